Context: an optimization exercise on an open-source flow, tuned for small area, a short achievable clock period and few clock cycles per item. The choices shown serve that exercise and are no tape-out recipe.
RTL that was checked went through simulation tests only; none was proved equivalent to the original.
The runs stand in the order in which they began. Some may have run side by side, so a run need not build on the results above it, and the first need not be the original design.
Not every run is shown, and edits may drop behaviour that the tests do not exercise.
The RTL of runs 2 to 5, 8, 11, 23 and 32 was laid out without a check of its function.

==> design.v <==
module SHA1_hash (
	clk,
	nreset,
	start_hash,
	message_addr,
	message_size,
	hash,
	done,
   port_A_data_out,
   port_A_addr
	);
input  clk;
input  nreset;
input  start_hash;
input  [31:0] message_addr;
input  [31:0] message_size;
output [159:0] hash;
input  [31:0] port_A_data_out;
output [15:0] port_A_addr;
output done;  
function [31:0] changeEndian;
		input [31:0] value;
		changeEndian = { value[7:0], value[15:8], value[23:16], value[31:24]};
endfunction
function [31:0] leftCircleShift;
	input [31:0] value;
	input [31:0] shiftAmount;
	leftCircleShift = (value << shiftAmount) | (value >> (32 - shiftAmount));
endfunction
reg [1:0] STATE;
parameter s_set = 0,
			s_compute = 1,
			s_post = 2,
			s_done = 3;
reg [1:0] READ_STATE;
parameter s_msg = 0,
			s_one = 1,
			s_zero = 2,
			s_length = 3;
reg [1:0] T_STATE;
parameter s_0 = 0,
			s_1 = 1,
			s_2 = 2,
			s_3 = 3;
integer i;
reg [6:0]  t;
reg [15:0] read_addr;
reg [31:0] amount_read;
reg [31:0] W[0:15];
reg [31:0] A, B, C, D, E, F, K, P;
wire [31:0]	word_in, total_length;
wire [15:0]	read_addr_n;
reg [159:0] hash;
reg done;
assign port_A_addr = read_addr;
assign total_length = (message_size * 8) + 1 + 512 - (((8 * message_size) + 65) % 512) + 64;
assign read_addr_n = read_addr + 4;
assign word_in = changeEndian(port_A_data_out);
always@(posedge clk or negedge nreset)
begin
	if(!nreset) begin
		STATE <= s_set;
		T_STATE <= s_0;
		READ_STATE <= s_msg;
		read_addr <= 0;
		done <= 0;
		hash <= 0;
	end
	else begin
		case(STATE)
			s_set:
			begin
				if(start_hash) begin
					STATE <= s_compute;
					read_addr <= message_addr[15:0];
					hash[159:128] <= 32'h67452301;
					hash[127:96]  <= 32'hefcdab89;
					hash[95:64]   <= 32'h98badcfe;
					hash[63:32]   <= 32'h10325476;
					hash[31:0]    <= 32'hc3d2e1f0;
				end
			end
			s_compute:
			begin
				if(t < 16)
				begin
					read_addr <= read_addr + 4;
				end
				if(t < 17)
				begin
					case(READ_STATE)
						s_msg:
						begin
							if((message_size  < (amount_read + 32)/8)) READ_STATE <= s_one;
						end
						s_one:
						begin
							if(t != 0) READ_STATE <= s_zero;
						end
						s_zero:
						begin
							if(amount_read == total_length-32) READ_STATE <= s_length;
						end
						s_length:
						begin
						end
					endcase
				end
				if(t > 1)
				begin
					case(T_STATE)
						s_0: if(t == 20) begin T_STATE <= s_1; end
						s_1: if(t == 40) begin T_STATE <= s_2; end
						s_2: if(t == 60) begin T_STATE <= s_3; end
						s_3: if(t == 81) begin T_STATE <= s_0; end
					endcase
					if(t == 81)
					begin
						STATE <= s_post;
					end
				end
			end
			s_post:
			begin
				hash[159:128] <= hash[159:128] + A;
				hash[127:96]  <= hash[127:96]  + B;
				hash[95:64]   <= hash[95:64]   + C;
				hash[63:32]   <= hash[63:32]   + D;
				hash[31:0]    <= hash[31:0]    + E;
				if(amount_read >= total_length)
				begin
					STATE <= s_done;
				end
				else
				begin
					STATE <= s_compute;
				end
			end
			s_done:
			begin
				done <= 1;
			end
		endcase
	end
end
always@(posedge clk)
begin
	if(nreset) begin
		case(STATE)
			s_set:
			begin
				if(start_hash) begin
					amount_read <= 0;
					t <= 0;
					A <= 32'h67452301;
					B <= 32'hefcdab89;
					C <= 32'h98badcfe;
					D <= 32'h10325476;
					E <= 32'hc3d2e1f0;
					F <= (32'hefcdab89 & 32'h98badcfe) ^ (~32'hefcdab89 & 32'h10325476);
					P <= leftCircleShift( 32'hefcdab89, 30);
					K <= 32'h5a827999;
				end
			end
			s_compute:
			begin
				t <= t + 1;
				if(t < 16)
				begin
					amount_read <= amount_read+32;
				end
				if(t < 17)
				begin
					case(READ_STATE)
						s_msg:
						begin
							W[15] <= word_in;								 
						end
						s_one:
						begin
							case(message_size % 4)           
							0: W[15] <= 32'h80000000;
							1: W[15] <= word_in & 32'hFF000000 | 32'h00800000;
							2: W[15] <= word_in & 32'hFFFF0000 | 32'h00008000;
							3: W[15] <= word_in & 32'hFFFFFF00 | 32'h00000080;
							endcase
						end
						s_zero:
						begin
							W[15] <= 32'h00000000;           
						end
						s_length:
						begin
							W[15] <= (message_size * 8);		 
						end
					endcase
				end
				else
				begin
					W[15] <= leftCircleShift((W[13] ^ W[8] ^ W[2] ^ W[0]), 1);
				end
				for(i = 0; i < 15; i=i+1)
				begin
					W[i] <= W[i+1];
				end
				if(t > 1)
				begin
					case(T_STATE)
						s_0:
						begin
							K <= 32'h5a827999;
							F <= (A & P) ^ (~A & C);
						end
						s_1:
						begin
							K <= 32'h6ed9eba1;
							F <= A ^ P ^ C;
						end
						s_2:
						begin
							K <= 32'h8f1bbcdc;
							F <= (A & P) ^ (A & C) ^ (P & C);
						end
						s_3:
						begin
							K <= 32'hca62c1d6;
							F <=  A ^ P ^ C;
						end
					endcase
					A <= ((A << 5) | (A >> 27)) + F + W[15] + K + E;
					B <= A;
					C <= P;
					D <= C;
					E <= D;
					P <= leftCircleShift(A, 30);
				end
			end
			s_post:
			begin
				t <= 0;
				A <= hash[159:128] + A;
				B <= hash[127:96]  + B;
				C <= hash[95:64]   + C;
				D <= hash[63:32]   + D;
				E <= hash[31:0]    + E;
				F <= ((hash[127:96] + B) & (hash[95:64] + C)) ^ (~(hash[127:96] + B) & (hash[63:32] + D));
				P <= leftCircleShift((hash[127:96] + B), 30);
				K <= 32'h5a827999;
			end
			default:
			begin
			end
		endcase
	end
end
endmodule
==> run.sh <==
#!/bin/bash
# synth_recipe.tcl (not shown) runs the flow's synth.tcl, then flattens the netlist and writes it again
# the make line also repeats each setting of config.mk as NAME=value (left out here)
make -C /OpenROAD-flow-scripts/flow DESIGN_CONFIG=/design/flow/config.mk WORK_HOME=/design/flow/orfs CLKGATE_MAP_FILE= SYNTH_SCRIPT=/design/flow/synth_recipe.tcl finish
==> config.mk <==
export PLATFORM = sky130hd
export DESIGN_NAME = SHA1_hash
export DESIGN_NICKNAME = SHA1_hash
export VERILOG_FILES = /design/flow/design.v
export SDC_FILE = /design/flow/constraint.sdc
export NUM_CORES = 4
export LEC_CHECK = 0
export CAP_MARGIN = 20
export CORE_MARGIN = 2
export CORE_UTILIZATION = 40
export SLEW_MARGIN = 20
==> constraint.sdc <==
create_clock -name core_clock -period 6.0 [get_ports {clk}]
set_input_delay 1.2000 -clock core_clock [delete_from_list [all_inputs] [get_ports {clk}]]
set_output_delay 1.2000 -clock core_clock [all_outputs]
set_load 0.01 [all_outputs]
==> results of run 1 <==
[kinds of logic after synthesis]
kind of cell	Yosys count	synth area share
multiplexers	66	0.0139
flip-flops	934	0.537
AND/OR/NAND/NOR	792	0.0762
XOR/XNOR	342	0.0611
adder cells (fa/ha/maj)	423	0.123
AO/OA/AOI/OAI	1178	0.166
buffers and inverters	300	0.0227
[path summary, 6_finish.rpt]
kind                              to  cells after the start    start
setup / recovery               A[29]                     19     E[1]
hold / removal              hash[37]                      1   nreset
setup reg to reg               A[29]                     19     E[1]
hold reg to reg              W[8][8]                      0  W[9][8]
max in group asynchronous  hash[138]                      3   nreset
min in group core_clock      W[8][8]                      0  W[9][8]
[sequential cells by signal, summed over array words and instances (netlist names)]
signal,count
hash,160
W,512
t,7
K,13
E,32
done,1
B,1
C,32
READ_STATE,2
F,32
amount_read,27
T_STATE,2
P,31
D,32
read_addr,16
A,32
STATE,2
[synthesized netlist by cell type (all sizes together) (30+ instances only)]
library cell,n
clkbuf,131
a21o,105
nor3,36
dfrtp,183
inv,147
a211oi,30
nand3,89
mux2,33
mux2i,33
a22oi,41
o21bai,41
xnor2,257
nand2,212
a22o,58
xor2,81
edfxtp,751
nand4,35
o21a,43
o211ai,37
o22a,72
fa,125
nor2,222
o21ai,160
ha,298
and3,38
a221o,73
a21oi,286
[final cells by class]
cell class                      instances  area [um2]
Antenna cell                            1        2.50
Clock buffer                          147        2890
Clock inverter                         44         369
Fill cell                           11300       66900
Inverter                              147         567
Multi-Input combinational cell       2801       22400
Sequential cell                       934       27100
Tap cell                             1650        2060
Timing Repair Buffer                  333        3260
[metrics by stage]
step                      setup TNS (ns)  area [um2]  hold WS [ns]
final                                  0       58600         0.323
after global placement                 0       55300         0.401
after detailed placement               0       55300         0.405
after CTS                              0       58600         0.275
after global routing            -0.00400       58600         0.294
after floorplan                 -1711.37       50600         0.400
[per-layer routing]
metal	track usage	share of wire	up-vias
li1	-	-	16000
met1	0.319	0.42	17700
met2	0.373	0.46	1350
met3	0.0405	0.072	289
met4	0.101	0.047	0
met5	0	0	-
==> summary.log, run 1 <==
[die] floorplan die width 359 um
[sta] post-route worst setup slack 0.214 ns
[cts] post-CTS setup repair buffer count 0
[setup_path] Worst Path Max Fanout 3
[layout] fraction of final layout cells with drive strength greater than 1 0.0747
[cts] clock tree sinks 934
[sta] f_max 173 MHz
[cts] number of H-tree branching levels 3
[place] final weighted congestion of routability-driven global placement 0.920
[place] quantity of I/O buffers inserted on ports 259
[grt] GRT overflow 0
[route] DR pass1 iterations 7
[sta] skew final 0.0390 ns
[grt] Total GRT Usage 0.236
[route] post-route DRC violation count 0
[layout] post-route core utilization 0.467
[place] placement-stage worst setup slack 0.0664 ns
[layout] commonest cells after routing, fill and taps aside sky130_fd_sc_hd__edfxtp_1 (751), sky130_fd_sc_hd__ha_1 (296), sky130_fd_sc_hd__a21oi_1 (282)
[synthesis] yosys synthesis warning count 2
[die] Initial Util 0.402
[sta] Final Hold Fails 0
[cts] hold buffers post-CTS 0
[die] row count 130
[synthesis] share of the yosys chip area belonging to registers 0.537
[synthesis] number of flip-flops and latches in the synthesized netlist 934
[sta] transition time at the pin with the least slew margin 1.19 ns
[setup_path] required time of the critical path 6.44 ns
[cts] Clock Tree Root sky130_fd_sc_hd__clkbuf_16
[setup_path] kind of launch point of the worst setup path flip-flop
[grt] largest net degree at the start of global routing 166
[synthesis] top cell type by total area after synthesis sky130_fd_sc_hd__edfxtp_1
[die] area of the die 129000 um2
[cts] Worst-path clk slew 0.06 ns
[cts] number of CTS-inserted buffers 102
[setup_path] cell with the most instances on the worst path sky130_fd_sc_hd__fa_1
[setup_path] critical path's largest stage delay 0.67 ns
[synthesis] most instantiated flip-flop cell in the synthesis netlist sky130_fd_sc_hd__edfxtp_1
[setup_path] cell with the biggest individual delay on the critical path sky130_fd_sc_hd__o31ai_1
[setup_path] type of destination of the critical path flip-flop
[synthesis] number of flops mapped to enable cells by yosys 751
[setup_path] Buf+Inv Stages, Crit Path 2
[die] Core Footprint 126000 um2
[cts] worst skew pair latency 0.72 ns
[sta] number of max-slew violations in the final report 0
[setup_path] ordered cell list for the critical path fa_1 -> fa_1 -> inv_1 -> fa_1 -> inv_1 -> ha_1 -> fa_1 -> a21oi_1 -> o21bai_1 -> a211oi_2 -> o31ai_1 -> a211oi_2 -> o31a_1 -> a31oi_1 -> and3_1 -> o21ai_0 -> nor2b_1 -> xnor2_1 -> a221o_1
[route] starting DRC count in detailed routing 3790
[synthesis] proportion of netlist area held by the largest area contributor 0.446
[layout] NumNets Final 4841
[synthesis] Post-Syn Area 50500 um2
[place] cell count after placement 5864
[cts] TritonCTS clock tree done
[sta] Final Cycle Share 0.964
[synthesis] dominant cells by area after synthesis sky130_fd_sc_hd__edfxtp_1 (45%), sky130_fd_sc_hd__dfrtp_1 (9.1%), sky130_fd_sc_hd__ha_1 (7.4%)
[synthesis] gate count after technology mapping 4035
[route] Vias per Instance 5.83
[sta] post-route minimum period 5.79 ns
[grt] global-route wire length before repair 228000 um
[route] antenna-violating nets left 0
[synthesis] number of distinct library cells after synthesis 100
[hold_path] path category of the worst min-delay check in2async
[place] hpwl dp 113000 um
[cts] cts repair resizes 0
[cts] maximum clock path buffer count 3
[setup_path] arrival time of the worst setup path 6.23 ns
[route] routed length per placed instance 25.6 um
[die] Die Y-Extent 359 um
[setup_path] slack of the worst reg-to-reg path 0.21 ns
[grt] number of antenna violations at the first check in global routing 3
[layout] post-route non-filler standard cell count 6057
[layout] most common library cell in the layout ignoring fill and taps sky130_fd_sc_hd__edfxtp_1
[sta] remaining max-slew budget at the tightest pin 0.205
[route] DR vias 35300
[sta] final count of negative-setup-slack endpoints 0
[die] number of I/O pins 276
[grt] via count of the first global-routing pass 34300
[synthesis] fraction of registers with async set/reset 0.196
[route] wire length reported by the detailed router 155000 um
[job] number of violations of the max-capacitance limit 0
[synthesis] average footprint of a synthesized cell 12.5 um2
[setup_path] crit path kind reg2reg
[setup_path] top cell family by delay on the critical path compound AO/OA/AOI/OAI gates
[run_status] result of the run no timing/DRC/antenna violations
[layout] synthesis-to-layout area growth 16.0%
Testbench counts, summed over its fixed seeds: cycles 215,859, bytes 152,657.
Power of run 1 is left out: the tool's default activity adds up to more than one toggle a clock period on the data nets, which glitch-free logic cannot reach.
==> run 2: changes to the inputs <==
==> design.v (replaced) <==
module SHA1_hash (
    input              clk,
    input              nreset,
    input              start_hash,
    input      [31:0]  message_addr,
    input      [31:0]  message_size,
    output     [159:0] hash,
    output reg         done,
    input      [31:0]  port_A_data_out,
    output     [15:0]  port_A_addr
);
localparam [31:0] H0I = 32'h67452301, H1I = 32'hefcdab89, H2I = 32'h98badcfe,
                  H3I = 32'h10325476, H4I = 32'hc3d2e1f0;
localparam [31:0] K0 = 32'h5a827999, K1 = 32'h6ed9eba1, K2 = 32'h8f1bbcdc,
                  K3 = 32'hca62c1d6;
reg        run;         
reg        first;       
reg        lastblk;     
reg        past;        
reg [6:0]  t;           
reg [10:0] lb;          
reg [13:0] raddr;       
reg        c_inc;       
reg        c_ld;        
reg [3:0]  c_j;         
reg        c_part;      
reg        c_len;       
reg        c_hupd;      
reg        c_hxa;       
reg        c_ldc;       
reg        c_ldb;       
reg        c_lda;       
reg [1:0]  c_k;         
reg        c_ch, c_maj; 
reg        c_fin;       
assign port_A_addr = {raddr, 2'b00};
wire start  = !run && !done && start_hash;
wire finish = run && c_fin;
wire run_n  = start || (run && !c_fin);
wire [6:0] tn = !run ? 7'd76 : (t == 7'd81) ? 7'd0 : t + 7'd1;
wire       ldn = (tn >= 7'd79) || (tn <= 7'd12);
wire [6:0] jtn = (tn >= 7'd79) ? tn - 7'd79 : tn + 7'd3;
wire [14:0] gn = {lb, jtn[3:0]};
always @(posedge clk or negedge nreset) begin
    if (!nreset) begin
        run    <= 1'b0;
        done   <= 1'b0;
        raddr  <= 14'd0;
        c_hupd <= 1'b0;
    end else begin
        run    <= run_n;
        c_hupd <= run_n && (tn >= 7'd76) && (tn <= 7'd80);
        if (finish)
            done <= 1'b1;
        if (start)
            raddr <= message_addr[15:2];
        else if (run && c_inc)
            raddr <= raddr + 14'd1;
    end
end
always @(posedge clk) begin
    t      <= tn;
    c_inc  <= (tn >= 7'd78) || (tn <= 7'd11);
    c_ld   <= ldn;
    c_j    <= jtn[3:0];
    c_part <= ldn && (gn == message_size[16:2]);
    c_len  <= ldn && (jtn[3:0] == 4'd15) && past;
    c_hxa  <= (tn >= 7'd79);
    c_ldc  <= (tn == 7'd79) || (tn == 7'd80);
    c_ldb  <= (tn == 7'd80);
    c_lda  <= (tn >= 7'd80);
    c_k    <= (tn <= 7'd17 || tn >= 7'd80) ? 2'd0 :
              (tn <= 7'd37) ? 2'd1 : (tn <= 7'd57) ? 2'd2 : 2'd3;
    c_ch   <= (tn <= 7'd18) || (tn == 7'd81);
    c_maj  <= (tn >= 7'd39) && (tn <= 7'd58);
    c_fin  <= (tn == 7'd80) && lastblk;
    if (!run) begin
        first   <= 1'b1;
        lb      <= 11'd0;
        lastblk <= 1'b0;
        past    <= 1'b0;
    end else begin
        if (t == 7'd81)
            first <= 1'b0;
        if (t == 7'd77 && !first)
            lb <= lb + 11'd1;
        if (c_ld && c_part)
            past <= 1'b1;
        if (c_ld && c_len)
            lastblk <= 1'b1;
    end
end
wire [31:0] word_in = {port_A_data_out[7:0], port_A_data_out[15:8],
                       port_A_data_out[23:16], port_A_data_out[31:24]};
wire        w_full = !past && !c_part;
reg  [31:0] mword;
always @* begin
    if (w_full)
        mword = word_in;
    else if (c_part)
        case (message_size[1:0])
            2'd0: mword = 32'h80000000;
            2'd1: mword = {word_in[31:24], 24'h800000};
            2'd2: mword = {word_in[31:16], 16'h8000};
            default: mword = {word_in[31:8], 8'h80};
        endcase
    else if (c_len)
        mword = {message_size[28:0], 3'b000};
    else
        mword = 32'd0;
end
reg  [31:0] W [0:15];
wire [31:0] wx = W[13] ^ W[8] ^ W[2] ^ W[0];
integer i;
always @(posedge clk) begin
    for (i = 0; i < 15; i = i + 1)
        W[i] <= W[i+1];
    W[15] <= c_ld ? mword : {wx[30:0], wx[31]};
end
reg [31:0] A, B, C, Y, Z;
reg [31:0] Q0, Q1, Q2, Q3, Q4;
assign hash = {Q0, Q1, Q2, Q3, Q4};
wire [31:0] Br = {B[1:0], B[31:2]};    
reg [31:0] kz;
always @* begin
    case (c_k)
        2'd0: kz = K0;
        2'd1: kz = K1;
        2'd2: kz = K2;
        default: kz = K3;
    endcase
end
wire [31:0] fy = c_ch  ? ((A & Br) | (~A & C)) :
                 c_maj ? ((A & Br) | (A & C) | (Br & C)) :
                         (A ^ Br ^ C);
wire [31:0] hx = c_hxa ? A : {A[1:0], A[31:2]};
wire [31:0] hsum = Q4 + hx;
reg  [31:0] hinit;
always @* begin
    case (t[2:0])
        3'd4: hinit = H4I;    
        3'd5: hinit = H3I;
        3'd6: hinit = H2I;
        3'd7: hinit = H1I;
        default: hinit = H0I;  
    endcase
end
always @(posedge clk) begin
    Z <= C + kz + W[15];
    Y <= fy + Z;
    A <= c_lda ? Q0 : ({A[26:0], A[31:27]} + Y);
    B <= c_ldb ? {Q1[29:0], Q1[31:30]} : A;
    C <= c_ldc ? Q2 : Br;
    if (c_hupd) begin
        Q0 <= first ? hinit : hsum;
        Q1 <= Q0;
        Q2 <= Q1;
        Q3 <= Q2;
        Q4 <= Q3;
    end
end
endmodule
--- a/config.mk
+++ b/config.mk
@@ -9,3 +9,4 @@
 export CORE_MARGIN = 2
 export CORE_UTILIZATION = 40
+export SETUP_SLACK_MARGIN = 4
 export SLEW_MARGIN = 20
==> run 2 against run 1 <==
Area after synthesis decreased by 35%. Count of clock-buffer cells in the layout decreased by 32. Critical endpoint is now Z[19]. Critical path type unchanged. Cell count decreased by 24%. Synthesized cell count decreased by 31%. Critical path depth decreased by 2. Global-route usage decreased by 0.39 points. Die area decreased by 34%. Sequential share of layout area decreased by 3.5 points. Non-clock buffer count increased by 344. Largest cell class unchanged. Cell area decreased by 22%.
==> summary.log, run 2 <==
[synthesis] gate count after technology mapping 2776 [was 4035]
[die] row count 105 [was 130]
[layout] number of flip-flops in the largest register 512 [unchanged]
[setup_path] Worst setup startpoint c_k[1] [was E[1]]
[synthesis] share of the yosys chip area belonging to registers 0.586 [was 0.537]
[grt] largest net degree at the start of global routing 161 [was 166]
[die] number of I/O pins 276 [unchanged]
[synthesis] yosys synthesis warning count 2 [unchanged]
[grt] via count of the first global-routing pass 23800 [was 34300]
[setup_path] crit path kind reg2reg [unchanged]
[sta] transition time at the pin with the least slew margin 1.08 ns [was 1.19 ns]
[route] DR vias 23700 [was 35300]
[route] antenna-violating nets left 0 [unchanged]
[layout] synthesis-to-layout area growth 38.2% [was 16.0%]
[layout] Largest Register W [unchanged]
[sta] post-route minimum period 3.49 ns [was 5.79 ns]
[setup_path] Worst Path Max Fanout 3 [unchanged]
[grt] GRT overflow 0 [unchanged]
[cts] clock tree sinks 883 [was 934]
[grt] Total GRT Usage 0.232 [was 0.236]
[sta] skew final 0.0358 ns [was 0.0390 ns]
[synthesis] fraction of registers with async set/reset 0.0193 [was 0.196]
[grt] global-route wire length before repair 149000 um [was 228000 um]
[route] routed length per placed instance 22.0 um [was 25.6 um]
[synthesis] most common library cells after synthesis sky130_fd_sc_hd__dfxtp_1 (706), sky130_fd_sc_hd__a21oi_1 (184), sky130_fd_sc_hd__edfxtp_1 (160) [was sky130_fd_sc_hd__edfxtp_1 (751), sky130_fd_sc_hd__ha_1 (298), sky130_fd_sc_hd__a21oi_1 (283)]
[synthesis] proportion of netlist area held by the largest area contributor 0.428 [was 0.446]
[setup_path] required time of the critical path 6.55 ns [was 6.44 ns]
[route] starting DRC count in detailed routing 1482 [was 3790]
[sta] setup TNS 0 ns [unchanged]
[layout] commonest cells after routing, fill and taps aside sky130_fd_sc_hd__dfxtp_1 (649), sky130_fd_sc_hd__buf_4 (328), sky130_fd_sc_hd__edfxtp_1 (160) [was sky130_fd_sc_hd__edfxtp_1 (751), sky130_fd_sc_hd__ha_1 (296), sky130_fd_sc_hd__a21oi_1 (282)]
[synthesis] average footprint of a synthesized cell 11.9 um2 [was 12.5 um2]
[synthesis] number of distinct library cells after synthesis 83 [was 100]
[route] DR pass1 iterations 6 [was 7]
[place] final weighted congestion of routability-driven global placement 0.934 [was 0.920]
[synthesis] number of flops mapped to enable cells by yosys 160 [was 751]
[layout] most common library cell in the layout ignoring fill and taps sky130_fd_sc_hd__dfxtp_1 [was sky130_fd_sc_hd__edfxtp_1]
[layout] NumNets Final 3785 [was 4841]
[die] floorplan die width 291 um [was 359 um]
[die] Die Y-Extent 291 um [was 359 um]
[hold_path] path category of the worst min-delay check reg2reg [was in2async]
[layout] number of filler cells placed in the layout 6822 [was 11300]
[cts] number of CTS-inserted buffers 89 [was 102]
[cts] Worst-path clk slew 0.07 ns [was 0.06 ns]
[sta] RSZ-0062 raised after global routing true
[cts] number of H-tree branching levels 3 [unchanged]
[layout] ant diodes 0 [was 1]
[cts] maximum clock path buffer count 3 [unchanged]
[cts] TritonCTS clock tree done [unchanged]
[sta] remaining max-slew budget at the tightest pin 0.277 [was 0.205]
[run_status] result of the run no timing/DRC/antenna violations [unchanged]
[sta] number of max-slew violations in the final report 0 [unchanged]
[sta] Final Cycle Share 0.582 [was 0.964]
[sta] Final Hold Fails 0 [unchanged]
[synthesis] top cell type by total area after synthesis sky130_fd_sc_hd__dfxtp_1 [was sky130_fd_sc_hd__edfxtp_1]
[cts] worst skew pair latency 0.67 ns [was 0.72 ns]
[route] post-route DRC violation count 0 [unchanged]
[route] wire length reported by the detailed router 102000 um [was 155000 um]
[route] Vias per Instance 5.14 [was 5.83]
[place] quantity of I/O buffers inserted on ports 252 [was 259]
[synthesis] most instantiated flip-flop cell in the synthesis netlist sky130_fd_sc_hd__dfxtp_1 [was sky130_fd_sc_hd__edfxtp_1]
[synthesis] Post-Syn Area 33000 um2 [was 50500 um2]
[sta] f_max 286 MHz [was 173 MHz]
[die] Core Footprint 82000 um2 [was 126000 um2]
[sta] final count of negative-setup-slack endpoints 0 [unchanged]
[setup_path] type of destination of the critical path flip-flop [unchanged]
[synthesis] dominant cells by area after synthesis sky130_fd_sc_hd__dfxtp_1 (43%), sky130_fd_sc_hd__edfxtp_1 (15%), sky130_fd_sc_hd__ha_1 (5.6%) [was sky130_fd_sc_hd__edfxtp_1 (45%), sky130_fd_sc_hd__dfrtp_1 (9.1%), sky130_fd_sc_hd__ha_1 (7.4%)]
[cts] Clock Tree Root sky130_fd_sc_hd__clkbuf_16 [unchanged]
[grt] number of antenna violations at the first check in global routing 7 [was 3]
[place] hpwl dp 67200 um [was 113000 um]
[layout] fraction of final layout cells with drive strength greater than 1 0.364 [was 0.0747]
[hold_path] hold_sp W[4][26]
[die] area of the die 84900 um2 [was 129000 um2]
[synthesis] number of flip-flops and latches in the synthesized netlist 883 [was 934]
[setup_path] kind of launch point of the worst setup path flip-flop [unchanged]
[setup_path] origin of the critical flop-to-flop path c_k[1] [was E[1]]
[synthesis] most instantiated library cell after synthesis sky130_fd_sc_hd__dfxtp_1 [was sky130_fd_sc_hd__edfxtp_1]
[job] number of violations of the max-capacitance limit 0 [unchanged]
[die] Initial Util 0.403 [was 0.402]
[setup_path] arrival time of the worst setup path 4.05 ns [was 6.23 ns]
==> run 2: cell types whose count changed in the layout (fill, tap and decap cells not counted), moves of 76 or more <==
cell                              previous run  this run
sky130_fd_sc_hd__xnor2_1                   255       118
sky130_fd_sc_hd__buf_6                       0       107
sky130_fd_sc_hd__ha_1                      296        96
sky130_fd_sc_hd__dfrtp_1                   183        15
sky130_fd_sc_hd__dfxtp_1                     0       649
sky130_fd_sc_hd__o21ai_0                   152        76
sky130_fd_sc_hd__buf_4                      66       328
sky130_fd_sc_hd__buf_2                       0       146
sky130_fd_sc_hd__nor2_1                    216        94
sky130_fd_sc_hd__clkdlybuf4s50_1           258        75
sky130_fd_sc_hd__nand2_1                   210       123
sky130_fd_sc_hd__edfxtp_1                  751       160
sky130_fd_sc_hd__a21oi_1                   282       116
==> run 2: kinds of logic (layout without fill, tap and decap cells) <==
kind of cell,after synthesis,after routing,share of synthesized area
muxes,114,114,0.0377
adders and majority gates,213,213,0.0952
xor gates and xnor gates,228,228,0.0605
buffers and inverters,210,978,0.0244
other,1,2,0.000114
and+or+nand+nor,509,510,0.0760
AOI/OAI and AO/OA,618,618,0.120
DFF,883,883,0.586
==> run 2: timing repair <==
action | 4_1_cts | 5_1_grt
setup endpoints to repair | 358 | 317
hold buffers | 0 | 0
setup buffers | 298 | 112
gates resized for setup | 1040 | 241
cloned | 3 | 0
pin swaps | 180 | 160
==> run 2: worst max-delay path, cell delays in order, from the launching register on <==
cell and delay [ns]:
sky130_fd_sc_hd__dfxtp_4 0.37, sky130_fd_sc_hd__inv_4 0.08, sky130_fd_sc_hd__ha_4 0.15, sky130_fd_sc_hd__nor2_2 0.04, sky130_fd_sc_hd__or2_4 0.26, sky130_fd_sc_hd__fa_2 0.36
sky130_fd_sc_hd__inv_2 0.07, sky130_fd_sc_hd__ha_4 0.13, sky130_fd_sc_hd__inv_2 0.04, sky130_fd_sc_hd__fa_2 0.39, sky130_fd_sc_hd__nor2b_4 0.16, sky130_fd_sc_hd__o2111ai_4 0.13
sky130_fd_sc_hd__nand4b_1 0.23, sky130_fd_sc_hd__nand2_2 0.12, sky130_fd_sc_hd__o31ai_4 0.28, sky130_fd_sc_hd__a21o_1 0.20, sky130_fd_sc_hd__a2111oi_1 0.08, sky130_fd_sc_hd__a311o_1 0.28
==> run 2: final timing paths <==
check                      cells after the start   endpoint  slack [ns]
hold reg to reg                                0   W[3][26]        0.32
setup / recovery                              17      Z[19]        2.51
max in group asynchronous                      1     c_hupd        4.41
setup reg to reg                              17      Z[19]        2.51
hold / removal                                 0   W[3][26]        0.32
min in group asynchronous                      1  raddr[10]        0.99
==> run 2: final cells by class <==
type | instances | area, um2 | share of cell area
Timing Repair Buffer | 677 | 5560 | 0.122
Clock inverter | 49 | 706 | 0.0155
Inverter | 137 | 543 | 0.0119
Sequential cell | 883 | 19500 | 0.427
Tap cell | 1070 | 1340 | 0.0293
Clock buffer | 115 | 2450 | 0.0538
Multi-Input combinational cell | 1685 | 15500 | 0.340
==> run 2: routing by layer <==
metal  vias to the layer above  track usage  wire (um)
met2                       689        0.378      47600
met1                     11700        0.317      45700
met3                       171       0.0344       4800
li1                      11200            -          -
met5                         -            0          0
met4                         0       0.0761       3540
==> run 2: stage by stage <==
step                      area, um2   util  setup WS (ns)  hold slack, ns  instances
after global routing          45600  0.557           2.39           0.323       4616
after CTS                     43800  0.534           2.46           0.316       4504
after global placement        37500  0.458           2.17           0.310       4039
after floorplan               33900      -           2.79           0.310       2777
final                         45600  0.557           2.51           0.316       4616
after detailed placement      37500  0.458           2.12           0.312       4039
Power of run 2 is not shown: the default activity estimate is doubtful for this run.
==> run 3: changes to the inputs <==
--- a/config.mk
+++ b/config.mk
@@ -9,4 +9,4 @@
 export CORE_MARGIN = 2
 export CORE_UTILIZATION = 40
-export SETUP_SLACK_MARGIN = 4
+export SETUP_SLACK_MARGIN = 3
 export SLEW_MARGIN = 20
==> run 3 against run 2 <==
Register-to-register slack worse by 0.08 ns. Critical path type unchanged. Setup slack got worse by 0.079 ns. Wire length is 13% lower. Core utilization fell by 3.7 points. Clock skew shrank 0.010 ns. Global-route usage shrank 2.8 points. Non-clock buffer count is 277 lower. Count of clock-buffer cells in the layout stayed put. Area after synthesis unchanged. Via count fell by 6.7%.
==> summary.log, run 3 <==
[place] quantity of I/O buffers inserted on ports 252 [unchanged]
[setup_path] Worst setup startpoint A[13] [was c_k[1]]
[synthesis] number of flip-flops and latches in the synthesized netlist 883 [unchanged]
[layout] Largest Register W [unchanged]
[synthesis] dominant cells by area after synthesis sky130_fd_sc_hd__dfxtp_1 (43%), sky130_fd_sc_hd__edfxtp_1 (15%), sky130_fd_sc_hd__ha_1 (5.6%) [unchanged]
[layout] number of flip-flops in the largest register 512 [unchanged]
[route] routed length per placed instance 20.4 um [was 22.0 um]
[setup_path] origin of the critical flop-to-flop path A[13] [was c_k[1]]
[setup_path] R2R depth 14 [was 17]
[die] row count 105 [unchanged]
[route] wire length reported by the detailed router 88600 um [was 102000 um]
[synthesis] number of distinct library cells after synthesis 83 [unchanged]
[setup_path] worst setup path endpoint Y[29] [was Z[19]]
[sta] post-route minimum period 3.57 ns [was 3.49 ns]
[die] Core Footprint 82000 um2 [unchanged]
[setup_path] slack of the worst reg-to-reg path 2.43 ns [was 2.51 ns]
[die] floorplan die width 291 um [unchanged]
[layout] post-route core utilization 0.520 [was 0.557]
[layout] post-route non-filler standard cell count 4343 [was 4616]
[synthesis] most instantiated flip-flop cell in the synthesis netlist sky130_fd_sc_hd__dfxtp_1 [unchanged]
[synthesis] proportion of netlist area held by the largest area contributor 0.428 [unchanged]
[sta] RSZ-0062 raised after global routing true [unchanged]
[synthesis] most instantiated library cell after synthesis sky130_fd_sc_hd__dfxtp_1 [unchanged]
[cts] Worst-path clk slew 0.06 ns [was 0.07 ns]
[setup_path] kind of launch point of the worst setup path flip-flop [unchanged]
[synthesis] gate count after technology mapping 2776 [unchanged]
[grt] via count of the first global-routing pass 22800 [was 23800]
[grt] Total GRT Usage 0.204 [was 0.232]
[route] DR pass1 iterations 6 [unchanged]
[cts] maximum clock path buffer count 3 [unchanged]
[sta] skew final 0.0253 ns [was 0.0358 ns]
[route] starting DRC count in detailed routing 1344 [was 1482]
[setup_path] arrival time of the worst setup path 4.15 ns [was 4.05 ns]
[die] Initial Util 0.403 [unchanged]
[place] cell count after placement 4038 [was 4039]
[route] Vias per Instance 5.10 [was 5.14]
[layout] number of filler cells placed in the layout 7045 [was 6822]
[layout] NumNets Final 3508 [was 3785]
[grt] largest net degree at the start of global routing 77 [was 161]
[synthesis] Post-Syn Area 33000 um2 [unchanged]
[place] final weighted congestion of routability-driven global placement 0.954 [was 0.934]
[cts] number of CTS-inserted buffers 90 [was 89]
[route] DR vias 22200 [was 23700]
[sta] Final Cycle Share 0.595 [was 0.582]
[setup_path] endpoint of the lowest-slack register-to-register path Y[29] [was Z[19]]
[layout] most common library cell in the layout ignoring fill and taps sky130_fd_sc_hd__dfxtp_1 [unchanged]
[layout] fraction of final layout cells with drive strength greater than 1 0.204 [was 0.364]
[layout] commonest cells after routing, fill and taps aside sky130_fd_sc_hd__dfxtp_1 (658), sky130_fd_sc_hd__clkdlybuf4s50_1 (252), sky130_fd_sc_hd__edfxtp_1 (160) [was sky130_fd_sc_hd__dfxtp_1 (649), sky130_fd_sc_hd__buf_4 (328), sky130_fd_sc_hd__edfxtp_1 (160)]
[cts] number of H-tree branching levels 3 [unchanged]
[die] Die Y-Extent 291 um [unchanged]
[setup_path] type of destination of the critical path flip-flop [unchanged]
[grt] global-route wire length before repair 134000 um [was 149000 um]
[synthesis] average footprint of a synthesized cell 11.9 um2 [unchanged]
[synthesis] yosys synthesis warning count 2 [unchanged]
[die] area of the die 84900 um2 [unchanged]
[setup_path] crit path kind reg2reg [unchanged]
[synthesis] share of the yosys chip area belonging to registers 0.586 [unchanged]
[layout] synthesis-to-layout area growth 29.1% [was 38.2%]
[sta] number of max-slew violations in the final report 0 [unchanged]
[synthesis] fraction of registers with async set/reset 0.0193 [unchanged]
[cts] TritonCTS clock tree done [unchanged]
[die] number of I/O pins 276 [unchanged]
[cts] clock tree sinks 883 [unchanged]
[hold_path] path category of the worst min-delay check reg2reg [unchanged]
[setup_path] Worst Path Max Fanout 5 [was 3]
[cts] hold buffers post-CTS 0 [unchanged]
[place] hpwl dp 61900 um [was 67200 um]
[sta] transition time at the pin with the least slew margin 1.05 ns [was 1.08 ns]
[setup_path] required time of the critical path 6.57 ns [was 6.55 ns]
[synthesis] number of flops mapped to enable cells by yosys 160 [unchanged]
[cts] Clock Tree Root sky130_fd_sc_hd__clkbuf_16 [unchanged]
[sta] remaining max-slew budget at the tightest pin 0.302 [was 0.277]
[synthesis] top cell type by total area after synthesis sky130_fd_sc_hd__dfxtp_1 [unchanged]
[cts] worst skew pair latency 0.65 ns [was 0.67 ns]
[sta] Final Hold Fails 0 [unchanged]
[sta] final count of negative-setup-slack endpoints 0 [unchanged]
[job] number of violations of the max-capacitance limit 0 [unchanged]
[route] post-route DRC violation count 0 [unchanged]
[run_status] result of the run no timing/DRC/antenna violations [unchanged]
[sta] f_max 280 MHz [was 286 MHz]
[route] antenna-violating nets left 0 [unchanged]
[grt] GRT overflow 0 [unchanged]
[sta] setup TNS 0 ns [unchanged]
[grt] number of antenna violations at the first check in global routing 2 [was 7]
[synthesis] most common library cells after synthesis sky130_fd_sc_hd__dfxtp_1 (706), sky130_fd_sc_hd__a21oi_1 (184), sky130_fd_sc_hd__edfxtp_1 (160) [unchanged]
==> run 3: cell counts after synthesis <==
Identical to the previous run, type by type.
==> run 3: layer usage <==
metal / vias up / wire length [um] / global-route usage
li1: 10600 / - / -
met1: 10700 / 40400 / 0.273
met2: 643 / 40700 / 0.332
met3: 147 / 4370 / 0.0315
met4: 0 / 3130 / 0.0768
met5: - / 0 / 0
==> run 3: per-stage QoR <==
stage / area, um2 / hold slack (ns) / setup slack, ns
global route: 42600 / 0.316 / 2.33
detailed placement: 36900 / 0.312 / 2.01
global placement: 36900 / 0.310 / 2.02
finish: 42600 / 0.312 / 2.43
CTS: 41900 / 0.307 / 2.53
floorplan: 33200 / 0.310 / 2.77
==> run 3: logic make-up (layout without fill, tap and decap cells) <==
| logic type | Yosys count | count (layout) | synth area share |
|---|---|---|---|
| flip-flops | 883 | 883 | 0.586 |
| AO/OA/AOI/OAI | 618 | 618 | 0.120 |
| AND/OR/NAND/NOR | 509 | 509 | 0.0760 |
| XOR/XNOR | 228 | 228 | 0.0605 |
| adder cells (fa/ha/maj) | 213 | 213 | 0.0952 |
| buffers and inverters | 210 | 705 | 0.0244 |
| multiplexers | 114 | 114 | 0.0377 |
| other | 1 | 3 | 0.000114 |
==> run 3: worst max-delay path, stage by stage (launching register included) <==
cell	delay (ns)
sky130_fd_sc_hd__dfxtp_4	0.37
sky130_fd_sc_hd__fa_1	0.45
sky130_fd_sc_hd__nor2b_4	0.14
sky130_fd_sc_hd__a211oi_2	0.23
sky130_fd_sc_hd__a21oi_2	0.06
sky130_fd_sc_hd__ha_1	0.31
sky130_fd_sc_hd__and2_4	0.15
sky130_fd_sc_hd__a221o_1	0.37
sky130_fd_sc_hd__a211o_1	0.32
sky130_fd_sc_hd__a21oi_4	0.25
sky130_fd_sc_hd__buf_6	0.15
sky130_fd_sc_hd__nor3_2	0.03
sky130_fd_sc_hd__or3b_4	0.40
sky130_fd_sc_hd__a21oi_2	0.14
sky130_fd_sc_hd__xnor2_1	0.13
==> run 3: final cells by class <==
class,count,area [um2],area share
clock inverters,53,687,0.0161
diodes,1,2.50,0.0000587
flip-flops and latches,883,19500,0.457
inverters,137,532,0.0125
clock buffers,115,2470,0.0578
well taps,1070,1340,0.0314
repair buffers,400,3820,0.0897
multi-input cells,1684,14300,0.336
==> run 3: repair_timing <==
item,4_1_cts,5_1_grt
pin swaps,126,110
gates cloned,1,0
resized for setup,239,124
endpoints found under the hold margin,0,0
setup buffers,101,34
setup endpoints to repair,89,75
==> run 3: worst min-delay path by stage <==
stage               to  slack (ns)  cells after the start  startpoint
2_1_floorplan  W[0][0]        0.31                      0     W[1][0]
3_3_place_gp   W[5][0]        0.31                      0     W[6][0]
3_5_place_dp   W[0][1]        0.31                      0     W[1][1]
4_1_cts        W[6][7]        0.31                      0     W[7][7]
5_1_grt        W[6][7]        0.32                      0     W[7][7]
6_report       W[6][7]        0.31                      0     W[7][7]
Power of run 3 is not shown: the default activity estimate is doubtful for this run.
==> run 4: changes to the inputs <==
--- a/design.v
+++ b/design.v
@@ -70,6 +70,6 @@
     c_ldb  <= (tn == 7'd80);
     c_lda  <= (tn >= 7'd80);
-    c_k    <= (tn <= 7'd17 || tn >= 7'd80) ? 2'd0 :
-              (tn <= 7'd37) ? 2'd1 : (tn <= 7'd57) ? 2'd2 : 2'd3;
+    c_k    <= (tn <= 7'd16 || tn >= 7'd79) ? 2'd0 :
+              (tn <= 7'd36) ? 2'd1 : (tn <= 7'd56) ? 2'd2 : 2'd3;
     c_ch   <= (tn <= 7'd18) || (tn == 7'd81);
     c_maj  <= (tn >= 7'd39) && (tn <= 7'd58);
@@ -106,5 +106,5 @@
         endcase
     else if (c_len)
-        mword = {message_size[28:0], 3'b000};
+        mword = {12'd0, message_size[16:0], 3'b000};
     else
         mword = 32'd0;
@@ -118,5 +118,5 @@
     W[15] <= c_ld ? mword : {wx[30:0], wx[31]};
 end
-reg [31:0] A, B, C, Y, Z;
+reg [31:0] A, B, C, CK, Y, Z;
 reg [31:0] Q0, Q1, Q2, Q3, Q4;
 assign hash = {Q0, Q1, Q2, Q3, Q4};
@@ -147,5 +147,6 @@
 end
 always @(posedge clk) begin
-    Z <= C + kz + W[15];
+    Z <= CK + W[15];
+    CK <= (c_ldc ? Q2 : Br) + kz;
     Y <= fy + Z;
     A <= c_lda ? Q0 : ({A[26:0], A[31:27]} + Y);
==> flow/run.sh (new file) <==
#!/bin/bash
# Own flow: the standard layout, but synthesis maps adders without Yosys's
# full-adder extraction and with a delay-driven ABC script (flow/abc_speed.script).
set -euo pipefail
W=$PWD
rm -rf "$W/scripts_own"
cp -r "$FLOW_HOME/scripts" "$W/scripts_own"
cp "$W/flow/abc_speed.script" "$W/scripts_own/abc_speed.script"
bash standard.sh SCRIPTS_DIR="$W/scripts_own" ADDER_MAP_FILE= synth > "$W/synth.log" 2>&1
bash standard.sh > "$W/layout.log" 2>&1
==> flow/abc_speed.script (new file) <==
strash
dch
map -D 1800
buffer -c
upsize -c -D 1800
dnsize -c -D 1800
==> standard.sh (new file) <==
#!/bin/bash
# synth_recipe.tcl (not shown) runs the flow's synth.tcl, then flattens the netlist and writes it again
# the make line also repeats each setting of config.mk as NAME=value (left out here)
make -C /OpenROAD-flow-scripts/flow DESIGN_CONFIG=/design/flow/config.mk WORK_HOME=/design/flow/orfs CLKGATE_MAP_FILE= SYNTH_SCRIPT=/design/flow/synth_recipe.tcl "${@:-finish}"
--- a/config.mk
+++ b/config.mk
@@ -9,4 +9,4 @@
 export CORE_MARGIN = 2
 export CORE_UTILIZATION = 40
-export SETUP_SLACK_MARGIN = 3
+export SETUP_SLACK_MARGIN = 3.5
 export SLEW_MARGIN = 20
removed: run.sh
==> run 4 against run 3 <==
Area after synthesis rose by 4.2%. Cell area rose by 15%. Global-route usage rose by 2.8 points. Via count rose by 32%. Largest cell class unchanged. Die area rose by 4.1%. Worst hold slack got worse by 0.031 ns. Setup slack improved by 0.61 ns. Still clean on timing, DRC and antenna. Highest routed layer unchanged. Sequential share of layout area fell by 4.5 points. Core utilization rose by 5.4 points.
==> summary.log, run 4 <==
[run_status] result of the run no timing/DRC/antenna violations [unchanged]
[setup_path] type of destination of the critical path flip-flop [unchanged]
[die] Die Y-Extent 297 um [was 291 um]
[sta] number of max-slew violations in the final report 0 [unchanged]
[grt] number of antenna violations at the first check in global routing 4 [was 2]
[synthesis] number of distinct library cells after synthesis 74 [was 83]
[sta] f_max 337 MHz [was 280 MHz]
[route] routed length per placed instance 18.9 um [was 20.4 um]
[layout] NumNets Final 4735 [was 3508]
[synthesis] number of flops mapped to enable cells by yosys 160 [unchanged]
[setup_path] WP depth 17 [was 14]
[sta] RSZ-0062 raised after global routing true [unchanged]
[job] number of violations of the max-capacitance limit 0 [unchanged]
[sta] final hold slack 0.281 ns [was 0.312 ns]
[grt] via count of the first global-routing pass 27600 [was 22800]
[setup_path] Buf+Inv Stages, Crit Path 2 [was 1]
[setup_path] top cell family by delay on the critical path compound AO/OA/AOI/OAI gates [unchanged]
[setup_path] Worst Path Max Fanout 12 [was 5]
[sta] setup TNS 0 ns [unchanged]
[setup_path] arrival time of the worst setup path 3.36 ns [was 4.15 ns]
[synthesis] compound-cell area share of the yosys netlist 0.137 [was 0.120]
[setup_path] required time of the critical path 6.39 ns [was 6.57 ns]
[hold_path] path category of the worst min-delay check reg2reg [unchanged]
[setup_path] critical path's largest stage delay 0.37 ns [was 0.45 ns]
[route] Vias per Instance 5.00 [was 5.10]
[setup_path] R2R depth 17 [was 14]
[die] area of the die 88400 um2 [was 84900 um2]
[place] final weighted congestion of routability-driven global placement 0.942 [was 0.954]
[setup_path] slack of the worst reg-to-reg path 3.04 ns [was 2.43 ns]
[layout] commonest cells after routing, fill and taps aside sky130_fd_sc_hd__dfxtp_1 (689), sky130_fd_sc_hd__nor2_1 (476), sky130_fd_sc_hd__inv_1 (437) [was sky130_fd_sc_hd__dfxtp_1 (658), sky130_fd_sc_hd__clkdlybuf4s50_1 (252), sky130_fd_sc_hd__edfxtp_1 (160)]
[cts] worst skew pair latency 0.70 ns [was 0.65 ns]
[route] DR pass1 iterations 7 [was 6]
[sta] post-route minimum period 2.96 ns [was 3.57 ns]
[grt] Total GRT Usage 0.231 [was 0.204]
[cts] number of CTS-inserted buffers 92 [was 90]
[cts] clock tree sinks 915 [was 883]
[synthesis] dominant cells by area after synthesis sky130_fd_sc_hd__dfxtp_1 (43%), sky130_fd_sc_hd__edfxtp_1 (14%), sky130_fd_sc_hd__nor2_1 (7.4%) [was sky130_fd_sc_hd__dfxtp_1 (43%), sky130_fd_sc_hd__edfxtp_1 (15%), sky130_fd_sc_hd__ha_1 (5.6%)]
[synthesis] main combinational cell family by area after synthesis simple AND/OR/NAND/NOR gates [was compound AO/OA/AOI/OAI gates]
[die] Initial Util 0.404 [was 0.403]
[setup_path] cell with the biggest individual delay on the critical path sky130_fd_sc_hd__dfxtp_4 [was sky130_fd_sc_hd__fa_1]
[synthesis] average footprint of a synthesized cell 8.93 um2 [was 11.9 um2]
[synthesis] yosys synthesis warning count 2 [unchanged]
[route] post-route DRC violation count 0 [unchanged]
[synthesis] proportion of netlist area held by the largest area contributor 0.429 [was 0.428]
[synthesis] post-synthesis simple-gate area fraction 0.156 [was 0.0760]
[route] starting DRC count in detailed routing 1985 [was 1344]
[synthesis] Post-Syn Area 34400 um2 [was 33000 um2]
[die] row count 107 [was 105]
[synthesis] multiplexer share of the synthesized area 0 [was 0.0377]
[layout] number of flip-flops in the largest register 512 [unchanged]
[grt] largest net degree at the start of global routing 67 [was 77]
[die] number of I/O pins 276 [unchanged]
[synthesis] most common library cells after synthesis sky130_fd_sc_hd__dfxtp_1 (738), sky130_fd_sc_hd__nor2_1 (677), sky130_fd_sc_hd__inv_1 (476) [was sky130_fd_sc_hd__dfxtp_1 (706), sky130_fd_sc_hd__a21oi_1 (184), sky130_fd_sc_hd__edfxtp_1 (160)]
[synthesis] share of the yosys chip area belonging to registers 0.581 [was 0.586]
[sta] remaining max-slew budget at the tightest pin 0.282 [was 0.302]
[die] Core Footprint 85100 um2 [was 82000 um2]
[layout] most common library cell in the layout ignoring fill and taps sky130_fd_sc_hd__dfxtp_1 [unchanged]
[grt] GRT overflow 0 [unchanged]
[hold_path] hold_sp W[3][11] [was W[7][7]]
[sta] skew final 0.0677 ns [was 0.0253 ns]
[setup_path] worst setup path endpoint Q0[29] [was Y[29]]
[cts] Clock Tree Root sky130_fd_sc_hd__clkbuf_16 [unchanged]
[setup_path] endpoint of the lowest-slack register-to-register path Q0[29] [was Y[29]]
[sta] Final Hold Fails 0 [unchanged]
[setup_path] Worst setup startpoint c_hxa [was A[13]]
[cts] maximum clock path buffer count 3 [unchanged]
[grt] global-route wire length before repair 158000 um [was 134000 um]
[setup_path] kind of launch point of the worst setup path flip-flop [unchanged]
[cts] Worst-path clk slew 0.06 ns [about the same]
[synthesis] gate count after technology mapping 3851 [was 2776]
[setup_path] crit path kind reg2reg [unchanged]
[die] floorplan die width 297 um [was 291 um]
[synthesis] number of flip-flops and latches in the synthesized netlist 915 [was 883]
[route] antenna-violating nets left 0 [unchanged]
[place] quantity of I/O buffers inserted on ports 240 [was 252]
[route] wire length reported by the detailed router 110000 um [was 88600 um]
[synthesis] fraction of registers with async set/reset 0.0186 [was 0.0193]
[setup_path] origin of the critical flop-to-flop path c_hxa [was A[13]]
[synthesis] adder-cell area share of the yosys netlist 0 [was 0.0952]
[synthesis] most instantiated flip-flop cell in the synthesis netlist sky130_fd_sc_hd__dfxtp_1 [unchanged]
[cts] number of H-tree branching levels 3 [unchanged]
[layout] Largest Register W [unchanged]
[cts] hold buffers post-CTS 0 [unchanged]
[sta] final count of negative-setup-slack endpoints 0 [unchanged]
[setup_path] ordered cell list for the critical path buf_12 -> buf_12 -> nand2_1 -> o21ai_2 -> nor2_2 -> nor2_4 -> a21oi_2 -> o21ai_1 -> a21oi_2 -> o21ai_4 -> a21oi_4 -> o21ai_2 -> nand3_2 -> nand2_2 -> a31oi_2 -> xor2_1 -> o21ai_1 [was fa_1 -> nor2b_4 -> a211oi_2 -> a21oi_2 -> ha_1 -> and2_4 -> a221o_1 -> a211o_1 -> a21oi_4 -> buf_6 -> nor3_2 -> or3b_4 -> a21oi_2 -> xnor2_1]
[sta] transition time at the pin with the least slew margin 1.07 ns [was 1.05 ns]
[layout] synthesis-to-layout area growth 42.1% [was 29.1%]
[cts] TritonCTS clock tree done [unchanged]
[route] DR vias 29300 [was 22200]
[layout] fraction of final layout cells with drive strength greater than 1 0.337 [was 0.204]
[synthesis] most instantiated library cell after synthesis sky130_fd_sc_hd__dfxtp_1 [unchanged]
[place] hpwl dp 70700 um [was 61900 um]
[synthesis] top cell type by total area after synthesis sky130_fd_sc_hd__dfxtp_1 [unchanged]
[sta] Final Cycle Share 0.494 [was 0.595]
[synthesis] Post-Synth XOR/XNOR Area 0.0642 [was 0.0605]
-- run 4: how the worst min path moves through the flow --
stage / to / slack [ns] / depth (start not counted)
floorplan: W[0][0] / 0.31 / 0
global placement: W[5][2] / 0.31 / 0
detailed placement: W[10][23] / 0.31 / 0
CTS: W[6][10] / 0.28 / 0
global route: W[6][10] / 0.29 / 0
finish: W[2][11] / 0.28 / 0
-- run 4: final cells by class --
type                       count  area (um2)
fill                        7296       36300
timing repair buffer         746        6220
sequential                   915       20100
timing repair inverter         1        8.76
multi-input combinational   2390       16100
tap                         1144        1430
clock buffer                 120        2540
inverter                     490        1940
clock inverter                45         522
antenna                        1        2.50
-- run 4: stage by stage --
step           std cells  setup WS (ns)   util  area, um2
2_1_floorplan       3852           3.47      -      34500
3_3_place_gp        5196           2.05  0.448      38200
3_5_place_dp        5196           2.06  0.448      38200
4_1_cts             5731           3.00  0.546      46500
5_1_grt             5851           2.90  0.574      48900
6_report            5852           3.04  0.574      48900
-- run 4: cell families after synthesis --
kind of cell           after synthesis
AND/OR/NAND/NOR                   1330
flip-flops                         915
buffers and inverters              547
AO/OA/AOI/OAI                      809
other                                1
XOR/XNOR                           249
-- run 4: timing repair --
action	in CTS	in global routing
gates cloned	7	2
setup buffers	363	118
resized for setup	1476	450
endpoints found under the setup margin	331	159
pin swaps	194	268
-- run 4: layer usage --
metal,track usage,vias to the layer above,part of all wire
met5,0,-,0
met4,0.116,0,0.054
met3,0.0329,278,0.062
met2,0.372,1006,0.46
met1,0.305,13900,0.43
li1,-,14100,-
Power of run 4 is not shown: the default activity estimate is doubtful for this run.
==> run 5: changes to the inputs <==
==> run.sh (new file) <==
#!/bin/bash
# synth_recipe.tcl (not shown) runs the flow's synth.tcl, then flattens the netlist and writes it again
# the make line also repeats each setting of config.mk as NAME=value (left out here)
make -C /OpenROAD-flow-scripts/flow DESIGN_CONFIG=/design/flow/config.mk WORK_HOME=/design/flow/orfs CLKGATE_MAP_FILE= SYNTH_SCRIPT=/design/flow/synth_recipe.tcl finish
--- a/config.mk
+++ b/config.mk
@@ -9,4 +9,4 @@
 export CORE_MARGIN = 2
 export CORE_UTILIZATION = 40
-export SETUP_SLACK_MARGIN = 3.5
+export SETUP_SLACK_MARGIN = 2
 export SLEW_MARGIN = 20
removed: flow/run.sh
removed: flow/abc_speed.script
removed: standard.sh
==> run 5 against run 4 <==
Clock skew fell by 0.031 ns. Fmax is 24% lower. Critical path depth down 3. Global-route usage is 4.1 points lower. Cell area down 15%. Synthesized cell count shrank 23%. Critical endpoint is now CK[28].
==> summary.log, run 5 <==
[setup_path] kind of launch point of the worst setup path flip-flop [unchanged]
[synthesis] top cell type by total area after synthesis sky130_fd_sc_hd__dfxtp_1 [unchanged]
[place] hpwl dp 62800 um [was 70700 um]
[synthesis] dominant cells by area after synthesis sky130_fd_sc_hd__dfxtp_1 (43%), sky130_fd_sc_hd__edfxtp_1 (14%), sky130_fd_sc_hd__ha_1 (7.2%) [was sky130_fd_sc_hd__dfxtp_1 (43%), sky130_fd_sc_hd__edfxtp_1 (14%), sky130_fd_sc_hd__nor2_1 (7.4%)]
[grt] number of antenna violations at the first check in global routing 0 [was 4]
[sta] RSZ-0062 raised after global routing true [unchanged]
[hold_path] hold_sp W[9][17] [was W[3][11]]
[setup_path] type of destination of the critical path flip-flop [unchanged]
[sta] f_max 258 MHz [was 337 MHz]
[sta] transition time at the pin with the least slew margin 1.09 ns [was 1.07 ns]
[die] Die Y-Extent 296 um [was 297 um]
[grt] largest net degree at the start of global routing 68 [was 67]
[synthesis] average footprint of a synthesized cell 11.5 um2 [was 8.93 um2]
[layout] commonest cells after routing, fill and taps aside sky130_fd_sc_hd__dfxtp_1 (725), sky130_fd_sc_hd__clkdlybuf4s50_1 (240), sky130_fd_sc_hd__nand2_1 (217) [was sky130_fd_sc_hd__dfxtp_1 (689), sky130_fd_sc_hd__nor2_1 (476), sky130_fd_sc_hd__inv_1 (437)]
[run_status] result of the run no timing/DRC/antenna violations [unchanged]
[die] area of the die 87800 um2 [was 88400 um2]
[layout] most common library cell in the layout ignoring fill and taps sky130_fd_sc_hd__dfxtp_1 [unchanged]
[synthesis] share of the yosys chip area belonging to registers 0.585 [was 0.581]
[setup_path] origin of the critical flop-to-flop path c_k[0] [was c_hxa]
[cts] Clock Tree Root sky130_fd_sc_hd__clkbuf_16 [unchanged]
[cts] number of H-tree branching levels 3 [unchanged]
[synthesis] number of flops mapped to enable cells by yosys 160 [unchanged]
[die] Core Footprint 84900 um2 [was 85100 um2]
[sta] Final Cycle Share 0.646 [was 0.494]
[synthesis] gate count after technology mapping 2966 [was 3851]
[die] floorplan die width 296 um [was 297 um]
[synthesis] number of distinct library cells after synthesis 88 [was 74]
[cts] Worst-path clk slew 0.07 ns [was 0.06 ns]
[layout] synthesis-to-layout area growth 20.9% [was 42.1%]
[route] DR pass1 iterations 7 [unchanged]
[grt] Total GRT Usage 0.190 [was 0.231]
[layout] fraction of final layout cells with drive strength greater than 1 0.0841 [was 0.337]
[synthesis] most instantiated library cell after synthesis sky130_fd_sc_hd__dfxtp_1 [unchanged]
[setup_path] worst setup path endpoint CK[28] [was Q0[29]]
[route] starting DRC count in detailed routing 1664 [was 1985]
[setup_path] R2R depth 14 [was 17]
[synthesis] Post-Syn Area 34200 um2 [was 34400 um2]
[job] number of violations of the max-capacitance limit 0 [unchanged]
[synthesis] most common library cells after synthesis sky130_fd_sc_hd__dfxtp_1 (738), sky130_fd_sc_hd__nand2_1 (217), sky130_fd_sc_hd__a21oi_1 (210), sky130_fd_sc_hd__o21ai_0 (210), sky130_fd_sc_hd__ha_1 (198) [was sky130_fd_sc_hd__dfxtp_1 (738), sky130_fd_sc_hd__nor2_1 (677), sky130_fd_sc_hd__inv_1 (476)]
[cts] clock tree sinks 915 [unchanged]
[setup_path] Worst Path Max Fanout 4 [was 12]
[route] post-route DRC violation count 0 [unchanged]
[die] Initial Util 0.403 [was 0.404]
[synthesis] proportion of netlist area held by the largest area contributor 0.432 [was 0.429]
[sta] skew final 0.0364 ns [was 0.0677 ns]
[setup_path] crit path kind reg2reg [unchanged]
[cts] TritonCTS clock tree done [unchanged]
[layout] number of flip-flops in the largest register 512 [unchanged]
[grt] via count of the first global-routing pass 21400 [was 27600]
[sta] Final Hold Fails 0 [unchanged]
[place] quantity of I/O buffers inserted on ports 240 [unchanged]
[sta] setup TNS 0 ns [unchanged]
[cts] worst skew pair latency 0.66 ns [was 0.70 ns]
[synthesis] most instantiated flip-flop cell in the synthesis netlist sky130_fd_sc_hd__dfxtp_1 [unchanged]
[cts] hold buffers post-CTS 0 [unchanged]
[sta] post-route minimum period 3.88 ns [was 2.96 ns]
[grt] global-route wire length before repair 126000 um [was 158000 um]
[route] wire length reported by the detailed router 84100 um [was 110000 um]
[sta] number of max-slew violations in the final report 0 [unchanged]
[synthesis] fraction of registers with async set/reset 0.0186 [unchanged]
[place] placement-stage cell area 37800 um2 [was 38200 um2]
[route] Vias per Instance 5.02 [was 5.00]
[setup_path] slack of the worst reg-to-reg path 2.12 ns [was 3.04 ns]
[layout] Largest Register W [unchanged]
[cts] maximum clock path buffer count 3 [unchanged]
[place] final weighted congestion of routability-driven global placement 0.948 [was 0.942]
[die] row count 107 [unchanged]
[layout] total non-filler cell area in the finished layout 41300 um2 [was 48900 um2]
[layout] NumNets Final 3581 [was 4735]
[route] DR vias 22400 [was 29300]
[sta] final count of negative-setup-slack endpoints 0 [unchanged]
[setup_path] required time of the critical path 6.54 ns [was 6.39 ns]
[route] routed length per placed instance 18.8 um [was 18.9 um]
[synthesis] yosys synthesis warning count 2 [unchanged]
[synthesis] number of flip-flops and latches in the synthesized netlist 915 [unchanged]
[setup_path] endpoint of the lowest-slack register-to-register path CK[28] [was Q0[29]]
[die] number of I/O pins 276 [unchanged]
[setup_path] Worst setup startpoint c_k[0] [was c_hxa]
[hold_path] path category of the worst min-delay check reg2reg [unchanged]
[setup_path] arrival time of the worst setup path 4.41 ns [was 3.36 ns]
[grt] GRT overflow 0 [unchanged]
[sta] remaining max-slew budget at the tightest pin 0.272 [was 0.282]
[route] antenna-violating nets left 0 [unchanged]
[cts] number of CTS-inserted buffers 91 [was 92]
run 5: layer usage:
metal | GRT usage | part of all wire
met4 | 0.0632 | 0.026
met5 | 0 | 0
met1 | 0.260 | 0.46
met3 | 0.0273 | 0.045
met2 | 0.310 | 0.47
run 5: worst min-delay path by stage:
stage	end	slack (ns)	cells past startpoint
after floorplan	W[0][0]	0.31	0
after global placement	W[0][26]	0.31	0
after detailed placement	W[0][5]	0.31	0
after CTS	W[8][17]	0.30	0
after global routing	W[8][17]	0.30	0
final	W[8][17]	0.30	0
run 5: critical path, cell delays in order, from the launching register on:
cell	delay, ns
sky130_fd_sc_hd__dfxtp_1	0.40
sky130_fd_sc_hd__inv_1	0.10
sky130_fd_sc_hd__ha_1	0.34
sky130_fd_sc_hd__inv_4	0.17
sky130_fd_sc_hd__nand2_1	0.18
sky130_fd_sc_hd__ha_1	0.40
sky130_fd_sc_hd__nor2b_1	0.16
sky130_fd_sc_hd__o31a_1	0.27
sky130_fd_sc_hd__o211ai_1	0.38
sky130_fd_sc_hd__a31oi_2	0.25
sky130_fd_sc_hd__a2111oi_4	0.39
sky130_fd_sc_hd__nor2_1	0.11
sky130_fd_sc_hd__o2111ai_1	0.26
sky130_fd_sc_hd__nand4_1	0.17
sky130_fd_sc_hd__xor2_1	0.17
run 5: cell families after synthesis:
kind of cell | after synthesis | synth area share
AOI/OAI and AO/OA | 755 | 0.139
muxes | 45 | 0.0145
buffers and inverters | 184 | 0.0206
other | 1 | 0.000110
DFF | 915 | 0.585
and+or+nand+nor | 567 | 0.0790
xor gates and xnor gates | 263 | 0.0674
adders and majority gates | 236 | 0.0947
run 5: metrics by stage:
step	worst slack (ns)	hold slack, ns	std cells	util
after floorplan	2.28	0.310	2967	-
after global placement	1.72	0.310	4288	0.446
after detailed placement	1.70	0.312	4288	0.446
after CTS	2.01	0.300	4454	0.485
after global routing	1.94	0.301	4461	0.487
final	2.12	0.299	4462	0.487
run 5: timing repair:
| item | in CTS | in global routing |
|---|---|---|
| pin swaps | 3 | 16 |
| endpoints found under the hold margin | 0 | 0 |
| resized for setup | 9 | 38 |
| buffers inserted | 2 | 7 |
| setup endpoints to repair | 9 | 26 |
| gates cloned | 0 | 0 |
run 5: layout make-up:
| cell class | instances | area, um2 |
|---|---|---|
| fillers | 7766 | 43500 |
| flip-flops and latches | 915 | 20000 |
| multi-input cells | 1868 | 13600 |
| repair buffers | 262 | 2570 |
| clock buffers | 116 | 2470 |
| well taps | 1144 | 1430 |
| clock inverters | 48 | 787 |
| inverters | 108 | 412 |
| diodes | 1 | 2.50 |
Power of run 5 is not shown: the default activity estimate is doubtful for this run.
==> run 6: changes to the inputs <==
--- a/design.v
+++ b/design.v
@@ -19,9 +19,8 @@
 reg        past;        
 reg [6:0]  t;           
-reg [10:0] lb;          
+reg [14:0] rq;          
 reg [13:0] raddr;       
 reg        c_inc;       
 reg        c_ld;        
-reg [3:0]  c_j;         
 reg        c_part;      
 reg        c_len;       
@@ -38,8 +37,7 @@
 wire finish = run && c_fin;
 wire run_n  = start || (run && !c_fin);
+wire       first_n = !run || (first && t != 7'd81);
 wire [6:0] tn = !run ? 7'd76 : (t == 7'd81) ? 7'd0 : t + 7'd1;
 wire       ldn = (tn >= 7'd79) || (tn <= 7'd12);
-wire [6:0] jtn = (tn >= 7'd79) ? tn - 7'd79 : tn + 7'd3;
-wire [14:0] gn = {lb, jtn[3:0]};
 always @(posedge clk or negedge nreset) begin
     if (!nreset) begin
@@ -63,7 +61,6 @@
     c_inc  <= (tn >= 7'd78) || (tn <= 7'd11);
     c_ld   <= ldn;
-    c_j    <= jtn[3:0];
-    c_part <= ldn && (gn == message_size[16:2]);
-    c_len  <= ldn && (jtn[3:0] == 4'd15) && past;
+    c_part <= ldn && (c_ld ? (rq == 15'd1) : (rq == 15'd0));
+    c_len  <= (tn == 7'd12) && past;
     c_hxa  <= (tn >= 7'd79);
     c_ldc  <= (tn == 7'd79) || (tn == 7'd80);
@@ -75,14 +72,12 @@
     c_maj  <= (tn >= 7'd39) && (tn <= 7'd58);
     c_fin  <= (tn == 7'd80) && lastblk;
+    first <= first_n;
     if (!run) begin
-        first   <= 1'b1;
-        lb      <= 11'd0;
+        rq      <= message_size[16:2];
         lastblk <= 1'b0;
         past    <= 1'b0;
     end else begin
-        if (t == 7'd81)
-            first <= 1'b0;
-        if (t == 7'd77 && !first)
-            lb <= lb + 11'd1;
+        if (c_ld)
+            rq <= rq - 15'd1;
         if (c_ld && c_part)
             past <= 1'b1;
==> flow/run.sh (new file) <==
#!/bin/bash
# Own flow: the standard layout, but synthesis maps adders without Yosys's
# full-adder extraction and with a delay-driven ABC script (flow/abc_speed.script).
set -euo pipefail
W=$PWD
rm -rf "$W/scripts_own"
cp -r "$FLOW_HOME/scripts" "$W/scripts_own"
cp "$W/flow/abc_speed.script" "$W/scripts_own/abc_speed.script"
bash standard.sh SCRIPTS_DIR="$W/scripts_own" ADDER_MAP_FILE= synth > "$W/synth.log" 2>&1
bash standard.sh > "$W/layout.log" 2>&1
==> flow/abc_speed.script (new file) <==
strash
dch
map -D 1800
buffer -c
upsize -c -D 1800
dnsize -c -D 1800
==> standard.sh (new file) <==
#!/bin/bash
# synth_recipe.tcl (not shown) runs the flow's synth.tcl, then flattens the netlist and writes it again
# the make line also repeats each setting of config.mk as NAME=value (left out here)
make -C /OpenROAD-flow-scripts/flow DESIGN_CONFIG=/design/flow/config.mk WORK_HOME=/design/flow/orfs CLKGATE_MAP_FILE= SYNTH_SCRIPT=/design/flow/synth_recipe.tcl "${@:-finish}"
--- a/config.mk
+++ b/config.mk
@@ -9,4 +9,4 @@
 export CORE_MARGIN = 2
 export CORE_UTILIZATION = 40
-export SETUP_SLACK_MARGIN = 2
+export SETUP_SLACK_MARGIN = 3.0
 export SLEW_MARGIN = 20
removed: run.sh
==> run 6 against run 5 <==
Still clean on timing, DRC and antenna. Via count increased by 18%. Die area rose by 1.5%. Global-route usage rose by 1.7 points. Critical path type is now reg2out. Critical endpoint is now hash[88].
==> summary.log, run 6 <==
[run_status] result of the run no timing/DRC/antenna violations [unchanged]
[place] final weighted congestion of routability-driven global placement 0.920 [was 0.948]
[sta] post-route minimum period 2.96 ns [was 3.88 ns]
[place] quantity of I/O buffers inserted on ports 240 [unchanged]
[setup_path] WP depth 1 [was 14]
[sta] RSZ-0062 raised after global routing true [unchanged]
[setup_path] arrival time of the worst setup path 1.76 ns [was 4.41 ns]
[sta] setup TNS 0 ns [unchanged]
[synthesis] most instantiated library cell after synthesis sky130_fd_sc_hd__dfxtp_1 [unchanged]
[setup_path] endpoint of the lowest-slack register-to-register path Q0[31] [was CK[28]]
[synthesis] dominant cells by area after synthesis sky130_fd_sc_hd__dfxtp_1 (42%), sky130_fd_sc_hd__edfxtp_1 (15%), sky130_fd_sc_hd__nor2_1 (7.4%) [was sky130_fd_sc_hd__dfxtp_1 (43%), sky130_fd_sc_hd__edfxtp_1 (14%), sky130_fd_sc_hd__ha_1 (7.2%)]
[route] routed length per placed instance 17.5 um [was 18.8 um]
[setup_path] type of destination of the critical path output pin [was flip-flop]
[die] Core Footprint 86300 um2 [was 84900 um2]
[cts] maximum clock path buffer count 3 [unchanged]
[setup_path] cell with the biggest individual delay on the critical path sky130_fd_sc_hd__clkdlybuf4s50_1 [was sky130_fd_sc_hd__dfxtp_1]
[grt] largest net degree at the start of global routing 68 [unchanged]
[synthesis] gate count after technology mapping 3872 [was 2966]
[route] antenna-violating nets left 0 [unchanged]
[layout] synthesis-to-layout area growth 24.9% [was 20.9%]
[setup_path] top cell family by delay on the critical path buffers and inverters [was compound AO/OA/AOI/OAI gates]
[synthesis] number of distinct library cells after synthesis 76 [was 88]
[layout] NumNets Final 4338 [was 3581]
[grt] global-route wire length before repair 143000 um [was 126000 um]
[die] row count 108 [was 107]
[job] number of violations of the max-capacitance limit 0 [unchanged]
[layout] post-route core utilization 0.502 [was 0.487]
[setup_path] worst setup path endpoint hash[88] [was CK[28]]
[route] DR pass1 iterations 5 [was 7]
[sta] skew final 0.0579 ns [was 0.0364 ns]
[route] DRT met1 WL 43800 um [was 38600 um]
[grt] number of antenna violations at the first check in global routing 2 [was 0]
[synthesis] number of flops mapped to enable cells by yosys 175 [was 160]
[layout] number of flip-flops in the largest register 512 [unchanged]
[sta] transition time at the pin with the least slew margin 1.11 ns [was 1.09 ns]
[die] Die Y-Extent 299 um [was 296 um]
[synthesis] average footprint of a synthesized cell 8.96 um2 [was 11.5 um2]
[cts] number of CTS-inserted buffers 92 [was 91]
[layout] most common library cell in the layout ignoring fill and taps sky130_fd_sc_hd__dfxtp_1 [unchanged]
[cts] hold buffers post-CTS 0 [unchanged]
[die] number of I/O pins 276 [unchanged]
[route] post-route DRC violation count 0 [unchanged]
[synthesis] top cell type by total area after synthesis sky130_fd_sc_hd__dfxtp_1 [unchanged]
[layout] commonest cells after routing, fill and taps aside sky130_fd_sc_hd__dfxtp_1 (701), sky130_fd_sc_hd__nor2_1 (609), sky130_fd_sc_hd__nand2_1 (484) [was sky130_fd_sc_hd__dfxtp_1 (725), sky130_fd_sc_hd__clkdlybuf4s50_1 (240), sky130_fd_sc_hd__nand2_1 (217)]
[grt] via count of the first global-routing pass 25500 [was 21400]
[setup_path] kind of launch point of the worst setup path flip-flop [unchanged]
[route] met3 layer wire length in the routed design 4700 um [was 3780 um]
[die] floorplan die width 299 um [was 296 um]
[cts] clock tree sinks 919 [was 915]
[layout] fraction of final layout cells with drive strength greater than 1 0.125 [was 0.0841]
[layout] number of filler cells placed in the layout 7961 [was 7766]
[synthesis] yosys synthesis warning count 2 [unchanged]
[cts] worst skew pair latency 0.69 ns [was 0.66 ns]
[route] met2 wire length 43700 um [was 39500 um]
[layout] Largest Register W [unchanged]
[sta] f_max 337 MHz [was 258 MHz]
[cts] TritonCTS clock tree done [unchanged]
[cts] Worst-path clk slew 0.06 ns [was 0.07 ns]
[sta] Final Hold Fails 0 [unchanged]
[setup_path] critical path's largest stage delay 0.60 ns [was 0.40 ns]
[route] starting DRC count in detailed routing 1912 [was 1664]
[setup_path] slack of the worst reg-to-reg path 3.07 ns [was 2.12 ns]
[synthesis] share of the yosys chip area belonging to registers 0.583 [was 0.585]
[synthesis] number of flip-flops and latches in the synthesized netlist 919 [was 915]
[setup_path] crit path kind reg2out [was reg2reg]
[grt] Total GRT Usage 0.207 [was 0.190]
[setup_path] Buf+Inv Stages, Crit Path 1 [was 2]
[setup_path] required time of the critical path 4.80 ns [was 6.54 ns]
[sta] remaining max-slew budget at the tightest pin 0.258 [was 0.272]
[route] DR vias 26500 [was 22400]
[synthesis] most common library cells after synthesis sky130_fd_sc_hd__dfxtp_1 (727), sky130_fd_sc_hd__nor2_1 (682), sky130_fd_sc_hd__nand2_1 (500) [was sky130_fd_sc_hd__dfxtp_1 (738), sky130_fd_sc_hd__nand2_1 (217), sky130_fd_sc_hd__a21oi_1 (210), sky130_fd_sc_hd__o21ai_0 (210), sky130_fd_sc_hd__ha_1 (198)]
[grt] GRT overflow 0 [unchanged]
[setup_path] Worst setup startpoint Q2[24] [was c_k[0]]
[synthesis] most instantiated flip-flop cell in the synthesis netlist sky130_fd_sc_hd__dfxtp_1 [unchanged]
[synthesis] fraction of registers with async set/reset 0.0185 [was 0.0186]
[die] area of the die 89200 um2 [was 87800 um2]
[synthesis] Post-Syn Area 34700 um2 [was 34200 um2]
[cts] number of H-tree branching levels 3 [unchanged]
[sta] final count of negative-setup-slack endpoints 0 [unchanged]
[cts] Clock Tree Root sky130_fd_sc_hd__clkbuf_16 [unchanged]
[route] wire length reported by the detailed router 95900 um [was 84100 um]
[place] hpwl dp 70100 um [was 62800 um]
[synthesis] proportion of netlist area held by the largest area contributor 0.419 [was 0.432]
[sta] number of max-slew violations in the final report 0 [unchanged]
[setup_path] origin of the critical flop-to-flop path c_hxa [was c_k[0]]
[hold_path] path category of the worst min-delay check reg2reg [unchanged]
[sta] Final Cycle Share 0.494 [was 0.646]
[setup_path] R2R depth 14 [unchanged]
[die] Initial Util 0.402 [was 0.403]
[route] uppermost signal routing layer after detailed routing met4 [unchanged]
[setup_path] ordered cell list for the critical path clkdlybuf4s50_1 [was inv_1 -> ha_1 -> inv_4 -> nand2_1 -> ha_1 -> nor2b_1 -> o31a_1 -> o211ai_1 -> a31oi_2 -> a2111oi_4 -> nor2_1 -> o2111ai_1 -> nand4_1 -> xor2_1]
[route] Vias per Instance 4.84 [was 5.02]
[setup_path] Worst Path Max Fanout 3 [was 4]
[run 6: metal layers]
layer	vias to the layer above	global-route usage
met5	-	0
met4	0	0.0810
met3	183	0.0351
met2	677	0.336
met1	12300	0.276
li1	13300	-
[run 6: worst reg2reg max path, cell delays in order, from the launching register on]
cell and delay [ns]:
sky130_fd_sc_hd__dfxtp_4 0.41, sky130_fd_sc_hd__buf_12 0.19, sky130_fd_sc_hd__nand2_1 0.07, sky130_fd_sc_hd__o21ai_1 0.17, sky130_fd_sc_hd__nor2_1 0.07, sky130_fd_sc_hd__inv_1 0.12
sky130_fd_sc_hd__nand2_1 0.14, sky130_fd_sc_hd__o21ai_0 0.37, sky130_fd_sc_hd__a21oi_1 0.07, sky130_fd_sc_hd__o21a_1 0.18, sky130_fd_sc_hd__o21ai_2 0.25, sky130_fd_sc_hd__a21o_1 0.23
sky130_fd_sc_hd__a41oi_2 0.14, sky130_fd_sc_hd__nor2_1 0.11, sky130_fd_sc_hd__o21ai_1 0.07
[run 6: final cells by class]
class | instances | area [um2] | area share
flip-flops and latches | 919 | 20300 | 0.468
inverters | 475 | 1840 | 0.0423
multi-input cells | 2417 | 13300 | 0.306
repair buffers | 334 | 3300 | 0.0762
well taps | 1155 | 1450 | 0.0333
clock inverters | 49 | 592 | 0.0136
clock buffers | 121 | 2600 | 0.0600
diodes | 1 | 2.50 | 0.0000577
[run 6: stage by stage]
stage | setup slack, ns | instance area, um2 | std cells | hold WS [ns]
2_1_floorplan | 3.49 | 34700 | 3873 | 0.310
3_3_place_gp | 2.43 | 38400 | 5224 | 0.310
3_5_place_dp | 2.41 | 38400 | 5224 | 0.312
4_1_cts | 2.91 | 42100 | 5417 | 0.300
5_1_grt | 2.96 | 43400 | 5471 | 0.317
6_report | 3.04 | 43400 | 5471 | 0.304
[run 6: cell families (layout without fill, tap and decap cells)]
group | count (synthesis) | in the layout | share of synthesized area
AND/OR/NAND/NOR | 1368 | 1368 | 0.159
flip-flops | 919 | 919 | 0.583
AO/OA/AOI/OAI | 793 | 793 | 0.134
buffers and inverters | 537 | 979 | 0.0598
XOR/XNOR | 254 | 254 | 0.0645
other | 1 | 3 | 0.000108
[run 6: repair_timing]
action | 4_1_cts | 5_1_grt
buffers inserted | 22 | 51
gates cloned | 1 | 2
setup endpoints to repair | 74 | 63
pin swaps | 15 | 52
gates resized for setup | 91 | 242
[run 6: worst min-delay path by stage]
stage	startpoint	to	slack (ns)	depth (start not counted)
4_1_cts	W[5][30]	W[4][30]	0.30	0
3_3_place_gp	W[5][17]	W[4][17]	0.31	0
5_1_grt	W[6][0]	W[5][0]	0.32	0
2_1_floorplan	W[1][0]	W[0][0]	0.31	0
3_5_place_dp	W[7][0]	W[6][0]	0.31	0
6_report	W[6][0]	W[5][0]	0.30	0
Testbench counts for the RTL of run 6, summed over its fixed seeds: cycles 214,546, bytes 152,657.
Power of run 6 is not shown: the default activity estimate is doubtful for this run.
==> run 7: changes to the inputs <==
--- a/config.mk
+++ b/config.mk
@@ -9,4 +9,4 @@
 export CORE_MARGIN = 2
 export CORE_UTILIZATION = 40
-export SETUP_SLACK_MARGIN = 3.0
+export SETUP_SLACK_MARGIN = 3.3
 export SLEW_MARGIN = 20
==> run 7 against run 6 <==
Still clean. Clock skew fell by 0.0042 ns. Worst hold slack improved by 0.00055 ns. Cell area increased by 8.0%. Fmax up 3.1%. Global-route usage rose by 1.2 points. Sequential share of layout area shrank 3.4 points. Synthesized cell count unchanged. Register-to-register slack improved by 0.05 ns. Non-clock buffer count up 203.
==> summary.log, run 7 <==
[layout] synthesis-to-layout area growth 34.9% [was 24.9%]
[synthesis] number of flip-flops and latches in the synthesized netlist 919 [unchanged]
[die] number of I/O pins 276 [unchanged]
[synthesis] most common library cells after synthesis sky130_fd_sc_hd__dfxtp_1 (727), sky130_fd_sc_hd__nor2_1 (682), sky130_fd_sc_hd__nand2_1 (500) [unchanged]
[die] area of the die 89200 um2 [unchanged]
[synthesis] most instantiated library cell after synthesis sky130_fd_sc_hd__dfxtp_1 [unchanged]
[setup_path] required time of the critical path 6.37 ns [was 4.80 ns]
[route] wire length reported by the detailed router 103000 um [was 95900 um]
[grt] largest net degree at the start of global routing 68 [unchanged]
[setup_path] endpoint of the lowest-slack register-to-register path Q0[27] [was Q0[31]]
[route] post-route DRC violation count 0 [unchanged]
[sta] final count of negative-setup-slack endpoints 0 [unchanged]
[setup_path] critical path's largest stage delay 0.42 ns [was 0.60 ns]
[run_status] result of the run no timing/DRC/antenna violations [unchanged]
[sta] number of max-slew violations in the final report 0 [unchanged]
[grt] via count of the first global-routing pass 26600 [was 25500]
[cts] worst skew pair latency 0.69 ns [about the same]
[setup_path] arrival time of the worst setup path 3.25 ns [was 1.76 ns]
[synthesis] top cell type by total area after synthesis sky130_fd_sc_hd__dfxtp_1 [unchanged]
[setup_path] Worst Path Max Fanout 28 [was 3]
[synthesis] fraction of registers with async set/reset 0.0185 [unchanged]
[layout] Largest Register W [unchanged]
[sta] setup TNS 0 ns [unchanged]
[grt] GRT overflow 0 [unchanged]
[synthesis] gate count after technology mapping 3872 [unchanged]
[grt] number of antenna violations at the first check in global routing 3 [was 2]
[route] antenna-violating nets left 0 [unchanged]
[place] hpwl dp 70100 um [unchanged]
[layout] number of flip-flops in the largest register 512 [unchanged]
[place] quantity of I/O buffers inserted on ports 240 [unchanged]
[job] number of violations of the max-capacitance limit 0 [unchanged]
[synthesis] proportion of netlist area held by the largest area contributor 0.419 [unchanged]
[die] row count 108 [unchanged]
[die] Die Y-Extent 299 um [unchanged]
[sta] remaining max-slew budget at the tightest pin 0.322 [was 0.258]
[synthesis] yosys synthesis warning count 2 [unchanged]
[hold_path] sink of the worst hold path W[4][30] [was W[5][0]]
[cts] TritonCTS clock tree done [unchanged]
[hold_path] path category of the worst min-delay check reg2reg [unchanged]
[cts] clock tree sinks 919 [unchanged]
[layout] commonest cells after routing, fill and taps aside sky130_fd_sc_hd__dfxtp_1 (685), sky130_fd_sc_hd__nor2_1 (534), sky130_fd_sc_hd__inv_1 (433) [was sky130_fd_sc_hd__dfxtp_1 (701), sky130_fd_sc_hd__nor2_1 (609), sky130_fd_sc_hd__nand2_1 (484)]
[sta] post-route minimum period 2.88 ns [was 2.96 ns]
[setup_path] kind of launch point of the worst setup path flip-flop [unchanged]
[setup_path] cell with the biggest individual delay on the critical path sky130_fd_sc_hd__dfxtp_4 [was sky130_fd_sc_hd__clkdlybuf4s50_1]
[cts] hold buffers post-CTS 0 [unchanged]
[setup_path] crit path kind reg2reg [was reg2out]
[layout] most common library cell in the layout ignoring fill and taps sky130_fd_sc_hd__dfxtp_1 [unchanged]
[die] floorplan die width 299 um [unchanged]
[sta] RSZ-0062 raised after global routing true [unchanged]
[sta] f_max 348 MHz [was 337 MHz]
[die] Initial Util 0.402 [unchanged]
[setup_path] origin of the critical flop-to-flop path c_hxa [unchanged]
[setup_path] R2R depth 15 [was 14]
[sta] Final Hold Fails 0 [unchanged]
[cts] Clock Tree Root sky130_fd_sc_hd__clkbuf_16 [unchanged]
[synthesis] share of the yosys chip area belonging to registers 0.583 [unchanged]
[hold_path] hold path cells 0 [unchanged]
[cts] Worst-path clk slew 0.06 ns [about the same]
[route] routed length per placed instance 18.2 um [was 17.5 um]
[layout] number of filler cells placed in the layout 7594 [was 7961]
[layout] NumNets Final 4542 [was 4338]
[route] DR vias 27900 [was 26500]
[synthesis] most instantiated flip-flop cell in the synthesis netlist sky130_fd_sc_hd__dfxtp_1 [unchanged]
[setup_path] ordered cell list for the critical path buf_12 -> nand2_1 -> o21ai_1 -> nor2_1 -> inv_1 -> nand2_2 -> nor3_4 -> nand3_1 -> o21a_4 -> o21ai_2 -> a21o_1 -> buf_4 -> a21oi_2 -> nor2_1 -> o21ai_1 [was clkdlybuf4s50_1]
[grt] global-route wire length before repair 151000 um [was 143000 um]
[route] Vias per Instance 4.92 [was 4.84]
[layout] fraction of final layout cells with drive strength greater than 1 0.233 [was 0.125]
[cts] maximum clock path buffer count 3 [unchanged]
[die] Core Footprint 86300 um2 [unchanged]
[setup_path] type of destination of the critical path flip-flop [was output pin]
[synthesis] dominant cells by area after synthesis sky130_fd_sc_hd__dfxtp_1 (42%), sky130_fd_sc_hd__edfxtp_1 (15%), sky130_fd_sc_hd__nor2_1 (7.4%) [unchanged]
[grt] Total GRT Usage 0.220 [was 0.207]
[route] starting DRC count in detailed routing 1965 [was 1912]
[hold_path] hold_sp W[5][30] [was W[6][0]]
[sta] Final Cycle Share 0.479 [was 0.494]
[place] final weighted congestion of routability-driven global placement 0.920 [unchanged]
[synthesis] number of distinct library cells after synthesis 76 [unchanged]
[cts] number of H-tree branching levels 3 [unchanged]
[sta] transition time at the pin with the least slew margin 1.02 ns [was 1.11 ns]
[synthesis] Post-Syn Area 34700 um2 [unchanged]
[cts] number of CTS-inserted buffers 92 [unchanged]
[sta] skew final 0.0536 ns [was 0.0579 ns]
[route] DR pass1 iterations 5 [unchanged]
[setup_path] slack of the worst reg-to-reg path 3.12 ns [was 3.07 ns]
[synthesis] average footprint of a synthesized cell 8.96 um2 [unchanged]
[synthesis] number of flops mapped to enable cells by yosys 175 [unchanged]
-- run 7: cell count changes in the layout (fill, tap and decap cells not counted), sizes merged, moves of 3 or more --
cell	change
clkdlybuf4s50	-173
dlygate4sd2	+169
clkbuf	-3
buf	+205
clkinvlp	+3
clkdlybuf4s15	+6
inv	-3
-- run 7: final cells by class --
cell class | count | area, um2 | area share
timing repair inverter | 1 | 5.00 | 0.000107
clock buffer | 121 | 2600 | 0.0556
clock inverter | 49 | 592 | 0.0126
multi-input combinational | 2417 | 15100 | 0.323
tap | 1155 | 1450 | 0.0309
antenna | 1 | 2.50 | 0.0000534
timing repair buffer | 537 | 4820 | 0.103
sequential | 919 | 20300 | 0.435
inverter | 475 | 1860 | 0.0398
-- run 7: worst max path at each step --
stage                     from         to  slack (ns)  cells after the start
5_1_grt                  c_hxa     Q0[31]        3.02                     14
3_5_place_dp   message_size[1]  W[15][23]        2.41                      5
4_1_cts                  c_hxa     Q0[31]        3.13                     15
3_3_place_gp   message_size[1]  W[15][23]        2.43                      5
2_1_floorplan            c_hxa     Q0[31]        3.49                     13
6_report                 c_hxa     Q0[27]        3.12                     15
-- run 7: timing repair --
item | in CTS | in global routing
resized for setup | 590 | 465
gates cloned | 5 | 1
endpoints found under the setup margin | 280 | 92
pin swaps | 94 | 211
setup buffers | 170 | 104
-- run 7: cell families after synthesis --
group                  Yosys count  share of synthesized area
AND/OR/NAND/NOR               1368                      0.159
flip-flops                     919                      0.583
AO/OA/AOI/OAI                  793                      0.134
other                            1                   0.000108
buffers and inverters          537                     0.0598
XOR/XNOR                       254                     0.0645
-- run 7: per-layer routing --
layer | GRT usage | part of all wire | up-vias
li1 | - | - | 13800
met1 | 0.290 | 0.44 | 13100
met3 | 0.0350 | 0.055 | 222
met5 | 0 | 0 | -
met2 | 0.358 | 0.46 | 830
met4 | 0.0916 | 0.046 | 0
-- run 7: stage by stage --
| step | worst slack (ns) | hold WS [ns] | cell area [um2] | utilization | std cells |
|---|---|---|---|---|---|
| after global routing | 3.02 | 0.317 | 46800 | 0.542 | 5675 |
| after detailed placement | 2.41 | 0.312 | 38400 | 0.445 | 5224 |
| final | 3.12 | 0.305 | 46800 | 0.542 | 5675 |
| after CTS | 3.13 | 0.300 | 44300 | 0.514 | 5569 |
| after floorplan | 3.49 | 0.310 | 34700 | - | 3873 |
| after global placement | 2.43 | 0.310 | 38400 | 0.445 | 5224 |
-- run 7: worst max-delay path: cells and delay by family (launching register included) --
kind,cells,cell delay (ns)
compound gates,6,0.97
buf+inv,3,0.46
flops,1,0.42
simple gates,6,0.69
Power of run 7 is not shown: the default activity estimate is doubtful for this run.
==> run 8: changes to the inputs <==
--- a/design.v
+++ b/design.v
@@ -26,10 +26,11 @@
 reg        c_len;       
 reg        c_hupd;      
-reg        c_hxa;       
-reg        c_ldc;       
+reg        c_hxa, c_hxa2;   
+reg        c_ldc, c_ldc2;   
 reg        c_ldb;       
-reg        c_lda;       
-reg [1:0]  c_k;         
-reg        c_ch, c_maj; 
+reg        c_lda, c_lda2;   
+reg [1:0]  c_k, c_k2;   
+reg        c_ch, c_maj, c_ch2, c_maj2;  
+reg        first2;
 reg        c_fin;       
 assign port_A_addr = {raddr, 2'b00};
@@ -46,5 +47,20 @@
         raddr  <= 14'd0;
         c_hupd <= 1'b0;
+        c_hxa2 <= 1'b0;
+        c_ldc2 <= 1'b0;
+        c_lda2 <= 1'b0;
+        c_k2   <= 2'd0;
+        c_ch2  <= 1'b0;
+        c_maj2 <= 1'b0;
+        first2 <= 1'b1;
     end else begin
+        c_hxa2 <= (tn >= 7'd79);
+        c_ldc2 <= (tn == 7'd79) || (tn == 7'd80);
+        c_lda2 <= (tn >= 7'd80);
+        c_k2   <= (tn <= 7'd16 || tn >= 7'd79) ? 2'd0 :
+                  (tn <= 7'd36) ? 2'd1 : (tn <= 7'd56) ? 2'd2 : 2'd3;
+        c_ch2  <= (tn <= 7'd18) || (tn == 7'd81);
+        c_maj2 <= (tn >= 7'd39) && (tn <= 7'd58);
+        first2 <= first_n;
         run    <= run_n;
         c_hupd <= run_n && (tn >= 7'd76) && (tn <= 7'd80);
@@ -117,18 +133,28 @@
 assign hash = {Q0, Q1, Q2, Q3, Q4};
 wire [31:0] Br = {B[1:0], B[31:2]};    
-reg [31:0] kz;
-always @* begin
-    case (c_k)
-        2'd0: kz = K0;
-        2'd1: kz = K1;
-        2'd2: kz = K2;
-        default: kz = K3;
+function [31:0] kof;
+    input [1:0] k;
+    case (k)
+        2'd0: kof = K0;
+        2'd1: kof = K1;
+        2'd2: kof = K2;
+        default: kof = K3;
     endcase
-end
-wire [31:0] fy = c_ch  ? ((A & Br) | (~A & C)) :
-                 c_maj ? ((A & Br) | (A & C) | (Br & C)) :
-                         (A ^ Br ^ C);
-wire [31:0] hx = c_hxa ? A : {A[1:0], A[31:2]};
-wire [31:0] hsum = Q4 + hx;
+endfunction
+wire [31:0] k_lo = kof(c_k);
+wire [31:0] k_hi = kof(c_k2);
+wire [31:0] kz = {k_hi[31:16], k_lo[15:0]};
+function [15:0] f16;
+    input ch, maj;
+    input [15:0] a, b, c;
+    f16 = ch  ? ((a & b) | (~a & c)) :
+          maj ? ((a & b) | (a & c) | (b & c)) :
+                (a ^ b ^ c);
+endfunction
+wire [31:0] fy = {f16(c_ch2, c_maj2, A[31:16], Br[31:16], C[31:16]),
+                  f16(c_ch,  c_maj,  A[15:0],  Br[15:0],  C[15:0])};
+wire [31:0] Ar = {A[1:0], A[31:2]};    
+wire [31:0] hx = {first2 ? 16'd0 : c_hxa2 ? A[31:16] : Ar[31:16],
+                  first  ? 16'd0 : c_hxa  ? A[15:0]  : Ar[15:0]};
 reg  [31:0] hinit;
 always @* begin
@@ -141,13 +167,20 @@
     endcase
 end
+wire [31:0] hq = {first2 ? hinit[31:16] : Q4[31:16],
+                  first  ? hinit[15:0]  : Q4[15:0]};
+wire [31:0] hsum = hq + hx;
+wire [31:0] cin  = c_ldc  ? Q2 : Br;
+wire [31:0] cin2 = c_ldc2 ? Q2 : Br;
 always @(posedge clk) begin
     Z <= CK + W[15];
-    CK <= (c_ldc ? Q2 : Br) + kz;
+    CK <= cin2 + kz;
     Y <= fy + Z;
-    A <= c_lda ? Q0 : ({A[26:0], A[31:27]} + Y);
+    A <= {c_lda2 ? Q0[31:16] : 16'd0, c_lda ? Q0[15:0] : 16'd0} |
+         ({c_lda2 ? 16'd0 : 16'hffff, c_lda ? 16'd0 : 16'hffff} &
+          ({A[26:0], A[31:27]} + Y));
     B <= c_ldb ? {Q1[29:0], Q1[31:30]} : A;
-    C <= c_ldc ? Q2 : Br;
+    C <= cin;
     if (c_hupd) begin
-        Q0 <= first ? hinit : hsum;
+        Q0 <= hsum;
         Q1 <= Q0;
         Q2 <= Q1;
--- a/config.mk
+++ b/config.mk
@@ -9,4 +9,4 @@
 export CORE_MARGIN = 2
 export CORE_UTILIZATION = 40
-export SETUP_SLACK_MARGIN = 3.3
+export SETUP_SLACK_MARGIN = 3.0
 export SLEW_MARGIN = 20
==> run 8 against run 7 <==
Critical path type unchanged. Cell count is 1.8% lower. Sequential share of layout area rose by 2.8 points. Critical endpoint is now Q0[31]. Still clean. Global-route usage down 0.61 points. Setup slack worse by 0.23 ns. Worst hold slack worse by 0.022 ns. Sequential cell count is 8 higher. Fmax shrank 7.3%.
==> summary.log, run 8 <==
[layout] number of filler cells placed in the layout 8146 [was 7594]
[synthesis] share of the yosys chip area belonging to registers 0.578 [was 0.583]
[synthesis] average footprint of a synthesized cell 8.97 um2 [was 8.96 um2]
[cts] TritonCTS clock tree done [unchanged]
[setup_path] origin of the critical flop-to-flop path first2 [was c_hxa]
[hold_path] hold path cells 0 [unchanged]
[sta] post-route minimum period 3.10 ns [was 2.88 ns]
[layout] commonest cells after routing, fill and taps aside sky130_fd_sc_hd__dfxtp_1 (697), sky130_fd_sc_hd__nor2_1 (581), sky130_fd_sc_hd__nand2_1 (514) [was sky130_fd_sc_hd__dfxtp_1 (685), sky130_fd_sc_hd__nor2_1 (534), sky130_fd_sc_hd__inv_1 (433)]
[cts] Worst-path clk slew 0.06 ns [about the same]
[synthesis] main combinational cell family by area after synthesis simple AND/OR/NAND/NOR gates [unchanged]
[grt] Total GRT Usage 0.213 [was 0.220]
[cts] number of CTS-inserted buffers 94 [was 92]
[route] antenna-violating nets left 0 [unchanged]
[setup_path] critical path's largest stage delay 0.56 ns [was 0.42 ns]
[layout] flip-flop and latch area 20500 um2 [was 20300 um2]
[layout] fraction of final layout cells with drive strength greater than 1 0.139 [was 0.233]
[synthesis] proportion of netlist area held by the largest area contributor 0.412 [was 0.419]
[synthesis] post-synthesis simple-gate area fraction 0.161 [was 0.159]
[sta] f_max 322 MHz [was 348 MHz]
[synthesis] top cell type by total area after synthesis sky130_fd_sc_hd__dfxtp_1 [unchanged]
[synthesis] fraction of registers with async set/reset 0.0270 [was 0.0185]
[hold_path] hold_sp W[4][25] [was W[5][30]]
[sta] Final Cycle Share 0.517 [was 0.479]
[route] wire length reported by the detailed router 99800 um [was 103000 um]
[sta] transition time at the pin with the least slew margin 1.03 ns [was 1.02 ns]
[die] number of I/O pins 276 [unchanged]
[grt] via count of the first global-routing pass 26400 [was 26600]
[sta] remaining max-slew budget at the tightest pin 0.315 [was 0.322]
[synthesis] dominant cells by area after synthesis sky130_fd_sc_hd__dfxtp_1 (41%), sky130_fd_sc_hd__edfxtp_1 (15%), sky130_fd_sc_hd__nor2_1 (6.9%) [was sky130_fd_sc_hd__dfxtp_1 (42%), sky130_fd_sc_hd__edfxtp_1 (15%), sky130_fd_sc_hd__nor2_1 (7.4%)]
[die] Initial Util 0.402 [about the same]
[route] Vias per Instance 4.92 [about the same]
[place] final weighted congestion of routability-driven global placement 0.917 [was 0.920]
[grt] largest net degree at the start of global routing 79 [was 68]
[sta] number of max-slew violations in the final report 0 [unchanged]
[synthesis] number of flip-flops and latches in the synthesized netlist 927 [was 919]
[job] number of violations of the max-capacitance limit 0 [unchanged]
[synthesis] multiplexer share of the synthesized area 0.000319 [was 0]
[synthesis] Post-Syn Area 35300 um2 [was 34700 um2]
[route] DR vias 27400 [was 27900]
[synthesis] number of distinct library cells after synthesis 76 [unchanged]
[setup_path] cell with the biggest individual delay on the critical path sky130_fd_sc_hd__dfstp_2 [was sky130_fd_sc_hd__dfxtp_4]
[cts] number of H-tree branching levels 3 [unchanged]
[die] floorplan die width 301 um [was 299 um]
[synthesis] adder-cell area share of the yosys netlist 0 [unchanged]
[synthesis] number of flops mapped to enable cells by yosys 175 [unchanged]
[sta] Final Hold Fails 0 [unchanged]
[layout] multi-input logic area 14100 um2 [was 15100 um2]
[die] Die Y-Extent 301 um [was 299 um]
[sta] setup TNS 0 ns [unchanged]
[layout] synthesis-to-layout area growth 25.6% [was 34.9%]
[route] DR pass1 iterations 6 [was 5]
[setup_path] type of destination of the critical path flip-flop [unchanged]
[sta] final count of negative-setup-slack endpoints 0 [unchanged]
[hold_path] path category of the worst min-delay check reg2reg [unchanged]
[run_status] result of the run no timing/DRC/antenna violations [unchanged]
[sta] skew final 0.0566 ns [was 0.0536 ns]
[synthesis] most instantiated library cell after synthesis sky130_fd_sc_hd__dfxtp_1 [unchanged]
[grt] global-route wire length before repair 149000 um [was 151000 um]
[synthesis] Post-Synth XOR/XNOR Area 0.0679 [was 0.0645]
[setup_path] kind of launch point of the worst setup path flip-flop [unchanged]
[route] routed length per placed instance 17.9 um [was 18.2 um]
[synthesis] yosys synthesis warning count 2 [unchanged]
[cts] Clock Tree Root sky130_fd_sc_hd__clkbuf_16 [unchanged]
[hold_path] sink of the worst hold path W[3][25] [was W[4][30]]
[layout] Largest Register W [unchanged]
[setup_path] arrival time of the worst setup path 3.48 ns [was 3.25 ns]
[synthesis] most common library cells after synthesis sky130_fd_sc_hd__dfxtp_1 (727), sky130_fd_sc_hd__nor2_1 (650), sky130_fd_sc_hd__nand2_1 (543) [was sky130_fd_sc_hd__dfxtp_1 (727), sky130_fd_sc_hd__nor2_1 (682), sky130_fd_sc_hd__nand2_1 (500)]
[grt] GRT overflow 0 [unchanged]
[route] starting DRC count in detailed routing 1628 [was 1965]
[cts] maximum clock path buffer count 3 [unchanged]
[setup_path] required time of the critical path 6.38 ns [was 6.37 ns]
[die] row count 109 [was 108]
[synthesis] most instantiated flip-flop cell in the synthesis netlist sky130_fd_sc_hd__dfxtp_1 [unchanged]
[cts] clock tree sinks 927 [was 919]
[route] post-route DRC violation count 0 [unchanged]
[layout] NumNets Final 4430 [was 4542]
[sta] RSZ-0062 raised after global routing true [unchanged]
[layout] number of flip-flops in the largest register 512 [unchanged]
[die] area of the die 90700 um2 [was 89200 um2]
[place] hpwl dp 72100 um [was 70100 um]
[setup_path] ordered cell list for the critical path buf_12 -> clkinvlp_4 -> buf_4 -> a21oi_4 -> nor2_1 -> inv_1 -> nand2_1 -> inv_1 -> nor2_1 -> inv_1 -> nor2_1 -> and3_1 -> nand2_1 -> o21ai_0 -> a2111oi_2 -> o21ai_2 -> xor2_1 [was buf_12 -> nand2_1 -> o21ai_1 -> nor2_1 -> inv_1 -> nand2_2 -> nor3_4 -> nand3_1 -> o21a_4 -> o21ai_2 -> a21o_1 -> buf_4 -> a21oi_2 -> nor2_1 -> o21ai_1]
[grt] number of antenna violations at the first check in global routing 1 [was 3]
[synthesis] compound-cell area share of the yosys netlist 0.137 [was 0.134]
[place] quantity of I/O buffers inserted on ports 240 [unchanged]
[setup_path] endpoint of the lowest-slack register-to-register path Q0[31] [was Q0[27]]
[layout] most common library cell in the layout ignoring fill and taps sky130_fd_sc_hd__dfxtp_1 [unchanged]
[setup_path] R2R depth 17 [was 15]
[setup_path] crit path kind reg2reg [unchanged]
[layout] post-route non-filler standard cell count 5574 [was 5675]
[cts] worst skew pair latency 0.68 ns [was 0.69 ns]
[place] cell count after placement 5297 [was 5224]
[synthesis] gate count after technology mapping 3941 [was 3872]
[setup_path] Worst Path Max Fanout 12 [was 28]
[die] Core Footprint 88000 um2 [was 86300 um2]
[setup_path] slack of the worst reg-to-reg path 2.90 ns [was 3.12 ns]
==> run 8: cell types whose count changed in the layout (fill, tap and decap cells not counted), moves of 57 or more <==
cell | previous run | this run
sky130_fd_sc_hd__clkdlybuf4s50_1 | 65 | 240
sky130_fd_sc_hd__dlygate4sd2_1 | 169 | 0
sky130_fd_sc_hd__buf_4 | 250 | 102
sky130_fd_sc_hd__nand2_1 | 417 | 514
sky130_fd_sc_hd__nor2_4 | 79 | 13
sky130_fd_sc_hd__o21ai_0 | 209 | 266
==> run 8: area by class of cell <==
class / count / area share
diodes: 2 / 0.000113
inverters: 448 / 0.0391
repair buffers: 357 / 0.0776
repair inverters: 3 / 0.000536
well taps: 1165 / 0.0329
clock inverters: 35 / 0.00953
clock buffers: 137 / 0.0610
multi-input cells: 2500 / 0.317
flip-flops and latches: 927 / 0.462
==> run 8: what timing repair did <==
action / 4_1_cts / 5_1_grt
cloned: 5 / 0
hold buffers: 0 / 0
pin swaps: 32 / 64
setup endpoints to repair: 75 / 74
setup buffers: 44 / 53
gates resized for setup: 140 / 249
==> run 8: metrics by stage <==
| step | area [um2] | hold slack, ns | setup slack [ns] | utilization |
|---|---|---|---|---|
| 2_1_floorplan | 35300 | 0.310 | 3.49 | - |
| 3_3_place_gp | 39000 | 0.310 | 2.31 | 0.444 |
| 3_5_place_dp | 39000 | 0.312 | 2.31 | 0.444 |
| 4_1_cts | 43100 | 0.285 | 2.90 | 0.490 |
| 5_1_grt | 44400 | 0.300 | 2.79 | 0.504 |
| 6_report | 44400 | 0.283 | 2.90 | 0.504 |
==> run 8: worst max path at each step <==
stage                start     end  cells after the start
CTS                 first2  Q0[31]                     13
global placement    first2  Q0[31]                     13
finish              first2  Q0[31]                     17
floorplan           c_hupd   Q0[0]                      0
global route        first2  Q0[31]                     17
detailed placement  first2  Q0[31]                     13
==> run 8: cell families after synthesis <==
logic type	count (synthesis)
compound gates	830
flops	927
simple gates	1397
mux	1
xor+xnor	270
other cells	1
buf+inv	515
==> run 8: routing by layer <==
layer / global-route usage / share of wire / up-vias
li1: - / - / 13700
met1: 0.287 / 0.45 / 12800
met2: 0.342 / 0.45 / 751
met3: 0.0339 / 0.049 / 199
met4: 0.0893 / 0.043 / 2
met5: 0 / 0.000070 / -
==> run 8: worst max-delay path, delay by kind of cell (launching register included) <==
family	cells	cell delay, ns
compound gates	4	0.75
xor+xnor	1	0.16
simple gates	6	0.56
buf+inv	6	0.74
flops	1	0.56
Power of run 8 is not shown: the default activity estimate is doubtful for this run.
==> run 9: changes to the inputs <==
==> design.v: back to that of run 6 <==
--- a/config.mk
+++ b/config.mk
@@ -9,4 +9,6 @@
 export CORE_MARGIN = 2
 export CORE_UTILIZATION = 40
+export CTS_CLUSTER_DIAMETER = 60
+export CTS_CLUSTER_SIZE = 24
 export SETUP_SLACK_MARGIN = 3.0
 export SLEW_MARGIN = 20
==> run 9 against run 8 <==
Still clean on timing, DRC and antenna. Global-route usage shrank 0.99 points. Area after synthesis shrank 1.8%. Setup slack gained 0.17 ns. Worst hold slack gained 0.041 ns.
==> summary.log, run 9 <==
[grt] number of antenna violations at the first check in global routing 1 [unchanged]
[grt] Total GRT Usage 0.204 [was 0.213]
[die] area of the die 89200 um2 [was 90700 um2]
[cts] TritonCTS clock tree done [unchanged]
[route] routed length per placed instance 17.4 um [was 17.9 um]
[layout] number of flip-flops in the largest register 512 [unchanged]
[synthesis] Post-Syn Area 34700 um2 [was 35300 um2]
[sta] remaining max-slew budget at the tightest pin 0.276 [was 0.315]
[setup_path] top cell family by delay on the critical path buffers and inverters [was compound AO/OA/AOI/OAI gates]
[cts] clock tree sinks 919 [was 927]
[route] DR pass1 iterations 5 [was 6]
[synthesis] yosys synthesis warning count 2 [unchanged]
[synthesis] most instantiated library cell after synthesis sky130_fd_sc_hd__dfxtp_1 [unchanged]
[layout] Largest Register W [unchanged]
[sta] final count of negative-setup-slack endpoints 0 [unchanged]
[synthesis] fraction of registers with async set/reset 0.0185 [was 0.0270]
[sta] skew final 0.0256 ns [was 0.0566 ns]
[setup_path] Buf+Inv Stages, Crit Path 1 [was 6]
[hold_path] hold path cells 0 [unchanged]
[synthesis] number of flip-flops and latches in the synthesized netlist 919 [was 927]
[grt] global-route wire length before repair 141000 um [was 149000 um]
[sta] transition time at the pin with the least slew margin 1.09 ns [was 1.03 ns]
[route] post-route DRC violation count 0 [unchanged]
[die] Die Y-Extent 299 um [was 301 um]
[route] starting DRC count in detailed routing 1848 [was 1628]
[setup_path] R2R depth 16 [was 17]
[grt] largest net degree at the start of global routing 68 [was 79]
[setup_path] required time of the critical path 4.80 ns [was 6.38 ns]
[synthesis] dominant cells by area after synthesis sky130_fd_sc_hd__dfxtp_1 (42%), sky130_fd_sc_hd__edfxtp_1 (15%), sky130_fd_sc_hd__nor2_1 (7.4%) [was sky130_fd_sc_hd__dfxtp_1 (41%), sky130_fd_sc_hd__edfxtp_1 (15%), sky130_fd_sc_hd__nor2_1 (6.9%)]
[synthesis] most instantiated flip-flop cell in the synthesis netlist sky130_fd_sc_hd__dfxtp_1 [unchanged]
[cts] number of H-tree branching levels 3 [unchanged]
[setup_path] Worst Path Max Fanout 3 [was 12]
[setup_path] arrival time of the worst setup path 1.73 ns [was 3.48 ns]
[die] row count 108 [was 109]
[die] Core Footprint 86300 um2 [was 88000 um2]
[layout] fraction of final layout cells with drive strength greater than 1 0.103 [was 0.139]
[route] Vias per Instance 4.82 [was 4.92]
[synthesis] proportion of netlist area held by the largest area contributor 0.419 [was 0.412]
[setup_path] kind of launch point of the worst setup path flip-flop [unchanged]
[synthesis] most common library cells after synthesis sky130_fd_sc_hd__dfxtp_1 (727), sky130_fd_sc_hd__nor2_1 (682), sky130_fd_sc_hd__nand2_1 (500) [was sky130_fd_sc_hd__dfxtp_1 (727), sky130_fd_sc_hd__nor2_1 (650), sky130_fd_sc_hd__nand2_1 (543)]
[sta] number of max-slew violations in the final report 0 [unchanged]
[layout] NumNets Final 4297 [was 4430]
[route] DR vias 26000 [was 27400]
[job] number of violations of the max-capacitance limit 0 [unchanged]
[die] floorplan die width 299 um [was 301 um]
[layout] commonest cells after routing, fill and taps aside sky130_fd_sc_hd__dfxtp_1 (703), sky130_fd_sc_hd__nor2_1 (621), sky130_fd_sc_hd__nand2_1 (492) [was sky130_fd_sc_hd__dfxtp_1 (697), sky130_fd_sc_hd__nor2_1 (581), sky130_fd_sc_hd__nand2_1 (514)]
[synthesis] average footprint of a synthesized cell 8.96 um2 [was 8.97 um2]
[cts] number of CTS-inserted buffers 69 [was 94]
[sta] f_max 341 MHz [was 322 MHz]
[setup_path] WP depth 1 [was 17]
[setup_path] crit path kind reg2out [was reg2reg]
[synthesis] gate count after technology mapping 3872 [was 3941]
[synthesis] top cell type by total area after synthesis sky130_fd_sc_hd__dfxtp_1 [unchanged]
[synthesis] number of distinct library cells after synthesis 76 [unchanged]
[cts] Clock Tree Root sky130_fd_sc_hd__clkbuf_16 [unchanged]
[setup_path] ordered cell list for the critical path clkdlybuf4s50_1 [was buf_12 -> clkinvlp_4 -> buf_4 -> a21oi_4 -> nor2_1 -> inv_1 -> nand2_1 -> inv_1 -> nor2_1 -> inv_1 -> nor2_1 -> and3_1 -> nand2_1 -> o21ai_0 -> a2111oi_2 -> o21ai_2 -> xor2_1]
[synthesis] number of flops mapped to enable cells by yosys 175 [unchanged]
[sta] Final Cycle Share 0.488 [was 0.517]
[grt] GRT overflow 0 [unchanged]
[sta] Final Hold Fails 0 [unchanged]
[route] antenna-violating nets left 0 [unchanged]
[setup_path] cell with the biggest individual delay on the critical path sky130_fd_sc_hd__clkdlybuf4s50_1 [was sky130_fd_sc_hd__dfstp_2]
[place] final weighted congestion of routability-driven global placement 0.920 [was 0.917]
[cts] Worst-path clk slew 0.08 ns [was 0.06 ns]
[layout] most common library cell in the layout ignoring fill and taps sky130_fd_sc_hd__dfxtp_1 [unchanged]
[place] hpwl dp 70100 um [was 72100 um]
[run_status] result of the run no timing/DRC/antenna violations [unchanged]
[sta] post-route minimum period 2.93 ns [was 3.10 ns]
[hold_path] path category of the worst min-delay check reg2reg [unchanged]
[route] wire length reported by the detailed router 93800 um [was 99800 um]
[place] quantity of I/O buffers inserted on ports 240 [unchanged]
[cts] worst skew pair latency 0.62 ns [was 0.68 ns]
[synthesis] share of the yosys chip area belonging to registers 0.583 [was 0.578]
[setup_path] type of destination of the critical path output pin [was flip-flop]
[cts] maximum clock path buffer count 3 [unchanged]
[grt] via count of the first global-routing pass 25100 [was 26400]
[die] Initial Util 0.402 [about the same]
[sta] setup TNS 0 ns [unchanged]
[cts] hold buffers post-CTS 0 [unchanged]
[sta] RSZ-0062 raised after global routing true [unchanged]
[layout] synthesis-to-layout area growth 21.1% [was 25.6%]
[die] number of I/O pins 276 [unchanged]
[setup_path] critical path's largest stage delay 0.61 ns [was 0.56 ns]
run 9: final cells by class:
class                           instances  area (um2)
Clock inverter                         38         438
Fill cell                            8102       44300
Timing Repair Buffer                  316        3100
Multi-Input combinational cell       2417       13100
Clock buffer                           80        1820
Antenna cell                            1        2.50
Sequential cell                       919       20300
Tap cell                             1155        1450
Inverter                              475        1830
run 9: cells by family after synthesis:
logic type / Yosys count / synth area share
and+or+nand+nor: 1368 / 0.159
DFF: 919 / 0.583
AOI/OAI and AO/OA: 793 / 0.134
buffers and inverters: 537 / 0.0598
xor gates and xnor gates: 254 / 0.0645
other: 1 / 0.000108
run 9: per-layer routing:
layer,track usage,part of all wire,routed length (um),vias to the layer above
met3,0.0333,0.049,4630,156
met4,0.0790,0.038,3540,0
met1,0.273,0.46,42900,12000
met2,0.330,0.46,42700,588
met5,0,0,0,-
li1,-,-,-,13200
run 9: worst paths after layout:
check,from,endpoint,slack [ns]
max reg2reg,A[27],Y[30],3.08
min in group asynchronous,nreset,raddr[7],1.04
min reg2reg,W[1][24],W[0][24],0.32
max,Q2[25],hash[89],3.07
min,W[1][24],W[0][24],0.32
max in group asynchronous,nreset,c_hupd,4.36
run 9: timing repair:
item / 4_1_cts / 5_1_grt
resized for setup: 71 / 190
pin swaps: 8 / 38
setup buffers: 17 / 39
setup endpoints to repair: 68 / 57
cloned: 1 / 1
run 9: stage by stage:
step,area (um2),hold slack [ns],std cells,util,setup slack [ns]
floorplan,34700,0.310,3873,-,3.49
global placement,38400,0.310,5224,0.445,2.43
detailed placement,38400,0.312,5224,0.445,2.41
CTS,41100,0.329,5360,0.476,2.94
global route,42000,0.318,5401,0.487,2.91
finish,42000,0.323,5401,0.487,3.07
Testbench counts for the RTL of run 9, summed over its fixed seeds: cycles 214,546, bytes 152,657.
Power of run 9 is not shown: the default activity estimate is doubtful for this run.
==> run 10: changes to the inputs <==
==> flow/run.sh (replaced) <==
#!/bin/bash
# Own flow: the standard layout (standard.sh) with three changes:
# - synthesis maps adders without Yosys's full-adder extraction
#   (ADDER_MAP_FILE empty) and with a delay-driven ABC script
#   (flow/abc_speed.script, copied over ORFS's);
# - ports are buffered with a plain buffer instead of a delay buffer.
# Each step's output goes to a log file of its own here.
set -euo pipefail
W=$PWD
rm -rf "$W/scripts_own"
cp -r "$FLOW_HOME/scripts" "$W/scripts_own"
cp "$W/flow/abc_speed.script" "$W/scripts_own/abc_speed.script"
bash standard.sh SCRIPTS_DIR="$W/scripts_own" ADDER_MAP_FILE= synth > "$W/synth.log" 2>&1
bash standard.sh "BUFFER_PORTS_ARGS=-buffer_cell sky130_fd_sc_hd__buf_2" > "$W/layout.log" 2>&1
--- a/config.mk
+++ b/config.mk
@@ -9,6 +9,4 @@
 export CORE_MARGIN = 2
 export CORE_UTILIZATION = 40
-export CTS_CLUSTER_DIAMETER = 60
-export CTS_CLUSTER_SIZE = 24
 export SETUP_SLACK_MARGIN = 3.0
 export SLEW_MARGIN = 20
==> run 10 against run 9 <==
Critical path depth is 13 higher. Cell count is 1.1% higher. Cell area is 0.11% higher. Count of clock-buffer cells in the layout is 41 higher. Clock skew is 0.027 ns higher. Synthesized cell count stayed put. Area after synthesis stayed put. Die area stayed put.
==> summary.log, run 10 <==
[route] Vias per Instance 4.87 [was 4.82]
[synthesis] post-synthesis simple-gate area fraction 0.159 [unchanged]
[layout] number of flip-flops in the largest register 512 [unchanged]
[setup_path] kind of launch point of the worst setup path flip-flop [unchanged]
[synthesis] most instantiated flip-flop cell in the synthesis netlist sky130_fd_sc_hd__dfxtp_1 [unchanged]
[hold_path] hold_sp W[14][0] [was W[1][24]]
[sta] remaining max-slew budget at the tightest pin 0.264 [was 0.276]
[cts] maximum clock path buffer count 3 [unchanged]
[synthesis] average footprint of a synthesized cell 8.96 um2 [unchanged]
[route] DR vias 26600 [was 26000]
[layout] synthesis-to-layout area growth 21.3% [was 21.1%]
[place] quantity of I/O buffers inserted on ports 240 [unchanged]
[sta] RSZ-0062 raised after global routing true [unchanged]
[sta] Final Cycle Share 0.493 [was 0.488]
[cts] worst skew pair latency 0.69 ns [was 0.62 ns]
[sta] post-route minimum period 2.96 ns [was 2.93 ns]
[cts] hold buffers post-CTS 0 [unchanged]
[layout] number of filler cells placed in the layout 8177 [was 8102]
[setup_path] origin of the critical flop-to-flop path c_hxa [was A[27]]
[grt] number of antenna violations at the first check in global routing 2 [was 1]
[route] post-route DRC violation count 0 [unchanged]
[grt] Total GRT Usage 0.205 [was 0.204]
[grt] via count of the first global-routing pass 25300 [was 25100]
[grt] global-route wire length before repair 141000 um [about the same]
[setup_path] top cell family by delay on the critical path compound AO/OA/AOI/OAI gates [was buffers and inverters]
[synthesis] compound-cell area share of the yosys netlist 0.134 [unchanged]
[synthesis] most instantiated library cell after synthesis sky130_fd_sc_hd__dfxtp_1 [unchanged]
[setup_path] required time of the critical path 6.35 ns [was 4.80 ns]
[setup_path] Buf+Inv Stages, Crit Path 3 [was 1]
[setup_path] arrival time of the worst setup path 3.31 ns [was 1.73 ns]
[layout] fraction of final layout cells with drive strength greater than 1 0.174 [was 0.103]
[hold_path] hold path cells 0 [unchanged]
[die] Core Footprint 86300 um2 [unchanged]
[synthesis] share of the yosys chip area belonging to registers 0.583 [unchanged]
[route] uppermost signal routing layer after detailed routing met4 [unchanged]
[die] area of the die 89200 um2 [unchanged]
[sta] transition time at the pin with the least slew margin 1.09 ns [about the same]
[synthesis] yosys synthesis warning count 2 [unchanged]
[synthesis] most common library cells after synthesis sky130_fd_sc_hd__dfxtp_1 (727), sky130_fd_sc_hd__nor2_1 (682), sky130_fd_sc_hd__nand2_1 (500) [unchanged]
[route] DRT met1 WL 43300 um [was 42900 um]
[route] routed length per placed instance 17.4 um [about the same]
[synthesis] multiplexer share of the synthesized area 0 [unchanged]
[sta] setup TNS 0 ns [unchanged]
[route] DR pass1 iterations 5 [unchanged]
[cts] clock tree sinks 919 [unchanged]
[cts] Clock Tree Root sky130_fd_sc_hd__clkbuf_16 [unchanged]
[setup_path] critical path's largest stage delay 0.40 ns [was 0.61 ns]
[place] placement-stage cell area 37200 um2 [was 38400 um2]
[layout] Largest Register W [unchanged]
[sta] f_max 338 MHz [was 341 MHz]
[synthesis] fraction of registers with async set/reset 0.0185 [unchanged]
[cts] Worst-path clk slew 0.06 ns [was 0.08 ns]
[place] final weighted congestion of routability-driven global placement 0.930 [was 0.920]
[setup_path] slack of the worst reg-to-reg path 3.04 ns [was 3.08 ns]
[route] met3 layer wire length in the routed design 4350 um [was 4630 um]
[sta] skew final 0.0529 ns [was 0.0256 ns]
[run_status] result of the run no timing/DRC/antenna violations [unchanged]
[route] starting DRC count in detailed routing 1781 [was 1848]
[layout] total non-filler cell area in the finished layout 42100 um2 [was 42000 um2]
[setup_path] ordered cell list for the critical path buf_12 -> buf_16 -> o211a_1 -> or3_1 -> o21ai_2 -> inv_1 -> a21oi_2 -> o21a_2 -> o21ai_2 -> a21o_1 -> a41oi_2 -> nand2_1 -> nand2_1 -> o21ai_1 [was clkdlybuf4s50_1]
[synthesis] main combinational cell family by area after synthesis simple AND/OR/NAND/NOR gates [unchanged]
[cts] number of CTS-inserted buffers 93 [was 69]
[place] hpwl dp 69600 um [was 70100 um]
[route] met2 wire length 44200 um [was 42700 um]
[setup_path] endpoint of the lowest-slack register-to-register path Q0[31] [was Y[30]]
[route] wire length reported by the detailed router 95100 um [was 93800 um]
[synthesis] number of distinct library cells after synthesis 76 [unchanged]
[die] floorplan die width 299 um [unchanged]
[die] row count 108 [unchanged]
[setup_path] Worst Path Max Fanout 33 [was 3]
[synthesis] adder-cell area share of the yosys netlist 0 [unchanged]
[route] antenna-violating nets left 0 [unchanged]
[hold_path] sink of the worst hold path W[13][0] [was W[0][24]]
[cts] TritonCTS clock tree done [unchanged]
[grt] GRT overflow 0 [unchanged]
[setup_path] R2R depth 14 [was 16]
[layout] commonest cells after routing, fill and taps aside sky130_fd_sc_hd__dfxtp_1 (700), sky130_fd_sc_hd__nor2_1 (608), sky130_fd_sc_hd__nand2_1 (488) [was sky130_fd_sc_hd__dfxtp_1 (703), sky130_fd_sc_hd__nor2_1 (621), sky130_fd_sc_hd__nand2_1 (492)]
[die] Die Y-Extent 299 um [unchanged]
[layout] most common library cell in the layout ignoring fill and taps sky130_fd_sc_hd__dfxtp_1 [unchanged]
[synthesis] number of flip-flops and latches in the synthesized netlist 919 [unchanged]
[cts] number of H-tree branching levels 3 [unchanged]
[synthesis] Post-Syn Area 34700 um2 [unchanged]
[job] number of violations of the max-capacitance limit 0 [unchanged]
[sta] Final Hold Fails 0 [unchanged]
[sta] number of max-slew violations in the final report 0 [unchanged]
[die] number of I/O pins 276 [unchanged]
[setup_path] crit path kind reg2reg [was reg2out]
[synthesis] Post-Synth XOR/XNOR Area 0.0645 [unchanged]
[die] Initial Util 0.402 [unchanged]
[synthesis] dominant cells by area after synthesis sky130_fd_sc_hd__dfxtp_1 (42%), sky130_fd_sc_hd__edfxtp_1 (15%), sky130_fd_sc_hd__nor2_1 (7.4%) [unchanged]
[sta] final hold slack 0.297 ns [was 0.323 ns]
[setup_path] WP depth 14 [was 1]
[synthesis] number of flops mapped to enable cells by yosys 175 [unchanged]
[grt] largest net degree at the start of global routing 145 [was 68]
[hold_path] path category of the worst min-delay check reg2reg [unchanged]
[layout] NumNets Final 4320 [was 4297]
[synthesis] top cell type by total area after synthesis sky130_fd_sc_hd__dfxtp_1 [unchanged]
[synthesis] gate count after technology mapping 3872 [unchanged]
[synthesis] proportion of netlist area held by the largest area contributor 0.419 [unchanged]
[sta] final count of negative-setup-slack endpoints 0 [unchanged]
[setup_path] type of destination of the critical path flip-flop [was output pin]
[setup_path] cell with the biggest individual delay on the critical path sky130_fd_sc_hd__dfxtp_4 [was sky130_fd_sc_hd__clkdlybuf4s50_1]
[run 10: cells by family (layout without fill, tap and decap cells)]
family | Yosys count | after routing
AOI/OAI and AO/OA | 793 | 793
xor gates and xnor gates | 254 | 254
buffers and inverters | 537 | 966
DFF | 919 | 919
other | 1 | 3
and+or+nand+nor | 1368 | 1368
[run 10: final cells by class]
| cell class | count | area, um2 | share of cell area |
|---|---|---|---|
| diodes | 1 | 2.50 | 0.0000595 |
| clock buffers | 121 | 2580 | 0.0612 |
| clock inverters | 55 | 838 | 0.0199 |
| inverters | 475 | 1820 | 0.0433 |
| multi-input cells | 2417 | 13200 | 0.313 |
| flip-flops and latches | 919 | 20300 | 0.482 |
| well taps | 1155 | 1450 | 0.0343 |
| repair buffers | 315 | 1950 | 0.0462 |
[run 10: worst max-delay path by stage]
stage	start	to
finish	c_hxa	Q0[31]
global route	c_hxa	Q0[30]
CTS	A[7]	Y[30]
detailed placement	c_maj	Y[30]
global placement	c_maj	Y[30]
floorplan	c_hxa	Q0[31]
[run 10: layer usage]
layer | vias to the layer above | track usage
met5 | - | 0
li1 | 13300 | -
met2 | 667 | 0.339
met3 | 162 | 0.0305
met4 | 0 | 0.0750
met1 | 12400 | 0.273
[run 10: through the flow]
| stage | util | worst slack, ns | cells |
|---|---|---|---|
| after floorplan | - | 3.49 | 3873 |
| after CTS | 0.477 | 2.97 | 5428 |
| after global routing | 0.487 | 2.91 | 5458 |
| after detailed placement | 0.431 | 2.49 | 5222 |
| final | 0.487 | 3.04 | 5458 |
| after global placement | 0.431 | 2.50 | 5222 |
[run 10: worst register-to-register path: stages, from the launching register on]
cell and delay [ns]:
sky130_fd_sc_hd__dfxtp_4 0.40, sky130_fd_sc_hd__buf_12 0.15, sky130_fd_sc_hd__buf_16 0.17, sky130_fd_sc_hd__o211a_1 0.28, sky130_fd_sc_hd__or3_1 0.36, sky130_fd_sc_hd__o21ai_2 0.10, sky130_fd_sc_hd__inv_1 0.11, sky130_fd_sc_hd__a21oi_2 0.18
sky130_fd_sc_hd__o21a_2 0.21, sky130_fd_sc_hd__o21ai_2 0.10, sky130_fd_sc_hd__a21o_1 0.22, sky130_fd_sc_hd__a41oi_2 0.18, sky130_fd_sc_hd__nand2_1 0.07, sky130_fd_sc_hd__nand2_1 0.06, sky130_fd_sc_hd__o21ai_1 0.05
[run 10: repair_timing]
| item | CTS | global route |
|---|---|---|
| setup endpoints to repair | 68 | 57 |
| setup buffers | 28 | 27 |
| gates cloned | 2 | 2 |
| endpoints found under the hold margin | 0 | 0 |
| resized for setup | 88 | 195 |
| pin swaps | 14 | 38 |
Power of run 10 is not shown: the default activity estimate is doubtful for this run.
==> run 11: changes to the inputs <==
--- a/design.v
+++ b/design.v
@@ -113,4 +113,25 @@
     W[15] <= c_ld ? mword : {wx[30:0], wx[31]};
 end
+function [31:0] add32;
+    input [31:0] x, y;
+    reg [31:0] g, p, g2, p2;
+    integer k, d;
+    begin
+        g = x & y;
+        p = x ^ y;
+        for (d = 1; d < 32; d = d * 2) begin
+            g2 = g;
+            p2 = p;
+            for (k = 0; k < 32; k = k + 1)
+                if (k & d) begin
+                    g2[k] = g[k] | (p[k] & g[(k & ~(d - 1)) - 1]);
+                    p2[k] = p[k] & p[(k & ~(d - 1)) - 1];
+                end
+            g = g2;
+            p = p2;
+        end
+        add32 = x ^ y ^ {g[30:0], 1'b0};
+    end
+endfunction
 reg [31:0] A, B, C, CK, Y, Z;
 reg [31:0] Q0, Q1, Q2, Q3, Q4;
@@ -130,5 +151,5 @@
                          (A ^ Br ^ C);
 wire [31:0] hx = c_hxa ? A : {A[1:0], A[31:2]};
-wire [31:0] hsum = Q4 + hx;
+wire [31:0] hsum = add32(Q4, hx);
 reg  [31:0] hinit;
 always @* begin
@@ -142,8 +163,8 @@
 end
 always @(posedge clk) begin
-    Z <= CK + W[15];
-    CK <= (c_ldc ? Q2 : Br) + kz;
-    Y <= fy + Z;
-    A <= c_lda ? Q0 : ({A[26:0], A[31:27]} + Y);
+    Z <= add32(CK, W[15]);
+    CK <= add32(c_ldc ? Q2 : Br, kz);
+    Y <= add32(fy, Z);
+    A <= c_lda ? Q0 : add32({A[26:0], A[31:27]}, Y);
     B <= c_ldb ? {Q1[29:0], Q1[31:30]} : A;
     C <= c_ldc ? Q2 : Br;
--- a/config.mk
+++ b/config.mk
@@ -9,4 +9,6 @@
 export CORE_MARGIN = 2
 export CORE_UTILIZATION = 40
+export CTS_CLUSTER_DIAMETER = 60
+export CTS_CLUSTER_SIZE = 30
 export SETUP_SLACK_MARGIN = 3.0
 export SLEW_MARGIN = 20
==> run 11 against run 10 <==
Critical path type unchanged. Sequential cell count did not move. Global-route usage shrank 1.8 points. Count of clock-buffer cells in the layout decreased by 42. Via count decreased by 9.3%. Cell area shrank 5.9%. Core utilization shrank 1.2 points. Non-clock buffer count is 16 lower. Setup slack better by 0.065 ns. Worst hold slack better by 0.019 ns. Die area is 3.6% lower. Area after synthesis shrank 3.6%.
==> summary.log, run 11 <==
[run_status] result of the run no timing/DRC/antenna violations [unchanged]
[sta] post-route minimum period 2.90 ns [was 2.96 ns]
[layout] flip-flop and latch area 20300 um2 [about the same]
[setup_path] type of destination of the critical path flip-flop [unchanged]
[route] starting DRC count in detailed routing 1529 [was 1781]
[sta] remaining max-slew budget at the tightest pin 0.309 [was 0.264]
[job] number of violations of the max-capacitance limit 0 [unchanged]
[layout] most common library cell in the layout ignoring fill and taps sky130_fd_sc_hd__dfxtp_1 [unchanged]
[grt] global-route wire length before repair 125000 um [was 141000 um]
[layout] synthesis-to-layout area growth 18.4% [was 21.3%]
[route] antenna-violating nets left 0 [unchanged]
[die] number of I/O pins 276 [unchanged]
[sta] transition time at the pin with the least slew margin 1.04 ns [was 1.09 ns]
[place] quantity of I/O buffers inserted on ports 240 [unchanged]
[sta] Final Cycle Share 0.483 [was 0.493]
[cts] worst skew pair latency 0.63 ns [was 0.69 ns]
[die] row count 106 [was 108]
[synthesis] yosys synthesis warning count 2 [unchanged]
[cts] clock tree sinks 919 [unchanged]
[layout] commonest cells after routing, fill and taps aside sky130_fd_sc_hd__dfxtp_1 (695), sky130_fd_sc_hd__nor2_1 (517), sky130_fd_sc_hd__nand2_1 (489) [was sky130_fd_sc_hd__dfxtp_1 (700), sky130_fd_sc_hd__nor2_1 (608), sky130_fd_sc_hd__nand2_1 (488)]
[hold_path] path category of the worst min-delay check reg2reg [unchanged]
[synthesis] most instantiated flip-flop cell in the synthesis netlist sky130_fd_sc_hd__dfxtp_1 [unchanged]
[synthesis] top cell type by total area after synthesis sky130_fd_sc_hd__dfxtp_1 [unchanged]
[layout] multi-input logic area 11900 um2 [was 13200 um2]
[place] final weighted congestion of routability-driven global placement 0.879 [was 0.930]
[grt] number of antenna violations at the first check in global routing 1 [was 2]
[grt] GRT overflow 0 [unchanged]
[route] DR vias 24100 [was 26600]
[setup_path] arrival time of the worst setup path 3.26 ns [was 3.31 ns]
[sta] Final Hold Fails 0 [unchanged]
[synthesis] most common library cells after synthesis sky130_fd_sc_hd__dfxtp_1 (727), sky130_fd_sc_hd__nor2_1 (548), sky130_fd_sc_hd__nand2_1 (504) [was sky130_fd_sc_hd__dfxtp_1 (727), sky130_fd_sc_hd__nor2_1 (682), sky130_fd_sc_hd__nand2_1 (500)]
[synthesis] dominant cells by area after synthesis sky130_fd_sc_hd__dfxtp_1 (43%), sky130_fd_sc_hd__edfxtp_1 (16%), sky130_fd_sc_hd__nor2_1 (6.1%) [was sky130_fd_sc_hd__dfxtp_1 (42%), sky130_fd_sc_hd__edfxtp_1 (15%), sky130_fd_sc_hd__nor2_1 (7.4%)]
[cts] number of CTS-inserted buffers 68 [was 93]
[route] DRT met1 WL 39000 um [was 43300 um]
[route] uppermost signal routing layer after detailed routing met5 [was met4]
[synthesis] number of distinct library cells after synthesis 75 [was 76]
[setup_path] kind of launch point of the worst setup path flip-flop [unchanged]
[sta] number of max-slew violations in the final report 0 [unchanged]
[route] Vias per Instance 4.79 [was 4.87]
[place] hpwl dp 60000 um [was 69600 um]
[setup_path] slack of the worst reg-to-reg path 3.10 ns [was 3.04 ns]
[layout] Largest Register W [unchanged]
[synthesis] fraction of registers with async set/reset 0.0185 [unchanged]
[setup_path] endpoint of the lowest-slack register-to-register path Q0[29] [was Q0[31]]
[cts] maximum clock path buffer count 3 [unchanged]
[grt] Total GRT Usage 0.188 [was 0.205]
[sta] skew final 0.0378 ns [was 0.0529 ns]
[setup_path] crit path kind reg2reg [unchanged]
[route] met2 wire length 36200 um [was 44200 um]
[die] Die Y-Extent 293 um [was 299 um]
[layout] NumNets Final 3988 [was 4320]
[sta] f_max 345 MHz [was 338 MHz]
[grt] via count of the first global-routing pass 22100 [was 25300]
[cts] number of H-tree branching levels 3 [unchanged]
[hold_path] hold_sp W[5][17] [was W[14][0]]
[die] Initial Util 0.402 [about the same]
[setup_path] required time of the critical path 6.37 ns [was 6.35 ns]
[synthesis] most instantiated library cell after synthesis sky130_fd_sc_hd__dfxtp_1 [unchanged]
[route] DR pass1 iterations 6 [was 5]
[cts] TritonCTS clock tree done [unchanged]
[sta] RSZ-0062 raised after global routing true [unchanged]
[cts] hold buffers post-CTS 0 [unchanged]
[hold_path] hold path cells 0 [unchanged]
[route] met3 layer wire length in the routed design 4710 um [was 4350 um]
[route] wire length reported by the detailed router 83000 um [was 95100 um]
[synthesis] number of flops mapped to enable cells by yosys 175 [unchanged]
[layout] fraction of final layout cells with drive strength greater than 1 0.171 [was 0.174]
[synthesis] share of the yosys chip area belonging to registers 0.605 [was 0.583]
[layout] number of filler cells placed in the layout 7797 [was 8177]
[synthesis] gate count after technology mapping 3581 [was 3872]
[sta] setup TNS 0 ns [unchanged]
[die] Core Footprint 83300 um2 [was 86300 um2]
[die] area of the die 86000 um2 [was 89200 um2]
[setup_path] R2R depth 16 [was 14]
[cts] Clock Tree Root sky130_fd_sc_hd__clkbuf_16 [unchanged]
[sta] final count of negative-setup-slack endpoints 0 [unchanged]
[cts] Worst-path clk slew 0.09 ns [was 0.06 ns]
[setup_path] Worst Path Max Fanout 7 [was 33]
[synthesis] number of flip-flops and latches in the synthesized netlist 919 [unchanged]
[die] floorplan die width 293 um [was 299 um]
[grt] largest net degree at the start of global routing 161 [was 145]
[synthesis] average footprint of a synthesized cell 9.34 um2 [was 8.96 um2]
[setup_path] origin of the critical flop-to-flop path c_hxa [unchanged]
[layout] number of flip-flops in the largest register 512 [unchanged]
[route] routed length per placed instance 16.5 um [was 17.4 um]
[route] post-route DRC violation count 0 [unchanged]
[synthesis] proportion of netlist area held by the largest area contributor 0.435 [was 0.419]
[synthesis] Post-Syn Area 33500 um2 [was 34700 um2]
[hold_path] sink of the worst hold path W[4][17] [was W[13][0]]
==> run 11: cell types whose count changed after synthesis, sizes merged, moves of 17 or more <==
cell   previous run  this run
nor3             38        20
xor2            143       105
nor2            688       571
o21ai           344       319
a21oi           254       161
a31oi            34        51
inv             474       433
nand3            73        55
==> run 11: cell type report <==
| class | count | share of cell area |
|---|---|---|
| inverters | 434 | 0.0423 |
| well taps | 1080 | 0.0341 |
| flip-flops and latches | 919 | 0.512 |
| clock inverters | 47 | 0.0169 |
| multi-input cells | 2167 | 0.300 |
| diodes | 3 | 0.000190 |
| repair buffers | 299 | 0.0469 |
| clock buffers | 79 | 0.0472 |
==> run 11: timing repair <==
item,in CTS,in global routing
setup buffers,9,29
pin swaps,5,44
setup endpoints to repair,83,78
resized for setup,53,189
gates cloned,3,4
==> run 11: metal layers <==
metal  vias to the layer above  GRT usage
met3                       134     0.0267
met5                         -          0
met2                       691      0.288
li1                      12300          -
met4                         2     0.0727
met1                     11000      0.267
==> run 11: cell families after synthesis <==
logic type | share of synthesized area
other | 0.000112
AO/OA/AOI/OAI | 0.123
adder cells (fa/ha/maj) | 0.000598
XOR/XNOR | 0.0591
flip-flops | 0.605
AND/OR/NAND/NOR | 0.154
buffers and inverters | 0.0586
==> run 11: how the worst max path moves through the flow <==
| stage | startpoint | end | slack (ns) |
|---|---|---|---|
| finish | c_hxa | Q0[29] | 3.10 |
| global route | c_hxa | Q0[29] | 2.89 |
| CTS | c_ldc | CK[26] | 3.01 |
| detailed placement | c_maj | Y[19] | 2.15 |
| global placement | c_maj | Y[23] | 2.15 |
| floorplan | c_hupd | Q0[0] | 3.49 |
==> run 11: worst max-delay path, stage by stage (launching register included) <==
cell	delay [ns]
sky130_fd_sc_hd__dfxtp_4	0.47
sky130_fd_sc_hd__buf_12	0.16
sky130_fd_sc_hd__nand2_2	0.07
sky130_fd_sc_hd__o21ai_4	0.08
sky130_fd_sc_hd__or2_4	0.16
sky130_fd_sc_hd__nand2_2	0.06
sky130_fd_sc_hd__o21ai_2	0.17
sky130_fd_sc_hd__a21oi_2	0.09
sky130_fd_sc_hd__o21bai_2	0.23
sky130_fd_sc_hd__nand2_2	0.10
sky130_fd_sc_hd__o211ai_4	0.14
sky130_fd_sc_hd__nand2_2	0.09
sky130_fd_sc_hd__o31a_1	0.33
sky130_fd_sc_hd__nor2_2	0.18
sky130_fd_sc_hd__a311oi_4	0.06
sky130_fd_sc_hd__a21oi_2	0.17
sky130_fd_sc_hd__a21oi_2	0.07
==> run 11: stage by stage <==
step	hold WS, ns	cell area [um2]	utilization	cells	setup slack, ns
final	0.316	39600	0.476	5028	3.10
after global routing	0.312	39600	0.475	5025	2.89
after CTS	0.316	38700	0.465	4992	3.01
after detailed placement	0.312	35800	0.430	4854	2.15
after global placement	0.310	35800	0.430	4854	2.15
after floorplan	0.310	33500	-	3582	3.49
Power of run 11 is not shown: the default activity estimate is doubtful for this run.
==> run 12: changes to the inputs <==
--- a/design.v
+++ b/design.v
@@ -113,25 +113,4 @@
     W[15] <= c_ld ? mword : {wx[30:0], wx[31]};
 end
-function [31:0] add32;
-    input [31:0] x, y;
-    reg [31:0] g, p, g2, p2;
-    integer k, d;
-    begin
-        g = x & y;
-        p = x ^ y;
-        for (d = 1; d < 32; d = d * 2) begin
-            g2 = g;
-            p2 = p;
-            for (k = 0; k < 32; k = k + 1)
-                if (k & d) begin
-                    g2[k] = g[k] | (p[k] & g[(k & ~(d - 1)) - 1]);
-                    p2[k] = p[k] & p[(k & ~(d - 1)) - 1];
-                end
-            g = g2;
-            p = p2;
-        end
-        add32 = x ^ y ^ {g[30:0], 1'b0};
-    end
-endfunction
 reg [31:0] A, B, C, CK, Y, Z;
 reg [31:0] Q0, Q1, Q2, Q3, Q4;
@@ -151,5 +130,5 @@
                          (A ^ Br ^ C);
 wire [31:0] hx = c_hxa ? A : {A[1:0], A[31:2]};
-wire [31:0] hsum = add32(Q4, hx);
+wire [31:0] hsum = Q4 + hx;
 reg  [31:0] hinit;
 always @* begin
@@ -163,8 +142,8 @@
 end
 always @(posedge clk) begin
-    Z <= add32(CK, W[15]);
-    CK <= add32(c_ldc ? Q2 : Br, kz);
-    Y <= add32(fy, Z);
-    A <= c_lda ? Q0 : add32({A[26:0], A[31:27]}, Y);
+    Z <= CK + W[15];
+    CK <= (c_ldc ? Q2 : Br) + kz;
+    Y <= fy + Z;
+    A <= c_lda ? Q0 : ({A[26:0], A[31:27]} + Y);
     B <= c_ldb ? {Q1[29:0], Q1[31:30]} : A;
     C <= c_ldc ? Q2 : Br;
--- a/config.mk
+++ b/config.mk
@@ -10,5 +10,5 @@
 export CORE_UTILIZATION = 40
 export CTS_CLUSTER_DIAMETER = 60
-export CTS_CLUSTER_SIZE = 30
+export CTS_CLUSTER_SIZE = 24
 export SETUP_SLACK_MARGIN = 3.0
 export SLEW_MARGIN = 20
==> run 12 against run 11 <==
Sequential cell count unchanged. Worst hold slack got worse by 0.0050 ns. Non-clock buffer count increased by 13. Setup slack got worse by 0.071 ns. Global-route usage increased by 1.4 points. Sequential share of layout area decreased by 2.0 points. Critical endpoint is now Q0[31].
==> summary.log, run 12 <==
[setup_path] type of destination of the critical path flip-flop [unchanged]
[setup_path] origin of the critical flop-to-flop path c_hxa [unchanged]
[cts] clock tree sinks 919 [unchanged]
[hold_path] hold path cells 0 [unchanged]
[synthesis] number of flops mapped to enable cells by yosys 175 [unchanged]
[sta] final hold slack 0.311 ns [was 0.316 ns]
[route] wire length reported by the detailed router 93600 um [was 83000 um]
[cts] Clock Tree Root sky130_fd_sc_hd__clkbuf_16 [unchanged]
[layout] multi-input logic area 13200 um2 [was 11900 um2]
[die] floorplan die width 299 um [was 293 um]
[synthesis] number of distinct library cells after synthesis 76 [was 75]
[setup_path] kind of launch point of the worst setup path flip-flop [unchanged]
[die] Initial Util 0.402 [about the same]
[synthesis] yosys synthesis warning count 2 [unchanged]
[place] final weighted congestion of routability-driven global placement 0.930 [was 0.879]
[grt] met2 Usage GRT 0.334 [was 0.288]
[grt] Total GRT Usage 0.202 [was 0.188]
[route] DR vias 26200 [was 24100]
[grt] GRT overflow 0 [unchanged]
[synthesis] top cell type by total area after synthesis sky130_fd_sc_hd__dfxtp_1 [unchanged]
[place] quantity of I/O buffers inserted on ports 240 [unchanged]
[synthesis] share of the yosys chip area belonging to registers 0.583 [was 0.605]
[layout] number of filler cells placed in the layout 8254 [was 7797]
[die] area of the die 89200 um2 [was 86000 um2]
[grt] busiest grt layer met2 [unchanged]
[sta] post-route worst setup slack 3.03 ns [was 3.10 ns]
[synthesis] average footprint of a synthesized cell 8.96 um2 [was 9.34 um2]
[grt] GRT met3 Usage 0.0275 [was 0.0267]
[grt] global-route wire length before repair 139000 um [was 125000 um]
[place] placement-stage worst setup slack 2.49 ns [was 2.15 ns]
[route] Vias per Instance 4.84 [was 4.79]
[grt] via count of the first global-routing pass 24900 [was 22100]
[hold_path] path category of the worst min-delay check reg2reg [unchanged]
[place] hpwl dp 69600 um [was 60000 um]
[sta] Final Cycle Share 0.494 [was 0.483]
[route] routed length per placed instance 17.3 um [was 16.5 um]
[layout] synthesis-to-layout area growth 18.9% [was 18.4%]
[cts] worst skew pair latency 0.65 ns [was 0.63 ns]
[layout] number of flip-flops in the largest register 512 [unchanged]
[synthesis] dominant cells by area after synthesis sky130_fd_sc_hd__dfxtp_1 (42%), sky130_fd_sc_hd__edfxtp_1 (15%), sky130_fd_sc_hd__nor2_1 (7.4%) [was sky130_fd_sc_hd__dfxtp_1 (43%), sky130_fd_sc_hd__edfxtp_1 (16%), sky130_fd_sc_hd__nor2_1 (6.1%)]
[sta] remaining max-slew budget at the tightest pin 0.285 [was 0.309]
[grt] number of antenna violations at the first check in global routing 2 [was 1]
[route] DR pass1 iterations 6 [unchanged]
[cts] number of CTS-inserted buffers 73 [was 68]
[sta] transition time at the pin with the least slew margin 1.07 ns [was 1.04 ns]
[cts] maximum clock path buffer count 3 [unchanged]
[cts] number of H-tree branching levels 3 [unchanged]
[grt] met1 usage 0.271 [was 0.267]
[setup_path] crit path kind reg2reg [unchanged]
[sta] setup TNS 0 ns [unchanged]
[hold_path] sink of the worst hold path W[13][18] [was W[4][17]]
[sta] Final Hold Fails 0 [unchanged]
[synthesis] proportion of netlist area held by the largest area contributor 0.419 [was 0.435]
[synthesis] fraction of registers with async set/reset 0.0185 [unchanged]
[layout] total non-filler cell area in the finished layout 41300 um2 [was 39600 um2]
[synthesis] most common library cells after synthesis sky130_fd_sc_hd__dfxtp_1 (727), sky130_fd_sc_hd__nor2_1 (682), sky130_fd_sc_hd__nand2_1 (500) [was sky130_fd_sc_hd__dfxtp_1 (727), sky130_fd_sc_hd__nor2_1 (548), sky130_fd_sc_hd__nand2_1 (504)]
[hold_path] hold_sp W[14][18] [was W[5][17]]
[layout] commonest cells after routing, fill and taps aside sky130_fd_sc_hd__dfxtp_1 (700), sky130_fd_sc_hd__nor2_1 (617), sky130_fd_sc_hd__nand2_1 (487) [was sky130_fd_sc_hd__dfxtp_1 (695), sky130_fd_sc_hd__nor2_1 (517), sky130_fd_sc_hd__nand2_1 (489)]
[die] Die Y-Extent 299 um [was 293 um]
[die] row count 108 [was 106]
[layout] NumNets Final 4297 [was 3988]
[job] number of violations of the max-capacitance limit 0 [unchanged]
[synthesis] Post-Syn Area 34700 um2 [was 33500 um2]
[setup_path] required time of the critical path 6.36 ns [was 6.37 ns]
[synthesis] gate count after technology mapping 3872 [was 3581]
[cts] TritonCTS clock tree done [unchanged]
[setup_path] slack of the worst reg-to-reg path 3.03 ns [was 3.10 ns]
[layout] most common library cell in the layout ignoring fill and taps sky130_fd_sc_hd__dfxtp_1 [unchanged]
[cts] hold buffers post-CTS 0 [unchanged]
[sta] f_max 337 MHz [was 345 MHz]
[route] post-route DRC violation count 0 [unchanged]
[sta] RSZ-0062 raised after global routing true [unchanged]
[setup_path] arrival time of the worst setup path 3.32 ns [was 3.26 ns]
[run_status] result of the run no timing/DRC/antenna violations [unchanged]
[place] placement-stage cell area 37200 um2 [was 35800 um2]
[setup_path] R2R depth 16 [unchanged]
[layout] flip-flop and latch area 20300 um2 [about the same]
[sta] skew final 0.0393 ns [was 0.0378 ns]
[route] starting DRC count in detailed routing 1727 [was 1529]
[route] antenna-violating nets left 0 [unchanged]
[setup_path] Worst Path Max Fanout 7 [unchanged]
[synthesis] most instantiated library cell after synthesis sky130_fd_sc_hd__dfxtp_1 [unchanged]
[layout] fraction of final layout cells with drive strength greater than 1 0.167 [was 0.171]
[setup_path] endpoint of the lowest-slack register-to-register path Q0[31] [was Q0[29]]
[layout] Largest Register W [unchanged]
[die] number of I/O pins 276 [unchanged]
[sta] final count of negative-setup-slack endpoints 0 [unchanged]
[grt] largest net degree at the start of global routing 145 [was 161]
[synthesis] number of flip-flops and latches in the synthesized netlist 919 [unchanged]
[sta] number of max-slew violations in the final report 0 [unchanged]
[synthesis] most instantiated flip-flop cell in the synthesis netlist sky130_fd_sc_hd__dfxtp_1 [unchanged]
[cts] Worst-path clk slew 0.09 ns [about the same]
[sta] post-route minimum period 2.97 ns [was 2.90 ns]
[die] Core Footprint 86300 um2 [was 83300 um2]
[run 12: worst max-delay path, stage by stage, from the launching register on]
cell and delay [ns]:
sky130_fd_sc_hd__dfxtp_4 0.40, sky130_fd_sc_hd__buf_12 0.16, sky130_fd_sc_hd__nand2_4 0.07, sky130_fd_sc_hd__o21ai_4 0.06, sky130_fd_sc_hd__and2_4 0.17, sky130_fd_sc_hd__buf_4 0.13, sky130_fd_sc_hd__or3_1 0.37, sky130_fd_sc_hd__o21ai_2 0.10
sky130_fd_sc_hd__inv_1 0.11, sky130_fd_sc_hd__a21oi_2 0.17, sky130_fd_sc_hd__o21a_1 0.25, sky130_fd_sc_hd__o21ai_2 0.11, sky130_fd_sc_hd__a21o_1 0.23, sky130_fd_sc_hd__a41oi_2 0.18, sky130_fd_sc_hd__nand2_1 0.07, sky130_fd_sc_hd__nand2_1 0.06
sky130_fd_sc_hd__o21ai_1 0.05
[run 12: final cells by class]
type,count,area share
Sequential cell,919,0.492
Multi-Input combinational cell,2417,0.319
Clock buffer,82,0.0471
Timing Repair Buffer,312,0.0469
Inverter,475,0.0443
Tap cell,1155,0.0350
Clock inverter,48,0.0158
Antenna cell,2,0.000121
[run 12: logic make-up after synthesis]
logic type | synth area share
buffers and inverters | 0.0598
other | 0.000108
DFF | 0.583
AOI/OAI and AO/OA | 0.134
xor gates and xnor gates | 0.0645
and+or+nand+nor | 0.159
[run 12: worst max-delay path by stage]
stage,from,end,slack (ns),cells past startpoint
2_1_floorplan,c_hxa,Q0[31],3.49,13
3_3_place_gp,c_maj,Y[30],2.50,16
3_5_place_dp,c_maj,Y[30],2.49,16
4_1_cts,c_ch,Y[30],2.95,14
5_1_grt,c_hxa,Q0[30],2.94,16
6_report,c_hxa,Q0[31],3.03,16
[run 12: repair_timing]
action	4_1_cts	5_1_grt
endpoints found under the hold margin	0	0
setup endpoints to repair	70	57
resized for setup	81	209
gates cloned	2	2
pin swaps	8	46
setup buffers	14	38
[run 12: layer usage]
metal	share of wire	vias up	wire length (um)
met5	0	-	0
met4	0.034	0	3150
met3	0.046	135	4330
met2	0.46	605	43300
met1	0.46	12200	42900
li1	-	13300	-
[run 12: stage by stage]
stage,utilization,cells
6_report,0.478,5410
5_1_grt,0.478,5409
4_1_cts,0.466,5368
3_5_place_dp,0.431,5222
3_3_place_gp,0.431,5222
2_1_floorplan,-,3873
Testbench counts for the RTL of run 12, summed over its fixed seeds: cycles 214,546, bytes 152,657.
Power of run 12 is not shown: the default activity estimate is doubtful for this run.
==> run 13: changes to the inputs <==
--- a/design.v
+++ b/design.v
@@ -23,4 +23,5 @@
 reg        c_inc;       
 reg        c_ld;        
+reg        c_ldw;       
 reg        c_part;      
 reg        c_len;       
@@ -61,5 +62,6 @@
     c_inc  <= (tn >= 7'd78) || (tn <= 7'd11);
     c_ld   <= ldn;
-    c_part <= ldn && (c_ld ? (rq == 15'd1) : (rq == 15'd0));
+    c_ldw  <= run && (t >= 7'd78 || t <= 7'd11);
+    c_part <= c_ld ? (rq == 15'd1) : (rq == 15'd0);
     c_len  <= (tn == 7'd12) && past;
     c_hxa  <= (tn >= 7'd79);
@@ -111,6 +113,27 @@
     for (i = 0; i < 15; i = i + 1)
         W[i] <= W[i+1];
-    W[15] <= c_ld ? mword : {wx[30:0], wx[31]};
+    W[15] <= c_ldw ? mword : {wx[30:0], wx[31]};
 end
+function [31:0] add32;
+    input [31:0] x, y;
+    reg [31:0] g, p, g2, p2;
+    integer k, d;
+    begin
+        g = x & y;
+        p = x ^ y;
+        for (d = 1; d < 32; d = d * 2) begin
+            g2 = g;
+            p2 = p;
+            for (k = 0; k < 32; k = k + 1)
+                if (k & d) begin
+                    g2[k] = g[k] | (p[k] & g[(k & ~(d - 1)) - 1]);
+                    p2[k] = p[k] & p[(k & ~(d - 1)) - 1];
+                end
+            g = g2;
+            p = p2;
+        end
+        add32 = x ^ y ^ {g[30:0], 1'b0};
+    end
+endfunction
 reg [31:0] A, B, C, CK, Y, Z;
 reg [31:0] Q0, Q1, Q2, Q3, Q4;
@@ -130,5 +153,5 @@
                          (A ^ Br ^ C);
 wire [31:0] hx = c_hxa ? A : {A[1:0], A[31:2]};
-wire [31:0] hsum = Q4 + hx;
+wire [31:0] hsum = add32(Q4, hx);
 reg  [31:0] hinit;
 always @* begin
@@ -142,8 +165,8 @@
 end
 always @(posedge clk) begin
-    Z <= CK + W[15];
-    CK <= (c_ldc ? Q2 : Br) + kz;
-    Y <= fy + Z;
-    A <= c_lda ? Q0 : ({A[26:0], A[31:27]} + Y);
+    Z <= add32(CK, W[15]);
+    CK <= add32(c_ldc ? Q2 : Br, kz);
+    Y <= add32(fy, Z);
+    A <= c_lda ? Q0 : add32({A[26:0], A[31:27]}, Y);
     B <= c_ldb ? {Q1[29:0], Q1[31:30]} : A;
     C <= c_ldc ? Q2 : Br;
--- a/config.mk
+++ b/config.mk
@@ -10,5 +10,5 @@
 export CORE_UTILIZATION = 40
 export CTS_CLUSTER_DIAMETER = 60
-export CTS_CLUSTER_SIZE = 24
+export CTS_CLUSTER_SIZE = 30
 export SETUP_SLACK_MARGIN = 3.0
 export SLEW_MARGIN = 20
==> run 13 against run 12 <==
Still clean. Cell area fell by 4.5%. Non-clock buffer count fell by 18. Core utilization down 0.48 points. Critical path depth fell by 1. Register-to-register slack better by 0.11 ns. First-iteration DRC count fell by 8.0%. Global-route usage down 1.5 points. Wire length down 12%. Die area fell by 3.4%. Cell count fell by 7.9%. Worst hold slack improved by 0.0017 ns. Critical endpoint is now Y[30]. Largest cell class unchanged. Highest routed layer unchanged.
==> summary.log, run 13 <==
[run_status] result of the run no timing/DRC/antenna violations [unchanged]
[sta] final count of negative-setup-slack endpoints 0 [unchanged]
[cts] TritonCTS clock tree done [unchanged]
[layout] commonest cells after routing, fill and taps aside sky130_fd_sc_hd__dfxtp_1 (697), sky130_fd_sc_hd__nor2_1 (522), sky130_fd_sc_hd__nand2_1 (461) [was sky130_fd_sc_hd__dfxtp_1 (700), sky130_fd_sc_hd__nor2_1 (617), sky130_fd_sc_hd__nand2_1 (487)]
[grt] largest net degree at the start of global routing 69 [was 145]
[grt] via count of the first global-routing pass 21900 [was 24900]
[sta] Final Cycle Share 0.476 [was 0.494]
[route] routed length per placed instance 16.6 um [was 17.3 um]
[synthesis] compound-cell area share of the yosys netlist 0.123 [was 0.134]
[setup_path] crit path kind reg2reg [unchanged]
[synthesis] yosys synthesis warning count 2 [unchanged]
[synthesis] dominant cells by area after synthesis sky130_fd_sc_hd__dfxtp_1 (43%), sky130_fd_sc_hd__edfxtp_1 (16%), sky130_fd_sc_hd__nor2_1 (6.2%) [was sky130_fd_sc_hd__dfxtp_1 (42%), sky130_fd_sc_hd__edfxtp_1 (15%), sky130_fd_sc_hd__nor2_1 (7.4%)]
[synthesis] top cell type by total area after synthesis sky130_fd_sc_hd__dfxtp_1 [unchanged]
[grt] number of antenna violations at the first check in global routing 3 [was 2]
[setup_path] arrival time of the worst setup path 3.35 ns [was 3.32 ns]
[synthesis] multiplexer share of the synthesized area 0 [unchanged]
[setup_path] cell with the most instances on the worst path sky130_fd_sc_hd__nand2_1
[sta] transition time at the pin with the least slew margin 0.897 ns [was 1.07 ns]
[synthesis] share of the yosys chip area belonging to registers 0.604 [was 0.583]
[die] Die Y-Extent 293 um [was 299 um]
[synthesis] most instantiated library cell after synthesis sky130_fd_sc_hd__dfxtp_1 [unchanged]
[setup_path] endpoint of the lowest-slack register-to-register path Y[30] [was Q0[31]]
[layout] number of flip-flops in the largest register 512 [unchanged]
[grt] Total GRT Usage 0.187 [was 0.202]
[setup_path] ordered cell list for the critical path inv_2 -> nor2_4 -> nor2_1 -> a211oi_1 -> a31oi_1 -> o21ai_2 -> xor2_1 -> and2_1 -> a221oi_2 -> nand2_2 -> a21boi_4 -> clkbuf_16 -> o21ai_0 -> nand2_1 -> nand2_1 [was buf_12 -> nand2_4 -> o21ai_4 -> and2_4 -> buf_4 -> or3_1 -> o21ai_2 -> inv_1 -> a21oi_2 -> o21a_1 -> o21ai_2 -> a21o_1 -> a41oi_2 -> nand2_1 -> nand2_1 -> o21ai_1]
[setup_path] kind of launch point of the worst setup path flip-flop [unchanged]
[place] hpwl dp 59700 um [was 69600 um]
[setup_path] origin of the critical flop-to-flop path A[6] [was c_hxa]
[place] placement-stage worst setup slack 2.47 ns [was 2.49 ns]
[layout] fraction of final layout cells with drive strength greater than 1 0.171 [was 0.167]
[route] starting DRC count in detailed routing 1589 [was 1727]
[synthesis] post-synthesis simple-gate area fraction 0.152 [was 0.159]
[synthesis] main combinational cell family by area after synthesis simple AND/OR/NAND/NOR gates [unchanged]
[die] area of the die 86100 um2 [was 89200 um2]
[setup_path] Buf+Inv Stages, Crit Path 2 [was 3]
[layout] most common library cell in the layout ignoring fill and taps sky130_fd_sc_hd__dfxtp_1 [unchanged]
[die] number of I/O pins 276 [unchanged]
[route] DR vias 23900 [was 26200]
[layout] number of filler cells placed in the layout 7821 [was 8254]
[synthesis] most instantiated flip-flop cell in the synthesis netlist sky130_fd_sc_hd__dfxtp_1 [unchanged]
[die] Core Footprint 83300 um2 [was 86300 um2]
[cts] number of H-tree branching levels 3 [unchanged]
[route] Vias per Instance 4.80 [was 4.84]
[cts] maximum clock path buffer count 3 [unchanged]
[sta] remaining max-slew budget at the tightest pin 0.398 [was 0.285]
[setup_path] Worst Path Max Fanout 7 [unchanged]
[layout] synthesis-to-layout area growth 17.6% [was 18.9%]
[sta] f_max 350 MHz [was 337 MHz]
[cts] Clock Tree Root sky130_fd_sc_hd__clkbuf_16 [unchanged]
[setup_path] cell with the biggest individual delay on the critical path sky130_fd_sc_hd__dfxtp_2 [was sky130_fd_sc_hd__dfxtp_4]
[die] row count 106 [was 108]
[hold_path] sink of the worst hold path W[11][3] [was W[13][18]]
[hold_path] hold_sp W[12][3] [was W[14][18]]
[grt] GRT overflow 0 [unchanged]
[place] quantity of I/O buffers inserted on ports 240 [unchanged]
[sta] setup TNS 0 ns [unchanged]
[cts] clock tree sinks 920 [was 919]
[grt] global-route wire length before repair 124000 um [was 139000 um]
[setup_path] R2R depth 15 [was 16]
[setup_path] type of destination of the critical path flip-flop [unchanged]
[synthesis] Post-Synth XOR/XNOR Area 0.0609 [was 0.0645]
[cts] worst skew pair latency 0.63 ns [was 0.65 ns]
[synthesis] number of flip-flops and latches in the synthesized netlist 920 [was 919]
[synthesis] average footprint of a synthesized cell 9.44 um2 [was 8.96 um2]
[setup_path] top cell family by delay on the critical path compound AO/OA/AOI/OAI gates [unchanged]
[synthesis] gate count after technology mapping 3552 [was 3872]
[layout] NumNets Final 3950 [was 4297]
[sta] Final Hold Fails 0 [unchanged]
[route] wire length reported by the detailed router 82500 um [was 93600 um]
[synthesis] Post-Syn Area 33500 um2 [was 34700 um2]
[job] number of violations of the max-capacitance limit 0 [unchanged]
[sta] skew final 0.0383 ns [was 0.0393 ns]
[sta] post-route minimum period 2.85 ns [was 2.97 ns]
[synthesis] number of distinct library cells after synthesis 79 [was 76]
[place] final weighted congestion of routability-driven global placement 0.887 [was 0.930]
[die] floorplan die width 293 um [was 299 um]
[setup_path] critical path's largest stage delay 0.41 ns [was 0.40 ns]
[sta] RSZ-0062 raised after global routing true [unchanged]
[synthesis] fraction of registers with async set/reset 0.0185 [about the same]
[cts] Worst-path clk slew 0.10 ns [was 0.09 ns]
[die] Initial Util 0.402 [about the same]
[synthesis] most common library cells after synthesis sky130_fd_sc_hd__dfxtp_1 (728), sky130_fd_sc_hd__nor2_1 (552), sky130_fd_sc_hd__nand2_1 (464) [was sky130_fd_sc_hd__dfxtp_1 (727), sky130_fd_sc_hd__nor2_1 (682), sky130_fd_sc_hd__nand2_1 (500)]
[layout] Largest Register W [unchanged]
[route] DR pass1 iterations 5 [was 6]
[cts] number of CTS-inserted buffers 67 [was 73]
[setup_path] required time of the critical path 6.50 ns [was 6.36 ns]
[hold_path] path category of the worst min-delay check reg2reg [unchanged]
[sta] number of max-slew violations in the final report 0 [unchanged]
[route] antenna-violating nets left 0 [unchanged]
[sta] post-route worst setup slack 3.15 ns [was 3.03 ns]
[hold_path] hold path cells 0 [unchanged]
[synthesis] number of flops mapped to enable cells by yosys 175 [unchanged]
[synthesis] adder-cell area share of the yosys netlist 0.000635 [was 0]
[synthesis] proportion of netlist area held by the largest area contributor 0.435 [was 0.419]
[route] post-route DRC violation count 0 [unchanged]
[setup_path] slack of the worst reg-to-reg path 3.15 ns [was 3.03 ns]
-- run 13: worst register-to-register path: cells and delay by family (launching register included) --
kind                   cells  cell delay (ns)
buffers and inverters      2             0.33
XOR/XNOR                   1             0.12
flip-flops                 1             0.41
AO/OA/AOI/OAI              6             1.17
AND/OR/NAND/NOR            6             0.74
-- run 13: cells by family (layout without fill, tap and decap cells) --
logic type | count (synthesis) | in the layout
buf+inv | 493 | 843
xor+xnor | 232 | 232
other cells | 1 | 3
simple gates | 1226 | 1226
flops | 920 | 920
fa+ha+maj | 2 | 2
compound gates | 678 | 678
-- run 13: cell type report --
class | count | area, um2 | share of cell area
clock buffer | 74 | 1790 | 0.0454
tap | 1080 | 1350 | 0.0343
multi-input combinational | 2140 | 11800 | 0.298
sequential | 920 | 20300 | 0.516
clock inverter | 47 | 704 | 0.0179
inverter | 428 | 1650 | 0.0419
antenna | 1 | 2.50 | 0.0000635
timing repair buffer | 294 | 1830 | 0.0465
-- run 13: worst max-delay path by stage --
stage,cells past startpoint,end,slack (ns),from
final,15,Y[30],3.15,A[6]
after global routing,18,CK[28],2.97,c_ldc
after CTS,13,Y[21],3.01,c_ch
after detailed placement,13,Y[25],2.47,c_ch
after global placement,13,Y[21],2.55,c_ch
after floorplan,0,Q0[0],3.49,c_hupd
-- run 13: repair_timing --
item	4_1_cts	5_1_grt
endpoints found under the setup margin	68	67
pin swaps	5	35
gates cloned	3	4
setup buffers	4	26
gates resized for setup	38	156
hold buffers	0	0
-- run 13: layer usage --
metal  track usage  vias to the layer above  wire length, um
li1              -                    12100                -
met1         0.262                    11000            38400
met2         0.287                      631            36500
met3        0.0280                      141             4390
met4        0.0768                        0             3280
met5             0                        -                0
-- run 13: through the flow --
| stage | utilization | instance area [um2] | hold slack [ns] | std cells |
|---|---|---|---|---|
| after floorplan | - | 33500 | 0.310 | 3553 |
| after global placement | 0.430 | 35800 | 0.310 | 4825 |
| after detailed placement | 0.430 | 35800 | 0.312 | 4825 |
| after CTS | 0.463 | 38600 | 0.311 | 4953 |
| after global routing | 0.473 | 39400 | 0.313 | 4984 |
| final | 0.473 | 39400 | 0.313 | 4984 |
Testbench counts for the RTL of run 13, summed over its fixed seeds: cycles 214,546, bytes 152,657.
Power of run 13 is not shown: the default activity estimate is doubtful for this run.
==> run 14: changes to the inputs <==
--- a/config.mk
+++ b/config.mk
@@ -11,4 +11,4 @@
 export CTS_CLUSTER_DIAMETER = 60
 export CTS_CLUSTER_SIZE = 30
-export SETUP_SLACK_MARGIN = 3.0
+export SETUP_SLACK_MARGIN = 3.2
 export SLEW_MARGIN = 20
==> run 14 against run 13 <==
Worst hold slack got worse by 0.00059 ns. Non-clock buffer count rose by 61. Global-route usage rose by 0.35 points. Clock skew fell by 0.0010 ns. Via count rose by 2.2%. Area after synthesis did not move. Critical path type unchanged.
==> summary.log, run 14 <==
[synthesis] fraction of registers with async set/reset 0.0185 [unchanged]
[sta] number of max-slew violations in the final report 0 [unchanged]
[cts] number of H-tree branching levels 3 [unchanged]
[cts] hold buffers post-CTS 0 [unchanged]
[place] placement-stage cell area 35800 um2 [unchanged]
[place] hpwl dp 59700 um [unchanged]
[cts] maximum clock path buffer count 3 [unchanged]
[sta] f_max 352 MHz [was 350 MHz]
[sta] setup TNS 0 ns [unchanged]
[route] Vias per Instance 4.84 [was 4.80]
[synthesis] proportion of netlist area held by the largest area contributor 0.435 [unchanged]
[setup_path] kind of launch point of the worst setup path flip-flop [unchanged]
[sta] final count of negative-setup-slack endpoints 0 [unchanged]
[synthesis] dominant cells by area after synthesis sky130_fd_sc_hd__dfxtp_1 (43%), sky130_fd_sc_hd__edfxtp_1 (16%), sky130_fd_sc_hd__nor2_1 (6.2%) [unchanged]
[route] starting DRC count in detailed routing 1724 [was 1589]
[synthesis] most common library cells after synthesis sky130_fd_sc_hd__dfxtp_1 (728), sky130_fd_sc_hd__nor2_1 (552), sky130_fd_sc_hd__nand2_1 (464) [unchanged]
[setup_path] crit path kind reg2reg [unchanged]
[grt] largest net degree at the start of global routing 69 [unchanged]
[layout] synthesis-to-layout area growth 21.7% [was 17.6%]
[die] Initial Util 0.402 [unchanged]
[route] antenna-violating nets left 0 [unchanged]
[cts] Worst-path clk slew 0.10 ns [about the same]
[cts] worst skew pair latency 0.63 ns [about the same]
[synthesis] top cell type by total area after synthesis sky130_fd_sc_hd__dfxtp_1 [unchanged]
[synthesis] yosys synthesis warning count 2 [unchanged]
[synthesis] share of the yosys chip area belonging to registers 0.604 [unchanged]
[sta] RSZ-0062 raised after global routing true [unchanged]
[synthesis] most instantiated library cell after synthesis sky130_fd_sc_hd__dfxtp_1 [unchanged]
[job] number of violations of the max-capacitance limit 0 [unchanged]
[setup_path] required time of the critical path 6.36 ns [was 6.50 ns]
[route] routed length per placed instance 16.8 um [was 16.6 um]
[run_status] result of the run no timing/DRC/antenna violations [unchanged]
[grt] global-route wire length before repair 126000 um [was 124000 um]
[layout] multi-input logic area 12500 um2 [was 11800 um2]
[layout] fraction of final layout cells with drive strength greater than 1 0.221 [was 0.171]
[synthesis] number of flops mapped to enable cells by yosys 175 [unchanged]
[synthesis] gate count after technology mapping 3552 [unchanged]
[synthesis] number of distinct library cells after synthesis 79 [unchanged]
[route] post-route DRC violation count 0 [unchanged]
[layout] commonest cells after routing, fill and taps aside sky130_fd_sc_hd__dfxtp_1 (687), sky130_fd_sc_hd__nor2_1 (482), sky130_fd_sc_hd__nand2_1 (439) [was sky130_fd_sc_hd__dfxtp_1 (697), sky130_fd_sc_hd__nor2_1 (522), sky130_fd_sc_hd__nand2_1 (461)]
[synthesis] most instantiated flip-flop cell in the synthesis netlist sky130_fd_sc_hd__dfxtp_1 [unchanged]
[sta] Final Hold Fails 0 [unchanged]
[cts] clock tree sinks 920 [unchanged]
[sta] Final Cycle Share 0.473 [was 0.476]
[die] Core Footprint 83300 um2 [unchanged]
[place] quantity of I/O buffers inserted on ports 240 [unchanged]
[die] area of the die 86100 um2 [unchanged]
[layout] total non-filler cell area in the finished layout 40800 um2 [was 39400 um2]
[route] DR pass1 iterations 8 [was 5]
[die] Die Y-Extent 293 um [unchanged]
[grt] GRT overflow 0 [unchanged]
[sta] transition time at the pin with the least slew margin 1.03 ns [was 0.897 ns]
[setup_path] type of destination of the critical path flip-flop [unchanged]
[synthesis] number of flip-flops and latches in the synthesized netlist 920 [unchanged]
[cts] Clock Tree Root sky130_fd_sc_hd__clkbuf_16 [unchanged]
[grt] via count of the first global-routing pass 22300 [was 21900]
[layout] Largest Register W [unchanged]
[layout] number of flip-flops in the largest register 512 [unchanged]
[sta] remaining max-slew budget at the tightest pin 0.307 [was 0.398]
[cts] number of CTS-inserted buffers 67 [unchanged]
[route] wire length reported by the detailed router 84900 um [was 82500 um]
[grt] number of antenna violations at the first check in global routing 2 [was 3]
[hold_path] path category of the worst min-delay check reg2reg [unchanged]
[layout] most common library cell in the layout ignoring fill and taps sky130_fd_sc_hd__dfxtp_1 [unchanged]
[route] DR vias 24400 [was 23900]
[setup_path] arrival time of the worst setup path 3.20 ns [was 3.35 ns]
[die] floorplan die width 293 um [unchanged]
[layout] flip-flop and latch area 20400 um2 [was 20300 um2]
[cts] TritonCTS clock tree done [unchanged]
[setup_path] Worst Path Max Fanout 6 [was 7]
[synthesis] average footprint of a synthesized cell 9.44 um2 [unchanged]
[sta] post-route minimum period 2.84 ns [was 2.85 ns]
[layout] NumNets Final 4011 [was 3950]
[place] final weighted congestion of routability-driven global placement 0.887 [unchanged]
[die] number of I/O pins 276 [unchanged]
[sta] skew final 0.0373 ns [was 0.0383 ns]
[synthesis] Post-Syn Area 33500 um2 [unchanged]
[layout] number of filler cells placed in the layout 7642 [was 7821]
[die] row count 106 [unchanged]
[grt] Total GRT Usage 0.190 [was 0.187]
[run 14: cell types whose count changed in the layout (fill, tap and decap cells not counted), sizes merged]
cell / change
buf: +63
inv: -3
clkinvlp: +3
clkbuf: -2
[run 14: per-stage QoR]
step / instances / hold WS, ns / setup slack [ns] / util
finish: 5045 / 0.312 / 3.16 / 0.490
global route: 5045 / 0.312 / 3.06 / 0.490
CTS: 4986 / 0.311 / 3.13 / 0.472
detailed placement: 4825 / 0.312 / 2.47 / 0.430
global placement: 4825 / 0.310 / 2.55 / 0.430
floorplan: 3553 / 0.310 / 3.49 / -
[run 14: kinds of logic (layout without fill, tap and decap cells)]
family	after synthesis	count (layout)	synth area share
buffers and inverters	493	904	0.0591
adders and majority gates	2	2	0.000635
xor gates and xnor gates	232	232	0.0609
other	1	3	0.000112
DFF	920	920	0.604
and+or+nand+nor	1226	1226	0.152
AOI/OAI and AO/OA	678	678	0.123
[run 14: timing repair]
item,in CTS,in global routing
endpoints found under the hold margin,0,0
resized for setup,153,304
gates cloned,6,2
pin swaps,31,94
setup endpoints to repair,89,87
buffers inserted,34,56
[run 14: layer usage]
layer	vias to the layer above	global-route usage	share of wire
met1	11400	0.264	0.46
met4	0	0.0808	0.042
met2	642	0.296	0.45
met5	-	0	0
li1	12300	-	-
met3	158	0.0277	0.048
[run 14: worst paths after layout]
path | from | to | slack [ns] | depth (start not counted)
max | c_hxa | Q0[28] | 3.16 | 16
min | W[12][3] | W[11][3] | 0.31 | 0
max reg2reg | c_hxa | Q0[28] | 3.16 | 16
min reg2reg | W[12][3] | W[11][3] | 0.31 | 0
max in group asynchronous | nreset | c_hupd | 5.16 | 1
min in group asynchronous | nreset | raddr[9] | 0.49 | 1
[run 14: critical path, cell delays in order (launching register included)]
cell	delay, ns
sky130_fd_sc_hd__dfxtp_4	0.40
sky130_fd_sc_hd__buf_8	0.16
sky130_fd_sc_hd__clkbuf_16	0.17
sky130_fd_sc_hd__o21ai_2	0.12
sky130_fd_sc_hd__inv_1	0.07
sky130_fd_sc_hd__or2_0	0.21
sky130_fd_sc_hd__nand2_2	0.12
sky130_fd_sc_hd__nor2_2	0.06
sky130_fd_sc_hd__nand2_1	0.14
sky130_fd_sc_hd__nor2_4	0.06
sky130_fd_sc_hd__nand2_1	0.07
sky130_fd_sc_hd__o211ai_1	0.11
sky130_fd_sc_hd__buf_4	0.16
sky130_fd_sc_hd__a31oi_4	0.31
sky130_fd_sc_hd__o21a_1	0.21
sky130_fd_sc_hd__or2_0	0.12
sky130_fd_sc_hd__a31oi_1	0.08
[run 14: final cells by class]
class	count	area share
repair buffers	355	0.0590
multi-input cells	2140	0.307
inverters	428	0.0411
diodes	1	0.0000613
flip-flops and latches	920	0.499
clock inverters	47	0.0173
well taps	1080	0.0331
clock buffers	74	0.0438
Power of run 14 is not shown: the default activity estimate is doubtful for this run.
==> run 15: changes to the inputs <==
--- a/config.mk
+++ b/config.mk
@@ -8,7 +8,8 @@
 export CAP_MARGIN = 20
 export CORE_MARGIN = 2
-export CORE_UTILIZATION = 40
+export CORE_UTILIZATION = 55
 export CTS_CLUSTER_DIAMETER = 60
 export CTS_CLUSTER_SIZE = 30
-export SETUP_SLACK_MARGIN = 3.2
+export PLACE_DENSITY = 0.75
+export SETUP_SLACK_MARGIN = 3.0
 export SLEW_MARGIN = 20
==> run 15 against run 14 <==
Still clean. Count of clock-buffer cells in the layout fell by 18. Non-clock buffer count fell by 67. Clock skew rose by 0.0048 ns.
==> summary.log, run 15 <==
[setup_path] Worst Path Max Fanout 7 [was 6]
[setup_path] type of destination of the critical path flip-flop [unchanged]
[setup_path] arrival time of the worst setup path 3.45 ns [was 3.20 ns]
[layout] post-route non-filler standard cell count 4645 [was 5045]
[setup_path] kind of launch point of the worst setup path flip-flop [unchanged]
[synthesis] top cell type by total area after synthesis sky130_fd_sc_hd__dfxtp_1 [unchanged]
[sta] Final Hold Fails 0 [unchanged]
[synthesis] number of flops mapped to enable cells by yosys 175 [unchanged]
[die] floorplan die width 251 um [was 293 um]
[die] Initial Util 0.556 [was 0.402]
[synthesis] dominant cells by area after synthesis sky130_fd_sc_hd__dfxtp_1 (43%), sky130_fd_sc_hd__edfxtp_1 (16%), sky130_fd_sc_hd__nor2_1 (6.2%) [unchanged]
[synthesis] number of distinct library cells after synthesis 79 [unchanged]
[die] area of the die 62900 um2 [was 86100 um2]
[route] DR vias 24100 [was 24400]
[synthesis] fraction of registers with async set/reset 0.0185 [unchanged]
[grt] largest net degree at the start of global routing 66 [was 69]
[route] antenna-violating nets left 0 [unchanged]
[cts] maximum clock path buffer count 3 [unchanged]
[grt] via count of the first global-routing pass 21400 [was 22300]
[route] DR pass1 iterations 5 [was 8]
[synthesis] most instantiated library cell after synthesis sky130_fd_sc_hd__dfxtp_1 [unchanged]
[cts] clock tree sinks 920 [unchanged]
[die] Die Y-Extent 251 um [was 293 um]
[cts] worst skew pair latency 0.66 ns [was 0.63 ns]
[sta] RSZ-0062 raised after global routing true [unchanged]
[route] post-route DRC violation count 0 [unchanged]
[die] row count 90 [was 106]
[setup_path] slack of the worst reg-to-reg path 3.07 ns [was 3.16 ns]
[hold_path] hold path cells 0 [unchanged]
[sta] setup TNS 0 ns [unchanged]
[cts] number of CTS-inserted buffers 52 [was 67]
[layout] flip-flop and latch area 20300 um2 [was 20400 um2]
[synthesis] Post-Syn Area 33500 um2 [unchanged]
[route] Vias per Instance 5.18 [was 4.84]
[sta] skew final 0.0421 ns [was 0.0373 ns]
[route] wire length reported by the detailed router 78300 um [was 84900 um]
[setup_path] required time of the critical path 6.52 ns [was 6.36 ns]
[synthesis] proportion of netlist area held by the largest area contributor 0.435 [unchanged]
[die] Core Footprint 60200 um2 [was 83300 um2]
[grt] GRT overflow 0 [unchanged]
[sta] f_max 342 MHz [was 352 MHz]
[cts] Clock Tree Root sky130_fd_sc_hd__clkbuf_16 [unchanged]
[sta] remaining max-slew budget at the tightest pin 0.332 [was 0.307]
[synthesis] average footprint of a synthesized cell 9.44 um2 [unchanged]
[setup_path] R2R depth 15 [was 16]
[hold_path] hold_sp W[11][7] [was W[12][3]]
[synthesis] most common library cells after synthesis sky130_fd_sc_hd__dfxtp_1 (728), sky130_fd_sc_hd__nor2_1 (552), sky130_fd_sc_hd__nand2_1 (464) [unchanged]
[cts] number of H-tree branching levels 2 [was 3]
[layout] number of filler cells placed in the layout 4813 [was 7642]
[place] quantity of I/O buffers inserted on ports 240 [unchanged]
[grt] Total GRT Usage 0.239 [was 0.190]
[setup_path] crit path kind reg2reg [unchanged]
[grt] number of antenna violations at the first check in global routing 0 [was 2]
[synthesis] most instantiated flip-flop cell in the synthesis netlist sky130_fd_sc_hd__dfxtp_1 [unchanged]
[sta] Final Cycle Share 0.488 [was 0.473]
[route] starting DRC count in detailed routing 1818 [was 1724]
[synthesis] gate count after technology mapping 3552 [unchanged]
[setup_path] origin of the critical flop-to-flop path c_k[0] [was c_hxa]
[layout] number of flip-flops in the largest register 512 [unchanged]
[run_status] result of the run no timing/DRC/antenna violations [unchanged]
[route] routed length per placed instance 16.8 um [about the same]
[synthesis] number of flip-flops and latches in the synthesized netlist 920 [unchanged]
[synthesis] share of the yosys chip area belonging to registers 0.604 [unchanged]
[layout] NumNets Final 3929 [was 4011]
[place] cell count after placement 4524 [was 4825]
[hold_path] path category of the worst min-delay check reg2reg [unchanged]
[hold_path] sink of the worst hold path W[10][7] [was W[11][3]]
[sta] post-route minimum period 2.93 ns [was 2.84 ns]
[cts] Worst-path clk slew 0.10 ns [about the same]
[layout] post-route core utilization 0.634 [was 0.490]
[job] number of violations of the max-capacitance limit 0 [unchanged]
[setup_path] Worst setup startpoint c_k[0] [was c_hxa]
[layout] synthesis-to-layout area growth 13.9% [was 21.7%]
[sta] final hold slack 0.305 ns [was 0.312 ns]
[layout] most common library cell in the layout ignoring fill and taps sky130_fd_sc_hd__dfxtp_1 [unchanged]
[grt] global-route wire length before repair 117000 um [was 126000 um]
[layout] ant diodes 0 [was 1]
[sta] final count of negative-setup-slack endpoints 0 [unchanged]
[layout] commonest cells after routing, fill and taps aside sky130_fd_sc_hd__dfxtp_1 (705), sky130_fd_sc_hd__nor2_1 (527), sky130_fd_sc_hd__nand2_1 (460) [was sky130_fd_sc_hd__dfxtp_1 (687), sky130_fd_sc_hd__nor2_1 (482), sky130_fd_sc_hd__nand2_1 (439)]
[die] number of I/O pins 276 [unchanged]
[layout] multi-input logic area 11600 um2 [was 12500 um2]
[layout] Largest Register W [unchanged]
[synthesis] yosys synthesis warning count 2 [unchanged]
[cts] TritonCTS clock tree done [unchanged]
[setup_path] endpoint of the lowest-slack register-to-register path CK[28] [was Q0[28]]
[sta] number of max-slew violations in the final report 0 [unchanged]
[sta] transition time at the pin with the least slew margin 0.997 ns [was 1.03 ns]
[layout] fraction of final layout cells with drive strength greater than 1 0.157 [was 0.221]
[place] final weighted congestion of routability-driven global placement 0.943 [was 0.887]
[place] hpwl dp 56300 um [was 59700 um]
==> run 15: cell types whose count changed in the layout (fill, tap and decap cells not counted), moves of 16 or more <==
cell / before / now
sky130_fd_sc_hd__clkbuf_16: 73 / 57
sky130_fd_sc_hd__nand2_2: 31 / 12
sky130_fd_sc_hd__o21ai_0: 214 / 243
sky130_fd_sc_hd__a21oi_1: 122 / 142
sky130_fd_sc_hd__nor2_4: 41 / 12
sky130_fd_sc_hd__a21oi_2: 27 / 9
sky130_fd_sc_hd__nor2_2: 53 / 37
sky130_fd_sc_hd__nor2_1: 482 / 527
sky130_fd_sc_hd__dfxtp_1: 687 / 705
sky130_fd_sc_hd__nand2_1: 439 / 460
sky130_fd_sc_hd__buf_4: 89 / 34
==> run 15: critical path, cell delays in order (launching register included) <==
cell and delay [ns]:
sky130_fd_sc_hd__dfxtp_4 0.42, sky130_fd_sc_hd__inv_2 0.11, sky130_fd_sc_hd__nor2_4 0.20, sky130_fd_sc_hd__clkinvlp_4 0.25, sky130_fd_sc_hd__nand2_4 0.15, sky130_fd_sc_hd__nand2_1 0.10
sky130_fd_sc_hd__inv_1 0.10, sky130_fd_sc_hd__or2_2 0.13, sky130_fd_sc_hd__nor2_2 0.06, sky130_fd_sc_hd__a221oi_2 0.34, sky130_fd_sc_hd__o21bai_2 0.15, sky130_fd_sc_hd__a21oi_4 0.23
sky130_fd_sc_hd__nor2_2 0.06, sky130_fd_sc_hd__a211oi_2 0.26, sky130_fd_sc_hd__nand2_1 0.09, sky130_fd_sc_hd__xor2_1 0.15
==> run 15: stage by stage <==
stage / area [um2] / setup WS, ns
floorplan: 33500 / 3.49
global placement: 35400 / 2.41
detailed placement: 35400 / 2.36
CTS: 37500 / 3.00
global route: 38200 / 2.93
finish: 38200 / 3.07
==> run 15: worst max-delay path by stage <==
| stage | end |
|---|---|
| after CTS | c_k[0] |
| after floorplan | Q0[0] |
| after global placement | c_k[0] |
| after detailed placement | c_k[0] |
| final | CK[28] |
| after global routing | CK[28] |
==> run 15: cell families after synthesis <==
| kind of cell | after synthesis | synth area share |
|---|---|---|
| simple gates | 1226 | 0.152 |
| flops | 920 | 0.604 |
| compound gates | 678 | 0.123 |
| buf+inv | 493 | 0.0591 |
| xor+xnor | 232 | 0.0609 |
| fa+ha+maj | 2 | 0.000635 |
| other cells | 1 | 0.000112 |
==> run 15: final cells by class <==
cell class | instances | share of cell area
clock buffers | 56 | 0.0356
clock inverters | 31 | 0.0123
inverters | 428 | 0.0434
multi-input cells | 2140 | 0.305
flip-flops and latches | 920 | 0.532
well taps | 782 | 0.0256
repair buffers | 288 | 0.0462
==> run 15: routing by layer <==
layer	track usage	routed length, um	part of all wire	up-vias
met5	0	0	0	-
met2	0.368	34200	0.44	791
met3	0.0337	5160	0.066	131
li1	-	-	-	12100
met4	0.0862	2920	0.037	0
met1	0.347	36000	0.46	11100
==> run 15: what timing repair did <==
| action | CTS | global route |
|---|---|---|
| resized for setup | 33 | 127 |
| hold endpoints to repair | 0 | 0 |
| gates cloned | 2 | 4 |
| setup buffers | 4 | 24 |
| hold buffers | 0 | 0 |
| pin swaps | 3 | 20 |
| endpoints found under the setup margin | 103 | 78 |
Power of run 15 is not shown: the default activity estimate is doubtful for this run.
==> run 16: changes to the inputs <==
==> flow/run.sh (replaced) <==
#!/bin/bash
# Own flow: the standard layout (standard.sh) with three changes:
# - synthesis maps adders without Yosys's full-adder extraction
#   (ADDER_MAP_FILE empty) and with a delay-driven ABC script
#   (flow/abc_speed.script, copied over ORFS's);
# - ports are buffered with a plain buffer instead of a delay buffer;
# - clock tree sinks are clustered in groups of up to 30, without dummy loads.
# Each step's output goes to a log file of its own here.
set -euo pipefail
W=$PWD
rm -rf "$W/scripts_own"
cp -r "$FLOW_HOME/scripts" "$W/scripts_own"
cp "$W/flow/abc_speed.script" "$W/scripts_own/abc_speed.script"
bash standard.sh SCRIPTS_DIR="$W/scripts_own" ADDER_MAP_FILE= synth > "$W/synth.log" 2>&1
bash standard.sh "BUFFER_PORTS_ARGS=-buffer_cell sky130_fd_sc_hd__buf_2" \
  "CTS_ARGS=-sink_clustering_enable -repair_clock_nets -sink_clustering_size 30 -sink_clustering_max_diameter 60 -buf_list sky130_fd_sc_hd__clkbuf_16 -dont_use_dummy_load" > "$W/layout.log" 2>&1
--- a/config.mk
+++ b/config.mk
@@ -8,8 +8,5 @@
 export CAP_MARGIN = 20
 export CORE_MARGIN = 2
-export CORE_UTILIZATION = 55
-export CTS_CLUSTER_DIAMETER = 60
-export CTS_CLUSTER_SIZE = 30
-export PLACE_DENSITY = 0.75
+export CORE_UTILIZATION = 40
 export SETUP_SLACK_MARGIN = 3.0
 export SLEW_MARGIN = 20
==> run 16 against run 15 <==
Area after synthesis unchanged. Critical endpoint unchanged. Critical path depth down 2. Sequential share of layout area down 0.82 points. Fmax up 1.0%. Cell area up 1.7%. Core utilization down 17 points. Clock skew up 0.026 ns. Sequential cell count unchanged. Via count down 0.66%. Global-route usage down 5.3 points. Register-to-register slack better by 0.03 ns.
==> summary.log, run 16 <==
[cts] TritonCTS clock tree done [unchanged]
[synthesis] gate count after technology mapping 3552 [unchanged]
[place] cell count after placement 4825 [was 4524]
[cts] maximum clock path buffer count 3 [unchanged]
[sta] f_max 345 MHz [was 342 MHz]
[synthesis] most common library cells after synthesis sky130_fd_sc_hd__dfxtp_1 (728), sky130_fd_sc_hd__nor2_1 (552), sky130_fd_sc_hd__nand2_1 (464) [unchanged]
[grt] via count of the first global-routing pass 21900 [was 21400]
[sta] number of max-slew violations in the final report 0 [unchanged]
[layout] synthesis-to-layout area growth 15.8% [was 13.9%]
[layout] number of flip-flops in the largest register 512 [unchanged]
[die] number of I/O pins 276 [unchanged]
[grt] global-route wire length before repair 124000 um [was 117000 um]
[synthesis] number of distinct library cells after synthesis 79 [unchanged]
[setup_path] type of destination of the critical path flip-flop [unchanged]
[grt] GRT overflow 0 [unchanged]
[sta] setup TNS 0 ns [unchanged]
[sta] post-route minimum period 2.90 ns [was 2.93 ns]
[hold_path] path category of the worst min-delay check reg2reg [unchanged]
[setup_path] origin of the critical flop-to-flop path c_ldc [was c_k[0]]
[hold_path] hold_sp W[14][17] [was W[11][7]]
[cts] hold buffers post-CTS 0 [unchanged]
[setup_path] slack of the worst reg-to-reg path 3.10 ns [was 3.07 ns]
[setup_path] WP depth 13 [was 15]
[die] Initial Util 0.402 [was 0.556]
[synthesis] most instantiated flip-flop cell in the synthesis netlist sky130_fd_sc_hd__dfxtp_1 [unchanged]
[route] post-route DRC violation count 0 [unchanged]
[sta] transition time at the pin with the least slew margin 0.896 ns [was 0.997 ns]
[setup_path] R2R depth 13 [was 15]
[run_status] result of the run no timing/DRC/antenna violations [unchanged]
[die] row count 106 [was 90]
[route] routed length per placed instance 16.7 um [was 16.8 um]
[synthesis] share of the yosys chip area belonging to registers 0.604 [unchanged]
[sta] remaining max-slew budget at the tightest pin 0.400 [was 0.332]
[synthesis] yosys synthesis warning count 2 [unchanged]
[route] DR vias 23900 [was 24100]
[sta] RSZ-0062 raised after global routing true [unchanged]
[synthesis] top cell type by total area after synthesis sky130_fd_sc_hd__dfxtp_1 [unchanged]
[layout] commonest cells after routing, fill and taps aside sky130_fd_sc_hd__dfxtp_1 (696), sky130_fd_sc_hd__nor2_1 (519), sky130_fd_sc_hd__nand2_1 (459) [was sky130_fd_sc_hd__dfxtp_1 (705), sky130_fd_sc_hd__nor2_1 (527), sky130_fd_sc_hd__nand2_1 (460)]
[setup_path] required time of the critical path 6.46 ns [was 6.52 ns]
[cts] Clock Tree Root sky130_fd_sc_hd__clkbuf_16 [unchanged]
[cts] Worst-path clk slew 0.10 ns [about the same]
[cts] number of H-tree branching levels 3 [was 2]
[cts] clock tree sinks 920 [unchanged]
[route] antenna-violating nets left 0 [unchanged]
[sta] Final Cycle Share 0.483 [was 0.488]
[place] final weighted congestion of routability-driven global placement 0.887 [was 0.943]
[setup_path] Buf+Inv Stages, Crit Path 2 [was 3]
[setup_path] top cell family by delay on the critical path compound AO/OA/AOI/OAI gates [unchanged]
[layout] most common library cell in the layout ignoring fill and taps sky130_fd_sc_hd__dfxtp_1 [unchanged]
[setup_path] critical path's largest stage delay 0.39 ns [was 0.42 ns]
[place] hpwl dp 59700 um [was 56300 um]
[die] Die Y-Extent 293 um [was 251 um]
[grt] number of antenna violations at the first check in global routing 2 [was 0]
[sta] skew final 0.0679 ns [was 0.0421 ns]
[setup_path] crit path kind reg2reg [unchanged]
[setup_path] Worst setup startpoint c_ldc [was c_k[0]]
[synthesis] fraction of registers with async set/reset 0.0185 [unchanged]
[synthesis] average footprint of a synthesized cell 9.44 um2 [unchanged]
[hold_path] hold path cells 0 [unchanged]
[setup_path] arrival time of the worst setup path 3.36 ns [was 3.45 ns]
[setup_path] cell with the biggest individual delay on the critical path sky130_fd_sc_hd__dfxtp_4 [unchanged]
[layout] NumNets Final 3965 [was 3929]
[synthesis] most instantiated library cell after synthesis sky130_fd_sc_hd__dfxtp_1 [unchanged]
[synthesis] Post-Syn Area 33500 um2 [unchanged]
[layout] fraction of final layout cells with drive strength greater than 1 0.165 [was 0.157]
[sta] Final Hold Fails 0 [unchanged]
[route] DR pass1 iterations 5 [unchanged]
[sta] final count of negative-setup-slack endpoints 0 [unchanged]
[die] area of the die 86100 um2 [was 62900 um2]
[setup_path] Worst Path Max Fanout 5 [was 7]
[synthesis] dominant cells by area after synthesis sky130_fd_sc_hd__dfxtp_1 (43%), sky130_fd_sc_hd__edfxtp_1 (16%), sky130_fd_sc_hd__nor2_1 (6.2%) [unchanged]
[layout] number of filler cells placed in the layout 7866 [was 4813]
[grt] Total GRT Usage 0.186 [was 0.239]
[route] wire length reported by the detailed router 82800 um [was 78300 um]
[route] starting DRC count in detailed routing 1725 [was 1818]
[die] floorplan die width 293 um [was 251 um]
[setup_path] kind of launch point of the worst setup path flip-flop [unchanged]
[die] Core Footprint 83300 um2 [was 60200 um2]
[synthesis] number of flip-flops and latches in the synthesized netlist 920 [unchanged]
[layout] Largest Register W [unchanged]
[grt] largest net degree at the start of global routing 69 [was 66]
[place] quantity of I/O buffers inserted on ports 240 [unchanged]
[synthesis] number of flops mapped to enable cells by yosys 175 [unchanged]
[cts] worst skew pair latency 0.63 ns [was 0.66 ns]
[cts] number of CTS-inserted buffers 67 [was 52]
[layout] post-route non-filler standard cell count 4945 [was 4645]
[setup_path] ordered cell list for the critical path buf_12 -> buf_8 -> o21ai_1 -> xor2_1 -> nand2_1 -> o21ai_2 -> a221oi_2 -> o21bai_2 -> a21oi_4 -> nor2_2 -> a211oi_2 -> nand2_1 -> xor2_1 [was inv_2 -> nor2_4 -> clkinvlp_4 -> nand2_4 -> nand2_1 -> inv_1 -> or2_2 -> nor2_2 -> a221oi_2 -> o21bai_2 -> a21oi_4 -> nor2_2 -> a211oi_2 -> nand2_1 -> xor2_1]
[synthesis] proportion of netlist area held by the largest area contributor 0.435 [unchanged]
[job] number of violations of the max-capacitance limit 0 [unchanged]
[route] Vias per Instance 4.84 [was 5.18]
[run 16: changes by cell type in the layout (fill, tap and decap cells not counted), sizes merged]
cell	before	now
inv	438	425
clkbuf	61	73
clkinv	18	3
diode	0	1
clkinvlp	3	1
bufbuf	2	3
buf	281	299
[run 16: what timing repair did]
| item | 4_1_cts | 5_1_grt |
|---|---|---|
| resized for setup | 37 | 181 |
| buffers inserted | 4 | 40 |
| cloned | 3 | 5 |
| pin swaps | 6 | 50 |
| endpoints found under the setup margin | 71 | 68 |
[run 16: cell families (layout without fill, tap and decap cells)]
kind of cell / Yosys count / in the layout / share of synthesized area
simple gates: 1226 / 1226 / 0.152
other cells: 1 / 3 / 0.000112
fa+ha+maj: 2 / 2 / 0.000635
xor+xnor: 232 / 232 / 0.0609
buf+inv: 493 / 804 / 0.0591
flops: 920 / 920 / 0.604
compound gates: 678 / 678 / 0.123
[run 16: final timing paths]
check	to
worst max-delay path	CK[28]
worst min-delay path	W[13][17]
worst max register to register	CK[28]
worst min register to register	W[13][17]
max in group asynchronous	c_hupd
min in group asynchronous	raddr[9]
[run 16: cell type report]
type / count / area (um2) / area share
inverters: 428 / 1670 / 0.0431
multi-input cells: 2140 / 11800 / 0.305
well taps: 1080 / 1350 / 0.0348
clock buffers: 67 / 1680 / 0.0432
repair buffers: 308 / 1950 / 0.0502
repair inverters: 1 / 11.3 / 0.000290
diodes: 1 / 2.50 / 0.0000645
flip-flops and latches: 920 / 20300 / 0.524
[run 16: per-layer routing]
layer / vias up / global-route usage / part of all wire
met5: - / 0 / 0
met4: 0 / 0.0765 / 0.040
met3: 146 / 0.0244 / 0.049
met2: 645 / 0.289 / 0.44
met1: 11000 / 0.262 / 0.47
li1: 12100 / - / -
[run 16: stage by stage]
step	cell area [um2]	hold WS [ns]	utilization	setup slack [ns]
floorplan	33500	0.310	-	3.49
global placement	35800	0.310	0.430	2.55
detailed placement	35800	0.312	0.430	2.47
CTS	37800	0.290	0.454	3.00
global route	38800	0.295	0.466	2.91
finish	38800	0.290	0.466	3.10
[run 16: worst register-to-register path, delay by kind of cell, from the launching register on]
kind	cells	cell delay (ns)
flip-flops	1	0.39
buffers and inverters	2	0.29
XOR/XNOR	2	0.33
AO/OA/AOI/OAI	6	1.38
AND/OR/NAND/NOR	3	0.36
Power of run 16 is not shown: the default activity estimate is doubtful for this run.
==> run 17: changes to the inputs <==
==> flow/run.sh (replaced) <==
#!/bin/bash
# Own flow: the standard layout (standard.sh) with three changes:
# - synthesis maps adders without Yosys's full-adder extraction
#   (ADDER_MAP_FILE empty) and with a delay-driven ABC script
#   (flow/abc_speed.script, copied over ORFS's);
# - ports are buffered with a plain buffer instead of a delay buffer.
# Each step's output goes to a log file of its own here.
set -euo pipefail
W=$PWD
rm -rf "$W/scripts_own"
cp -r "$FLOW_HOME/scripts" "$W/scripts_own"
cp "$W/flow/abc_speed.script" "$W/scripts_own/abc_speed.script"
bash standard.sh SCRIPTS_DIR="$W/scripts_own" ADDER_MAP_FILE= synth > "$W/synth.log" 2>&1
bash standard.sh "BUFFER_PORTS_ARGS=-buffer_cell sky130_fd_sc_hd__buf_2" > "$W/layout.log" 2>&1
==> flow/abc_speed.script (replaced) <==
strash
dch
map -D 2200
buffer -c
upsize -c -D 2200
dnsize -c -D 2200
--- a/config.mk
+++ b/config.mk
@@ -9,4 +9,6 @@
 export CORE_MARGIN = 2
 export CORE_UTILIZATION = 40
+export CTS_CLUSTER_DIAMETER = 60
+export CTS_CLUSTER_SIZE = 30
 export SETUP_SLACK_MARGIN = 3.0
 export SLEW_MARGIN = 20
==> run 17 against run 16 <==
Highest routed layer unchanged. Worst hold slack gained 0.030 ns. Die area shrank 1.2%. First-iteration DRC count shrank 17%. Critical endpoint is now Q0[25]. Global-route usage shrank 0.40 points.
==> summary.log, run 17 <==
[run_status] result of the run no timing/DRC/antenna violations [unchanged]
[sta] setup TNS 0 ns [unchanged]
[sta] final hold slack 0.320 ns [was 0.290 ns]
[grt] Total GRT Usage 0.182 [was 0.186]
[route] wire length reported by the detailed router 80900 um [was 82800 um]
[setup_path] arrival time of the worst setup path 3.31 ns [was 3.36 ns]
[sta] f_max 340 MHz [was 345 MHz]
[layout] commonest cells after routing, fill and taps aside sky130_fd_sc_hd__dfxtp_1 (701), sky130_fd_sc_hd__nor2_1 (531), sky130_fd_sc_hd__inv_1 (424) [was sky130_fd_sc_hd__dfxtp_1 (696), sky130_fd_sc_hd__nor2_1 (519), sky130_fd_sc_hd__nand2_1 (459)]
[die] Initial Util 0.404 [was 0.402]
[layout] total non-filler cell area in the finished layout 39000 um2 [was 38800 um2]
[route] antenna-violating nets left 0 [unchanged]
[cts] maximum clock path buffer count 3 [unchanged]
[die] row count 105 [was 106]
[route] DR vias 23600 [was 23900]
[sta] Final Hold Fails 0 [unchanged]
[grt] via count of the first global-routing pass 21500 [was 21900]
[sta] remaining max-slew budget at the tightest pin 0.272 [was 0.400]
[setup_path] kind of launch point of the worst setup path flip-flop [unchanged]
[route] routed length per placed instance 16.3 um [was 16.7 um]
[die] Die Y-Extent 292 um [was 293 um]
[grt] GRT overflow 0 [unchanged]
[synthesis] gate count after technology mapping 3514 [was 3552]
[route] starting DRC count in detailed routing 1432 [was 1725]
[synthesis] most instantiated library cell after synthesis sky130_fd_sc_hd__dfxtp_1 [unchanged]
[sta] RSZ-0062 raised after global routing true [unchanged]
[die] Core Footprint 82000 um2 [was 83300 um2]
[setup_path] crit path kind reg2reg [unchanged]
[synthesis] dominant cells by area after synthesis sky130_fd_sc_hd__dfxtp_1 (44%), sky130_fd_sc_hd__edfxtp_1 (16%), sky130_fd_sc_hd__nor2_1 (6.5%) [was sky130_fd_sc_hd__dfxtp_1 (43%), sky130_fd_sc_hd__edfxtp_1 (16%), sky130_fd_sc_hd__nor2_1 (6.2%)]
[layout] number of filler cells placed in the layout 7787 [was 7866]
[sta] post-route worst setup slack 3.06 ns [was 3.10 ns]
[route] Vias per Instance 4.76 [was 4.84]
[layout] Largest Register W [unchanged]
[synthesis] top cell type by total area after synthesis sky130_fd_sc_hd__dfxtp_1 [unchanged]
[sta] number of max-slew violations in the final report 0 [unchanged]
[layout] fraction of final layout cells with drive strength greater than 1 0.179 [was 0.165]
[setup_path] Worst Path Max Fanout 16 [was 5]
[layout] synthesis-to-layout area growth 17.7% [was 15.8%]
[cts] number of CTS-inserted buffers 56 [was 67]
[hold_path] path category of the worst min-delay check reg2reg [unchanged]
[place] hpwl dp 58400 um [was 59700 um]
[layout] NumNets Final 3940 [was 3965]
[die] number of I/O pins 276 [unchanged]
[synthesis] number of flip-flops and latches in the synthesized netlist 920 [unchanged]
[grt] number of antenna violations at the first check in global routing 1 [was 2]
[synthesis] number of flops mapped to enable cells by yosys 175 [unchanged]
[cts] Worst-path clk slew 0.10 ns [about the same]
[cts] number of H-tree branching levels 2 [was 3]
[grt] largest net degree at the start of global routing 65 [was 69]
[synthesis] fraction of registers with async set/reset 0.0185 [unchanged]
[place] final weighted congestion of routability-driven global placement 0.884 [was 0.887]
[synthesis] share of the yosys chip area belonging to registers 0.612 [was 0.604]
[setup_path] type of destination of the critical path flip-flop [unchanged]
[synthesis] most instantiated flip-flop cell in the synthesis netlist sky130_fd_sc_hd__dfxtp_1 [unchanged]
[route] DR pass1 iterations 8 [was 5]
[die] floorplan die width 292 um [was 293 um]
[cts] Clock Tree Root sky130_fd_sc_hd__clkbuf_16 [unchanged]
[place] placement-stage cell area 35500 um2 [was 35800 um2]
[synthesis] proportion of netlist area held by the largest area contributor 0.440 [was 0.435]
[die] area of the die 85100 um2 [was 86100 um2]
[cts] TritonCTS clock tree done [unchanged]
[sta] post-route minimum period 2.94 ns [was 2.90 ns]
[sta] Final Cycle Share 0.490 [was 0.483]
[setup_path] slack of the worst reg-to-reg path 3.06 ns [was 3.10 ns]
[place] quantity of I/O buffers inserted on ports 240 [unchanged]
[synthesis] average footprint of a synthesized cell 9.42 um2 [was 9.44 um2]
[job] number of violations of the max-capacitance limit 0 [unchanged]
[setup_path] required time of the critical path 6.37 ns [was 6.46 ns]
[synthesis] number of distinct library cells after synthesis 70 [was 79]
[cts] worst skew pair latency 0.65 ns [was 0.63 ns]
[synthesis] Post-Syn Area 33100 um2 [was 33500 um2]
[layout] most common library cell in the layout ignoring fill and taps sky130_fd_sc_hd__dfxtp_1 [unchanged]
[sta] skew final 0.0339 ns [was 0.0679 ns]
[synthesis] most common library cells after synthesis sky130_fd_sc_hd__dfxtp_1 (728), sky130_fd_sc_hd__nor2_1 (577), sky130_fd_sc_hd__inv_1 (437) [was sky130_fd_sc_hd__dfxtp_1 (728), sky130_fd_sc_hd__nor2_1 (552), sky130_fd_sc_hd__nand2_1 (464)]
[layout] number of flip-flops in the largest register 512 [unchanged]
[sta] transition time at the pin with the least slew margin 1.08 ns [was 0.896 ns]
[place] placement-stage worst setup slack 2.26 ns [was 2.47 ns]
[cts] clock tree sinks 920 [unchanged]
[route] post-route DRC violation count 0 [unchanged]
[grt] global-route wire length before repair 121000 um [was 124000 um]
[sta] final count of negative-setup-slack endpoints 0 [unchanged]
[synthesis] yosys synthesis warning count 2 [unchanged]
-- run 17: metal layers --
metal	track usage	share of wire	routed length, um	vias to the layer above
li1	-	-	-	12000
met1	0.260	0.48	38800	10900
met2	0.280	0.43	35000	576
met3	0.0229	0.043	3510	136
met4	0.0742	0.044	3540	0
met5	0	0	0	-
-- run 17: timing repair --
| item | CTS | global route |
|---|---|---|
| setup endpoints to repair | 103 | 99 |
| gates cloned | 3 | 3 |
| hold buffers | 0 | 0 |
| buffers inserted | 13 | 56 |
| resized for setup | 64 | 216 |
| pin swaps | 10 | 50 |
-- run 17: worst max-delay path, stage by stage, from the launching register on --
cell,delay (ns)
sky130_fd_sc_hd__dfxtp_4,0.40
sky130_fd_sc_hd__bufbuf_16,0.31
sky130_fd_sc_hd__o21ai_1,0.25
sky130_fd_sc_hd__nor2_1,0.09
sky130_fd_sc_hd__inv_1,0.09
sky130_fd_sc_hd__o21ai_0,0.17
sky130_fd_sc_hd__a21oi_2,0.25
sky130_fd_sc_hd__inv_1,0.08
sky130_fd_sc_hd__nand2_2,0.09
sky130_fd_sc_hd__nand3_4,0.10
sky130_fd_sc_hd__nor2_4,0.26
sky130_fd_sc_hd__clkinv_4,0.15
sky130_fd_sc_hd__nand2_2,0.09
sky130_fd_sc_hd__o211ai_1,0.09
sky130_fd_sc_hd__xor2_1,0.16
sky130_fd_sc_hd__o21ai_1,0.08
-- run 17: path summary, 6_finish.rpt --
kind,start,end,cells after the start
setup / recovery,c_hxa,Q0[25],15
hold / removal,W[5][2],W[4][2],0
setup reg to reg,c_hxa,Q0[25],15
max in group asynchronous,nreset,c_hupd,1
min in group asynchronous,nreset,raddr[10],1
hold reg to reg,W[5][2],W[4][2],0
-- run 17: layout make-up --
class | instances | area, um2 | area share
inverter | 462 | 1810 | 0.0463
antenna | 1 | 2.50 | 0.0000642
multi-input combinational | 2074 | 11500 | 0.295
timing repair buffer | 327 | 2010 | 0.0517
tap | 1070 | 1340 | 0.0343
clock buffer | 63 | 1500 | 0.0385
clock inverter | 35 | 499 | 0.0128
sequential | 920 | 20300 | 0.521
-- run 17: metrics by stage --
stage | util | cells
global route | 0.476 | 4952
detailed placement | 0.433 | 4778
CTS | 0.461 | 4892
global placement | 0.433 | 4778
floorplan | - | 3515
finish | 0.476 | 4952
-- run 17: logic make-up (layout without fill, tap and decap cells) --
family / after synthesis / count (layout) / synth area share
simple gates: 1169 / 1170 / 0.146
flops: 920 / 920 / 0.612
compound gates: 655 / 655 / 0.115
buf+inv: 522 / 887 / 0.0615
xor+xnor: 247 / 247 / 0.0658
other cells: 1 / 3 / 0.000113
Power of run 17 is not shown: the default activity estimate is doubtful for this run.
==> run 18: changes to the inputs <==
==> flow/run.sh (replaced) <==
#!/bin/bash
# Own flow: the standard layout (standard.sh) with three changes:
# - synthesis maps adders without Yosys's full-adder extraction
#   (ADDER_MAP_FILE empty) and with a delay-driven ABC script
#   (flow/abc_speed.script, copied over ORFS's);
# - ports are buffered with a plain buffer instead of a delay buffer;
# - clock tree sinks are clustered in groups of up to 30, without dummy loads.
# Each step's output goes to a log file of its own here.
set -euo pipefail
W=$PWD
rm -rf "$W/scripts_own"
cp -r "$FLOW_HOME/scripts" "$W/scripts_own"
cp "$W/flow/abc_speed.script" "$W/scripts_own/abc_speed.script"
bash standard.sh SCRIPTS_DIR="$W/scripts_own" ADDER_MAP_FILE= synth > "$W/synth.log" 2>&1
bash standard.sh "BUFFER_PORTS_ARGS=-buffer_cell sky130_fd_sc_hd__buf_2" \
  "CTS_ARGS=-sink_clustering_enable -repair_clock_nets -sink_clustering_size 30 -sink_clustering_max_diameter 60 -buf_list sky130_fd_sc_hd__clkbuf_16 -dont_use_dummy_load" > "$W/layout.log" 2>&1
==> flow/abc_speed.script (replaced) <==
strash
dch
map -D 1800
buffer -c
upsize -c -D 1800
dnsize -c -D 1800
--- a/config.mk
+++ b/config.mk
@@ -9,6 +9,4 @@
 export CORE_MARGIN = 2
 export CORE_UTILIZATION = 40
-export CTS_CLUSTER_DIAMETER = 60
-export CTS_CLUSTER_SIZE = 30
-export SETUP_SLACK_MARGIN = 3.0
+export SETUP_SLACK_MARGIN = 2.8
 export SLEW_MARGIN = 20
==> run 18 against run 17 <==
Still clean on timing, DRC and antenna. Die area grew 1.2%. Global-route usage grew 0.15 points. Synthesized cell count grew 1.1%. Non-clock buffer count shrank 55. Wire length shrank 0.12%. Count of clock-buffer cells in the layout grew 4. Sequential cell count is the same. Highest routed layer unchanged.
==> summary.log, run 18 <==
[run_status] result of the run no timing/DRC/antenna violations [unchanged]
[setup_path] R2R depth 15 [unchanged]
[grt] number of antenna violations at the first check in global routing 2 [was 1]
[die] number of I/O pins 276 [unchanged]
[setup_path] endpoint of the lowest-slack register-to-register path Y[17] [was Q0[25]]
[synthesis] Post-Syn Area 33500 um2 [was 33100 um2]
[synthesis] gate count after technology mapping 3552 [was 3514]
[synthesis] yosys synthesis warning count 2 [unchanged]
[sta] final hold slack 0.289 ns [was 0.320 ns]
[synthesis] most instantiated flip-flop cell in the synthesis netlist sky130_fd_sc_hd__dfxtp_1 [unchanged]
[synthesis] share of the yosys chip area belonging to registers 0.604 [was 0.612]
[synthesis] dominant cells by area after synthesis sky130_fd_sc_hd__dfxtp_1 (43%), sky130_fd_sc_hd__edfxtp_1 (16%), sky130_fd_sc_hd__nor2_1 (6.2%) [was sky130_fd_sc_hd__dfxtp_1 (44%), sky130_fd_sc_hd__edfxtp_1 (16%), sky130_fd_sc_hd__nor2_1 (6.5%)]
[setup_path] arrival time of the worst setup path 3.45 ns [was 3.31 ns]
[setup_path] Worst Path Max Fanout 29 [was 16]
[die] row count 106 [was 105]
[layout] multi-input logic area 11400 um2 [was 11500 um2]
[route] antenna-violating nets left 0 [unchanged]
[sta] transition time at the pin with the least slew margin 1.01 ns [was 1.08 ns]
[cts] Worst-path clk slew 0.10 ns [about the same]
[grt] Total GRT Usage 0.184 [was 0.182]
[synthesis] number of distinct library cells after synthesis 79 [was 70]
[cts] clock tree sinks 920 [unchanged]
[cts] number of H-tree branching levels 3 [was 2]
[sta] Final Hold Fails 0 [unchanged]
[route] Vias per Instance 4.82 [was 4.76]
[grt] global-route wire length before repair 122000 um [was 121000 um]
[synthesis] average footprint of a synthesized cell 9.44 um2 [was 9.42 um2]
[route] DR vias 23700 [was 23600]
[hold_path] hold path cells 0 [unchanged]
[cts] TritonCTS clock tree done [unchanged]
[job] number of violations of the max-capacitance limit 0 [unchanged]
[synthesis] most instantiated library cell after synthesis sky130_fd_sc_hd__dfxtp_1 [unchanged]
[cts] maximum clock path buffer count 3 [unchanged]
[layout] NumNets Final 3928 [was 3940]
[synthesis] top cell type by total area after synthesis sky130_fd_sc_hd__dfxtp_1 [unchanged]
[synthesis] most common library cells after synthesis sky130_fd_sc_hd__dfxtp_1 (728), sky130_fd_sc_hd__nor2_1 (552), sky130_fd_sc_hd__nand2_1 (464) [was sky130_fd_sc_hd__dfxtp_1 (728), sky130_fd_sc_hd__nor2_1 (577), sky130_fd_sc_hd__inv_1 (437)]
[layout] number of flip-flops in the largest register 512 [unchanged]
[hold_path] sink of the worst hold path W[13][17] [was W[4][2]]
[cts] hold buffers post-CTS 0 [unchanged]
[sta] skew final 0.0683 ns [was 0.0339 ns]
[die] area of the die 86100 um2 [was 85100 um2]
[setup_path] kind of launch point of the worst setup path flip-flop [unchanged]
[cts] worst skew pair latency 0.63 ns [was 0.65 ns]
[grt] via count of the first global-routing pass 21700 [was 21500]
[place] hpwl dp 59700 um [was 58400 um]
[sta] Final Cycle Share 0.500 [was 0.490]
[place] quantity of I/O buffers inserted on ports 240 [unchanged]
[die] Die Y-Extent 293 um [was 292 um]
[sta] f_max 334 MHz [was 340 MHz]
[synthesis] number of flip-flops and latches in the synthesized netlist 920 [unchanged]
[layout] synthesis-to-layout area growth 13.2% [was 17.7%]
[route] starting DRC count in detailed routing 1665 [was 1432]
[setup_path] crit path kind reg2reg [unchanged]
[cts] Clock Tree Root sky130_fd_sc_hd__clkbuf_16 [unchanged]
[sta] RSZ-0062 raised after global routing false [was true]
[synthesis] number of flops mapped to enable cells by yosys 175 [unchanged]
[layout] flip-flop and latch area 20300 um2 [about the same]
[hold_path] path category of the worst min-delay check reg2reg [unchanged]
[grt] largest net degree at the start of global routing 69 [was 65]
[sta] number of max-slew violations in the final report 0 [unchanged]
[layout] fraction of final layout cells with drive strength greater than 1 0.136 [was 0.179]
[layout] commonest cells after routing, fill and taps aside sky130_fd_sc_hd__dfxtp_1 (714), sky130_fd_sc_hd__nor2_1 (543), sky130_fd_sc_hd__nand2_1 (464) [was sky130_fd_sc_hd__dfxtp_1 (701), sky130_fd_sc_hd__nor2_1 (531), sky130_fd_sc_hd__inv_1 (424)]
[sta] final count of negative-setup-slack endpoints 0 [unchanged]
[synthesis] proportion of netlist area held by the largest area contributor 0.435 [was 0.440]
[cts] number of CTS-inserted buffers 67 [was 56]
[layout] Largest Register W [unchanged]
[route] DR pass1 iterations 6 [was 8]
[route] post-route DRC violation count 0 [unchanged]
[die] floorplan die width 293 um [was 292 um]
[hold_path] hold_sp W[14][17] [was W[5][2]]
[setup_path] slack of the worst reg-to-reg path 3.00 ns [was 3.06 ns]
[setup_path] origin of the critical flop-to-flop path A[9] [was c_hxa]
[die] Initial Util 0.402 [was 0.404]
[route] wire length reported by the detailed router 80800 um [was 80900 um]
[layout] most common library cell in the layout ignoring fill and taps sky130_fd_sc_hd__dfxtp_1 [unchanged]
[layout] number of filler cells placed in the layout 7953 [was 7787]
[sta] remaining max-slew budget at the tightest pin 0.327 [was 0.272]
[die] Core Footprint 83300 um2 [was 82000 um2]
[sta] post-route minimum period 3.00 ns [was 2.94 ns]
[place] final weighted congestion of routability-driven global placement 0.887 [was 0.884]
[grt] GRT overflow 0 [unchanged]
[synthesis] fraction of registers with async set/reset 0.0185 [unchanged]
[route] routed length per placed instance 16.5 um [was 16.3 um]
[setup_path] required time of the critical path 6.46 ns [was 6.37 ns]
[layout] post-route core utilization 0.455 [was 0.476]
[setup_path] type of destination of the critical path flip-flop [unchanged]
[sta] setup TNS 0 ns [unchanged]
## run 18: final cells by class
cell class / count / share of cell area
antenna: 1 / 0.0000660
clock buffer: 67 / 0.0442
inverter: 428 / 0.0427
multi-input combinational: 2140 / 0.302
sequential: 920 / 0.535
tap: 1080 / 0.0356
timing repair buffer: 272 / 0.0410
## run 18: worst max-delay path, cell delays in order, from the launching register on
cell,delay (ns)
sky130_fd_sc_hd__dfxtp_1,0.54
sky130_fd_sc_hd__inv_2,0.14
sky130_fd_sc_hd__nor2_2,0.19
sky130_fd_sc_hd__nor2_1,0.08
sky130_fd_sc_hd__a211oi_1,0.20
sky130_fd_sc_hd__a31oi_1,0.06
sky130_fd_sc_hd__o21ai_1,0.17
sky130_fd_sc_hd__or2_2,0.15
sky130_fd_sc_hd__nand2_1,0.08
sky130_fd_sc_hd__nor2_1,0.23
sky130_fd_sc_hd__nand2_1,0.12
sky130_fd_sc_hd__nor3_1,0.30
sky130_fd_sc_hd__a21boi_2,0.12
sky130_fd_sc_hd__buf_8,0.19
sky130_fd_sc_hd__o2111ai_1,0.21
sky130_fd_sc_hd__nand2_1,0.08
## run 18: cell families (layout without fill, tap and decap cells)
logic type,after synthesis,count (layout),share of synthesized area
buffers and inverters,493,767,0.0591
flip-flops,920,920,0.604
adder cells (fa/ha/maj),2,2,0.000635
XOR/XNOR,232,232,0.0609
AO/OA/AOI/OAI,678,678,0.123
AND/OR/NAND/NOR,1226,1226,0.152
other,1,3,0.000112
## run 18: worst max-delay path by stage
stage                 from     to  slack, ns  depth (start not counted)
floorplan           c_hupd  Q0[0]       3.49                          0
global placement      c_ch  Y[21]       2.55                         13
detailed placement    c_ch  Y[25]       2.47                         13
CTS                   c_ch  Y[21]       2.82                         15
global route         A[11]  Y[21]       2.78                         17
finish                A[9]  Y[17]       3.00                         15
## run 18: layer usage
layer  up-vias  share of wire  routed length [um]  GRT usage
met5         -              0                   0          0
met4         0          0.040                3240     0.0781
met3       138          0.054                4370     0.0253
met2       656           0.44               35300      0.280
met1     10800           0.47               37900      0.261
li1      12000              -                   -          -
## run 18: timing repair
item,4_1_cts,5_1_grt
buffers inserted,0,12
gates resized for setup,14,49
endpoints found under the setup margin,42,51
pin swaps,0,11
cloned,0,3
## run 18: through the flow
stage | setup slack [ns] | cell area, um2 | std cells
4_1_cts | 2.82 | 37600 | 4892
3_5_place_dp | 2.47 | 35800 | 4825
2_1_floorplan | 3.49 | 33500 | 3553
5_1_grt | 2.78 | 37900 | 4908
6_report | 3.00 | 37900 | 4908
3_3_place_gp | 2.55 | 35800 | 4825
Power of run 18 is not shown: the default activity estimate is doubtful for this run.
==> run 19: changes to the inputs <==
==> flow/run.sh (replaced) <==
#!/bin/bash
# Own flow: the standard layout (standard.sh) with three changes:
# - synthesis maps adders without Yosys's full-adder extraction
#   (ADDER_MAP_FILE empty) and with a delay-driven ABC script
#   (flow/abc_speed.script, copied over ORFS's);
# - ports are buffered with a plain buffer instead of a delay buffer;
# - clock tree sinks are clustered in groups of up to 36, without dummy loads.
# Each step's output goes to a log file of its own here.
set -euo pipefail
W=$PWD
rm -rf "$W/scripts_own"
cp -r "$FLOW_HOME/scripts" "$W/scripts_own"
cp "$W/flow/abc_speed.script" "$W/scripts_own/abc_speed.script"
bash standard.sh SCRIPTS_DIR="$W/scripts_own" ADDER_MAP_FILE= synth > "$W/synth.log" 2>&1
bash standard.sh "BUFFER_PORTS_ARGS=-buffer_cell sky130_fd_sc_hd__buf_2" \
  "CTS_ARGS=-sink_clustering_enable -repair_clock_nets -sink_clustering_size 36 -sink_clustering_max_diameter 60 -buf_list sky130_fd_sc_hd__clkbuf_16 -dont_use_dummy_load" > "$W/layout.log" 2>&1
--- a/config.mk
+++ b/config.mk
@@ -9,4 +9,4 @@
 export CORE_MARGIN = 2
 export CORE_UTILIZATION = 40
-export SETUP_SLACK_MARGIN = 2.8
+export SETUP_SLACK_MARGIN = 3.0
 export SLEW_MARGIN = 20
==> run 19 against run 18 <==
Still clean. Global-route usage up 0.21 points. Sequential share of layout area down 1.0 points. Area after synthesis unchanged. Setup slack better by 0.11 ns. Critical path depth unchanged. Worst hold slack worse by 0.012 ns. Cell area up 2.1%.
==> summary.log, run 19 <==
[setup_path] kind of launch point of the worst setup path flip-flop [unchanged]
[layout] NumNets Final 3960 [was 3928]
[route] antenna-violating nets left 0 [unchanged]
[cts] TritonCTS clock tree done [unchanged]
[die] floorplan die width 293 um [unchanged]
[layout] synthesis-to-layout area growth 15.6% [was 13.2%]
[grt] number of antenna violations at the first check in global routing 3 [was 2]
[die] Initial Util 0.402 [unchanged]
[synthesis] top cell type by total area after synthesis sky130_fd_sc_hd__dfxtp_1 [unchanged]
[sta] Final Hold Fails 0 [unchanged]
[synthesis] number of flip-flops and latches in the synthesized netlist 920 [unchanged]
[place] final weighted congestion of routability-driven global placement 0.887 [unchanged]
[place] quantity of I/O buffers inserted on ports 240 [unchanged]
[die] Core Footprint 83300 um2 [unchanged]
[synthesis] gate count after technology mapping 3552 [unchanged]
[setup_path] Worst Path Max Fanout 7 [was 29]
[route] wire length reported by the detailed router 82400 um [was 80800 um]
[setup_path] endpoint of the lowest-slack register-to-register path CK[28] [was Y[17]]
[route] DR vias 23800 [was 23700]
[die] number of I/O pins 276 [unchanged]
[synthesis] dominant cells by area after synthesis sky130_fd_sc_hd__dfxtp_1 (43%), sky130_fd_sc_hd__edfxtp_1 (16%), sky130_fd_sc_hd__nor2_1 (6.2%) [unchanged]
[cts] clock tree sinks 920 [unchanged]
[route] post-route DRC violation count 0 [unchanged]
[synthesis] share of the yosys chip area belonging to registers 0.604 [unchanged]
[layout] fraction of final layout cells with drive strength greater than 1 0.165 [was 0.136]
[run_status] result of the run no timing/DRC/antenna violations [unchanged]
[hold_path] sink of the worst hold path W[4][23] [was W[13][17]]
[setup_path] slack of the worst reg-to-reg path 3.12 ns [was 3.00 ns]
[sta] transition time at the pin with the least slew margin 0.996 ns [was 1.01 ns]
[grt] global-route wire length before repair 124000 um [was 122000 um]
[setup_path] origin of the critical flop-to-flop path c_ldc [was A[9]]
[sta] remaining max-slew budget at the tightest pin 0.336 [was 0.327]
[setup_path] required time of the critical path 6.47 ns [was 6.46 ns]
[sta] RSZ-0062 raised after global routing true [was false]
[hold_path] hold path cells 0 [unchanged]
[synthesis] yosys synthesis warning count 2 [unchanged]
[die] row count 106 [unchanged]
[grt] GRT overflow 0 [unchanged]
[grt] Total GRT Usage 0.186 [was 0.184]
[cts] number of H-tree branching levels 3 [unchanged]
[layout] number of flip-flops in the largest register 512 [unchanged]
[route] DR pass1 iterations 5 [was 6]
[layout] post-route core utilization 0.465 [was 0.455]
[setup_path] R2R depth 15 [unchanged]
[synthesis] Post-Syn Area 33500 um2 [unchanged]
[setup_path] type of destination of the critical path flip-flop [unchanged]
[grt] largest net degree at the start of global routing 69 [unchanged]
[hold_path] path category of the worst min-delay check reg2reg [unchanged]
[synthesis] most instantiated library cell after synthesis sky130_fd_sc_hd__dfxtp_1 [unchanged]
[sta] setup TNS 0 ns [unchanged]
[setup_path] arrival time of the worst setup path 3.35 ns [was 3.45 ns]
[grt] via count of the first global-routing pass 21900 [was 21700]
[cts] Clock Tree Root sky130_fd_sc_hd__clkbuf_16 [unchanged]
[place] hpwl dp 59700 um [unchanged]
[hold_path] hold_sp W[5][23] [was W[14][17]]
[sta] Final Cycle Share 0.481 [was 0.500]
[layout] most common library cell in the layout ignoring fill and taps sky130_fd_sc_hd__dfxtp_1 [unchanged]
[cts] number of CTS-inserted buffers 66 [was 67]
[sta] final hold slack 0.278 ns [was 0.289 ns]
[synthesis] number of flops mapped to enable cells by yosys 175 [unchanged]
[die] Die Y-Extent 293 um [unchanged]
[route] Vias per Instance 4.83 [was 4.82]
[synthesis] most instantiated flip-flop cell in the synthesis netlist sky130_fd_sc_hd__dfxtp_1 [unchanged]
[layout] Largest Register W [unchanged]
[synthesis] most common library cells after synthesis sky130_fd_sc_hd__dfxtp_1 (728), sky130_fd_sc_hd__nor2_1 (552), sky130_fd_sc_hd__nand2_1 (464) [unchanged]
[cts] Worst-path clk slew 0.12 ns [was 0.10 ns]
[layout] commonest cells after routing, fill and taps aside sky130_fd_sc_hd__dfxtp_1 (697), sky130_fd_sc_hd__nor2_1 (519), sky130_fd_sc_hd__nand2_1 (459) [was sky130_fd_sc_hd__dfxtp_1 (714), sky130_fd_sc_hd__nor2_1 (543), sky130_fd_sc_hd__nand2_1 (464)]
[sta] final count of negative-setup-slack endpoints 0 [unchanged]
[sta] skew final 0.0873 ns [was 0.0683 ns]
[route] starting DRC count in detailed routing 1710 [was 1665]
[die] area of the die 86100 um2 [unchanged]
[job] number of violations of the max-capacitance limit 0 [unchanged]
[route] routed length per placed instance 16.7 um [was 16.5 um]
[cts] hold buffers post-CTS 0 [unchanged]
[synthesis] number of distinct library cells after synthesis 79 [unchanged]
[cts] maximum clock path buffer count 3 [unchanged]
[synthesis] average footprint of a synthesized cell 9.44 um2 [unchanged]
[synthesis] proportion of netlist area held by the largest area contributor 0.435 [unchanged]
[setup_path] crit path kind reg2reg [unchanged]
[synthesis] fraction of registers with async set/reset 0.0185 [unchanged]
[sta] number of max-slew violations in the final report 0 [unchanged]
[cts] worst skew pair latency 0.65 ns [was 0.63 ns]
[sta] post-route minimum period 2.88 ns [was 3.00 ns]
[sta] f_max 347 MHz [was 334 MHz]
run 19: cell counts after synthesis:
No cell type changed its count.
run 19: cell families after synthesis:
| logic type | share of synthesized area |
|---|---|
| other | 0.000112 |
| xor gates and xnor gates | 0.0609 |
| buffers and inverters | 0.0591 |
| DFF | 0.604 |
| and+or+nand+nor | 0.152 |
| adders and majority gates | 0.000635 |
| AOI/OAI and AO/OA | 0.123 |
run 19: worst max path at each step:
stage | start | end | cells after the start
after CTS | c_ch | Y[31] | 13
after global placement | c_ch | Y[21] | 13
after global routing | c_ldc | CK[22] | 16
after floorplan | c_hupd | Q0[0] | 0
after detailed placement | c_ch | Y[25] | 13
final | c_ldc | CK[28] | 15
run 19: final cells by class:
class / instances / area [um2]
fill: 7869 / 44600
sequential: 920 / 20300
multi-input combinational: 2140 / 11800
timing repair buffer: 304 / 1900
inverter: 428 / 1670
clock buffer: 66 / 1650
tap: 1080 / 1350
timing repair inverter: 1 / 11.3
antenna: 1 / 2.50
run 19: per-layer routing:
metal  vias up  track usage  share of wire
met1     11000        0.261           0.47
met4         0       0.0714          0.036
met3       131       0.0283          0.051
met5         -            0              0
li1      12100            -              -
met2       627        0.288           0.45
run 19: timing repair:
action                                  in CTS  in global routing
gates cloned                                 3                  4
resized for setup                           37                180
pin swaps                                    6                 49
buffers inserted                             4                 37
endpoints found under the setup margin      72                 68
run 19: critical path, stage by stage, from the launching register on:
cell and delay [ns]:
sky130_fd_sc_hd__dfxtp_4 0.42, sky130_fd_sc_hd__buf_12 0.16, sky130_fd_sc_hd__clkinv_16 0.06, sky130_fd_sc_hd__buf_2 0.18, sky130_fd_sc_hd__or2_2 0.28, sky130_fd_sc_hd__o21ai_0 0.13
sky130_fd_sc_hd__inv_1 0.15, sky130_fd_sc_hd__nor2_4 0.13, sky130_fd_sc_hd__a21oi_4 0.05, sky130_fd_sc_hd__nand4_1 0.14, sky130_fd_sc_hd__nand2_4 0.10, sky130_fd_sc_hd__a31oi_4 0.34
sky130_fd_sc_hd__nor2_4 0.09, sky130_fd_sc_hd__a211oi_2 0.24, sky130_fd_sc_hd__nand2_1 0.10, sky130_fd_sc_hd__xor2_1 0.16
run 19: per-stage QoR:
stage	setup slack (ns)	std cells	instance area, um2
2_1_floorplan	3.49	3553	33500
3_3_place_gp	2.55	4825	35800
3_5_place_dp	2.47	4825	35800
4_1_cts	3.00	4898	37800
5_1_grt	2.94	4940	38700
6_report	3.12	4940	38700
Power of run 19 is not shown: the default activity estimate is doubtful for this run.
==> run 20: changes to the inputs <==
==> flow/run.sh (replaced) <==
#!/bin/bash
# Own flow: the standard layout (standard.sh) with three changes:
# - synthesis maps adders without Yosys's full-adder extraction
#   (ADDER_MAP_FILE empty) and with a delay-driven ABC script
#   (flow/abc_speed.script, copied over ORFS's);
# - ports are buffered with a plain buffer instead of a delay buffer;
# - clock tree sinks are clustered in groups of up to 30, without dummy loads.
# Each step's output goes to a log file of its own here.
set -euo pipefail
W=$PWD
rm -rf "$W/scripts_own"
cp -r "$FLOW_HOME/scripts" "$W/scripts_own"
cp "$W/flow/abc_speed.script" "$W/scripts_own/abc_speed.script"
bash standard.sh SCRIPTS_DIR="$W/scripts_own" ADDER_MAP_FILE= synth > "$W/synth.log" 2>&1
bash standard.sh "BUFFER_PORTS_ARGS=-buffer_cell sky130_fd_sc_hd__buf_2" \
  "CTS_ARGS=-sink_clustering_enable -repair_clock_nets -sink_clustering_size 30 -sink_clustering_max_diameter 60 -buf_list sky130_fd_sc_hd__clkbuf_16 -dont_use_dummy_load" > "$W/layout.log" 2>&1
--- a/config.mk
+++ b/config.mk
@@ -9,4 +9,5 @@
 export CORE_MARGIN = 2
 export CORE_UTILIZATION = 40
-export SETUP_SLACK_MARGIN = 3.0
+export SETUP_SLACK_MARGIN = 3.25
 export SLEW_MARGIN = 20
+export TNS_END_PERCENT = 5
==> run 20 against run 19 <==
Cell count grew 0.87%. Fmax grew 2.2%. Core utilization grew 1.2 points. Area after synthesis is the same. Critical endpoint is now Q0[28].
==> summary.log, run 20 <==
[place] final weighted congestion of routability-driven global placement 0.887 [unchanged]
[layout] NumNets Final 4003 [was 3960]
[synthesis] fraction of registers with async set/reset 0.0185 [unchanged]
[route] antenna-violating nets left 0 [unchanged]
[die] Die Y-Extent 293 um [unchanged]
[synthesis] most instantiated flip-flop cell in the synthesis netlist sky130_fd_sc_hd__dfxtp_1 [unchanged]
[grt] number of antenna violations at the first check in global routing 2 [was 3]
[setup_path] slack of the worst reg-to-reg path 3.18 ns [was 3.12 ns]
[setup_path] type of destination of the critical path flip-flop [unchanged]
[synthesis] adder-cell area share of the yosys netlist 0.000635 [unchanged]
[grt] Total GRT Usage 0.187 [was 0.186]
[setup_path] origin of the critical flop-to-flop path c_hxa [was c_ldc]
[hold_path] path category of the worst min-delay check reg2reg [unchanged]
[sta] Final Hold Fails 0 [unchanged]
[synthesis] number of flip-flops and latches in the synthesized netlist 920 [unchanged]
[layout] fraction of final layout cells with drive strength greater than 1 0.202 [was 0.165]
[route] met3 layer wire length in the routed design 4310 um [was 4160 um]
[setup_path] R2R depth 17 [was 15]
[route] met2 wire length 38000 um [was 36800 um]
[route] uppermost signal routing layer after detailed routing met4 [unchanged]
[cts] number of H-tree branching levels 3 [unchanged]
[hold_path] sink of the worst hold path W[13][16] [was W[4][23]]
[synthesis] main combinational cell family by area after synthesis simple AND/OR/NAND/NOR gates [unchanged]
[setup_path] arrival time of the worst setup path 3.26 ns [was 3.35 ns]
[layout] most common library cell in the layout ignoring fill and taps sky130_fd_sc_hd__dfxtp_1 [unchanged]
[synthesis] multiplexer share of the synthesized area 0 [unchanged]
[synthesis] average footprint of a synthesized cell 9.44 um2 [unchanged]
[die] number of I/O pins 276 [unchanged]
[synthesis] gate count after technology mapping 3552 [unchanged]
[grt] GRT overflow 0 [unchanged]
[sta] Final Cycle Share 0.470 [was 0.481]
[synthesis] dominant cells by area after synthesis sky130_fd_sc_hd__dfxtp_1 (43%), sky130_fd_sc_hd__edfxtp_1 (16%), sky130_fd_sc_hd__nor2_1 (6.2%) [unchanged]
[layout] number of flip-flops in the largest register 512 [unchanged]
[grt] via count of the first global-routing pass 22000 [was 21900]
[setup_path] Worst setup startpoint c_hxa [was c_ldc]
[run_status] result of the run no timing/DRC/antenna violations [unchanged]
[die] row count 106 [unchanged]
[synthesis] compound-cell area share of the yosys netlist 0.123 [unchanged]
[cts] TritonCTS clock tree done [unchanged]
[route] starting DRC count in detailed routing 1710 [unchanged]
[layout] post-route core utilization 0.477 [was 0.465]
[route] post-route DRC violation count 0 [unchanged]
[grt] largest net degree at the start of global routing 69 [unchanged]
[grt] global-route wire length before repair 125000 um [was 124000 um]
[cts] Worst-path clk slew 0.10 ns [was 0.12 ns]
[route] DR pass1 iterations 6 [was 5]
[synthesis] yosys synthesis warning count 2 [unchanged]
[synthesis] share of the yosys chip area belonging to registers 0.604 [unchanged]
[hold_path] hold path cells 0 [unchanged]
[setup_path] crit path kind reg2reg [unchanged]
[route] DR vias 24300 [was 23800]
[sta] post-route minimum period 2.82 ns [was 2.88 ns]
[setup_path] kind of launch point of the worst setup path flip-flop [unchanged]
[sta] remaining max-slew budget at the tightest pin 0.397 [was 0.336]
[layout] synthesis-to-layout area growth 18.5% [was 15.6%]
[sta] setup TNS 0 ns [unchanged]
[die] Initial Util 0.402 [unchanged]
[cts] clock tree sinks 920 [unchanged]
[sta] skew final 0.0699 ns [was 0.0873 ns]
[place] quantity of I/O buffers inserted on ports 240 [unchanged]
[synthesis] number of distinct library cells after synthesis 79 [unchanged]
[layout] commonest cells after routing, fill and taps aside sky130_fd_sc_hd__dfxtp_1 (690), sky130_fd_sc_hd__nor2_1 (488), sky130_fd_sc_hd__nand2_1 (442) [was sky130_fd_sc_hd__dfxtp_1 (697), sky130_fd_sc_hd__nor2_1 (519), sky130_fd_sc_hd__nand2_1 (459)]
[synthesis] Post-Syn Area 33500 um2 [unchanged]
[cts] worst skew pair latency 0.63 ns [was 0.65 ns]
[synthesis] most common library cells after synthesis sky130_fd_sc_hd__dfxtp_1 (728), sky130_fd_sc_hd__nor2_1 (552), sky130_fd_sc_hd__nand2_1 (464) [unchanged]
[setup_path] Worst Path Max Fanout 6 [was 7]
[cts] hold buffers post-CTS 0 [unchanged]
[synthesis] most instantiated library cell after synthesis sky130_fd_sc_hd__dfxtp_1 [unchanged]
[die] floorplan die width 293 um [unchanged]
[synthesis] proportion of netlist area held by the largest area contributor 0.435 [unchanged]
[sta] transition time at the pin with the least slew margin 0.898 ns [was 0.996 ns]
[synthesis] post-synthesis simple-gate area fraction 0.152 [unchanged]
[route] DRT met1 WL 38700 um [was 38400 um]
[cts] maximum clock path buffer count 3 [unchanged]
[setup_path] endpoint of the lowest-slack register-to-register path Q0[28] [was CK[28]]
[place] placement-stage cell area 35800 um2 [unchanged]
[synthesis] number of flops mapped to enable cells by yosys 175 [unchanged]
[die] Core Footprint 83300 um2 [unchanged]
[layout] total non-filler cell area in the finished layout 39700 um2 [was 38700 um2]
[route] Vias per Instance 4.87 [was 4.83]
[synthesis] top cell type by total area after synthesis sky130_fd_sc_hd__dfxtp_1 [unchanged]
[sta] RSZ-0062 raised after global routing true [unchanged]
[cts] Clock Tree Root sky130_fd_sc_hd__clkbuf_16 [unchanged]
[sta] final count of negative-setup-slack endpoints 0 [unchanged]
[setup_path] required time of the critical path 6.44 ns [was 6.47 ns]
[layout] Largest Register W [unchanged]
[synthesis] Post-Synth XOR/XNOR Area 0.0609 [unchanged]
[job] number of violations of the max-capacitance limit 0 [unchanged]
[place] hpwl dp 59700 um [unchanged]
[sta] number of max-slew violations in the final report 0 [unchanged]
[route] wire length reported by the detailed router 84500 um [was 82400 um]
[cts] number of CTS-inserted buffers 67 [was 66]
[sta] f_max 354 MHz [was 347 MHz]
[hold_path] hold_sp W[14][16] [was W[5][23]]
[route] routed length per placed instance 17.0 um [was 16.7 um]
[die] area of the die 86100 um2 [unchanged]
[run 20: routing by layer]
metal / track usage / up-vias
met1: 0.263 / 11300
met2: 0.291 / 634
met3: 0.0251 / 154
met4: 0.0783 / 0
li1: - / 12200
met5: 0 / -
[run 20: what timing repair did]
action | 4_1_cts | 5_1_grt
setup buffers | 16 | 65
pin swaps | 18 | 99
resized for setup | 97 | 307
endpoints found under the setup margin | 97 | 109
cloned | 4 | 5
[run 20: area by class of cell]
cell class | instances | area (um2)
diodes | 1 | 2.50
repair buffers | 346 | 2300
well taps | 1080 | 1350
flip-flops and latches | 920 | 20400
repair inverters | 1 | 11.3
clock buffers | 67 | 1680
fillers | 7752 | 43600
multi-input cells | 2140 | 12300
inverters | 428 | 1700
[run 20: kinds of logic (layout without fill, tap and decap cells)]
family	after synthesis	count (layout)
DFF	920	920
xor gates and xnor gates	232	232
and+or+nand+nor	1226	1226
other	1	3
buffers and inverters	493	842
adders and majority gates	2	2
AOI/OAI and AO/OA	678	678
[run 20: how the worst max path moves through the flow]
stage | to | slack, ns | cells after the start
4_1_cts | CK[30] | 3.05 | 15
6_report | Q0[28] | 3.18 | 17
5_1_grt | Q0[28] | 3.02 | 17
2_1_floorplan | Q0[0] | 3.49 | 0
3_5_place_dp | Y[25] | 2.47 | 13
3_3_place_gp | Y[21] | 2.55 | 13
[run 20: critical path: stages, from the launching register on]
cell                        delay, ns
sky130_fd_sc_hd__dfxtp_4         0.40
sky130_fd_sc_hd__buf_8           0.16
sky130_fd_sc_hd__clkbuf_16       0.16
sky130_fd_sc_hd__nand2_1         0.05
sky130_fd_sc_hd__o21ai_0         0.13
sky130_fd_sc_hd__nand2_1         0.11
sky130_fd_sc_hd__inv_1           0.08
sky130_fd_sc_hd__nor2_4          0.15
sky130_fd_sc_hd__nand3_2         0.12
sky130_fd_sc_hd__nor3_4          0.23
sky130_fd_sc_hd__nand2_2         0.12
sky130_fd_sc_hd__nor2_4          0.12
sky130_fd_sc_hd__nand2_1         0.09
sky130_fd_sc_hd__nor2_2          0.11
sky130_fd_sc_hd__nand2_1         0.09
sky130_fd_sc_hd__o21a_1          0.21
sky130_fd_sc_hd__or2_0           0.20
sky130_fd_sc_hd__a31oi_1         0.15
[run 20: per-stage QoR]
stage | std cells | worst slack [ns] | hold WS, ns
3_3_place_gp | 4825 | 2.55 | 0.310
2_1_floorplan | 3553 | 3.49 | 0.310
6_report | 4983 | 3.18 | 0.290
3_5_place_dp | 4825 | 2.47 | 0.312
5_1_grt | 4983 | 3.02 | 0.295
4_1_cts | 4912 | 3.05 | 0.290
Power of run 20 is not shown: the default activity estimate is doubtful for this run.
==> run 21: changes to the inputs <==
==> flow/abc_speed.script (replaced) <==
strash
dch
map -D 1800
topo
dnsize -c -D 1800
--- a/config.mk
+++ b/config.mk
@@ -9,5 +9,5 @@
 export CORE_MARGIN = 2
 export CORE_UTILIZATION = 40
-export SETUP_SLACK_MARGIN = 3.25
+export SETUP_SLACK_MARGIN = 3.1
 export SLEW_MARGIN = 20
-export TNS_END_PERCENT = 5
+export TNS_END_PERCENT = 10
==> run 21 against run 20 <==
Still clean. Sequential cell count unchanged. Fmax decreased by 4.1%. Clock skew increased by 0.017 ns. Cell count decreased by 1.0%. Register-to-register slack got worse by 0.12 ns. Non-clock buffer count decreased by 21.
==> summary.log, run 21 <==
[setup_path] origin of the critical flop-to-flop path c_ldc [was c_hxa]
[hold_path] sink of the worst hold path W[3][24] [was W[13][16]]
[layout] synthesis-to-layout area growth 18.1% [was 18.5%]
[die] Core Footprint 80800 um2 [was 83300 um2]
[sta] final count of negative-setup-slack endpoints 0 [unchanged]
[hold_path] hold_sp W[4][24] [was W[14][16]]
[sta] Final Hold Fails 0 [unchanged]
[sta] skew final 0.0864 ns [was 0.0699 ns]
[die] number of I/O pins 276 [unchanged]
[sta] Final Cycle Share 0.490 [was 0.470]
[layout] number of flip-flops in the largest register 512 [unchanged]
[route] post-route DRC violation count 0 [unchanged]
[layout] number of filler cells placed in the layout 7456 [was 7752]
[hold_path] hold path cells 0 [unchanged]
[place] quantity of I/O buffers inserted on ports 240 [unchanged]
[synthesis] most common library cells after synthesis sky130_fd_sc_hd__dfxtp_1 (728), sky130_fd_sc_hd__nor2_1 (576), sky130_fd_sc_hd__nand2_1 (474) [was sky130_fd_sc_hd__dfxtp_1 (728), sky130_fd_sc_hd__nor2_1 (552), sky130_fd_sc_hd__nand2_1 (464)]
[synthesis] number of flip-flops and latches in the synthesized netlist 920 [unchanged]
[layout] most common library cell in the layout ignoring fill and taps sky130_fd_sc_hd__dfxtp_1 [unchanged]
[die] area of the die 84300 um2 [was 86100 um2]
[layout] commonest cells after routing, fill and taps aside sky130_fd_sc_hd__dfxtp_1 (691), sky130_fd_sc_hd__nor2_1 (517), sky130_fd_sc_hd__nand2_1 (455) [was sky130_fd_sc_hd__dfxtp_1 (690), sky130_fd_sc_hd__nor2_1 (488), sky130_fd_sc_hd__nand2_1 (442)]
[cts] Worst-path clk slew 0.10 ns [about the same]
[die] Initial Util 0.406 [was 0.402]
[hold_path] path category of the worst min-delay check reg2reg [unchanged]
[sta] f_max 340 MHz [was 354 MHz]
[cts] Clock Tree Root sky130_fd_sc_hd__clkbuf_16 [unchanged]
[setup_path] kind of launch point of the worst setup path flip-flop [unchanged]
[layout] flip-flop and latch area 20300 um2 [was 20400 um2]
[synthesis] top cell type by total area after synthesis sky130_fd_sc_hd__dfxtp_1 [unchanged]
[synthesis] dominant cells by area after synthesis sky130_fd_sc_hd__dfxtp_1 (44%), sky130_fd_sc_hd__edfxtp_1 (16%), sky130_fd_sc_hd__nor2_1 (6.6%) [was sky130_fd_sc_hd__dfxtp_1 (43%), sky130_fd_sc_hd__edfxtp_1 (16%), sky130_fd_sc_hd__nor2_1 (6.2%)]
[place] final weighted congestion of routability-driven global placement 0.919 [was 0.887]
[setup_path] R2R depth 12 [was 17]
[sta] transition time at the pin with the least slew margin 0.973 ns [was 0.898 ns]
[synthesis] number of distinct library cells after synthesis 48 [was 79]
[cts] maximum clock path buffer count 3 [unchanged]
[setup_path] arrival time of the worst setup path 3.42 ns [was 3.26 ns]
[die] floorplan die width 290 um [was 293 um]
[layout] NumNets Final 3972 [was 4003]
[synthesis] proportion of netlist area held by the largest area contributor 0.445 [was 0.435]
[synthesis] share of the yosys chip area belonging to registers 0.618 [was 0.604]
[cts] hold buffers post-CTS 0 [unchanged]
[sta] RSZ-0062 raised after global routing true [unchanged]
[setup_path] required time of the critical path 6.48 ns [was 6.44 ns]
[route] Vias per Instance 4.89 [was 4.87]
[cts] worst skew pair latency 0.66 ns [was 0.63 ns]
[setup_path] Worst setup startpoint c_ldc [was c_hxa]
[cts] number of CTS-inserted buffers 55 [was 67]
[job] number of violations of the max-capacitance limit 0 [unchanged]
[sta] remaining max-slew budget at the tightest pin 0.348 [was 0.397]
[route] starting DRC count in detailed routing 1456 [was 1710]
[setup_path] slack of the worst reg-to-reg path 3.06 ns [was 3.18 ns]
[route] DR vias 24100 [was 24300]
[grt] largest net degree at the start of global routing 65 [was 69]
[route] wire length reported by the detailed router 84000 um [was 84500 um]
[sta] setup TNS 0 ns [unchanged]
[route] antenna-violating nets left 0 [unchanged]
[sta] post-route minimum period 2.94 ns [was 2.82 ns]
[die] row count 104 [was 106]
[synthesis] yosys synthesis warning count 2 [unchanged]
[setup_path] crit path kind reg2reg [unchanged]
[grt] global-route wire length before repair 123000 um [was 125000 um]
[layout] Largest Register W [unchanged]
[synthesis] average footprint of a synthesized cell 9.40 um2 [was 9.44 um2]
[grt] number of antenna violations at the first check in global routing 0 [was 2]
[run_status] result of the run no timing/DRC/antenna violations [unchanged]
[grt] GRT overflow 0 [unchanged]
[synthesis] most instantiated library cell after synthesis sky130_fd_sc_hd__dfxtp_1 [unchanged]
[synthesis] number of flops mapped to enable cells by yosys 175 [unchanged]
[cts] number of H-tree branching levels 2 [was 3]
[setup_path] type of destination of the critical path flip-flop [unchanged]
[layout] fraction of final layout cells with drive strength greater than 1 0.176 [was 0.202]
[grt] Total GRT Usage 0.187 [about the same]
[layout] multi-input logic area 11900 um2 [was 12300 um2]
[cts] TritonCTS clock tree done [unchanged]
[layout] post-route core utilization 0.479 [was 0.477]
[cts] clock tree sinks 920 [unchanged]
[synthesis] fraction of registers with async set/reset 0.0185 [unchanged]
[setup_path] endpoint of the lowest-slack register-to-register path CK[29] [was Q0[28]]
[synthesis] gate count after technology mapping 3489 [was 3552]
[setup_path] Worst Path Max Fanout 22 [was 6]
[sta] final hold slack 0.275 ns [was 0.290 ns]
[place] hpwl dp 59500 um [was 59700 um]
[synthesis] Post-Syn Area 32800 um2 [was 33500 um2]
[sta] number of max-slew violations in the final report 0 [unchanged]
[route] routed length per placed instance 17.0 um [about the same]
[grt] via count of the first global-routing pass 21500 [was 22000]
[synthesis] most instantiated flip-flop cell in the synthesis netlist sky130_fd_sc_hd__dfxtp_1 [unchanged]
[route] DR pass1 iterations 5 [was 6]
[die] Die Y-Extent 290 um [was 293 um]
run 21: cell count changes after synthesis, moves of 20 or more:
cell | previous run | this run
sky130_fd_sc_hd__inv_2 | 28 | 0
sky130_fd_sc_hd__o21ai_0 | 262 | 317
sky130_fd_sc_hd__clkinv_1 | 2 | 428
sky130_fd_sc_hd__nor2_2 | 20 | 0
sky130_fd_sc_hd__o21ai_1 | 44 | 0
sky130_fd_sc_hd__clkbuf_1 | 32 | 0
sky130_fd_sc_hd__nor2_1 | 552 | 576
sky130_fd_sc_hd__inv_1 | 398 | 0
run 21: how the worst max path moves through the flow:
stage	depth (start not counted)	slack (ns)	end
after floorplan	15	2.26	CK[28]
after global placement	16	1.55	CK[28]
after detailed placement	16	1.49	CK[26]
after CTS	16	2.86	Y[29]
after global routing	16	2.90	Q0[22]
final	12	3.06	CK[29]
run 21: kinds of logic after synthesis:
kind of cell               synth area share
AOI/OAI and AO/OA                     0.119
and+or+nand+nor                       0.151
adders and majority gates          0.000611
other                              0.000114
DFF                                   0.618
xor gates and xnor gates             0.0620
buffers and inverters                0.0495
run 21: routing by layer:
metal,share of wire,track usage,vias up
li1,-,-,12200
met1,0.46,0.265,11100
met2,0.44,0.287,687
met3,0.055,0.0260,146
met4,0.043,0.0742,0
met5,0,0,-
run 21: repair_timing:
action,CTS,global route
setup endpoints to repair,131,116
pin swaps,13,51
cloned,3,3
setup buffers,19,44
gates resized for setup,129,274
run 21: area by class of cell:
| cell class | count | area share |
|---|---|---|
| antenna | 1 | 0.0000646 |
| sequential | 920 | 0.525 |
| timing repair buffer | 325 | 0.0530 |
| inverter | 428 | 0.0442 |
| multi-input combinational | 2141 | 0.307 |
| clock buffer | 55 | 0.0356 |
| timing repair inverter | 2 | 0.000582 |
| tap | 1060 | 0.0343 |
run 21: through the flow:
step | area, um2 | setup WS [ns] | instances
global route | 38700 | 2.90 | 4931
global placement | 35500 | 1.55 | 4806
floorplan | 32800 | 2.26 | 3490
finish | 38700 | 3.06 | 4932
detailed placement | 35500 | 1.49 | 4806
CTS | 37500 | 2.86 | 4883
run 21: critical path, cell delays in order (launching register included):
cell and delay [ns]:
sky130_fd_sc_hd__dfxtp_4 0.40, sky130_fd_sc_hd__bufbuf_16 0.32, sky130_fd_sc_hd__o21ai_2 0.31, sky130_fd_sc_hd__xor2_1 0.37, sky130_fd_sc_hd__nor2_2 0.12, sky130_fd_sc_hd__a221oi_2 0.29, sky130_fd_sc_hd__o21bai_1 0.14, sky130_fd_sc_hd__a21oi_2 0.27
sky130_fd_sc_hd__buf_4 0.16, sky130_fd_sc_hd__nor2_1 0.04, sky130_fd_sc_hd__nor2_1 0.14, sky130_fd_sc_hd__o221ai_2 0.12, sky130_fd_sc_hd__xor2_1 0.15
Power of run 21 is not shown: the default activity estimate is doubtful for this run.
==> run 22: changes to the inputs <==
==> flow/abc_speed.script (replaced) <==
strash
dch
map -D 1800
buffer -c
upsize -c -D 1800
dnsize -c -D 1800
==> run 22 against run 21 <==
Critical path depth increased by 2. Cell count grew 0.28%. Via count decreased by 0.90%. Global-route usage fell by 0.061 points. Largest cell class unchanged. Count of clock-buffer cells in the layout increased by 12. Setup slack better by 0.11 ns. Area after synthesis is 2.2% higher. Sequential share of layout area shrank 0.25 points. Synthesized cell count grew 1.8%. Worst hold slack improved by 0.015 ns.
==> summary.log, run 22 <==
[die] floorplan die width 293 um [was 290 um]
[synthesis] Post-Syn Area 33500 um2 [was 32800 um2]
[sta] Final Hold Fails 0 [unchanged]
[cts] maximum clock path buffer count 3 [unchanged]
[synthesis] share of the yosys chip area belonging to registers 0.604 [was 0.618]
[sta] remaining max-slew budget at the tightest pin 0.409 [was 0.348]
[setup_path] cell with the biggest individual delay on the critical path sky130_fd_sc_hd__dfxtp_4 [unchanged]
[grt] Total GRT Usage 0.186 [was 0.187]
[setup_path] Buf+Inv Stages, Crit Path 1 [was 2]
[cts] TritonCTS clock tree done [unchanged]
[setup_path] kind of launch point of the worst setup path flip-flop [unchanged]
[layout] most common library cell in the layout ignoring fill and taps sky130_fd_sc_hd__dfxtp_1 [unchanged]
[hold_path] path category of the worst min-delay check reg2reg [unchanged]
[cts] clock tree sinks 920 [unchanged]
[synthesis] top cell type by total area after synthesis sky130_fd_sc_hd__dfxtp_1 [unchanged]
[layout] commonest cells after routing, fill and taps aside sky130_fd_sc_hd__dfxtp_1 (692), sky130_fd_sc_hd__nor2_1 (519), sky130_fd_sc_hd__nand2_1 (456) [was sky130_fd_sc_hd__dfxtp_1 (691), sky130_fd_sc_hd__nor2_1 (517), sky130_fd_sc_hd__nand2_1 (455)]
[sta] final count of negative-setup-slack endpoints 0 [unchanged]
[route] antenna-violating nets left 0 [unchanged]
[setup_path] critical path's largest stage delay 0.40 ns [about the same]
[route] routed length per placed instance 16.7 um [was 17.0 um]
[place] hpwl dp 59700 um [was 59500 um]
[synthesis] most common library cells after synthesis sky130_fd_sc_hd__dfxtp_1 (728), sky130_fd_sc_hd__nor2_1 (552), sky130_fd_sc_hd__nand2_1 (464) [was sky130_fd_sc_hd__dfxtp_1 (728), sky130_fd_sc_hd__nor2_1 (576), sky130_fd_sc_hd__nand2_1 (474)]
[grt] largest net degree at the start of global routing 69 [was 65]
[synthesis] fraction of registers with async set/reset 0.0185 [unchanged]
[cts] Worst-path clk slew 0.10 ns [about the same]
[setup_path] required time of the critical path 6.44 ns [was 6.48 ns]
[setup_path] Worst Path Max Fanout 13 [was 22]
[synthesis] average footprint of a synthesized cell 9.44 um2 [was 9.40 um2]
[route] DR vias 23900 [was 24100]
[layout] fraction of final layout cells with drive strength greater than 1 0.172 [was 0.176]
[cts] number of CTS-inserted buffers 67 [was 55]
[cts] number of H-tree branching levels 3 [was 2]
[layout] NumNets Final 3966 [was 3972]
[sta] RSZ-0062 raised after global routing true [unchanged]
[sta] transition time at the pin with the least slew margin 0.880 ns [was 0.973 ns]
[job] number of violations of the max-capacitance limit 0 [unchanged]
[sta] post-route minimum period 2.84 ns [was 2.94 ns]
[route] starting DRC count in detailed routing 1819 [was 1456]
[route] post-route DRC violation count 0 [unchanged]
[route] DR pass1 iterations 6 [was 5]
[synthesis] most instantiated flip-flop cell in the synthesis netlist sky130_fd_sc_hd__dfxtp_1 [unchanged]
[sta] setup TNS 0 ns [unchanged]
[route] wire length reported by the detailed router 82500 um [was 84000 um]
[die] row count 106 [was 104]
[synthesis] number of flops mapped to enable cells by yosys 175 [unchanged]
[synthesis] dominant cells by area after synthesis sky130_fd_sc_hd__dfxtp_1 (43%), sky130_fd_sc_hd__edfxtp_1 (16%), sky130_fd_sc_hd__nor2_1 (6.2%) [was sky130_fd_sc_hd__dfxtp_1 (44%), sky130_fd_sc_hd__edfxtp_1 (16%), sky130_fd_sc_hd__nor2_1 (6.6%)]
[layout] synthesis-to-layout area growth 16.1% [was 18.1%]
[setup_path] type of destination of the critical path flip-flop [unchanged]
[setup_path] ordered cell list for the critical path buf_12 -> o21ai_0 -> nor2_1 -> nor2_2 -> nand3_1 -> nor3_4 -> nand2_1 -> nor2_2 -> nand2_1 -> nor2_1 -> nand2_1 -> o21a_1 -> or2_0 -> a31oi_1 [was bufbuf_16 -> o21ai_2 -> xor2_1 -> nor2_2 -> a221oi_2 -> o21bai_1 -> a21oi_2 -> buf_4 -> nor2_1 -> nor2_1 -> o221ai_2 -> xor2_1]
[synthesis] number of distinct library cells after synthesis 79 [was 48]
[place] final weighted congestion of routability-driven global placement 0.887 [was 0.919]
[sta] skew final 0.0671 ns [was 0.0864 ns]
[synthesis] yosys synthesis warning count 2 [unchanged]
[grt] global-route wire length before repair 124000 um [was 123000 um]
[sta] number of max-slew violations in the final report 0 [unchanged]
[setup_path] crit path kind reg2reg [unchanged]
[synthesis] proportion of netlist area held by the largest area contributor 0.435 [was 0.445]
[die] Core Footprint 83300 um2 [was 80800 um2]
[setup_path] cell with the most instances on the worst path sky130_fd_sc_hd__nand2_1
[grt] via count of the first global-routing pass 21900 [was 21500]
[cts] Clock Tree Root sky130_fd_sc_hd__clkbuf_16 [unchanged]
[layout] Largest Register W [unchanged]
[synthesis] most instantiated library cell after synthesis sky130_fd_sc_hd__dfxtp_1 [unchanged]
[grt] GRT overflow 0 [unchanged]
[die] number of I/O pins 276 [unchanged]
[place] quantity of I/O buffers inserted on ports 240 [unchanged]
[route] Vias per Instance 4.83 [was 4.89]
[sta] Final Cycle Share 0.473 [was 0.490]
[synthesis] number of flip-flops and latches in the synthesized netlist 920 [unchanged]
[synthesis] gate count after technology mapping 3552 [was 3489]
[cts] worst skew pair latency 0.63 ns [was 0.66 ns]
[setup_path] arrival time of the worst setup path 3.27 ns [was 3.42 ns]
[grt] number of antenna violations at the first check in global routing 2 [was 0]
[die] area of the die 86100 um2 [was 84300 um2]
[sta] f_max 353 MHz [was 340 MHz]
[run_status] result of the run no timing/DRC/antenna violations [unchanged]
[setup_path] top cell family by delay on the critical path simple AND/OR/NAND/NOR gates [was compound AO/OA/AOI/OAI gates]
[die] Die Y-Extent 293 um [was 290 um]
[die] Initial Util 0.402 [was 0.406]
[layout] number of flip-flops in the largest register 512 [unchanged]
-- run 22: cell types whose count changed after synthesis, sizes merged --
cell | previous run | this run
clkinv | 428 | 2
clkbuf | 0 | 33
buf | 2 | 32
inv | 0 | 426
-- run 22: worst paths after layout --
| path | slack, ns | cells past startpoint | end | startpoint |
|---|---|---|---|---|
| max in group asynchronous | 5.16 | 1 | c_hupd | nreset |
| setup / recovery | 3.16 | 14 | Q0[28] | c_hxa |
| min in group asynchronous | 0.50 | 1 | raddr[9] | nreset |
| hold reg to reg | 0.29 | 0 | W[13][17] | W[14][17] |
| setup reg to reg | 3.16 | 14 | Q0[28] | c_hxa |
| hold / removal | 0.29 | 0 | W[13][17] | W[14][17] |
-- run 22: layer usage --
metal	part of all wire	vias up	GRT usage
li1	-	12100	-
met1	0.47	11100	0.262
met2	0.44	598	0.289
met3	0.051	141	0.0244
met4	0.040	0	0.0770
met5	0	-	0
-- run 22: through the flow --
step / setup slack (ns) / area, um2 / util / instances / hold slack (ns)
6_report: 3.16 / 38900 / 0.467 / 4946 / 0.290
5_1_grt: 2.97 / 38900 / 0.467 / 4946 / 0.295
4_1_cts: 3.04 / 37800 / 0.454 / 4902 / 0.290
3_5_place_dp: 2.47 / 35800 / 0.430 / 4825 / 0.312
3_3_place_gp: 2.55 / 35800 / 0.430 / 4825 / 0.310
2_1_floorplan: 3.49 / 33500 / - / 3553 / 0.310
-- run 22: logic make-up (layout without fill, tap and decap cells) --
family | Yosys count | in the layout | share of synthesized area
buf+inv | 493 | 805 | 0.0591
flops | 920 | 920 | 0.604
fa+ha+maj | 2 | 2 | 0.000635
other cells | 1 | 3 | 0.000112
xor+xnor | 232 | 232 | 0.0609
simple gates | 1226 | 1226 | 0.152
compound gates | 678 | 678 | 0.123
-- run 22: worst register-to-register path: stages, from the launching register on --
cell and delay (ns):
sky130_fd_sc_hd__dfxtp_4 0.40, sky130_fd_sc_hd__buf_12 0.18, sky130_fd_sc_hd__o21ai_0 0.30, sky130_fd_sc_hd__nor2_1 0.09
sky130_fd_sc_hd__nor2_2 0.18, sky130_fd_sc_hd__nand3_1 0.18, sky130_fd_sc_hd__nor3_4 0.19, sky130_fd_sc_hd__nand2_1 0.14
sky130_fd_sc_hd__nor2_2 0.15, sky130_fd_sc_hd__nand2_1 0.08, sky130_fd_sc_hd__nor2_1 0.14, sky130_fd_sc_hd__nand2_1 0.10
sky130_fd_sc_hd__o21a_1 0.21, sky130_fd_sc_hd__or2_0 0.20, sky130_fd_sc_hd__a31oi_1 0.15
-- run 22: cell type report --
class	count	area (um2)
tap	1080	1350
sequential	920	20300
antenna	1	2.50
multi-input combinational	2140	11900
timing repair buffer	310	1980
clock buffer	67	1680
fill	7870	44400
inverter	428	1670
-- run 22: what timing repair did --
item	CTS	global route
hold buffers	0	0
resized for setup	48	202
setup endpoints to repair	82	88
gates cloned	3	4
buffers inserted	7	39
pin swaps	6	52
Power of run 22 is not shown: the default activity estimate is doubtful for this run.
==> run 23: changes to the inputs <==
--- a/design.v
+++ b/design.v
@@ -167,6 +167,6 @@
     Z <= add32(CK, W[15]);
     CK <= add32(c_ldc ? Q2 : Br, kz);
-    Y <= add32(fy, Z);
-    A <= c_lda ? Q0 : add32({A[26:0], A[31:27]}, Y);
+    Y <= fy + Z;
+    A <= c_lda ? Q0 : ({A[26:0], A[31:27]} + Y);
     B <= c_ldb ? {Q1[29:0], Q1[31:30]} : A;
     C <= c_ldc ? Q2 : Br;
==> run 23 against run 22 <==
Sequential share of layout area shrank 1.1 points. Critical path depth is 1 higher. Non-clock buffer count increased by 1. Register-to-register slack worse by 0.04 ns. Highest routed layer unchanged. Worst hold slack worse by 0.0051 ns. Sequential cell count did not move. Die area rose by 2.2%. Fmax shrank 1.3%.
==> summary.log, run 23 <==
[run_status] result of the run no timing/DRC/antenna violations [unchanged]
[job] number of violations of the max-capacitance limit 0 [unchanged]
[hold_path] path category of the worst min-delay check reg2reg [unchanged]
[setup_path] ordered cell list for the critical path inv_4 -> nand2_2 -> nand4_4 -> nand2_4 -> a31oi_4 -> a221oi_4 -> a31oi_4 -> o21bai_4 -> nand2_1 -> nand2_1 -> and3_4 -> nor2_1 -> o211ai_1 -> xor2_1 -> o21ai_1 [was buf_12 -> o21ai_0 -> nor2_1 -> nor2_2 -> nand3_1 -> nor3_4 -> nand2_1 -> nor2_2 -> nand2_1 -> nor2_1 -> nand2_1 -> o21a_1 -> or2_0 -> a31oi_1]
[sta] Final Hold Fails 0 [unchanged]
[route] Vias per Instance 4.82 [was 4.83]
[grt] GRT met3 Usage 0.0268 [was 0.0244]
[layout] most common library cell in the layout ignoring fill and taps sky130_fd_sc_hd__dfxtp_1 [unchanged]
[place] quantity of I/O buffers inserted on ports 240 [unchanged]
[synthesis] Post-Syn Area 34300 um2 [was 33500 um2]
[grt] met2 Usage GRT 0.317 [was 0.289]
[grt] busiest grt layer met2 [unchanged]
[synthesis] gate count after technology mapping 3724 [was 3552]
[grt] Total GRT Usage 0.195 [was 0.186]
[route] post-route DRC violation count 0 [unchanged]
[cts] TritonCTS clock tree done [unchanged]
[grt] GRT overflow 0 [unchanged]
[route] antenna-violating nets left 0 [unchanged]
[setup_path] type of destination of the critical path flip-flop [unchanged]
[die] row count 107 [was 106]
[synthesis] share of the yosys chip area belonging to registers 0.591 [was 0.604]
[setup_path] cell with the biggest individual delay on the critical path sky130_fd_sc_hd__dfxtp_4 [unchanged]
[grt] global-route wire length before repair 131000 um [was 124000 um]
[synthesis] most common library cells after synthesis sky130_fd_sc_hd__dfxtp_1 (728), sky130_fd_sc_hd__nor2_1 (654), sky130_fd_sc_hd__nand2_1 (498) [was sky130_fd_sc_hd__dfxtp_1 (728), sky130_fd_sc_hd__nor2_1 (552), sky130_fd_sc_hd__nand2_1 (464)]
[grt] largest net degree at the start of global routing 135 [was 69]
[synthesis] fraction of registers with async set/reset 0.0185 [unchanged]
[cts] worst skew pair latency 0.67 ns [was 0.63 ns]
[layout] post-route core utilization 0.467 [about the same]
[synthesis] most instantiated flip-flop cell in the synthesis netlist sky130_fd_sc_hd__dfxtp_1 [unchanged]
[cts] Worst-path clk slew 0.10 ns [about the same]
[route] routed length per placed instance 17.1 um [was 16.7 um]
[setup_path] arrival time of the worst setup path 3.37 ns [was 3.27 ns]
[sta] post-route minimum period 2.87 ns [was 2.84 ns]
[cts] number of H-tree branching levels 2 [was 3]
[cts] number of CTS-inserted buffers 61 [was 67]
[grt] via count of the first global-routing pass 23200 [was 21900]
[die] Initial Util 0.403 [was 0.402]
[synthesis] dominant cells by area after synthesis sky130_fd_sc_hd__dfxtp_1 (43%), sky130_fd_sc_hd__edfxtp_1 (15%), sky130_fd_sc_hd__nor2_1 (7.2%) [was sky130_fd_sc_hd__dfxtp_1 (43%), sky130_fd_sc_hd__edfxtp_1 (16%), sky130_fd_sc_hd__nor2_1 (6.2%)]
[layout] synthesis-to-layout area growth 15.9% [was 16.1%]
[die] Die Y-Extent 297 um [was 293 um]
[route] starting DRC count in detailed routing 1557 [was 1819]
[cts] clock tree sinks 920 [unchanged]
[die] number of I/O pins 276 [unchanged]
[place] hpwl dp 64600 um [was 59700 um]
[setup_path] crit path kind reg2reg [unchanged]
[hold_path] hold path cells 0 [unchanged]
[layout] ant diodes 0 [was 1]
[synthesis] number of flip-flops and latches in the synthesized netlist 920 [unchanged]
[layout] commonest cells after routing, fill and taps aside sky130_fd_sc_hd__dfxtp_1 (697), sky130_fd_sc_hd__nor2_1 (590), sky130_fd_sc_hd__nand2_1 (486) [was sky130_fd_sc_hd__dfxtp_1 (692), sky130_fd_sc_hd__nor2_1 (519), sky130_fd_sc_hd__nand2_1 (456)]
[synthesis] number of flops mapped to enable cells by yosys 175 [unchanged]
[synthesis] number of distinct library cells after synthesis 88 [was 79]
[sta] Final Cycle Share 0.479 [was 0.473]
[sta] setup TNS 0 ns [unchanged]
[cts] Clock Tree Root sky130_fd_sc_hd__clkbuf_16 [unchanged]
[synthesis] yosys synthesis warning count 2 [unchanged]
[setup_path] required time of the critical path 6.50 ns [was 6.44 ns]
[synthesis] proportion of netlist area held by the largest area contributor 0.425 [was 0.435]
[layout] fraction of final layout cells with drive strength greater than 1 0.162 [was 0.172]
[setup_path] kind of launch point of the worst setup path flip-flop [unchanged]
[layout] Largest Register W [unchanged]
[route] DR pass1 iterations 5 [was 6]
[cts] hold buffers post-CTS 0 [unchanged]
[synthesis] most instantiated library cell after synthesis sky130_fd_sc_hd__dfxtp_1 [unchanged]
[sta] final count of negative-setup-slack endpoints 0 [unchanged]
[setup_path] R2R depth 15 [was 14]
[sta] f_max 348 MHz [was 353 MHz]
[route] DR vias 25000 [was 23900]
[cts] maximum clock path buffer count 3 [unchanged]
[sta] remaining max-slew budget at the tightest pin 0.409 [about the same]
[route] wire length reported by the detailed router 88500 um [was 82500 um]
[setup_path] Worst Path Max Fanout 5 [was 13]
[sta] RSZ-0062 raised after global routing true [unchanged]
[layout] number of flip-flops in the largest register 512 [unchanged]
[sta] skew final 0.0731 ns [was 0.0671 ns]
[place] final weighted congestion of routability-driven global placement 0.916 [was 0.887]
[grt] number of antenna violations at the first check in global routing 0 [was 2]
[sta] number of max-slew violations in the final report 0 [unchanged]
[die] area of the die 88000 um2 [was 86100 um2]
[die] Core Footprint 85000 um2 [was 83300 um2]
[synthesis] average footprint of a synthesized cell 9.20 um2 [was 9.44 um2]
[layout] NumNets Final 4134 [was 3966]
[synthesis] top cell type by total area after synthesis sky130_fd_sc_hd__dfxtp_1 [unchanged]
[die] floorplan die width 297 um [was 293 um]
[grt] met1 usage 0.268 [was 0.262]
[sta] transition time at the pin with the least slew margin 0.886 ns [was 0.880 ns]
[setup_path] critical path's largest stage delay 0.44 ns [was 0.40 ns]
[run 23: repair_timing]
item,in CTS,in global routing
endpoints found under the setup margin,85,81
buffers inserted,16,31
resized for setup,66,195
cloned,5,3
pin swaps,12,43
[run 23: cells by family (layout without fill, tap and decap cells)]
family / Yosys count / after routing / share of synthesized area
AOI/OAI and AO/OA: 692 / 692 / 0.122
DFF: 920 / 920 / 0.591
adders and majority gates: 1 / 1 / 0.000292
buffers and inverters: 510 / 817 / 0.0596
other: 1 / 2 / 0.000109
muxes: 1 / 1 / 0.000329
and+or+nand+nor: 1348 / 1349 / 0.162
xor gates and xnor gates: 251 / 251 / 0.0644
[run 23: per-stage QoR]
stage                     hold WS, ns  cells  setup WS [ns]  cell area [um2]
final                           0.285   5177           3.13            39700
after global routing            0.285   5177           2.99            39700
after global placement          0.310   5061           2.24            36700
after detailed placement        0.312   5061           2.24            36700
after CTS                       0.285   5143           3.05            38700
after floorplan                 0.310   3725           3.49            34300
[run 23: path summary, 6_finish.rpt]
kind                       slack (ns)       end  startpoint
max                              3.13     A[24]       A[28]
min reg2reg                      0.29  W[11][2]    W[12][2]
max reg2reg                      3.13     A[24]       A[28]
min                              0.29  W[11][2]    W[12][2]
min in group asynchronous        0.45  raddr[4]      nreset
max in group asynchronous        5.20    c_hupd      nreset
[run 23: critical path: cells and delay by family (launching register included)]
family / cells / cell delay, ns
simple gates: 7 / 0.79
buf+inv: 1 / 0.10
xor+xnor: 1 / 0.27
compound gates: 6 / 1.13
flops: 1 / 0.44
[run 23: per-layer routing]
layer | up-vias | part of all wire
met5 | - | 0
met4 | 0 | 0.035
met3 | 149 | 0.048
met2 | 601 | 0.45
met1 | 11600 | 0.46
li1 | 12600 | -
[run 23: layout make-up]
type | instances | area (um2)
fill | 8050 | 45300
sequential | 920 | 20300
multi-input combinational | 2296 | 12700
timing repair buffer | 311 | 2010
inverter | 445 | 1700
clock buffer | 61 | 1530
tap | 1144 | 1430
Power of run 23 is not shown: the default activity estimate is doubtful for this run.
==> run 24: changes to the inputs <==
--- a/design.v
+++ b/design.v
@@ -167,6 +167,6 @@
     Z <= add32(CK, W[15]);
     CK <= add32(c_ldc ? Q2 : Br, kz);
-    Y <= fy + Z;
-    A <= c_lda ? Q0 : ({A[26:0], A[31:27]} + Y);
+    Y <= add32(fy, Z);
+    A <= c_lda ? Q0 : add32({A[26:0], A[31:27]}, Y);
     B <= c_ldb ? {Q1[29:0], Q1[31:30]} : A;
     C <= c_ldc ? Q2 : Br;
--- a/flow/run.sh
+++ b/flow/run.sh
@@ -13,4 +13,4 @@
 cp "$W/flow/abc_speed.script" "$W/scripts_own/abc_speed.script"
 bash standard.sh SCRIPTS_DIR="$W/scripts_own" ADDER_MAP_FILE= synth > "$W/synth.log" 2>&1
-bash standard.sh "BUFFER_PORTS_ARGS=-buffer_cell sky130_fd_sc_hd__buf_2" \
+bash standard.sh "BUFFER_PORTS_ARGS=-buffer_cell sky130_fd_sc_hd__buf_1" \
   "CTS_ARGS=-sink_clustering_enable -repair_clock_nets -sink_clustering_size 30 -sink_clustering_max_diameter 60 -buf_list sky130_fd_sc_hd__clkbuf_16 -dont_use_dummy_load" > "$W/layout.log" 2>&1
==> run 24 against run 23 <==
Sequential cell count is the same. Cell count is 4.7% lower. Synthesized cell count shrank 4.6%. Wire length decreased by 7.0%. Register-to-register slack got worse by 0.04 ns. Clock skew grew 0.0043 ns.
==> summary.log, run 24 <==
[layout] most common library cell in the layout ignoring fill and taps sky130_fd_sc_hd__dfxtp_1 [unchanged]
[cts] Clock Tree Root sky130_fd_sc_hd__clkbuf_16 [unchanged]
[setup_path] cell with the most instances on the worst path sky130_fd_sc_hd__nand2_1
[synthesis] most instantiated library cell after synthesis sky130_fd_sc_hd__dfxtp_1 [unchanged]
[sta] skew final 0.0775 ns [was 0.0731 ns]
[die] row count 106 [was 107]
[die] number of I/O pins 276 [unchanged]
[die] area of the die 86100 um2 [was 88000 um2]
[route] Vias per Instance 4.83 [was 4.82]
[setup_path] arrival time of the worst setup path 3.25 ns [was 3.37 ns]
[die] Core Footprint 83300 um2 [was 85000 um2]
[layout] number of flip-flops in the largest register 512 [unchanged]
[place] final weighted congestion of routability-driven global placement 0.879 [was 0.916]
[setup_path] critical path's largest stage delay 0.40 ns [was 0.44 ns]
[setup_path] type of destination of the critical path flip-flop [unchanged]
[layout] Largest Register W [unchanged]
[cts] hold buffers post-CTS 0 [unchanged]
[die] Die Y-Extent 293 um [was 297 um]
[route] post-route DRC violation count 0 [unchanged]
[setup_path] required time of the critical path 6.34 ns [was 6.50 ns]
[layout] fraction of final layout cells with drive strength greater than 1 0.108 [was 0.162]
[route] DR vias 23800 [was 25000]
[synthesis] most instantiated flip-flop cell in the synthesis netlist sky130_fd_sc_hd__dfxtp_1 [unchanged]
[layout] synthesis-to-layout area growth 14.6% [was 15.9%]
[die] Initial Util 0.402 [was 0.403]
[synthesis] number of flip-flops and latches in the synthesized netlist 920 [unchanged]
[route] antenna-violating nets left 0 [unchanged]
[cts] number of CTS-inserted buffers 61 [unchanged]
[synthesis] gate count after technology mapping 3552 [was 3724]
[synthesis] average footprint of a synthesized cell 9.44 um2 [was 9.20 um2]
[sta] f_max 344 MHz [was 348 MHz]
[cts] maximum clock path buffer count 3 [unchanged]
[synthesis] top cell type by total area after synthesis sky130_fd_sc_hd__dfxtp_1 [unchanged]
[setup_path] ordered cell list for the critical path buf_8 -> clkbuf_16 -> o21ai_2 -> inv_1 -> or2_0 -> nand2_1 -> nor2_1 -> nand2_1 -> nor2_4 -> nand2_1 -> o211ai_1 -> buf_4 -> o21bai_4 -> a21oi_1 -> xor2_1 -> o21ai_0 [was inv_4 -> nand2_2 -> nand4_4 -> nand2_4 -> a31oi_4 -> a221oi_4 -> a31oi_4 -> o21bai_4 -> nand2_1 -> nand2_1 -> and3_4 -> nor2_1 -> o211ai_1 -> xor2_1 -> o21ai_1]
[sta] post-route minimum period 2.91 ns [was 2.87 ns]
[layout] number of filler cells placed in the layout 7890 [was 8050]
[grt] number of antenna violations at the first check in global routing 1 [was 0]
[sta] RSZ-0062 raised after global routing true [unchanged]
[layout] multi-input logic area 12000 um2 [was 12700 um2]
[run_status] result of the run no timing/DRC/antenna violations [unchanged]
[synthesis] Post-Syn Area 33500 um2 [was 34300 um2]
[setup_path] crit path kind reg2reg [unchanged]
[grt] GRT overflow 0 [unchanged]
[sta] setup TNS 0 ns [unchanged]
[cts] worst skew pair latency 0.66 ns [was 0.67 ns]
[synthesis] most common library cells after synthesis sky130_fd_sc_hd__dfxtp_1 (728), sky130_fd_sc_hd__nor2_1 (552), sky130_fd_sc_hd__nand2_1 (464) [was sky130_fd_sc_hd__dfxtp_1 (728), sky130_fd_sc_hd__nor2_1 (654), sky130_fd_sc_hd__nand2_1 (498)]
[job] number of violations of the max-capacitance limit 0 [unchanged]
[synthesis] fraction of registers with async set/reset 0.0185 [unchanged]
[synthesis] share of the yosys chip area belonging to registers 0.604 [was 0.591]
[route] wire length reported by the detailed router 82400 um [was 88500 um]
[place] hpwl dp 59300 um [was 64600 um]
[cts] clock tree sinks 920 [unchanged]
[synthesis] proportion of netlist area held by the largest area contributor 0.435 [was 0.425]
[sta] remaining max-slew budget at the tightest pin 0.369 [was 0.409]
[synthesis] number of flops mapped to enable cells by yosys 175 [unchanged]
[grt] global-route wire length before repair 123000 um [was 131000 um]
[layout] ant diodes 0 [unchanged]
[synthesis] dominant cells by area after synthesis sky130_fd_sc_hd__dfxtp_1 (43%), sky130_fd_sc_hd__edfxtp_1 (16%), sky130_fd_sc_hd__nor2_1 (6.2%) [was sky130_fd_sc_hd__dfxtp_1 (43%), sky130_fd_sc_hd__edfxtp_1 (15%), sky130_fd_sc_hd__nor2_1 (7.2%)]
[layout] NumNets Final 3957 [was 4134]
[layout] flip-flop and latch area 20300 um2 [about the same]
[grt] largest net degree at the start of global routing 66 [was 135]
[die] floorplan die width 293 um [was 297 um]
[cts] Worst-path clk slew 0.10 ns [about the same]
[route] DR pass1 iterations 6 [was 5]
[route] starting DRC count in detailed routing 1603 [was 1557]
[sta] Final Cycle Share 0.485 [was 0.479]
[cts] TritonCTS clock tree done [unchanged]
[cts] number of H-tree branching levels 2 [unchanged]
[setup_path] Worst Path Max Fanout 12 [was 5]
[grt] via count of the first global-routing pass 21700 [was 23200]
[place] quantity of I/O buffers inserted on ports 240 [unchanged]
[sta] number of max-slew violations in the final report 0 [unchanged]
[sta] Final Hold Fails 0 [unchanged]
[sta] final count of negative-setup-slack endpoints 0 [unchanged]
[sta] transition time at the pin with the least slew margin 0.947 ns [was 0.886 ns]
[hold_path] path category of the worst min-delay check reg2reg [unchanged]
[route] routed length per placed instance 16.7 um [was 17.1 um]
[synthesis] number of distinct library cells after synthesis 79 [was 88]
[setup_path] cell with the biggest individual delay on the critical path sky130_fd_sc_hd__dfxtp_4 [unchanged]
[grt] Total GRT Usage 0.184 [was 0.195]
[synthesis] yosys synthesis warning count 2 [unchanged]
[layout] commonest cells after routing, fill and taps aside sky130_fd_sc_hd__dfxtp_1 (695), sky130_fd_sc_hd__nor2_1 (515), sky130_fd_sc_hd__nand2_1 (453) [was sky130_fd_sc_hd__dfxtp_1 (697), sky130_fd_sc_hd__nor2_1 (590), sky130_fd_sc_hd__nand2_1 (486)]
[setup_path] kind of launch point of the worst setup path flip-flop [unchanged]
-- run 24: changes by cell type after synthesis, moves of 15 or more --
cell / previous run / this run
sky130_fd_sc_hd__nor2_1: 654 / 552
sky130_fd_sc_hd__nand2_1: 498 / 464
sky130_fd_sc_hd__a21oi_1: 175 / 146
sky130_fd_sc_hd__inv_1: 423 / 398
sky130_fd_sc_hd__a211o_1: 22 / 6
sky130_fd_sc_hd__a211oi_1: 12 / 27
-- run 24: worst max-delay path: cells and delay by family (launching register included) --
kind                      cells  cell delay (ns)
AOI/OAI and AO/OA             5             0.79
xor gates and xnor gates      1             0.15
DFF                           1             0.40
buffers and inverters         4             0.63
and+or+nand+nor               6             0.65
-- run 24: cell type report --
class / count / area share
well taps: 1080 / 0.0352
multi-input cells: 2141 / 0.311
inverters: 428 / 0.0429
clock buffers: 61 / 0.0397
repair buffers: 306 / 0.0414
flip-flops and latches: 920 / 0.529
-- run 24: logic make-up (layout without fill, tap and decap cells) --
family                   count (synthesis)  in the layout  share of synthesized area
AO/OA/AOI/OAI                          678            679                      0.123
XOR/XNOR                               232            232                     0.0609
adder cells (fa/ha/maj)                  2              2                   0.000635
buffers and inverters                  493            795                     0.0591
flip-flops                             920            920                      0.604
other                                    1              2                   0.000112
AND/OR/NAND/NOR                       1226           1226                      0.152
-- run 24: stage by stage --
step	utilization	hold WS [ns]	worst slack, ns	area (um2)	cells
5_1_grt	0.461	0.262	2.96	38400	4936
3_5_place_dp	0.427	0.312	2.14	35500	4825
4_1_cts	0.448	0.272	3.07	37300	4898
3_3_place_gp	0.427	0.310	2.24	35500	4825
2_1_floorplan	-	0.310	3.49	33500	3553
6_report	0.461	0.273	3.09	38400	4936
-- run 24: worst paths after layout --
kind / end / startpoint / depth (start not counted) / slack, ns
setup / recovery: Q0[27] / c_hxa / 16 / 3.09
hold / removal: W[8][18] / W[9][18] / 0 / 0.27
setup reg to reg: Q0[27] / c_hxa / 16 / 3.09
hold reg to reg: W[8][18] / W[9][18] / 0 / 0.27
max in group asynchronous: c_hupd / nreset / 1 / 4.64
min in group asynchronous: raddr[9] / nreset / 1 / 0.65
-- run 24: repair_timing --
item / CTS / global route
pin swaps: 4 / 45
setup buffers: 10 / 33
gates resized for setup: 43 / 215
gates cloned: 2 / 4
setup endpoints to repair: 87 / 79
-- run 24: layer usage --
layer | vias to the layer above | share of wire | track usage
li1 | 12100 | - | -
met1 | 11000 | 0.47 | 0.261
met2 | 625 | 0.44 | 0.282
met3 | 155 | 0.049 | 0.0259
met4 | 0 | 0.043 | 0.0755
met5 | - | 0 | 0
Testbench counts for the RTL of run 24, summed over its fixed seeds: cycles 214,546, bytes 152,657.
Power of run 24 is not shown: the default activity estimate is doubtful for this run.
==> run 25: changes to the inputs <==
--- a/config.mk
+++ b/config.mk
@@ -9,4 +9,5 @@
 export CORE_MARGIN = 2
 export CORE_UTILIZATION = 40
+export GPL_TIMING_DRIVEN = 0
 export SETUP_SLACK_MARGIN = 3.1
 export SLEW_MARGIN = 20
==> run 25 against run 24 <==
Still clean. Global-route usage up 0.74 points. Fmax up 0.63%. Critical path depth down 3. First-iteration DRC count up 7.8%. Non-clock buffer count up 41. Die area unchanged. Cell area up 0.63%. Count of clock-buffer cells in the layout up 6. Clock skew down 0.025 ns. Core utilization up 0.29 points. Critical path type unchanged.
==> summary.log, run 25 <==
[synthesis] proportion of netlist area held by the largest area contributor 0.435 [unchanged]
[setup_path] type of destination of the critical path flip-flop [unchanged]
[synthesis] Post-Syn Area 33500 um2 [unchanged]
[grt] GRT overflow 0 [unchanged]
[grt] via count of the first global-routing pass 21700 [about the same]
[layout] multi-input logic area 11900 um2 [was 12000 um2]
[sta] setup TNS 0 ns [unchanged]
[setup_path] required time of the critical path 6.44 ns [was 6.34 ns]
[cts] Worst-path clk slew 0.11 ns [was 0.10 ns]
[layout] commonest cells after routing, fill and taps aside sky130_fd_sc_hd__dfxtp_1 (699), sky130_fd_sc_hd__nor2_1 (501), sky130_fd_sc_hd__nand2_1 (454) [was sky130_fd_sc_hd__dfxtp_1 (695), sky130_fd_sc_hd__nor2_1 (515), sky130_fd_sc_hd__nand2_1 (453)]
[route] wire length reported by the detailed router 84900 um [was 82400 um]
[synthesis] top cell type by total area after synthesis sky130_fd_sc_hd__dfxtp_1 [unchanged]
[route] antenna-violating nets left 0 [unchanged]
[sta] post-route minimum period 2.89 ns [was 2.91 ns]
[place] final weighted congestion of routability-driven global placement 0.897 [was 0.879]
[layout] ant diodes 0 [unchanged]
[synthesis] fraction of registers with async set/reset 0.0185 [unchanged]
[die] row count 106 [unchanged]
[setup_path] slack of the worst reg-to-reg path 3.11 ns [was 3.09 ns]
[cts] TritonCTS clock tree done [unchanged]
[setup_path] Buf+Inv Stages, Crit Path 3 [was 4]
[run_status] result of the run no timing/DRC/antenna violations [unchanged]
[grt] number of antenna violations at the first check in global routing 1 [unchanged]
[route] DRT met1 WL 38900 um [was 38700 um]
[setup_path] cell with the biggest individual delay on the critical path sky130_fd_sc_hd__dfxtp_1 [was sky130_fd_sc_hd__dfxtp_4]
[grt] Total GRT Usage 0.191 [was 0.184]
[hold_path] path category of the worst min-delay check reg2reg [unchanged]
[cts] number of H-tree branching levels 3 [was 2]
[sta] number of max-slew violations in the final report 0 [unchanged]
[route] met2 wire length 38300 um [was 36000 um]
[route] starting DRC count in detailed routing 1728 [was 1603]
[route] uppermost signal routing layer after detailed routing met5 [was met4]
[grt] global-route wire length before repair 126000 um [was 123000 um]
[place] quantity of I/O buffers inserted on ports 240 [unchanged]
[synthesis] most instantiated flip-flop cell in the synthesis netlist sky130_fd_sc_hd__dfxtp_1 [unchanged]
[sta] skew final 0.0526 ns [was 0.0775 ns]
[layout] NumNets Final 4003 [was 3957]
[die] Die Y-Extent 293 um [unchanged]
[route] routed length per placed instance 17.0 um [was 16.7 um]
[synthesis] average footprint of a synthesized cell 9.44 um2 [unchanged]
[sta] transition time at the pin with the least slew margin 1.10 ns [was 0.947 ns]
[cts] maximum clock path buffer count 3 [unchanged]
[setup_path] arrival time of the worst setup path 3.33 ns [was 3.25 ns]
[cts] Clock Tree Root sky130_fd_sc_hd__clkbuf_16 [unchanged]
[synthesis] number of flip-flops and latches in the synthesized netlist 920 [unchanged]
[sta] remaining max-slew budget at the tightest pin 0.262 [was 0.369]
[route] met3 layer wire length in the routed design 4380 um [was 4000 um]
[synthesis] number of distinct library cells after synthesis 79 [unchanged]
[layout] most common library cell in the layout ignoring fill and taps sky130_fd_sc_hd__dfxtp_1 [unchanged]
[setup_path] ordered cell list for the critical path inv_1 -> nor2_1 -> nor2_1 -> inv_1 -> nor2_1 -> a21oi_2 -> o21ai_2 -> nand3_1 -> nand2_2 -> buf_4 -> a21oi_1 -> xor2_1 -> o21ai_0 [was buf_8 -> clkbuf_16 -> o21ai_2 -> inv_1 -> or2_0 -> nand2_1 -> nor2_1 -> nand2_1 -> nor2_4 -> nand2_1 -> o211ai_1 -> buf_4 -> o21bai_4 -> a21oi_1 -> xor2_1 -> o21ai_0]
[die] Initial Util 0.402 [unchanged]
[sta] f_max 346 MHz [was 344 MHz]
[setup_path] cell with the most instances on the worst path sky130_fd_sc_hd__nor2_1 [was sky130_fd_sc_hd__nand2_1]
[setup_path] Worst Path Max Fanout 10 [was 12]
[synthesis] share of the yosys chip area belonging to registers 0.604 [unchanged]
[sta] RSZ-0062 raised after global routing true [unchanged]
[setup_path] kind of launch point of the worst setup path flip-flop [unchanged]
[die] area of the die 86100 um2 [unchanged]
[die] floorplan die width 293 um [unchanged]
[layout] flip-flop and latch area 20300 um2 [about the same]
[sta] Final Hold Fails 0 [unchanged]
[synthesis] most instantiated library cell after synthesis sky130_fd_sc_hd__dfxtp_1 [unchanged]
[layout] fraction of final layout cells with drive strength greater than 1 0.114 [was 0.108]
[synthesis] yosys synthesis warning count 2 [unchanged]
[route] DR vias 24100 [was 23800]
[setup_path] crit path kind reg2reg [unchanged]
[sta] final count of negative-setup-slack endpoints 0 [unchanged]
[setup_path] top cell family by delay on the critical path simple AND/OR/NAND/NOR gates [was compound AO/OA/AOI/OAI gates]
[setup_path] critical path's largest stage delay 0.61 ns [was 0.40 ns]
[place] hpwl dp 64400 um [was 59300 um]
[job] number of violations of the max-capacitance limit 0 [unchanged]
[synthesis] number of flops mapped to enable cells by yosys 175 [unchanged]
[layout] Largest Register W [unchanged]
[layout] synthesis-to-layout area growth 15.4% [was 14.6%]
[cts] number of CTS-inserted buffers 67 [was 61]
[route] Vias per Instance 4.84 [was 4.83]
[synthesis] gate count after technology mapping 3552 [unchanged]
[layout] number of filler cells placed in the layout 7878 [was 7890]
[route] post-route DRC violation count 0 [unchanged]
[synthesis] dominant cells by area after synthesis sky130_fd_sc_hd__dfxtp_1 (43%), sky130_fd_sc_hd__edfxtp_1 (16%), sky130_fd_sc_hd__nor2_1 (6.2%) [unchanged]
[cts] worst skew pair latency 0.63 ns [was 0.66 ns]
[synthesis] most common library cells after synthesis sky130_fd_sc_hd__dfxtp_1 (728), sky130_fd_sc_hd__nor2_1 (552), sky130_fd_sc_hd__nand2_1 (464) [unchanged]
[route] DR pass1 iterations 6 [unchanged]
[grt] largest net degree at the start of global routing 60 [was 66]
[layout] number of flip-flops in the largest register 512 [unchanged]
[die] Core Footprint 83300 um2 [unchanged]
[cts] hold buffers post-CTS 0 [unchanged]
[die] number of I/O pins 276 [unchanged]
[cts] clock tree sinks 920 [unchanged]
[sta] Final Cycle Share 0.482 [was 0.485]
[layout] post-route core utilization 0.464 [was 0.461]
==> run 25: final timing paths <==
kind,startpoint,cells after the start,to
worst min-delay path,W[14][5],0,W[13][5]
worst max-delay path,A[31],13,A[20]
worst max register to register,A[31],13,A[20]
min in group asynchronous,nreset,1,raddr[8]
worst min register to register,W[14][5],0,W[13][5]
max in group asynchronous,nreset,1,c_hupd
==> run 25: per-layer routing <==
layer / vias up / global-route usage
li1: 12200 / -
met1: 11100 / 0.262
met2: 674 / 0.305
met3: 154 / 0.0281
met4: 2 / 0.0753
met5: - / 0
==> run 25: cell type report <==
type | instances | share of cell area
sequential | 920 | 0.526
multi-input combinational | 2140 | 0.309
clock buffer | 67 | 0.0434
inverter | 428 | 0.0420
tap | 1080 | 0.0349
timing repair buffer | 282 | 0.0339
buffer | 65 | 0.0113
==> run 25: cells by family after synthesis <==
group | Yosys count | share of synthesized area
xor gates and xnor gates | 232 | 0.0609
adders and majority gates | 2 | 0.000635
buffers and inverters | 493 | 0.0591
and+or+nand+nor | 1226 | 0.152
other | 1 | 0.000112
DFF | 920 | 0.604
AOI/OAI and AO/OA | 678 | 0.123
==> run 25: per-stage QoR <==
step	instance area, um2	std cells	hold WS, ns	worst slack (ns)
after floorplan	33500	3553	0.310	3.49
after global placement	35800	4873	0.310	2.54
after detailed placement	35800	4875	0.312	2.57
after CTS	37700	4947	0.273	3.01
after global routing	38700	4982	0.268	2.95
final	38700	4982	0.273	3.11
==> run 25: repair_timing <==
item / 4_1_cts / 5_1_grt
cloned: 0 / 2
pin swaps: 5 / 43
setup buffers: 5 / 33
gates resized for setup: 36 / 230
setup endpoints to repair: 76 / 90
Power of run 25 is not shown: the default activity estimate is doubtful for this run.
==> run 26: changes to the inputs <==
==> flow/abc_speed.script (replaced) <==
strash
dch
map -D 2000
buffer -c
upsize -c -D 2000
dnsize -c -D 2000
--- a/config.mk
+++ b/config.mk
@@ -9,5 +9,4 @@
 export CORE_MARGIN = 2
 export CORE_UTILIZATION = 40
-export GPL_TIMING_DRIVEN = 0
 export SETUP_SLACK_MARGIN = 3.1
 export SLEW_MARGIN = 20
==> run 26 against run 25 <==
Still clean. Sequential cell count stayed put. Core utilization is 0.82 points lower. Register-to-register slack worse by 0.13 ns. Synthesized cell count is 1.6% lower. Worst hold slack better by 0.015 ns. Non-clock buffer count is 52 lower. Global-route usage is 0.96 points lower. Critical endpoint is now Q0[17]. Largest cell class unchanged. Highest routed layer is now met4.
==> summary.log, run 26 <==
[run_status] result of the run no timing/DRC/antenna violations [unchanged]
[layout] fraction of final layout cells with drive strength greater than 1 0.0911 [was 0.114]
[die] Die Y-Extent 293 um [about the same]
[hold_path] hold path cells 0 [unchanged]
[setup_path] slack of the worst reg-to-reg path 2.98 ns [was 3.11 ns]
[layout] commonest cells after routing, fill and taps aside sky130_fd_sc_hd__dfxtp_1 (707), sky130_fd_sc_hd__nor2_1 (550), sky130_fd_sc_hd__nand2_1 (410) [was sky130_fd_sc_hd__dfxtp_1 (699), sky130_fd_sc_hd__nor2_1 (501), sky130_fd_sc_hd__nand2_1 (454)]
[setup_path] origin of the critical flop-to-flop path c_hxa [was A[31]]
[grt] Total GRT Usage 0.182 [was 0.191]
[hold_path] hold_sp W[4][23] [was W[14][5]]
[setup_path] crit path kind reg2reg [unchanged]
[cts] worst skew pair latency 0.65 ns [was 0.63 ns]
[synthesis] gate count after technology mapping 3495 [was 3552]
[grt] global-route wire length before repair 121000 um [was 126000 um]
[sta] transition time at the pin with the least slew margin 0.973 ns [was 1.10 ns]
[synthesis] yosys synthesis warning count 2 [unchanged]
[synthesis] proportion of netlist area held by the largest area contributor 0.437 [was 0.435]
[sta] post-route minimum period 3.02 ns [was 2.89 ns]
[route] post-route DRC violation count 0 [unchanged]
[place] final weighted congestion of routability-driven global placement 0.894 [was 0.897]
[place] quantity of I/O buffers inserted on ports 240 [unchanged]
[die] floorplan die width 293 um [about the same]
[job] number of violations of the max-capacitance limit 0 [unchanged]
[setup_path] R2R depth 18 [was 13]
[hold_path] path category of the worst min-delay check reg2reg [unchanged]
[route] routed length per placed instance 16.5 um [was 17.0 um]
[synthesis] dominant cells by area after synthesis sky130_fd_sc_hd__dfxtp_1 (44%), sky130_fd_sc_hd__edfxtp_1 (16%), sky130_fd_sc_hd__nor2_1 (6.3%) [was sky130_fd_sc_hd__dfxtp_1 (43%), sky130_fd_sc_hd__edfxtp_1 (16%), sky130_fd_sc_hd__nor2_1 (6.2%)]
[synthesis] share of the yosys chip area belonging to registers 0.607 [was 0.604]
[setup_path] endpoint of the lowest-slack register-to-register path Q0[17] [was A[20]]
[layout] synthesis-to-layout area growth 12.6% [was 15.4%]
[sta] skew final 0.0660 ns [was 0.0526 ns]
[layout] ant diodes 0 [unchanged]
[die] area of the die 85700 um2 [was 86100 um2]
[sta] remaining max-slew budget at the tightest pin 0.349 [was 0.262]
[sta] f_max 331 MHz [was 346 MHz]
[setup_path] arrival time of the worst setup path 3.39 ns [was 3.33 ns]
[cts] Worst-path clk slew 0.09 ns [was 0.11 ns]
[grt] largest net degree at the start of global routing 65 [was 60]
[cts] maximum clock path buffer count 3 [unchanged]
[layout] number of filler cells placed in the layout 7757 [was 7878]
[route] DR pass1 iterations 6 [unchanged]
[synthesis] most instantiated flip-flop cell in the synthesis netlist sky130_fd_sc_hd__dfxtp_1 [unchanged]
[synthesis] Post-Syn Area 33400 um2 [was 33500 um2]
[synthesis] most common library cells after synthesis sky130_fd_sc_hd__dfxtp_1 (728), sky130_fd_sc_hd__nor2_1 (559), sky130_fd_sc_hd__nand2_1 (418) [was sky130_fd_sc_hd__dfxtp_1 (728), sky130_fd_sc_hd__nor2_1 (552), sky130_fd_sc_hd__nand2_1 (464)]
[synthesis] average footprint of a synthesized cell 9.54 um2 [was 9.44 um2]
[synthesis] number of flops mapped to enable cells by yosys 175 [unchanged]
[setup_path] required time of the critical path 6.37 ns [was 6.44 ns]
[cts] number of CTS-inserted buffers 55 [was 67]
[route] Vias per Instance 4.79 [was 4.84]
[grt] number of antenna violations at the first check in global routing 0 [was 1]
[synthesis] number of flip-flops and latches in the synthesized netlist 920 [unchanged]
[layout] number of flip-flops in the largest register 512 [unchanged]
[route] wire length reported by the detailed router 80000 um [was 84900 um]
[sta] Final Cycle Share 0.504 [was 0.482]
[setup_path] Worst setup startpoint c_hxa [was A[31]]
[route] starting DRC count in detailed routing 1363 [was 1728]
[sta] RSZ-0062 raised after global routing true [unchanged]
[cts] TritonCTS clock tree done [unchanged]
[setup_path] Worst Path Max Fanout 6 [was 10]
[setup_path] kind of launch point of the worst setup path flip-flop [unchanged]
[route] DR vias 23200 [was 24100]
[synthesis] number of distinct library cells after synthesis 83 [was 79]
[die] number of I/O pins 276 [unchanged]
[cts] clock tree sinks 920 [unchanged]
[grt] GRT overflow 0 [unchanged]
[place] hpwl dp 58800 um [was 64400 um]
[sta] setup TNS 0 ns [unchanged]
[route] antenna-violating nets left 0 [unchanged]
[synthesis] fraction of registers with async set/reset 0.0185 [unchanged]
[die] Initial Util 0.405 [was 0.402]
[layout] Largest Register W [unchanged]
[setup_path] type of destination of the critical path flip-flop [unchanged]
[cts] number of H-tree branching levels 2 [was 3]
[sta] final count of negative-setup-slack endpoints 0 [unchanged]
[hold_path] sink of the worst hold path W[3][23] [was W[13][5]]
[die] row count 105 [was 106]
[synthesis] most instantiated library cell after synthesis sky130_fd_sc_hd__dfxtp_1 [unchanged]
[synthesis] top cell type by total area after synthesis sky130_fd_sc_hd__dfxtp_1 [unchanged]
[die] Core Footprint 82400 um2 [was 83300 um2]
[cts] Clock Tree Root sky130_fd_sc_hd__clkbuf_16 [unchanged]
[grt] via count of the first global-routing pass 21400 [was 21700]
[sta] Final Hold Fails 0 [unchanged]
[layout] NumNets Final 3887 [was 4003]
[sta] number of max-slew violations in the final report 0 [unchanged]
[layout] most common library cell in the layout ignoring fill and taps sky130_fd_sc_hd__dfxtp_1 [unchanged]
[layout] post-route core utilization 0.456 [was 0.464]
## run 26: worst max-delay path by stage
| stage | endpoint | slack [ns] | depth (start not counted) |
|---|---|---|---|
| 5_1_grt | Q0[25] | 2.85 | 18 |
| 3_5_place_dp | Q0[30] | 2.52 | 15 |
| 6_report | Q0[17] | 2.98 | 18 |
| 2_1_floorplan | Q0[30] | 3.45 | 18 |
| 4_1_cts | CK[29] | 2.96 | 18 |
| 3_3_place_gp | Q0[30] | 2.48 | 19 |
## run 26: repair_timing
| action | CTS | global route |
|---|---|---|
| hold buffers | 0 | 0 |
| gates cloned | 1 | 2 |
| pin swaps | 4 | 26 |
| endpoints found under the setup margin | 82 | 98 |
| setup buffers | 10 | 28 |
| gates resized for setup | 38 | 102 |
| endpoints found under the hold margin | 0 | 0 |
## run 26: cells by family (layout without fill, tap and decap cells)
group | after synthesis | count (layout) | share of synthesized area
compound gates | 642 | 642 | 0.116
flops | 920 | 920 | 0.607
buf+inv | 500 | 789 | 0.0601
xor+xnor | 251 | 251 | 0.0666
other cells | 1 | 2 | 0.000112
simple gates | 1181 | 1182 | 0.149
## run 26: final cells by class
cell class / instances / area [um2] / area share
flip-flops and latches: 920 / 20300 / 0.540
repair buffers: 295 / 1420 / 0.0378
multi-input cells: 2077 / 11400 / 0.304
well taps: 1070 / 1340 / 0.0356
inverters: 439 / 1710 / 0.0454
clock buffers: 55 / 1380 / 0.0366
## run 26: critical path: stages, from the launching register on
cell and delay (ns):
sky130_fd_sc_hd__dfxtp_4 0.40, sky130_fd_sc_hd__buf_8 0.15, sky130_fd_sc_hd__o21ai_4 0.16, sky130_fd_sc_hd__xnor2_2 0.16, sky130_fd_sc_hd__nor2_4 0.05, sky130_fd_sc_hd__nor2_1 0.09
sky130_fd_sc_hd__nor2_1 0.07, sky130_fd_sc_hd__a21oi_2 0.16, sky130_fd_sc_hd__a21oi_2 0.10, sky130_fd_sc_hd__a21oi_2 0.22, sky130_fd_sc_hd__o21ai_4 0.12, sky130_fd_sc_hd__and3_4 0.18
sky130_fd_sc_hd__nor2_4 0.22, sky130_fd_sc_hd__clkinv_4 0.10, sky130_fd_sc_hd__buf_4 0.17, sky130_fd_sc_hd__buf_4 0.13, sky130_fd_sc_hd__nand3_2 0.06, sky130_fd_sc_hd__and3_1 0.16
sky130_fd_sc_hd__o31ai_2 0.07
## run 26: metal layers
metal	share of wire	global-route usage
met5	0	0
met4	0.028	0.0520
met3	0.050	0.0222
met2	0.45	0.289
met1	0.48	0.260
## run 26: through the flow
step | std cells | worst slack (ns) | hold slack [ns] | area, um2
2_1_floorplan | 3496 | 3.45 | 0.310 | 33400
3_5_place_dp | 4760 | 2.52 | 0.312 | 35400
6_report | 4856 | 2.98 | 0.288 | 37600
5_1_grt | 4856 | 2.85 | 0.304 | 37600
4_1_cts | 4826 | 2.96 | 0.293 | 36900
3_3_place_gp | 4760 | 2.48 | 0.310 | 35400
Power of run 26 is not shown: the default activity estimate is doubtful for this run.
==> run 27: changes to the inputs <==
==> flow/abc_speed.script (replaced) <==
strash
dch
map -D 1800
buffer -c
upsize -c -D 1800
dnsize -c -D 1800
--- a/config.mk
+++ b/config.mk
@@ -8,5 +8,6 @@
 export CAP_MARGIN = 20
 export CORE_MARGIN = 2
-export CORE_UTILIZATION = 40
+export CORE_UTILIZATION = 50
+export PLACE_DENSITY = 0.7
 export SETUP_SLACK_MARGIN = 3.1
 export SLEW_MARGIN = 20
==> run 27 against run 26 <==
Synthesized cell count rose by 1.6%. Fmax rose by 2.1%. Critical path depth fell by 6. Register-to-register slack improved by 0.06 ns. Global-route usage rose by 3.5 points. Die area fell by 19%. Clock skew rose by 0.020 ns. Non-clock buffer count rose by 44.
==> summary.log, run 27 <==
[cts] Worst-path clk slew 0.10 ns [was 0.09 ns]
[route] wire length reported by the detailed router 81200 um [was 80000 um]
[grt] largest net degree at the start of global routing 65 [unchanged]
[setup_path] cell with the biggest individual delay on the critical path sky130_fd_sc_hd__dfxtp_1 [was sky130_fd_sc_hd__dfxtp_4]
[sta] setup TNS 0 ns [unchanged]
[route] antenna-violating nets left 0 [unchanged]
[synthesis] number of flops mapped to enable cells by yosys 175 [unchanged]
[cts] number of H-tree branching levels 2 [unchanged]
[route] DR pass1 iterations 7 [was 6]
[die] row count 94 [was 105]
[place] final weighted congestion of routability-driven global placement 0.919 [was 0.894]
[hold_path] hold path cells 0 [unchanged]
[setup_path] ordered cell list for the critical path inv_1 -> nor2_1 -> nor2_1 -> inv_1 -> nor2_1 -> a21oi_2 -> o21ai_4 -> nand3_1 -> nand2_4 -> a221oi_1 -> xor2_1 -> o21ai_1 [was buf_8 -> o21ai_4 -> xnor2_2 -> nor2_4 -> nor2_1 -> nor2_1 -> a21oi_2 -> a21oi_2 -> a21oi_2 -> o21ai_4 -> and3_4 -> nor2_4 -> clkinv_4 -> buf_4 -> buf_4 -> nand3_2 -> and3_1 -> o31ai_2]
[grt] via count of the first global-routing pass 21600 [was 21400]
[hold_path] hold_sp W[14][31] [was W[4][23]]
[synthesis] most instantiated library cell after synthesis sky130_fd_sc_hd__dfxtp_1 [unchanged]
[die] floorplan die width 263 um [was 293 um]
[grt] GRT overflow 0 [unchanged]
[setup_path] origin of the critical flop-to-flop path A[31] [was c_hxa]
[synthesis] gate count after technology mapping 3552 [was 3495]
[cts] clock tree sinks 920 [unchanged]
[grt] Total GRT Usage 0.217 [was 0.182]
[synthesis] fraction of registers with async set/reset 0.0185 [unchanged]
[place] quantity of I/O buffers inserted on ports 240 [unchanged]
[place] hpwl dp 56800 um [was 58800 um]
[job] number of violations of the max-capacitance limit 0 [unchanged]
[run_status] result of the run no timing/DRC/antenna violations [unchanged]
[die] Initial Util 0.507 [was 0.405]
[synthesis] Post-Syn Area 33500 um2 [was 33400 um2]
[setup_path] cell with the most instances on the worst path sky130_fd_sc_hd__nor2_1 [was sky130_fd_sc_hd__a21oi_2]
[synthesis] yosys synthesis warning count 2 [unchanged]
[sta] skew final 0.0859 ns [was 0.0660 ns]
[synthesis] most instantiated flip-flop cell in the synthesis netlist sky130_fd_sc_hd__dfxtp_1 [unchanged]
[synthesis] proportion of netlist area held by the largest area contributor 0.435 [was 0.437]
[sta] RSZ-0062 raised after global routing true [unchanged]
[layout] commonest cells after routing, fill and taps aside sky130_fd_sc_hd__dfxtp_1 (692), sky130_fd_sc_hd__nor2_1 (507), sky130_fd_sc_hd__nand2_1 (449) [was sky130_fd_sc_hd__dfxtp_1 (707), sky130_fd_sc_hd__nor2_1 (550), sky130_fd_sc_hd__nand2_1 (410)]
[route] starting DRC count in detailed routing 1852 [was 1363]
[layout] ant diodes 0 [unchanged]
[layout] synthesis-to-layout area growth 14.8% [was 12.6%]
[sta] transition time at the pin with the least slew margin 1.09 ns [was 0.973 ns]
[synthesis] most common library cells after synthesis sky130_fd_sc_hd__dfxtp_1 (728), sky130_fd_sc_hd__nor2_1 (552), sky130_fd_sc_hd__nand2_1 (464) [was sky130_fd_sc_hd__dfxtp_1 (728), sky130_fd_sc_hd__nor2_1 (559), sky130_fd_sc_hd__nand2_1 (418)]
[cts] TritonCTS clock tree done [unchanged]
[grt] global-route wire length before repair 118000 um [was 121000 um]
[die] Die Y-Extent 263 um [was 293 um]
[cts] worst skew pair latency 0.65 ns [about the same]
[sta] final count of negative-setup-slack endpoints 0 [unchanged]
[setup_path] Worst Path Max Fanout 14 [was 6]
[layout] number of flip-flops in the largest register 512 [unchanged]
[setup_path] kind of launch point of the worst setup path flip-flop [unchanged]
[die] number of I/O pins 276 [unchanged]
[sta] Final Cycle Share 0.493 [was 0.504]
[die] Core Footprint 66100 um2 [was 82400 um2]
[synthesis] top cell type by total area after synthesis sky130_fd_sc_hd__dfxtp_1 [unchanged]
[setup_path] endpoint of the lowest-slack register-to-register path A[30] [was Q0[17]]
[route] DR vias 24400 [was 23200]
[synthesis] share of the yosys chip area belonging to registers 0.604 [was 0.607]
[route] routed length per placed instance 17.1 um [was 16.5 um]
[sta] post-route minimum period 2.96 ns [was 3.02 ns]
[hold_path] sink of the worst hold path W[13][31] [was W[3][23]]
[layout] NumNets Final 3984 [was 3887]
[setup_path] R2R depth 12 [was 18]
[layout] Largest Register W [unchanged]
[sta] number of max-slew violations in the final report 0 [unchanged]
[cts] maximum clock path buffer count 3 [unchanged]
[sta] remaining max-slew budget at the tightest pin 0.271 [was 0.349]
[setup_path] slack of the worst reg-to-reg path 3.04 ns [was 2.98 ns]
[cts] number of CTS-inserted buffers 53 [was 55]
[grt] number of antenna violations at the first check in global routing 1 [was 0]
[sta] f_max 338 MHz [was 331 MHz]
[layout] most common library cell in the layout ignoring fill and taps sky130_fd_sc_hd__dfxtp_1 [unchanged]
[setup_path] crit path kind reg2reg [unchanged]
[setup_path] type of destination of the critical path flip-flop [unchanged]
[hold_path] path category of the worst min-delay check reg2reg [unchanged]
[layout] fraction of final layout cells with drive strength greater than 1 0.120 [was 0.0911]
[route] Vias per Instance 5.13 [was 4.79]
[route] post-route DRC violation count 0 [unchanged]
[sta] Final Hold Fails 0 [unchanged]
[synthesis] average footprint of a synthesized cell 9.44 um2 [was 9.54 um2]
[synthesis] dominant cells by area after synthesis sky130_fd_sc_hd__dfxtp_1 (43%), sky130_fd_sc_hd__edfxtp_1 (16%), sky130_fd_sc_hd__nor2_1 (6.2%) [was sky130_fd_sc_hd__dfxtp_1 (44%), sky130_fd_sc_hd__edfxtp_1 (16%), sky130_fd_sc_hd__nor2_1 (6.3%)]
[cts] Clock Tree Root sky130_fd_sc_hd__clkbuf_16 [unchanged]
[setup_path] arrival time of the worst setup path 3.46 ns [was 3.39 ns]
[setup_path] critical path's largest stage delay 0.63 ns [was 0.40 ns]
[die] area of the die 69100 um2 [was 85700 um2]
[setup_path] required time of the critical path 6.50 ns [was 6.37 ns]
[synthesis] number of flip-flops and latches in the synthesized netlist 920 [unchanged]
[cts] hold buffers post-CTS 0 [unchanged]
[synthesis] number of distinct library cells after synthesis 79 [was 83]
==> run 27: cell count changes in the layout (fill, tap and decap cells not counted), sizes merged, moves of 11 or more <==
cell / before / now
buf: 292 / 328
and2: 20 / 34
nor2: 587 / 576
xor2: 124 / 113
nand2: 426 / 474
o21ai: 304 / 317
==> run 27: worst max-delay path by stage <==
stage	to	slack (ns)	startpoint	cells past startpoint
after floorplan	Q0[0]	3.49	c_hupd	0
after global placement	Y[18]	2.52	c_maj	17
after detailed placement	Y[18]	2.47	c_maj	17
after CTS	CK[28]	2.96	c_k[0]	14
after global routing	CK[28]	2.94	c_k[0]	15
final	A[30]	3.04	A[31]	12
==> run 27: routing by layer <==
layer / up-vias / wire (um) / track usage
li1: 12100 / - / -
met3: 190 / 5170 / 0.0288
met2: 874 / 35100 / 0.330
met1: 11200 / 36500 / 0.311
met4: 0 / 4380 / 0.0962
met5: - / 0 / 0
==> run 27: logic make-up (layout without fill, tap and decap cells) <==
logic type	count (synthesis)	after routing	synth area share
fa+ha+maj	2	2	0.000635
compound gates	678	679	0.123
other cells	1	2	0.000112
buf+inv	493	822	0.0591
xor+xnor	232	232	0.0609
flops	920	920	0.604
simple gates	1226	1226	0.152
==> run 27: critical path, delay by kind of cell, from the launching register on <==
family,cells,cell delay [ns]
flip-flops,1,0.63
AO/OA/AOI/OAI,4,0.83
AND/OR/NAND/NOR,5,0.71
XOR/XNOR,1,0.26
buffers and inverters,2,0.39
==> run 27: timing repair <==
| item | in CTS | in global routing |
|---|---|---|
| buffers inserted | 5 | 68 |
| resized for setup | 51 | 247 |
| gates cloned | 2 | 12 |
| pin swaps | 3 | 77 |
| setup endpoints to repair | 92 | 99 |
==> run 27: stage by stage <==
| step | setup WS (ns) | utilization | hold slack (ns) | std cells | area [um2] |
|---|---|---|---|---|---|
| floorplan | 3.49 | - | 0.310 | 3553 | 33500 |
| global placement | 2.52 | 0.533 | 0.310 | 4607 | 35300 |
| detailed placement | 2.47 | 0.533 | 0.312 | 4607 | 35300 |
| CTS | 2.96 | 0.558 | 0.249 | 4667 | 36900 |
| global route | 2.94 | 0.582 | 0.248 | 4747 | 38500 |
| finish | 3.04 | 0.582 | 0.247 | 4747 | 38500 |
==> run 27: cell type report <==
class	count	area (um2)
tap	864	1080
clock buffer	53	1330
timing repair inverter	2	22.5
sequential	920	20300
fill	5622	27600
timing repair buffer	339	2000
inverter	428	1670
multi-input combinational	2141	12000
Power of run 27 is not shown: the default activity estimate is doubtful for this run.
==> run 28: changes to the inputs <==
--- a/flow/run.sh
+++ b/flow/run.sh
@@ -14,3 +14,3 @@
 bash standard.sh SCRIPTS_DIR="$W/scripts_own" ADDER_MAP_FILE= synth > "$W/synth.log" 2>&1
 bash standard.sh "BUFFER_PORTS_ARGS=-buffer_cell sky130_fd_sc_hd__buf_1" \
-  "CTS_ARGS=-sink_clustering_enable -repair_clock_nets -sink_clustering_size 30 -sink_clustering_max_diameter 60 -buf_list sky130_fd_sc_hd__clkbuf_16 -dont_use_dummy_load" > "$W/layout.log" 2>&1
+  "CTS_ARGS=-sink_clustering_enable -repair_clock_nets -sink_clustering_size 30 -sink_clustering_max_diameter 100 -buf_list sky130_fd_sc_hd__clkbuf_16 -dont_use_dummy_load" > "$W/layout.log" 2>&1
--- a/config.mk
+++ b/config.mk
@@ -8,6 +8,5 @@
 export CAP_MARGIN = 20
 export CORE_MARGIN = 2
-export CORE_UTILIZATION = 50
-export PLACE_DENSITY = 0.7
+export CORE_UTILIZATION = 40
 export SETUP_SLACK_MARGIN = 3.1
 export SLEW_MARGIN = 20
==> run 28 against run 27 <==
Cell area down 2.4%. Critical endpoint is now A[29]. Non-clock buffer count down 45. Global-route usage down 3.5 points. Sequential cell count unchanged. Still clean on timing, DRC and antenna. Register-to-register slack better by 0.07 ns. Fmax up 2.3%.
==> summary.log, run 28 <==
[route] Vias per Instance 4.81 [was 5.13]
[sta] post-route minimum period 2.89 ns [was 2.96 ns]
[layout] post-route core utilization 0.451 [was 0.582]
[hold_path] path category of the worst min-delay check reg2reg [unchanged]
[route] DR vias 23600 [was 24400]
[sta] f_max 346 MHz [was 338 MHz]
[layout] NumNets Final 3924 [was 3984]
[place] hpwl dp 59300 um [was 56800 um]
[synthesis] number of flops mapped to enable cells by yosys 175 [unchanged]
[layout] synthesis-to-layout area growth 12.1% [was 14.8%]
[die] Initial Util 0.402 [was 0.507]
[die] floorplan die width 293 um [was 263 um]
[setup_path] crit path kind reg2reg [unchanged]
[sta] final hold slack 0.305 ns [was 0.247 ns]
[grt] largest net degree at the start of global routing 66 [was 65]
[cts] maximum clock path buffer count 3 [unchanged]
[cts] number of H-tree branching levels 2 [unchanged]
[hold_path] sink of the worst hold path W[1][21] [was W[13][31]]
[setup_path] kind of launch point of the worst setup path flip-flop [unchanged]
[run_status] result of the run no timing/DRC/antenna violations [unchanged]
[die] area of the die 86100 um2 [was 69100 um2]
[synthesis] yosys synthesis warning count 2 [unchanged]
[layout] commonest cells after routing, fill and taps aside sky130_fd_sc_hd__dfxtp_1 (695), sky130_fd_sc_hd__nor2_1 (524), sky130_fd_sc_hd__nand2_1 (459) [was sky130_fd_sc_hd__dfxtp_1 (692), sky130_fd_sc_hd__nor2_1 (507), sky130_fd_sc_hd__nand2_1 (449)]
[synthesis] proportion of netlist area held by the largest area contributor 0.435 [unchanged]
[setup_path] endpoint of the lowest-slack register-to-register path A[29] [was A[30]]
[die] number of I/O pins 276 [unchanged]
[route] post-route DRC violation count 0 [unchanged]
[synthesis] average footprint of a synthesized cell 9.44 um2 [unchanged]
[synthesis] most instantiated flip-flop cell in the synthesis netlist sky130_fd_sc_hd__dfxtp_1 [unchanged]
[synthesis] share of the yosys chip area belonging to registers 0.604 [unchanged]
[sta] setup TNS 0 ns [unchanged]
[sta] Final Cycle Share 0.482 [was 0.493]
[cts] hold buffers post-CTS 0 [unchanged]
[synthesis] top cell type by total area after synthesis sky130_fd_sc_hd__dfxtp_1 [unchanged]
[place] final weighted congestion of routability-driven global placement 0.879 [was 0.919]
[grt] number of antenna violations at the first check in global routing 2 [was 1]
[synthesis] number of distinct library cells after synthesis 79 [unchanged]
[layout] Largest Register W [unchanged]
[layout] most common library cell in the layout ignoring fill and taps sky130_fd_sc_hd__dfxtp_1 [unchanged]
[grt] via count of the first global-routing pass 21400 [was 21600]
[route] DR pass1 iterations 6 [was 7]
[setup_path] required time of the critical path 6.48 ns [was 6.50 ns]
[cts] number of CTS-inserted buffers 41 [was 53]
[cts] worst skew pair latency 0.61 ns [was 0.65 ns]
[place] quantity of I/O buffers inserted on ports 240 [unchanged]
[synthesis] gate count after technology mapping 3552 [unchanged]
[synthesis] most common library cells after synthesis sky130_fd_sc_hd__dfxtp_1 (728), sky130_fd_sc_hd__nor2_1 (552), sky130_fd_sc_hd__nand2_1 (464) [unchanged]
[synthesis] Post-Syn Area 33500 um2 [unchanged]
[setup_path] R2R depth 12 [unchanged]
[sta] transition time at the pin with the least slew margin 0.998 ns [was 1.09 ns]
[setup_path] Worst Path Max Fanout 14 [unchanged]
[synthesis] fraction of registers with async set/reset 0.0185 [unchanged]
[cts] Worst-path clk slew 0.11 ns [was 0.10 ns]
[grt] Total GRT Usage 0.182 [was 0.217]
[route] antenna-violating nets left 0 [unchanged]
[cts] clock tree sinks 920 [unchanged]
[setup_path] arrival time of the worst setup path 3.38 ns [was 3.46 ns]
[synthesis] dominant cells by area after synthesis sky130_fd_sc_hd__dfxtp_1 (43%), sky130_fd_sc_hd__edfxtp_1 (16%), sky130_fd_sc_hd__nor2_1 (6.2%) [unchanged]
[cts] Clock Tree Root sky130_fd_sc_hd__clkbuf_16 [unchanged]
[setup_path] origin of the critical flop-to-flop path A[27] [was A[31]]
[place] cell count after placement 4825 [was 4607]
[setup_path] type of destination of the critical path flip-flop [unchanged]
[route] starting DRC count in detailed routing 1726 [was 1852]
[sta] Final Hold Fails 0 [unchanged]
[sta] skew final 0.0672 ns [was 0.0859 ns]
[job] number of violations of the max-capacitance limit 0 [unchanged]
[die] Core Footprint 83300 um2 [was 66100 um2]
[layout] fraction of final layout cells with drive strength greater than 1 0.0910 [was 0.120]
[die] row count 106 [was 94]
[sta] RSZ-0062 raised after global routing true [unchanged]
[cts] TritonCTS clock tree done [unchanged]
[grt] GRT overflow 0 [unchanged]
[synthesis] most instantiated library cell after synthesis sky130_fd_sc_hd__dfxtp_1 [unchanged]
[route] routed length per placed instance 16.6 um [was 17.1 um]
[sta] final count of negative-setup-slack endpoints 0 [unchanged]
[hold_path] hold path cells 0 [unchanged]
[die] Die Y-Extent 293 um [was 263 um]
[sta] remaining max-slew budget at the tightest pin 0.335 [was 0.271]
[hold_path] hold_sp W[2][21] [was W[14][31]]
[grt] global-route wire length before repair 121000 um [was 118000 um]
[route] wire length reported by the detailed router 81200 um [about the same]
[layout] post-route non-filler standard cell count 4904 [was 4747]
[setup_path] slack of the worst reg-to-reg path 3.11 ns [was 3.04 ns]
[synthesis] number of flip-flops and latches in the synthesized netlist 920 [unchanged]
[sta] number of max-slew violations in the final report 0 [unchanged]
[layout] number of flip-flops in the largest register 512 [unchanged]
[run 28: changes by cell type in the layout (fill, tap and decap cells not counted), moves of 6 or more]
| cell | before | now |
|---|---|---|
| sky130_fd_sc_hd__buf_4 | 72 | 40 |
| sky130_fd_sc_hd__clkbuf_16 | 62 | 45 |
| sky130_fd_sc_hd__nor2_1 | 507 | 524 |
| sky130_fd_sc_hd__nor2_2 | 52 | 40 |
| sky130_fd_sc_hd__nand2_1 | 449 | 459 |
| sky130_fd_sc_hd__nand2_2 | 20 | 12 |
| sky130_fd_sc_hd__a211oi_1 | 20 | 27 |
| sky130_fd_sc_hd__a211oi_2 | 9 | 3 |
[run 28: cells by family (layout without fill, tap and decap cells)]
kind of cell,count (synthesis),count (layout),share of synthesized area
and+or+nand+nor,1226,1226,0.152
other,1,3,0.000112
DFF,920,920,0.604
buffers and inverters,493,763,0.0591
AOI/OAI and AO/OA,678,678,0.123
xor gates and xnor gates,232,232,0.0609
adders and majority gates,2,2,0.000635
[run 28: final cells by class]
| cell class | instances | area, um2 |
|---|---|---|
| Tap cell | 1080 | 1350 |
| Fill cell | 7961 | 45700 |
| Clock buffer | 41 | 1030 |
| Sequential cell | 920 | 20300 |
| Timing Repair Buffer | 294 | 1480 |
| Multi-Input combinational cell | 2140 | 11700 |
| Antenna cell | 1 | 2.50 |
| Inverter | 428 | 1650 |
[run 28: worst max path at each step]
stage / startpoint / to / slack (ns) / cells past startpoint
floorplan: c_hupd / Q0[0] / 3.49 / 0
global placement: c_ldc / CK[26] / 2.24 / 15
detailed placement: c_ldc / CK[28] / 2.14 / 15
CTS: A[0] / Q0[17] / 3.00 / 16
global route: c_hxa / Q0[25] / 2.94 / 15
finish: A[27] / A[29] / 3.11 / 12
[run 28: timing repair]
item	CTS	global route
buffers inserted	8	24
cloned	0	4
gates resized for setup	30	172
pin swaps	3	42
setup endpoints to repair	90	83
[run 28: routing by layer]
metal / vias up / track usage / wire (um)
li1: 12000 / - / -
met1: 10800 / 0.261 / 38400
met2: 622 / 0.278 / 35100
met3: 133 / 0.0243 / 3980
met4: 2 / 0.0704 / 3660
met5: - / 0 / 13
[run 28: critical path: stages, from the launching register on]
cell and delay, ns:
sky130_fd_sc_hd__dfxtp_4 0.44, sky130_fd_sc_hd__nand2_1 0.12, sky130_fd_sc_hd__maj3_2 0.33, sky130_fd_sc_hd__or2_1 0.28, sky130_fd_sc_hd__a31oi_4 0.23, sky130_fd_sc_hd__a21oi_2 0.12, sky130_fd_sc_hd__o21ai_2 0.25, sky130_fd_sc_hd__nand3_1 0.16
sky130_fd_sc_hd__nand2_4 0.21, sky130_fd_sc_hd__inv_2 0.11, sky130_fd_sc_hd__o221ai_1 0.24, sky130_fd_sc_hd__xnor2_1 0.18, sky130_fd_sc_hd__o21ai_1 0.08
[run 28: stage by stage]
step                area, um2  worst slack (ns)
floorplan               33500              3.49
global placement        35500              2.24
detailed placement      35500              2.14
CTS                     36800              3.00
global route            37600              2.94
finish                  37600              3.11
Power of run 28 is not shown: the default activity estimate is doubtful for this run.
==> run 29: changes to the inputs <==
--- a/flow/run.sh
+++ b/flow/run.sh
@@ -14,3 +14,3 @@
 bash standard.sh SCRIPTS_DIR="$W/scripts_own" ADDER_MAP_FILE= synth > "$W/synth.log" 2>&1
 bash standard.sh "BUFFER_PORTS_ARGS=-buffer_cell sky130_fd_sc_hd__buf_1" \
-  "CTS_ARGS=-sink_clustering_enable -repair_clock_nets -sink_clustering_size 30 -sink_clustering_max_diameter 100 -buf_list sky130_fd_sc_hd__clkbuf_16 -dont_use_dummy_load" > "$W/layout.log" 2>&1
+  "CTS_ARGS=-sink_clustering_enable -repair_clock_nets -sink_clustering_size 24 -sink_clustering_max_diameter 100 -buf_list sky130_fd_sc_hd__clkbuf_16 -dont_use_dummy_load" > "$W/layout.log" 2>&1
==> run 29 against run 28 <==
Non-clock buffer count increased by 14. Register-to-register slack about the same. Core utilization increased by 0.48 points. Highest routed layer is now met4. Fmax increased by 0.20%. Cell area increased by 1.1%. Via count increased by 0.39%. Sequential cell count unchanged.
==> summary.log, run 29 <==
[synthesis] number of distinct library cells after synthesis 79 [unchanged]
[synthesis] most instantiated library cell after synthesis sky130_fd_sc_hd__dfxtp_1 [unchanged]
[layout] number of filler cells placed in the layout 7942 [was 7961]
[sta] f_max 346 MHz [about the same]
[sta] post-route worst setup slack 3.11 ns [about the same]
[cts] TritonCTS clock tree done [unchanged]
[cts] Clock Tree Root sky130_fd_sc_hd__clkbuf_16 [unchanged]
[setup_path] cell with the biggest individual delay on the critical path sky130_fd_sc_hd__dfxtp_4 [unchanged]
[setup_path] critical path's largest stage delay 0.43 ns [was 0.44 ns]
[sta] final hold slack 0.304 ns [was 0.305 ns]
[route] Vias per Instance 4.81 [about the same]
[synthesis] top cell type by total area after synthesis sky130_fd_sc_hd__dfxtp_1 [unchanged]
[place] placement-stage worst setup slack 2.14 ns [unchanged]
[setup_path] arrival time of the worst setup path 3.37 ns [was 3.38 ns]
[route] DR vias 23700 [was 23600]
[route] DR pass1 iterations 5 [was 6]
[place] final weighted congestion of routability-driven global placement 0.879 [unchanged]
[layout] flip-flop and latch area 20300 um2 [about the same]
[die] floorplan die width 293 um [unchanged]
[die] Die Y-Extent 293 um [unchanged]
[grt] global-route wire length before repair 122000 um [was 121000 um]
[layout] ant diodes 0 [was 1]
[synthesis] proportion of netlist area held by the largest area contributor 0.435 [unchanged]
[grt] GRT overflow 0 [unchanged]
[place] quantity of I/O buffers inserted on ports 240 [unchanged]
[grt] Total GRT Usage 0.183 [was 0.182]
[layout] fraction of final layout cells with drive strength greater than 1 0.102 [was 0.0910]
[synthesis] most common library cells after synthesis sky130_fd_sc_hd__dfxtp_1 (728), sky130_fd_sc_hd__nor2_1 (552), sky130_fd_sc_hd__nand2_1 (464) [unchanged]
[setup_path] crit path kind reg2reg [unchanged]
[sta] setup TNS 0 ns [unchanged]
[die] row count 106 [unchanged]
[synthesis] multiplexer share of the synthesized area 0 [unchanged]
[cts] number of H-tree branching levels 2 [unchanged]
[sta] Final Cycle Share 0.481 [was 0.482]
[sta] skew final 0.0424 ns [was 0.0672 ns]
[sta] Final Hold Fails 0 [unchanged]
[layout] NumNets Final 3944 [was 3924]
[layout] post-route non-filler standard cell count 4923 [was 4904]
[layout] most common library cell in the layout ignoring fill and taps sky130_fd_sc_hd__dfxtp_1 [unchanged]
[synthesis] main combinational cell family by area after synthesis simple AND/OR/NAND/NOR gates [unchanged]
[synthesis] compound-cell area share of the yosys netlist 0.123 [unchanged]
[die] Core Footprint 83300 um2 [unchanged]
[job] number of violations of the max-capacitance limit 0 [unchanged]
[setup_path] ordered cell list for the critical path nand2_1 -> maj3_2 -> or2_1 -> a31oi_4 -> a21oi_2 -> o21ai_2 -> nand3_1 -> nand2_4 -> inv_2 -> o31ai_2 -> xnor2_1 -> o21ai_1 [was nand2_1 -> maj3_2 -> or2_1 -> a31oi_4 -> a21oi_2 -> o21ai_2 -> nand3_1 -> nand2_4 -> inv_2 -> o221ai_1 -> xnor2_1 -> o21ai_1]
[layout] number of flip-flops in the largest register 512 [unchanged]
[die] area of the die 86100 um2 [unchanged]
[setup_path] required time of the critical path 6.48 ns [about the same]
[setup_path] Worst Path Max Fanout 14 [unchanged]
[synthesis] number of flip-flops and latches in the synthesized netlist 920 [unchanged]
[synthesis] average footprint of a synthesized cell 9.44 um2 [unchanged]
[setup_path] kind of launch point of the worst setup path flip-flop [unchanged]
[die] Initial Util 0.402 [unchanged]
[cts] Worst-path clk slew 0.10 ns [was 0.11 ns]
[sta] transition time at the pin with the least slew margin 0.969 ns [was 0.998 ns]
[layout] commonest cells after routing, fill and taps aside sky130_fd_sc_hd__dfxtp_1 (695), sky130_fd_sc_hd__nor2_1 (512), sky130_fd_sc_hd__nand2_1 (456) [was sky130_fd_sc_hd__dfxtp_1 (695), sky130_fd_sc_hd__nor2_1 (524), sky130_fd_sc_hd__nand2_1 (459)]
[synthesis] Post-Syn Area 33500 um2 [unchanged]
[cts] clock tree sinks 920 [unchanged]
[die] number of I/O pins 276 [unchanged]
[synthesis] adder-cell area share of the yosys netlist 0.000635 [unchanged]
[route] wire length reported by the detailed router 81900 um [was 81200 um]
[synthesis] yosys synthesis warning count 2 [unchanged]
[place] cell count after placement 4825 [unchanged]
[sta] remaining max-slew budget at the tightest pin 0.354 [was 0.335]
[route] post-route DRC violation count 0 [unchanged]
[grt] via count of the first global-routing pass 21500 [was 21400]
[place] hpwl dp 59300 um [unchanged]
[route] routed length per placed instance 16.6 um [about the same]
[hold_path] path category of the worst min-delay check reg2reg [unchanged]
[cts] number of CTS-inserted buffers 46 [was 41]
[synthesis] Post-Synth XOR/XNOR Area 0.0609 [unchanged]
[cts] maximum clock path buffer count 3 [unchanged]
[sta] RSZ-0062 raised after global routing true [unchanged]
[synthesis] fraction of registers with async set/reset 0.0185 [unchanged]
[grt] largest net degree at the start of global routing 66 [unchanged]
[synthesis] gate count after technology mapping 3552 [unchanged]
[grt] number of antenna violations at the first check in global routing 2 [unchanged]
[synthesis] number of flops mapped to enable cells by yosys 175 [unchanged]
[route] starting DRC count in detailed routing 1460 [was 1726]
[layout] Largest Register W [unchanged]
[synthesis] share of the yosys chip area belonging to registers 0.604 [unchanged]
[setup_path] type of destination of the critical path flip-flop [unchanged]
[sta] final count of negative-setup-slack endpoints 0 [unchanged]
[sta] number of max-slew violations in the final report 0 [unchanged]
[synthesis] dominant cells by area after synthesis sky130_fd_sc_hd__dfxtp_1 (43%), sky130_fd_sc_hd__edfxtp_1 (16%), sky130_fd_sc_hd__nor2_1 (6.2%) [unchanged]
[sta] post-route minimum period 2.89 ns [about the same]
[layout] synthesis-to-layout area growth 13.3% [was 12.1%]
[cts] worst skew pair latency 0.60 ns [was 0.61 ns]
[run_status] result of the run no timing/DRC/antenna violations [unchanged]
[synthesis] most instantiated flip-flop cell in the synthesis netlist sky130_fd_sc_hd__dfxtp_1 [unchanged]
[layout] multi-input logic area 11900 um2 [was 11700 um2]
[route] antenna-violating nets left 0 [unchanged]
[synthesis] post-synthesis simple-gate area fraction 0.152 [unchanged]
run 29: layout make-up:
| type | instances | share of cell area |
|---|---|---|
| multi-input cells | 2141 | 0.313 |
| well taps | 1080 | 0.0356 |
| repair buffers | 308 | 0.0418 |
| clock buffers | 46 | 0.0303 |
| inverters | 428 | 0.0435 |
| flip-flops and latches | 920 | 0.536 |
run 29: routing by layer:
layer / GRT usage / vias up / part of all wire
met5: 0 / - / 0
met4: 0.0775 / 0 / 0.045
met3: 0.0252 / 146 / 0.049
met2: 0.278 / 597 / 0.44
met1: 0.260 / 10800 / 0.47
li1: - / 12100 / -
run 29: critical path, delay by kind of cell (launching register included):
| family | cells | cell delay [ns] |
|---|---|---|
| flops | 1 | 0.43 |
| compound gates | 5 | 0.89 |
| xor+xnor | 1 | 0.21 |
| fa+ha+maj | 1 | 0.33 |
| buf+inv | 1 | 0.11 |
| simple gates | 4 | 0.78 |
run 29: kinds of logic after synthesis:
kind of cell,count (synthesis)
adder cells (fa/ha/maj),2
other,1
XOR/XNOR,232
AND/OR/NAND/NOR,1226
buffers and inverters,493
flip-flops,920
AO/OA/AOI/OAI,678
run 29: worst paths after layout:
path                               start        to  slack, ns  cells after the start
worst max-delay path               A[27]     A[22]       3.11                     12
worst min-delay path            W[4][16]  W[3][16]       0.30                      0
worst max register to register     A[27]     A[22]       3.11                     12
worst min register to register  W[4][16]  W[3][16]       0.30                      0
max in group asynchronous         nreset    c_hupd       4.63                      1
min in group asynchronous         nreset  raddr[9]       0.70                      1
run 29: what timing repair did:
action,4_1_cts,5_1_grt
gates resized for setup,35,210
setup buffers,7,38
pin swaps,3,51
gates cloned,1,5
setup endpoints to repair,88,84
hold buffers,0,0
run 29: through the flow:
step | utilization | area, um2
after floorplan | - | 33500
after global placement | 0.427 | 35500
after detailed placement | 0.427 | 35500
after CTS | 0.443 | 36900
after global routing | 0.456 | 38000
final | 0.456 | 38000
Power of run 29 is not shown: the default activity estimate is doubtful for this run.
==> run 30: changes to the inputs <==
--- a/flow/run.sh
+++ b/flow/run.sh
@@ -14,3 +14,3 @@
 bash standard.sh SCRIPTS_DIR="$W/scripts_own" ADDER_MAP_FILE= synth > "$W/synth.log" 2>&1
 bash standard.sh "BUFFER_PORTS_ARGS=-buffer_cell sky130_fd_sc_hd__buf_1" \
-  "CTS_ARGS=-sink_clustering_enable -repair_clock_nets -sink_clustering_size 24 -sink_clustering_max_diameter 100 -buf_list sky130_fd_sc_hd__clkbuf_16 -dont_use_dummy_load" > "$W/layout.log" 2>&1
+  "CTS_ARGS=-sink_clustering_enable -repair_clock_nets -sink_clustering_size 30 -sink_clustering_max_diameter 80 -buf_list sky130_fd_sc_hd__clkbuf_16 -dont_use_dummy_load" > "$W/layout.log" 2>&1
==> run 30 against run 29 <==
Synthesized cell count is the same. Cell area is essentially flat. Register-to-register slack gained 0.04 ns. Critical path depth grew 2. First-iteration DRC count grew 2.5%. Count of clock-buffer cells in the layout shrank 1. Sequential share of layout area is essentially flat. Highest routed layer unchanged. Setup slack gained 0.040 ns.
==> summary.log, run 30 <==
[die] floorplan die width 293 um [unchanged]
[die] row count 106 [unchanged]
[cts] worst skew pair latency 0.60 ns [about the same]
[cts] Worst-path clk slew 0.10 ns [about the same]
[grt] largest net degree at the start of global routing 66 [unchanged]
[setup_path] type of destination of the critical path flip-flop [unchanged]
[cts] TritonCTS clock tree done [unchanged]
[route] DR vias 23700 [about the same]
[layout] number of filler cells placed in the layout 7934 [was 7942]
[grt] global-route wire length before repair 122000 um [about the same]
[sta] RSZ-0062 raised after global routing true [unchanged]
[synthesis] Post-Synth XOR/XNOR Area 0.0609 [unchanged]
[sta] Final Cycle Share 0.475 [was 0.481]
[sta] post-route worst setup slack 3.15 ns [was 3.11 ns]
[synthesis] dominant cells by area after synthesis sky130_fd_sc_hd__dfxtp_1 (43%), sky130_fd_sc_hd__edfxtp_1 (16%), sky130_fd_sc_hd__nor2_1 (6.2%) [unchanged]
[place] quantity of I/O buffers inserted on ports 240 [unchanged]
[die] number of I/O pins 276 [unchanged]
[grt] GRT overflow 0 [unchanged]
[sta] skew final 0.0642 ns [was 0.0424 ns]
[setup_path] crit path kind reg2reg [unchanged]
[setup_path] endpoint of the lowest-slack register-to-register path CK[25] [was A[22]]
[route] starting DRC count in detailed routing 1496 [was 1460]
[layout] NumNets Final 3940 [was 3944]
[synthesis] compound-cell area share of the yosys netlist 0.123 [unchanged]
[synthesis] share of the yosys chip area belonging to registers 0.604 [unchanged]
[synthesis] average footprint of a synthesized cell 9.44 um2 [unchanged]
[synthesis] gate count after technology mapping 3552 [unchanged]
[place] placement-stage worst setup slack 2.14 ns [unchanged]
[synthesis] top cell type by total area after synthesis sky130_fd_sc_hd__dfxtp_1 [unchanged]
[grt] Total GRT Usage 0.183 [about the same]
[sta] remaining max-slew budget at the tightest pin 0.389 [was 0.354]
[synthesis] number of flops mapped to enable cells by yosys 175 [unchanged]
[die] area of the die 86100 um2 [unchanged]
[hold_path] hold_sp W[2][21] [was W[4][16]]
[die] Initial Util 0.402 [unchanged]
[synthesis] most common library cells after synthesis sky130_fd_sc_hd__dfxtp_1 (728), sky130_fd_sc_hd__nor2_1 (552), sky130_fd_sc_hd__nand2_1 (464) [unchanged]
[sta] Final Hold Fails 0 [unchanged]
[synthesis] Post-Syn Area 33500 um2 [unchanged]
[setup_path] arrival time of the worst setup path 3.39 ns [was 3.37 ns]
[setup_path] ordered cell list for the critical path inv_4 -> nor2_4 -> clkinvlp_4 -> nor2_2 -> nor2_1 -> a21oi_2 -> o21ai_2 -> a221oi_2 -> o21bai_2 -> a21oi_4 -> nor2_1 -> a211oi_2 -> buf_4 -> xor2_1 [was nand2_1 -> maj3_2 -> or2_1 -> a31oi_4 -> a21oi_2 -> o21ai_2 -> nand3_1 -> nand2_4 -> inv_2 -> o31ai_2 -> xnor2_1 -> o21ai_1]
[job] number of violations of the max-capacitance limit 0 [unchanged]
[setup_path] worst setup path endpoint CK[25] [was A[22]]
[setup_path] Worst setup startpoint c_k[0] [was A[27]]
[synthesis] fraction of registers with async set/reset 0.0185 [unchanged]
[setup_path] cell with the biggest individual delay on the critical path sky130_fd_sc_hd__dfxtp_4 [unchanged]
[layout] most common library cell in the layout ignoring fill and taps sky130_fd_sc_hd__dfxtp_1 [unchanged]
[sta] transition time at the pin with the least slew margin 0.917 ns [was 0.969 ns]
[synthesis] proportion of netlist area held by the largest area contributor 0.435 [unchanged]
[sta] post-route minimum period 2.85 ns [was 2.89 ns]
[die] Die Y-Extent 293 um [unchanged]
[layout] number of flip-flops in the largest register 512 [unchanged]
[synthesis] adder-cell area share of the yosys netlist 0.000635 [unchanged]
[cts] number of CTS-inserted buffers 45 [was 46]
[grt] via count of the first global-routing pass 21500 [about the same]
[setup_path] critical path's largest stage delay 0.43 ns [about the same]
[layout] commonest cells after routing, fill and taps aside sky130_fd_sc_hd__dfxtp_1 (696), sky130_fd_sc_hd__nor2_1 (513), sky130_fd_sc_hd__nand2_1 (457) [was sky130_fd_sc_hd__dfxtp_1 (695), sky130_fd_sc_hd__nor2_1 (512), sky130_fd_sc_hd__nand2_1 (456)]
[sta] setup TNS 0 ns [unchanged]
[setup_path] R2R depth 14 [was 12]
[synthesis] number of distinct library cells after synthesis 79 [unchanged]
[cts] hold buffers post-CTS 0 [unchanged]
[setup_path] required time of the critical path 6.54 ns [was 6.48 ns]
[synthesis] post-synthesis simple-gate area fraction 0.152 [unchanged]
[sta] final count of negative-setup-slack endpoints 0 [unchanged]
[place] final weighted congestion of routability-driven global placement 0.879 [unchanged]
[setup_path] kind of launch point of the worst setup path flip-flop [unchanged]
[synthesis] most instantiated flip-flop cell in the synthesis netlist sky130_fd_sc_hd__dfxtp_1 [unchanged]
[sta] number of max-slew violations in the final report 0 [unchanged]
[synthesis] yosys synthesis warning count 2 [unchanged]
[setup_path] Worst Path Max Fanout 6 [was 14]
[die] Core Footprint 83300 um2 [unchanged]
[cts] maximum clock path buffer count 3 [unchanged]
[route] antenna-violating nets left 0 [unchanged]
[layout] synthesis-to-layout area growth 13.2% [was 13.3%]
[layout] ant diodes 0 [unchanged]
[hold_path] path category of the worst min-delay check reg2reg [unchanged]
[place] hpwl dp 59300 um [unchanged]
[grt] number of antenna violations at the first check in global routing 1 [was 2]
[layout] fraction of final layout cells with drive strength greater than 1 0.101 [was 0.102]
[layout] Largest Register W [unchanged]
[synthesis] number of flip-flops and latches in the synthesized netlist 920 [unchanged]
[layout] multi-input logic area 11900 um2 [about the same]
[route] wire length reported by the detailed router 81800 um [was 81900 um]
[synthesis] main combinational cell family by area after synthesis simple AND/OR/NAND/NOR gates [unchanged]
[setup_path] slack of the worst reg-to-reg path 3.15 ns [was 3.11 ns]
[route] DR pass1 iterations 5 [unchanged]
[cts] clock tree sinks 920 [unchanged]
[route] Vias per Instance 4.81 [about the same]
[setup_path] origin of the critical flop-to-flop path c_k[0] [was A[27]]
[synthesis] multiplexer share of the synthesized area 0 [unchanged]
[synthesis] most instantiated library cell after synthesis sky130_fd_sc_hd__dfxtp_1 [unchanged]
[setup_path] cell with the most instances on the worst path sky130_fd_sc_hd__nor2_1
[route] routed length per placed instance 16.6 um [about the same]
[sta] f_max 351 MHz [was 346 MHz]
[layout] flip-flop and latch area 20300 um2 [about the same]
[run_status] result of the run no timing/DRC/antenna violations [unchanged]
[cts] Clock Tree Root sky130_fd_sc_hd__clkbuf_16 [unchanged]
[route] post-route DRC violation count 0 [unchanged]
[cts] number of H-tree branching levels 2 [unchanged]
-- run 30: cell counts after synthesis --
No cell type changed its count.
-- run 30: worst max-delay path: cells and delay by family, from the launching register on --
family          cells  cell delay [ns]
compound gates      6             1.19
simple gates        4             0.55
buf+inv             3             0.48
flops               1             0.43
xor+xnor            1             0.14
-- run 30: area by class of cell --
| class | instances | share of cell area |
|---|---|---|
| flip-flops and latches | 920 | 0.536 |
| multi-input cells | 2141 | 0.313 |
| inverters | 428 | 0.0437 |
| repair buffers | 305 | 0.0416 |
| well taps | 1080 | 0.0356 |
| clock buffers | 45 | 0.0297 |
-- run 30: timing repair --
item                                    in CTS  in global routing
setup buffers                                9                 33
pin swaps                                    4                 47
gates cloned                                 1                  5
gates resized for setup                     40                201
endpoints found under the setup margin      87                 77
-- run 30: how the worst min path moves through the flow --
stage	endpoint	cells past startpoint
6_report	W[1][21]	0
5_1_grt	W[1][21]	0
4_1_cts	W[1][21]	0
3_5_place_dp	W[10][26]	0
3_3_place_gp	W[13][15]	0
2_1_floorplan	W[0][0]	0
-- run 30: cell families (layout without fill, tap and decap cells) --
group	Yosys count	after routing
compound gates	678	679
buf+inv	493	778
fa+ha+maj	2	2
simple gates	1226	1226
flops	920	920
other cells	1	2
xor+xnor	232	232
-- run 30: layer usage --
metal / wire length [um] / GRT usage
met5: 0 / 0
met3: 3950 / 0.0234
met4: 3320 / 0.0687
met1: 38600 / 0.261
met2: 35900 / 0.281
-- run 30: metrics by stage --
step                cell area (um2)  std cells  hold WS [ns]   util
floorplan                     33500       3553         0.310      -
global placement              35500       4825         0.310  0.427
detailed placement            35500       4825         0.312  0.427
CTS                           36900       4880         0.289  0.443
global route                  37900       4919         0.292  0.456
finish                        37900       4919         0.291  0.456
Power of run 30 is not shown: the default activity estimate is doubtful for this run.
==> run 31: changes to the inputs <==
--- a/flow/run.sh
+++ b/flow/run.sh
@@ -5,5 +5,6 @@
 #   (flow/abc_speed.script, copied over ORFS's);
 # - ports are buffered with a plain buffer instead of a delay buffer;
-# - clock tree sinks are clustered in groups of up to 30, without dummy loads.
+# - clock tree sinks are clustered in groups of up to 30 flip-flops at most
+#   80 um across, without dummy loads.
 # Each step's output goes to a log file of its own here.
 set -euo pipefail
==> run 31 against run 30 <==
Highest routed layer unchanged. Still clean. Synthesized cell count unchanged. Area after synthesis did not move. Cell count unchanged. Critical endpoint unchanged.
==> summary.log, run 31 <==
[layout] most common library cell in the layout ignoring fill and taps sky130_fd_sc_hd__dfxtp_1 [unchanged]
[setup_path] required time of the critical path 6.54 ns [about the same]
[sta] f_max 351 MHz [unchanged]
[die] row count 106 [unchanged]
[die] area of the die 86100 um2 [unchanged]
[synthesis] most instantiated library cell after synthesis sky130_fd_sc_hd__dfxtp_1 [unchanged]
[setup_path] origin of the critical flop-to-flop path c_k[0] [unchanged]
[sta] Final Cycle Share 0.475 [unchanged]
[synthesis] share of the yosys chip area belonging to registers 0.604 [unchanged]
[die] Initial Util 0.402 [unchanged]
[layout] Largest Register W [unchanged]
[synthesis] multiplexer share of the synthesized area 0 [unchanged]
[grt] Total GRT Usage 0.183 [unchanged]
[sta] skew final 0.0642 ns [unchanged]
[setup_path] worst setup path endpoint CK[25] [unchanged]
[synthesis] post-synthesis simple-gate area fraction 0.152 [unchanged]
[setup_path] Worst setup startpoint c_k[0] [unchanged]
[layout] fraction of final layout cells with drive strength greater than 1 0.101 [unchanged]
[sta] number of max-slew violations in the final report 0 [unchanged]
[synthesis] adder-cell area share of the yosys netlist 0.000635 [unchanged]
[sta] setup TNS 0 ns [unchanged]
[synthesis] main combinational cell family by area after synthesis simple AND/OR/NAND/NOR gates [unchanged]
[synthesis] number of flip-flops and latches in the synthesized netlist 920 [unchanged]
[die] Core Footprint 83300 um2 [unchanged]
[synthesis] fraction of registers with async set/reset 0.0185 [unchanged]
[route] routed length per placed instance 16.6 um [unchanged]
[grt] via count of the first global-routing pass 21500 [unchanged]
[grt] global-route wire length before repair 122000 um [unchanged]
[setup_path] type of destination of the critical path flip-flop [unchanged]
[die] Die Y-Extent 293 um [unchanged]
[route] antenna-violating nets left 0 [unchanged]
[setup_path] arrival time of the worst setup path 3.39 ns [about the same]
[synthesis] gate count after technology mapping 3552 [unchanged]
[synthesis] compound-cell area share of the yosys netlist 0.123 [unchanged]
[setup_path] kind of launch point of the worst setup path flip-flop [unchanged]
[grt] number of antenna violations at the first check in global routing 1 [unchanged]
[route] starting DRC count in detailed routing 1496 [unchanged]
[synthesis] most instantiated flip-flop cell in the synthesis netlist sky130_fd_sc_hd__dfxtp_1 [unchanged]
[sta] RSZ-0062 raised after global routing true [unchanged]
[setup_path] slack of the worst reg-to-reg path 3.15 ns [about the same]
[route] DR vias 23700 [unchanged]
[cts] Clock Tree Root sky130_fd_sc_hd__clkbuf_16 [unchanged]
[synthesis] dominant cells by area after synthesis sky130_fd_sc_hd__dfxtp_1 (43%), sky130_fd_sc_hd__edfxtp_1 (16%), sky130_fd_sc_hd__nor2_1 (6.2%) [unchanged]
[cts] maximum clock path buffer count 3 [unchanged]
[die] number of I/O pins 276 [unchanged]
[setup_path] crit path kind reg2reg [unchanged]
[sta] post-route minimum period 2.85 ns [unchanged]
[place] final weighted congestion of routability-driven global placement 0.879 [unchanged]
[cts] Worst-path clk slew 0.10 ns [about the same]
[synthesis] top cell type by total area after synthesis sky130_fd_sc_hd__dfxtp_1 [unchanged]
[sta] remaining max-slew budget at the tightest pin 0.389 [unchanged]
[die] floorplan die width 293 um [unchanged]
[synthesis] most common library cells after synthesis sky130_fd_sc_hd__dfxtp_1 (728), sky130_fd_sc_hd__nor2_1 (552), sky130_fd_sc_hd__nand2_1 (464) [unchanged]
[cts] clock tree sinks 920 [unchanged]
[synthesis] yosys synthesis warning count 2 [unchanged]
[layout] synthesis-to-layout area growth 13.2% [unchanged]
[synthesis] Post-Syn Area 33500 um2 [unchanged]
[synthesis] Post-Synth XOR/XNOR Area 0.0609 [unchanged]
[synthesis] number of flops mapped to enable cells by yosys 175 [unchanged]
[route] post-route DRC violation count 0 [unchanged]
[cts] number of H-tree branching levels 2 [unchanged]
[sta] final count of negative-setup-slack endpoints 0 [unchanged]
[run_status] result of the run no timing/DRC/antenna violations [unchanged]
[hold_path] path category of the worst min-delay check reg2reg [unchanged]
[setup_path] R2R depth 14 [unchanged]
[synthesis] proportion of netlist area held by the largest area contributor 0.435 [unchanged]
[route] wire length reported by the detailed router 81800 um [unchanged]
[route] Vias per Instance 4.81 [unchanged]
[synthesis] number of distinct library cells after synthesis 79 [unchanged]
[place] hpwl dp 59300 um [unchanged]
[layout] number of filler cells placed in the layout 7934 [unchanged]
[route] DR pass1 iterations 5 [unchanged]
[layout] commonest cells after routing, fill and taps aside sky130_fd_sc_hd__dfxtp_1 (696), sky130_fd_sc_hd__nor2_1 (513), sky130_fd_sc_hd__nand2_1 (457) [unchanged]
[layout] number of flip-flops in the largest register 512 [unchanged]
[place] quantity of I/O buffers inserted on ports 240 [unchanged]
[job] number of violations of the max-capacitance limit 0 [unchanged]
[sta] Final Hold Fails 0 [unchanged]
[setup_path] endpoint of the lowest-slack register-to-register path CK[25] [unchanged]
[setup_path] Worst Path Max Fanout 6 [unchanged]
[synthesis] average footprint of a synthesized cell 9.44 um2 [unchanged]
[grt] largest net degree at the start of global routing 66 [unchanged]
[sta] transition time at the pin with the least slew margin 0.917 ns [unchanged]
[grt] GRT overflow 0 [unchanged]
[cts] number of CTS-inserted buffers 45 [unchanged]
[layout] NumNets Final 3940 [unchanged]
[cts] TritonCTS clock tree done [unchanged]
[cts] hold buffers post-CTS 0 [unchanged]
[layout] ant diodes 0 [unchanged]
[cts] worst skew pair latency 0.60 ns [about the same]
## run 31: worst min-delay path by stage
| stage | to | cells after the start | start | slack (ns) |
|---|---|---|---|---|
| CTS | W[1][21] | 0 | W[2][21] | 0.29 |
| global route | W[1][21] | 0 | W[2][21] | 0.29 |
| global placement | W[13][15] | 0 | W[14][15] | 0.31 |
| finish | W[1][21] | 0 | W[2][21] | 0.29 |
| detailed placement | W[10][26] | 0 | W[11][26] | 0.31 |
| floorplan | W[0][0] | 0 | W[1][0] | 0.31 |
## run 31: repair_timing
item                                    in CTS  in global routing
endpoints found under the setup margin      87                 77
buffers inserted                             9                 33
cloned                                       1                  5
pin swaps                                    4                 47
resized for setup                           40                201
## run 31: layer usage
metal	routed length (um)	track usage	part of all wire	up-vias
li1	-	-	-	12000
met1	38600	0.261	0.47	10900
met2	35900	0.281	0.44	581
met3	3950	0.0234	0.048	128
met4	3320	0.0687	0.041	0
met5	0	0	0	-
## run 31: cell type report
cell class	count	area (um2)	area share
inverters	428	1660	0.0437
clock buffers	45	1130	0.0297
flip-flops and latches	920	20300	0.536
repair buffers	305	1580	0.0416
multi-input cells	2141	11900	0.313
well taps	1080	1350	0.0356
## run 31: critical path, cell delays in order, from the launching register on
cell and delay [ns]:
sky130_fd_sc_hd__dfxtp_4 0.43, sky130_fd_sc_hd__inv_4 0.08, sky130_fd_sc_hd__nor2_4 0.21, sky130_fd_sc_hd__clkinvlp_4 0.25
sky130_fd_sc_hd__nor2_2 0.18, sky130_fd_sc_hd__nor2_1 0.08, sky130_fd_sc_hd__a21oi_2 0.17, sky130_fd_sc_hd__o21ai_2 0.09
sky130_fd_sc_hd__a221oi_2 0.31, sky130_fd_sc_hd__o21bai_2 0.15, sky130_fd_sc_hd__a21oi_4 0.24, sky130_fd_sc_hd__nor2_1 0.08
sky130_fd_sc_hd__a211oi_2 0.23, sky130_fd_sc_hd__buf_4 0.15, sky130_fd_sc_hd__xor2_1 0.14
## run 31: kinds of logic after synthesis
| kind of cell | count (synthesis) |
|---|---|
| xor+xnor | 232 |
| simple gates | 1226 |
| buf+inv | 493 |
| other cells | 1 |
| compound gates | 678 |
| fa+ha+maj | 2 |
| flops | 920 |
## run 31: metrics by stage
| stage | util | std cells | hold WS, ns | setup slack, ns | cell area (um2) |
|---|---|---|---|---|---|
| 2_1_floorplan | - | 3553 | 0.310 | 3.49 | 33500 |
| 3_3_place_gp | 0.427 | 4825 | 0.310 | 2.24 | 35500 |
| 3_5_place_dp | 0.427 | 4825 | 0.312 | 2.14 | 35500 |
| 4_1_cts | 0.443 | 4880 | 0.289 | 3.04 | 36900 |
| 5_1_grt | 0.456 | 4919 | 0.292 | 2.96 | 37900 |
| 6_report | 0.456 | 4919 | 0.291 | 3.15 | 37900 |
Power of run 31 is not shown: the default activity estimate is doubtful for this run.
==> run 32: changes to the inputs <==
--- a/design.v
+++ b/design.v
@@ -152,6 +152,6 @@
                  c_maj ? ((A & Br) | (A & C) | (Br & C)) :
                          (A ^ Br ^ C);
-wire [31:0] hx = c_hxa ? A : {A[1:0], A[31:2]};
-wire [31:0] hsum = add32(Q4, hx);
+wire [31:0] hx = (!c_hupd || first) ? 32'd0 : c_hxa ? A : {A[1:0], A[31:2]};
+wire [31:0] hq;
 reg  [31:0] hinit;
 always @* begin
@@ -164,4 +164,6 @@
     endcase
 end
+assign hq = !c_hupd ? Q0 : first ? hinit : Q4;
+wire [31:0] hsum = add32(hq, hx);
 always @(posedge clk) begin
     Z <= add32(CK, W[15]);
@@ -171,6 +173,6 @@
     B <= c_ldb ? {Q1[29:0], Q1[31:30]} : A;
     C <= c_ldc ? Q2 : Br;
+    Q0 <= hsum;
     if (c_hupd) begin
-        Q0 <= first ? hinit : hsum;
         Q1 <= Q0;
         Q2 <= Q1;
==> run 32 against run 31 <==
Still clean. Core utilization up 1.2 points. Clock skew decreased by 0.012 ns. Register-to-register slack got worse by 0.09 ns. Synthesized cell count grew 2.6%. Area after synthesis increased by 0.66%. Critical endpoint is now Q0[25].
==> summary.log, run 32 <==
[run_status] result of the run no timing/DRC/antenna violations [unchanged]
[synthesis] yosys synthesis warning count 2 [unchanged]
[setup_path] kind of launch point of the worst setup path flip-flop [unchanged]
[route] routed length per placed instance 17.5 um [was 16.6 um]
[route] starting DRC count in detailed routing 1753 [was 1496]
[cts] worst skew pair latency 0.61 ns [was 0.60 ns]
[sta] post-route minimum period 2.93 ns [was 2.85 ns]
[sta] f_max 341 MHz [was 351 MHz]
[cts] maximum clock path buffer count 3 [unchanged]
[layout] ant diodes 0 [unchanged]
[sta] final count of negative-setup-slack endpoints 0 [unchanged]
[die] floorplan die width 294 um [was 293 um]
[layout] commonest cells after routing, fill and taps aside sky130_fd_sc_hd__dfxtp_1 (719), sky130_fd_sc_hd__nor2_1 (547), sky130_fd_sc_hd__nand2_1 (454) [was sky130_fd_sc_hd__dfxtp_1 (696), sky130_fd_sc_hd__nor2_1 (513), sky130_fd_sc_hd__nand2_1 (457)]
[setup_path] endpoint of the lowest-slack register-to-register path Q0[25] [was CK[25]]
[setup_path] Worst Path Max Fanout 8 [was 6]
[die] number of I/O pins 276 [unchanged]
[synthesis] number of flops mapped to enable cells by yosys 143 [was 175]
[grt] via count of the first global-routing pass 22200 [was 21500]
[synthesis] share of the yosys chip area belonging to registers 0.591 [was 0.604]
[grt] GRT overflow 0 [unchanged]
[cts] clock tree sinks 920 [unchanged]
[place] placement-stage cell area 35800 um2 [was 35500 um2]
[synthesis] most instantiated flip-flop cell in the synthesis netlist sky130_fd_sc_hd__dfxtp_1 [unchanged]
[cts] number of CTS-inserted buffers 43 [was 45]
[route] post-route DRC violation count 0 [unchanged]
[synthesis] dominant cells by area after synthesis sky130_fd_sc_hd__dfxtp_1 (45%), sky130_fd_sc_hd__edfxtp_1 (13%), sky130_fd_sc_hd__nor2_1 (6.7%) [was sky130_fd_sc_hd__dfxtp_1 (43%), sky130_fd_sc_hd__edfxtp_1 (16%), sky130_fd_sc_hd__nor2_1 (6.2%)]
[die] area of the die 86700 um2 [was 86100 um2]
[layout] NumNets Final 4080 [was 3940]
[cts] Worst-path clk slew 0.10 ns [about the same]
[sta] Final Cycle Share 0.489 [was 0.475]
[place] hpwl dp 61200 um [was 59300 um]
[layout] Largest Register W [unchanged]
[job] number of violations of the max-capacitance limit 0 [unchanged]
[place] final weighted congestion of routability-driven global placement 0.887 [was 0.879]
[synthesis] top cell type by total area after synthesis sky130_fd_sc_hd__dfxtp_1 [unchanged]
[grt] number of antenna violations at the first check in global routing 0 [was 1]
[setup_path] origin of the critical flop-to-flop path c_hupd [was c_k[0]]
[setup_path] crit path kind reg2reg [unchanged]
[synthesis] Post-Syn Area 33700 um2 [was 33500 um2]
[layout] post-route core utilization 0.468 [was 0.456]
[grt] global-route wire length before repair 127000 um [was 122000 um]
[layout] most common library cell in the layout ignoring fill and taps sky130_fd_sc_hd__dfxtp_1 [unchanged]
[grt] Total GRT Usage 0.189 [was 0.183]
[setup_path] R2R depth 14 [unchanged]
[place] quantity of I/O buffers inserted on ports 240 [unchanged]
[synthesis] most instantiated library cell after synthesis sky130_fd_sc_hd__dfxtp_1 [unchanged]
[sta] transition time at the pin with the least slew margin 0.942 ns [was 0.917 ns]
[sta] number of max-slew violations in the final report 0 [unchanged]
[sta] Final Hold Fails 0 [unchanged]
[setup_path] required time of the critical path 6.48 ns [was 6.54 ns]
[synthesis] proportion of netlist area held by the largest area contributor 0.451 [was 0.435]
[layout] synthesis-to-layout area growth 15.8% [was 13.2%]
[die] Core Footprint 83600 um2 [was 83300 um2]
[hold_path] hold path cells 0 [unchanged]
[grt] largest net degree at the start of global routing 71 [was 66]
[route] wire length reported by the detailed router 88500 um [was 81800 um]
[sta] remaining max-slew budget at the tightest pin 0.372 [was 0.389]
[setup_path] type of destination of the critical path flip-flop [unchanged]
[layout] total non-filler cell area in the finished layout 39100 um2 [was 37900 um2]
[setup_path] slack of the worst reg-to-reg path 3.07 ns [was 3.15 ns]
[sta] setup TNS 0 ns [unchanged]
[route] Vias per Instance 4.93 [was 4.81]
[layout] fraction of final layout cells with drive strength greater than 1 0.122 [was 0.101]
[synthesis] average footprint of a synthesized cell 9.26 um2 [was 9.44 um2]
[cts] number of H-tree branching levels 2 [unchanged]
[cts] hold buffers post-CTS 0 [unchanged]
[hold_path] hold_sp W[12][29] [was W[2][21]]
[route] DR pass1 iterations 6 [was 5]
[hold_path] path category of the worst min-delay check reg2reg [unchanged]
[route] DR vias 24900 [was 23700]
[sta] skew final 0.0521 ns [was 0.0642 ns]
[synthesis] most common library cells after synthesis sky130_fd_sc_hd__dfxtp_1 (760), sky130_fd_sc_hd__nor2_1 (602), sky130_fd_sc_hd__nand2_1 (469) [was sky130_fd_sc_hd__dfxtp_1 (728), sky130_fd_sc_hd__nor2_1 (552), sky130_fd_sc_hd__nand2_1 (464)]
[sta] RSZ-0062 raised after global routing true [unchanged]
[die] row count 106 [unchanged]
[die] Initial Util 0.404 [was 0.402]
[cts] Clock Tree Root sky130_fd_sc_hd__clkbuf_16 [unchanged]
[route] antenna-violating nets left 0 [unchanged]
[synthesis] gate count after technology mapping 3643 [was 3552]
[layout] number of flip-flops in the largest register 512 [unchanged]
[synthesis] fraction of registers with async set/reset 0.0185 [unchanged]
[die] Die Y-Extent 294 um [was 293 um]
[cts] TritonCTS clock tree done [unchanged]
[setup_path] arrival time of the worst setup path 3.42 ns [was 3.39 ns]
[synthesis] number of distinct library cells after synthesis 81 [was 79]
[synthesis] number of flip-flops and latches in the synthesized netlist 920 [unchanged]
[hold_path] sink of the worst hold path W[11][29] [was W[1][21]]
run 32: cell types whose count changed after synthesis, sizes merged, moves of 11 or more:
cell,previous run,this run
a21oi,155,184
edfxtp,175,143
a31oi,45,57
dfxtp,728,760
xor2,113,102
nor3,24,40
inv,426,394
nor2,576,617
run 32: area by class of cell:
cell class / instances / area [um2]
clock buffer: 43 / 1080
fill: 7924 / 44500
inverter: 397 / 1560
multi-input combinational: 2260 / 12800
sequential: 920 / 20000
tap: 1080 / 1350
timing repair buffer: 357 / 2210
timing repair inverter: 2 / 16.3
run 32: metrics by stage:
| stage | std cells | worst slack (ns) | hold slack [ns] |
|---|---|---|---|
| 6_report | 5059 | 3.07 | 0.301 |
| 5_1_grt | 5059 | 2.92 | 0.309 |
| 4_1_cts | 4979 | 3.03 | 0.302 |
| 3_5_place_dp | 4908 | 2.18 | 0.312 |
| 3_3_place_gp | 4908 | 2.16 | 0.310 |
| 2_1_floorplan | 3644 | 2.64 | 0.310 |
run 32: cell families (layout without fill, tap and decap cells):
group | count (synthesis) | in the layout | synth area share
adders and majority gates | 2 | 2 | 0.000593
AOI/OAI and AO/OA | 727 | 728 | 0.132
other | 1 | 2 | 0.000111
DFF | 920 | 920 | 0.591
and+or+nand+nor | 1298 | 1301 | 0.162
buffers and inverters | 468 | 799 | 0.0555
xor gates and xnor gates | 227 | 227 | 0.0589
run 32: worst max-delay path by stage:
stage	from	end	slack (ns)	cells after the start
floorplan	c_hupd	Q0[31]	2.64	13
global placement	c_maj	Y[27]	2.16	15
detailed placement	c_maj	Y[27]	2.18	15
CTS	c_k[1]	CK[31]	3.03	14
global route	c_hupd	Q0[27]	2.92	18
finish	c_hupd	Q0[25]	3.07	14
run 32: repair_timing:
action,4_1_cts,5_1_grt
endpoints found under the setup margin,79,95
setup buffers,24,69
pin swaps,10,62
resized for setup,89,219
gates cloned,4,11
run 32: worst max-delay path, cell delays in order, from the launching register on:
cell	delay (ns)
sky130_fd_sc_hd__dfrtp_4	0.57
sky130_fd_sc_hd__buf_12	0.17
sky130_fd_sc_hd__buf_16	0.15
sky130_fd_sc_hd__buf_4	0.16
sky130_fd_sc_hd__or2_2	0.29
sky130_fd_sc_hd__a21oi_1	0.25
sky130_fd_sc_hd__nor2_4	0.08
sky130_fd_sc_hd__inv_1	0.09
sky130_fd_sc_hd__nor2_2	0.06
sky130_fd_sc_hd__a221oi_4	0.33
sky130_fd_sc_hd__o21bai_4	0.17
sky130_fd_sc_hd__buf_4	0.17
sky130_fd_sc_hd__a21oi_1	0.16
sky130_fd_sc_hd__o2bb2ai_1	0.13
sky130_fd_sc_hd__nand2_1	0.05
run 32: layer usage:
metal / wire, um / global-route usage / up-vias
li1: - / - / 12500
met5: 0 / 0 / -
met3: 4260 / 0.0225 / 144
met4: 3920 / 0.0753 / 0
met2: 39000 / 0.292 / 699
met1: 41300 / 0.270 / 11600
Power of run 32 is not shown: the default activity estimate is doubtful for this run.
==> run 33: changes to the inputs <==
--- a/design.v
+++ b/design.v
@@ -152,6 +152,6 @@
                  c_maj ? ((A & Br) | (A & C) | (Br & C)) :
                          (A ^ Br ^ C);
-wire [31:0] hx = (!c_hupd || first) ? 32'd0 : c_hxa ? A : {A[1:0], A[31:2]};
-wire [31:0] hq;
+wire [31:0] hx = c_hxa ? A : {A[1:0], A[31:2]};
+wire [31:0] hsum = add32(Q4, hx);
 reg  [31:0] hinit;
 always @* begin
@@ -164,6 +164,4 @@
     endcase
 end
-assign hq = !c_hupd ? Q0 : first ? hinit : Q4;
-wire [31:0] hsum = add32(hq, hx);
 always @(posedge clk) begin
     Z <= add32(CK, W[15]);
@@ -173,6 +171,6 @@
     B <= c_ldb ? {Q1[29:0], Q1[31:30]} : A;
     C <= c_ldc ? Q2 : Br;
-    Q0 <= hsum;
     if (c_hupd) begin
+        Q0 <= first ? hinit : hsum;
         Q1 <= Q0;
         Q2 <= Q1;
--- a/config.mk
+++ b/config.mk
@@ -9,5 +9,5 @@
 export CORE_MARGIN = 2
 export CORE_UTILIZATION = 40
-export SETUP_SLACK_MARGIN = 3.1
+export SETUP_SLACK_MARGIN = 3.2
 export SLEW_MARGIN = 20
-export TNS_END_PERCENT = 10
+export TNS_END_PERCENT = 5
==> run 33 against run 32 <==
Still clean. Register-to-register slack better by 0.098 ns. First-iteration DRC count fell by 6.3%. Cell area decreased by 1.1%. Sequential share of layout area grew 1.4 points. Clock skew increased by 0.012 ns. Wire length fell by 5.4%. Critical endpoint is now A[22].
==> summary.log, run 33 <==
[layout] synthesis-to-layout area growth 15.3% [was 15.8%]
[layout] number of filler cells placed in the layout 7902 [was 7924]
[grt] largest net degree at the start of global routing 66 [was 71]
[route] wire length reported by the detailed router 83700 um [was 88500 um]
[synthesis] gate count after technology mapping 3552 [was 3643]
[synthesis] most common library cells after synthesis sky130_fd_sc_hd__dfxtp_1 (728), sky130_fd_sc_hd__nor2_1 (552), sky130_fd_sc_hd__nand2_1 (464) [was sky130_fd_sc_hd__dfxtp_1 (760), sky130_fd_sc_hd__nor2_1 (602), sky130_fd_sc_hd__nand2_1 (469)]
[cts] clock tree sinks 920 [unchanged]
[layout] commonest cells after routing, fill and taps aside sky130_fd_sc_hd__dfxtp_1 (691), sky130_fd_sc_hd__nor2_1 (495), sky130_fd_sc_hd__nand2_1 (449) [was sky130_fd_sc_hd__dfxtp_1 (719), sky130_fd_sc_hd__nor2_1 (547), sky130_fd_sc_hd__nand2_1 (454)]
[grt] global-route wire length before repair 122000 um [was 127000 um]
[setup_path] crit path kind reg2reg [unchanged]
[cts] Worst-path clk slew 0.10 ns [about the same]
[synthesis] most instantiated library cell after synthesis sky130_fd_sc_hd__dfxtp_1 [unchanged]
[cts] TritonCTS clock tree done [unchanged]
[die] number of I/O pins 276 [unchanged]
[setup_path] critical path's largest stage delay 0.44 ns [was 0.57 ns]
[cts] maximum clock path buffer count 3 [unchanged]
[setup_path] Worst Path Max Fanout 6 [was 8]
[synthesis] Post-Syn Area 33500 um2 [was 33700 um2]
[cts] hold buffers post-CTS 0 [unchanged]
[sta] f_max 353 MHz [was 341 MHz]
[sta] remaining max-slew budget at the tightest pin 0.398 [was 0.372]
[sta] final count of negative-setup-slack endpoints 0 [unchanged]
[grt] number of antenna violations at the first check in global routing 1 [was 0]
[place] quantity of I/O buffers inserted on ports 240 [unchanged]
[synthesis] fraction of registers with async set/reset 0.0185 [unchanged]
[die] floorplan die width 293 um [was 294 um]
[sta] post-route minimum period 2.84 ns [was 2.93 ns]
[place] final weighted congestion of routability-driven global placement 0.879 [was 0.887]
[cts] Clock Tree Root sky130_fd_sc_hd__clkbuf_16 [unchanged]
[synthesis] number of flip-flops and latches in the synthesized netlist 920 [unchanged]
[die] Die Y-Extent 293 um [was 294 um]
[route] antenna-violating nets left 0 [unchanged]
[grt] Total GRT Usage 0.183 [was 0.189]
[synthesis] average footprint of a synthesized cell 9.44 um2 [was 9.26 um2]
[grt] via count of the first global-routing pass 21500 [was 22200]
[layout] most common library cell in the layout ignoring fill and taps sky130_fd_sc_hd__dfxtp_1 [unchanged]
[place] hpwl dp 59300 um [was 61200 um]
[cts] number of CTS-inserted buffers 45 [was 43]
[synthesis] proportion of netlist area held by the largest area contributor 0.435 [was 0.451]
[route] post-route DRC violation count 0 [unchanged]
[sta] Final Cycle Share 0.473 [was 0.489]
[run_status] result of the run no timing/DRC/antenna violations [unchanged]
[layout] NumNets Final 3980 [was 4080]
[sta] number of max-slew violations in the final report 0 [unchanged]
[die] Initial Util 0.402 [was 0.404]
[sta] setup TNS 0 ns [unchanged]
[die] Core Footprint 83300 um2 [was 83600 um2]
[die] row count 106 [unchanged]
[route] DR vias 24000 [was 24900]
[layout] Largest Register W [unchanged]
[sta] RSZ-0062 raised after global routing true [unchanged]
[sta] transition time at the pin with the least slew margin 0.903 ns [was 0.942 ns]
[setup_path] arrival time of the worst setup path 3.28 ns [was 3.42 ns]
[synthesis] yosys synthesis warning count 2 [unchanged]
[sta] skew final 0.0642 ns [was 0.0521 ns]
[setup_path] ordered cell list for the critical path nand2_1 -> maj3_2 -> or2_1 -> a31oi_4 -> a21oi_2 -> o21ai_2 -> nand3_2 -> nand2_4 -> inv_2 -> o31ai_2 -> xnor2_1 -> o21ai_1 [was buf_12 -> buf_16 -> buf_4 -> or2_2 -> a21oi_1 -> nor2_4 -> inv_1 -> nor2_2 -> a221oi_4 -> o21bai_4 -> buf_4 -> a21oi_1 -> o2bb2ai_1 -> nand2_1]
[setup_path] type of destination of the critical path flip-flop [unchanged]
[layout] number of flip-flops in the largest register 512 [unchanged]
[synthesis] number of flops mapped to enable cells by yosys 175 [was 143]
[setup_path] required time of the critical path 6.44 ns [was 6.48 ns]
[layout] fraction of final layout cells with drive strength greater than 1 0.126 [was 0.122]
[cts] number of H-tree branching levels 2 [unchanged]
[synthesis] share of the yosys chip area belonging to registers 0.604 [was 0.591]
[job] number of violations of the max-capacitance limit 0 [unchanged]
[synthesis] most instantiated flip-flop cell in the synthesis netlist sky130_fd_sc_hd__dfxtp_1 [unchanged]
[cts] worst skew pair latency 0.60 ns [was 0.61 ns]
[synthesis] number of distinct library cells after synthesis 79 [was 81]
[sta] final hold slack 0.291 ns [was 0.301 ns]
[hold_path] path category of the worst min-delay check reg2reg [unchanged]
[route] Vias per Instance 4.84 [was 4.93]
[setup_path] kind of launch point of the worst setup path flip-flop [unchanged]
[route] DR pass1 iterations 6 [unchanged]
[grt] GRT overflow 0 [unchanged]
[synthesis] dominant cells by area after synthesis sky130_fd_sc_hd__dfxtp_1 (43%), sky130_fd_sc_hd__edfxtp_1 (16%), sky130_fd_sc_hd__nor2_1 (6.2%) [was sky130_fd_sc_hd__dfxtp_1 (45%), sky130_fd_sc_hd__edfxtp_1 (13%), sky130_fd_sc_hd__nor2_1 (6.7%)]
[sta] Final Hold Fails 0 [unchanged]
[die] area of the die 86100 um2 [was 86700 um2]
[synthesis] top cell type by total area after synthesis sky130_fd_sc_hd__dfxtp_1 [unchanged]
[route] starting DRC count in detailed routing 1642 [was 1753]
[setup_path] cell with the biggest individual delay on the critical path sky130_fd_sc_hd__dfxtp_4 [was sky130_fd_sc_hd__dfrtp_4]
[route] routed length per placed instance 16.9 um [was 17.5 um]
[run 33: cell types whose count changed after synthesis, sizes merged, moves of 10 or more]
| cell | before | now |
|---|---|---|
| inv | 394 | 426 |
| xor2 | 102 | 113 |
| dfxtp | 760 | 728 |
| nor3 | 40 | 24 |
| edfxtp | 143 | 175 |
| nand3 | 65 | 55 |
| a31oi | 57 | 45 |
| nor2 | 617 | 576 |
| a21oi | 184 | 155 |
[run 33: final cells by class]
| cell class | instances | area (um2) | area share |
|---|---|---|---|
| Antenna cell | 1 | 2.50 | 0.0000648 |
| Clock buffer | 45 | 1130 | 0.0291 |
| Inverter | 428 | 1690 | 0.0436 |
| Multi-Input combinational cell | 2141 | 12200 | 0.315 |
| Sequential cell | 920 | 20400 | 0.527 |
| Tap cell | 1080 | 1350 | 0.0350 |
| Timing Repair Buffer | 344 | 1930 | 0.0500 |
| Timing Repair inverter | 1 | 8.76 | 0.000227 |
[run 33: final timing paths]
kind	start	end	slack (ns)	cells after the start
max	A[27]	A[22]	3.16	12
min in group asynchronous	nreset	raddr[9]	0.70	1
min reg2reg	W[2][21]	W[1][21]	0.29	0
max in group asynchronous	nreset	c_hupd	4.64	1
max reg2reg	A[27]	A[22]	3.16	12
min	W[2][21]	W[1][21]	0.29	0
[run 33: what timing repair did]
| item | 4_1_cts | 5_1_grt |
|---|---|---|
| pin swaps | 4 | 76 |
| gates resized for setup | 44 | 304 |
| setup endpoints to repair | 94 | 99 |
| buffers inserted | 9 | 70 |
| cloned | 1 | 8 |
[run 33: per-stage QoR]
step | util | std cells | instance area [um2] | setup slack (ns)
3_5_place_dp | 0.427 | 4825 | 35500 | 2.14
4_1_cts | 0.443 | 4880 | 36900 | 3.04
3_3_place_gp | 0.427 | 4825 | 35500 | 2.24
6_report | 0.464 | 4960 | 38600 | 3.16
5_1_grt | 0.464 | 4959 | 38600 | 3.04
2_1_floorplan | - | 3553 | 33500 | 3.49
[run 33: worst max-delay path: cells and delay by family, from the launching register on]
kind	cells	cell delay [ns]
AOI/OAI and AO/OA	5	0.92
xor gates and xnor gates	1	0.20
adders and majority gates	1	0.34
buffers and inverters	1	0.10
DFF	1	0.44
and+or+nand+nor	4	0.69
[run 33: cells by family (layout without fill, tap and decap cells)]
family | after synthesis | count (layout) | share of synthesized area
compound gates | 678 | 679 | 0.123
xor+xnor | 232 | 232 | 0.0609
fa+ha+maj | 2 | 2 | 0.000635
buf+inv | 493 | 818 | 0.0591
flops | 920 | 920 | 0.604
other cells | 1 | 3 | 0.000112
simple gates | 1226 | 1226 | 0.152
[run 33: per-layer routing]
metal,share of wire,routed length [um],track usage,vias to the layer above
met5,0,0,0,-
met4,0.041,3410,0.0681,0
met3,0.046,3820,0.0235,137
met2,0.45,37400,0.282,611
met1,0.47,39100,0.261,11100
li1,-,-,-,12100
Testbench counts for the RTL of run 33, summed over its fixed seeds: cycles 214,546, bytes 152,657.
Power of run 33 is not shown: the default activity estimate is doubtful for this run.
==> run 34: changes to the inputs <==
--- a/config.mk
+++ b/config.mk
@@ -9,5 +9,5 @@
 export CORE_MARGIN = 2
 export CORE_UTILIZATION = 40
-export SETUP_SLACK_MARGIN = 3.2
+export SETUP_SLACK_MARGIN = 3.0
 export SLEW_MARGIN = 20
-export TNS_END_PERCENT = 5
+export TNS_END_PERCENT = 10
==> run 34 against run 33 <==
Still clean on timing, DRC and antenna. Non-clock buffer count is 59 lower. Setup slack got worse by 0.15 ns. Clock skew hardly changed. Wire length is 3.7% lower. Sequential cell count unchanged. Cell count shrank 1.3%. Via count is 2.4% lower. Fmax decreased by 5.0%. Cell area down 3.0%. Area after synthesis unchanged. Core utilization fell by 1.4 points. Sequential share of layout area rose by 1.5 points. Critical path type unchanged. Critical endpoint unchanged. Highest routed layer unchanged.
==> summary.log, run 34 <==
[run_status] result of the run no timing/DRC/antenna violations [unchanged]
[layout] ant diodes 0 [was 1]
[grt] number of antenna violations at the first check in global routing 1 [unchanged]
[layout] post-route core utilization 0.450 [was 0.464]
[layout] synthesis-to-layout area growth 11.8% [was 15.3%]
[die] row count 106 [unchanged]
[synthesis] yosys synthesis warning count 2 [unchanged]
[cts] number of CTS-inserted buffers 45 [unchanged]
[synthesis] number of distinct library cells after synthesis 79 [unchanged]
[setup_path] Buf+Inv Stages, Crit Path 1 [unchanged]
[setup_path] arrival time of the worst setup path 3.42 ns [was 3.28 ns]
[cts] clock tree sinks 920 [unchanged]
[grt] via count of the first global-routing pass 21400 [was 21500]
[synthesis] dominant cells by area after synthesis sky130_fd_sc_hd__dfxtp_1 (43%), sky130_fd_sc_hd__edfxtp_1 (16%), sky130_fd_sc_hd__nor2_1 (6.2%) [unchanged]
[place] final weighted congestion of routability-driven global placement 0.879 [unchanged]
[die] Die Y-Extent 293 um [unchanged]
[setup_path] slack of the worst reg-to-reg path 3.02 ns [was 3.16 ns]
[place] hpwl dp 59300 um [unchanged]
[sta] f_max 335 MHz [was 353 MHz]
[die] area of the die 86100 um2 [unchanged]
[synthesis] top cell type by total area after synthesis sky130_fd_sc_hd__dfxtp_1 [unchanged]
[cts] Clock Tree Root sky130_fd_sc_hd__clkbuf_16 [unchanged]
[sta] Final Hold Fails 0 [unchanged]
[sta] post-route minimum period 2.98 ns [was 2.84 ns]
[setup_path] critical path's largest stage delay 0.48 ns [was 0.44 ns]
[setup_path] required time of the critical path 6.44 ns [about the same]
[place] cell count after placement 4825 [unchanged]
[synthesis] fraction of registers with async set/reset 0.0185 [unchanged]
[place] quantity of I/O buffers inserted on ports 240 [unchanged]
[setup_path] ordered cell list for the critical path nand2_1 -> maj3_2 -> or2_1 -> a31oi_4 -> a21oi_2 -> o21ai_2 -> nand3_1 -> nand2_4 -> inv_2 -> o31ai_2 -> xnor2_1 -> o21ai_1 [was nand2_1 -> maj3_2 -> or2_1 -> a31oi_4 -> a21oi_2 -> o21ai_2 -> nand3_2 -> nand2_4 -> inv_2 -> o31ai_2 -> xnor2_1 -> o21ai_1]
[sta] final count of negative-setup-slack endpoints 0 [unchanged]
[route] starting DRC count in detailed routing 1594 [was 1642]
[sta] setup TNS 0 ns [unchanged]
[grt] Total GRT Usage 0.182 [was 0.183]
[cts] TritonCTS clock tree done [unchanged]
[setup_path] Worst setup startpoint A[27] [unchanged]
[synthesis] number of flops mapped to enable cells by yosys 175 [unchanged]
[setup_path] endpoint of the lowest-slack register-to-register path A[22] [unchanged]
[synthesis] proportion of netlist area held by the largest area contributor 0.435 [unchanged]
[sta] skew final 0.0644 ns [was 0.0642 ns]
[die] Initial Util 0.402 [unchanged]
[layout] Largest Register W [unchanged]
[synthesis] share of the yosys chip area belonging to registers 0.604 [unchanged]
[synthesis] gate count after technology mapping 3552 [unchanged]
[synthesis] most common library cells after synthesis sky130_fd_sc_hd__dfxtp_1 (728), sky130_fd_sc_hd__nor2_1 (552), sky130_fd_sc_hd__nand2_1 (464) [unchanged]
[synthesis] Post-Syn Area 33500 um2 [unchanged]
[sta] Final Cycle Share 0.497 [was 0.473]
[route] DR vias 23400 [was 24000]
[sta] number of max-slew violations in the final report 0 [unchanged]
[setup_path] worst setup path endpoint A[22] [unchanged]
[die] Core Footprint 83300 um2 [unchanged]
[grt] global-route wire length before repair 122000 um [about the same]
[synthesis] average footprint of a synthesized cell 9.44 um2 [unchanged]
[route] post-route DRC violation count 0 [unchanged]
[grt] largest net degree at the start of global routing 66 [unchanged]
[layout] post-route non-filler standard cell count 4898 [was 4960]
[route] wire length reported by the detailed router 80600 um [was 83700 um]
[setup_path] kind of launch point of the worst setup path flip-flop [unchanged]
[layout] fraction of final layout cells with drive strength greater than 1 0.0817 [was 0.126]
[setup_path] crit path kind reg2reg [unchanged]
[synthesis] most instantiated flip-flop cell in the synthesis netlist sky130_fd_sc_hd__dfxtp_1 [unchanged]
[layout] most common library cell in the layout ignoring fill and taps sky130_fd_sc_hd__dfxtp_1 [unchanged]
[setup_path] R2R depth 12 [unchanged]
[sta] RSZ-0062 raised after global routing true [unchanged]
[sta] remaining max-slew budget at the tightest pin 0.324 [was 0.398]
[die] floorplan die width 293 um [unchanged]
[sta] final hold slack 0.290 ns [was 0.291 ns]
[setup_path] origin of the critical flop-to-flop path A[27] [unchanged]
[route] Vias per Instance 4.78 [was 4.84]
[cts] maximum clock path buffer count 3 [unchanged]
[hold_path] path category of the worst min-delay check reg2reg [unchanged]
[cts] number of H-tree branching levels 2 [unchanged]
[route] DR pass1 iterations 6 [unchanged]
[sta] transition time at the pin with the least slew margin 1.01 ns [was 0.903 ns]
[setup_path] top cell family by delay on the critical path compound AO/OA/AOI/OAI gates [unchanged]
[grt] GRT overflow 0 [unchanged]
[setup_path] type of destination of the critical path flip-flop [unchanged]
[die] number of I/O pins 276 [unchanged]
[setup_path] WP depth 12 [unchanged]
[cts] worst skew pair latency 0.60 ns [about the same]
[synthesis] most instantiated library cell after synthesis sky130_fd_sc_hd__dfxtp_1 [unchanged]
[layout] NumNets Final 3919 [was 3980]
[layout] number of flip-flops in the largest register 512 [unchanged]
[setup_path] Worst Path Max Fanout 14 [was 6]
[layout] commonest cells after routing, fill and taps aside sky130_fd_sc_hd__dfxtp_1 (698), sky130_fd_sc_hd__nor2_1 (533), sky130_fd_sc_hd__nand2_1 (461) [was sky130_fd_sc_hd__dfxtp_1 (691), sky130_fd_sc_hd__nor2_1 (495), sky130_fd_sc_hd__nand2_1 (449)]
[route] routed length per placed instance 16.5 um [was 16.9 um]
[cts] Worst-path clk slew 0.10 ns [about the same]
[route] antenna-violating nets left 0 [unchanged]
[setup_path] cell with the biggest individual delay on the critical path sky130_fd_sc_hd__dfxtp_2 [was sky130_fd_sc_hd__dfxtp_4]
[job] number of violations of the max-capacitance limit 0 [unchanged]
[synthesis] number of flip-flops and latches in the synthesized netlist 920 [unchanged]
[run 34: worst min path at each step]
stage / startpoint / end / depth (start not counted)
after floorplan: W[1][0] / W[0][0] / 0
after global placement: W[14][15] / W[13][15] / 0
after detailed placement: W[11][26] / W[10][26] / 0
after CTS: W[2][21] / W[1][21] / 0
after global routing: W[2][21] / W[1][21] / 0
final: W[2][21] / W[1][21] / 0
[run 34: worst register-to-register path: stages (launching register included)]
cell and delay [ns]:
sky130_fd_sc_hd__dfxtp_2 0.48, sky130_fd_sc_hd__nand2_1 0.16, sky130_fd_sc_hd__maj3_2 0.34, sky130_fd_sc_hd__or2_1 0.28
sky130_fd_sc_hd__a31oi_4 0.23, sky130_fd_sc_hd__a21oi_2 0.13, sky130_fd_sc_hd__o21ai_2 0.25, sky130_fd_sc_hd__nand3_1 0.16
sky130_fd_sc_hd__nand2_4 0.21, sky130_fd_sc_hd__inv_2 0.12, sky130_fd_sc_hd__o31ai_2 0.21, sky130_fd_sc_hd__xnor2_1 0.19
sky130_fd_sc_hd__o21ai_1 0.08
[run 34: layer usage]
metal,global-route usage,routed length [um]
met4,0.0656,2920
met2,0.280,35500
met1,0.262,38400
met3,0.0224,3800
met5,0,0
[run 34: timing repair]
item | CTS | global route
hold buffers | 0 | 0
pin swaps | 2 | 20
resized for setup | 23 | 117
setup buffers | 4 | 20
setup endpoints to repair | 78 | 67
cloned | 0 | 3
[run 34: cell type report]
| class | instances | area (um2) |
|---|---|---|
| fill | 7977 | 45800 |
| sequential | 920 | 20300 |
| multi-input combinational | 2140 | 11600 |
| inverter | 428 | 1640 |
| timing repair buffer | 285 | 1410 |
| tap | 1080 | 1350 |
| clock buffer | 45 | 1130 |
[run 34: kinds of logic after synthesis]
logic type	Yosys count	synth area share
AO/OA/AOI/OAI	678	0.123
adder cells (fa/ha/maj)	2	0.000635
buffers and inverters	493	0.0591
AND/OR/NAND/NOR	1226	0.152
XOR/XNOR	232	0.0609
flip-flops	920	0.604
other	1	0.000112
[run 34: per-stage QoR]
stage,area (um2),worst slack [ns]
floorplan,33500,3.49
global placement,35500,2.24
detailed placement,35500,2.14
CTS,36800,2.93
global route,37500,2.90
finish,37500,3.02
Power of run 34 is not shown: the default activity estimate is doubtful for this run.

==> re-timing with driven ports <==
The flow's constraints put no driver on any port. The routed layouts listed below were extracted and timed again, unchanged, in two steps. Step 1: set_driving_cell puts a clkbuf_16 on clk and a buf_2 on each other input, an assumption about the parent block. Step 2, shift: input delay + t, output delay - t, t = (earliest + latest rising clock arrival at the registers) / 2. This alone moves slack from input paths to output paths. Slacks: ideal / step 1 / step 2; pairs: ideal / step 1.
run | t, ns | setup slack, ns | worst setup path after step 2 | slew at the worst register clock pin (ns)
run 1 | 0.781 | 0.214 / 0.214 / -0.013 | input to register | 0.07 / 0.07
run 2 | 0.728 | 2.507 / 2.507 / 2.507 | register to register | 0.07 / 0.07
run 3 | 0.710 | 2.428 / 2.428 / 2.428 | register to register | 0.07 / 0.07
run 4 | 0.736 | 3.035 / 3.035 / 2.790 | input to register | 0.07 / 0.07
run 5 | 0.702 | 2.123 / 2.123 / 2.123 | register to register | 0.07 / 0.07
run 6 | 0.729 | 3.035 / 2.966 / 2.580 | input to register | 0.07 / 0.07
run 7 | 0.732 | 3.125 / 3.125 / 2.708 | input to register | 0.07 / 0.07
run 8 | 0.724 | 2.898 / 2.898 / 2.633 | input to register | 0.07 / 0.07
run 9 | 0.671 | 3.069 / 3.004 / 2.607 | input to register | 0.09 / 0.09
run 10 | 0.737 | 3.039 / 3.039 / 2.922 | input to register | 0.07 / 0.07
run 11 | 0.674 | 3.104 / 3.104 / 2.843 | input to register | 0.10 / 0.10
run 12 | 0.696 | 3.033 / 3.033 / 2.938 | input to register | 0.09 / 0.09
run 13 | 0.676 | 3.146 / 3.146 / 2.914 | input to register | 0.10 / 0.10
run 14 | 0.679 | 3.159 / 3.159 / 2.805 | input to register | 0.11 / 0.11
run 15 | 0.700 | 3.074 / 3.074 / 3.001 | input to register | 0.11 / 0.11
run 16 | 0.654 | 3.103 / 3.103 / 2.942 | input to register | 0.10 / 0.10
run 17 | 0.695 | 3.062 / 3.062 / 2.944 | input to register | 0.11 / 0.11
run 18 | 0.657 | 3.002 / 3.002 / 2.941 | input to register | 0.11 / 0.11
run 19 | 0.663 | 3.116 / 3.116 / 2.944 | input to register | 0.12 / 0.12
run 20 | 0.657 | 3.178 / 3.178 / 2.945 | input to register | 0.10 / 0.10
run 21 | 0.681 | 3.058 / 3.058 / 2.902 | input to register | 0.11 / 0.11
run 22 | 0.654 | 3.165 / 3.165 / 2.944 | input to register | 0.10 / 0.10
run 23 | 0.695 | 3.126 / 3.126 / 2.837 | input to register | 0.10 / 0.10
run 24 | 0.680 | 3.090 / 3.090 / 2.937 | input to register | 0.10 / 0.10
run 25 | 0.660 | 3.109 / 3.109 / 2.888 | input to register | 0.11 / 0.11
run 26 | 0.675 | 2.979 / 2.979 / 2.617 | input to register | 0.11 / 0.11
run 27 | 0.668 | 3.040 / 3.040 / 2.876 | input to register | 0.11 / 0.11
run 28 | 0.636 | 3.106 / 3.106 / 2.918 | input to register | 0.12 / 0.12
run 29 | 0.653 | 3.112 / 3.112 / 2.894 | input to register | 0.10 / 0.10
run 30 | 0.636 | 3.152 / 3.152 / 2.896 | input to register | 0.11 / 0.11
run 31 | 0.636 | 3.152 / 3.152 / 2.896 | input to register | 0.11 / 0.11
run 32 | 0.649 | 3.066 / 3.066 / 2.835 | input to register | 0.11 / 0.11
run 33 | 0.638 | 3.164 / 3.164 / 2.888 | input to register | 0.11 / 0.11
run 34 | 0.637 | 3.016 / 3.016 / 2.892 | input to register | 0.11 / 0.11
Met with ideal ports but missed after step 2: setup timing in run 1. The setup slack of run 9, which loses most, moves by -0.065 ns with the drivers and by -0.462 ns with both steps.
